Context: an optimization exercise on an open-source flow, tuned for small area. The choices shown serve that exercise and are no tape-out recipe. At most, simulation tests tie the RTL to the original design; equivalence was not proved. Runs are listed by start time; runs that overlapped did not see each other's results, and the first one shown may already differ from the original design. The series may have gaps, and a smaller design here may also do less where the tests do not look. For runs 6 to 10, 12, 21 and 29, only the layout was checked, not whether the RTL still works. No driver is modelled on the clock port, so clock power and skew are understated where the tree is cut down; a real chip needs a root buffer or a tree. Power is estimated from default activity; no workload was simulated.

<file path="design/flow/config.mk">
export PLATFORM = sky130hd
export DESIGN_NAME = fsm
export DESIGN_NICKNAME = fsm
export VERILOG_FILES = /design/flow/design.v
export SDC_FILE = /design/flow/constraint.sdc
export NUM_CORES = 8
export LEC_CHECK = 0
export CAP_MARGIN = 20
export CORE_MARGIN = 2
export CORE_UTILIZATION = 40
export SLEW_MARGIN = 20
</file>
<file path="design/flow/constraint.sdc">
create_clock -name core_clock -period 6.0 [get_ports {clk}]
set_input_delay 1.2000 -clock core_clock [delete_from_list [all_inputs] [get_ports {clk}]]
set_output_delay 1.2000 -clock core_clock [all_outputs]
set_load 0.01 [all_outputs]
</file>
<file path="design/flow/design.v">
module fsm(
input clk,
input arst,
input [15:0]s_data,
input s_valid,
input s_last,
output s_ready,
input [7:0]s_keep,
output  reg [15:0] m_data,
output reg m_valid,
output reg m_last,
input  m_ready,
output reg [7:0]m_keep,
input rd_en,
input [11:0]block_len,
output reg last
    );
    reg [6:0]temp,temp1,temp2,tem;
    reg [3:0]fifo[127:0];reg[11:0]count; 
    reg [6:0]wr_ptr,rd_ptr;
    wire [6:0]wr_p1=wr_ptr+7'd1,wr_p2=wr_ptr+7'd2,wr_p3=wr_ptr+7'd3;
    wire [6:0]rd_p1=rd_ptr+7'd1,rd_p2=rd_ptr+7'd2,rd_p3=rd_ptr+7'd3;
    reg [3:0]state,next_state;
    parameter s0=3'd0,s1=3'd1,s2=3'd2,s3=3'd3,s4=3'd4,idle=3'd5;
    assign s_ready=m_ready;
    always@(posedge clk)
    begin
    if(~arst) begin
    state<=idle;end
    else
    state<=next_state;
    end
    always@(posedge clk)
    begin
    case(state)
    idle:begin
           next_state<=s0;
        end
    s0:begin
          if(s_valid & s_ready)
          begin
            if(s_keep==7'd0)
            next_state<=s0;
            else if(s_keep==7'd4)
            next_state<=s1;
            else if(s_keep==7'd8)
            next_state<=s2;
            else if(s_keep==7'd12)
            next_state<=s3;
            else if(s_keep==7'd16)
            next_state<=s4;
          end
        end
     s1:begin
           if(s_valid & s_ready)
              begin
                if(s_keep==7'd0)
                next_state<=s0;
                else if(s_keep==7'd4)
                next_state<=s1;
                else if(s_keep==7'd8)
                next_state<=s2;
                else if(s_keep==7'd12)
                next_state<=s3;
                else if(s_keep==7'd16)
                next_state<=s4;
              end
        end
     s2:begin
          if(s_valid & s_ready)
             begin
               if(s_keep==7'd0)
                 next_state<=s0;
                 else if(s_keep==7'd4)
                  next_state<=s1;
                  else if(s_keep==7'd8)
                  next_state<=s2;
                  else if(s_keep==7'd12)
                   next_state<=s3;
                   else if(s_keep==7'd16)
                  next_state<=s4;
               end
         end
   s3:begin
     if(s_valid & s_ready)
          begin
            if(s_keep==7'd0)
            next_state<=s0;
            else if(s_keep==7'd4)
            next_state<=s1;
            else if(s_keep==7'd8)
            next_state<=s2;
            else if(s_keep==7'd12)
            next_state<=s3;
            else if(s_keep==7'd16)
            next_state<=s4;
          end 
          end      
    s4:begin
    if(s_valid & s_ready)
              begin
                if(s_keep==7'd0)
                next_state<=s0;
                else if(s_keep==7'd4)
                next_state<=s1;
                else if(s_keep==7'd8)
                next_state<=s2;
                else if(s_keep==7'd12)
                next_state<=s3;
                else if(s_keep==7'd16)
                next_state<=s4;
              end
       end          
    endcase
    end
    always@(posedge clk)
    begin
    case(next_state)
    s0:begin
        wr_ptr<=0;
       end
    s1:begin
       fifo[wr_ptr]<=s_data[3:0];
       wr_ptr<=wr_ptr+1;   
       end
    s2:begin
       fifo[wr_ptr]<=s_data[3:0];
       fifo[wr_p1]<=s_data[7:4];
       wr_ptr<=wr_ptr+2;
       end
    s3:begin
       fifo[wr_ptr]<=s_data[3:0];
       fifo[wr_p1]<=s_data[7:4];
       fifo[wr_p2]<=s_data[12:8];
       wr_ptr<=wr_ptr+3;
       end
    s4:begin
          fifo[wr_ptr]<=s_data[3:0];
           fifo[wr_p1]<=s_data[7:4];
           fifo[wr_p2]<=s_data[11:8];
           fifo[wr_p3]<=s_data[15:12];
           wr_ptr<=wr_ptr+4;
       end
    endcase
    end
        always@(posedge clk)
          begin
			 if(s_last==1)
               begin
                 temp<=wr_ptr;
               end
               if(~arst) begin
               rd_ptr<=0;count<=0;
               end
            if(rd_en & m_ready)
              begin
                 if(temp==rd_ptr ) 
                    begin
                       m_data<={{fifo[rd_p3]},{fifo[rd_p2]},{fifo[rd_p1]},{fifo[rd_ptr]}};
                       rd_ptr<=rd_ptr+4;
                       m_keep<=7'd16;
                       m_valid<=1;
                       m_last<=1; 
                       count<=0;
                    end
               else if(temp==rd_ptr+1)
                    begin
                        m_data<={{4'b0},{4'b0},{4'b0},{fifo[rd_ptr]}};
                        rd_ptr<=rd_ptr+1;
                        m_keep<=7'd4;
                        m_valid<=1;m_last<=1;
                         temp<=0;  
                        count<=0;      
                    end
              else if(temp==rd_ptr+2)
                   begin
                       m_data<={{4'b0},{4'b0},{fifo[rd_p1]},{fifo[rd_ptr]}};
                       rd_ptr<=rd_ptr+2;
                       m_keep<=7'd8;
                       m_valid<=1;
                       m_last<=1; 
                       temp<=0; 
                       count<=0; 
                  end
             else if(temp==rd_ptr+3)
                   begin          
                      m_data<={{4'b0},{fifo[rd_p2]},{fifo[rd_p1]},{fifo[rd_ptr]}};
                      rd_ptr<=rd_ptr+3;
                      m_keep<=7'd12;
                      m_valid<=1;
                      m_last<=1; 
                       temp<=0; 
                      count<=0; 
                   end 
            else
                   begin 
                       if(count+4==block_len)
                       begin
                          m_data<={{4'b0},{4'b0},{4'b0},{fifo[rd_ptr]}};
                          rd_ptr<=rd_ptr+1;
                          m_keep<=7'd4;
                          m_valid<=1;
                          count<=0;
                         last<=1; 
                           m_last<=0; 
                       end
                       else if(count+8==block_len)
                                              begin
                                                 m_data<={{4'b0},{4'b0},{fifo[rd_p1]},{fifo[rd_ptr]}};
                                                 rd_ptr<=rd_ptr+2;
                                                 m_keep<=7'd8;
                                                 m_valid<=1;
                                                 count<=0;
                                                last<=1; 
                                                  m_last<=0; 
                                              end
                        else if(count+12==block_len)
                            begin
                                                                       m_data<={{4'b0},{fifo[rd_p2]},{fifo[rd_p1]},{fifo[rd_ptr]}};
                                                                       rd_ptr<=rd_ptr+3;
                                                                       m_keep<=7'd12;
                                                                       m_valid<=1;
                                                                       count<=0;
                                                                      last<=1; 
                                                                      m_last<=0; 
                                                                    end
                       else if(count<block_len)
                                              begin
                                              m_data<={{fifo[rd_p3],{fifo[rd_p2]},{fifo[rd_p1]},{fifo[rd_ptr]}}};
                                              rd_ptr<=rd_ptr+4;
                                              m_keep<=7'd16;
                                              m_valid<=1;
                                              last<=0;
                                              count<=count+16;
                                                m_last<=0; 
                                              end
                   end
        end
        else
                begin
                m_data<=0;
                m_valid<=0;
                m_last<=0;
                m_keep<=0;
                last<=0;
                end
        end
endmodule
</file>
<file path="design/flow/run.sh">
#!/bin/bash
# synth_recipe.tcl (not shown) runs the flow's synth.tcl, then flattens the netlist and writes it again
# the make line also repeats each setting of config.mk as NAME=value (left out here)
make -C /OpenROAD-flow-scripts/flow DESIGN_CONFIG=/design/flow/config.mk WORK_HOME=/design/flow/orfs CLKGATE_MAP_FILE= SYNTH_SCRIPT=/design/flow/synth_recipe.tcl finish
</file>
==> reports/results.ini, run 1 <==
[timing]
rsz0062_at_grt = false
finalSetupViolations = 0
max_slew_margin_pct = 6.274
fin_setup_tns_ns = 0
hold_violations = 0
maxClockFrequency_mhz = 187.4
tightest_slew_ns = 1.401
fin_worst_skew_ns = 0.02732
hold_slack_ns = 0.4521
period_needed_ns = 5.336
finalCritPeriodShare_pct = 88.93
slew_violations = 0

[worst_setup_path]
reg2reg_slack_ns = 0.66
timing.rr.end = m_data[14]
end_kind = flop
crit_type = reg2reg
r2r_cells = 11
r2r-start = rd_ptr[0]
crit_required_ns = 6.55
worstPathMaxFanout = 25
crit_path_start_kind = flop
crit_arrival_ns = 5.89

[cts]
h-tree-depth = 3
post_cts_buffers = 0
cts_root_buffer = clkbuf_16
clockBufferDepth = 3
cts.hold.buffers_added = 0
cts_buffers = 73
clock-sinks = 573
cts_tree = yes
worstSkewPairLatency_ns = 0.71
cts_resized = 0
path_clk_slew_ns = 0.06

[global_routing]
antenna_found_initial = 21
grt_max_degree = 137
track_usage_pct = 37.63
gr-total-overflow = 0
grt_pass1_vias = 51820
grt_first_pass_wirelength_um = 397100

[placed_design]
hpwl_um = 190400
io_buffers = 64
gp_congestion = 1.132
placed_area_um2 = 60470
place_inst = 7477

[synth]
synth-edff-count = 528
syn_area_per_cell_um2 = 9.851
async_flop_share_pct = 0
ys_seq_elements = 573
yosysUniqueCellTypes = 87
yosys_warnings = 1
synth_seq_area_share_pct = 29.03
synth_area_um2 = 57720
ys.flop_type = edfxtp_1
syn_inst = 5860

[drt]
drcViolationCount = 0
via_count = 55990
post_drt_wl_per_cell_um = 37.35
routed_wl_um = 284800
drtPass1Iterations = 6
viasPerCell = 7.345
drt_iter0_markers = 9710
ant_nets = 0

[run]
max_cap_violations = 0

[layout]
n_fill_cell = 13550
fin_util_pct = 43.80
area_growth_syn_to_layout_pct = 8.868
mostFrequentLayoutCell = nand2_1
finalInstanceArea_um2 = 62840
drive_gt1_share_pct = 21.69
fin_cells = 7623
final_cell_mix = nand2_1, nor2_1, mux2i_1, edfxtp_1, mux4_2
nNetsFinal = 5721

[status]
status = finished clean

[floorplanning]
io_pins = 70
initial_core_util_pct = 40.23
coreArea_um2 = 143500
dieArea_um2 = 147400
die_height_um = 383.9
dieWidth_um = 383.9
num_rows = 139

[pwr]
powerDensity_nw_per_um2 = 348.1
peakVddDrop_mv = 0.4251
p_leak_uw = 0.02159

[worst_hold_path]
hold_path_depth = 2
min_path_type = reg2reg
min_from = m_data[9]
min_to = m_data[9]

-- per-layer routing --
layer / global-route usage [%] / wire length [um]
met1: 46.65 / 97730
met2: 52.50 / 115900
met3: 14.75 / 45090
met4: 28.37 / 25810
met5: 0 / 179
-- critical path, stage by stage (launching register included) --
cell,delay [ns]
edfxtp_1,0.71
inv_1,0.23
ha_4,0.64
and2_2,0.69
buf_4,0.38
nand3_1,0.11
a31oi_1,0.26
nor3_1,0.13
a21oi_1,0.92
o21ai_0,0.57
o31ai_1,0.38
a21oi_1,0.10
-- registers in the layout, summed over array words and instances, names as in the netlist --
register    flops
rd_ptr          7
last            1
count          12
m_keep          3
m_data         16
wr_ptr          7
fifo          512
state           3
m_valid         1
m_last          1
next_state      3
temp            7
-- cell families (layout without fill, tap and decap cells) --
kind of cell / after synthesis / after routing / synth area share (%)
AND/OR/NAND/NOR: 1939 / 1939 / 14.05
multiplexers: 1489 / 1489 / 37.57
AO/OA/AOI/OAI: 1197 / 1197 / 13.46
flip-flops: 573 / 573 / 29.03
buffers and inverters: 540 / 383 / 3.832
XOR/XNOR: 91 / 91 / 1.394
adder cells (fa/ha/maj): 30 / 30 / 0.6503
other: 1 / 18 / 0.006496
-- through the flow --
stage | power (uW) | setup slack [ns]
CTS | 20990 | 1.330
floorplan | 11800 | 2.279
global route | 21930 | 0.7968
global placement | 16450 | 1.144
finish | 21870 | 0.6644
detailed placement | 16550 | 1.179
-- final cells by class --
| type | instances | area, um^2 | area share, % |
|---|---|---|---|
| Timing Repair Buffer | 222 | 2156 | 3.430 |
| Clock inverter | 39 | 334.1 | 0.5316 |
| Antenna cell | 13 | 32.53 | 0.05177 |
| Clock buffer | 94 | 1989 | 3.166 |
| Inverter | 28 | 105.1 | 0.1672 |
| Tap cell | 1903 | 2381 | 3.789 |
| Sequential cell | 573 | 16760 | 26.68 |
| Multi-Input combinational cell | 4751 | 39080 | 62.19 |
-- cell usage after synthesis, types with 15 or more instances --
master / count / area [um^2]
nand2_1: 950 / 3566
nor2_1: 616 / 2312
mux2i_1: 603 / 6036
edfxtp_1: 528 / 15860
mux4_2: 504 / 11350
mux2_2: 382 / 4302
clkbuf_1: 362 / 1359
o21ai_0: 344 / 1722
a21oi_1: 218 / 1091
a211oi_1: 164 / 1231
a21o_1: 154 / 1156
nand3_1: 135 / 675.7
buf_2: 106 / 530.5
xnor2_1: 50 / 437.9
o211ai_1: 46 / 345.3
dfxtp_1: 45 / 900.9
nor3_1: 45 / 225.2
nand4_1: 42 / 262.8
xor2_1: 40 / 350.3
a31oi_1: 33 / 206.5
buf_1: 31 / 116.4
ha_1: 30 / 375.4
o2111ai_1: 28 / 245.2
and3_1: 27 / 168.9
inv_1: 27 / 101.4
and2_1: 26 / 162.7
o22ai_1: 26 / 162.7
a2111o_1: 24 / 270.3
nor2b_1: 22 / 137.6
a22oi_1: 20 / 150.1
nand2b_1: 17 / 106.4
a32oi_1: 16 / 140.1
nand4b_1: 16 / 140.1
o221ai_1: 16 / 140.1
a311oi_1: 15 / 131.4
o31ai_1: 15 / 112.6
-- power by group --
| group | leakage [uW] | total, uW | switching [uW] | internal (uW) |
|---|---|---|---|---|
| Clock | 0.00115 | 4500 | 1980 | 2520 |
| Combinational | 0.0153 | 12400 | 8130 | 4270 |
| Sequential | 0.00515 | 4980 | 365 | 4610 |
-- how the worst max path moves through the flow --
stage | cells past startpoint | start | slack [ns] | endpoint
after floorplan | 16 | rd_ptr[0] | 2.28 | m_data[12]
after global placement | 11 | block_len[5] | 1.14 | m_data[13]
after detailed placement | 11 | block_len[5] | 1.18 | m_data[13]
after CTS | 11 | rd_ptr[1] | 1.33 | m_data[4]
after global routing | 11 | rd_ptr[0] | 0.80 | m_data[14]
final | 11 | rd_ptr[0] | 0.66 | m_data[14]
==> run 2: changes to the inputs <==
==> design/flow/design.v (replaced) <==
module fsm(
input clk,
input arst,
input [15:0]s_data,
input s_valid,
input s_last,
output s_ready,
input [7:0]s_keep,
output reg [15:0] m_data,
output m_valid,
output reg m_last,
input  m_ready,
output [7:0]m_keep,
input rd_en,
input [11:0]block_len,
output reg last
    );
    assign s_ready = m_ready;
    reg        rst_q;         
    reg  [2:0] wn;            
    reg  [6:0] wr_ptr;
    reg  [6:0] temp;          
    reg  [6:0] rd_ptr;
    reg  [7:0] cnt;           
    reg  [2:0] kq;            
    always @(posedge clk) rst_q <= ~arst;
    always @(posedge clk)
      if (rst_q) wn <= 3'd0;
      else if (s_valid & m_ready & (s_keep[7:5] == 3'd0) & (s_keep[1:0] == 2'd0) &
               ~(s_keep[4] & |s_keep[3:2]))
        wn <= s_keep[4:2];
    always @(posedge clk)
      wr_ptr <= (wn == 3'd0) ? 7'd0 : wr_ptr + {4'd0, wn};
    reg [511:0] mem;    
    genvar b, r;
    generate
      for (b = 0; b < 4; b = b + 1) begin : g_wb
        localparam [1:0] B = b;
        wire [1:0] off = B - wr_ptr[1:0];           
        wire       ben = {1'b0, off} < wn;
        wire [4:0] row = wr_ptr[6:2] + {4'd0, (B < wr_ptr[1:0])};
        wire [3:0] d   = s_data[{off, 2'b00} +: 4];
        for (r = 0; r < 32; r = r + 1) begin : g_r
          always @(posedge clk)
            if (ben && row == r) mem[(b*32+r)*4 +: 4] <= d;
        end
      end
    endgenerate
    wire [3:0] rq [0:3];    
    generate
      for (b = 0; b < 4; b = b + 1) begin : g_rb
        localparam [1:0] B = b;
        wire [4:0] row = rd_ptr[6:2] + {4'd0, (B < rd_ptr[1:0])};
        wire [127:0] bk = mem[b*128 +: 128];
        assign rq[b] = bk[{row, 2'b00} +: 4];
      end
    endgenerate
    wire [1:0] ro1 = rd_ptr[1:0] + 2'd1, ro2 = rd_ptr[1:0] + 2'd2, ro3 = rd_ptr[1:0] + 2'd3;
    wire [3:0] n0 = rq[rd_ptr[1:0]];
    wire [3:0] n1 = rq[ro1];
    wire [3:0] n2 = rq[ro2];
    wire [3:0] n3 = rq[ro3];
    wire [7:0] diff = {1'b0, temp} - {1'b0, rd_ptr};
    wire pe   = diff[7:2] == 6'd0;                  
    wire hieq = block_len[11:4] == cnt;
    wire blk  = hieq & (block_len[1:0] == 2'd0) & (block_len[3:2] != 2'd0);
    wire lt   = (cnt < block_len[11:4]) | (hieq & (block_len[3:0] != 4'd0));
    wire go   = rd_en & m_ready;
    wire adv  = go & (pe | blk | lt);
    wire [1:0] k  = pe ? diff[1:0] : blk ? block_len[3:2] : 2'd0;
    wire [2:0] nk = {k == 2'd0, k};
    always @(posedge clk) begin
      if (s_last) temp <= wr_ptr;
      if (adv & pe & (diff[1:0] != 2'd0)) temp <= 7'd0;
    end
    always @(posedge clk) begin
      if (adv) begin
        rd_ptr <= rd_ptr + {5'd0, k} + {4'd0, k == 2'd0, 2'd0};
        cnt    <= (pe | blk) ? 8'd0 : cnt + 8'd1;
      end else if (~arst) begin
        rd_ptr <= 7'd0;
        cnt    <= 8'd0;
      end
    end
    always @(posedge clk) begin
      if (~go) begin
        m_data <= 16'd0;
        kq     <= 3'd0;
        m_last <= 1'b0;
        last   <= 1'b0;
      end else if (adv) begin
        m_data <= {(k == 2'd0) ? n3 : 4'd0,
                   (k == 2'd0 || k == 2'd3) ? n2 : 4'd0,
                   (k != 2'd1) ? n1 : 4'd0,
                   n0};
        kq     <= nk;
        m_last <= pe;
        if (~pe) last <= blk;
      end
    end
    assign m_keep  = {3'd0, kq, 2'd0};
    assign m_valid = |kq;
endmodule
==> run 2 against run 1 <==
Cell count down 65%; fmax up 10%; largest cell class is now flip-flops and latches; sequential power down 12%; utilization up 2.0 points; highest routed layer is now met4; count of clock-buffer cells in the layout down 20.
==> reports/results.ini, run 2 <==
[worst_setup_path]
crit_required_ns = 6.35  ; was 6.55 ns
crit_arrival_ns = 5.18  ; was 5.89 ns
crit_slowest_cell = edfxtp_1  ; was a21oi_1
worstPathMaxFanout = 18  ; was 25
crit_type = reg2reg  ; unchanged
crit_family = adder cells  ; was compound AO/OA/AOI/OAI gates
crit_path_start_kind = flop  ; unchanged
worstPathCellList = inv_1 > ha_1 > a2111oi_0 > o221ai_1 > nor2_1 > mux2_2 > inv_1 > ha_1 > inv_1 > fa_1 > nor2b_1 > o21ai_0 > nor3_1 > xnor2_1 > nor2_1  ; was inv_1 > ha_4 > and2_2 > buf_4 > nand3_1 > a31oi_1 > nor3_1 > a21oi_1 > o21ai_0 > o31ai_1 > a21oi_1
end_kind = flop  ; unchanged
cpMostUsedCell = inv_1  ; was a21oi_1
crit_path_max_incr_delay_ns = 0.85  ; was 0.92 ns
path_buf_inv = 3  ; was 2

[synth]
ys_seq_elements = 566  ; was 573
syn_area_per_cell_um2 = 14.80  ; was 9.851 um^2
synth.top_cells.by_count = edfxtp_1, nor2_1, mux2i_1  ; was nand2_1, nor2_1, mux2i_1
ys.flop_type = edfxtp_1  ; unchanged
netlist.area_leader.share_pct = 62.84  ; was 27.47%
yosys_warnings = 1  ; unchanged
synth.most_common_cell = edfxtp_1  ; was nand2_1
async_flop_share_pct = 0  ; unchanged
synth.top_cells.by_area = edfxtp_1, mux2i_1, mux4_2, dfxtp_1, mux2_2  ; was edfxtp_1, mux4_2, mux2i_1, mux2_2, nand2_1
synth_seq_area_share_pct = 65.94  ; was 29.03%
yosysUniqueCellTypes = 68  ; was 87
yosysTopAreaCell = edfxtp_1  ; unchanged
synth-edff-count = 527  ; was 528
synth_area_um2 = 25180  ; was 57720 um^2
syn_inst = 1702  ; was 5860

[floorplanning]
dieWidth_um = 254.9  ; was 383.9 um
io_pins = 70  ; unchanged
die_height_um = 254.9  ; was 383.9 um
dieArea_um2 = 64980  ; was 147400 um^2
initial_core_util_pct = 40.66  ; was 40.23%
coreArea_um2 = 61940  ; was 143500 um^2
num_rows = 91  ; was 139

[timing]
fin_worst_skew_ns = 0.01964  ; was 0.02732 ns
hold_violations = 0  ; unchanged
max_slew_margin_pct = 19.75  ; was 6.274%
period_needed_ns = 4.836  ; was 5.336 ns
finalCritPeriodShare_pct = 80.59  ; was 88.93%
maxClockFrequency_mhz = 206.8  ; was 187.4 MHz
tightest_slew_ns = 1.196  ; was 1.401 ns
slew_violations = 0  ; unchanged
rsz0062_at_grt = false  ; unchanged
fin_setup_tns_ns = 0  ; unchanged
finalSetupViolations = 0  ; unchanged

[layout]
regMostFlops = mem  ; was fifo
area_growth_syn_to_layout_pct = 12.69  ; was 8.868%
n_fill_cell = 5438  ; was 13550
seqCellArea_um2 = 16610  ; was 16760 um^2
nNetsFinal = 1839  ; was 5721
top_regs = mem (512), m_data (16), cnt (8)  ; was fifo (512), m_data (16), count (12)
mostFrequentLayoutCell = edfxtp_1  ; was nand2_1
drive_gt1_share_pct = 12.53  ; was 21.69%
final_cell_mix = edfxtp_1, nor2_1, mux2i_1, clkdlybuf4s50_1, mux2_2  ; was nand2_1, nor2_1, mux2i_1, edfxtp_1, mux4_2
multiInputGateArea_um2 = 8000  ; was 39080 um^2
largest_register_ffs = 512  ; unchanged

[run]
max_cap_violations = 0  ; unchanged

[global_routing]
grt_first_pass_wirelength_um = 89940  ; was 397100 um
grt_max_degree = 84  ; was 137
track_usage_pct = 18.35  ; was 37.63%
gr-total-overflow = 0  ; unchanged
antenna_found_initial = 1  ; was 21
grt_pass1_vias = 14640  ; was 51820

[drt]
ant_nets = 0  ; unchanged
via_count = 14720  ; was 55990
drt_iter0_markers = 1491  ; was 9710
routed_wl_um = 59500  ; was 284800 um
viasPerCell = 5.590  ; was 7.345
drtPass1Iterations = 5  ; was 6
post_drt_wl_per_cell_um = 22.59  ; was 37.35 um
drcViolationCount = 0  ; unchanged

[pwr]
clockPowerShare_pct = 39.0  ; was 20.6%
switching_share_pct = 24.05  ; was 47.88%
seq_power_share_pct = 49.4  ; was 22.8%
p_int_uw = 6708  ; was 11400 uW
p_sw_uw = 2124  ; was 10470 uW
pwr-share-comb_pct = 11.6  ; was 56.7%
peakVddDrop_mv = 0.2180  ; was 0.4251 mV
report.power.total_uw = 8833  ; was 21870 uW
p_leak_uw = 0.009176  ; was 0.02159 uW
powerDensity_nw_per_um2 = 311.2  ; was 348.1 nW/um^2

[cts]
cts_tree = yes  ; unchanged
post_cts_buffers = 0  ; unchanged
clock-sinks = 566  ; was 573
cts_resized = 0  ; unchanged
clockBufferDepth = 3  ; unchanged
worstSkewPairLatency_ns = 0.62  ; was 0.71 ns
path_clk_slew_ns = 0.06  ; about the same
cts_buffers = 59  ; was 73
cts.hold.buffers_added = 0  ; unchanged
h-tree-depth = 2  ; was 3
cts_root_buffer = clkbuf_16  ; unchanged

[placed_design]
io_buffers = 64  ; unchanged
gp_congestion = 0.8394  ; was 1.132
hpwl_um = 39420  ; was 190400 um

[worst_hold_path]
min_path_type = reg2reg  ; unchanged

[status]
status = finished clean  ; unchanged

[run 2: layout make-up]
class                   instances  share of cell area (%)
diodes                          1                0.008818
clock buffers                  74                   5.401
repair buffers                 85                   2.857
clock inverters                32                  0.9127
well taps                     837                   3.690
flip-flops and latches        566                   58.52
multi-input cells            1007                   28.19
inverters                      32                  0.4233
[run 2: stage by stage]
| step | instance area (um^2) | hold WS, ns | setup slack [ns] | instances | util (%) |
|---|---|---|---|---|---|
| 3_3_place_gp | 26580 | 0.4325 | 1.219 | 2527 | 42.92 |
| 3_5_place_dp | 26580 | 0.4329 | 1.143 | 2527 | 42.92 |
| 6_report | 28380 | 0.4424 | 1.164 | 2634 | 45.82 |
| 2_1_floorplan | 25200 | 0.4139 | 1.343 | 1706 | - |
| 4_1_cts | 28380 | 0.4433 | 1.246 | 2633 | 45.81 |
| 5_1_grt | 28380 | 0.4610 | 0.8839 | 2634 | 45.82 |
[run 2: worst paths after layout]
path	from	cells after the start	slack, ns	to
worst min register to register	rst_q	1	0.44	wn[2]
worst max register to register	rd_ptr[3]	15	1.16	rd_ptr[6]
worst max-delay path	rd_ptr[3]	15	1.16	rd_ptr[6]
worst min-delay path	rst_q	1	0.44	wn[2]
[run 2: logic make-up after synthesis]
| group | share of synthesized area (%) |
|---|---|
| other | 0.01489 |
| XOR/XNOR | 1.009 |
| AND/OR/NAND/NOR | 7.865 |
| AO/OA/AOI/OAI | 7.835 |
| flip-flops | 65.94 |
| buffers and inverters | 2.499 |
| multiplexers | 12.46 |
| adder cells (fa/ha/maj) | 2.375 |
[run 2: power by group through the flow]
| stage | Clock (uW) | Combinational (uW) | Sequential, uW |
|---|---|---|---|
| 2_1_floorplan | 0 | 669 | 4440 |
| 3_3_place_gp | 0 | 1000 | 4450 |
| 3_5_place_dp | 0 | 1010 | 4450 |
| 4_1_cts | 3520 | 1020 | 4370 |
| 5_1_grt | 3670 | 1090 | 4370 |
| 6_report | 3440 | 1020 | 4370 |
[run 2: layer usage]
metal | vias up | track usage, % | share of wire, %
li1 | 6751 | - | -
met1 | 7349 | 26.61 | 46
met2 | 522 | 27.93 | 44
met3 | 102 | 3.356 | 7.2
met4 | 0 | 6.032 | 2.7
met5 | - | 0 | 0
==> run 3: changes to the inputs <==
--- a/design/flow/config.mk
+++ b/design/flow/config.mk
@@ -9,3 +9,4 @@
 export CORE_MARGIN = 2
-export CORE_UTILIZATION = 40
+export CORE_UTILIZATION = 60
+export CTS_BUF_LIST = sky130_fd_sc_hd__clkbuf_4
 export SLEW_MARGIN = 20
==> run 3 against run 2 <==
Critical path type unchanged; non-clock buffer count decreased by 4; worst hold slack improved by 0.0058 ns; critical endpoint unchanged; count of clock-buffer cells in the layout increased by 136; power decreased by 3.5%; die area decreased by 33%; synthesized area unchanged; synthesized cell count unchanged; fmax increased by 0.13%.
==> reports/results.ini, run 3 <==
[drt]
drt_iter0_markers = 1215  ; was 1491
post_drt_wl_per_cell_um = 23.07  ; was 22.59 um
ant_nets = 0  ; unchanged
via_count = 15140  ; was 14720
viasPerCell = 6.136  ; was 5.590
drcViolationCount = 0  ; unchanged
drtPass1Iterations = 5  ; unchanged
routed_wl_um = 56940  ; was 59500 um

[timing]
max_slew_margin_pct = 26.40  ; was 19.75%
fin_setup_tns_ns = 0  ; unchanged
rsz0062_at_grt = false  ; unchanged
finalCritPeriodShare_pct = 80.49  ; was 80.59%
final.setup.worst_slack_ns = 1.171  ; was 1.164 ns
fin_worst_skew_ns = 0.04594  ; was 0.01964 ns
period_needed_ns = 4.829  ; was 4.836 ns
finalSetupViolations = 0  ; unchanged
slew_violations = 0  ; unchanged
maxClockFrequency_mhz = 207.1  ; was 206.8 MHz
hold_slack_ns = 0.4482  ; was 0.4424 ns
hold_violations = 0  ; unchanged
tightest_slew_ns = 1.104  ; was 1.196 ns

[floorplanning]
coreArea_um2 = 41670  ; was 61940 um^2
io_pins = 70  ; unchanged
initial_core_util_pct = 60.44  ; was 40.66%
die_height_um = 208.9  ; was 254.9 um
dieArea_um2 = 43630  ; was 64980 um^2
num_rows = 75  ; was 91
dieWidth_um = 208.9  ; was 254.9 um

[synth]
yosysUniqueCellTypes = 68  ; unchanged
synth-edff-count = 527  ; unchanged
netlist.area_leader.share_pct = 62.84  ; unchanged
synthAdderAreaFrac_pct = 2.375  ; unchanged
synth.top_cells.by_count = edfxtp_1, nor2_1, mux2i_1  ; unchanged
synth.most_common_cell = edfxtp_1  ; unchanged
yosysTopAreaCell = edfxtp_1  ; unchanged
synth_seq_area_share_pct = 65.94  ; unchanged
async_flop_share_pct = 0  ; unchanged
yosys_warnings = 1  ; unchanged
ys_seq_elements = 566  ; unchanged
synth_top_family_by_area = multiplexers  ; unchanged
synth.top_cells.by_area = edfxtp_1, mux2i_1, mux4_2, dfxtp_1, mux2_2  ; unchanged
synth_compound_area_share_pct = 7.835  ; unchanged
syn_area_per_cell_um2 = 14.80  ; unchanged
ys.flop_type = edfxtp_1  ; unchanged
synth_area_um2 = 25180  ; unchanged
synthMuxAreaShare_pct = 12.46  ; unchanged
syn_inst = 1702  ; unchanged
synthSimpleGateAreaFrac_pct = 7.865  ; unchanged
synth_xor_area_share_pct = 1.009  ; unchanged

[layout]
final_cell_mix = edfxtp_1, clkbuf_4, nor2_1, mux2i_1, clkdlybuf4s50_1  ; was edfxtp_1, nor2_1, mux2i_1, clkdlybuf4s50_1, mux2_2
regMostFlops = mem  ; unchanged
fin_cells = 2468  ; was 2634
area_growth_syn_to_layout_pct = 10.94  ; was 12.69%
largest_register_ffs = 512  ; unchanged
drive_gt1_share_pct = 18.84  ; was 12.53%
top_regs = mem (512), m_data (16), cnt (8)  ; unchanged
nNetsFinal = 1921  ; was 1839
mostFrequentLayoutCell = edfxtp_1  ; unchanged

[cts]
cts_buffers = 145  ; was 59
cts_tree = yes  ; unchanged
worstSkewPairLatency_ns = 0.86  ; was 0.62 ns
post_cts_buffers = 0  ; unchanged
clockBufferDepth = 3  ; unchanged
clock-sinks = 566  ; unchanged
h-tree-depth = 4  ; was 2
cts_resized = 0  ; unchanged
cts.hold.buffers_added = 0  ; unchanged
cts_root_buffer = clkbuf_4  ; was clkbuf_16
path_clk_slew_ns = 0.07  ; was 0.06 ns

[worst_setup_path]
end_kind = flop  ; unchanged
worstPathCellList = buf_4 > clkinv_1 > ha_1 > a2111oi_0 > o221ai_1 > nor2_1 > mux2_2 > inv_1 > ha_1 > inv_1 > fa_1 > nor2b_1 > o21ai_0 > nor3_1 > xnor2_1 > nor2_1  ; was inv_1 > ha_1 > a2111oi_0 > o221ai_1 > nor2_1 > mux2_2 > inv_1 > ha_1 > inv_1 > fa_1 > nor2b_1 > o21ai_0 > nor3_1 > xnor2_1 > nor2_1
r2r-start = rd_ptr[5]  ; was rd_ptr[3]
crit_type = reg2reg  ; unchanged
crit_required_ns = 6.60  ; was 6.35 ns
crit_slowest_cell = nor2_1  ; was edfxtp_1
r2r_cells = 16  ; was 15
crit_path_max_incr_delay_ns = 0.51  ; was 0.85 ns
worstPathMaxFanout = 22  ; was 18
reg2reg_slack_ns = 1.17  ; was 1.16 ns
crit_arrival_ns = 5.43  ; was 5.18 ns
timing.rr.end = rd_ptr[6]  ; unchanged
crit_path_start_kind = flop  ; unchanged

[placed_design]
place_inst = 2225  ; was 2527
gp_congestion = 0.8683  ; was 0.8394
pre_cts_ws_ns = 1.085  ; was 1.143 ns
io_buffers = 64  ; unchanged
hpwl_um = 36930  ; was 39420 um

[worst_hold_path]
min_from = rst_q  ; unchanged
min_to = wn[2]  ; unchanged
hold_path_depth = 1  ; unchanged
min_path_type = reg2reg  ; unchanged

[pwr]
report.power.total_uw = 8523  ; was 8833 uW
peakVddDrop_mv = 0.1986  ; was 0.2180 mV
p_leak_uw = 0.009342  ; was 0.009176 uW
powerDensity_nw_per_um2 = 305.1  ; was 311.2 nW/um^2

[global_routing]
antenna_found_initial = 3  ; was 1
gr-total-overflow = 0  ; unchanged
track_usage_pct = 26.66  ; was 18.35%
grt_pass1_vias = 15520  ; was 14640
grt_first_pass_wirelength_um = 87770  ; was 89940 um
grt_max_degree = 84  ; unchanged

[status]
status = finished clean  ; unchanged

[run]
max_cap_violations = 0  ; unchanged

[run 3: per-layer routing]
metal  part of all wire (%)  global-route usage [%]
met1                     43                   36.39
met2                     47                   41.47
met3                    7.3                   6.643
met4                    2.5                   10.91
met5                      0                       0
[run 3: logic make-up after synthesis]
kind of cell	count (synthesis)
AOI/OAI and AO/OA	263
muxes	247
DFF	566
other	1
buffers and inverters	133
adders and majority gates	46
and+or+nand+nor	417
xor gates and xnor gates	29
[run 3: area by class of cell]
| type | instances | area, um^2 |
|---|---|---|
| Tap cell | 539 | 674.4 |
| Timing Repair Buffer | 81 | 768.2 |
| Antenna cell | 2 | 5.005 |
| Inverter | 32 | 120.1 |
| Fill cell | 3070 | 13730 |
| Sequential cell | 566 | 16610 |
| Clock inverter | 31 | 171.4 |
| Multi-Input combinational cell | 1007 | 8016 |
| Clock buffer | 210 | 1577 |
[run 3: report_power, final]
group	switching (uW)	internal [uW]
logic	607	400
clock network	1480	1680
registers	25.5	4330
total	2110	6410
[run 3: worst max path at each step]
stage | from | end | slack [ns] | depth (start not counted)
after floorplan | rd_ptr[1] | rd_ptr[6] | 1.34 | 19
after global placement | block_len[9] | rd_ptr[6] | 1.22 | 17
after CTS | rd_ptr[5] | rd_ptr[6] | 1.25 | 16
final | rd_ptr[5] | rd_ptr[6] | 1.17 | 16
after detailed placement | block_len[9] | rd_ptr[6] | 1.09 | 17
after global routing | rd_ptr[5] | rd_ptr[6] | 0.83 | 16
[run 3: per-stage QoR]
stage                     cell area, um^2  util [%]
final                               27940     67.05
after global routing                27940     67.05
after floorplan                     25200         -
after CTS                           27930     67.02
after detailed placement            26180     62.83
after global placement              26180     62.82
[run 3: worst max-delay path: cells and delay by family, from the launching register on]
kind	cells	cell delay (ns)
adders and majority gates	3	1.00
AOI/OAI and AO/OA	3	0.96
and+or+nand+nor	4	0.95
buffers and inverters	4	0.76
muxes	1	0.42
DFF	1	0.33
xor gates and xnor gates	1	0.15
==> run 4: changes to the inputs <==
--- a/design/flow/config.mk
+++ b/design/flow/config.mk
@@ -10,3 +10,5 @@
 export CORE_UTILIZATION = 60
-export CTS_BUF_LIST = sky130_fd_sc_hd__clkbuf_4
+export CTS_BUF_LIST = sky130_fd_sc_hd__clkbuf_16
+export CTS_CLUSTER_DIAMETER = 100
+export CTS_CLUSTER_SIZE = 30
 export SLEW_MARGIN = 20
==> run 4 against run 3 <==
Register-to-register slack is essentially flat; clock power shrank 41%; worst setup slack is essentially flat; count of clock-buffer cells in the layout shrank 186; routed wire length shrank 3.3%; global-route usage shrank 1.4 points; highest routed layer unchanged.
==> reports/results.ini, run 4 <==
[cts]
cts_buffers = 22  ; was 145
cts_resized = 0  ; unchanged
post_cts_buffers = 0  ; unchanged
clockBufferDepth = 3  ; unchanged
path_clk_slew_ns = 0.12  ; was 0.07 ns
worstSkewPairLatency_ns = 0.60  ; was 0.86 ns
cts_tree = yes  ; unchanged
h-tree-depth = 1  ; was 4
cts_root_buffer = clkbuf_16  ; was clkbuf_4
cts.hold.buffers_added = 0  ; unchanged
clock-sinks = 566  ; unchanged

[worst_setup_path]
path_buf_inv = 4  ; unchanged
worstPathMaxFanout = 22  ; unchanged
crit_slowest_cell = nor2_1  ; unchanged
crit_required_ns = 6.36  ; was 6.60 ns
crit_path_max_incr_delay_ns = 0.52  ; was 0.51 ns
crit_arrival_ns = 5.19  ; was 5.43 ns
end_kind = flop  ; unchanged
r2r-start = rd_ptr[5]  ; unchanged
crit_type = reg2reg  ; unchanged
startpoint = rd_ptr[5]  ; unchanged
worstPathCellList = buf_4 > clkinv_1 > ha_1 > a2111oi_0 > o221ai_1 > nor2_1 > mux2_2 > inv_1 > ha_1 > inv_1 > fa_1 > nor2b_1 > o21ai_0 > nor3_1 > xnor2_1 > nor2_1  ; unchanged
crit_path_start_kind = flop  ; unchanged
crit_family = adder cells  ; unchanged

[pwr]
p_sw_uw = 1760  ; was 2112 uW
p_leak_uw = 0.008667  ; was 0.009342 uW
clockPowerShare_pct = 25.8  ; was 37.0%
pwr-share-comb_pct = 13.9  ; was 11.8%
powerDensity_nw_per_um2 = 269.0  ; was 305.1 nW/um^2
seq_power_share_pct = 60.3  ; was 51.2%
p_int_uw = 5463  ; was 6412 uW
switching_share_pct = 24.37  ; was 24.77%
peakVddDrop_mv = 0.2255  ; was 0.1986 mV

[timing]
fin_worst_skew_ns = 0.02608  ; was 0.04594 ns
slew_violations = 0  ; unchanged
rsz0062_at_grt = false  ; unchanged
hold_violations = 0  ; unchanged
period_needed_ns = 4.829  ; about the same
finalSetupViolations = 0  ; unchanged
max_slew_margin_pct = 26.18  ; was 26.40%
tightest_slew_ns = 1.107  ; was 1.104 ns
finalCritPeriodShare_pct = 80.49  ; about the same
hold_slack_ns = 0.4577  ; was 0.4482 ns
fin_setup_tns_ns = 0  ; unchanged
maxClockFrequency_mhz = 207.1  ; about the same

[placed_design]
gp_congestion = 0.8683  ; unchanged
io_buffers = 64  ; unchanged
place_inst = 2225  ; unchanged
hpwl_um = 36930  ; unchanged

[layout]
top_regs = mem (512), m_data (16), cnt (8)  ; unchanged
final_cell_mix = edfxtp_1, nor2_1, mux2i_1, clkdlybuf4s50_1, mux2_2  ; was edfxtp_1, clkbuf_4, nor2_1, mux2i_1, clkdlybuf4s50_1
area_growth_syn_to_layout_pct = 6.613  ; was 10.94%
fin_util_pct = 64.44  ; was 67.05%
largest_register_ffs = 512  ; unchanged
nNetsFinal = 1798  ; was 1921
drive_gt1_share_pct = 9.791  ; was 18.84%
fin_cells = 2266  ; was 2468
regMostFlops = mem  ; unchanged
mostFrequentLayoutCell = edfxtp_1  ; unchanged
n_fill_cell = 3076  ; was 3070

[synth]
syn_area_per_cell_um2 = 14.80  ; unchanged
netlist.area_leader.share_pct = 62.84  ; unchanged
synth_seq_area_share_pct = 65.94  ; unchanged
synth_xor_area_share_pct = 1.009  ; unchanged
synth.top_cells.by_count = edfxtp_1, nor2_1, mux2i_1  ; unchanged
yosys_warnings = 1  ; unchanged
async_flop_share_pct = 0  ; unchanged
synth-edff-count = 527  ; unchanged
synthAdderAreaFrac_pct = 2.375  ; unchanged
synthMuxAreaShare_pct = 12.46  ; unchanged
yosysUniqueCellTypes = 68  ; unchanged
ys.flop_type = edfxtp_1  ; unchanged
synth_compound_area_share_pct = 7.835  ; unchanged
synth.most_common_cell = edfxtp_1  ; unchanged
synth.top_cells.by_area = edfxtp_1, mux2i_1, mux4_2, dfxtp_1, mux2_2  ; unchanged
yosysTopAreaCell = edfxtp_1  ; unchanged
synth_top_family_by_area = multiplexers  ; unchanged
syn_inst = 1702  ; unchanged
synthSimpleGateAreaFrac_pct = 7.865  ; unchanged
synth_area_um2 = 25180  ; unchanged
ys_seq_elements = 566  ; unchanged

[global_routing]
gr-total-overflow = 0  ; unchanged
grt_first_pass_wirelength_um = 84220  ; was 87770 um
antenna_found_initial = 2  ; was 3
grt_pass1_vias = 14300  ; was 15520
track_usage_pct = 25.28  ; was 26.66%
grt_max_degree = 84  ; unchanged

[drt]
ant_nets = 0  ; unchanged
post_drt_wl_per_cell_um = 24.30  ; was 23.07 um
routed_wl_um = 55070  ; was 56940 um
via_count = 14440  ; was 15140
drtPass1Iterations = 5  ; unchanged
viasPerCell = 6.370  ; was 6.136
drt_iter0_markers = 1302  ; was 1215
drcViolationCount = 0  ; unchanged

[worst_hold_path]
min_from = rst_q  ; unchanged
min_path_type = reg2reg  ; unchanged

[floorplanning]
dieArea_um2 = 43630  ; unchanged
coreArea_um2 = 41670  ; unchanged
initial_core_util_pct = 60.44  ; unchanged
die_height_um = 208.9  ; unchanged
num_rows = 75  ; unchanged
io_pins = 70  ; unchanged
dieWidth_um = 208.9  ; unchanged

[status]
status = finished clean  ; unchanged

[run]
max_cap_violations = 0  ; unchanged

[run 4: cell counts after synthesis]
Identical to the previous run, type by type.
[run 4: metal layers]
metal / track usage, % / vias to the layer above / share of wire (%)
li1: - / 6634 / -
met1: 36.46 / 7265 / 44
met2: 40.69 / 462 / 47
met3: 3.998 / 74 / 6.6
met4: 6.626 / 0 / 2.2
met5: 0 / - / 0
[run 4: cell families after synthesis]
group,count (synthesis)
other cells,1
simple gates,417
xor+xnor,29
flops,566
buf+inv,133
compound gates,263
mux,247
fa+ha+maj,46
[run 4: power groups by stage]
stage,clock [uW],sequential [uW],combinational (uW)
floorplan,0,4440,669
global placement,0,4440,982
detailed placement,0,4450,994
CTS,1890,4360,998
global route,2020,4360,1080
finish,1860,4350,1000
[run 4: layout make-up]
type                    instances  area (um^2)  area share (%)
clock buffers                  24        600.6           2.237
diodes                          1        2.502        0.009321
repair buffers                 81        768.2           2.861
well taps                     539        674.4           2.512
flip-flops and latches        566        16610           61.85
multi-input cells            1007         8016           29.86
clock inverters                16        60.06          0.2237
inverters                      32        120.1          0.4474
[run 4: path summary, 6_finish.rpt]
kind	depth (start not counted)	end	slack, ns
setup / recovery	16	rd_ptr[6]	1.17
setup reg to reg	16	rd_ptr[6]	1.17
hold reg to reg	1	wn[2]	0.46
hold / removal	1	wn[2]	0.46
[run 4: through the flow]
stage          worst slack (ns)  total power, uW  cell area [um^2]
2_1_floorplan             1.343             5108             25200
3_3_place_gp              1.221             5427             26180
3_5_place_dp              1.085             5439             26180
4_1_cts                   1.248             7245             26840
5_1_grt                  0.8173             7451             26850
6_report                  1.171             7223             26850
==> run 5: changes to the inputs <==
--- a/design/flow/config.mk
+++ b/design/flow/config.mk
@@ -10,5 +10,5 @@
 export CORE_UTILIZATION = 60
-export CTS_BUF_LIST = sky130_fd_sc_hd__clkbuf_16
+export CTS_BUF_LIST = sky130_fd_sc_hd__clkbuf_8
 export CTS_CLUSTER_DIAMETER = 100
-export CTS_CLUSTER_SIZE = 30
+export CTS_CLUSTER_SIZE = 18
 export SLEW_MARGIN = 20
==> run 5 against run 4 <==
Critical endpoint unchanged; worst hold slack lost 0.00051 ns; still clean; non-clock buffer count is the same; via count grew 0.57%; largest power group unchanged; first-iteration DRC count shrank 1.1%; global-route usage grew 0.42 points.
==> reports/results.ini, run 5 <==
[synth]
syn_area_per_cell_um2 = 14.80  ; unchanged
synth.most_common_cell = edfxtp_1  ; unchanged
synth_area_um2 = 25180  ; unchanged
yosysUniqueCellTypes = 68  ; unchanged
syn_inst = 1702  ; unchanged
yosys_warnings = 1  ; unchanged
ys.flop_type = edfxtp_1  ; unchanged
synth.top_cells.by_count = edfxtp_1, nor2_1, mux2i_1  ; unchanged
netlist.area_leader.share_pct = 62.84  ; unchanged
yosysTopAreaCell = edfxtp_1  ; unchanged
ys_seq_elements = 566  ; unchanged
async_flop_share_pct = 0  ; unchanged
synth.top_cells.by_area = edfxtp_1, mux2i_1, mux4_2, dfxtp_1, mux2_2  ; unchanged
synth-edff-count = 527  ; unchanged
synth_seq_area_share_pct = 65.94  ; unchanged

[drt]
routed_wl_um = 55430  ; was 55070 um
post_drt_wl_per_cell_um = 24.19  ; was 24.30 um
viasPerCell = 6.337  ; was 6.370
via_count = 14520  ; was 14440
drt_iter0_markers = 1288  ; was 1302
drtPass1Iterations = 5  ; unchanged
drcViolationCount = 0  ; unchanged
ant_nets = 0  ; unchanged

[layout]
area_growth_syn_to_layout_pct = 6.459  ; was 6.613%
largest_register_ffs = 512  ; unchanged
finalInstanceArea_um2 = 26810  ; was 26850 um^2
mostFrequentLayoutCell = edfxtp_1  ; unchanged
final_cell_mix = edfxtp_1, nor2_1, mux2i_1, clkdlybuf4s50_1, mux2_2  ; unchanged
nNetsFinal = 1813  ; was 1798
regMostFlops = mem  ; unchanged
top_regs = mem (512), m_data (16), cnt (8)  ; unchanged
drive_gt1_share_pct = 10.45  ; was 9.791%

[cts]
h-tree-depth = 2  ; was 1
path_clk_slew_ns = 0.12  ; about the same
worstSkewPairLatency_ns = 0.63  ; was 0.60 ns
cts_root_buffer = clkbuf_8  ; was clkbuf_16
clockBufferDepth = 3  ; unchanged
clock-sinks = 566  ; unchanged
cts_resized = 0  ; unchanged
cts_buffers = 37  ; was 22
post_cts_buffers = 0  ; unchanged
cts.hold.buffers_added = 0  ; unchanged
cts_tree = yes  ; unchanged

[floorplanning]
num_rows = 75  ; unchanged
io_pins = 70  ; unchanged
dieArea_um2 = 43630  ; unchanged
initial_core_util_pct = 60.44  ; unchanged
coreArea_um2 = 41670  ; unchanged
dieWidth_um = 208.9  ; unchanged
die_height_um = 208.9  ; unchanged

[timing]
final.setup.worst_slack_ns = 1.178  ; was 1.171 ns
finalCritPeriodShare_pct = 80.37  ; was 80.49%
tightest_slew_ns = 1.110  ; was 1.107 ns
hold_violations = 0  ; unchanged
finalSetupViolations = 0  ; unchanged
slew_violations = 0  ; unchanged
fin_setup_tns_ns = 0  ; unchanged
maxClockFrequency_mhz = 207.4  ; was 207.1 MHz
max_slew_margin_pct = 26.00  ; was 26.18%
rsz0062_at_grt = false  ; unchanged
period_needed_ns = 4.822  ; was 4.829 ns
fin_worst_skew_ns = 0.02933  ; was 0.02608 ns

[pwr]
powerDensity_nw_per_um2 = 265.5  ; was 269.0 nW/um^2
peakVddDrop_mv = 0.2090  ; was 0.2255 mV
p_leak_uw = 0.008702  ; was 0.008667 uW

[run]
max_cap_violations = 0  ; unchanged

[placed_design]
io_buffers = 64  ; unchanged
pre_cts_ws_ns = 1.085  ; unchanged
gp_congestion = 0.8683  ; unchanged
placed_area_um2 = 26180  ; unchanged
hpwl_um = 36930  ; unchanged

[worst_setup_path]
crit_slowest_cell = nor2_1  ; unchanged
crit_path_max_incr_delay_ns = 0.50  ; was 0.52 ns
end_kind = flop  ; unchanged
crit_path_start_kind = flop  ; unchanged
worstPathCellList = buf_4 > clkinv_1 > ha_1 > a2111oi_0 > o221ai_1 > nor2_1 > mux2_2 > inv_1 > ha_1 > inv_1 > fa_1 > nor2b_1 > o21ai_0 > nor3_1 > xnor2_1 > nor2_1  ; unchanged
crit_required_ns = 6.39  ; was 6.36 ns
crit_type = reg2reg  ; unchanged
crit_arrival_ns = 5.21  ; was 5.19 ns
worstPathMaxFanout = 22  ; unchanged

[global_routing]
grt_max_degree = 84  ; unchanged
gr-total-overflow = 0  ; unchanged
antenna_found_initial = 2  ; unchanged
track_usage_pct = 25.70  ; was 25.28%
grt_pass1_vias = 14460  ; was 14300
grt_first_pass_wirelength_um = 84880  ; was 84220 um

[worst_hold_path]
min_path_type = reg2reg  ; unchanged

[status]
status = finished clean  ; unchanged

run 5: cell counts after synthesis:
No cell type changed its count.
run 5: cells by family (layout without fill, tap and decap cells):
family          Yosys count  after routing  share of synthesized area [%]
flops                   566            566                          65.94
simple gates            417            417                          7.865
compound gates          263            263                          7.835
mux                     247            247                          12.46
buf+inv                 133            178                          2.499
fa+ha+maj                46             46                          2.375
xor+xnor                 29             29                          1.009
other cells               1              6                        0.01489
run 5: final cells by class:
| cell class | count | area [um^2] |
|---|---|---|
| Tap cell | 539 | 674.4 |
| Inverter | 32 | 120.1 |
| Clock inverter | 28 | 112.6 |
| Multi-Input combinational cell | 1007 | 8016 |
| Sequential cell | 566 | 16610 |
| Fill cell | 3119 | 14860 |
| Clock buffer | 37 | 509.2 |
| Timing Repair Buffer | 81 | 768.2 |
| Antenna cell | 1 | 2.502 |
run 5: path summary, 6_finish.rpt:
path | cells after the start | startpoint | to | slack, ns
worst max-delay path | 16 | rd_ptr[5] | rd_ptr[6] | 1.18
worst max register to register | 16 | rd_ptr[5] | rd_ptr[6] | 1.18
worst min register to register | 1 | rst_q | wn[2] | 0.46
worst min-delay path | 1 | rst_q | wn[2] | 0.46
run 5: power breakdown:
part / internal (uW) / switching, uW / total, uW
combinational: 400 / 605 / 1010
clock: 588 / 1170 / 1760
sequential: 4330 / 25.5 / 4350
total: 5320 / 1800 / 7120
run 5: through the flow:
stage	hold slack, ns	power [uW]	util, %	instances
5_1_grt	0.4805	7362	64.35	2291
3_3_place_gp	0.4365	5427	62.82	2225
6_report	0.4572	7119	64.35	2291
2_1_floorplan	0.4139	5108	-	1706
4_1_cts	0.4546	7155	64.32	2290
3_5_place_dp	0.4338	5439	62.83	2225
run 5: worst max-delay path: cells and delay by family (launching register included):
kind / cells / cell delay [ns]
xor gates and xnor gates: 1 / 0.15
buffers and inverters: 4 / 0.75
muxes: 1 / 0.41
and+or+nand+nor: 4 / 0.95
AOI/OAI and AO/OA: 3 / 0.95
adders and majority gates: 3 / 1.01
DFF: 1 / 0.35
run 5: layer usage:
metal	wire (um)	share of wire, %	vias to the layer above	track usage (%)
met3	4220	7.6	80	4.719
met1	24030	43	7238	36.68
met2	25920	47	526	40.82
met5	0	0	-	0
li1	-	-	6674	-
met4	1253	2.3	0	7.759
==> run 6: changes to the inputs <==
--- a/design/flow/design.v
+++ b/design/flow/design.v
@@ -48,3 +48,12 @@
     endgenerate
+    function [3:0] m4(input [15:0] x, input [1:0] s);
+      case (s)
+        2'd0: m4 = x[3:0];
+        2'd1: m4 = x[7:4];
+        2'd2: m4 = x[11:8];
+        default: m4 = x[15:12];
+      endcase
+    endfunction
     wire [3:0] rq [0:3];    
+    genvar i;
     generate
@@ -54,10 +63,15 @@
         wire [127:0] bk = mem[b*128 +: 128];
-        assign rq[b] = bk[{row, 2'b00} +: 4];
+        wire [31:0] l1;
+        for (i = 0; i < 8; i = i + 1) begin : g_l1
+          assign l1[i*4 +: 4] = m4(bk[i*16 +: 16], row[1:0]);
+        end
+        wire [7:0] l2 = {m4(l1[31:16], row[3:2]), m4(l1[15:0], row[3:2])};
+        assign rq[b] = row[4] ? l2[7:4] : l2[3:0];
       end
     endgenerate
-    wire [1:0] ro1 = rd_ptr[1:0] + 2'd1, ro2 = rd_ptr[1:0] + 2'd2, ro3 = rd_ptr[1:0] + 2'd3;
-    wire [3:0] n0 = rq[rd_ptr[1:0]];
-    wire [3:0] n1 = rq[ro1];
-    wire [3:0] n2 = rq[ro2];
-    wire [3:0] n3 = rq[ro3];
+    wire [1:0] ro = rd_ptr[1:0];
+    wire [3:0] n0 = m4({rq[3], rq[2], rq[1], rq[0]}, ro);
+    wire [3:0] n1 = m4({rq[0], rq[3], rq[2], rq[1]}, ro);
+    wire [3:0] n2 = m4({rq[1], rq[0], rq[3], rq[2]}, ro);
+    wire [3:0] n3 = m4({rq[2], rq[1], rq[0], rq[3]}, ro);
     wire [7:0] diff = {1'b0, temp} - {1'b0, rd_ptr};
--- a/design/flow/config.mk
+++ b/design/flow/config.mk
@@ -10,5 +10,5 @@
 export CORE_UTILIZATION = 60
-export CTS_BUF_LIST = sky130_fd_sc_hd__clkbuf_8
+export CTS_BUF_LIST = sky130_fd_sc_hd__clkbuf_16
 export CTS_CLUSTER_DIAMETER = 100
-export CTS_CLUSTER_SIZE = 18
+export CTS_CLUSTER_SIZE = 30
 export SLEW_MARGIN = 20
==> run 6 against run 5 <==
Worst hold slack improved by 0.016 ns; cell area down 1.3%; die area fell by 2.2%; routed wire length down 2.4%; register-to-register slack improved by 0.23 ns; critical path depth is 1 higher; clock skew is 0.0082 ns lower; utilization grew 0.77 points; worst setup slack better by 0.23 ns; non-clock buffer count rose by 9; first-iteration DRC count increased by 12%; via count decreased by 7.0%; highest routed layer unchanged.
==> reports/results.ini, run 6 <==
[synth]
syn_area_per_cell_um2 = 16.09  ; was 14.80 um^2
yosysTopAreaCell = edfxtp_1  ; unchanged
synthSimpleGateAreaFrac_pct = 7.732  ; was 7.865%
ys.flop_type = edfxtp_1  ; unchanged
synth.top_cells.by_count = edfxtp_1, nor2_1, mux4_2  ; was edfxtp_1, nor2_1, mux2i_1
synthAdderAreaFrac_pct = 2.428  ; was 2.375%
synth_compound_area_share_pct = 4.989  ; was 7.835%
async_flop_share_pct = 0  ; unchanged
syn_inst = 1531  ; was 1702
synth_seq_area_share_pct = 67.43  ; was 65.94%
synth-edff-count = 527  ; unchanged
ys_seq_elements = 566  ; unchanged
yosysUniqueCellTypes = 69  ; was 68
synth_area_um2 = 24630  ; was 25180 um^2
synth.top_cells.by_area = edfxtp_1, mux4_2, dfxtp_1, nor2_1, ha_1  ; was edfxtp_1, mux2i_1, mux4_2, dfxtp_1, mux2_2
yosys_warnings = 1  ; unchanged
netlist.area_leader.share_pct = 64.26  ; was 62.84%
synth_xor_area_share_pct = 0.9907  ; was 1.009%
synth.most_common_cell = edfxtp_1  ; unchanged
synthMuxAreaShare_pct = 14.42  ; was 12.46%
synth_top_family_by_area = multiplexers  ; unchanged

[drt]
ant_nets = 0  ; unchanged
drtPass1Iterations = 7  ; was 5
drcViolationCount = 0  ; unchanged
via_count = 13500  ; was 14520
post_drt_wl_per_cell_um = 25.54  ; was 24.19 um
drt_iter0_markers = 1448  ; was 1288
viasPerCell = 6.373  ; was 6.337
routed_wl_um = 54110  ; was 55430 um

[timing]
fin_worst_skew_ns = 0.02110  ; was 0.02933 ns
maxClockFrequency_mhz = 217.8  ; was 207.4 MHz
slew_violations = 0  ; unchanged
finalCritPeriodShare_pct = 76.51  ; was 80.37%
fin_setup_tns_ns = 0  ; unchanged
hold_slack_ns = 0.4736  ; was 0.4572 ns
rsz0062_at_grt = false  ; unchanged
period_needed_ns = 4.591  ; was 4.822 ns
tightest_slew_ns = 1.061  ; was 1.110 ns
finalSetupViolations = 0  ; unchanged
max_slew_margin_pct = 27.42  ; was 26.00%
hold_violations = 0  ; unchanged

[layout]
top_regs = mem (512), m_data (16), cnt (8)  ; unchanged
nNetsFinal = 1659  ; was 1813
drive_gt1_share_pct = 13.55  ; was 10.45%
n_fill_cell = 2877  ; was 3119
area_growth_syn_to_layout_pct = 7.468  ; was 6.459%
final_cell_mix = edfxtp_1, nor2_1, mux4_2, nand2_1, clkdlybuf4s50_1  ; was edfxtp_1, nor2_1, mux2i_1, clkdlybuf4s50_1, mux2_2
regMostFlops = mem  ; unchanged
mostFrequentLayoutCell = edfxtp_1  ; unchanged
num_antenna_cells = 0  ; was 1
largest_register_ffs = 512  ; unchanged

[cts]
post_cts_buffers = 0  ; unchanged
worstSkewPairLatency_ns = 0.59  ; was 0.63 ns
cts.hold.buffers_added = 0  ; unchanged
clock-sinks = 566  ; unchanged
cts_buffers = 22  ; was 37
h-tree-depth = 1  ; was 2
path_clk_slew_ns = 0.12  ; about the same
cts_tree = yes  ; unchanged
cts_resized = 0  ; unchanged
cts_root_buffer = clkbuf_16  ; was clkbuf_8
clockBufferDepth = 3  ; unchanged

[status]
status = finished clean  ; unchanged

[placed_design]
hpwl_um = 37230  ; was 36930 um
io_buffers = 64  ; unchanged
gp_congestion = 0.8545  ; was 0.8683

[global_routing]
track_usage_pct = 25.78  ; was 25.70%
grt_first_pass_wirelength_um = 80810  ; was 84880 um
gr-total-overflow = 0  ; unchanged
grt_pass1_vias = 12940  ; was 14460
grt_max_degree = 35  ; was 84
antenna_found_initial = 0  ; was 2

[worst_setup_path]
r2r-start = rd_ptr[3]  ; was rd_ptr[5]
timing.rr.end = rd_ptr[6]  ; unchanged
end_kind = flop  ; unchanged
crit_path_start_kind = flop  ; unchanged
r2r_cells = 17  ; was 16
crit_type = reg2reg  ; unchanged
crit_required_ns = 6.34  ; was 6.39 ns
crit_arrival_ns = 4.93  ; was 5.21 ns
reg2reg_slack_ns = 1.41  ; was 1.18 ns
worstPathMaxFanout = 34  ; was 22

[pwr]
peakVddDrop_mv = 0.2344  ; was 0.2090 mV
powerDensity_nw_per_um2 = 271.2  ; was 265.5 nW/um^2
p_leak_uw = 0.008491  ; was 0.008702 uW
report.power.total_uw = 7178  ; was 7119 uW

[worst_hold_path]
min_to = m_data[1]  ; was wn[2]
min_from = m_data[1]  ; was rst_q
hold_path_depth = 2  ; was 1
min_path_type = reg2reg  ; unchanged

[floorplanning]
num_rows = 74  ; was 75
coreArea_um2 = 40650  ; was 41670 um^2
die_height_um = 206.6  ; was 208.9 um
io_pins = 70  ; unchanged
initial_core_util_pct = 60.59  ; was 60.44%
dieWidth_um = 206.6  ; was 208.9 um
dieArea_um2 = 42680  ; was 43630 um^2

[run]
max_cap_violations = 0  ; unchanged

-- run 6: changes by cell type after synthesis, moves of 26 or more --
cell and delta:
a2111oi_0 -36, a211oi_1 -26, mux2_2 -51, mux2i_1 -97
mux4_2 +87, nor2b_1 -38
-- run 6: metal layers --
metal	track usage, %	vias up	part of all wire [%]
li1	-	6078	-
met1	39.13	6900	44
met2	41.05	470	47
met3	2.904	56	6.6
met4	5.714	0	2.1
met5	0	-	0
-- run 6: worst max-delay path by stage --
| stage | from | to | slack [ns] |
|---|---|---|---|
| detailed placement | block_len[6] | rd_ptr[6] | 1.20 |
| global route | rd_ptr[3] | rd_ptr[6] | 1.03 |
| finish | rd_ptr[3] | rd_ptr[6] | 1.41 |
| floorplan | rd_ptr[3] | rd_ptr[6] | 1.77 |
| global placement | block_len[6] | rd_ptr[6] | 1.29 |
| CTS | rd_ptr[2] | m_data[9] | 1.31 |
-- run 6: layout make-up --
cell class | count | area [um^2] | share of cell area, %
inverter | 37 | 138.9 | 0.5247
multi-input combinational | 854 | 7561 | 28.57
sequential | 566 | 16610 | 62.74
clock buffer | 24 | 600.6 | 2.269
clock inverter | 16 | 60.06 | 0.2269
timing repair buffer | 90 | 835.8 | 3.158
tap | 532 | 665.6 | 2.515
-- run 6: report_power, final --
part	total (uW)	leakage [uW]	switching [uW]	internal [uW]
sequential	4370	0.00508	36.5	4330
combinational	957	0.00303	528	428
clock	1860	0.000381	1120	733
total	7180	0.00849	1690	5490
-- run 6: stage by stage --
step	utilization (%)	setup WS, ns	cell area (um^2)	instances
global route	65.12	1.028	26470	2119
global placement	63.47	1.286	25800	2079
finish	65.12	1.409	26470	2119
floorplan	-	1.772	24640	1535
CTS	65.10	1.306	26460	2119
detailed placement	63.47	1.201	25800	2079
-- run 6: worst max-delay path, cell delays in order, from the launching register on --
cell and delay [ns]:
edfxtp_1 0.60, buf_4 0.49, inv_1 0.20, ha_1 0.37
o2111ai_1 0.23, o41ai_1 0.11, o2111a_1 0.13, o21ai_1 0.42
mux2_2 0.43, inv_1 0.11, ha_1 0.17, inv_1 0.06
fa_1 0.38, nor2b_1 0.17, o21ai_0 0.14, nor2_1 0.17
xnor2_1 0.13, nor2_1 0.06
-- run 6: logic make-up after synthesis --
logic type,count (synthesis)
simple gates,415
xor+xnor,27
other cells,1
mux,186
flops,566
buf+inv,115
compound gates,175
fa+ha+maj,46
==> run 7: changes to the inputs <==
--- a/design/flow/config.mk
+++ b/design/flow/config.mk
@@ -9,6 +9,6 @@
 export CORE_MARGIN = 2
-export CORE_UTILIZATION = 60
+export CORE_UTILIZATION = 70
 export CTS_BUF_LIST = sky130_fd_sc_hd__clkbuf_16
 export CTS_CLUSTER_DIAMETER = 100
-export CTS_CLUSTER_SIZE = 30
+export CTS_CLUSTER_SIZE = 25
 export SLEW_MARGIN = 20
==> run 7 against run 6 <==
Still clean on timing, DRC and antenna; first-iteration DRC count is 15% higher; combinational power is 0.4% higher; global-route usage is 4.2 points higher; worst setup slack worse by 0.19 ns; die area is 14% lower; synthesized area stayed put; largest cell class unchanged; highest routed layer unchanged.
==> reports/results.ini, run 7 <==
[worst_setup_path]
r2r-start = rd_ptr[1]  ; was rd_ptr[3]
crit_arrival_ns = 5.12  ; was 4.93 ns
path_buf_inv = 3  ; was 4
r2r_cells = 16  ; was 17
crit_family = compound AO/OA/AOI/OAI gates  ; unchanged
timing.rr.end = rd_ptr[6]  ; unchanged
crit_cells = 16  ; was 17
worstPathCellList = clkinv_1 > ha_1 > nor2b_1 > o21ai_0 > a21boi_0 > o21ai_1 > mux2_2 > inv_1 > ha_1 > inv_1 > fa_1 > nor2b_1 > o21ai_0 > nor2_1 > xnor2_1 > nor2_1  ; was buf_4 > inv_1 > ha_1 > o2111ai_1 > o41ai_1 > o2111a_1 > o21ai_1 > mux2_2 > inv_1 > ha_1 > inv_1 > fa_1 > nor2b_1 > o21ai_0 > nor2_1 > xnor2_1 > nor2_1
crit_slowest_cell = edfxtp_1  ; unchanged
crit_required_ns = 6.34  ; about the same
worstPathMaxFanout = 16  ; was 34
reg2reg_slack_ns = 1.22  ; was 1.41 ns
end_kind = flop  ; unchanged
crit_path_start_kind = flop  ; unchanged
endpoint = rd_ptr[6]  ; unchanged
crit_type = reg2reg  ; unchanged
crit_path_max_incr_delay_ns = 0.75  ; was 0.60 ns
startpoint = rd_ptr[1]  ; was rd_ptr[3]

[pwr]
peakVddDrop_mv = 0.3386  ; was 0.2344 mV
powerDensity_nw_per_um2 = 275.7  ; was 271.2 nW/um^2
p_leak_uw = 0.008547  ; was 0.008491 uW

[synth]
synth.top_cells.by_area = edfxtp_1, mux4_2, dfxtp_1, nor2_1, ha_1  ; unchanged
async_flop_share_pct = 0  ; unchanged
synth.most_common_cell = edfxtp_1  ; unchanged
synthSimpleGateAreaFrac_pct = 7.732  ; unchanged
yosysUniqueCellTypes = 69  ; unchanged
syn_inst = 1531  ; unchanged
synth_compound_area_share_pct = 4.989  ; unchanged
synth_seq_area_share_pct = 67.43  ; unchanged
syn_area_per_cell_um2 = 16.09  ; unchanged
synth_top_family_by_area = multiplexers  ; unchanged
ys_seq_elements = 566  ; unchanged
synthAdderAreaFrac_pct = 2.428  ; unchanged
yosysTopAreaCell = edfxtp_1  ; unchanged
yosys_warnings = 1  ; unchanged
synthMuxAreaShare_pct = 14.42  ; unchanged
synth_area_um2 = 24630  ; unchanged
netlist.area_leader.share_pct = 64.26  ; unchanged
ys.flop_type = edfxtp_1  ; unchanged
synth_xor_area_share_pct = 0.9907  ; unchanged
synth.top_cells.by_count = edfxtp_1, nor2_1, mux4_2  ; unchanged
synth-edff-count = 527  ; unchanged

[layout]
mostFrequentLayoutCell = edfxtp_1  ; unchanged
num_antenna_cells = 0  ; unchanged
finalInstanceArea_um2 = 26460  ; was 26470 um^2
area_growth_syn_to_layout_pct = 7.453  ; was 7.468%
n_fill_cell = 1957  ; was 2877
drive_gt1_share_pct = 13.56  ; was 13.55%
final_cell_mix = edfxtp_1, nor2_1, mux4_2, nand2_1, clkdlybuf4s50_1  ; unchanged
largest_register_ffs = 512  ; unchanged
top_regs = mem (512), m_data (16), cnt (8)  ; unchanged
regMostFlops = mem  ; unchanged
nNetsFinal = 1661  ; was 1659

[floorplanning]
io_pins = 70  ; unchanged
die_height_um = 191.6  ; was 206.6 um
dieArea_um2 = 36700  ; was 42680 um^2
dieWidth_um = 191.6  ; was 206.6 um
num_rows = 68  ; was 74
initial_core_util_pct = 71.12  ; was 60.59%
coreArea_um2 = 34630  ; was 40650 um^2

[timing]
finalSetupViolations = 0  ; unchanged
hold_violations = 0  ; unchanged
period_needed_ns = 4.780  ; was 4.591 ns
maxClockFrequency_mhz = 209.2  ; was 217.8 MHz
fin_setup_tns_ns = 0  ; unchanged
rsz0062_at_grt = false  ; unchanged
fin_worst_skew_ns = 0.02200  ; was 0.02110 ns
tightest_slew_ns = 1.037  ; was 1.061 ns
slew_violations = 0  ; unchanged
finalCritPeriodShare_pct = 79.67  ; was 76.51%
max_slew_margin_pct = 30.43  ; was 27.42%

[drt]
post_drt_wl_per_cell_um = 26.32  ; was 25.54 um
drt_iter0_markers = 1664  ; was 1448
drcViolationCount = 0  ; unchanged
ant_nets = 0  ; unchanged
via_count = 14070  ; was 13500
routed_wl_um = 53900  ; was 54110 um
drtPass1Iterations = 5  ; was 7
viasPerCell = 6.868  ; was 6.373

[placed_design]
placed_area_um2 = 25680  ; was 25800 um^2
io_buffers = 64  ; unchanged
gp_congestion = 0.9112  ; was 0.8545
hpwl_um = 36840  ; was 37230 um

[global_routing]
track_usage_pct = 29.96  ; was 25.78%
grt_max_degree = 43  ; was 35
gr-total-overflow = 0  ; unchanged
grt_pass1_vias = 13630  ; was 12940
grt_first_pass_wirelength_um = 81310  ; was 80810 um
antenna_found_initial = 0  ; unchanged

[cts]
clockBufferDepth = 3  ; unchanged
worstSkewPairLatency_ns = 0.59  ; about the same
path_clk_slew_ns = 0.10  ; was 0.12 ns
cts_buffers = 26  ; was 22
h-tree-depth = 1  ; unchanged
clock-sinks = 566  ; unchanged
cts_tree = yes  ; unchanged
cts_resized = 0  ; unchanged
post_cts_buffers = 0  ; unchanged
cts_root_buffer = clkbuf_16  ; unchanged
cts.hold.buffers_added = 0  ; unchanged

[worst_hold_path]
min_path_type = reg2reg  ; unchanged
min_from = rst_q  ; was m_data[1]
hold_path_depth = 1  ; was 2

[run]
max_cap_violations = 0  ; unchanged

[status]
status = finished clean  ; unchanged

## run 7: cell counts after synthesis
Identical to the previous run, type by type.
## run 7: cell type report
class	count	area [um^2]	area share, %
well taps	455	569.3	2.151
repair buffers	88	833.3	3.149
flip-flops and latches	566	16610	62.75
inverters	37	138.9	0.5248
clock inverters	21	86.33	0.3262
multi-input cells	854	7555	28.55
clock buffers	27	675.6	2.553
## run 7: per-layer routing
layer | track usage [%] | wire length (um) | vias up
met2 | 47.06 | 25320 | 830
met5 | 0 | 0 | -
met3 | 4.915 | 5443 | 89
met1 | 45.24 | 21880 | 7053
li1 | - | - | 6094
met4 | 7.012 | 1260 | 0
## run 7: per-stage QoR
step / hold WS [ns] / total power [uW] / worst slack [ns] / instances / util [%]
floorplan: 0.4139 / 5088 / 1.772 / 1535 / -
finish: 0.4782 / 7295 / 1.220 / 2048 / 76.42
global route: 0.4996 / 7488 / 0.9044 / 2048 / 76.42
CTS: 0.4772 / 7284 / 1.344 / 2047 / 76.37
detailed placement: 0.4464 / 5393 / 1.230 / 1999 / 74.17
global placement: 0.4524 / 5376 / 1.385 / 1999 / 74.16
## run 7: power by group
part | internal (uW) | switching (uW)
clock | 824 | 1150
combinational | 432 | 530
sequential | 4330 | 31.4
## run 7: worst min-delay path by stage
stage	end	slack (ns)
6_report	wn[0]	0.48
5_1_grt	wn[0]	0.50
4_1_cts	wn[0]	0.48
2_1_floorplan	wn[0]	0.41
3_5_place_dp	wn[0]	0.45
3_3_place_gp	wn[0]	0.45
## run 7: logic make-up (layout without fill, tap and decap cells)
logic type	after synthesis	after routing
flops	566	566
simple gates	415	415
mux	186	186
compound gates	175	175
buf+inv	115	173
fa+ha+maj	46	46
xor+xnor	27	27
other cells	1	5
==> run 8: changes to the inputs <==
--- a/design/flow/config.mk
+++ b/design/flow/config.mk
@@ -9,6 +9,6 @@
 export CORE_MARGIN = 2
-export CORE_UTILIZATION = 70
-export CTS_BUF_LIST = sky130_fd_sc_hd__clkbuf_16
-export CTS_CLUSTER_DIAMETER = 100
-export CTS_CLUSTER_SIZE = 25
+export CORE_UTILIZATION = 60
+export CTS_BUF_LIST = sky130_fd_sc_hd__clkbuf_8 sky130_fd_sc_hd__clkbuf_16
+export CTS_CLUSTER_DIAMETER = 80
+export CTS_CLUSTER_SIZE = 22
 export SLEW_MARGIN = 20
==> run 8 against run 7 <==
Still clean; critical path depth grew 1; worst setup slack gained 0.19 ns; first-iteration DRC count shrank 15%; utilization shrank 11 points; clock power grew 11%; sequential cell count is the same; register-to-register slack gained 0.19 ns; via count shrank 3.1%; sequential share of layout area shrank 0.60 points; cell area grew 0.96%; power grew 2.9%; synthesized area is the same; critical endpoint unchanged; highest routed layer unchanged.
==> reports/results.ini, run 8 <==
[layout]
regMostFlops = mem  ; unchanged
mostFrequentLayoutCell = edfxtp_1  ; unchanged
largest_register_ffs = 512  ; unchanged
fin_cells = 2135  ; was 2048
area_growth_syn_to_layout_pct = 8.489  ; was 7.453%
top_regs = mem (512), m_data (16), cnt (8)  ; unchanged
num_antenna_cells = 0  ; unchanged
nNetsFinal = 1667  ; was 1661
drive_gt1_share_pct = 14.16  ; was 13.56%
seqCellArea_um2 = 16610  ; unchanged
fin_util_pct = 65.74  ; was 76.42%
multiInputGateArea_um2 = 7561  ; was 7555 um^2
n_fill_cell = 2865  ; was 1957
final_cell_mix = edfxtp_1, nor2_1, mux4_2, nand2_1, clkdlybuf4s50_1  ; unchanged

[timing]
fin_setup_tns_ns = 0  ; unchanged
tightest_slew_ns = 1.099  ; was 1.037 ns
hold_slack_ns = 0.4719  ; was 0.4782 ns
fin_worst_skew_ns = 0.01859  ; was 0.02200 ns
rsz0062_at_grt = false  ; unchanged
max_slew_margin_pct = 24.81  ; was 30.43%
maxClockFrequency_mhz = 217.7  ; was 209.2 MHz
slew_violations = 0  ; unchanged
finalSetupViolations = 0  ; unchanged
finalCritPeriodShare_pct = 76.54  ; was 79.67%
period_needed_ns = 4.592  ; was 4.780 ns
hold_violations = 0  ; unchanged

[synth]
yosys_warnings = 1  ; unchanged
ys.flop_type = edfxtp_1  ; unchanged
yosysTopAreaCell = edfxtp_1  ; unchanged
synth_seq_area_share_pct = 67.43  ; unchanged
ys_seq_elements = 566  ; unchanged
yosysUniqueCellTypes = 69  ; unchanged
synth_area_um2 = 24630  ; unchanged
synth.top_cells.by_count = edfxtp_1, nor2_1, mux4_2  ; unchanged
async_flop_share_pct = 0  ; unchanged
synth.most_common_cell = edfxtp_1  ; unchanged
syn_area_per_cell_um2 = 16.09  ; unchanged
netlist.area_leader.share_pct = 64.26  ; unchanged
synth.top_cells.by_area = edfxtp_1, mux4_2, dfxtp_1, nor2_1, ha_1  ; unchanged
synth-edff-count = 527  ; unchanged
syn_inst = 1531  ; unchanged

[placed_design]
place_inst = 2079  ; was 1999
hpwl_um = 37230  ; was 36840 um
gp_congestion = 0.8545  ; was 0.9112
io_buffers = 64  ; unchanged

[floorplanning]
initial_core_util_pct = 60.59  ; was 71.12%
coreArea_um2 = 40650  ; was 34630 um^2
dieArea_um2 = 42680  ; was 36700 um^2
io_pins = 70  ; unchanged
dieWidth_um = 206.6  ; was 191.6 um
num_rows = 74  ; was 68
die_height_um = 206.6  ; was 191.6 um

[worst_setup_path]
worstPathMaxFanout = 34  ; was 16
end_kind = flop  ; unchanged
crit_family = compound AO/OA/AOI/OAI gates  ; unchanged
reg2reg_slack_ns = 1.41  ; was 1.22 ns
crit_arrival_ns = 4.95  ; was 5.12 ns
r2r_cells = 17  ; was 16
path_buf_inv = 4  ; was 3
worstPathCellList = buf_4 > inv_1 > ha_1 > o2111ai_1 > o41ai_1 > o2111a_1 > o21ai_1 > mux2_2 > inv_1 > ha_1 > inv_1 > fa_1 > nor2b_1 > o21ai_0 > nor2_1 > xnor2_1 > nor2_1  ; was clkinv_1 > ha_1 > nor2b_1 > o21ai_0 > a21boi_0 > o21ai_1 > mux2_2 > inv_1 > ha_1 > inv_1 > fa_1 > nor2b_1 > o21ai_0 > nor2_1 > xnor2_1 > nor2_1
crit_path_max_incr_delay_ns = 0.58  ; was 0.75 ns
cpMostUsedCell = inv_1
r2r-start = rd_ptr[3]  ; was rd_ptr[1]
crit_type = reg2reg  ; unchanged
crit_slowest_cell = edfxtp_1  ; unchanged
timing.rr.end = rd_ptr[6]  ; unchanged
crit_required_ns = 6.36  ; was 6.34 ns
crit_path_start_kind = flop  ; unchanged

[cts]
post_cts_buffers = 0  ; unchanged
cts_root_buffer = clkbuf_16  ; unchanged
path_clk_slew_ns = 0.09  ; was 0.10 ns
worstSkewPairLatency_ns = 0.61  ; was 0.59 ns
cts_tree = yes  ; unchanged
cts_resized = 0  ; unchanged
cts_buffers = 30  ; was 26
clock-sinks = 566  ; unchanged
h-tree-depth = 1  ; unchanged
clockBufferDepth = 3  ; unchanged
cts.hold.buffers_added = 0  ; unchanged

[global_routing]
track_usage_pct = 25.87  ; was 29.96%
antenna_found_initial = 0  ; unchanged
grt_first_pass_wirelength_um = 80720  ; was 81310 um
grt_pass1_vias = 12950  ; was 13630
gr-total-overflow = 0  ; unchanged
grt_max_degree = 35  ; was 43

[worst_hold_path]
min_to = m_data[1]  ; was wn[0]
min_path_type = reg2reg  ; unchanged
hold_path_depth = 2  ; was 1
min_from = m_data[1]  ; was rst_q

[drt]
post_drt_wl_per_cell_um = 25.36  ; was 26.32 um
viasPerCell = 6.385  ; was 6.868
via_count = 13630  ; was 14070
drt_iter0_markers = 1414  ; was 1664
routed_wl_um = 54140  ; was 53900 um
drtPass1Iterations = 5  ; unchanged
drcViolationCount = 0  ; unchanged
ant_nets = 0  ; unchanged

[pwr]
peakVddDrop_mv = 0.2878  ; was 0.3386 mV
powerDensity_nw_per_um2 = 280.9  ; was 275.7 nW/um^2
p_leak_uw = 0.008631  ; was 0.008547 uW
report.power.total_uw = 7505  ; was 7295 uW

[run]
max_cap_violations = 0  ; unchanged

[status]
status = finished clean  ; unchanged

[run 8: stage by stage]
stage,cell area [um^2],setup WS (ns)
2_1_floorplan,24640,1.772
3_3_place_gp,25800,1.286
3_5_place_dp,25800,1.201
4_1_cts,26710,1.307
5_1_grt,26720,1.032
6_report,26720,1.408
[run 8: worst max-delay path by stage]
stage / endpoint / slack, ns / start / depth (start not counted)
after detailed placement: rd_ptr[6] / 1.20 / block_len[6] / 17
after CTS: m_data[9] / 1.31 / rd_ptr[2] / 10
after floorplan: rd_ptr[6] / 1.77 / rd_ptr[3] / 19
after global placement: rd_ptr[6] / 1.29 / block_len[6] / 17
final: rd_ptr[6] / 1.41 / rd_ptr[3] / 17
after global routing: rd_ptr[6] / 1.03 / rd_ptr[3] / 17
[run 8: cells by family (layout without fill, tap and decap cells)]
logic type,Yosys count,in the layout,synth area share [%]
flip-flops,566,566,67.43
multiplexers,186,186,14.42
other,1,5,0.01523
AO/OA/AOI/OAI,175,175,4.989
XOR/XNOR,27,27,0.9907
buffers and inverters,115,183,1.996
adder cells (fa/ha/maj),46,46,2.428
AND/OR/NAND/NOR,415,415,7.732
[run 8: cell type report]
| class | instances | share of cell area, % |
|---|---|---|
| multi-input combinational | 854 | 28.30 |
| clock buffer | 31 | 2.903 |
| clock inverter | 25 | 0.5104 |
| sequential | 566 | 62.15 |
| tap | 532 | 2.491 |
| inverter | 37 | 0.5198 |
| timing repair buffer | 90 | 3.128 |
[run 8: worst min-delay path, delay by kind of cell, from the launching register on]
family	cells	cell delay [ns]
DFF	1	0.32
AOI/OAI and AO/OA	1	0.06
and+or+nand+nor	1	0.05
[run 8: power by group]
| group | internal [uW] | leakage (uW) | switching, uW | total, uW |
|---|---|---|---|---|
| registers | 4330 | 0.00508 | 36.5 | 4360 |
| clock network | 986 | 0.000521 | 1200 | 2180 |
| logic | 428 | 0.00303 | 530 | 958 |
| total | 5740 | 0.00863 | 1760 | 7500 |
[run 8: per-layer routing]
metal	global-route usage [%]	vias to the layer above	wire (um)
met4	6.429	0	1203
met3	3.673	65	4387
met1	38.95	6900	23220
met5	0	-	0
met2	40.61	565	25330
li1	-	6102	-
==> run 9: changes to the inputs <==
==> design/flow/flow/run.sh (new file) <==
#!/bin/bash
# Standard ORFS layout, with single-strength port buffers and a clock tree without dummy loads.
set -euo pipefail
export BUFFER_PORTS_ARGS="-buffer_cell sky130_fd_sc_hd__buf_1"
export CTS_ARGS="-sink_clustering_enable -repair_clock_nets -sink_clustering_size 30 -sink_clustering_max_diameter 100 -buf_list sky130_fd_sc_hd__clkbuf_16 -dont_use_dummy_load"
bash standard.sh synth > synth.log 2>&1
bash standard.sh > layout.log 2>&1
==> design/flow/standard.sh (new file) <==
#!/bin/bash
# synth_recipe.tcl (not shown) runs the flow's synth.tcl, then flattens the netlist and writes it again
# the make line also repeats each setting of config.mk as NAME=value (left out here)
make -C /OpenROAD-flow-scripts/flow DESIGN_CONFIG=/design/flow/config.mk WORK_HOME=/design/flow/orfs CLKGATE_MAP_FILE= SYNTH_SCRIPT=/design/flow/synth_recipe.tcl "${@:-finish}"
--- a/design/flow/config.mk
+++ b/design/flow/config.mk
@@ -10,5 +10,2 @@
 export CORE_UTILIZATION = 60
-export CTS_BUF_LIST = sky130_fd_sc_hd__clkbuf_8 sky130_fd_sc_hd__clkbuf_16
-export CTS_CLUSTER_DIAMETER = 80
-export CTS_CLUSTER_SIZE = 22
 export SLEW_MARGIN = 20
removed: design/flow/run.sh
==> run 9 against run 8 <==
Still clean; clock power fell by about 20%; clock skew rose by 0.0077 ns; routed wire length barely moved; cell area fell by 2.9%; cell count fell by 1.7%; die area did not move; power fell by 6.3%; count of clock-buffer cells in the layout fell by 9; highest routed layer unchanged.
==> reports/results.ini, run 9 <==
[status]
status = finished clean  ; unchanged

[synth]
ys.flop_type = edfxtp_1  ; unchanged
synth_area_um2 = 24630  ; unchanged
synth.top_cells.by_area = edfxtp_1, mux4_2, dfxtp_1, nor2_1, ha_1  ; unchanged
syn_inst = 1531  ; unchanged
yosys_warnings = 1  ; unchanged
synth.top_cells.by_count = edfxtp_1, nor2_1, mux4_2  ; unchanged
yosysUniqueCellTypes = 69  ; unchanged
netlist.area_leader.share_pct = 64.26  ; unchanged
syn_area_per_cell_um2 = 16.09  ; unchanged
async_flop_share_pct = 0  ; unchanged
ys_seq_elements = 566  ; unchanged
yosysTopAreaCell = edfxtp_1  ; unchanged
synth-edff-count = 527  ; unchanged
synth.most_common_cell = edfxtp_1  ; unchanged
synth_seq_area_share_pct = 67.43  ; unchanged

[pwr]
p_leak_uw = 0.008202  ; was 0.008631 uW
powerDensity_nw_per_um2 = 271.2  ; was 280.9 nW/um^2
peakVddDrop_mv = 0.2468  ; was 0.2878 mV
report.power.total_uw = 7035  ; was 7505 uW

[worst_setup_path]
crit_path_start_kind = flop  ; unchanged
r2r-start = rd_ptr[1]  ; was rd_ptr[3]
path_buf_inv = 3  ; was 4
crit_slowest_cell = edfxtp_1  ; unchanged
end_kind = flop  ; unchanged
crit_path_max_incr_delay_ns = 0.74  ; was 0.58 ns
crit_family = compound AO/OA/AOI/OAI gates  ; unchanged
crit_arrival_ns = 5.13  ; was 4.95 ns
timing.rr.end = rd_ptr[6]  ; unchanged
worstPathCellList = clkinv_1 > ha_1 > nor2b_1 > o21ai_0 > a21boi_0 > o21ai_1 > mux2_2 > inv_1 > ha_1 > inv_1 > fa_1 > nor2b_1 > o21ai_0 > nor2_1 > xnor2_1 > nor2_1  ; was buf_4 > inv_1 > ha_1 > o2111ai_1 > o41ai_1 > o2111a_1 > o21ai_1 > mux2_2 > inv_1 > ha_1 > inv_1 > fa_1 > nor2b_1 > o21ai_0 > nor2_1 > xnor2_1 > nor2_1
crit_required_ns = 6.33  ; was 6.36 ns
crit_type = reg2reg  ; unchanged
r2r_cells = 16  ; was 17
reg2reg_slack_ns = 1.20  ; was 1.41 ns
worstPathMaxFanout = 16  ; was 34
crit_cells = 16  ; was 17

[cts]
cts_buffers = 22  ; was 30
clock-sinks = 566  ; unchanged
post_cts_buffers = 0  ; unchanged
path_clk_slew_ns = 0.11  ; was 0.09 ns
cts.hold.buffers_added = 0  ; unchanged
worstSkewPairLatency_ns = 0.58  ; was 0.61 ns
h-tree-depth = 1  ; unchanged
cts_tree = yes  ; unchanged
cts_resized = 0  ; unchanged
clockBufferDepth = 3  ; unchanged
cts_root_buffer = clkbuf_16  ; unchanged

[global_routing]
grt_pass1_vias = 13160  ; was 12950
gr-total-overflow = 0  ; unchanged
grt_first_pass_wirelength_um = 81040  ; was 80720 um
grt-busiest-layer = met2  ; unchanged
antenna_found_initial = 1  ; was 0
grt_util_met2_pct = 41.11  ; was 40.61%
met1_usage_pct = 38.22  ; was 38.95%
grt_util_met3_pct = 3.987  ; was 3.673%
grt_max_degree = 42  ; was 35
track_usage_pct = 25.91  ; was 25.87%

[layout]
drive_gt1_share_pct = 13.41  ; was 14.16%
mostFrequentLayoutCell = edfxtp_1  ; unchanged
final_cell_mix = edfxtp_1, nor2_1, mux4_2, nand2_1, buf_1  ; was edfxtp_1, nor2_1, mux4_2, nand2_1, clkdlybuf4s50_1
top_regs = mem (512), m_data (16), cnt (8)  ; unchanged
n_fill_cell = 2983  ; was 2865
largest_register_ffs = 512  ; unchanged
area_growth_syn_to_layout_pct = 5.314  ; was 8.489%
finalInstanceArea_um2 = 25940  ; was 26720 um^2
fin_util_pct = 63.81  ; was 65.74%
fin_cells = 2099  ; was 2135
regMostFlops = mem  ; unchanged
nNetsFinal = 1656  ; was 1667

[drt]
routed_wl_um = 54160  ; was 54140 um
ant_nets = 0  ; unchanged
via_count = 13390  ; was 13630
post_drt_wl_per_cell_um = 25.80  ; was 25.36 um
drt_iter0_markers = 1273  ; was 1414
viasPerCell = 6.377  ; was 6.385
drcViolationCount = 0  ; unchanged
drtPass1Iterations = 5  ; unchanged

[worst_hold_path]
min_from = rst_q  ; was m_data[1]
min_to = wn[2]  ; was m_data[1]
hold_path_depth = 1  ; was 2
min_path_type = reg2reg  ; unchanged

[placed_design]
placed_area_um2 = 25380  ; was 25800 um^2
hpwl_um = 37340  ; was 37230 um
io_buffers = 64  ; unchanged
gp_congestion = 0.8784  ; was 0.8545
place_inst = 2076  ; was 2079

[timing]
hold_violations = 0  ; unchanged
maxClockFrequency_mhz = 208.3  ; was 217.7 MHz
finalSetupViolations = 0  ; unchanged
fin_setup_tns_ns = 0  ; unchanged
slew_violations = 0  ; unchanged
fin_worst_skew_ns = 0.02630  ; was 0.01859 ns
rsz0062_at_grt = false  ; unchanged
period_needed_ns = 4.800  ; was 4.592 ns
finalCritPeriodShare_pct = 80.00  ; was 76.54%
max_slew_margin_pct = 28.54  ; was 24.81%
tightest_slew_ns = 1.072  ; was 1.099 ns

[run]
max_cap_violations = 0  ; unchanged

[floorplanning]
dieArea_um2 = 42680  ; unchanged
io_pins = 70  ; unchanged
coreArea_um2 = 40650  ; unchanged
num_rows = 74  ; unchanged
die_height_um = 206.6  ; unchanged
initial_core_util_pct = 60.59  ; unchanged
dieWidth_um = 206.6  ; unchanged

run 9: kinds of logic after synthesis:
family,after synthesis,share of synthesized area [%]
xor+xnor,27,0.9907
buf+inv,115,1.996
mux,186,14.42
simple gates,415,7.732
other cells,1,0.01523
fa+ha+maj,46,2.428
flops,566,67.43
compound gates,175,4.989
run 9: where the power goes:
part | switching (uW) | leakage [uW] | internal, uW | total, uW
clock network | 1090 | 0.000271 | 665 | 1750
logic | 531 | 0.00286 | 390 | 920
registers | 31.2 | 0.00508 | 4330 | 4360
total | 1650 | 0.00820 | 5380 | 7030
run 9: cell type report:
| cell class | instances | area [um^2] | area share (%) |
|---|---|---|---|
| Sequential cell | 566 | 16610 | 64.02 |
| Multi-Input combinational cell | 854 | 7561 | 29.15 |
| Timing Repair Buffer | 87 | 412.9 | 1.592 |
| Inverter | 37 | 138.9 | 0.5355 |
| Antenna cell | 1 | 2.502 | 0.009648 |
| Clock buffer | 22 | 550.5 | 2.123 |
| Tap cell | 532 | 665.6 | 2.566 |
run 9: per-stage QoR:
| stage | hold WS, ns | worst slack (ns) |
|---|---|---|
| after floorplan | 0.4139 | 1.772 |
| after global placement | 0.4325 | 1.246 |
| after detailed placement | 0.4424 | 1.272 |
| after CTS | 0.4669 | 1.244 |
| after global routing | 0.4784 | 0.7409 |
| final | 0.4577 | 1.200 |
run 9: layer usage:
layer | routed length [um] | vias to the layer above
met5 | 0 | -
met4 | 1443 | 0
met3 | 3705 | 75
met2 | 25540 | 479
met1 | 23480 | 6780
li1 | - | 6052
run 9: worst max path at each step:
| stage | from | endpoint |
|---|---|---|
| after floorplan | rd_ptr[3] | rd_ptr[6] |
| after global placement | rd_ptr[1] | m_data[9] |
| after detailed placement | rd_ptr[1] | rd_ptr[6] |
| after CTS | rd_ptr[1] | rd_ptr[6] |
| after global routing | rd_ptr[1] | rd_ptr[6] |
| final | rd_ptr[1] | rd_ptr[6] |
==> run 10: changes to the inputs <==
--- a/design/flow/design.v
+++ b/design/flow/design.v
@@ -1 +1,26 @@
+module fsm_rdmux(
+input  [511:0] mem,     
+input  [31:0]  hb,      
+input  [15:0]  la,      
+input  [3:0]   rot,     
+output [15:0]  n        
+    );
+    reg [3:0] rq [0:3];
+    reg [15:0] nn;
+    integer b, h, l, i;
+    always @* begin
+      for (b = 0; b < 4; b = b + 1) begin
+        rq[b] = 4'd0;
+        for (h = 0; h < 8; h = h + 1)
+          for (l = 0; l < 4; l = l + 1)
+            rq[b] = rq[b] | ({4{hb[b*8+h] & la[b*4+l]}} & mem[(b*32+h*4+l)*4 +: 4]);
+      end
+      for (i = 0; i < 4; i = i + 1) begin
+        nn[i*4 +: 4] = 4'd0;
+        for (b = 0; b < 4; b = b + 1)
+          nn[i*4 +: 4] = nn[i*4 +: 4] | ({4{rot[(b - i + 4) % 4]}} & rq[b]);
+      end
+    end
+    assign n = nn;
+endmodule
 module fsm(
@@ -25,2 +50,3 @@
     reg  [2:0] kq;            
+    reg  [511:0] mem;         
     always @(posedge clk) rst_q <= ~arst;
@@ -33,3 +59,2 @@
       wr_ptr <= (wn == 3'd0) ? 7'd0 : wr_ptr + {4'd0, wn};
-    reg [511:0] mem;    
     genvar b, r;
@@ -48,12 +73,4 @@
     endgenerate
-    function [3:0] m4(input [15:0] x, input [1:0] s);
-      case (s)
-        2'd0: m4 = x[3:0];
-        2'd1: m4 = x[7:4];
-        2'd2: m4 = x[11:8];
-        default: m4 = x[15:12];
-      endcase
-    endfunction
-    wire [3:0] rq [0:3];    
-    genvar i;
+    wire [31:0] hb;
+    wire [15:0] la;
     generate
@@ -61,22 +78,19 @@
         localparam [1:0] B = b;
-        wire [4:0] row = rd_ptr[6:2] + {4'd0, (B < rd_ptr[1:0])};
-        wire [127:0] bk = mem[b*128 +: 128];
-        wire [31:0] l1;
-        for (i = 0; i < 8; i = i + 1) begin : g_l1
-          assign l1[i*4 +: 4] = m4(bk[i*16 +: 16], row[1:0]);
-        end
-        wire [7:0] l2 = {m4(l1[31:16], row[3:2]), m4(l1[15:0], row[3:2])};
-        assign rq[b] = row[4] ? l2[7:4] : l2[3:0];
+        wire       inc = B < rd_ptr[1:0];
+        wire [1:0] l   = rd_ptr[3:2] + {1'b0, inc};
+        wire [2:0] h   = rd_ptr[6:4] + {2'd0, inc & (rd_ptr[3:2] == 2'd3)};
+        assign la[b*4 +: 4] = 4'd1 << l;
+        assign hb[b*8 +: 8] = 8'd1 << h;
       end
     endgenerate
-    wire [1:0] ro = rd_ptr[1:0];
-    wire [3:0] n0 = m4({rq[3], rq[2], rq[1], rq[0]}, ro);
-    wire [3:0] n1 = m4({rq[0], rq[3], rq[2], rq[1]}, ro);
-    wire [3:0] n2 = m4({rq[1], rq[0], rq[3], rq[2]}, ro);
-    wire [3:0] n3 = m4({rq[2], rq[1], rq[0], rq[3]}, ro);
+    wire [3:0]  rot = 4'd1 << rd_ptr[1:0];
+    wire [15:0] nx;
+    fsm_rdmux u_rd (.mem(mem), .hb(hb), .la(la), .rot(rot), .n(nx));
+    wire [3:0] n0 = nx[3:0], n1 = nx[7:4], n2 = nx[11:8], n3 = nx[15:12];
     wire [7:0] diff = {1'b0, temp} - {1'b0, rd_ptr};
     wire pe   = diff[7:2] == 6'd0;                  
-    wire hieq = block_len[11:4] == cnt;
+    wire [8:0] cdf = {1'b0, block_len[11:4]} - {1'b0, cnt};
+    wire hieq = cdf == 9'd0;
     wire blk  = hieq & (block_len[1:0] == 2'd0) & (block_len[3:2] != 2'd0);
-    wire lt   = (cnt < block_len[11:4]) | (hieq & (block_len[3:0] != 4'd0));
+    wire lt   = (~cdf[8] & ~hieq) | (hieq & (block_len[3:0] != 4'd0));
     wire go   = rd_en & m_ready;
==> design/flow/flow/run.sh (replaced) <==
#!/bin/bash
# Layout flow: the standard synthesis for reference, then the same synthesis with the read
# mux (module fsm_rdmux) mapped by hand to cells; if both give the same flip-flops the mapped
# netlist is laid out, else the standard one. The layout is ORFS's, with buf_1 port buffers
# and a clock tree without dummy loads.
set -euo pipefail
W=$PWD
R=$W/orfs/results/$FLOW_PLATFORM/fsm/base
export BUFFER_PORTS_ARGS="-buffer_cell sky130_fd_sc_hd__buf_1"
export CTS_ARGS="-sink_clustering_enable -repair_clock_nets -sink_clustering_size 30 -sink_clustering_max_diameter 100 -buf_list sky130_fd_sc_hd__clkbuf_16 -dont_use_dummy_load"

bash standard.sh synth > std_synth.log 2>&1
cp $R/1_2_yosys.v std_1_2_yosys.v

python3 flow/gen_rdmux.py rdmux_cells.v > gen.log 2>&1
python3 flow/swap.py design.v rdmux_cells.v design_mapped.v >> gen.log 2>&1
sed -e "s#WORK_HOME=[^ ]*#WORK_HOME=$W/orfs_map VERILOG_FILES=$W/design_mapped.v#" standard.sh > mapped.sh
bash mapped.sh synth > map_synth.log 2>&1
M=$W/orfs_map/results/$FLOW_PLATFORM/fsm/base
if python3 flow/regs.py std_1_2_yosys.v $M/1_2_yosys.v mapped_1_2_yosys.v > regs.log 2>&1; then
  echo "using the mapped netlist" >> regs.log
  cp mapped_1_2_yosys.v $R/1_2_yosys.v
  rm -f $R/1_synth.odb
else
  echo "flip-flops differ: using the standard netlist" >> regs.log
fi
bash standard.sh > layout.log 2>&1
==> design/flow/flow/gen_rdmux.py (new file) <==
#!/usr/bin/env python3
"""Writes module fsm_rdmux of rtl/fsm.v built from sky130_fd_sc_hd cells (argv[1]).

Per bank b, bit j and low row bits l: the 8 rows 4h+l go through a222oi, a222oi and a22oi
under the one-hot hb lines, and a nand3 gives their OR; two a22oi and a nand2 pick one of
the four under the one-hot la lines. The output rotation is a one-hot 4:1 AND-OR (two a22oi
and a nand2) per output bit.
"""
import sys

P = "sky130_fd_sc_hd__"
out = []
w = out.append
n = [0]


def inst(cell, pins):
    n[0] += 1
    w(f"  {P}{cell} c{n[0]} ({', '.join(f'.{k}({v})' for k, v in pins)});")


def andor(pairs, y):
    """y = NOT OR of (s AND d) over 2 or 3 pairs."""
    pins = []
    for (s, d), (a, c) in zip(pairs, [("A1", "A2"), ("B1", "B2"), ("C1", "C2")]):
        pins += [(a, s), (c, d)]
    inst("a222oi_1" if len(pairs) == 3 else "a22oi_1", pins + [("Y", y)])


def mux4(sel, data, y, pre):
    """y = OR of sel[k] AND data[k], k < 4, for one-hot sel."""
    w(f"  wire {pre}_a, {pre}_b;")
    andor(list(zip(sel[:2], data[:2])), f"{pre}_a")
    andor(list(zip(sel[2:], data[2:])), f"{pre}_b")
    inst("nand2_1", [("A", f"{pre}_a"), ("B", f"{pre}_b"), ("Y", y)])


w("module fsm_rdmux(mem, hb, la, rot, n);")
w("  input [511:0] mem;")
w("  input [31:0] hb;")
w("  input [15:0] la;")
w("  input [3:0] rot;")
w("  output [15:0] n;")
w("  wire [15:0] rq;")
for b in range(4):
    for j in range(4):
        ys = []
        for l in range(4):
            pre = f"b{b}_{j}_{l}"
            pairs = [(f"hb[{b*8+h}]", f"mem[{(b*32+h*4+l)*4+j}]") for h in range(8)]
            w(f"  wire {pre}_z0, {pre}_z1, {pre}_z2, {pre}_y;")
            andor(pairs[0:3], f"{pre}_z0")
            andor(pairs[3:6], f"{pre}_z1")
            andor(pairs[6:8], f"{pre}_z2")
            inst("nand3_1", [("A", f"{pre}_z0"), ("B", f"{pre}_z1"), ("C", f"{pre}_z2"), ("Y", f"{pre}_y")])
            ys.append(f"{pre}_y")
        mux4([f"la[{b*4+l}]" for l in range(4)], ys, f"rq[{b*4+j}]", f"b{b}_{j}")
for i in range(4):
    for j in range(4):
        # output nibble i takes bank b when rot[(b - i) mod 4]
        mux4([f"rot[{(b - i) % 4}]" for b in range(4)], [f"rq[{b*4+j}]" for b in range(4)],
             f"n[{i*4+j}]", f"o{i}_{j}")
w("endmodule")
open(sys.argv[1], "w").write("\n".join(out) + "\n")
==> design/flow/flow/regs.py (new file) <==
#!/usr/bin/env python3
"""regs.py STD MAPPED OUT: if netlist MAPPED has the same flip-flops as STD (same register
names, up to the Yosys cell-type suffix after '$', and the same cells), write MAPPED to OUT
with its flip-flop instances renamed to STD's names and exit 0; else exit 1."""
import re
import sys

PAT = re.compile(r"^(\s*)(sky130_fd_sc_hd__\w*(?:df|dl)\w*)(\s+)(\S+)(\s*\()", re.M)


def regs(text):
    d = {}
    for _, cell, _, name, _ in PAT.findall(text):
        base = name.split("$")[0]
        if base in d:
            sys.exit(f"regs.py: register {base} twice")
        d[base] = (name, cell)
    return d


std_text, map_text = open(sys.argv[1]).read(), open(sys.argv[2]).read()
a, b = regs(std_text), regs(map_text)
print(f"regs.py: {len(a)} and {len(b)} flip-flops")
if not a or a.keys() != b.keys() or any(a[k][1] != b[k][1] for k in a):
    sys.exit(1)
renamed = PAT.sub(lambda m: m.group(1) + m.group(2) + m.group(3) + a[m.group(4).split("$")[0]][0]
                  + m.group(5), map_text)
if regs(renamed) != a:
    sys.exit(1)
open(sys.argv[3], "w").write(renamed)
==> design/flow/flow/swap.py (new file) <==
#!/usr/bin/env python3
"""swap.py DESIGN CELLS OUT: copy DESIGN with module fsm_rdmux replaced by the one in CELLS."""
import re
import sys

design = open(sys.argv[1]).read()
m = re.search(r"^\s*module\s+fsm_rdmux\b.*?^\s*endmodule\b", design, re.S | re.M)
if not m:
    sys.exit("swap.py: module fsm_rdmux not found")
open(sys.argv[3], "w").write(design[:m.start()] + "\n" + open(sys.argv[2]).read() + design[m.end():])
==> run 10 against run 9 <==
Fmax is 3.6% lower; combinational power is 25% higher; register-to-register slack worse by 0.18 ns; critical path type unchanged; routed wire length is 35% higher; count of clock-buffer cells in the layout stayed put; worst setup slack worse by 0.18 ns; critical endpoint is now rd_ptr[6]; non-clock buffer count is 18 higher; synthesized cell count is 37% higher; clock power is 3% higher; power is 3.7% higher; synthesized area is 7.2% higher.
==> reports/results.ini, run 10 <==
[timing]
max_slew_margin_pct = 23.58  ; was 28.54%
finalSetupViolations = 0  ; unchanged
hold_violations = 0  ; unchanged
tightest_slew_ns = 1.146  ; was 1.072 ns
maxClockFrequency_mhz = 200.8  ; was 208.3 MHz
rsz0062_at_grt = false  ; unchanged
finalCritPeriodShare_pct = 82.98  ; was 80.00%
fin_setup_tns_ns = 0  ; unchanged
fin_worst_skew_ns = 0.03038  ; was 0.02630 ns
slew_violations = 0  ; unchanged
period_needed_ns = 4.979  ; was 4.800 ns

[drt]
drtPass1Iterations = 7  ; was 5
drcViolationCount = 0  ; unchanged
via_count = 17970  ; was 13390
ant_nets = 0  ; unchanged
routed_wl_um = 73050  ; was 54160 um
drt_iter0_markers = 2394  ; was 1273
viasPerCell = 6.755  ; was 6.377
post_drt_wl_per_cell_um = 27.46  ; was 25.80 um

[worst_setup_path]
crit_path_start_kind = flop  ; unchanged
timing.rr.end = rd_ptr[6]  ; unchanged
crit_type = reg2reg  ; unchanged
reg2reg_slack_ns = 1.02  ; was 1.20 ns
crit_required_ns = 6.35  ; was 6.33 ns
worstPathMaxFanout = 41  ; was 16
r2r_cells = 16  ; unchanged
r2r-start = rd_ptr[3]  ; was rd_ptr[1]
crit_arrival_ns = 5.33  ; was 5.13 ns
end_kind = flop  ; unchanged

[synth]
synth.top_cells.by_area = edfxtp_1, nor2_1, dfxtp_1, mux2i_1, nand3_1  ; was edfxtp_1, mux4_2, dfxtp_1, nor2_1, ha_1
netlist.area_leader.share_pct = 59.96  ; was 64.26%
ys_seq_elements = 566  ; unchanged
yosysUniqueCellTypes = 90  ; was 69
synth.most_common_cell = edfxtp_1  ; unchanged
syn_inst = 2094  ; was 1531
async_flop_share_pct = 0  ; unchanged
ys.flop_type = edfxtp_1  ; unchanged
synth-edff-count = 527  ; unchanged
synth_area_um2 = 26390  ; was 24630 um^2
syn_area_per_cell_um2 = 12.60  ; was 16.09 um^2
yosys_warnings = 3  ; was 1
synth.top_cells.by_count = edfxtp_1, nor2_1, nand2_1  ; was edfxtp_1, nor2_1, mux4_2
synth_seq_area_share_pct = 62.92  ; was 67.43%
yosysTopAreaCell = edfxtp_1  ; unchanged

[cts]
cts_tree = yes  ; unchanged
worstSkewPairLatency_ns = 0.60  ; was 0.58 ns
cts_root_buffer = clkbuf_16  ; unchanged
cts_resized = 0  ; unchanged
cts_buffers = 22  ; unchanged
clockBufferDepth = 3  ; unchanged
h-tree-depth = 1  ; unchanged
clock-sinks = 566  ; unchanged
path_clk_slew_ns = 0.12  ; was 0.11 ns
post_cts_buffers = 0  ; unchanged
cts.hold.buffers_added = 0  ; unchanged

[global_routing]
grt_max_degree = 56  ; was 42
track_usage_pct = 32.15  ; was 25.91%
gr-total-overflow = 0  ; unchanged
grt_first_pass_wirelength_um = 108400  ; was 81040 um
antenna_found_initial = 1  ; unchanged
grt_pass1_vias = 17250  ; was 13160

[pwr]
p_leak_uw = 0.008827  ; was 0.008202 uW
p_sw_uw = 1941  ; was 1652 uW
powerDensity_nw_per_um2 = 264.1  ; was 271.2 nW/um^2
peakVddDrop_mv = 0.2849  ; was 0.2468 mV
clockPowerShare_pct = 24.7  ; was 24.9%
p_int_uw = 5357  ; was 5383 uW
seq_power_share_pct = 59.6  ; was 62.0%
switching_share_pct = 26.59  ; was 23.48%
pwr-share-comb_pct = 15.7  ; was 13.1%

[worst_hold_path]
min_to = wn[1]  ; was wn[2]
min_from = rst_q  ; unchanged
hold_path_depth = 1  ; unchanged
min_path_type = reg2reg  ; unchanged

[layout]
n_fill_cell = 3335  ; was 2983
mostFrequentLayoutCell = edfxtp_1  ; unchanged
num_antenna_cells = 0  ; was 1
nNetsFinal = 2168  ; was 1656
drive_gt1_share_pct = 6.988  ; was 13.41%
area_growth_syn_to_layout_pct = 4.703  ; was 5.314%
regMostFlops = mem  ; unchanged
largest_register_ffs = 512  ; unchanged
top_regs = mem (512), m_data (16), cnt (8)  ; unchanged
final_cell_mix = edfxtp_1, nor2_1, nand2_1, nand3_1, mux2i_1  ; was edfxtp_1, nor2_1, mux4_2, nand2_1, buf_1
finalInstanceArea_um2 = 27630  ; was 25940 um^2

[placed_design]
gp_congestion = 0.9354  ; was 0.8784
io_buffers = 64  ; unchanged
hpwl_um = 49680  ; was 37340 um
placed_area_um2 = 27080  ; was 25380 um^2

[floorplanning]
io_pins = 70  ; unchanged
coreArea_um2 = 43270  ; was 40650 um^2
dieWidth_um = 213.7  ; was 206.6 um
dieArea_um2 = 45680  ; was 42680 um^2
initial_core_util_pct = 61.00  ; was 60.59%
die_height_um = 213.7  ; was 206.6 um
num_rows = 76  ; was 74

[run]
max_cap_violations = 0  ; unchanged

[status]
status = finished clean  ; unchanged

[run 10: cell count changes after synthesis, moves of 24 or more]
cell      before  now
a21oi_1       28   67
a31oi_1        9   44
buf_2         21   54
clkbuf_1      37   61
mux2i_1       41   78
mux4_2       134   18
nand2_1       70  139
nand3_1       32  128
nand4_1        7   35
nor2_1       184  209
[run 10: worst max path at each step]
stage / start / endpoint / slack, ns / cells past startpoint
2_1_floorplan: block_len[6] / rd_ptr[6] / 1.35 / 15
3_3_place_gp: block_len[6] / rd_ptr[6] / 1.00 / 16
3_5_place_dp: block_len[6] / rd_ptr[6] / 0.88 / 16
4_1_cts: rd_ptr[3] / rd_ptr[6] / 1.07 / 16
5_1_grt: rd_ptr[3] / rd_ptr[6] / 0.75 / 16
6_report: rd_ptr[3] / rd_ptr[6] / 1.02 / 16
[run 10: routing by layer]
metal | global-route usage, % | vias up | wire [um]
li1 | - | 7958 | -
met1 | 46.93 | 8833 | 30150
met2 | 48.65 | 1061 | 32700
met3 | 7.909 | 117 | 8332
met4 | 8.573 | 0 | 1865
met5 | 0 | - | 0
[run 10: final cells by class]
cell class / instances / area, um^2 / area share, %
Sequential cell: 566 / 16610 / 60.09
Inverter: 40 / 150.1 / 0.5434
Clock buffer: 22 / 550.5 / 1.992
Tap cell: 585 / 732.0 / 2.649
Multi-Input combinational cell: 1342 / 9009 / 32.60
Timing Repair Buffer: 105 / 585.6 / 2.119
[run 10: through the flow]
| step | setup WS [ns] | hold slack [ns] | instances | utilization, % | power, uW |
|---|---|---|---|---|---|
| after global placement | 1.002 | 0.4391 | 2638 | 62.58 | 5543 |
| after floorplan | 1.354 | 0.4139 | 2098 | - | 5169 |
| after CTS | 1.075 | 0.4701 | 2660 | 63.87 | 7285 |
| final | 1.021 | 0.4786 | 2660 | 63.87 | 7298 |
| after detailed placement | 0.8775 | 0.4376 | 2638 | 62.59 | 5554 |
| after global routing | 0.7455 | 0.4866 | 2660 | 63.87 | 7509 |
[run 10: cells by family (layout without fill, tap and decap cells)]
family | Yosys count | after routing | synth area share [%]
simple gates | 753 | 753 | 14.25
flops | 566 | 566 | 62.92
compound gates | 375 | 375 | 10.08
buf+inv | 190 | 167 | 3.229
mux | 126 | 126 | 5.774
fa+ha+maj | 49 | 49 | 2.408
xor+xnor | 34 | 34 | 1.327
other cells | 1 | 5 | 0.01421
[run 10: critical path: stages, from the launching register on]
cell,delay [ns]
edfxtp_1,0.38
buf_4,0.54
inv_2,0.25
ha_1,0.41
nor3_1,0.20
a21oi_1,0.07
o31a_1,0.27
or3_1,0.51
and3_1,0.24
a21oi_1,0.41
ha_1,0.37
ha_1,0.21
nor2b_1,0.17
o21ai_0,0.13
or3_1,0.38
xnor2_1,0.14
nor2_1,0.05
[run 10: power by group through the flow]
stage | combinational (uW) | clock [uW] | sequential, uW
4_1_cts | 1120 | 1820 | 4350
5_1_grt | 1220 | 1930 | 4350
2_1_floorplan | 733 | 0 | 4440
3_5_place_dp | 1110 | 0 | 4440
6_report | 1150 | 1800 | 4350
3_3_place_gp | 1100 | 0 | 4440
==> run 11: changes to the inputs <==
--- a/design/flow/design.v
+++ b/design/flow/design.v
@@ -2,4 +2,3 @@
 input  [511:0] mem,     
-input  [31:0]  hb,      
-input  [15:0]  la,      
+input  [127:0] rsel,    
 input  [3:0]   rot,     
@@ -9,3 +8,3 @@
     reg [15:0] nn;
-    integer b, h, l, i;
+    integer b, r, i;
     always @* begin
@@ -13,5 +12,4 @@
         rq[b] = 4'd0;
-        for (h = 0; h < 8; h = h + 1)
-          for (l = 0; l < 4; l = l + 1)
-            rq[b] = rq[b] | ({4{hb[b*8+h] & la[b*4+l]}} & mem[(b*32+h*4+l)*4 +: 4]);
+        for (r = 0; r < 32; r = r + 1)
+          rq[b] = rq[b] | ({4{rsel[b*32+r]}} & mem[(b*32+r)*4 +: 4]);
       end
@@ -73,4 +71,3 @@
     endgenerate
-    wire [31:0] hb;
-    wire [15:0] la;
+    wire [127:0] rsel;
     generate
@@ -78,7 +75,4 @@
         localparam [1:0] B = b;
-        wire       inc = B < rd_ptr[1:0];
-        wire [1:0] l   = rd_ptr[3:2] + {1'b0, inc};
-        wire [2:0] h   = rd_ptr[6:4] + {2'd0, inc & (rd_ptr[3:2] == 2'd3)};
-        assign la[b*4 +: 4] = 4'd1 << l;
-        assign hb[b*8 +: 8] = 8'd1 << h;
+        wire [4:0] row = rd_ptr[6:2] + {4'd0, (B < rd_ptr[1:0])};
+        assign rsel[b*32 +: 32] = 32'd1 << row;
       end
@@ -87,3 +81,3 @@
     wire [15:0] nx;
-    fsm_rdmux u_rd (.mem(mem), .hb(hb), .la(la), .rot(rot), .n(nx));
+    fsm_rdmux u_rd (.mem(mem), .rsel(rsel), .rot(rot), .n(nx));
     wire [3:0] n0 = nx[3:0], n1 = nx[7:4], n2 = nx[11:8], n3 = nx[15:12];
==> design/flow/flow/gen_rdmux.py (replaced) <==
#!/usr/bin/env python3
"""Writes module fsm_rdmux of rtl/fsm.v built from sky130_fd_sc_hd cells (argv[1]).

Per bank b and bit j: the 32 rows' (rsel, data) pairs go through ten a222oi and one a22oi
(active-low partial ORs); nand4/nand4/nand3 and an or3 give the bank's bit. The output
rotation is a one-hot 4:1 AND-OR (two a22oi and a nand2) per output bit.
"""
import sys

P = "sky130_fd_sc_hd__"
out = []
w = out.append
n = [0]


def inst(cell, pins):
    n[0] += 1
    w(f"  {P}{cell} c{n[0]} ({', '.join(f'.{k}({v})' for k, v in pins)});")


w("module fsm_rdmux(mem, rsel, rot, n);")
w("  input [511:0] mem;")
w("  input [127:0] rsel;")
w("  input [3:0] rot;")
w("  output [15:0] n;")
w("  wire [15:0] rq;")
for b in range(4):
    for j in range(4):
        pre = f"b{b}_{j}"
        ys = []
        pairs = [(f"rsel[{b*32+r}]", f"mem[{(b*32+r)*4+j}]") for r in range(32)]
        groups = [pairs[i:i + 3] for i in range(0, 30, 3)] + [pairs[30:32]]
        for g, grp in enumerate(groups):
            y = f"{pre}_y{g}"
            w(f"  wire {y};")
            ys.append(y)
            pins = []
            for (s, d), (a, c) in zip(grp, [("A1", "A2"), ("B1", "B2"), ("C1", "C2")]):
                pins += [(a, s), (c, d)]
            inst("a222oi_1" if len(grp) == 3 else "a22oi_1", pins + [("Y", y)])
        w(f"  wire {pre}_p0, {pre}_p1, {pre}_p2;")
        inst("nand4_1", [("A", ys[0]), ("B", ys[1]), ("C", ys[2]), ("D", ys[3]), ("Y", f"{pre}_p0")])
        inst("nand4_1", [("A", ys[4]), ("B", ys[5]), ("C", ys[6]), ("D", ys[7]), ("Y", f"{pre}_p1")])
        inst("nand3_1", [("A", ys[8]), ("B", ys[9]), ("C", ys[10]), ("Y", f"{pre}_p2")])
        inst("or3_1", [("A", f"{pre}_p0"), ("B", f"{pre}_p1"), ("C", f"{pre}_p2"), ("X", f"rq[{b*4+j}]")])
for i in range(4):
    for j in range(4):
        pre = f"o{i}_{j}"
        w(f"  wire {pre}_a, {pre}_b;")
        # output nibble i takes bank b when rot[(b - i) mod 4]
        t = [(f"rot[{(b - i) % 4}]", f"rq[{b*4+j}]") for b in range(4)]
        inst("a22oi_1", [("A1", t[0][0]), ("A2", t[0][1]), ("B1", t[1][0]), ("B2", t[1][1]), ("Y", f"{pre}_a")])
        inst("a22oi_1", [("A1", t[2][0]), ("A2", t[2][1]), ("B1", t[3][0]), ("B2", t[3][1]), ("Y", f"{pre}_b")])
        inst("nand2_1", [("A", f"{pre}_a"), ("B", f"{pre}_b"), ("Y", f"n[{i*4+j}]")])
w("endmodule")
open(sys.argv[1], "w").write("\n".join(out) + "\n")
==> run 11 against run 10 <==
Still clean; combinational power is 45% lower; synthesized cell count decreased by 20%; power is 7.7% lower; utilization grew 0.52 points; sequential power is essentially flat; non-clock buffer count is 38 lower; register-to-register slack gained 0.33 ns; worst setup slack better by 0.33 ns; cell area shrank 9.5%; fmax up 7.2%; global-route usage decreased by 4.1 points; clock skew fell by 0.0045 ns; largest cell class unchanged.
==> reports/results.ini, run 11 <==
[timing]
tightest_slew_ns = 1.088  ; was 1.146 ns
finalCritPeriodShare_pct = 77.42  ; was 82.98%
period_needed_ns = 4.645  ; was 4.979 ns
fin_worst_skew_ns = 0.02590  ; was 0.03038 ns
rsz0062_at_grt = false  ; unchanged
hold_violations = 0  ; unchanged
max_slew_margin_pct = 26.42  ; was 23.58%
final.setup.worst_slack_ns = 1.355  ; was 1.021 ns
finalSetupViolations = 0  ; unchanged
fin_setup_tns_ns = 0  ; unchanged
maxClockFrequency_mhz = 215.3  ; was 200.8 MHz
slew_violations = 0  ; unchanged

[worst_setup_path]
reg2reg_slack_ns = 1.35  ; was 1.02 ns
crit_type = reg2reg  ; unchanged
end_kind = flop  ; unchanged
crit_required_ns = 6.45  ; was 6.35 ns
endpoint = m_data[14]  ; was rd_ptr[6]
timing.rr.end = m_data[14]  ; was rd_ptr[6]
r2r-start = rd_ptr[1]  ; was rd_ptr[3]
r2r_cells = 13  ; was 16
crit_arrival_ns = 5.09  ; was 5.33 ns
crit_path_start_kind = flop  ; unchanged
startpoint = rd_ptr[1]  ; was rd_ptr[3]
worstPathMaxFanout = 17  ; was 41

[drt]
drcViolationCount = 0  ; unchanged
ant_nets = 0  ; unchanged
routed_wl_um = 57910  ; was 73050 um
drt_iter0_markers = 1990  ; was 2394
drtPass1Iterations = 10  ; was 7
via_count = 15250  ; was 17970
post_drt_wl_per_cell_um = 25.90  ; was 27.46 um
viasPerCell = 6.821  ; was 6.755

[layout]
largest_register_ffs = 512  ; unchanged
finalInstanceArea_um2 = 25000  ; was 27630 um^2
multiInputGateArea_um2 = 6812  ; was 9009 um^2
final_cell_mix = edfxtp_1, nor2_1, a222oi_1, nand2_1, buf_1  ; was edfxtp_1, nor2_1, nand2_1, nand3_1, mux2i_1
n_fill_cell = 2899  ; was 3335
regMostFlops = mem  ; unchanged
drive_gt1_share_pct = 3.786  ; was 6.988%
area_growth_syn_to_layout_pct = 5.236  ; was 4.703%
top_regs = mem (512), m_data (16), cnt (8)  ; unchanged
nNetsFinal = 1807  ; was 2168
mostFrequentLayoutCell = edfxtp_1  ; unchanged
seqCellArea_um2 = 16610  ; about the same

[cts]
post_cts_buffers = 0  ; unchanged
clockBufferDepth = 3  ; unchanged
clock-sinks = 566  ; unchanged
cts_tree = yes  ; unchanged
cts.hold.buffers_added = 0  ; unchanged
worstSkewPairLatency_ns = 0.57  ; was 0.60 ns
path_clk_slew_ns = 0.11  ; was 0.12 ns
h-tree-depth = 1  ; unchanged
cts_root_buffer = clkbuf_16  ; unchanged
cts_buffers = 22  ; unchanged
cts_resized = 0  ; unchanged

[run]
max_cap_violations = 0  ; unchanged

[floorplanning]
dieArea_um2 = 41200  ; was 45680 um^2
initial_core_util_pct = 61.18  ; was 61.00%
coreArea_um2 = 38830  ; was 43270 um^2
dieWidth_um = 203.0  ; was 213.7 um
die_height_um = 203.0  ; was 213.7 um
num_rows = 72  ; was 76
io_pins = 70  ; unchanged

[global_routing]
antenna_found_initial = 3  ; was 1
track_usage_pct = 28.08  ; was 32.15%
grt_pass1_vias = 14710  ; was 17250
grt_first_pass_wirelength_um = 87080  ; was 108400 um
grt_util_met2_pct = 45.40  ; was 48.65%
grt_util_met3_pct = 4.109  ; was 7.909%
gr-total-overflow = 0  ; unchanged
grt-busiest-layer = met2  ; unchanged
grt_max_degree = 33  ; was 56
met1_usage_pct = 40.45  ; was 46.93%

[synth]
synth_area_um2 = 23760  ; was 26390 um^2
yosys_warnings = 3  ; unchanged
syn_area_per_cell_um2 = 14.17  ; was 12.60 um^2
syn_inst = 1676  ; was 2094

[pwr]
peakVddDrop_mv = 0.2459  ; was 0.2849 mV
powerDensity_nw_per_um2 = 269.4  ; was 264.1 nW/um^2
p_leak_uw = 0.007891  ; was 0.008827 uW

[worst_hold_path]
min_path_type = reg2reg  ; unchanged
hold_path_depth = 2  ; was 1

[placed_design]
placed_area_um2 = 24440  ; was 27080 um^2
io_buffers = 64  ; unchanged
pre_cts_ws_ns = 1.056  ; was 0.8775 ns
hpwl_um = 39720  ; was 49680 um
gp_congestion = 0.9230  ; was 0.9354

[status]
status = finished clean  ; unchanged

## run 11: layout make-up
cell class / count / area share (%)
flip-flops and latches: 566 / 66.43
clock buffers: 22 / 2.202
diodes: 1 / 0.01001
repair buffers: 67 / 1.051
well taps: 518 / 2.593
inverters: 31 / 0.4655
multi-input cells: 1031 / 27.25
## run 11: how the worst min path moves through the flow
stage	from	endpoint	slack, ns
after floorplan	rst_q	wn[0]	0.41
after global routing	rst_q	wn[2]	0.50
after global placement	rst_q	wn[0]	0.45
after detailed placement	rst_q	wn[0]	0.44
after CTS	m_data[10]	m_data[10]	0.47
final	m_data[10]	m_data[10]	0.46
## run 11: layer usage
metal	share of wire [%]	vias to the layer above
li1	-	6802
met1	42	7500
met2	47	844
met3	9.4	105
met4	2.6	0
met5	0	-
## run 11: worst max-delay path: stages (launching register included)
cell      delay [ns]
edfxtp_1        0.51
and2_1          0.58
ha_1            0.29
ha_1            0.30
nor3_1          0.07
a31oi_1         0.78
nor2_1          0.23
a222oi_1        0.45
nand4_1         0.22
or3_1           0.58
a22oi_1         0.24
nand2_1         0.08
nand3_1         0.09
mux2i_1         0.09
## run 11: metrics by stage
step           util, %  hold slack [ns]  instances  power [uW]
4_1_cts          64.38           0.4666       2235        6759
3_5_place_dp     62.96           0.4379       2213        5057
6_report         64.39           0.4618       2236        6734
2_1_floorplan        -           0.4139       1680        4826
5_1_grt          64.38           0.4953       2235        6938
3_3_place_gp     62.96           0.4453       2213        5050
## run 11: power by group
| part | switching, uW | total [uW] | internal [uW] |
|---|---|---|---|
| registers | 23.5 | 4350 | 4320 |
| logic | 446 | 635 | 188 |
| clock network | 1090 | 1750 | 664 |
| total | 1560 | 6730 | 5170 |
==> run 12: changes to the inputs <==
--- a/design/flow/design.v
+++ b/design/flow/design.v
@@ -2,3 +2,4 @@
 input  [511:0] mem,     
-input  [127:0] rsel,    
+input  [31:0]  hb,      
+input  [15:0]  la,      
 input  [3:0]   rot,     
@@ -8,3 +9,3 @@
     reg [15:0] nn;
-    integer b, r, i;
+    integer b, h, l, i;
     always @* begin
@@ -12,4 +13,5 @@
         rq[b] = 4'd0;
-        for (r = 0; r < 32; r = r + 1)
-          rq[b] = rq[b] | ({4{rsel[b*32+r]}} & mem[(b*32+r)*4 +: 4]);
+        for (h = 0; h < 8; h = h + 1)
+          for (l = 0; l < 4; l = l + 1)
+            rq[b] = rq[b] | ({4{hb[b*8+h] & la[b*4+l]}} & mem[(b*32+h*4+l)*4 +: 4]);
       end
@@ -71,3 +73,4 @@
     endgenerate
-    wire [127:0] rsel;
+    wire [31:0] hb;
+    wire [15:0] la;
     generate
@@ -75,4 +78,7 @@
         localparam [1:0] B = b;
-        wire [4:0] row = rd_ptr[6:2] + {4'd0, (B < rd_ptr[1:0])};
-        assign rsel[b*32 +: 32] = 32'd1 << row;
+        wire       inc = B < rd_ptr[1:0];
+        wire [1:0] l   = rd_ptr[3:2] + {1'b0, inc};
+        wire [2:0] h   = rd_ptr[6:4] + {2'd0, inc & (rd_ptr[3:2] == 2'd3)};
+        assign la[b*4 +: 4] = 4'd1 << l;
+        assign hb[b*8 +: 8] = 8'd1 << h;
       end
@@ -81,3 +87,3 @@
     wire [15:0] nx;
-    fsm_rdmux u_rd (.mem(mem), .rsel(rsel), .rot(rot), .n(nx));
+    fsm_rdmux u_rd (.mem(mem), .hb(hb), .la(la), .rot(rot), .n(nx));
     wire [3:0] n0 = nx[3:0], n1 = nx[7:4], n2 = nx[11:8], n3 = nx[15:12];
==> design/flow/flow/gen_rdmux.py (replaced) <==
#!/usr/bin/env python3
"""Writes module fsm_rdmux of rtl/fsm.v built from sky130_fd_sc_hd cells (argv[1]).

Per bank b, bit j and low row bits l: the 8 rows 4h+l go through a222oi, a222oi and a22oi
under the one-hot hb lines, and a nand3 gives their OR; two a22oi and a nand2 pick one of
the four under the one-hot la lines. The output rotation is a one-hot 4:1 AND-OR (two a22oi
and a nand2) per output bit.
"""
import sys

P = "sky130_fd_sc_hd__"
out = []
w = out.append
n = [0]


def inst(cell, pins):
    n[0] += 1
    w(f"  {P}{cell} c{n[0]} ({', '.join(f'.{k}({v})' for k, v in pins)});")


def andor(pairs, y):
    """y = NOT OR of (s AND d) over 2 or 3 pairs."""
    pins = []
    for (s, d), (a, c) in zip(pairs, [("A1", "A2"), ("B1", "B2"), ("C1", "C2")]):
        pins += [(a, s), (c, d)]
    inst("a222oi_1" if len(pairs) == 3 else "a22oi_1", pins + [("Y", y)])


def mux4(sel, data, y, pre):
    """y = OR of sel[k] AND data[k], k < 4, for one-hot sel."""
    w(f"  wire {pre}_a, {pre}_b;")
    andor(list(zip(sel[:2], data[:2])), f"{pre}_a")
    andor(list(zip(sel[2:], data[2:])), f"{pre}_b")
    inst("nand2_1", [("A", f"{pre}_a"), ("B", f"{pre}_b"), ("Y", y)])


w("module fsm_rdmux(mem, hb, la, rot, n);")
w("  input [511:0] mem;")
w("  input [31:0] hb;")
w("  input [15:0] la;")
w("  input [3:0] rot;")
w("  output [15:0] n;")
w("  wire [15:0] rq;")
for b in range(4):
    for j in range(4):
        ys = []
        for l in range(4):
            pre = f"b{b}_{j}_{l}"
            pairs = [(f"hb[{b*8+h}]", f"mem[{(b*32+h*4+l)*4+j}]") for h in range(8)]
            w(f"  wire {pre}_z0, {pre}_z1, {pre}_z2, {pre}_y;")
            andor(pairs[0:3], f"{pre}_z0")
            andor(pairs[3:6], f"{pre}_z1")
            andor(pairs[6:8], f"{pre}_z2")
            inst("nand3_1", [("A", f"{pre}_z0"), ("B", f"{pre}_z1"), ("C", f"{pre}_z2"), ("Y", f"{pre}_y")])
            ys.append(f"{pre}_y")
        mux4([f"la[{b*4+l}]" for l in range(4)], ys, f"rq[{b*4+j}]", f"b{b}_{j}")
for i in range(4):
    for j in range(4):
        # output nibble i takes bank b when rot[(b - i) mod 4]
        mux4([f"rot[{(b - i) % 4}]" for b in range(4)], [f"rq[{b*4+j}]" for b in range(4)],
             f"n[{i*4+j}]", f"o{i}_{j}")
w("endmodule")
open(sys.argv[1], "w").write("\n".join(out) + "\n")
--- a/design/flow/flow/regs.py
+++ b/design/flow/flow/regs.py
@@ -7,3 +7,3 @@
 
-PAT = re.compile(r"^(\s*)(sky130_fd_sc_hd__\w*(?:df|dl)\w*)(\s+)(\S+)(\s*\()", re.M)
+PAT = re.compile(r"^(\s*)(sky130_fd_sc_hd__(?:s?e?df|dl[xr]|s?dlclkp)\w*)(\s+)(\S+)(\s*\()", re.M)
 
==> run 12 against run 11 <==
Register-to-register slack better by 0.51 ns; clock skew is 0.016 ns higher; critical path depth rose by 2; non-clock buffer count rose by 21; cell area barely moved; via count fell by 4.8%; clock power barely moved; worst setup slack gained 0.51 ns; global-route usage down 1.0 points; combinational power rose by 14%; largest power group unchanged; first-iteration DRC count fell by 1.9%.
==> reports/results.ini, run 12 <==
[status]
status = finished clean  ; unchanged

[cts]
cts.hold.buffers_added = 0  ; unchanged
path_clk_slew_ns = 0.12  ; was 0.11 ns
post_cts_buffers = 0  ; unchanged
cts_tree = yes  ; unchanged
cts_root_buffer = clkbuf_16  ; unchanged
clock-sinks = 566  ; unchanged
h-tree-depth = 1  ; unchanged
worstSkewPairLatency_ns = 0.58  ; was 0.57 ns
cts_buffers = 22  ; unchanged
clockBufferDepth = 3  ; unchanged
cts_resized = 0  ; unchanged

[synth]
syn_area_per_cell_um2 = 14.82  ; was 14.17 um^2
synth_area_um2 = 23570  ; was 23760 um^2
syn_inst = 1590  ; was 1676
yosys_warnings = 3  ; unchanged

[timing]
finalCritPeriodShare_pct = 68.89  ; was 77.42%
finalSetupViolations = 0  ; unchanged
rsz0062_at_grt = false  ; unchanged
hold_violations = 0  ; unchanged
fin_setup_tns_ns = 0  ; unchanged
period_needed_ns = 4.134  ; was 4.645 ns
fin_worst_skew_ns = 0.04153  ; was 0.02590 ns
maxClockFrequency_mhz = 241.9  ; was 215.3 MHz
tightest_slew_ns = 1.016  ; was 1.088 ns
max_slew_margin_pct = 32.15  ; was 26.42%
final.setup.worst_slack_ns = 1.866  ; was 1.355 ns
slew_violations = 0  ; unchanged

[drt]
via_count = 14520  ; was 15250
ant_nets = 0  ; unchanged
viasPerCell = 6.662  ; was 6.821
post_drt_wl_per_cell_um = 25.62  ; was 25.90 um
drt_iter0_markers = 1952  ; was 1990
drcViolationCount = 0  ; unchanged
routed_wl_um = 55840  ; was 57910 um
drtPass1Iterations = 10  ; unchanged

[layout]
regMostFlops = mem  ; unchanged
largest_register_ffs = 512  ; unchanged
final_cell_mix = edfxtp_1, nor2_1, a222oi_1, a22oi_1, nand2_1  ; was edfxtp_1, nor2_1, a222oi_1, nand2_1, buf_1
fin_util_pct = 64.56  ; was 64.39%
area_growth_syn_to_layout_pct = 6.127  ; was 5.236%
mostFrequentLayoutCell = edfxtp_1  ; unchanged
top_regs = mem (512), m_data (16), cnt (8)  ; unchanged
drive_gt1_share_pct = 5.659  ; was 3.786%
fin_cells = 2180  ; was 2236
nNetsFinal = 1754  ; was 1807

[pwr]
peakVddDrop_mv = 0.2784  ; was 0.2459 mV
report.power.total_uw = 6829  ; was 6734 uW
powerDensity_nw_per_um2 = 273.1  ; was 269.4 nW/um^2
p_leak_uw = 0.007987  ; was 0.007891 uW

[floorplanning]
dieWidth_um = 202.2  ; was 203.0 um
die_height_um = 202.2  ; was 203.0 um
io_pins = 70  ; unchanged
coreArea_um2 = 38740  ; was 38830 um^2
initial_core_util_pct = 60.83  ; was 61.18%
dieArea_um2 = 40880  ; was 41200 um^2
num_rows = 72  ; unchanged

[placed_design]
gp_congestion = 0.8662  ; was 0.9230
place_inst = 2157  ; was 2213
hpwl_um = 37880  ; was 39720 um
pre_cts_ws_ns = 1.442  ; was 1.056 ns
io_buffers = 64  ; unchanged

[worst_hold_path]
min_path_type = reg2reg  ; unchanged

[global_routing]
antenna_found_initial = 4  ; was 3
gr-total-overflow = 0  ; unchanged
grt_pass1_vias = 14080  ; was 14710
grt_max_degree = 41  ; was 33
grt_first_pass_wirelength_um = 83940  ; was 87080 um
track_usage_pct = 27.08  ; was 28.08%

[run]
max_cap_violations = 0  ; unchanged

[worst_setup_path]
worstPathCellList = nand2_1 > nor2b_1 > ha_1 > ha_1 > xor2_1 > nor2_1 > buf_4 > a222oi_1 > nand3_1 > a22oi_1 > nand2_1 > a22oi_1 > nand2_1 > nand3_1 > mux2i_1  ; was and2_1 > ha_1 > ha_1 > nor3_1 > a31oi_1 > nor2_1 > a222oi_1 > nand4_1 > or3_1 > a22oi_1 > nand2_1 > nand3_1 > mux2i_1
crit_slowest_cell = edfxtp_1  ; was a31oi_1
path_buf_inv = 1  ; was 0
end_kind = flop  ; unchanged
crit_type = reg2reg  ; unchanged
worstPathMaxFanout = 16  ; was 17
crit_family = simple AND/OR/NAND/NOR gates  ; unchanged
crit_required_ns = 6.48  ; was 6.45 ns
crit_path_max_incr_delay_ns = 0.77  ; was 0.78 ns
cpMostUsedCell = nand2_1  ; was ha_1
crit_arrival_ns = 4.61  ; was 5.09 ns
crit_path_start_kind = flop  ; unchanged

==> run 12: worst reg2reg max path, cell delays in order, from the launching register on <==
cell and delay (ns):
edfxtp_1 0.77, nand2_1 0.29, nor2b_1 0.19, ha_1 0.16
ha_1 0.20, xor2_1 0.36, nor2_1 0.09, buf_4 0.22
a222oi_1 0.48, nand3_1 0.15, a22oi_1 0.33, nand2_1 0.27
a22oi_1 0.25, nand2_1 0.09, nand3_1 0.10, mux2i_1 0.07
==> run 12: final cells by class <==
| class | count | area (um^2) |
|---|---|---|
| clock buffers | 22 | 550.5 |
| inverters | 30 | 112.6 |
| diodes | 1 | 2.502 |
| flip-flops and latches | 566 | 16610 |
| well taps | 518 | 648.1 |
| fillers | 2889 | 13730 |
| repair buffers | 88 | 420.4 |
| multi-input cells | 955 | 6668 |
==> run 12: stage by stage <==
| step | hold WS [ns] | area (um^2) |
|---|---|---|
| global placement | 0.4375 | 24420 |
| finish | 0.4641 | 25010 |
| floorplan | 0.4139 | 23580 |
| detailed placement | 0.4469 | 24440 |
| global route | 0.4979 | 25010 |
| CTS | 0.4736 | 24990 |
==> run 12: report_power, final <==
part	internal (uW)	leakage [uW]	switching, uW
Sequential	4320	0.00507	29.8
Clock	665	0.000271	1090
Combinational	237	0.00264	485
==> run 12: path summary, 6_finish.rpt <==
kind | start | endpoint | slack [ns] | cells after the start
worst max-delay path | rd_ptr[3] | m_data[14] | 1.87 | 15
worst min-delay path | rst_q | wn[1] | 0.46 | 1
worst max register to register | rd_ptr[3] | m_data[14] | 1.87 | 15
worst min register to register | rst_q | wn[1] | 0.46 | 1
==> run 12: metal layers <==
| metal | vias to the layer above | GRT usage [%] | share of wire [%] | routed length, um |
|---|---|---|---|---|
| met4 | 6 | 6.126 | 2.3 | 1265 |
| met2 | 613 | 44.87 | 48 | 26940 |
| met5 | - | 0 | 0.070 | 39 |
| met1 | 7253 | 38.65 | 42 | 23230 |
| met3 | 76 | 3.886 | 7.8 | 4362 |
| li1 | 6575 | - | - | - |
==> run 13: changes to the inputs <==
--- a/design/flow/design.v
+++ b/design/flow/design.v
@@ -1,25 +1,34 @@
+module fsm_wrdec(
+input  [6:0]   wr_ptr,
+input  [2:0]   wn,      
+input  [15:0]  s_data,
+output [127:0] we,      
+output [15:0]  wd       
+    );
+    genvar b, r;
+    generate
+      for (b = 0; b < 4; b = b + 1) begin : g_b
+        localparam [1:0] B = b;
+        wire [1:0] off = B - wr_ptr[1:0];           
+        wire       ben = {1'b0, off} < wn;
+        wire [4:0] row = wr_ptr[6:2] + {4'd0, (B < wr_ptr[1:0])};
+        assign wd[b*4 +: 4] = s_data[{off, 2'b00} +: 4];
+        for (r = 0; r < 32; r = r + 1) begin : g_r
+          assign we[b*32+r] = ben && row == r;
+        end
+      end
+    endgenerate
+endmodule
 module fsm_rdmux(
 input  [511:0] mem,     
-input  [31:0]  hb,      
-input  [15:0]  la,      
-input  [3:0]   rot,     
-output [15:0]  n        
+input  [6:0]   rd_ptr,
+output [15:0]  n
     );
-    reg [3:0] rq [0:3];
-    reg [15:0] nn;
-    integer b, h, l, i;
-    always @* begin
-      for (b = 0; b < 4; b = b + 1) begin
-        rq[b] = 4'd0;
-        for (h = 0; h < 8; h = h + 1)
-          for (l = 0; l < 4; l = l + 1)
-            rq[b] = rq[b] | ({4{hb[b*8+h] & la[b*4+l]}} & mem[(b*32+h*4+l)*4 +: 4]);
+    genvar i;
+    generate
+      for (i = 0; i < 4; i = i + 1) begin : g_n
+        wire [6:0] e = rd_ptr + i;
+        assign n[i*4 +: 4] = mem[{e[1:0], e[6:2], 2'b00} +: 4];
       end
-      for (i = 0; i < 4; i = i + 1) begin
-        nn[i*4 +: 4] = 4'd0;
-        for (b = 0; b < 4; b = b + 1)
-          nn[i*4 +: 4] = nn[i*4 +: 4] | ({4{rot[(b - i + 4) % 4]}} & rq[b]);
-      end
-    end
-    assign n = nn;
+    endgenerate
 endmodule
@@ -59,2 +68,5 @@
       wr_ptr <= (wn == 3'd0) ? 7'd0 : wr_ptr + {4'd0, wn};
+    wire [127:0] we;
+    wire [15:0]  wd;
+    fsm_wrdec u_wr (.wr_ptr(wr_ptr), .wn(wn), .s_data(s_data), .we(we), .wd(wd));
     genvar b, r;
@@ -62,10 +74,5 @@
       for (b = 0; b < 4; b = b + 1) begin : g_wb
-        localparam [1:0] B = b;
-        wire [1:0] off = B - wr_ptr[1:0];           
-        wire       ben = {1'b0, off} < wn;
-        wire [4:0] row = wr_ptr[6:2] + {4'd0, (B < wr_ptr[1:0])};
-        wire [3:0] d   = s_data[{off, 2'b00} +: 4];
         for (r = 0; r < 32; r = r + 1) begin : g_r
           always @(posedge clk)
-            if (ben && row == r) mem[(b*32+r)*4 +: 4] <= d;
+            if (we[b*32+r]) mem[(b*32+r)*4 +: 4] <= wd[b*4 +: 4];
         end
@@ -73,17 +80,4 @@
     endgenerate
-    wire [31:0] hb;
-    wire [15:0] la;
-    generate
-      for (b = 0; b < 4; b = b + 1) begin : g_rb
-        localparam [1:0] B = b;
-        wire       inc = B < rd_ptr[1:0];
-        wire [1:0] l   = rd_ptr[3:2] + {1'b0, inc};
-        wire [2:0] h   = rd_ptr[6:4] + {2'd0, inc & (rd_ptr[3:2] == 2'd3)};
-        assign la[b*4 +: 4] = 4'd1 << l;
-        assign hb[b*8 +: 8] = 8'd1 << h;
-      end
-    endgenerate
-    wire [3:0]  rot = 4'd1 << rd_ptr[1:0];
     wire [15:0] nx;
-    fsm_rdmux u_rd (.mem(mem), .hb(hb), .la(la), .rot(rot), .n(nx));
+    fsm_rdmux u_rd (.mem(mem), .rd_ptr(rd_ptr), .n(nx));
     wire [3:0] n0 = nx[3:0], n1 = nx[7:4], n2 = nx[11:8], n3 = nx[15:12];
--- a/design/flow/flow/run.sh
+++ b/design/flow/flow/run.sh
@@ -1,6 +1,6 @@
 #!/bin/bash
-# Layout flow: the standard synthesis for reference, then the same synthesis with the read
-# mux (module fsm_rdmux) mapped by hand to cells; if both give the same flip-flops the mapped
-# netlist is laid out, else the standard one. The layout is ORFS's, with buf_1 port buffers
-# and a clock tree without dummy loads.
+# Layout flow: the standard synthesis for reference, then the same synthesis with the
+# combinational modules fsm_wrdec and fsm_rdmux mapped by hand to cells (flow/gen_cells.py);
+# if both give the same flip-flops the mapped netlist is laid out, else the standard one.
+# The layout is ORFS's, with buf_1 port buffers and a clock tree without dummy loads.
 set -euo pipefail
@@ -14,4 +14,4 @@
 
-python3 flow/gen_rdmux.py rdmux_cells.v > gen.log 2>&1
-python3 flow/swap.py design.v rdmux_cells.v design_mapped.v >> gen.log 2>&1
+python3 flow/gen_cells.py cells.v > gen.log 2>&1
+python3 flow/swap.py design.v cells.v design_mapped.v >> gen.log 2>&1
 sed -e "s#WORK_HOME=[^ ]*#WORK_HOME=$W/orfs_map VERILOG_FILES=$W/design_mapped.v#" standard.sh > mapped.sh
==> design/flow/flow/gen_cells.py (new file) <==
#!/usr/bin/env python3
"""Writes modules fsm_wrdec and fsm_rdmux of rtl/fsm.v built from sky130_fd_sc_hd cells
to argv[1]. Both are combinational; fsm_rdmux's structure is described in rdmux()."""
import sys

P = "sky130_fd_sc_hd__"
out = []
w = out.append
cnt = [0]
PINS2 = [("A1", "A2"), ("B1", "B2"), ("C1", "C2")]


def g(cell, y, ins, yname="Y"):
    """Instance of cell with inputs ins (list of (pin, net)) driving net y."""
    cnt[0] += 1
    pins = ins + [(yname, y)]
    w(f"  {P}{cell} u{cnt[0]} ({', '.join(f'.{k}({v})' for k, v in pins)});")
    return y


def wire(*names):
    w(f"  wire {', '.join(names)};")


def inv(y, a):
    return g("inv_1", y, [("A", a)])


def nand2(y, a, b):
    return g("nand2_1", y, [("A", a), ("B", b)])


def nor2(y, a, b):
    return g("nor2_1", y, [("A", a), ("B", b)])


def nand3(y, a, b, c):
    return g("nand3_1", y, [("A", a), ("B", b), ("C", c)])


def nor3(y, a, b, c):
    return g("nor3_1", y, [("A", a), ("B", b), ("C", c)])


def and2(y, a, b):
    return g("and2_1", y, [("A", a), ("B", b)], "X")


def aoi(y, pairs):
    """y = NOT OR of (a AND b) over 2 or 3 pairs."""
    ins = []
    for (a, b), (p, q) in zip(pairs, PINS2):
        ins += [(p, a), (q, b)]
    return g("a222oi_1" if len(pairs) == 3 else "a22oi_1", y, ins)


def a22o(y, pairs):
    ins = []
    for (a, b), (p, q) in zip(pairs, PINS2):
        ins += [(p, a), (q, b)]
    return g("a22o_1", y, ins, "X")


def sel4(y, pre, sel, data):
    """y = OR over k < 4 of sel[k] AND data[k]."""
    wire(f"{pre}_a", f"{pre}_b")
    aoi(f"{pre}_a", list(zip(sel[:2], data[:2])))
    aoi(f"{pre}_b", list(zip(sel[2:], data[2:])))
    return nand2(y, f"{pre}_a", f"{pre}_b")


def decode(pre, bits, nbits, polarity):
    """One-hot lines pre[k] = (bits == k); active-high if polarity else active-low.
    bits and nbits: the bits and their complements, LSB first."""
    n = len(bits)
    lines = []
    for k in range(1 << n):
        y = f"{pre}{k}"
        wire(y)
        # active-high: NOR of the literals that must be 0; active-low: NAND of the true literals
        if polarity:
            lits = [nbits[i] if (k >> i) & 1 else bits[i] for i in range(n)]
            (nor2 if n == 2 else nor3)(y, *lits)
        else:
            lits = [bits[i] if (k >> i) & 1 else nbits[i] for i in range(n)]
            (nand2 if n == 2 else nand3)(y, *lits)
        lines.append(y)
    return lines


def inverted(pre, nets):
    res = []
    for i, a in enumerate(nets):
        y = f"{pre}{i}"
        wire(y)
        res.append(inv(y, a))
    return res


def wrdec():
    w("module fsm_wrdec(wr_ptr, wn, s_data, we, wd);")
    w("  input [6:0] wr_ptr;")
    w("  input [2:0] wn;")
    w("  input [15:0] s_data;")
    w("  output [127:0] we;")
    w("  output [15:0] wd;")
    p = [f"wr_ptr[{i}]" for i in range(7)]
    np_ = inverted("np", p)
    o = decode("o", p[0:2], np_[0:2], True)         # wr_ptr[1:0] == k
    lo = decode("l", p[2:4], np_[2:4], True)        # wr_ptr[3:2] == l
    hi = decode("h", p[4:7], np_[4:7], True)        # wr_ptr[6:4] == h
    hin = decode("hn", p[4:7], np_[4:7], False)     # active-low
    # e[k]: a bank k nibbles past the write pointer is written (wn > k)
    wire("e0", "e1", "e2")
    g("or3_1", "e0", [("A", "wn[0]"), ("B", "wn[1]"), ("C", "wn[2]")], "X")
    g("or2_1", "e1", [("A", "wn[1]"), ("B", "wn[2]")], "X")
    g("a21o_1", "e2", [("A1", "wn[1]"), ("A2", "wn[0]"), ("B1", "wn[2]")], "X")
    e = ["e0", "e1", "e2", "wn[2]"]
    # bank b holds nibble (b - wr_ptr[1:0]) mod 4 of s_data
    for b in range(4):
        for j in range(4):
            sel4(f"wd[{b*4+j}]", f"d{b}_{j}", o,
                 [f"s_data[{4*((b - k) % 4) + j}]" for k in range(4)])
    ben = []
    for b in range(4):
        wire(f"ben{b}")
        ben.append(sel4(f"ben{b}", f"be{b}", o, [e[(b - k) % 4] for k in range(4)]))
    # inc[b]: bank b's row is one past wr_ptr[6:2] (b < wr_ptr[1:0])
    wire("inc0", "inc2n")
    nand2("inc0", np_[0], np_[1])
    inc = ["inc0", p[1], o[3]]
    incn = [o[0], np_[1], nand2("inc2n", p[0], p[1])]
    for b in range(3):
        wire(f"bi0_{b}", f"bi1_{b}", f"pp{b}", f"qq{b}")
        and2(f"bi0_{b}", ben[b], incn[b])           # written, row = wr_ptr[6:2]
        and2(f"bi1_{b}", ben[b], inc[b])            # written, row = wr_ptr[6:2] + 1
        and2(f"pp{b}", f"bi0_{b}", lo[0])           # row bits 1:0 = 0, no carry
        and2(f"qq{b}", f"bi1_{b}", lo[3])           # row bits 1:0 = 0, carry into 4:2
        for h in range(8):
            a22o(f"we[{b*32+4*h}]", [(f"pp{b}", hi[h]), (f"qq{b}", hi[(h - 1) % 8])])
        for l in range(1, 4):
            wire(f"lan{b}_{l}")
            aoi(f"lan{b}_{l}", [(f"bi0_{b}", lo[l]), (f"bi1_{b}", lo[l - 1])])
            for h in range(8):
                nor2(f"we[{b*32+4*h+l}]", f"lan{b}_{l}", hin[h])
    for l in range(4):
        wire(f"lan3_{l}")
        nand2(f"lan3_{l}", ben[3], lo[l])
        for h in range(8):
            nor2(f"we[{96+4*h+l}]", f"lan3_{l}", hin[h])
    w("endmodule")


def rdmux():
    """Bank b reads row R + inc[b] (R = rd_ptr[6:2]). Per bank, bit and row bits 1:0 = l,
    an AND-OR over the 8 rows 4h+l under one-hot lines of the row's bits 4:2 (with the
    carry from bits 1:0 only for l = 0), then a one-hot 4:1 over l, then the rotation that
    puts bank (rd_ptr + i) mod 4 on output nibble i."""
    w("module fsm_rdmux(mem, rd_ptr, n);")
    w("  input [511:0] mem;")
    w("  input [6:0] rd_ptr;")
    w("  output [15:0] n;")
    p = [f"rd_ptr[{i}]" for i in range(7)]
    np_ = inverted("np", p)
    o = decode("o", p[0:2], np_[0:2], True)
    lo = decode("l", p[2:4], np_[2:4], True)
    hi = decode("h", p[4:7], np_[4:7], True)
    wire("inc0", "inc2n")
    nand2("inc0", np_[0], np_[1])
    inc = ["inc0", p[1], o[3]]
    incn = [o[0], np_[1], nand2("inc2n", p[0], p[1])]
    hb0, la = [], []
    for b in range(3):
        wire(f"c{b}", f"cn{b}")
        and2(f"c{b}", inc[b], lo[3])
        nand2(f"cn{b}", inc[b], lo[3])
        lines = []
        for h in range(8):
            y = f"hz{b}_{h}"
            wire(y)
            lines.append(a22o(y, [(f"cn{b}", hi[h]), (f"c{b}", hi[(h - 1) % 8])]))
        hb0.append(lines)
        lines = []
        for l in range(4):
            y = f"la{b}_{l}"
            wire(y)
            lines.append(a22o(y, [(incn[b], lo[l]), (inc[b], lo[(l - 1) % 4])]))
        la.append(lines)
    hb0.append(hi)
    la.append(lo)
    wire("rq[15:0]")
    for b in range(4):
        for j in range(4):
            ys = []
            for l in range(4):
                pre = f"m{b}_{j}_{l}"
                hb = hb0[b] if l == 0 else hi
                pairs = [(hb[h], f"mem[{(b*32 + 4*h + l)*4 + j}]") for h in range(8)]
                wire(f"{pre}_z0", f"{pre}_z1", f"{pre}_z2", f"{pre}_y")
                aoi(f"{pre}_z0", pairs[0:3])
                aoi(f"{pre}_z1", pairs[3:6])
                aoi(f"{pre}_z2", pairs[6:8])
                ys.append(nand3(f"{pre}_y", f"{pre}_z0", f"{pre}_z1", f"{pre}_z2"))
            sel4(f"rq[{b*4+j}]", f"q{b}_{j}", la[b], ys)
    for i in range(4):
        for j in range(4):
            sel4(f"n[{i*4+j}]", f"r{i}_{j}", [o[(b - i) % 4] for b in range(4)],
                 [f"rq[{b*4+j}]" for b in range(4)])
    w("endmodule")


wrdec()
cnt[0] = 0
rdmux()
open(sys.argv[1], "w").write("\n".join(out) + "\n")
==> design/flow/flow/swap.py (replaced) <==
#!/usr/bin/env python3
"""swap.py DESIGN CELLS OUT: copy DESIGN with each module that CELLS defines replaced by
CELLS's version."""
import re
import sys

design, cells = open(sys.argv[1]).read(), open(sys.argv[2]).read()
for name in re.findall(r"^\s*module\s+(\w+)", cells, re.M):
    m = re.search(r"^\s*module\s+" + name + r"\b.*?^\s*endmodule\b", design, re.S | re.M)
    if not m:
        sys.exit(f"swap.py: module {name} not found")
    design = design[:m.start()] + design[m.end():]
open(sys.argv[3], "w").write(design + "\n" + cells)
--- a/design/flow/config.mk
+++ b/design/flow/config.mk
@@ -7,5 +7,5 @@
 export LEC_CHECK = 0
-export CAP_MARGIN = 20
+export CAP_MARGIN = 10
 export CORE_MARGIN = 2
 export CORE_UTILIZATION = 60
-export SLEW_MARGIN = 20
+export SLEW_MARGIN = 10
removed: design/flow/flow/gen_rdmux.py
==> run 13 against run 12 <==
Still clean; die area shrank 2.6%; first-iteration DRC count increased by 3.0%; critical path depth unchanged; utilization up 0.68 points; sequential cell count did not move; count of clock-buffer cells in the layout stayed put; worst setup slack got worse by 0.50 ns; synthesized cell count down 4.5%; clock power barely moved; critical path type unchanged; critical endpoint is now rd_ptr[6]; largest power group unchanged.
==> reports/results.ini, run 13 <==
[status]
status = finished clean  ; unchanged

[worst_setup_path]
crit_path_max_incr_delay_ns = 0.76  ; was 0.77 ns
r2r_cells = 15  ; unchanged
cpMostUsedCell = inv_1  ; was nand2_1
crit_type = reg2reg  ; unchanged
crit_cells = 15  ; unchanged
crit_slowest_cell = a211o_1  ; was edfxtp_1
timing.rr.end = rd_ptr[6]  ; was m_data[14]
worstPathMaxFanout = 27  ; was 16
end_kind = flop  ; unchanged
path_buf_inv = 3  ; was 1
crit_path_start_kind = flop  ; unchanged
endpoint = rd_ptr[6]  ; was m_data[14]
r2r-start = rd_ptr[1]  ; was rd_ptr[3]
crit_family = compound AO/OA/AOI/OAI gates  ; was simple AND/OR/NAND/NOR gates
startpoint = rd_ptr[1]  ; was rd_ptr[3]
worstPathCellList = inv_1 > ha_1 > nand3b_1 > and3_1 > a311oi_1 > a211o_1 > a31oi_1 > inv_1 > ha_1 > inv_1 > fa_1 > o21ai_0 > nand4_1 > xnor2_1 > nor2_1  ; was nand2_1 > nor2b_1 > ha_1 > ha_1 > xor2_1 > nor2_1 > buf_4 > a222oi_1 > nand3_1 > a22oi_1 > nand2_1 > a22oi_1 > nand2_1 > nand3_1 > mux2i_1
crit_arrival_ns = 4.95  ; was 4.61 ns
reg2reg_slack_ns = 1.36  ; was 1.87 ns
crit_required_ns = 6.31  ; was 6.48 ns

[cts]
path_clk_slew_ns = 0.11  ; was 0.12 ns
cts_resized = 0  ; unchanged
worstSkewPairLatency_ns = 0.57  ; was 0.58 ns
clockBufferDepth = 3  ; unchanged
cts_root_buffer = clkbuf_16  ; unchanged
cts_buffers = 22  ; unchanged
h-tree-depth = 1  ; unchanged
cts.hold.buffers_added = 0  ; unchanged
clock-sinks = 566  ; unchanged
cts_tree = yes  ; unchanged
post_cts_buffers = 0  ; unchanged

[timing]
tightest_slew_ns = 1.208  ; was 1.016 ns
max_slew_margin_pct = 19.20  ; was 32.15%
fin_worst_skew_ns = 0.02903  ; was 0.04153 ns
fin_setup_tns_ns = 0  ; unchanged
period_needed_ns = 4.638  ; was 4.134 ns
slew_violations = 0  ; unchanged
finalCritPeriodShare_pct = 77.30  ; was 68.89%
maxClockFrequency_mhz = 215.6  ; was 241.9 MHz
finalSetupViolations = 0  ; unchanged
final.setup.worst_slack_ns = 1.362  ; was 1.866 ns
hold_violations = 0  ; unchanged
rsz0062_at_grt = false  ; unchanged

[layout]
final_cell_mix = edfxtp_1, a22oi_1, nor2_1, a222oi_1, nand3_1  ; was edfxtp_1, nor2_1, a222oi_1, a22oi_1, nand2_1
regMostFlops = mem  ; unchanged
mostFrequentLayoutCell = edfxtp_1  ; unchanged
drive_gt1_share_pct = 4.257  ; was 5.659%
nNetsFinal = 1692  ; was 1754
area_growth_syn_to_layout_pct = 7.094  ; was 6.127%
num_antenna_cells = 0  ; was 1
largest_register_ffs = 512  ; unchanged
top_regs = mem (512), m_data (16), cnt (8)  ; unchanged
fin_util_pct = 65.24  ; was 64.56%

[floorplanning]
dieWidth_um = 199.6  ; was 202.2 um
die_height_um = 199.6  ; was 202.2 um
dieArea_um2 = 39820  ; was 40880 um^2
io_pins = 70  ; unchanged
initial_core_util_pct = 60.92  ; was 60.83%
coreArea_um2 = 37670  ; was 38740 um^2
num_rows = 71  ; was 72

[global_routing]
grt_first_pass_wirelength_um = 84270  ; was 83940 um
track_usage_pct = 28.51  ; was 27.08%
antenna_found_initial = 0  ; was 4
gr-total-overflow = 0  ; unchanged
grt_pass1_vias = 13840  ; was 14080
grt_max_degree = 59  ; was 41

[placed_design]
io_buffers = 64  ; unchanged
gp_congestion = 0.8721  ; was 0.8662
pre_cts_ws_ns = 1.262  ; was 1.442 ns
hpwl_um = 35730  ; was 37880 um

[worst_hold_path]
min_path_type = reg2reg  ; unchanged

[pwr]
clockPowerShare_pct = 25.8  ; was 25.7%
powerDensity_nw_per_um2 = 273.5  ; was 273.1 nW/um^2
pwr-share-comb_pct = 9.6  ; was 10.6%
p_leak_uw = 0.007691  ; was 0.007987 uW
peakVddDrop_mv = 0.2771  ; was 0.2784 mV
p_sw_uw = 1533  ; was 1604 uW
switching_share_pct = 22.81  ; was 23.49%
p_int_uw = 5188  ; was 5225 uW
seq_power_share_pct = 64.6  ; was 63.7%

[drt]
drt_iter0_markers = 2010  ; was 1952
viasPerCell = 6.874  ; was 6.662
routed_wl_um = 56690  ; was 55840 um
drtPass1Iterations = 9  ; was 10
via_count = 14660  ; was 14520
post_drt_wl_per_cell_um = 26.59  ; was 25.62 um
ant_nets = 0  ; unchanged
drcViolationCount = 0  ; unchanged

[synth]
yosys_warnings = 1  ; was 3
synth_area_um2 = 22950  ; was 23570 um^2
syn_area_per_cell_um2 = 15.12  ; was 14.82 um^2
syn_inst = 1518  ; was 1590

[run]
max_cap_violations = 0  ; unchanged

## run 13: layout make-up
cell class | count | area, um^2
fill | 2806 | 13090
inverter | 40 | 150.1
tap | 511 | 639.4
sequential | 566 | 16610
clock buffer | 22 | 550.5
timing repair buffer | 95 | 493.0
multi-input combinational | 898 | 6135
## run 13: power groups by stage
stage / combinational [uW] / sequential, uW / clock (uW)
4_1_cts: 635 / 4340 / 1770
3_5_place_dp: 634 / 4430 / 0
3_3_place_gp: 619 / 4430 / 0
5_1_grt: 699 / 4340 / 1880
6_report: 645 / 4340 / 1730
2_1_floorplan: 414 / 4430 / 0
## run 13: worst reg2reg max path: cells and delay by family, from the launching register on
family                   cells  cell delay (ns)
AND/OR/NAND/NOR              4             0.47
AO/OA/AOI/OAI                4             1.76
XOR/XNOR                     1             0.16
adder cells (fa/ha/maj)      3             0.91
flip-flops                   1             0.65
buffers and inverters        3             0.44
## run 13: per-layer routing
| metal | global-route usage [%] | up-vias | part of all wire (%) | routed length (um) |
|---|---|---|---|---|
| met4 | 6.228 | 0 | 2.0 | 1150 |
| met5 | 0 | - | 0 | 0 |
| met3 | 3.578 | 58 | 9.0 | 5078 |
| met1 | 43.09 | 7329 | 43 | 24270 |
| met2 | 44.93 | 725 | 46 | 26190 |
| li1 | - | 6544 | - | - |
## run 13: worst min-delay path by stage
| stage | start | to | cells after the start |
|---|---|---|---|
| finish | m_data[12] | m_data[12] | 2 |
| global placement | m_data[5] | m_data[5] | 2 |
| global route | m_data[12] | m_data[12] | 2 |
| detailed placement | rst_q | wn[1] | 1 |
| floorplan | rst_q | wn[0] | 1 |
| CTS | m_data[12] | m_data[12] | 2 |
## run 13: metrics by stage
| stage | area [um^2] | instances | power, uW | hold slack, ns |
|---|---|---|---|---|
| finish | 24570 | 2132 | 6720 | 0.4717 |
| floorplan | 22960 | 1522 | 4841 | 0.4139 |
| CTS | 24550 | 2131 | 6748 | 0.4737 |
| global placement | 24000 | 2109 | 5050 | 0.4516 |
| global route | 24570 | 2132 | 6929 | 0.4966 |
| detailed placement | 24000 | 2109 | 5065 | 0.4381 |
==> run 14: changes to the inputs <==
--- a/design/flow/config.mk
+++ b/design/flow/config.mk
@@ -7,5 +7,5 @@
 export LEC_CHECK = 0
-export CAP_MARGIN = 10
+export CAP_MARGIN = 20
 export CORE_MARGIN = 2
-export CORE_UTILIZATION = 60
-export SLEW_MARGIN = 10
+export CORE_UTILIZATION = 70
+export SLEW_MARGIN = 20
==> run 14 against run 13 <==
Still clean on timing, DRC and antenna; routed wire length is 1.1% lower; clock power about the same; critical path depth unchanged; register-to-register slack got worse by 0.04 ns; cell count shrank 3.2%; sequential power about the same; sequential share of layout area grew 0.072 points; synthesized cell count did not move; count of clock-buffer cells in the layout stayed put; critical path type unchanged.
==> reports/results.ini, run 14 <==
[status]
status = finished clean  ; unchanged

[pwr]
powerDensity_nw_per_um2 = 273.4  ; was 273.5 nW/um^2
peakVddDrop_mv = 0.3859  ; was 0.2771 mV
p_sw_uw = 1523  ; was 1533 uW
switching_share_pct = 22.69  ; was 22.81%
pwr-share-comb_pct = 9.7  ; was 9.6%
clockPowerShare_pct = 25.7  ; was 25.8%
p_leak_uw = 0.007702  ; was 0.007691 uW
seq_power_share_pct = 64.7  ; was 64.6%
report.power.total_uw = 6712  ; was 6720 uW
p_int_uw = 5189  ; was 5188 uW

[synth]
yosys_warnings = 1  ; unchanged
syn_area_per_cell_um2 = 15.12  ; unchanged
syn_inst = 1518  ; unchanged
synth_area_um2 = 22950  ; unchanged

[worst_setup_path]
crit_type = reg2reg  ; unchanged
cpMostUsedCell = inv_1  ; unchanged
worstPathCellList = inv_1 > ha_1 > or3_1 > or4b_1 > a211o_1 > nor2_1 > a31oi_1 > inv_1 > ha_1 > inv_1 > fa_1 > o21ai_0 > nand4_1 > xnor2_1 > nor2_1  ; was inv_1 > ha_1 > nand3b_1 > and3_1 > a311oi_1 > a211o_1 > a31oi_1 > inv_1 > ha_1 > inv_1 > fa_1 > o21ai_0 > nand4_1 > xnor2_1 > nor2_1
worstPathMaxFanout = 27  ; unchanged
crit_path_start_kind = flop  ; unchanged
crit_slowest_cell = a211o_1  ; unchanged
end_kind = flop  ; unchanged
crit_arrival_ns = 4.99  ; was 4.95 ns
crit_required_ns = 6.31  ; about the same
crit_path_max_incr_delay_ns = 0.63  ; was 0.76 ns

[layout]
final_cell_mix = edfxtp_1, a22oi_1, nor2_1, a222oi_1, nand3_1  ; unchanged
regMostFlops = mem  ; unchanged
top_regs = mem (512), m_data (16), cnt (8)  ; unchanged
area_growth_syn_to_layout_pct = 6.980  ; was 7.094%
finalInstanceArea_um2 = 24550  ; was 24570 um^2
fin_util_pct = 75.83  ; was 65.24%
drive_gt1_share_pct = 4.994  ; was 4.257%
nNetsFinal = 1693  ; was 1692
mostFrequentLayoutCell = edfxtp_1  ; unchanged
largest_register_ffs = 512  ; unchanged
num_antenna_cells = 0  ; unchanged

[placed_design]
hpwl_um = 35010  ; was 35730 um
gp_congestion = 0.8967  ; was 0.8721
io_buffers = 64  ; unchanged
pre_cts_ws_ns = 1.246  ; was 1.262 ns
placed_area_um2 = 23890  ; was 24000 um^2

[timing]
slew_violations = 0  ; unchanged
finalSetupViolations = 0  ; unchanged
hold_violations = 0  ; unchanged
tightest_slew_ns = 1.195  ; was 1.208 ns
finalCritPeriodShare_pct = 78.01  ; was 77.30%
period_needed_ns = 4.680  ; was 4.638 ns
fin_worst_skew_ns = 0.04103  ; was 0.02903 ns
max_slew_margin_pct = 20.05  ; was 19.20%
final.setup.worst_slack_ns = 1.320  ; was 1.362 ns
maxClockFrequency_mhz = 213.7  ; was 215.6 MHz
rsz0062_at_grt = false  ; unchanged
fin_setup_tns_ns = 0  ; unchanged

[cts]
clockBufferDepth = 3  ; unchanged
cts_tree = yes  ; unchanged
post_cts_buffers = 0  ; unchanged
worstSkewPairLatency_ns = 0.57  ; about the same
clock-sinks = 566  ; unchanged
cts_root_buffer = clkbuf_16  ; unchanged
path_clk_slew_ns = 0.12  ; was 0.11 ns
cts_buffers = 22  ; unchanged
cts.hold.buffers_added = 0  ; unchanged
cts_resized = 0  ; unchanged
h-tree-depth = 1  ; unchanged

[drt]
drtPass1Iterations = 9  ; unchanged
drcViolationCount = 0  ; unchanged
ant_nets = 0  ; unchanged
via_count = 15260  ; was 14660
routed_wl_um = 56040  ; was 56690 um
viasPerCell = 7.393  ; was 6.874
post_drt_wl_per_cell_um = 27.15  ; was 26.59 um
drt_iter0_markers = 2430  ; was 2010

[global_routing]
gr-total-overflow = 0  ; unchanged
antenna_found_initial = 1  ; was 0
grt_pass1_vias = 14400  ; was 13840
grt_first_pass_wirelength_um = 83940  ; was 84270 um
grt_max_degree = 59  ; unchanged
track_usage_pct = 32.98  ; was 28.51%

[run]
max_cap_violations = 0  ; unchanged

[floorplanning]
coreArea_um2 = 32370  ; was 37670 um^2
dieArea_um2 = 34240  ; was 39820 um^2
num_rows = 66  ; was 71
dieWidth_um = 185.1  ; was 199.6 um
io_pins = 70  ; unchanged
die_height_um = 185.1  ; was 199.6 um
initial_core_util_pct = 70.88  ; was 60.92%

[worst_hold_path]
min_path_type = reg2reg  ; unchanged

run 14: final timing paths:
path / slack (ns) / end / cells past startpoint / from
max: 1.32 / rd_ptr[6] / 15 / rd_ptr[4]
min: 0.47 / wn[1] / 1 / rst_q
max reg2reg: 1.32 / rd_ptr[6] / 15 / rd_ptr[4]
min reg2reg: 0.47 / wn[1] / 1 / rst_q
run 14: metal layers:
layer | vias up | GRT usage [%] | part of all wire [%]
met5 | - | 0 | 0
met4 | 0 | 11.68 | 3.4
met3 | 128 | 6.351 | 12
met2 | 1074 | 51.78 | 46
met1 | 7511 | 47.04 | 38
li1 | 6546 | - | -
run 14: stage by stage:
| step | std cells | hold WS, ns |
|---|---|---|
| 5_1_grt | 2064 | 0.4839 |
| 3_5_place_dp | 2037 | 0.4374 |
| 4_1_cts | 2059 | 0.4702 |
| 6_report | 2064 | 0.4660 |
| 3_3_place_gp | 2037 | 0.4384 |
| 2_1_floorplan | 1522 | 0.4139 |
run 14: power groups by stage:
| stage | combinational [uW] | sequential, uW | clock (uW) |
|---|---|---|---|
| floorplan | 414 | 4430 | 0 |
| global placement | 606 | 4430 | 0 |
| detailed placement | 621 | 4430 | 0 |
| CTS | 624 | 4340 | 1740 |
| global route | 694 | 4340 | 1850 |
| finish | 648 | 4340 | 1720 |
run 14: worst max-delay path, delay by kind of cell, from the launching register on:
kind / cells / cell delay [ns]
xor gates and xnor gates: 1 / 0.16
and+or+nand+nor: 5 / 1.32
DFF: 1 / 0.57
AOI/OAI and AO/OA: 3 / 1.08
buffers and inverters: 3 / 0.38
adders and majority gates: 3 / 0.95
run 14: final cells by class:
type                       instances  area (um^2)
sequential                       566        16610
tap                              442        553.0
fill                            2040         7824
inverter                          40        150.1
clock buffer                      22        550.5
multi-input combinational        898         6165
timing repair buffer              96        523.0
==> run 15: changes to the inputs <==
--- a/design/flow/flow/run.sh
+++ b/design/flow/flow/run.sh
@@ -9,3 +9,3 @@
 export BUFFER_PORTS_ARGS="-buffer_cell sky130_fd_sc_hd__buf_1"
-export CTS_ARGS="-sink_clustering_enable -repair_clock_nets -sink_clustering_size 30 -sink_clustering_max_diameter 100 -buf_list sky130_fd_sc_hd__clkbuf_16 -dont_use_dummy_load"
+export CTS_ARGS="-sink_clustering_enable -repair_clock_nets -sink_clustering_size 32 -sink_clustering_max_diameter 60 -buf_list sky130_fd_sc_hd__clkbuf_16 -dont_use_dummy_load"
 
--- a/design/flow/config.mk
+++ b/design/flow/config.mk
@@ -9,3 +9,3 @@
 export CORE_MARGIN = 2
-export CORE_UTILIZATION = 70
+export CORE_UTILIZATION = 60
 export SLEW_MARGIN = 20
==> run 15 against run 14 <==
Sequential power is essentially flat; combinational power rose by 0.6%; still clean on timing, DRC and antenna; global-route usage is 3.9 points lower; cell count up 4.1%; clock power up about 30%; critical path depth unchanged; via count shrank 2.3%.
==> reports/results.ini, run 15 <==
[worst_setup_path]
reg2reg_slack_ns = 1.37  ; was 1.32 ns
crit_type = reg2reg  ; unchanged
crit_required_ns = 6.27  ; was 6.31 ns
crit_path_max_incr_delay_ns = 0.76  ; was 0.63 ns
worstPathMaxFanout = 27  ; unchanged
crit_arrival_ns = 4.91  ; was 4.99 ns
cpMostUsedCell = inv_1  ; unchanged
crit_path_start_kind = flop  ; unchanged
end_kind = flop  ; unchanged
crit_slowest_cell = a211o_1  ; unchanged
worstPathCellList = inv_1 > ha_1 > nand3b_1 > and3_1 > a311oi_1 > a211o_1 > a31oi_1 > inv_1 > ha_1 > inv_1 > fa_1 > o21ai_0 > nand4_1 > xnor2_1 > nor2_1  ; was inv_1 > ha_1 > or3_1 > or4b_1 > a211o_1 > nor2_1 > a31oi_1 > inv_1 > ha_1 > inv_1 > fa_1 > o21ai_0 > nand4_1 > xnor2_1 > nor2_1

[synth]
syn_inst = 1518  ; unchanged
syn_area_per_cell_um2 = 15.12  ; unchanged
yosys_warnings = 1  ; unchanged
synth_area_um2 = 22950  ; unchanged

[timing]
fin_setup_tns_ns = 0  ; unchanged
fin_worst_skew_ns = 0.06449  ; was 0.04103 ns
period_needed_ns = 4.635  ; was 4.680 ns
hold_slack_ns = 0.4659  ; was 0.4660 ns
max_slew_margin_pct = 24.90  ; was 20.05%
tightest_slew_ns = 1.118  ; was 1.195 ns
hold_violations = 0  ; unchanged
maxClockFrequency_mhz = 215.8  ; was 213.7 MHz
finalSetupViolations = 0  ; unchanged
finalCritPeriodShare_pct = 77.25  ; was 78.01%
rsz0062_at_grt = false  ; unchanged
slew_violations = 0  ; unchanged

[global_routing]
grt_max_degree = 59  ; unchanged
grt_first_pass_wirelength_um = 85120  ; was 83940 um
track_usage_pct = 29.04  ; was 32.98%
grt_pass1_vias = 14090  ; was 14400
antenna_found_initial = 0  ; was 1
gr-total-overflow = 0  ; unchanged

[run]
max_cap_violations = 0  ; unchanged

[placed_design]
hpwl_um = 35870  ; was 35010 um
gp_congestion = 0.8721  ; was 0.8967
io_buffers = 64  ; unchanged

[status]
status = finished clean  ; unchanged

[pwr]
p_leak_uw = 0.007881  ; was 0.007702 uW
clockPowerShare_pct = 30.9  ; was 25.7%
p_int_uw = 5595  ; was 5189 uW
powerDensity_nw_per_um2 = 289.2  ; was 273.4 nW/um^2
peakVddDrop_mv = 0.2573  ; was 0.3859 mV
p_sw_uw = 1630  ; was 1523 uW
pwr-share-comb_pct = 9.0  ; was 9.7%
switching_share_pct = 22.56  ; was 22.69%
seq_power_share_pct = 60.1  ; was 64.7%

[cts]
cts.hold.buffers_added = 0  ; unchanged
clockBufferDepth = 3  ; unchanged
clock-sinks = 566  ; unchanged
cts_resized = 0  ; unchanged
cts_tree = yes  ; unchanged
cts_root_buffer = clkbuf_16  ; unchanged
worstSkewPairLatency_ns = 0.58  ; was 0.57 ns
h-tree-depth = 2  ; was 1
path_clk_slew_ns = 0.07  ; was 0.12 ns
post_cts_buffers = 0  ; unchanged
cts_buffers = 36  ; was 22

[floorplanning]
initial_core_util_pct = 60.92  ; was 70.88%
dieArea_um2 = 39820  ; was 34240 um^2
dieWidth_um = 199.6  ; was 185.1 um
io_pins = 70  ; unchanged
die_height_um = 199.6  ; was 185.1 um
num_rows = 71  ; was 66
coreArea_um2 = 37670  ; was 32370 um^2

[layout]
drive_gt1_share_pct = 5.861  ; was 4.994%
mostFrequentLayoutCell = edfxtp_1  ; unchanged
nNetsFinal = 1709  ; was 1693
area_growth_syn_to_layout_pct = 8.861  ; was 6.980%
final_cell_mix = edfxtp_1, a22oi_1, nor2_1, a222oi_1, nand3_1  ; unchanged
num_antenna_cells = 0  ; unchanged
n_fill_cell = 2797  ; was 2040
top_regs = mem (512), m_data (16), cnt (8)  ; unchanged
largest_register_ffs = 512  ; unchanged
regMostFlops = mem  ; unchanged

[drt]
via_count = 14910  ; was 15260
drtPass1Iterations = 9  ; unchanged
routed_wl_um = 57390  ; was 56040 um
drt_iter0_markers = 2092  ; was 2430
drcViolationCount = 0  ; unchanged
ant_nets = 0  ; unchanged
viasPerCell = 6.938  ; was 7.393
post_drt_wl_per_cell_um = 26.70  ; was 27.15 um

[worst_hold_path]
min_path_type = reg2reg  ; unchanged

## run 15: changes by cell type in the layout (fill, tap and decap cells not counted), sizes merged
cell / previous run / this run
buf: 96 / 98
clkbuf: 22 / 36
## run 15: path summary, 6_finish.rpt
| kind | startpoint | endpoint | cells after the start |
|---|---|---|---|
| worst min-delay path | m_data[8] | m_data[8] | 2 |
| worst min register to register | m_data[8] | m_data[8] | 2 |
| worst max register to register | rd_ptr[1] | rd_ptr[6] | 15 |
| worst max-delay path | rd_ptr[1] | rd_ptr[6] | 15 |
## run 15: final cells by class
| type | instances | area, um^2 | area share [%] |
|---|---|---|---|
| inverters | 40 | 150.1 | 0.6011 |
| repair buffers | 98 | 523.0 | 2.094 |
| well taps | 511 | 639.4 | 2.560 |
| multi-input cells | 898 | 6160 | 24.66 |
| flip-flops and latches | 566 | 16610 | 66.48 |
| clock buffers | 36 | 900.9 | 3.606 |
## run 15: power by group through the flow
stage / clock [uW] / sequential, uW / combinational, uW
2_1_floorplan: 0 / 4430 / 414
3_3_place_gp: 0 / 4430 / 619
3_5_place_dp: 0 / 4430 / 635
4_1_cts: 2270 / 4340 / 637
5_1_grt: 2390 / 4340 / 703
6_report: 2230 / 4340 / 652
## run 15: critical path: cells and delay by family, from the launching register on
kind | cells | cell delay [ns]
flops | 1 | 0.64
xor+xnor | 1 | 0.16
compound gates | 4 | 1.77
buf+inv | 3 | 0.43
simple gates | 4 | 0.46
fa+ha+maj | 3 | 0.91
## run 15: routing by layer
layer / track usage (%) / up-vias / routed length, um
li1: - / 6585 / -
met1: 42.60 / 7472 / 24160
met2: 44.82 / 753 / 26320
met3: 4.895 / 99 / 5380
met4: 9.328 / 0 / 1526
met5: 0 / - / 0
## run 15: stage by stage
| step | area (um^2) | instances | setup WS, ns | utilization, % | power, uW |
|---|---|---|---|---|---|
| 5_1_grt | 24980 | 2149 | 1.011 | 66.32 | 7438 |
| 4_1_cts | 24920 | 2146 | 1.391 | 66.17 | 7246 |
| 2_1_floorplan | 22960 | 1522 | 1.132 | - | 4841 |
| 3_5_place_dp | 24020 | 2110 | 1.244 | 63.78 | 5066 |
| 6_report | 24980 | 2149 | 1.365 | 66.32 | 7225 |
| 3_3_place_gp | 24000 | 2109 | 1.367 | 63.71 | 5050 |
==> run 16: changes to the inputs <==
--- a/design/flow/flow/run.sh
+++ b/design/flow/flow/run.sh
@@ -9,3 +9,3 @@
 export BUFFER_PORTS_ARGS="-buffer_cell sky130_fd_sc_hd__buf_1"
-export CTS_ARGS="-sink_clustering_enable -repair_clock_nets -sink_clustering_size 32 -sink_clustering_max_diameter 60 -buf_list sky130_fd_sc_hd__clkbuf_16 -dont_use_dummy_load"
+export CTS_ARGS="-sink_clustering_enable -repair_clock_nets -sink_clustering_size 30 -sink_clustering_max_diameter 100 -buf_list sky130_fd_sc_hd__clkbuf_16 -dont_use_dummy_load"
 
==> run 16 against run 15 <==
Critical path type unchanged; critical path depth unchanged; highest routed layer unchanged; count of clock-buffer cells in the layout shrank 14; routed wire length shrank 1.2%; cell area is 1.4% lower; cell count decreased by 0.70%.
==> reports/results.ini, run 16 <==
[cts]
clock-sinks = 566  ; unchanged
path_clk_slew_ns = 0.11  ; was 0.07 ns
cts_resized = 0  ; unchanged
worstSkewPairLatency_ns = 0.57  ; was 0.58 ns
cts.hold.buffers_added = 0  ; unchanged
clockBufferDepth = 3  ; unchanged
post_cts_buffers = 0  ; unchanged
cts_tree = yes  ; unchanged
cts_root_buffer = clkbuf_16  ; unchanged
h-tree-depth = 1  ; was 2
cts_buffers = 22  ; was 36

[floorplanning]
initial_core_util_pct = 60.92  ; unchanged
dieWidth_um = 199.6  ; unchanged
coreArea_um2 = 37670  ; unchanged
die_height_um = 199.6  ; unchanged
io_pins = 70  ; unchanged
dieArea_um2 = 39820  ; unchanged
num_rows = 71  ; unchanged

[timing]
hold_violations = 0  ; unchanged
tightest_slew_ns = 1.141  ; was 1.118 ns
period_needed_ns = 4.606  ; was 4.635 ns
fin_worst_skew_ns = 0.03110  ; was 0.06449 ns
hold_slack_ns = 0.4715  ; was 0.4659 ns
finalSetupViolations = 0  ; unchanged
finalCritPeriodShare_pct = 76.77  ; was 77.25%
maxClockFrequency_mhz = 217.1  ; was 215.8 MHz
rsz0062_at_grt = false  ; unchanged
fin_setup_tns_ns = 0  ; unchanged
slew_violations = 0  ; unchanged
max_slew_margin_pct = 23.37  ; was 24.90%

[drt]
drt_iter0_markers = 2149  ; was 2092
via_count = 14840  ; was 14910
viasPerCell = 6.955  ; was 6.938
wl_met3_um = 5401  ; was 5380 um
highest_layer = met4  ; unchanged
drtPass1Iterations = 10  ; was 9
post_drt_wl_per_cell_um = 26.58  ; was 26.70 um
ant_nets = 0  ; unchanged
drcViolationCount = 0  ; unchanged
routed_wl_um = 56710  ; was 57390 um
wl_met1_um = 24010  ; was 24160 um
met2WireLength_um = 26020  ; was 26320 um

[worst_setup_path]
end_kind = flop  ; unchanged
crit_type = reg2reg  ; unchanged
crit_family = simple AND/OR/NAND/NOR gates  ; was compound AO/OA/AOI/OAI gates
worstPathCellList = inv_1 > ha_1 > or3_1 > or4b_1 > a211o_1 > nor2_1 > a31oi_1 > inv_1 > ha_1 > inv_1 > fa_1 > o21ai_0 > nand4_1 > xnor2_1 > nor2_1  ; was inv_1 > ha_1 > nand3b_1 > and3_1 > a311oi_1 > a211o_1 > a31oi_1 > inv_1 > ha_1 > inv_1 > fa_1 > o21ai_0 > nand4_1 > xnor2_1 > nor2_1
path_buf_inv = 3  ; unchanged
crit_arrival_ns = 4.92  ; was 4.91 ns
crit_required_ns = 6.32  ; was 6.27 ns
crit_path_max_incr_delay_ns = 0.63  ; was 0.76 ns
worstPathMaxFanout = 27  ; unchanged
crit_path_start_kind = flop  ; unchanged
cpMostUsedCell = inv_1  ; unchanged
crit_slowest_cell = a211o_1  ; unchanged

[layout]
regMostFlops = mem  ; unchanged
area_growth_syn_to_layout_pct = 7.312  ; was 8.861%
final_cell_mix = edfxtp_1, a22oi_1, nor2_1, a222oi_1, nand3_1  ; unchanged
largest_register_ffs = 512  ; unchanged
top_regs = mem (512), m_data (16), cnt (8)  ; unchanged
nNetsFinal = 1694  ; was 1709
num_antenna_cells = 0  ; unchanged
drive_gt1_share_pct = 5.052  ; was 5.861%
n_fill_cell = 2829  ; was 2797
mostFrequentLayoutCell = edfxtp_1  ; unchanged

[synth]
synth_area_um2 = 22950  ; unchanged
yosys_warnings = 1  ; unchanged
syn_inst = 1518  ; unchanged
syn_area_per_cell_um2 = 15.12  ; unchanged

[global_routing]
grt_pass1_vias = 13880  ; was 14090
gr-total-overflow = 0  ; unchanged
track_usage_pct = 28.55  ; was 29.04%
grt_first_pass_wirelength_um = 84440  ; was 85120 um
grt_max_degree = 59  ; unchanged
antenna_found_initial = 0  ; unchanged

[placed_design]
gp_congestion = 0.8721  ; unchanged
io_buffers = 64  ; unchanged
hpwl_um = 35870  ; unchanged

[run]
max_cap_violations = 0  ; unchanged

[pwr]
powerDensity_nw_per_um2 = 273.1  ; was 289.2 nW/um^2
report.power.total_uw = 6725  ; was 7225 uW
peakVddDrop_mv = 0.2317  ; was 0.2573 mV
p_leak_uw = 0.007703  ; was 0.007881 uW

[worst_hold_path]
min_path_type = reg2reg  ; unchanged

[status]
status = finished clean  ; unchanged

[run 16: report_power, final]
| group | internal [uW] | leakage, uW | total (uW) | switching, uW |
|---|---|---|---|---|
| Clock | 664 | 0.000271 | 1740 | 1070 |
| Combinational | 205 | 0.00236 | 648 | 444 |
| Sequential | 4320 | 0.00507 | 4340 | 18.3 |
| Total | 5190 | 0.00770 | 6720 | 1540 |
[run 16: metal layers]
metal / vias to the layer above / global-route usage (%)
met5: - / 0
met4: 0 / 6.612
met3: 76 / 3.848
met2: 780 / 44.65
met1: 7435 / 43.12
li1: 6550 / -
[run 16: area by class of cell]
type / count / area, um^2 / area share (%)
Inverter: 40 / 150.1 / 0.6098
Tap cell: 511 / 639.4 / 2.597
Timing Repair Buffer: 97 / 515.5 / 2.093
Multi-Input combinational cell: 898 / 6162 / 25.03
Clock buffer: 22 / 550.5 / 2.236
Sequential cell: 566 / 16610 / 67.44
[run 16: metrics by stage]
step	setup slack, ns	util [%]	std cells	cell area [um^2]
global placement	1.367	63.71	2109	24000
floorplan	1.132	-	1522	22960
detailed placement	1.244	63.78	2110	24020
finish	1.394	65.37	2134	24620
CTS	1.396	65.24	2132	24570
global route	1.033	65.37	2134	24620
[run 16: final timing paths]
kind	slack, ns	depth (start not counted)	to	start
min	0.47	2	m_data[8]	m_data[8]
min reg2reg	0.47	2	m_data[8]	m_data[8]
max	1.39	15	rd_ptr[6]	rd_ptr[4]
max reg2reg	1.39	15	rd_ptr[6]	rd_ptr[4]
[run 16: worst min-delay path: stages (launching register included)]
cell,delay (ns)
dfxtp_1,0.32
nand3_1,0.06
a21oi_1,0.05
==> run 17: changes to the inputs <==
--- a/design/flow/flow/run.sh
+++ b/design/flow/flow/run.sh
@@ -2,3 +2,4 @@
 # Layout flow: the standard synthesis for reference, then the same synthesis with the
-# combinational modules fsm_wrdec and fsm_rdmux mapped by hand to cells (flow/gen_cells.py);
+# combinational modules fsm_wrdec and fsm_rdmux mapped by hand to cells (flow/gen_cells.py),
+# without ORFS's adder cells and with Yosys's default ABC script (flow/my_synth.tcl);
 # if both give the same flip-flops the mapped netlist is laid out, else the standard one.
@@ -16,3 +17,4 @@
 python3 flow/swap.py design.v cells.v design_mapped.v >> gen.log 2>&1
-sed -e "s#WORK_HOME=[^ ]*#WORK_HOME=$W/orfs_map VERILOG_FILES=$W/design_mapped.v#" standard.sh > mapped.sh
+sed -e "s#WORK_HOME=[^ ]*#WORK_HOME=$W/orfs_map VERILOG_FILES=$W/design_mapped.v#" \
+    -e "s#SYNTH_SCRIPT=[^ ]*#SYNTH_SCRIPT=$W/flow/my_synth.tcl ADDER_MAP_FILE=#" standard.sh > mapped.sh
 bash mapped.sh synth > map_synth.log 2>&1
==> design/flow/flow/my_synth.tcl (new file) <==
# synth_recipe.tcl (the standard synthesis script) with Yosys's default ABC script in place of
# ORFS's speed script; registers are made exactly as in the standard synthesis.
proc synth {args} { yosys synth -nofsm -noshare {*}$args }
proc abc {args} {
  set out {}
  set skip 0
  foreach a $args {
    if {$skip} { set skip 0; continue }
    if {$a eq "-script"} { set skip 1; continue }
    lappend out $a
  }
  yosys abc {*}$out
}
source $::env(SCRIPTS_DIR)/synth.tcl
# left out here: clear keep_hierarchy, flatten, clean up, hide names made inside functions, write 1_2_yosys.v
--- a/design/flow/config.mk
+++ b/design/flow/config.mk
@@ -7,5 +7,5 @@
 export LEC_CHECK = 0
-export CAP_MARGIN = 20
+export CAP_MARGIN = 10
 export CORE_MARGIN = 2
 export CORE_UTILIZATION = 60
-export SLEW_MARGIN = 20
+export SLEW_MARGIN = 10
==> run 17 against run 16 <==
Critical path depth is 3 lower; synthesized area fell by 2.4%; sequential cell count did not move; cell area is 2.6% lower; via count is 3.7% lower; sequential power barely moved; sequential share of layout area rose by 1.8 points; utilization about the same; clock skew is 0.016 ns higher; die area is 2.4% lower; largest cell class unchanged; still clean.
==> reports/results.ini, run 17 <==
[status]
status = finished clean  ; unchanged

[drt]
viasPerCell = 7.072  ; was 6.955
routed_wl_um = 56560  ; was 56710 um
ant_nets = 0  ; unchanged
via_count = 14290  ; was 14840
drt_iter0_markers = 1773  ; was 2149
drcViolationCount = 0  ; unchanged
drtPass1Iterations = 12  ; was 10
post_drt_wl_per_cell_um = 28.00  ; was 26.58 um

[cts]
h-tree-depth = 1  ; unchanged
cts_tree = yes  ; unchanged
clockBufferDepth = 3  ; unchanged
cts_resized = 0  ; unchanged
post_cts_buffers = 0  ; unchanged
cts.hold.buffers_added = 0  ; unchanged
cts_root_buffer = clkbuf_16  ; unchanged
path_clk_slew_ns = 0.11  ; about the same
worstSkewPairLatency_ns = 0.58  ; was 0.57 ns
clock-sinks = 566  ; unchanged
cts_buffers = 22  ; unchanged

[placed_design]
io_buffers = 64  ; unchanged
hpwl_um = 35770  ; was 35870 um
gp_congestion = 0.8465  ; was 0.8721

[synth]
yosys_warnings = 1  ; unchanged
synth_area_um2 = 22390  ; was 22950 um^2
syn_inst = 1441  ; was 1518
syn_area_per_cell_um2 = 15.54  ; was 15.12 um^2

[worst_setup_path]
crit_required_ns = 6.44  ; was 6.32 ns
worstPathMaxFanout = 9  ; was 27
crit_path_start_kind = flop  ; unchanged
crit_type = reg2reg  ; unchanged
crit_arrival_ns = 4.72  ; was 4.92 ns
end_kind = flop  ; unchanged

[floorplanning]
dieArea_um2 = 38870  ; was 39820 um^2
initial_core_util_pct = 61.01  ; was 60.92%
die_height_um = 197.2  ; was 199.6 um
coreArea_um2 = 36700  ; was 37670 um^2
dieWidth_um = 197.2  ; was 199.6 um
io_pins = 70  ; unchanged
num_rows = 70  ; was 71

[timing]
max_slew_margin_pct = 16.88  ; was 23.37%
tightest_slew_ns = 1.243  ; was 1.141 ns
hold_violations = 0  ; unchanged
fin_worst_skew_ns = 0.04679  ; was 0.03110 ns
finalSetupViolations = 0  ; unchanged
slew_violations = 0  ; unchanged
fin_setup_tns_ns = 0  ; unchanged
maxClockFrequency_mhz = 233.8  ; was 217.1 MHz
rsz0062_at_grt = false  ; unchanged
finalCritPeriodShare_pct = 71.29  ; was 76.77%
period_needed_ns = 4.277  ; was 4.606 ns

[global_routing]
track_usage_pct = 29.16  ; was 28.55%
antenna_found_initial = 0  ; unchanged
grt_first_pass_wirelength_um = 84170  ; was 84440 um
grt_max_degree = 59  ; unchanged
gr-total-overflow = 0  ; unchanged
grt_pass1_vias = 13700  ; was 13880

[pwr]
report.power.total_uw = 6742  ; was 6725 uW
powerDensity_nw_per_um2 = 281.0  ; was 273.1 nW/um^2
peakVddDrop_mv = 0.2511  ; was 0.2317 mV
p_leak_uw = 0.007476  ; was 0.007703 uW

[layout]
regMostFlops = mem  ; unchanged
largest_register_ffs = 512  ; unchanged
area_growth_syn_to_layout_pct = 7.148  ; was 7.312%
top_regs = mem (512), m_data (16), cnt (8)  ; unchanged
drive_gt1_share_pct = 4.961  ; was 5.052%
final_cell_mix = edfxtp_1, a22oi_1, nor2_1, a222oi_1, nand3_1  ; unchanged
nNetsFinal = 1596  ; was 1694
num_antenna_cells = 0  ; unchanged
mostFrequentLayoutCell = edfxtp_1  ; unchanged
n_fill_cell = 2691  ; was 2829

[worst_hold_path]
min_path_type = reg2reg  ; unchanged

[run]
max_cap_violations = 0  ; unchanged

==> run 17: worst paths after layout <==
kind | from | endpoint | slack (ns) | cells after the start
worst min-delay path | rst_q | wn[2] | 0.47 | 1
worst min register to register | rst_q | wn[2] | 0.47 | 1
worst max register to register | rd_ptr[3] | m_data[0] | 1.72 | 12
worst max-delay path | rd_ptr[3] | m_data[0] | 1.72 | 12
==> run 17: critical path, cell delays in order (launching register included) <==
cell      delay (ns)
edfxtp_1        0.60
inv_1           0.11
nor2_1          0.88
buf_4           0.34
nand2_1         0.20
a22o_1          0.31
a222oi_1        0.39
nand3_1         0.11
a22oi_1         0.34
nand2_1         0.27
a22oi_1         0.27
nand2_1         0.13
a22o_1          0.23
==> run 17: final cells by class <==
class / count / area, um^2 / area share, %
inverter: 23 / 86.33 / 0.3599
tap: 468 / 585.6 / 2.441
sequential: 566 / 16610 / 69.23
timing repair buffer: 96 / 488.0 / 2.034
multi-input combinational: 845 / 5672 / 23.64
clock buffer: 22 / 550.5 / 2.295
==> run 17: where the power goes <==
| part | internal (uW) | switching, uW |
|---|---|---|
| clock network | 663 | 1070 |
| logic | 204 | 450 |
| registers | 4330 | 29.5 |
==> run 17: per-stage QoR <==
step	area [um^2]	setup WS [ns]	utilization, %	cells	hold slack (ns)
after floorplan	22400	1.246	-	1445	0.4139
after global placement	23420	1.680	63.83	1997	0.4382
after detailed placement	23420	1.580	63.83	1997	0.4413
after CTS	23970	1.930	65.33	2019	0.4641
after global routing	23990	1.627	65.37	2020	0.4937
final	23990	1.723	65.37	2020	0.4675
==> run 17: layer usage <==
| layer | part of all wire [%] | vias to the layer above | GRT usage, % |
|---|---|---|---|
| met3 | 8.5 | 87 | 3.807 |
| met5 | 0 | - | 0 |
| met4 | 2.9 | 0 | 8.438 |
| li1 | - | 6301 | - |
| met2 | 48 | 653 | 47.14 |
| met1 | 41 | 7244 | 42.22 |
==> run 18: changes to the inputs <==
--- a/design/flow/flow/run.sh
+++ b/design/flow/flow/run.sh
@@ -10,3 +10,3 @@
 export BUFFER_PORTS_ARGS="-buffer_cell sky130_fd_sc_hd__buf_1"
-export CTS_ARGS="-sink_clustering_enable -repair_clock_nets -sink_clustering_size 30 -sink_clustering_max_diameter 100 -buf_list sky130_fd_sc_hd__clkbuf_16 -dont_use_dummy_load"
+export CTS_ARGS="-sink_clustering_enable -repair_clock_nets -sink_clustering_size 30 -sink_clustering_max_diameter 150 -buf_list sky130_fd_sc_hd__clkbuf_16 -dont_use_dummy_load"
 
==> run 18 against run 17 <==
Largest cell class unchanged; highest routed layer unchanged; still clean on timing, DRC and antenna; register-to-register slack improved by 0.10 ns; global-route usage barely moved; routed wire length barely moved; die area did not move; clock skew fell by 0.0095 ns.
==> reports/results.ini, run 18 <==
[worst_setup_path]
timing.rr.end = m_data[0]  ; unchanged
end_kind = flop  ; unchanged
r2r_cells = 12  ; unchanged
cpMostUsedCell = nand2_1  ; unchanged
crit_path_start_kind = flop  ; unchanged
crit_required_ns = 6.45  ; was 6.44 ns
crit_family = simple AND/OR/NAND/NOR gates  ; unchanged
reg2reg_slack_ns = 1.82  ; was 1.72 ns
r2r-start = rd_ptr[3]  ; unchanged
worstPathCellList = inv_1 > nor2_1 > buf_4 > nand2_1 > a22o_1 > a222oi_1 > nand3_1 > a22oi_1 > nand2_1 > a22oi_1 > nand2_1 > a22o_1  ; unchanged
crit_arrival_ns = 4.63  ; was 4.72 ns
crit_cells = 12  ; unchanged
startpoint = rd_ptr[3]  ; unchanged
crit_type = reg2reg  ; unchanged
crit_slowest_cell = nor2_1  ; unchanged
crit_path_max_incr_delay_ns = 0.86  ; was 0.88 ns
worstPathMaxFanout = 9  ; unchanged
endpoint = m_data[0]  ; unchanged
path_buf_inv = 2  ; unchanged

[pwr]
clockPowerShare_pct = 25.7  ; about the same
peakVddDrop_mv = 0.2512  ; was 0.2511 mV
powerDensity_nw_per_um2 = 281.3  ; was 281.0 nW/um^2
pwr-share-comb_pct = 9.7  ; about the same
switching_share_pct = 23.01  ; was 22.97%
p_int_uw = 5193  ; about the same
seq_power_share_pct = 64.6  ; about the same
p_sw_uw = 1552  ; was 1548 uW
p_leak_uw = 0.007469  ; was 0.007476 uW

[cts]
post_cts_buffers = 0  ; unchanged
clockBufferDepth = 3  ; unchanged
worstSkewPairLatency_ns = 0.58  ; about the same
path_clk_slew_ns = 0.11  ; about the same
cts_tree = yes  ; unchanged
clock-sinks = 566  ; unchanged
cts_resized = 0  ; unchanged
cts.hold.buffers_added = 0  ; unchanged
cts_root_buffer = clkbuf_16  ; unchanged
h-tree-depth = 1  ; unchanged
cts_buffers = 22  ; unchanged

[drt]
routed_wl_um = 56500  ; was 56560 um
drt_iter0_markers = 2112  ; was 1773
drtPass1Iterations = 7  ; was 12
drcViolationCount = 0  ; unchanged
ant_nets = 0  ; unchanged
viasPerCell = 7.081  ; was 7.072
post_drt_wl_per_cell_um = 27.99  ; was 28.00 um
via_count = 14300  ; was 14290

[synth]
synth_area_um2 = 22390  ; unchanged
yosys_warnings = 1  ; unchanged
syn_area_per_cell_um2 = 15.54  ; unchanged
syn_inst = 1441  ; unchanged

[layout]
nNetsFinal = 1595  ; was 1596
drive_gt1_share_pct = 4.900  ; was 4.961%
largest_register_ffs = 512  ; unchanged
num_antenna_cells = 0  ; unchanged
mostFrequentLayoutCell = edfxtp_1  ; unchanged
top_regs = mem (512), m_data (16), cnt (8)  ; unchanged
regMostFlops = mem  ; unchanged
area_growth_syn_to_layout_pct = 7.081  ; was 7.148%
final_cell_mix = edfxtp_1, a22oi_1, nor2_1, a222oi_1, nand3_1  ; unchanged

[floorplanning]
num_rows = 70  ; unchanged
io_pins = 70  ; unchanged
initial_core_util_pct = 61.01  ; unchanged
dieWidth_um = 197.2  ; unchanged
dieArea_um2 = 38870  ; unchanged
die_height_um = 197.2  ; unchanged
coreArea_um2 = 36700  ; unchanged

[timing]
maxClockFrequency_mhz = 239.5  ; was 233.8 MHz
fin_worst_skew_ns = 0.03726  ; was 0.04679 ns
rsz0062_at_grt = false  ; unchanged
final.setup.worst_slack_ns = 1.824  ; was 1.723 ns
slew_violations = 0  ; unchanged
finalSetupViolations = 0  ; unchanged
finalCritPeriodShare_pct = 69.60  ; was 71.29%
max_slew_margin_pct = 14.49  ; was 16.88%
tightest_slew_ns = 1.279  ; was 1.243 ns
fin_setup_tns_ns = 0  ; unchanged
period_needed_ns = 4.176  ; was 4.277 ns
hold_violations = 0  ; unchanged

[worst_hold_path]
min_path_type = reg2reg  ; unchanged

[global_routing]
gr-total-overflow = 0  ; unchanged
track_usage_pct = 29.18  ; was 29.16%
grt_pass1_vias = 13700  ; about the same
grt_util_met3_pct = 3.876  ; was 3.807%
grt_max_degree = 59  ; unchanged
antenna_found_initial = 0  ; unchanged
grt_first_pass_wirelength_um = 84220  ; was 84170 um
met1_usage_pct = 42.23  ; was 42.22%
grt_util_met2_pct = 47.15  ; was 47.14%
grt-busiest-layer = met2  ; unchanged

[placed_design]
io_buffers = 64  ; unchanged
gp_congestion = 0.8465  ; unchanged
hpwl_um = 35770  ; unchanged
pre_cts_ws_ns = 1.580  ; unchanged

[run]
max_cap_violations = 0  ; unchanged

[status]
status = finished clean  ; unchanged

run 18: routing by layer:
| layer | vias up | part of all wire [%] | routed length [um] |
|---|---|---|---|
| met5 | - | 0 | 0 |
| met4 | 0 | 2.9 | 1634 |
| met3 | 87 | 8.6 | 4872 |
| met2 | 697 | 48 | 27070 |
| met1 | 7218 | 41 | 22930 |
| li1 | 6294 | - | - |
run 18: power by group through the flow:
stage	sequential, uW	combinational (uW)	clock [uW]
after floorplan	4440	402	0
after global placement	4440	628	0
after detailed placement	4440	642	0
after CTS	4360	643	1770
after global routing	4360	705	1890
final	4360	653	1740
run 18: worst register-to-register path, cell delays in order (launching register included):
cell and delay [ns]:
edfxtp_1 0.59, inv_1 0.12, nor2_1 0.86, buf_4 0.34, nand2_1 0.20, a22o_1 0.31, a222oi_1 0.37, nand3_1 0.11
a22oi_1 0.30, nand2_1 0.25, a22oi_1 0.27, nand2_1 0.13, a22o_1 0.23
run 18: how the worst min path moves through the flow:
| stage | endpoint | depth (start not counted) | from | slack, ns |
|---|---|---|---|---|
| 2_1_floorplan | wn[0] | 1 | rst_q | 0.41 |
| 3_3_place_gp | wn[1] | 1 | rst_q | 0.44 |
| 3_5_place_dp | wn[1] | 1 | rst_q | 0.44 |
| 4_1_cts | wn[2] | 1 | rst_q | 0.47 |
| 5_1_grt | m_data[6] | 1 | m_data[6] | 0.50 |
| 6_report | wn[2] | 1 | rst_q | 0.47 |
run 18: area by class of cell:
type                            count  area, um^2
Clock buffer                       22       550.5
Fill cell                        2691       12720
Inverter                           23       86.33
Multi-Input combinational cell    845        5672
Sequential cell                   566       16610
Tap cell                          468       585.6
Timing Repair Buffer               95       473.0
run 18: stage by stage:
stage	hold WS [ns]	total power, uW	instance area [um^2]	cells	utilization (%)
after floorplan	0.4139	4838	22400	1445	-
after global placement	0.4382	5073	23420	1997	63.83
after detailed placement	0.4413	5087	23420	1997	63.83
after CTS	0.4700	6769	23970	2019	65.33
after global routing	0.4987	6954	23970	2019	65.33
final	0.4745	6744	23970	2019	65.33
==> run 19: changes to the inputs <==
--- a/design/flow/flow/run.sh
+++ b/design/flow/flow/run.sh
@@ -10,3 +10,3 @@
 export BUFFER_PORTS_ARGS="-buffer_cell sky130_fd_sc_hd__buf_1"
-export CTS_ARGS="-sink_clustering_enable -repair_clock_nets -sink_clustering_size 30 -sink_clustering_max_diameter 150 -buf_list sky130_fd_sc_hd__clkbuf_16 -dont_use_dummy_load"
+export CTS_ARGS="-sink_clustering_enable -repair_clock_nets -sink_clustering_size 32 -sink_clustering_max_diameter 120 -buf_list sky130_fd_sc_hd__clkbuf_16 -dont_use_dummy_load"
 
==> run 19 against run 18 <==
Sequential cell count is the same; routed wire length is essentially flat; clock power shrank 2%.
==> reports/results.ini, run 19 <==
[floorplanning]
initial_core_util_pct = 61.01  ; unchanged
num_rows = 70  ; unchanged
dieArea_um2 = 38870  ; unchanged
coreArea_um2 = 36700  ; unchanged
io_pins = 70  ; unchanged
die_height_um = 197.2  ; unchanged
dieWidth_um = 197.2  ; unchanged

[cts]
post_cts_buffers = 0  ; unchanged
cts_tree = yes  ; unchanged
cts_buffers = 21  ; was 22
worstSkewPairLatency_ns = 0.58  ; about the same
cts_resized = 0  ; unchanged
h-tree-depth = 1  ; unchanged
path_clk_slew_ns = 0.12  ; was 0.11 ns
cts_root_buffer = clkbuf_16  ; unchanged
clock-sinks = 566  ; unchanged
cts.hold.buffers_added = 0  ; unchanged
clockBufferDepth = 3  ; unchanged

[synth]
syn_area_per_cell_um2 = 15.54  ; unchanged
yosys_warnings = 1  ; unchanged
synth_area_um2 = 22390  ; unchanged
syn_inst = 1441  ; unchanged

[worst_setup_path]
end_kind = flop  ; unchanged
reg2reg_slack_ns = 1.74  ; was 1.82 ns
crit_type = reg2reg  ; unchanged
crit_arrival_ns = 4.72  ; was 4.63 ns
crit_required_ns = 6.46  ; was 6.45 ns
r2r_cells = 12  ; unchanged
crit_path_start_kind = flop  ; unchanged
startpoint = rd_ptr[2]  ; was rd_ptr[3]
endpoint = m_data[0]  ; unchanged
worstPathMaxFanout = 9  ; unchanged
r2r-start = rd_ptr[2]  ; was rd_ptr[3]
timing.rr.end = m_data[0]  ; unchanged

[placed_design]
hpwl_um = 35770  ; unchanged
gp_congestion = 0.8465  ; unchanged
io_buffers = 64  ; unchanged

[drt]
viasPerCell = 7.078  ; was 7.081
drt_iter0_markers = 2085  ; was 2112
routed_wl_um = 56500  ; about the same
ant_nets = 0  ; unchanged
drcViolationCount = 0  ; unchanged
drtPass1Iterations = 9  ; was 7
via_count = 14280  ; was 14300
post_drt_wl_per_cell_um = 28.00  ; was 27.99 um

[global_routing]
grt_pass1_vias = 13710  ; was 13700
grt_max_degree = 59  ; unchanged
gr-total-overflow = 0  ; unchanged
track_usage_pct = 29.17  ; was 29.18%
antenna_found_initial = 0  ; unchanged
grt_first_pass_wirelength_um = 84370  ; was 84220 um

[timing]
fin_setup_tns_ns = 0  ; unchanged
fin_worst_skew_ns = 0.03526  ; was 0.03726 ns
period_needed_ns = 4.259  ; was 4.176 ns
finalSetupViolations = 0  ; unchanged
max_slew_margin_pct = 13.14  ; was 14.49%
slew_violations = 0  ; unchanged
tightest_slew_ns = 1.293  ; was 1.279 ns
rsz0062_at_grt = false  ; unchanged
finalCritPeriodShare_pct = 70.98  ; was 69.60%
hold_violations = 0  ; unchanged
maxClockFrequency_mhz = 234.8  ; was 239.5 MHz

[pwr]
peakVddDrop_mv = 0.2548  ; was 0.2512 mV
p_leak_uw = 0.007456  ; was 0.007469 uW
powerDensity_nw_per_um2 = 280.3  ; was 281.3 nW/um^2

[layout]
regMostFlops = mem  ; unchanged
top_regs = mem (512), m_data (16), cnt (8)  ; unchanged
nNetsFinal = 1594  ; was 1595
final_cell_mix = edfxtp_1, a22oi_1, nor2_1, a222oi_1, nand3_1  ; unchanged
largest_register_ffs = 512  ; unchanged
area_growth_syn_to_layout_pct = 6.969  ; was 7.081%
fin_util_pct = 65.26  ; was 65.33%
drive_gt1_share_pct = 4.839  ; was 4.900%
mostFrequentLayoutCell = edfxtp_1  ; unchanged
num_antenna_cells = 0  ; unchanged

[status]
status = finished clean  ; unchanged

[run]
max_cap_violations = 0  ; unchanged

[worst_hold_path]
min_path_type = reg2reg  ; unchanged

==> run 19: cell count changes in the layout (fill, tap and decap cells not counted), sizes merged <==
cell    delta
clkbuf     -1
==> run 19: per-layer routing <==
layer / track usage [%] / share of wire (%) / vias up
li1: - / - / 6302
met1: 42.33 / 41 / 7219
met2: 47.68 / 48 / 688
met3: 3.978 / 8.4 / 74
met4: 6.878 / 2.4 / 0
met5: 0 / 0 / -
==> run 19: critical path, cell delays in order, from the launching register on <==
cell and delay, ns:
edfxtp_1 0.58, inv_1 0.11, nor2_1 0.90, buf_4 0.34, nand2_1 0.20, a22o_1 0.31
a222oi_1 0.38, nand3_1 0.11, a22oi_1 0.33, nand2_1 0.27, a22oi_1 0.27, nand2_1 0.13
a22o_1 0.23
==> run 19: report_power, final <==
group | switching [uW] | internal (uW) | total [uW]
Clock | 1070 | 636 | 1700
Combinational | 448 | 203 | 651
Sequential | 30.1 | 4330 | 4360
Total | 1550 | 5170 | 6710
==> run 19: worst min-delay path by stage <==
stage	end	slack [ns]	depth (start not counted)	start
2_1_floorplan	wn[0]	0.41	1	rst_q
3_3_place_gp	wn[1]	0.44	1	rst_q
3_5_place_dp	wn[1]	0.44	1	rst_q
4_1_cts	wn[2]	0.46	1	rst_q
5_1_grt	wn[2]	0.48	1	rst_q
6_report	wn[2]	0.46	1	rst_q
==> run 19: cell type report <==
type | instances | area, um^2
clock buffers | 21 | 525.5
fillers | 2689 | 12750
inverters | 23 | 86.33
multi-input cells | 845 | 5672
flip-flops and latches | 566 | 16610
well taps | 468 | 585.6
repair buffers | 95 | 473.0
==> run 19: metrics by stage <==
step | power, uW | worst slack, ns | std cells | hold slack (ns) | instance area, um^2
2_1_floorplan | 4838 | 1.246 | 1445 | 0.4139 | 22400
5_1_grt | 6911 | 1.622 | 2018 | 0.4838 | 23950
3_5_place_dp | 5087 | 1.580 | 1997 | 0.4413 | 23420
6_report | 6712 | 1.741 | 2018 | 0.4576 | 23950
4_1_cts | 6730 | 1.929 | 2018 | 0.4567 | 23950
3_3_place_gp | 5073 | 1.680 | 1997 | 0.4382 | 23420
==> run 20: changes to the inputs <==
--- a/design/flow/flow/run.sh
+++ b/design/flow/flow/run.sh
@@ -10,3 +10,3 @@
 export BUFFER_PORTS_ARGS="-buffer_cell sky130_fd_sc_hd__buf_1"
-export CTS_ARGS="-sink_clustering_enable -repair_clock_nets -sink_clustering_size 32 -sink_clustering_max_diameter 120 -buf_list sky130_fd_sc_hd__clkbuf_16 -dont_use_dummy_load"
+export CTS_ARGS="-sink_clustering_enable -repair_clock_nets -sink_clustering_size 30 -sink_clustering_max_diameter 100 -sink_clustering_levels 1 -buf_list sky130_fd_sc_hd__clkbuf_16 -dont_use_dummy_load"
 
==> run 20 against run 19 <==
Highest routed layer unchanged; global-route usage about the same; first-iteration DRC count is 15% lower; critical path depth unchanged; power rose by 0.45%; via count is essentially flat; die area unchanged; synthesized cell count unchanged; largest power group unchanged; worst setup slack got worse by 0.018 ns; still clean; cell area increased by 0.17%; worst hold slack gained 0.0099 ns; count of clock-buffer cells in the layout grew 1; fmax is 0.43% lower.
==> reports/results.ini, run 20 <==
[placed_design]
pre_cts_ws_ns = 1.580  ; unchanged
hpwl_um = 35770  ; unchanged
gp_congestion = 0.8465  ; unchanged
io_buffers = 64  ; unchanged

[floorplanning]
initial_core_util_pct = 61.01  ; unchanged
io_pins = 70  ; unchanged
dieArea_um2 = 38870  ; unchanged
coreArea_um2 = 36700  ; unchanged
dieWidth_um = 197.2  ; unchanged
num_rows = 70  ; unchanged
die_height_um = 197.2  ; unchanged

[synth]
yosys_warnings = 1  ; unchanged
syn_area_per_cell_um2 = 15.54  ; unchanged
synth_area_um2 = 22390  ; unchanged
syn_inst = 1441  ; unchanged

[layout]
nNetsFinal = 1596  ; was 1594
final_cell_mix = edfxtp_1, a22oi_1, nor2_1, a222oi_1, nand3_1  ; unchanged
top_regs = mem (512), m_data (16), cnt (8)  ; unchanged
regMostFlops = mem  ; unchanged
largest_register_ffs = 512  ; unchanged
mostFrequentLayoutCell = edfxtp_1  ; unchanged
n_fill_cell = 2691  ; was 2689
num_antenna_cells = 0  ; unchanged
drive_gt1_share_pct = 4.961  ; was 4.839%
multiInputGateArea_um2 = 5672  ; unchanged
area_growth_syn_to_layout_pct = 7.148  ; was 6.969%
seqCellArea_um2 = 16610  ; unchanged
fin_util_pct = 65.37  ; was 65.26%

[worst_setup_path]
cpMostUsedCell = nand2_1  ; unchanged
crit_slowest_cell = nor2_1  ; unchanged
end_kind = flop  ; unchanged
crit_family = simple AND/OR/NAND/NOR gates  ; unchanged
startpoint = rd_ptr[3]  ; was rd_ptr[2]
crit_arrival_ns = 4.72  ; about the same
reg2reg_slack_ns = 1.72  ; was 1.74 ns
crit_path_max_incr_delay_ns = 0.88  ; was 0.90 ns
crit_required_ns = 6.44  ; was 6.46 ns
worstPathCellList = inv_1 > nor2_1 > buf_4 > nand2_1 > a22o_1 > a222oi_1 > nand3_1 > a22oi_1 > nand2_1 > a22oi_1 > nand2_1 > a22o_1  ; unchanged
crit_path_start_kind = flop  ; unchanged
worstPathMaxFanout = 9  ; unchanged
r2r-start = rd_ptr[3]  ; was rd_ptr[2]
crit_type = reg2reg  ; unchanged
path_buf_inv = 2  ; unchanged

[drt]
drtPass1Iterations = 12  ; was 9
viasPerCell = 7.072  ; was 7.078
ant_nets = 0  ; unchanged
wl_met3_um = 4800  ; was 4723 um
routed_wl_um = 56560  ; was 56500 um
via_count = 14290  ; was 14280
highest_layer = met4  ; unchanged
drt_iter0_markers = 1773  ; was 2085
met2WireLength_um = 27060  ; was 27090 um
wl_met1_um = 23030  ; was 23330 um
drcViolationCount = 0  ; unchanged
post_drt_wl_per_cell_um = 28.00  ; about the same

[timing]
period_needed_ns = 4.277  ; was 4.259 ns
maxClockFrequency_mhz = 233.8  ; was 234.8 MHz
finalCritPeriodShare_pct = 71.29  ; was 70.98%
fin_setup_tns_ns = 0  ; unchanged
max_slew_margin_pct = 16.88  ; was 13.14%
slew_violations = 0  ; unchanged
tightest_slew_ns = 1.243  ; was 1.293 ns
fin_worst_skew_ns = 0.04679  ; was 0.03526 ns
finalSetupViolations = 0  ; unchanged
hold_violations = 0  ; unchanged
rsz0062_at_grt = false  ; unchanged
final.setup.worst_slack_ns = 1.723  ; was 1.741 ns

[status]
status = finished clean  ; unchanged

[cts]
cts_tree = yes  ; unchanged
cts_root_buffer = clkbuf_16  ; unchanged
worstSkewPairLatency_ns = 0.58  ; about the same
cts_resized = 0  ; unchanged
cts.hold.buffers_added = 0  ; unchanged
path_clk_slew_ns = 0.11  ; was 0.12 ns
post_cts_buffers = 0  ; unchanged
cts_buffers = 22  ; was 21
clockBufferDepth = 3  ; unchanged
h-tree-depth = 1  ; unchanged
clock-sinks = 566  ; unchanged

[pwr]
peakVddDrop_mv = 0.2511  ; was 0.2548 mV
p_leak_uw = 0.007476  ; was 0.007456 uW
powerDensity_nw_per_um2 = 281.0  ; was 280.3 nW/um^2

[worst_hold_path]
min_path_type = reg2reg  ; unchanged
min_from = rst_q  ; unchanged

[global_routing]
gr-total-overflow = 0  ; unchanged
antenna_found_initial = 0  ; unchanged
track_usage_pct = 29.16  ; was 29.17%
grt_pass1_vias = 13700  ; was 13710
grt_max_degree = 59  ; unchanged
grt_first_pass_wirelength_um = 84170  ; was 84370 um

[run]
max_cap_violations = 0  ; unchanged

run 20: path summary, 6_finish.rpt:
check / end / cells after the start
worst max register to register: m_data[0] / 12
worst min register to register: wn[2] / 1
worst max-delay path: m_data[0] / 12
worst min-delay path: wn[2] / 1
run 20: per-layer routing:
| layer | GRT usage [%] | vias up |
|---|---|---|
| met1 | 42.22 | 7244 |
| met3 | 3.807 | 87 |
| met5 | 0 | - |
| li1 | - | 6301 |
| met4 | 8.438 | 0 |
| met2 | 47.14 | 653 |
run 20: through the flow:
stage	total power [uW]	std cells	cell area, um^2	hold slack (ns)
4_1_cts	6763	2019	23970	0.4641
2_1_floorplan	4838	1445	22400	0.4139
3_5_place_dp	5087	1997	23420	0.4413
3_3_place_gp	5073	1997	23420	0.4382
6_report	6742	2020	23990	0.4675
5_1_grt	6948	2020	23990	0.4937
run 20: power breakdown:
part	internal [uW]	switching (uW)
Combinational	204	450
Sequential	4330	29.5
Clock	663	1070
Total	5190	1550
run 20: layout make-up:
type	count	share of cell area (%)
sequential	566	69.23
multi-input combinational	845	23.64
tap	468	2.441
clock buffer	22	2.295
timing repair buffer	96	2.034
inverter	23	0.3599
==> run 21: changes to the inputs <==
--- a/design/flow/design.v
+++ b/design/flow/design.v
@@ -24,3 +24,3 @@
 input  [6:0]   rd_ptr,
-output [15:0]  n
+output [15:0]  nn       
     );
@@ -30,3 +30,3 @@
         wire [6:0] e = rd_ptr + i;
-        assign n[i*4 +: 4] = mem[{e[1:0], e[6:2], 2'b00} +: 4];
+        assign nn[i*4 +: 4] = ~mem[{e[1:0], e[6:2], 2'b00} +: 4];
       end
@@ -80,4 +80,5 @@
     endgenerate
-    wire [15:0] nx;
-    fsm_rdmux u_rd (.mem(mem), .rd_ptr(rd_ptr), .n(nx));
+    wire [15:0] nxn;
+    fsm_rdmux u_rd (.mem(mem), .rd_ptr(rd_ptr), .nn(nxn));
+    wire [15:0] nx = ~nxn;
     wire [3:0] n0 = nx[3:0], n1 = nx[7:4], n2 = nx[11:8], n3 = nx[15:12];
--- a/design/flow/flow/run.sh
+++ b/design/flow/flow/run.sh
@@ -10,3 +10,3 @@
 export BUFFER_PORTS_ARGS="-buffer_cell sky130_fd_sc_hd__buf_1"
-export CTS_ARGS="-sink_clustering_enable -repair_clock_nets -sink_clustering_size 30 -sink_clustering_max_diameter 100 -sink_clustering_levels 1 -buf_list sky130_fd_sc_hd__clkbuf_16 -dont_use_dummy_load"
+export CTS_ARGS="-sink_clustering_enable -repair_clock_nets -sink_clustering_size 30 -sink_clustering_max_diameter 100 -buf_list sky130_fd_sc_hd__clkbuf_16 -dont_use_dummy_load"
 
--- a/design/flow/flow/gen_cells.py
+++ b/design/flow/flow/gen_cells.py
@@ -153,21 +153,37 @@
 
+def a31oi(y, a1, a2, a3, b1):
+    return g("a31oi_1", y, [("A1", a1), ("A2", a2), ("A3", a3), ("B1", b1)])
+
+
+def nor4(y, a, b, c, d):
+    return g("nor4_1", y, [("A", a), ("B", b), ("C", c), ("D", d)])
+
+
+def o22ai(y, a1, a2, b1, b2):
+    return g("o22ai_1", y, [("A1", a1), ("A2", a2), ("B1", b1), ("B2", b2)])
+
+
 def rdmux():
-    """Bank b reads row R + inc[b] (R = rd_ptr[6:2]). Per bank, bit and row bits 1:0 = l,
+    """Bank b reads row R + inc[b] (R = rd_ptr[6:2]). Per bank, bit and row bits 1:0 = l:
     an AND-OR over the 8 rows 4h+l under one-hot lines of the row's bits 4:2 (with the
-    carry from bits 1:0 only for l = 0), then a one-hot 4:1 over l, then the rotation that
-    puts bank (rd_ptr + i) mod 4 on output nibble i."""
-    w("module fsm_rdmux(mem, rd_ptr, n);")
+    carry from bits 1:0 only for l = 0) gives three active-low partials, which an a31oi
+    combines with the active-low line of l; a nor4 over l gives the bank's bit inverted.
+    Then the rotation that puts bank (rd_ptr + i) mod 4 on output nibble i (inverted)."""
+    w("module fsm_rdmux(mem, rd_ptr, nn);")
     w("  input [511:0] mem;")
     w("  input [6:0] rd_ptr;")
-    w("  output [15:0] n;")
+    w("  output [15:0] nn;")
     p = [f"rd_ptr[{i}]" for i in range(7)]
     np_ = inverted("np", p)
-    o = decode("o", p[0:2], np_[0:2], True)
-    lo = decode("l", p[2:4], np_[2:4], True)
-    hi = decode("h", p[4:7], np_[4:7], True)
-    wire("inc0", "inc2n")
+    on = decode("on", p[0:2], np_[0:2], False)      # rd_ptr[1:0] == k, active-low
+    lo = decode("l", p[2:4], np_[2:4], True)        # rd_ptr[3:2] == l
+    lon = decode("ln", p[2:4], np_[2:4], False)
+    hi = decode("h", p[4:7], np_[4:7], True)        # rd_ptr[6:4] == h
+    wire("inc0", "inc2", "o0", "inc2n")
     nand2("inc0", np_[0], np_[1])
-    inc = ["inc0", p[1], o[3]]
-    incn = [o[0], np_[1], nand2("inc2n", p[0], p[1])]
-    hb0, la = [], []
+    nor2("inc2", np_[0], np_[1])
+    nor2("o0", p[0], p[1])
+    inc = ["inc0", p[1], "inc2"]
+    incn = ["o0", np_[1], nand2("inc2n", p[0], p[1])]
+    hb0, lan = [], []
     for b in range(3):
@@ -184,12 +200,12 @@
         for l in range(4):
-            y = f"la{b}_{l}"
+            y = f"lan{b}_{l}"
             wire(y)
-            lines.append(a22o(y, [(incn[b], lo[l]), (inc[b], lo[(l - 1) % 4])]))
-        la.append(lines)
+            lines.append(aoi(y, [(incn[b], lo[l]), (inc[b], lo[(l - 1) % 4])]))
+        lan.append(lines)
     hb0.append(hi)
-    la.append(lo)
-    wire("rq[15:0]")
+    lan.append(lon)
+    rqn = {}
     for b in range(4):
         for j in range(4):
-            ys = []
+            ts = []
             for l in range(4):
@@ -198,3 +214,3 @@
                 pairs = [(hb[h], f"mem[{(b*32 + 4*h + l)*4 + j}]") for h in range(8)]
-                wire(f"{pre}_z0", f"{pre}_z1", f"{pre}_z2", f"{pre}_y")
+                wire(f"{pre}_z0", f"{pre}_z1", f"{pre}_z2", f"{pre}_t")
                 aoi(f"{pre}_z0", pairs[0:3])
@@ -202,8 +218,14 @@
                 aoi(f"{pre}_z2", pairs[6:8])
-                ys.append(nand3(f"{pre}_y", f"{pre}_z0", f"{pre}_z1", f"{pre}_z2"))
-            sel4(f"rq[{b*4+j}]", f"q{b}_{j}", la[b], ys)
+                ts.append(a31oi(f"{pre}_t", f"{pre}_z0", f"{pre}_z1", f"{pre}_z2", lan[b][l]))
+            y = f"rqn{b}_{j}"
+            wire(y)
+            rqn[b, j] = nor4(y, *ts)
     for i in range(4):
         for j in range(4):
-            sel4(f"n[{i*4+j}]", f"r{i}_{j}", [o[(b - i) % 4] for b in range(4)],
-                 [f"rq[{b*4+j}]" for b in range(4)])
+            pre = f"r{i}_{j}"
+            wire(f"{pre}_a", f"{pre}_b")
+            s = [on[(b - i) % 4] for b in range(4)]
+            o22ai(f"{pre}_a", s[0], rqn[0, j], s[1], rqn[1, j])
+            o22ai(f"{pre}_b", s[2], rqn[2, j], s[3], rqn[3, j])
+            nor2(f"nn[{i*4+j}]", f"{pre}_a", f"{pre}_b")
     w("endmodule")
==> run 21 against run 20 <==
First-iteration DRC count is 20% higher; sequential power hardly changed; still clean; count of clock-buffer cells in the layout stayed put; power is 1.6% lower; global-route usage is 0.26 points lower; combinational power is 15% lower; synthesized area is 0.58% lower.
==> reports/results.ini, run 21 <==
[global_routing]
grt_util_met2_pct = 45.32  ; was 47.14%
track_usage_pct = 28.90  ; was 29.16%
grt_util_met3_pct = 4.569  ; was 3.807%
grt_max_degree = 59  ; unchanged
grt-busiest-layer = met2  ; unchanged
gr-total-overflow = 0  ; unchanged
grt_first_pass_wirelength_um = 82650  ; was 84170 um
grt_pass1_vias = 13520  ; was 13700
met1_usage_pct = 43.06  ; was 42.22%
antenna_found_initial = 0  ; unchanged

[placed_design]
io_buffers = 64  ; unchanged
hpwl_um = 36260  ; was 35770 um
pre_cts_ws_ns = 1.142  ; was 1.580 ns
gp_congestion = 0.8777  ; was 0.8465

[synth]
synth_area_um2 = 22260  ; was 22390 um^2
yosys_warnings = 1  ; unchanged
syn_area_per_cell_um2 = 15.49  ; was 15.54 um^2
syn_inst = 1437  ; was 1441

[timing]
maxClockFrequency_mhz = 234.8  ; was 233.8 MHz
final.setup.worst_slack_ns = 1.741  ; was 1.723 ns
finalCritPeriodShare_pct = 70.98  ; was 71.29%
rsz0062_at_grt = false  ; unchanged
fin_setup_tns_ns = 0  ; unchanged
fin_worst_skew_ns = 0.01885  ; was 0.04679 ns
tightest_slew_ns = 1.155  ; was 1.243 ns
max_slew_margin_pct = 22.81  ; was 16.88%
finalSetupViolations = 0  ; unchanged
hold_violations = 0  ; unchanged
period_needed_ns = 4.259  ; was 4.277 ns
slew_violations = 0  ; unchanged

[floorplanning]
die_height_um = 196.6  ; was 197.2 um
num_rows = 70  ; unchanged
coreArea_um2 = 36610  ; was 36700 um^2
initial_core_util_pct = 60.80  ; was 61.01%
dieArea_um2 = 38650  ; was 38870 um^2
io_pins = 70  ; unchanged
dieWidth_um = 196.6  ; was 197.2 um

[cts]
clock-sinks = 566  ; unchanged
cts.hold.buffers_added = 0  ; unchanged
path_clk_slew_ns = 0.11  ; about the same
cts_resized = 0  ; unchanged
worstSkewPairLatency_ns = 0.56  ; was 0.58 ns
clockBufferDepth = 3  ; unchanged
cts_buffers = 22  ; unchanged
cts_tree = yes  ; unchanged
cts_root_buffer = clkbuf_16  ; unchanged
post_cts_buffers = 0  ; unchanged
h-tree-depth = 1  ; unchanged

[layout]
regMostFlops = mem  ; unchanged
area_growth_syn_to_layout_pct = 7.521  ; was 7.148%
final_cell_mix = edfxtp_1, nor2_1, a222oi_1, a22oi_1, nand2_1  ; was edfxtp_1, a22oi_1, nor2_1, a222oi_1, nand3_1
num_antenna_cells = 0  ; unchanged
top_regs = mem (512), m_data (16), cnt (8)  ; unchanged
drive_gt1_share_pct = 5.395  ; was 4.961%
mostFrequentLayoutCell = edfxtp_1  ; unchanged
nNetsFinal = 1601  ; was 1596
largest_register_ffs = 512  ; unchanged

[run]
max_cap_violations = 0  ; unchanged

[pwr]
peakVddDrop_mv = 0.2355  ; was 0.2511 mV
p_leak_uw = 0.007133  ; was 0.007476 uW
powerDensity_nw_per_um2 = 277.3  ; was 281.0 nW/um^2

[worst_hold_path]
min_from = rst_q  ; unchanged
min_path_type = reg2reg  ; unchanged

[worst_setup_path]
startpoint = rd_ptr[1]  ; was rd_ptr[3]
end_kind = flop  ; unchanged
crit_type = reg2reg  ; unchanged
r2r-start = rd_ptr[1]  ; was rd_ptr[3]
crit_path_start_kind = flop  ; unchanged
worstPathMaxFanout = 16  ; was 9
crit_required_ns = 6.21  ; was 6.44 ns
crit_arrival_ns = 4.47  ; was 4.72 ns

[status]
status = finished clean  ; unchanged

[drt]
post_drt_wl_per_cell_um = 27.86  ; was 28.00 um
routed_wl_um = 56420  ; was 56560 um
via_count = 14410  ; was 14290
drtPass1Iterations = 12  ; unchanged
drcViolationCount = 0  ; unchanged
viasPerCell = 7.114  ; was 7.072
ant_nets = 0  ; unchanged
drt_iter0_markers = 2134  ; was 1773

-- run 21: critical path, cell delays in order, from the launching register on --
cell	delay, ns
edfxtp_1	0.63
xnor2_1	0.42
a21oi_2	0.13
o21a_1	0.21
xnor2_1	0.11
or4_1	0.42
or3_1	0.50
nand3_1	0.16
o21bai_1	0.17
nand3_1	0.46
nand2_1	0.68
-- run 21: worst paths after layout --
check	endpoint	slack [ns]	cells past startpoint
worst max register to register	cnt[2]	1.74	10
worst max-delay path	cnt[2]	1.74	10
worst min register to register	wn[2]	0.44	1
worst min-delay path	wn[2]	0.44	1
-- run 21: report_power, final --
| part | switching, uW | leakage, uW | total, uW | internal [uW] |
|---|---|---|---|---|
| combinational | 382 | 0.00179 | 558 | 176 |
| clock | 1070 | 0.000271 | 1730 | 664 |
| sequential | 21.6 | 0.00507 | 4340 | 4320 |
-- run 21: metal layers --
metal / vias to the layer above / share of wire, %
li1: 6312 / -
met1: 7207 / 41
met2: 803 / 46
met3: 84 / 11
met4: 0 / 2.8
met5: - / 0
-- run 21: stage by stage --
| stage | util (%) | hold WS (ns) | instance area, um^2 | std cells | power, uW |
|---|---|---|---|---|---|
| finish | 65.37 | 0.4439 | 23930 | 2025 | 6637 |
| global route | 65.37 | 0.4742 | 23930 | 2025 | 6835 |
| CTS | 65.36 | 0.4444 | 23930 | 2025 | 6656 |
| detailed placement | 63.86 | 0.4274 | 23380 | 2003 | 4979 |
| global placement | 63.86 | 0.4255 | 23380 | 2003 | 4972 |
| floorplan | - | 0.4139 | 22270 | 1441 | 4754 |
-- run 21: final cells by class --
cell class	instances	area, um^2
clock buffer	22	550.5
fill	2658	12680
tap	468	585.6
timing repair buffer	106	555.5
multi-input combinational	836	5533
inverter	27	101.3
sequential	566	16610
==> run 22: changes to the inputs <==
--- a/design/flow/design.v
+++ b/design/flow/design.v
@@ -84,4 +84,8 @@
     wire [3:0] n0 = nx[3:0], n1 = nx[7:4], n2 = nx[11:8], n3 = nx[15:12];
-    wire [7:0] diff = {1'b0, temp} - {1'b0, rd_ptr};
-    wire pe   = diff[7:2] == 6'd0;                  
+    wire eqh  = temp[6:2] == rd_ptr[6:2];
+    wire nxh  = {1'b0, temp[6:2]} == {1'b0, rd_ptr[6:2]} + 6'd1;
+    wire lge  = temp[1:0] >= rd_ptr[1:0];
+    wire pe   = (eqh & lge) | (nxh & ~lge);
+    wire [1:0] dlo = temp[1:0] - rd_ptr[1:0];
+    wire [7:0] diff = {6'd0, dlo};
     wire [8:0] cdf = {1'b0, block_len[11:4]} - {1'b0, cnt};
--- a/design/flow/flow/gen_cells.py
+++ b/design/flow/flow/gen_cells.py
@@ -63,3 +63,3 @@
 
-def sel4(y, pre, sel, data):
+def sel4(y, pre, sel, data, last="nand2_1"):
     """y = OR over k < 4 of sel[k] AND data[k]."""
@@ -68,3 +68,3 @@
     aoi(f"{pre}_b", list(zip(sel[2:], data[2:])))
-    return nand2(y, f"{pre}_a", f"{pre}_b")
+    return g(last, y, [("A", f"{pre}_a"), ("B", f"{pre}_b")])
 
@@ -90,2 +90,17 @@
 
+def inv2(y, a):
+    """Strong inverter (inv_2 is as small as inv_1) for lines with many loads."""
+    return g("inv_2", y, [("A", a)])
+
+
+def strong(pre, lines):
+    """Strong complements of lines."""
+    res = []
+    for k, a in enumerate(lines):
+        y = f"{pre}{k}"
+        wire(y)
+        res.append(inv2(y, a))
+    return res
+
+
 def inverted(pre, nets):
@@ -108,6 +123,6 @@
     np_ = inverted("np", p)
-    o = decode("o", p[0:2], np_[0:2], True)         # wr_ptr[1:0] == k
+    o = strong("o", decode("on", p[0:2], np_[0:2], False))   # wr_ptr[1:0] == k
     lo = decode("l", p[2:4], np_[2:4], True)        # wr_ptr[3:2] == l
     hi = decode("h", p[4:7], np_[4:7], True)        # wr_ptr[6:4] == h
-    hin = decode("hn", p[4:7], np_[4:7], False)     # active-low
+    hin = strong("hn", hi)                          # active-low
     # e[k]: a bank k nibbles past the write pointer is written (wn > k)
@@ -122,3 +137,3 @@
             sel4(f"wd[{b*4+j}]", f"d{b}_{j}", o,
-                 [f"s_data[{4*((b - k) % 4) + j}]" for k in range(4)])
+                 [f"s_data[{4*((b - k) % 4) + j}]" for k in range(4)], "nand2_2")
     ben = []
@@ -158,3 +173,3 @@
 def nor4(y, a, b, c, d):
-    return g("nor4_1", y, [("A", a), ("B", b), ("C", c), ("D", d)])
+    return g("nor4_2", y, [("A", a), ("B", b), ("C", c), ("D", d)])
 
@@ -180,3 +195,3 @@
     lon = decode("ln", p[2:4], np_[2:4], False)
-    hi = decode("h", p[4:7], np_[4:7], True)        # rd_ptr[6:4] == h
+    hi = strong("h", decode("hn", p[4:7], np_[4:7], False))  # rd_ptr[6:4] == h
     wire("inc0", "inc2", "o0", "inc2n")
==> run 22 against run 21 <==
Non-clock buffer count fell by 33; clock power is essentially flat; cell area shrank 0.59%; first-iteration DRC count decreased by 5.4%; die area increased by 0.62%; still clean on timing, DRC and antenna; count of clock-buffer cells in the layout did not move; critical endpoint is now m_data[5]; sequential cell count stayed put; sequential share of layout area rose by 0.41 points; routed wire length decreased by 1.9%; via count decreased by 1.4%; sequential power hardly changed; clock skew fell by 0.0043 ns.
==> reports/results.ini, run 22 <==
[placed_design]
place_inst = 1983  ; was 2003
io_buffers = 64  ; unchanged
hpwl_um = 35640  ; was 36260 um
gp_congestion = 0.9060  ; was 0.8777

[layout]
fin_util_pct = 64.83  ; was 65.37%
nNetsFinal = 1581  ; was 1601
regMostFlops = mem  ; unchanged
final_cell_mix = edfxtp_1, nor2_1, a222oi_1, a22oi_1  ; was edfxtp_1, nor2_1, a222oi_1, a22oi_1, nand2_1
num_antenna_cells = 0  ; unchanged
largest_register_ffs = 512  ; unchanged
top_regs = mem (512), m_data (16), cnt (8)  ; unchanged
n_fill_cell = 2626  ; was 2658
area_growth_syn_to_layout_pct = 6.217  ; was 7.521%
fin_cells = 2005  ; was 2025
drive_gt1_share_pct = 6.051  ; was 5.395%
mostFrequentLayoutCell = edfxtp_1  ; unchanged

[drt]
drcViolationCount = 0  ; unchanged
viasPerCell = 7.088  ; was 7.114
via_count = 14210  ; was 14410
ant_nets = 0  ; unchanged
post_drt_wl_per_cell_um = 27.59  ; was 27.86 um
drtPass1Iterations = 12  ; unchanged
drt_iter0_markers = 2019  ; was 2134
routed_wl_um = 55320  ; was 56420 um

[cts]
cts.hold.buffers_added = 0  ; unchanged
cts_root_buffer = clkbuf_16  ; unchanged
cts_tree = yes  ; unchanged
cts_buffers = 22  ; unchanged
clockBufferDepth = 3  ; unchanged
cts_resized = 0  ; unchanged
h-tree-depth = 1  ; unchanged
worstSkewPairLatency_ns = 0.56  ; about the same
clock-sinks = 566  ; unchanged
post_cts_buffers = 0  ; unchanged
path_clk_slew_ns = 0.11  ; about the same

[worst_hold_path]
min_from = rst_q  ; unchanged
hold_path_depth = 1  ; unchanged
min_path_type = reg2reg  ; unchanged
min_to = wn[1]  ; was wn[2]

[worst_setup_path]
crit_path_max_incr_delay_ns = 0.78  ; was 0.68 ns
worstPathCellList = inv_1 > nor2_1 > nand2_1 > a22o_1 > a222oi_1 > a31oi_1 > nor4_2 > o22ai_1 > nor2_1 > nor2_1 > nand3_1 > nand2_1  ; was xnor2_1 > a21oi_2 > o21a_1 > xnor2_1 > or4_1 > or3_1 > nand3_1 > o21bai_1 > nand3_1 > nand2_1
r2r-start = rd_ptr[2]  ; was rd_ptr[1]
path_buf_inv = 1  ; was 0
r2r_cells = 12  ; was 10
crit_required_ns = 6.46  ; was 6.21 ns
crit_path_start_kind = flop  ; unchanged
worstPathMaxFanout = 14  ; was 16
crit_type = reg2reg  ; unchanged
timing.rr.end = m_data[5]  ; was cnt[2]
end_kind = flop  ; unchanged
cpMostUsedCell = nor2_1
crit_arrival_ns = 4.69  ; was 4.47 ns
reg2reg_slack_ns = 1.77  ; was 1.74 ns
crit_slowest_cell = nor2_1  ; was nand2_1
crit_family = simple AND/OR/NAND/NOR gates  ; unchanged

[synth]
syn_area_per_cell_um2 = 15.45  ; was 15.49 um^2
syn_inst = 1450  ; was 1437
synth_area_um2 = 22400  ; was 22260 um^2
yosys_warnings = 1  ; unchanged

[floorplanning]
die_height_um = 197.2  ; was 196.6 um
dieWidth_um = 197.2  ; was 196.6 um
coreArea_um2 = 36700  ; was 36610 um^2
dieArea_um2 = 38890  ; was 38650 um^2
io_pins = 70  ; unchanged
initial_core_util_pct = 61.03  ; was 60.80%
num_rows = 70  ; unchanged

[global_routing]
grt_max_degree = 51  ; was 59
gr-total-overflow = 0  ; unchanged
grt_pass1_vias = 13340  ; was 13520
track_usage_pct = 28.34  ; was 28.90%
antenna_found_initial = 0  ; unchanged
grt_first_pass_wirelength_um = 81940  ; was 82650 um

[timing]
hold_violations = 0  ; unchanged
tightest_slew_ns = 1.007  ; was 1.155 ns
max_slew_margin_pct = 32.86  ; was 22.81%
finalSetupViolations = 0  ; unchanged
period_needed_ns = 4.230  ; was 4.259 ns
slew_violations = 0  ; unchanged
fin_worst_skew_ns = 0.01460  ; was 0.01885 ns
finalCritPeriodShare_pct = 70.50  ; was 70.98%
rsz0062_at_grt = false  ; unchanged
maxClockFrequency_mhz = 236.4  ; was 234.8 MHz
hold_slack_ns = 0.4542  ; was 0.4439 ns
fin_setup_tns_ns = 0  ; unchanged

[status]
status = finished clean  ; unchanged

[pwr]
p_leak_uw = 0.007039  ; was 0.007133 uW
peakVddDrop_mv = 0.2715  ; was 0.2355 mV
powerDensity_nw_per_um2 = 281.1  ; was 277.3 nW/um^2

[run]
max_cap_violations = 0  ; unchanged

[run 22: cell type report]
cell class	count	area [um^2]	area share, %
clock buffer	22	550.5	2.314
multi-input combinational	832	5575	23.44
timing repair buffer	73	307.8	1.294
sequential	566	16610	69.80
inverter	44	165.2	0.6942
tap	468	585.6	2.461
[run 22: how the worst max path moves through the flow]
stage                      endpoint  slack (ns)          from  cells past startpoint
after global placement       cnt[2]        1.99  block_len[5]                     11
after global routing      m_data[4]        1.63     rd_ptr[2]                     10
after detailed placement  m_data[0]        1.90  block_len[5]                     12
after floorplan           rd_ptr[5]        2.43  block_len[5]                     12
after CTS                 m_data[5]        1.92     rd_ptr[2]                     12
final                     m_data[5]        1.77     rd_ptr[2]                     12
[run 22: per-layer routing]
layer	up-vias	GRT usage, %	wire [um]	share of wire [%]
li1	6267	-	-	-
met1	7107	42.83	23320	42
met2	775	44.51	25300	46
met3	62	3.859	5455	9.9
met4	0	6.572	1251	2.3
met5	-	0	0	0
[run 22: power by group]
| part | total (uW) | leakage [uW] | switching (uW) | internal [uW] |
|---|---|---|---|---|
| Combinational | 610 | 0.00170 | 423 | 187 |
| Sequential | 4350 | 0.00507 | 27.1 | 4330 |
| Clock | 1720 | 0.000271 | 1060 | 663 |
| Total | 6690 | 0.00704 | 1510 | 5180 |
[run 22: worst reg2reg max path, cell delays in order (launching register included)]
cell	delay, ns
edfxtp_1	0.68
inv_1	0.17
nor2_1	0.78
nand2_1	0.39
a22o_1	0.34
a222oi_1	0.39
a31oi_1	0.16
nor4_2	0.66
o22ai_1	0.15
nor2_1	0.18
nor2_1	0.08
nand3_1	0.10
nand2_1	0.05
[run 22: metrics by stage]
step	total power [uW]	area (um^2)	setup slack [ns]
2_1_floorplan	4814	22410	2.433
4_1_cts	6713	23790	1.924
3_5_place_dp	5042	23240	1.896
6_report	6687	23790	1.770
3_3_place_gp	5032	23240	1.989
5_1_grt	6883	23790	1.634
==> run 23: changes to the inputs <==
--- a/design/flow/flow/gen_cells.py
+++ b/design/flow/flow/gen_cells.py
@@ -63,3 +63,3 @@
 
-def sel4(y, pre, sel, data, last="nand2_1"):
+def sel4(y, pre, sel, data):
     """y = OR over k < 4 of sel[k] AND data[k]."""
@@ -68,3 +68,3 @@
     aoi(f"{pre}_b", list(zip(sel[2:], data[2:])))
-    return g(last, y, [("A", f"{pre}_a"), ("B", f"{pre}_b")])
+    return nand2(y, f"{pre}_a", f"{pre}_b")
 
@@ -90,17 +90,2 @@
 
-def inv2(y, a):
-    """Strong inverter (inv_2 is as small as inv_1) for lines with many loads."""
-    return g("inv_2", y, [("A", a)])
-
-
-def strong(pre, lines):
-    """Strong complements of lines."""
-    res = []
-    for k, a in enumerate(lines):
-        y = f"{pre}{k}"
-        wire(y)
-        res.append(inv2(y, a))
-    return res
-
-
 def inverted(pre, nets):
@@ -123,6 +108,6 @@
     np_ = inverted("np", p)
-    o = strong("o", decode("on", p[0:2], np_[0:2], False))   # wr_ptr[1:0] == k
+    o = decode("o", p[0:2], np_[0:2], True)         # wr_ptr[1:0] == k
     lo = decode("l", p[2:4], np_[2:4], True)        # wr_ptr[3:2] == l
     hi = decode("h", p[4:7], np_[4:7], True)        # wr_ptr[6:4] == h
-    hin = strong("hn", hi)                          # active-low
+    hin = decode("hn", p[4:7], np_[4:7], False)     # active-low
     # e[k]: a bank k nibbles past the write pointer is written (wn > k)
@@ -137,3 +122,3 @@
             sel4(f"wd[{b*4+j}]", f"d{b}_{j}", o,
-                 [f"s_data[{4*((b - k) % 4) + j}]" for k in range(4)], "nand2_2")
+                 [f"s_data[{4*((b - k) % 4) + j}]" for k in range(4)])
     ben = []
@@ -173,3 +158,3 @@
 def nor4(y, a, b, c, d):
-    return g("nor4_2", y, [("A", a), ("B", b), ("C", c), ("D", d)])
+    return g("nor4_1", y, [("A", a), ("B", b), ("C", c), ("D", d)])
 
@@ -195,3 +180,3 @@
     lon = decode("ln", p[2:4], np_[2:4], False)
-    hi = strong("h", decode("hn", p[4:7], np_[4:7], False))  # rd_ptr[6:4] == h
+    hi = decode("h", p[4:7], np_[4:7], True)        # rd_ptr[6:4] == h
     wire("inc0", "inc2", "o0", "inc2n")
==> run 23 against run 22 <==
Still clean on timing, DRC and antenna; sequential power about the same; clock skew increased by 0.011 ns; cell area increased by 0.38%; via count increased by 2.6%; sequential share of layout area decreased by 0.26 points; combinational power increased by 1%; critical endpoint unchanged; largest cell class unchanged; largest power group unchanged.
==> reports/results.ini, run 23 <==
[status]
status = finished clean  ; unchanged

[cts]
worstSkewPairLatency_ns = 0.57  ; was 0.56 ns
cts_tree = yes  ; unchanged
h-tree-depth = 1  ; unchanged
cts_buffers = 22  ; unchanged
cts_root_buffer = clkbuf_16  ; unchanged
post_cts_buffers = 0  ; unchanged
clockBufferDepth = 3  ; unchanged
cts.hold.buffers_added = 0  ; unchanged
path_clk_slew_ns = 0.11  ; about the same
cts_resized = 0  ; unchanged
clock-sinks = 566  ; unchanged

[drt]
drcViolationCount = 0  ; unchanged
drtPass1Iterations = 11  ; was 12
post_drt_wl_per_cell_um = 28.63  ; was 27.59 um
viasPerCell = 7.224  ; was 7.088
drt_iter0_markers = 2199  ; was 2019
ant_nets = 0  ; unchanged
via_count = 14590  ; was 14210
routed_wl_um = 57800  ; was 55320 um

[pwr]
report.power.total_uw = 6732  ; was 6687 uW
peakVddDrop_mv = 0.2729  ; was 0.2715 mV
powerDensity_nw_per_um2 = 281.9  ; was 281.1 nW/um^2
p_leak_uw = 0.007071  ; was 0.007039 uW

[synth]
syn_inst = 1438  ; was 1450
yosys_warnings = 1  ; unchanged
syn_area_per_cell_um2 = 15.45  ; about the same
synth_area_um2 = 22220  ; was 22400 um^2

[layout]
final_cell_mix = edfxtp_1, nor2_1, a222oi_1, a22oi_1, nand2_1  ; was edfxtp_1, nor2_1, a222oi_1, a22oi_1
nNetsFinal = 1595  ; was 1581
area_growth_syn_to_layout_pct = 7.460  ; was 6.217%
top_regs = mem (512), m_data (16), cnt (8)  ; unchanged
drive_gt1_share_pct = 5.029  ; was 6.051%
num_antenna_cells = 0  ; unchanged
finalInstanceArea_um2 = 23880  ; was 23790 um^2
largest_register_ffs = 512  ; unchanged
regMostFlops = mem  ; unchanged
mostFrequentLayoutCell = edfxtp_1  ; unchanged

[floorplanning]
io_pins = 70  ; unchanged
coreArea_um2 = 36520  ; was 36700 um^2
num_rows = 70  ; unchanged
dieArea_um2 = 38590  ; was 38890 um^2
die_height_um = 196.5  ; was 197.2 um
initial_core_util_pct = 60.85  ; was 61.03%
dieWidth_um = 196.5  ; was 197.2 um

[timing]
fin_worst_skew_ns = 0.02584  ; was 0.01460 ns
tightest_slew_ns = 1.261  ; was 1.007 ns
slew_violations = 0  ; unchanged
period_needed_ns = 4.650  ; was 4.230 ns
fin_setup_tns_ns = 0  ; unchanged
maxClockFrequency_mhz = 215.0  ; was 236.4 MHz
hold_violations = 0  ; unchanged
finalSetupViolations = 0  ; unchanged
rsz0062_at_grt = false  ; unchanged
max_slew_margin_pct = 15.19  ; was 32.86%
finalCritPeriodShare_pct = 77.51  ; was 70.50%

[placed_design]
hpwl_um = 36810  ; was 35640 um
io_buffers = 64  ; unchanged
placed_area_um2 = 23310  ; was 23240 um^2
gp_congestion = 0.9094  ; was 0.9060

[worst_setup_path]
crit_type = reg2reg  ; unchanged
crit_arrival_ns = 5.10  ; was 4.69 ns
crit_path_start_kind = flop  ; unchanged
worstPathMaxFanout = 14  ; unchanged
crit_required_ns = 6.45  ; was 6.46 ns
end_kind = flop  ; unchanged

[run]
max_cap_violations = 0  ; unchanged

[worst_hold_path]
min_path_type = reg2reg  ; unchanged

[global_routing]
antenna_found_initial = 0  ; unchanged
grt_max_degree = 59  ; was 51
track_usage_pct = 29.72  ; was 28.34%
grt_first_pass_wirelength_um = 85170  ; was 81940 um
gr-total-overflow = 0  ; unchanged
grt_pass1_vias = 13500  ; was 13340

run 23: area by class of cell:
class,count,area [um^2]
multi-input cells,840,5538
fillers,2630,12640
clock buffers,22,550.5
well taps,468,585.6
flip-flops and latches,566,16610
inverters,24,90.09
repair buffers,99,510.5
run 23: path summary, 6_finish.rpt:
path	slack, ns	startpoint	end	cells past startpoint
min	0.46	rst_q	wn[2]	1
max	1.35	rd_ptr[2]	m_data[5]	12
max reg2reg	1.35	rd_ptr[2]	m_data[5]	12
min reg2reg	0.46	rst_q	wn[2]	1
run 23: stage by stage:
stage	cells	util [%]	setup slack [ns]	hold slack (ns)
floorplan	1442	-	1.114	0.4139
detailed placement	1996	63.82	1.456	0.4321
global placement	1996	63.80	1.538	0.4286
global route	2019	65.39	1.200	0.4726
CTS	2018	65.33	1.439	0.4505
finish	2019	65.39	1.350	0.4552
run 23: report_power, final:
| part | internal [uW] | switching, uW |
|---|---|---|
| registers | 4330 | 27.4 |
| clock network | 664 | 1100 |
| logic | 189 | 429 |
run 23: routing by layer:
metal	vias up	part of all wire, %	track usage [%]
met3	67	11	3.901
li1	6309	-	-
met1	7362	42	45.70
met5	-	0	0
met2	848	45	46.19
met4	0	2.2	6.425
run 23: critical path: stages (launching register included):
cell and delay [ns]:
edfxtp_1 0.63, inv_1 0.16, nor2_1 0.62, nand2_1 0.37, a22o_1 0.35, a222oi_1 0.40
a31oi_1 0.22, nor4_1 1.09, o22ai_1 0.18, nor2_1 0.25, nor2_1 0.10, nand3_1 0.12
nand2_1 0.06
==> run 24: changes to the inputs <==
--- a/design/flow/flow/gen_cells.py
+++ b/design/flow/flow/gen_cells.py
@@ -63,3 +63,3 @@
 
-def sel4(y, pre, sel, data):
+def sel4(y, pre, sel, data, last="nand2_1"):
     """y = OR over k < 4 of sel[k] AND data[k]."""
@@ -68,3 +68,3 @@
     aoi(f"{pre}_b", list(zip(sel[2:], data[2:])))
-    return nand2(y, f"{pre}_a", f"{pre}_b")
+    return g(last, y, [("A", f"{pre}_a"), ("B", f"{pre}_b")])
 
@@ -90,2 +90,17 @@
 
+def inv2(y, a):
+    """Strong inverter (inv_2 is as small as inv_1) for lines with many loads."""
+    return g("inv_2", y, [("A", a)])
+
+
+def strong(pre, lines):
+    """Strong complements of lines."""
+    res = []
+    for k, a in enumerate(lines):
+        y = f"{pre}{k}"
+        wire(y)
+        res.append(inv2(y, a))
+    return res
+
+
 def inverted(pre, nets):
@@ -108,6 +123,6 @@
     np_ = inverted("np", p)
-    o = decode("o", p[0:2], np_[0:2], True)         # wr_ptr[1:0] == k
+    o = strong("o", decode("on", p[0:2], np_[0:2], False))   # wr_ptr[1:0] == k
     lo = decode("l", p[2:4], np_[2:4], True)        # wr_ptr[3:2] == l
     hi = decode("h", p[4:7], np_[4:7], True)        # wr_ptr[6:4] == h
-    hin = decode("hn", p[4:7], np_[4:7], False)     # active-low
+    hin = strong("hn", hi)                          # active-low
     # e[k]: a bank k nibbles past the write pointer is written (wn > k)
@@ -122,3 +137,3 @@
             sel4(f"wd[{b*4+j}]", f"d{b}_{j}", o,
-                 [f"s_data[{4*((b - k) % 4) + j}]" for k in range(4)])
+                 [f"s_data[{4*((b - k) % 4) + j}]" for k in range(4)], "nand2_2")
     ben = []
@@ -180,3 +195,3 @@
     lon = decode("ln", p[2:4], np_[2:4], False)
-    hi = decode("h", p[4:7], np_[4:7], True)        # rd_ptr[6:4] == h
+    hi = strong("h", decode("hn", p[4:7], np_[4:7], False))  # rd_ptr[6:4] == h
     wire("inc0", "inc2", "o0", "inc2n")
--- a/design/flow/config.mk
+++ b/design/flow/config.mk
@@ -7,3 +7,3 @@
 export LEC_CHECK = 0
-export CAP_MARGIN = 10
+export CAP_MARGIN = 20
 export CORE_MARGIN = 2
==> run 24 against run 23 <==
Largest cell class unchanged; critical path depth unchanged; synthesized area up 0.34%; routed wire length up 0.57%; highest routed layer unchanged; worst hold slack better by 0.0024 ns; utilization down 0.50 points.
==> reports/results.ini, run 24 <==
[synth]
synth_area_um2 = 22300  ; was 22220 um^2
syn_inst = 1450  ; was 1438
yosys_warnings = 1  ; unchanged
syn_area_per_cell_um2 = 15.38  ; was 15.45 um^2

[worst_setup_path]
worstPathCellList = inv_1 > nor2_1 > nand2_1 > a22o_1 > a222oi_1 > a31oi_1 > nor4_1 > o22ai_1 > nor2_1 > nor2_1 > nand3_1 > nand2_1  ; unchanged
r2r_cells = 12  ; unchanged
worstPathMaxFanout = 14  ; unchanged
end_kind = flop  ; unchanged
crit_required_ns = 6.48  ; was 6.45 ns
reg2reg_slack_ns = 1.96  ; was 1.35 ns
crit_arrival_ns = 4.52  ; was 5.10 ns
r2r-start = rd_ptr[2]  ; unchanged
crit_type = reg2reg  ; unchanged
timing.rr.end = m_data[5]  ; unchanged
startpoint = rd_ptr[2]  ; unchanged
crit_slowest_cell = nor4_1  ; unchanged
crit_path_max_incr_delay_ns = 0.88  ; was 1.09 ns
endpoint = m_data[5]  ; unchanged
crit_path_start_kind = flop  ; unchanged
cpMostUsedCell = nor2_1  ; unchanged

[timing]
period_needed_ns = 4.042  ; was 4.650 ns
rsz0062_at_grt = false  ; unchanged
tightest_slew_ns = 1.093  ; was 1.261 ns
fin_setup_tns_ns = 0  ; unchanged
fin_worst_skew_ns = 0.02629  ; was 0.02584 ns
slew_violations = 0  ; unchanged
maxClockFrequency_mhz = 247.4  ; was 215.0 MHz
finalCritPeriodShare_pct = 67.37  ; was 77.51%
finalSetupViolations = 0  ; unchanged
hold_violations = 0  ; unchanged
max_slew_margin_pct = 26.44  ; was 15.19%

[drt]
viasPerCell = 7.130  ; was 7.224
routed_wl_um = 58130  ; was 57800 um
post_drt_wl_per_cell_um = 28.86  ; was 28.63 um
ant_nets = 0  ; unchanged
drcViolationCount = 0  ; unchanged
via_count = 14360  ; was 14590
drt_iter0_markers = 2193  ; was 2199
drtPass1Iterations = 11  ; unchanged

[cts]
h-tree-depth = 1  ; unchanged
cts_root_buffer = clkbuf_16  ; unchanged
cts_resized = 0  ; unchanged
cts_buffers = 22  ; unchanged
cts_tree = yes  ; unchanged
clockBufferDepth = 3  ; unchanged
cts.hold.buffers_added = 0  ; unchanged
clock-sinks = 566  ; unchanged
path_clk_slew_ns = 0.11  ; about the same
worstSkewPairLatency_ns = 0.58  ; was 0.57 ns
post_cts_buffers = 0  ; unchanged

[pwr]
p_leak_uw = 0.007054  ; was 0.007071 uW
powerDensity_nw_per_um2 = 282.8  ; was 281.9 nW/um^2
peakVddDrop_mv = 0.3277  ; was 0.2729 mV
report.power.total_uw = 6718  ; was 6732 uW

[run]
max_cap_violations = 0  ; unchanged

[worst_hold_path]
min_path_type = reg2reg  ; unchanged
min_from = m_data[5]  ; was rst_q

[layout]
seqCellArea_um2 = 16610  ; unchanged
nNetsFinal = 1589  ; was 1595
drive_gt1_share_pct = 5.566  ; was 5.029%
regMostFlops = mem  ; unchanged
mostFrequentLayoutCell = edfxtp_1  ; unchanged
top_regs = mem (512), m_data (16), cnt (8)  ; unchanged
n_fill_cell = 2667  ; was 2630
multiInputGateArea_um2 = 5485  ; was 5538 um^2
final_cell_mix = edfxtp_1, nor2_1, a222oi_1, a22oi_1  ; was edfxtp_1, nor2_1, a222oi_1, a22oi_1, nand2_1
largest_register_ffs = 512  ; unchanged
area_growth_syn_to_layout_pct = 6.526  ; was 7.460%

[global_routing]
gr-total-overflow = 0  ; unchanged
antenna_found_initial = 0  ; unchanged
grt_max_degree = 43  ; was 59
grt_pass1_vias = 13500  ; about the same
track_usage_pct = 29.95  ; was 29.72%
grt_first_pass_wirelength_um = 85100  ; was 85170 um

[placed_design]
io_buffers = 64  ; unchanged
hpwl_um = 37450  ; was 36810 um
gp_congestion = 0.9144  ; was 0.9094

[floorplanning]
die_height_um = 196.8  ; was 196.5 um
dieWidth_um = 196.8  ; was 196.5 um
num_rows = 70  ; unchanged
io_pins = 70  ; unchanged
initial_core_util_pct = 60.91  ; was 60.85%
dieArea_um2 = 38720  ; was 38590 um^2
coreArea_um2 = 36610  ; was 36520 um^2

[status]
status = finished clean  ; unchanged

## run 24: worst min-delay path by stage
| stage | slack, ns | depth (start not counted) | endpoint |
|---|---|---|---|
| after global placement | 0.43 | 1 | wn[2] |
| final | 0.46 | 2 | m_data[5] |
| after global routing | 0.47 | 2 | m_data[5] |
| after floorplan | 0.41 | 1 | wn[0] |
| after detailed placement | 0.44 | 1 | wn[0] |
| after CTS | 0.46 | 2 | m_data[5] |
## run 24: final cells by class
cell class,instances,area share [%]
Clock buffer,22,2.318
Inverter,44,0.6953
Timing Repair Buffer,81,1.507
Multi-Input combinational cell,832,23.09
Tap cell,468,2.465
Sequential cell,566,69.91
Antenna cell,1,0.01054
## run 24: critical path, delay by kind of cell (launching register included)
family	cells	cell delay, ns
simple gates	7	2.18
flops	1	0.63
compound gates	4	0.97
buf+inv	1	0.15
## run 24: per-layer routing
layer | global-route usage [%] | part of all wire (%)
met5 | 0 | 0
met4 | 9.552 | 3.6
met3 | 4.620 | 9.0
met2 | 48.00 | 47
met1 | 42.88 | 41
## run 24: per-stage QoR
| step | cells | area, um^2 | worst slack (ns) | util, % | hold WS (ns) |
|---|---|---|---|---|---|
| 6_report | 2014 | 23750 | 1.958 | 64.88 | 0.4576 |
| 5_1_grt | 2013 | 23750 | 1.803 | 64.87 | 0.4723 |
| 4_1_cts | 2012 | 23750 | 2.085 | 64.86 | 0.4582 |
| 3_5_place_dp | 1990 | 23190 | 2.064 | 63.36 | 0.4354 |
| 3_3_place_gp | 1986 | 23170 | 1.857 | 63.28 | 0.4336 |
| 2_1_floorplan | 1454 | 22310 | 2.433 | - | 0.4139 |
## run 24: report_power, final
group          switching (uW)  internal (uW)  total, uW
combinational             433            187        620
sequential               25.8           4330       4350
clock                    1080            664       1750
total                    1540           5180       6720
==> run 25: changes to the inputs <==
--- a/design/flow/flow/gen_cells.py
+++ b/design/flow/flow/gen_cells.py
@@ -204,5 +204,4 @@
     for b in range(3):
-        wire(f"c{b}", f"cn{b}")
-        and2(f"c{b}", inc[b], lo[3])
-        nand2(f"cn{b}", inc[b], lo[3])
+        # the l = 0 rows are read only when row bits 1:0 of R + inc[b] are 0, and then
+        # bits 4:2 carry exactly when inc[b]
         lines = []
@@ -211,3 +210,3 @@
             wire(y)
-            lines.append(a22o(y, [(f"cn{b}", hi[h]), (f"c{b}", hi[(h - 1) % 8])]))
+            lines.append(a22o(y, [(incn[b], hi[h]), (inc[b], hi[(h - 1) % 8])]))
         hb0.append(lines)
--- a/design/flow/flow/my_synth.tcl
+++ b/design/flow/flow/my_synth.tcl
@@ -1,3 +1,4 @@
-# synth_recipe.tcl (the standard synthesis script) with Yosys's default ABC script in place of
-# ORFS's speed script; registers are made exactly as in the standard synthesis.
+# synth_recipe.tcl (the standard synthesis script) with an area-oriented ABC script (deep
+# AIG synthesis, then area mapping) in place of ORFS's speed script; registers are made
+# exactly as in the standard synthesis.
 proc synth {args} { yosys synth -nofsm -noshare {*}$args }
@@ -11,2 +12,3 @@
   }
+  lappend out -script "+strash;&get,-n;&deepsyn,-J,50,-S,1;&put;&get,-n;&dch,-f;&nf,-a,-R,1000;&put"
   yosys abc {*}$out
==> run 25 against run 24 <==
Power is 0.52% lower; clock power hardly changed; clock skew is 0.00051 ns higher; combinational power is 3.5% lower; critical path type unchanged; critical endpoint is now m_data[4]; largest cell class unchanged; largest power group unchanged.
==> reports/results.ini, run 25 <==
[status]
status = finished clean  ; unchanged

[worst_setup_path]
worstPathMaxFanout = 20  ; was 14
reg2reg_slack_ns = 1.75  ; was 1.96 ns
crit_type = reg2reg  ; unchanged
end_kind = flop  ; unchanged
crit_arrival_ns = 4.69  ; was 4.52 ns
r2r_cells = 9  ; was 12
crit_required_ns = 6.44  ; was 6.48 ns
crit_path_start_kind = flop  ; unchanged
timing.rr.end = m_data[4]  ; was m_data[5]
r2r-start = rd_ptr[1]  ; was rd_ptr[2]

[cts]
worstSkewPairLatency_ns = 0.57  ; was 0.58 ns
cts_tree = yes  ; unchanged
clock-sinks = 566  ; unchanged
cts_resized = 0  ; unchanged
cts_root_buffer = clkbuf_16  ; unchanged
post_cts_buffers = 0  ; unchanged
path_clk_slew_ns = 0.12  ; was 0.11 ns
clockBufferDepth = 3  ; unchanged
cts.hold.buffers_added = 0  ; unchanged
cts_buffers = 22  ; unchanged
h-tree-depth = 1  ; unchanged

[layout]
nNetsFinal = 1567  ; was 1589
area_growth_syn_to_layout_pct = 6.660  ; was 6.526%
drive_gt1_share_pct = 4.924  ; was 5.566%
largest_register_ffs = 512  ; unchanged
top_regs = mem (512), m_data (16), cnt (8)  ; unchanged
num_antenna_cells = 0  ; was 1
n_fill_cell = 2711  ; was 2667
fin_cells = 1991  ; was 2014
seqCellArea_um2 = 16610  ; unchanged
mostFrequentLayoutCell = edfxtp_1  ; unchanged
final_cell_mix = edfxtp_1, nor2_1, a222oi_1, a22oi_1, a31oi_1  ; was edfxtp_1, nor2_1, a222oi_1, a22oi_1
multiInputGateArea_um2 = 5286  ; was 5485 um^2
regMostFlops = mem  ; unchanged

[timing]
finalSetupViolations = 0  ; unchanged
tightest_slew_ns = 1.301  ; was 1.093 ns
max_slew_margin_pct = 12.48  ; was 26.44%
final.setup.worst_slack_ns = 1.752  ; was 1.958 ns
rsz0062_at_grt = false  ; unchanged
finalCritPeriodShare_pct = 70.79  ; was 67.37%
hold_slack_ns = 0.4599  ; was 0.4576 ns
slew_violations = 0  ; unchanged
period_needed_ns = 4.248  ; was 4.042 ns
fin_setup_tns_ns = 0  ; unchanged
fin_worst_skew_ns = 0.02681  ; was 0.02629 ns
hold_violations = 0  ; unchanged
maxClockFrequency_mhz = 235.4  ; was 247.4 MHz

[floorplanning]
num_rows = 70  ; unchanged
dieArea_um2 = 38380  ; was 38720 um^2
dieWidth_um = 195.9  ; was 196.8 um
io_pins = 70  ; unchanged
die_height_um = 195.9  ; was 196.8 um
initial_core_util_pct = 60.64  ; was 60.91%
coreArea_um2 = 36430  ; was 36610 um^2

[worst_hold_path]
min_from = m_last  ; was m_data[5]
min_to = m_last  ; was m_data[5]
min_path_type = reg2reg  ; unchanged
hold_path_depth = 2  ; unchanged

[synth]
syn_inst = 1422  ; was 1450
synth_area_um2 = 22090  ; was 22300 um^2
syn_area_per_cell_um2 = 15.54  ; was 15.38 um^2
yosys_warnings = 1  ; unchanged

[global_routing]
grt_max_degree = 36  ; was 43
grt_pass1_vias = 13080  ; was 13500
grt_first_pass_wirelength_um = 82300  ; was 85100 um
antenna_found_initial = 1  ; was 0
track_usage_pct = 28.85  ; was 29.95%
gr-total-overflow = 0  ; unchanged

[drt]
routed_wl_um = 55990  ; was 58130 um
drtPass1Iterations = 13  ; was 11
drcViolationCount = 0  ; unchanged
post_drt_wl_per_cell_um = 28.12  ; was 28.86 um
drt_iter0_markers = 2319  ; was 2193
ant_nets = 0  ; unchanged
via_count = 14260  ; was 14360
viasPerCell = 7.162  ; was 7.130

[pwr]
p_sw_uw = 1516  ; was 1541 uW
clockPowerShare_pct = 25.9  ; was 26.0%
p_leak_uw = 0.006973  ; was 0.007054 uW
pwr-share-comb_pct = 8.9  ; was 9.2%
switching_share_pct = 22.68  ; was 22.94%
peakVddDrop_mv = 0.2931  ; was 0.3277 mV
seq_power_share_pct = 65.2  ; was 64.8%
powerDensity_nw_per_um2 = 283.6  ; was 282.8 nW/um^2
p_int_uw = 5167  ; was 5177 uW

[run]
max_cap_violations = 0  ; unchanged

[placed_design]
gp_congestion = 0.8649  ; was 0.9144
pre_cts_ws_ns = 1.662  ; was 2.064 ns
io_buffers = 64  ; unchanged
hpwl_um = 35490  ; was 37450 um
place_inst = 1968  ; was 1990

run 25: how the worst max path moves through the flow:
stage | startpoint | end | slack, ns | depth (start not counted)
after floorplan | block_len[5] | rd_ptr[6] | 2.21 | 16
after global placement | block_len[5] | rd_ptr[6] | 1.84 | 17
after detailed placement | block_len[5] | rd_ptr[6] | 1.66 | 17
after CTS | rd_ptr[1] | rd_ptr[6] | 1.94 | 16
after global routing | rd_ptr[1] | m_data[6] | 1.57 | 9
final | rd_ptr[1] | m_data[4] | 1.75 | 9
run 25: area by class of cell:
cell class              count  area share [%]
clock buffers              22           2.336
inverters                  46          0.7327
multi-input cells         808           22.43
flip-flops and latches    566           70.46
well taps                 468           2.485
repair buffers             81           1.550
run 25: critical path, stage by stage (launching register included):
cell and delay [ns]:
edfxtp_1 0.73, inv_1 0.54, nand2_1 0.40, a22o_1 0.34, a222oi_1 0.43, a31oi_1 0.20, nor4_1 0.95, o22ai_1 0.15
nor2_1 0.24, o21ai_0 0.12
run 25: through the flow:
step | power [uW] | cell area [um^2] | utilization (%)
after detailed placement | 5024 | 23010 | 63.16
final | 6683 | 23570 | 64.68
after floorplan | 4784 | 22110 | -
after CTS | 6712 | 23560 | 64.67
after global placement | 5010 | 23000 | 63.14
after global routing | 6885 | 23570 | 64.68
run 25: power groups by stage:
stage / combinational, uW / clock, uW / sequential [uW]
floorplan: 346 / 0 / 4440
global placement: 568 / 0 / 4440
detailed placement: 581 / 0 / 4440
CTS: 582 / 1780 / 4350
global route: 636 / 1890 / 4360
finish: 598 / 1730 / 4350
run 25: routing by layer:
metal  vias up  track usage [%]  part of all wire [%]
met5         -                0                     0
met4         0            7.884                   2.6
met3        75            4.642                    12
met2       892            42.24                    44
met1      7075            45.51                    41
li1       6217                -                     -
==> run 26: changes to the inputs <==
--- a/design/flow/flow/run.sh
+++ b/design/flow/flow/run.sh
@@ -5,3 +5,4 @@
 # if both give the same flip-flops the mapped netlist is laid out, else the standard one.
-# The layout is ORFS's, with buf_1 port buffers and a clock tree without dummy loads.
+# The layout is ORFS's, with buf_1 port buffers and a clock tree without dummy loads, whose
+# middle level of buffers flow/clk.tcl removes after CTS.
 set -euo pipefail
@@ -28,2 +29,4 @@
 fi
+bash standard.sh cts > layout_cts.log 2>&1
+CLK_ODB_IN=$R/4_cts.odb CLK_ODB_OUT=$R/4_cts.odb CLK_PORT=clk openroad -no_init -exit flow/clk.tcl > clk.log 2>&1
 bash standard.sh > layout.log 2>&1
==> design/flow/flow/clk.tcl (new file) <==
# Flatten the clock tree by one level: buffers that the root clock buffer drives and that drive
# only clock buffers are removed, and their loads are connected to the root buffer's output.
read_db $::env(CLK_ODB_IN)
set block [ord::get_db_block]
proc is_clkbuf {inst} { string match "sky130_fd_sc_hd__clkbuf_*" [[$inst getMaster] getName] }
set clk_net [[$block findBTerm $::env(CLK_PORT)] getNet]
set roots {}
foreach it [$clk_net getITerms] { lappend roots [$it getInst] }
if {[llength $roots] == 1 && [is_clkbuf [lindex $roots 0]]} {
  set root [lindex $roots 0]
  set rnet [[$root findITerm X] getNet]
  set mids {}
  foreach it [$rnet getITerms] {
    set inst [$it getInst]
    if {$inst == $root || ![is_clkbuf $inst]} { continue }
    set onet [[$inst findITerm X] getNet]
    set ok 1
    foreach l [$onet getITerms] {
      if {[$l getInst] != $inst && ![is_clkbuf [$l getInst]]} { set ok 0 }
    }
    if {$ok} { lappend mids $inst }
  }
  foreach inst $mids {
    set onet [[$inst findITerm X] getNet]
    set loads {}
    foreach l [$onet getITerms] { if {[$l getInst] != $inst} { lappend loads $l } }
    foreach l $loads { $l disconnect; $l connect $rnet }
    puts "removed clock buffer [$inst getName] ([llength $loads] loads moved)"
    [$inst findITerm A] disconnect
    [$inst findITerm X] disconnect
    odb::dbInst_destroy $inst
    odb::dbNet_destroy $onet
  }
}
write_db $::env(CLK_ODB_OUT)
==> run 26 against run 25 <==
Cell area fell by 0.19%; non-clock buffer count grew 1; worst setup slack got worse by 0.030 ns; still clean; register-to-register slack got worse by 0.03 ns; global-route usage up 0.75 points; worst hold slack is essentially flat; highest routed layer unchanged; fmax shrank 0.71%; cell count barely moved; clock power fell by 5%.
==> reports/results.ini, run 26 <==
[pwr]
p_sw_uw = 1501  ; was 1516 uW
pwr-share-comb_pct = 9.1  ; was 8.9%
peakVddDrop_mv = 0.2908  ; was 0.2931 mV
p_leak_uw = 0.006952  ; was 0.006973 uW
seq_power_share_pct = 66.0  ; was 65.2%
p_int_uw = 5099  ; was 5167 uW
powerDensity_nw_per_um2 = 280.6  ; was 283.6 nW/um^2
clockPowerShare_pct = 25.0  ; was 25.9%
switching_share_pct = 22.74  ; was 22.68%

[cts]
post_cts_buffers = 0  ; unchanged
cts.hold.buffers_added = 0  ; unchanged
cts_resized = 0  ; unchanged
worstSkewPairLatency_ns = 0.57  ; about the same
clock-sinks = 566  ; unchanged
path_clk_slew_ns = 0.12  ; about the same

[layout]
area_growth_syn_to_layout_pct = 6.456  ; was 6.660%
seqCellArea_um2 = 16610  ; unchanged
num_antenna_cells = 0  ; unchanged
largest_register_ffs = 512  ; unchanged
fin_util_pct = 64.56  ; was 64.68%
multiInputGateArea_um2 = 5286  ; unchanged
nNetsFinal = 1566  ; was 1567
final_cell_mix = edfxtp_1, nor2_1, a222oi_1, a22oi_1, a31oi_1  ; unchanged
regMostFlops = mem  ; unchanged
drive_gt1_share_pct = 4.862  ; was 4.924%
top_regs = mem (512), m_data (16), cnt (8)  ; unchanged
mostFrequentLayoutCell = edfxtp_1  ; unchanged
n_fill_cell = 2716  ; was 2711

[timing]
rsz0062_at_grt = false  ; unchanged
fin_worst_skew_ns = 0.02723  ; was 0.02681 ns
max_slew_margin_pct = 16.86  ; was 12.48%
tightest_slew_ns = 1.236  ; was 1.301 ns
finalSetupViolations = 0  ; unchanged
maxClockFrequency_mhz = 233.8  ; was 235.4 MHz
slew_violations = 0  ; unchanged
hold_violations = 0  ; unchanged
fin_setup_tns_ns = 0  ; unchanged
final.setup.worst_slack_ns = 1.722  ; was 1.752 ns
period_needed_ns = 4.278  ; was 4.248 ns
finalCritPeriodShare_pct = 71.30  ; was 70.79%

[worst_setup_path]
r2r_cells = 9  ; unchanged
crit_path_start_kind = flop  ; unchanged
end_kind = flop  ; unchanged
worstPathMaxFanout = 20  ; unchanged
endpoint = m_data[4]  ; unchanged
crit_path_max_incr_delay_ns = 0.97  ; was 0.95 ns
crit_arrival_ns = 4.72  ; was 4.69 ns
r2r-start = rd_ptr[1]  ; unchanged
crit_slowest_cell = nor4_1  ; unchanged
worstPathCellList = inv_1 > nand2_1 > a22o_1 > a222oi_1 > a31oi_1 > nor4_1 > o22ai_1 > nor2_1 > o21ai_0  ; unchanged
startpoint = rd_ptr[1]  ; unchanged
reg2reg_slack_ns = 1.72  ; was 1.75 ns
crit_required_ns = 6.45  ; was 6.44 ns
timing.rr.end = m_data[4]  ; unchanged
crit_type = reg2reg  ; unchanged

[global_routing]
grt_pass1_vias = 13030  ; was 13080
met1_usage_pct = 45.52  ; was 45.51%
gr-total-overflow = 0  ; unchanged
grt_max_degree = 36  ; unchanged
antenna_found_initial = 0  ; was 1
grt_util_met3_pct = 5.690  ; was 4.642%
grt_util_met2_pct = 43.18  ; was 42.24%
track_usage_pct = 29.61  ; was 28.85%
grt-busiest-layer = met1  ; unchanged
grt_first_pass_wirelength_um = 82170  ; was 82300 um

[floorplanning]
dieArea_um2 = 38380  ; unchanged
coreArea_um2 = 36430  ; unchanged
num_rows = 70  ; unchanged
initial_core_util_pct = 60.64  ; unchanged
io_pins = 70  ; unchanged
dieWidth_um = 195.9  ; unchanged
die_height_um = 195.9  ; unchanged

[drt]
drt_iter0_markers = 2340  ; was 2319
drcViolationCount = 0  ; unchanged
ant_nets = 0  ; unchanged
via_count = 14200  ; was 14260
viasPerCell = 7.135  ; was 7.162
post_drt_wl_per_cell_um = 28.11  ; was 28.12 um
routed_wl_um = 55940  ; was 55990 um
drtPass1Iterations = 12  ; was 13

[placed_design]
gp_congestion = 0.8649  ; unchanged
pre_cts_ws_ns = 1.662  ; unchanged
hpwl_um = 35490  ; unchanged
io_buffers = 64  ; unchanged

[synth]
syn_area_per_cell_um2 = 15.54  ; unchanged
syn_inst = 1422  ; unchanged
yosys_warnings = 1  ; unchanged
synth_area_um2 = 22090  ; unchanged

[worst_hold_path]
min_path_type = reg2reg  ; unchanged

[run]
max_cap_violations = 0  ; unchanged

[status]
status = finished clean  ; unchanged

run 26: layer usage:
metal  share of wire [%]  vias up
met4                 2.1        0
met5                   0        -
met3                  11       67
met1                  43     7057
met2                  44      859
li1                    -     6216
run 26: power groups by stage:
| stage | clock network (uW) | registers (uW) | logic [uW] |
|---|---|---|---|
| floorplan | 0 | 4440 | 346 |
| global placement | 0 | 4440 | 568 |
| detailed placement | 0 | 4440 | 581 |
| CTS | 1780 | 4350 | 582 |
| global route | 1800 | 4360 | 637 |
| finish | 1650 | 4350 | 598 |
run 26: metrics by stage:
stage | hold slack, ns | area [um^2] | total power (uW) | instances
after floorplan | 0.4587 | 22110 | 4784 | 1426
after global placement | 0.4293 | 23000 | 5010 | 1967
after detailed placement | 0.4411 | 23010 | 5024 | 1968
after CTS | 0.4570 | 23560 | 6712 | 1990
after global routing | 0.4949 | 23520 | 6795 | 1990
final | 0.4602 | 23520 | 6601 | 1990
run 26: worst min path at each step:
stage / start / end / cells after the start
6_report: m_last / m_last / 2
5_1_grt: m_data[10] / m_data[10] / 2
4_1_cts: m_last / m_last / 2
3_5_place_dp: m_last / m_last / 2
3_3_place_gp: m_last / m_last / 2
2_1_floorplan: temp[4] / temp[4] / 1
run 26: final cells by class:
class	count	area share, %
sequential	566	70.60
timing repair buffer	82	1.575
clock buffer	20	2.128
tap	468	2.489
multi-input combinational	808	22.47
inverter	46	0.7341
run 26: worst max-delay path: cells and delay by family (launching register included):
| kind | cells | cell delay, ns |
|---|---|---|
| buffers and inverters | 1 | 0.56 |
| and+or+nand+nor | 3 | 1.61 |
| AOI/OAI and AO/OA | 5 | 1.24 |
| DFF | 1 | 0.73 |
==> run 27: changes to the inputs <==
--- a/design/flow/flow/gen_cells.py
+++ b/design/flow/flow/gen_cells.py
@@ -95,4 +95,4 @@
 
-def strong(pre, lines):
-    """Strong complements of lines."""
+def strong(pre, lines, cell="inv_2"):
+    """Strong complements of lines (inv_2 is as small as inv_1)."""
     res = []
@@ -101,3 +101,3 @@
         wire(y)
-        res.append(inv2(y, a))
+        res.append(g(cell, y, [("A", a)]))
     return res
@@ -173,3 +173,4 @@
 def nor4(y, a, b, c, d):
-    return g("nor4_1", y, [("A", a), ("B", b), ("C", c), ("D", d)])
+    # nor4_1 can drive only 37 fF: too little for the wire to the output rotation
+    return g("nor4_2", y, [("A", a), ("B", b), ("C", c), ("D", d)])
 
@@ -195,3 +196,3 @@
     lon = decode("ln", p[2:4], np_[2:4], False)
-    hi = strong("h", decode("hn", p[4:7], np_[4:7], False))  # rd_ptr[6:4] == h
+    hi = strong("h", decode("hn", p[4:7], np_[4:7], False), "inv_4")  # rd_ptr[6:4] == h
     wire("inc0", "inc2", "o0", "inc2n")
--- a/design/flow/config.mk
+++ b/design/flow/config.mk
@@ -7,3 +7,3 @@
 export LEC_CHECK = 0
-export CAP_MARGIN = 20
+export CAP_MARGIN = 10
 export CORE_MARGIN = 2
==> run 27 against run 26 <==
Still clean on timing, DRC and antenna; utilization decreased by 0.17 points; worst setup slack better by 0.34 ns; die area increased by 0.53%; synthesized area is 0.54% higher; critical endpoint is now rd_ptr[6].
==> reports/results.ini, run 27 <==
[placed_design]
gp_congestion = 0.8627  ; was 0.8649
placed_area_um2 = 23010  ; unchanged
pre_cts_ws_ns = 1.669  ; was 1.662 ns
io_buffers = 64  ; unchanged
place_inst = 1952  ; was 1968
hpwl_um = 34510  ; was 35490 um

[cts]
clock-sinks = 566  ; unchanged
path_clk_slew_ns = 0.10  ; was 0.12 ns
cts_resized = 0  ; unchanged
worstSkewPairLatency_ns = 0.56  ; was 0.57 ns
post_cts_buffers = 0  ; unchanged
cts.hold.buffers_added = 0  ; unchanged

[timing]
finalCritPeriodShare_pct = 65.57  ; was 71.30%
tightest_slew_ns = 1.002  ; was 1.236 ns
max_slew_margin_pct = 32.70  ; was 16.86%
fin_setup_tns_ns = 0  ; unchanged
maxClockFrequency_mhz = 254.2  ; was 233.8 MHz
final.setup.worst_slack_ns = 2.066  ; was 1.722 ns
finalSetupViolations = 0  ; unchanged
rsz0062_at_grt = false  ; unchanged
fin_worst_skew_ns = 0.01260  ; was 0.02723 ns
period_needed_ns = 3.934  ; was 4.278 ns
hold_slack_ns = 0.4563  ; was 0.4602 ns
hold_violations = 0  ; unchanged
slew_violations = 0  ; unchanged

[floorplanning]
dieWidth_um = 196.4  ; was 195.9 um
dieArea_um2 = 38580  ; was 38380 um^2
die_height_um = 196.4  ; was 195.9 um
initial_core_util_pct = 60.83  ; was 60.64%
num_rows = 70  ; unchanged
io_pins = 70  ; unchanged
coreArea_um2 = 36520  ; was 36430 um^2

[layout]
final_cell_mix = edfxtp_1, nor2_1, a222oi_1, a22oi_1, a31oi_1  ; unchanged
area_growth_syn_to_layout_pct = 5.857  ; was 6.456%
fin_cells = 1973  ; was 1990
seqCellArea_um2 = 16610  ; unchanged
largest_register_ffs = 512  ; unchanged
regMostFlops = mem  ; unchanged
multiInputGateArea_um2 = 5389  ; was 5286 um^2
top_regs = mem (512), m_data (16), cnt (8)  ; unchanged
mostFrequentLayoutCell = edfxtp_1  ; unchanged
nNetsFinal = 1548  ; was 1566
n_fill_cell = 2643  ; was 2716
finalInstanceArea_um2 = 23520  ; about the same
drive_gt1_share_pct = 4.854  ; was 4.862%

[drt]
viasPerCell = 7.096  ; was 7.135
via_count = 14000  ; was 14200
drt_iter0_markers = 2192  ; was 2340
routed_wl_um = 55480  ; was 55940 um
post_drt_wl_per_cell_um = 28.12  ; was 28.11 um
drtPass1Iterations = 12  ; unchanged
ant_nets = 0  ; unchanged
drcViolationCount = 0  ; unchanged

[global_routing]
grt_first_pass_wirelength_um = 81790  ; was 82170 um
grt_pass1_vias = 13400  ; was 13030
antenna_found_initial = 1  ; was 0
grt_max_degree = 59  ; was 36
track_usage_pct = 29.35  ; was 29.61%
gr-total-overflow = 0  ; unchanged

[worst_setup_path]
crit_required_ns = 6.39  ; was 6.45 ns
end_kind = flop  ; unchanged
crit_path_start_kind = flop  ; unchanged
crit_arrival_ns = 4.33  ; was 4.72 ns
worstPathCellList = xnor2_1 > nand2_1 > o21ai_0 > nor3_1 > a21oi_1 > nor3_1 > a41o_1 > nor2_1 > a22o_1 > and2_0 > maj3_1 > nor2_1 > nor2_1 > and3_1 > and3_1 > nor3_1  ; was inv_1 > nand2_1 > a22o_1 > a222oi_1 > a31oi_1 > nor4_1 > o22ai_1 > nor2_1 > o21ai_0
crit_path_max_incr_delay_ns = 0.79  ; was 0.97 ns
worstPathMaxFanout = 20  ; unchanged
crit_type = reg2reg  ; unchanged
crit_slowest_cell = edfxtp_1  ; was nor4_1
reg2reg_slack_ns = 2.07  ; was 1.72 ns

[worst_hold_path]
min_path_type = reg2reg  ; unchanged

[synth]
syn_area_per_cell_um2 = 15.62  ; was 15.54 um^2
syn_inst = 1422  ; unchanged
synth_area_um2 = 22220  ; was 22090 um^2
yosys_warnings = 1  ; unchanged

[pwr]
powerDensity_nw_per_um2 = 280.4  ; was 280.6 nW/um^2
peakVddDrop_mv = 0.2663  ; was 0.2908 mV
p_leak_uw = 0.006882  ; was 0.006952 uW

[run]
max_cap_violations = 0  ; unchanged

[status]
status = finished clean  ; unchanged

-- run 27: layout make-up --
class                      instances  share of cell area (%)
antenna                            1                 0.01064
sequential                       566                   70.61
timing repair buffer              64                   1.022
tap                              468                   2.490
inverter                          46                  0.8194
multi-input combinational        808                   22.92
clock buffer                      20                   2.128
-- run 27: critical path: cells and delay by family (launching register included) --
| kind | cells | cell delay, ns |
|---|---|---|
| AO/OA/AOI/OAI | 4 | 0.74 |
| adder cells (fa/ha/maj) | 1 | 0.38 |
| AND/OR/NAND/NOR | 10 | 1.62 |
| XOR/XNOR | 1 | 0.23 |
| flip-flops | 1 | 0.79 |
-- run 27: final timing paths --
check	start	depth (start not counted)	endpoint
max	rd_ptr[1]	16	rd_ptr[6]
min	m_last	2	m_last
max reg2reg	rd_ptr[1]	16	rd_ptr[6]
min reg2reg	m_last	2	m_last
-- run 27: metal layers --
metal | routed length [um] | part of all wire [%] | vias to the layer above | track usage, %
li1 | - | - | 6192 | -
met1 | 23180 | 42 | 7007 | 42.40
met2 | 25530 | 46 | 725 | 45.00
met3 | 5400 | 9.7 | 76 | 6.331
met4 | 1367 | 2.5 | 0 | 9.933
met5 | 0 | 0 | - | 0
-- run 27: stage by stage --
| stage | total power, uW | utilization, % |
|---|---|---|
| after global routing | 6792 | 64.38 |
| after detailed placement | 5031 | 63.00 |
| after global placement | 5021 | 63.00 |
| after CTS | 6712 | 64.51 |
| final | 6593 | 64.39 |
| after floorplan | 4803 | - |
-- run 27: power by group --
| group | internal (uW) | leakage (uW) | total, uW | switching, uW |
|---|---|---|---|---|
| Clock | 594 | 0.000246 | 1640 | 1050 |
| Sequential | 4330 | 0.00507 | 4360 | 29.5 |
| Combinational | 177 | 0.00156 | 596 | 419 |
==> run 28: changes to the inputs <==
--- a/design/flow/config.mk
+++ b/design/flow/config.mk
@@ -7,3 +7,3 @@
 export LEC_CHECK = 0
-export CAP_MARGIN = 10
+export CAP_MARGIN = 20
 export CORE_MARGIN = 2
==> run 28 against run 27 <==
Synthesized cell count unchanged; power is the same; utilization is the same; synthesized area unchanged; worst setup slack stayed put; clock power is essentially flat; fmax is the same; sequential cell count did not move; worst hold slack is the same; cell area unchanged; die area unchanged.
==> reports/results.ini, run 28 <==
[cts]
cts.hold.buffers_added = 0  ; unchanged
worstSkewPairLatency_ns = 0.56  ; about the same
path_clk_slew_ns = 0.10  ; about the same
clock-sinks = 566  ; unchanged
post_cts_buffers = 0  ; unchanged
cts_resized = 0  ; unchanged

[timing]
finalCritPeriodShare_pct = 65.57  ; unchanged
maxClockFrequency_mhz = 254.2  ; unchanged
tightest_slew_ns = 1.002  ; unchanged
finalSetupViolations = 0  ; unchanged
slew_violations = 0  ; unchanged
hold_violations = 0  ; unchanged
period_needed_ns = 3.934  ; unchanged
fin_setup_tns_ns = 0  ; unchanged
fin_worst_skew_ns = 0.01260  ; unchanged
max_slew_margin_pct = 32.70  ; unchanged
rsz0062_at_grt = false  ; unchanged

[floorplanning]
coreArea_um2 = 36520  ; unchanged
io_pins = 70  ; unchanged
dieArea_um2 = 38580  ; unchanged
die_height_um = 196.4  ; unchanged
num_rows = 70  ; unchanged
initial_core_util_pct = 60.83  ; unchanged
dieWidth_um = 196.4  ; unchanged

[synth]
syn_area_per_cell_um2 = 15.62  ; unchanged
synth_area_um2 = 22220  ; unchanged
yosys_warnings = 1  ; unchanged
syn_inst = 1422  ; unchanged

[worst_setup_path]
crit_path_max_incr_delay_ns = 0.79  ; about the same
worstPathCellList = xnor2_1 > nand2_1 > o21ai_0 > nor3_1 > a21oi_1 > nor3_1 > a41o_1 > nor2_1 > a22o_1 > and2_0 > maj3_1 > nor2_1 > nor2_1 > and3_1 > and3_1 > nor3_1  ; unchanged
end_kind = flop  ; unchanged
worstPathMaxFanout = 20  ; unchanged
crit_required_ns = 6.39  ; about the same
crit_slowest_cell = edfxtp_1  ; unchanged
crit_arrival_ns = 4.33  ; about the same
crit_family = simple AND/OR/NAND/NOR gates  ; unchanged
path_buf_inv = 0  ; unchanged
crit_path_start_kind = flop  ; unchanged
crit_type = reg2reg  ; unchanged

[drt]
viasPerCell = 7.096  ; unchanged
drt_iter0_markers = 2192  ; unchanged
post_drt_wl_per_cell_um = 28.12  ; unchanged
ant_nets = 0  ; unchanged
drcViolationCount = 0  ; unchanged
routed_wl_um = 55480  ; unchanged
via_count = 14000  ; unchanged
drtPass1Iterations = 12  ; unchanged

[worst_hold_path]
min_path_type = reg2reg  ; unchanged

[status]
status = finished clean  ; unchanged

[layout]
multiInputGateArea_um2 = 5389  ; unchanged
mostFrequentLayoutCell = edfxtp_1  ; unchanged
top_regs = mem (512), m_data (16), cnt (8)  ; unchanged
final_cell_mix = edfxtp_1, nor2_1, a222oi_1, a22oi_1, a31oi_1  ; unchanged
regMostFlops = mem  ; unchanged
area_growth_syn_to_layout_pct = 5.857  ; unchanged
drive_gt1_share_pct = 4.854  ; unchanged
nNetsFinal = 1548  ; unchanged
seqCellArea_um2 = 16610  ; unchanged
largest_register_ffs = 512  ; unchanged
n_fill_cell = 2643  ; unchanged

[placed_design]
io_buffers = 64  ; unchanged
hpwl_um = 34510  ; unchanged
gp_congestion = 0.8627  ; unchanged

[global_routing]
grt_pass1_vias = 13400  ; unchanged
grt_max_degree = 59  ; unchanged
grt_first_pass_wirelength_um = 81790  ; unchanged
antenna_found_initial = 1  ; unchanged
track_usage_pct = 29.35  ; unchanged
gr-total-overflow = 0  ; unchanged

[run]
max_cap_violations = 0  ; unchanged

[pwr]
p_leak_uw = 0.006882  ; unchanged
peakVddDrop_mv = 0.2663  ; unchanged
report.power.total_uw = 6593  ; unchanged
powerDensity_nw_per_um2 = 280.4  ; unchanged

==> run 28: final cells by class <==
cell class,instances,share of cell area (%)
Antenna cell,1,0.01064
Clock buffer,20,2.128
Inverter,46,0.8194
Multi-Input combinational cell,808,22.92
Sequential cell,566,70.61
Tap cell,468,2.490
Timing Repair Buffer,64,1.022
==> run 28: worst register-to-register path: stages (launching register included) <==
cell      delay (ns)
edfxtp_1        0.79
xnor2_1         0.23
nand2_1         0.10
o21ai_0         0.13
nor3_1          0.21
a21oi_1         0.06
nor3_1          0.20
a41o_1          0.25
nor2_1          0.12
a22o_1          0.30
and2_0          0.22
maj3_1          0.38
nor2_1          0.10
nor2_1          0.08
and3_1          0.24
and3_1          0.19
nor3_1          0.16
==> run 28: through the flow <==
step	hold slack [ns]	instances	area, um^2	setup WS (ns)	util [%]
floorplan	0.4587	1426	22230	2.212	-
global placement	0.4338	1952	23010	1.773	63.00
detailed placement	0.4463	1952	23010	1.669	63.00
CTS	0.4644	1974	23560	2.118	64.51
global route	0.5020	1972	23510	1.767	64.38
finish	0.4563	1973	23520	2.066	64.39
==> run 28: worst paths after layout <==
check                           startpoint   endpoint  slack (ns)  cells after the start
worst max-delay path             rd_ptr[1]  rd_ptr[6]        2.07                     16
worst min-delay path                m_last     m_last        0.46                      2
worst max register to register   rd_ptr[1]  rd_ptr[6]        2.07                     16
worst min register to register      m_last     m_last        0.46                      2
==> run 28: routing by layer <==
metal  vias to the layer above  part of all wire (%)  track usage [%]
met4                         0                   2.5            9.933
met5                         -                     0                0
met1                      7007                    42            42.40
met3                        76                   9.7            6.331
met2                       725                    46            45.00
li1                       6192                     -                -
==> run 28: power breakdown <==
| group | total [uW] | internal (uW) | switching [uW] |
|---|---|---|---|
| clock network | 1640 | 594 | 1050 |
| registers | 4360 | 4330 | 29.5 |
| logic | 596 | 177 | 419 |
==> run 29: changes to the inputs <==
--- a/design/flow/design.v
+++ b/design/flow/design.v
@@ -24,3 +24,3 @@
 input  [6:0]   rd_ptr,
-output [15:0]  nn       
+output [15:0]  n
     );
@@ -30,3 +30,3 @@
         wire [6:0] e = rd_ptr + i;
-        assign nn[i*4 +: 4] = ~mem[{e[1:0], e[6:2], 2'b00} +: 4];
+        assign n[i*4 +: 4] = mem[{e[1:0], e[6:2], 2'b00} +: 4];
       end
@@ -80,5 +80,4 @@
     endgenerate
-    wire [15:0] nxn;
-    fsm_rdmux u_rd (.mem(mem), .rd_ptr(rd_ptr), .nn(nxn));
-    wire [15:0] nx = ~nxn;
+    wire [15:0] nx;
+    fsm_rdmux u_rd (.mem(mem), .rd_ptr(rd_ptr), .n(nx));
     wire [3:0] n0 = nx[3:0], n1 = nx[7:4], n2 = nx[11:8], n3 = nx[15:12];
--- a/design/flow/flow/run.sh
+++ b/design/flow/flow/run.sh
@@ -20,5 +20,5 @@
     -e "s#SYNTH_SCRIPT=[^ ]*#SYNTH_SCRIPT=$W/flow/my_synth.tcl ADDER_MAP_FILE=#" standard.sh > mapped.sh
-bash mapped.sh synth > map_synth.log 2>&1
 M=$W/orfs_map/results/$FLOW_PLATFORM/fsm/base
-if python3 flow/regs.py std_1_2_yosys.v $M/1_2_yosys.v mapped_1_2_yosys.v > regs.log 2>&1; then
+if bash mapped.sh synth > map_synth.log 2>&1 &&
+   python3 flow/regs.py std_1_2_yosys.v $M/1_2_yosys.v mapped_1_2_yosys.v > regs.log 2>&1; then
   echo "using the mapped netlist" >> regs.log
@@ -27,3 +27,3 @@
 else
-  echo "flip-flops differ: using the standard netlist" >> regs.log
+  echo "mapped synthesis failed or its flip-flops differ: using the standard netlist" >> regs.log
 fi
--- a/design/flow/flow/gen_cells.py
+++ b/design/flow/flow/gen_cells.py
@@ -172,9 +172,4 @@
 
-def nor4(y, a, b, c, d):
-    # nor4_1 can drive only 37 fF: too little for the wire to the output rotation
-    return g("nor4_2", y, [("A", a), ("B", b), ("C", c), ("D", d)])
-
-
-def o22ai(y, a1, a2, b1, b2):
-    return g("o22ai_1", y, [("A1", a1), ("A2", a2), ("B1", b1), ("B2", b2)])
+
+
 
@@ -185,11 +180,11 @@
     carry from bits 1:0 only for l = 0) gives three active-low partials, which an a31oi
-    combines with the active-low line of l; a nor4 over l gives the bank's bit inverted.
-    Then the rotation that puts bank (rd_ptr + i) mod 4 on output nibble i (inverted)."""
-    w("module fsm_rdmux(mem, rd_ptr, nn);")
+    combines with the active-low line of l; an or4 over l gives the bank's bit. Then the
+    rotation that puts bank (rd_ptr + i) mod 4 on output nibble i."""
+    w("module fsm_rdmux(mem, rd_ptr, n);")
     w("  input [511:0] mem;")
     w("  input [6:0] rd_ptr;")
-    w("  output [15:0] nn;")
+    w("  output [15:0] n;")
     p = [f"rd_ptr[{i}]" for i in range(7)]
     np_ = inverted("np", p)
-    on = decode("on", p[0:2], np_[0:2], False)      # rd_ptr[1:0] == k, active-low
+    o = strong("o", decode("on", p[0:2], np_[0:2], False))  # rd_ptr[1:0] == k
     lo = decode("l", p[2:4], np_[2:4], True)        # rd_ptr[3:2] == l
@@ -197,8 +192,6 @@
     hi = strong("h", decode("hn", p[4:7], np_[4:7], False), "inv_4")  # rd_ptr[6:4] == h
-    wire("inc0", "inc2", "o0", "inc2n")
+    wire("inc0", "inc2n")
     nand2("inc0", np_[0], np_[1])
-    nor2("inc2", np_[0], np_[1])
-    nor2("o0", p[0], p[1])
-    inc = ["inc0", p[1], "inc2"]
-    incn = ["o0", np_[1], nand2("inc2n", p[0], p[1])]
+    inc = ["inc0", p[1], o[3]]
+    incn = [o[0], np_[1], nand2("inc2n", p[0], p[1])]
     hb0, lan = [], []
@@ -221,3 +214,3 @@
     lan.append(lon)
-    rqn = {}
+    rq = {}
     for b in range(4):
@@ -234,13 +227,9 @@
                 ts.append(a31oi(f"{pre}_t", f"{pre}_z0", f"{pre}_z1", f"{pre}_z2", lan[b][l]))
-            y = f"rqn{b}_{j}"
+            y = f"rq{b}_{j}"
             wire(y)
-            rqn[b, j] = nor4(y, *ts)
+            rq[b, j] = g("or4_1", y, [("A", ts[0]), ("B", ts[1]), ("C", ts[2]), ("D", ts[3])], "X")
     for i in range(4):
         for j in range(4):
-            pre = f"r{i}_{j}"
-            wire(f"{pre}_a", f"{pre}_b")
-            s = [on[(b - i) % 4] for b in range(4)]
-            o22ai(f"{pre}_a", s[0], rqn[0, j], s[1], rqn[1, j])
-            o22ai(f"{pre}_b", s[2], rqn[2, j], s[3], rqn[3, j])
-            nor2(f"nn[{i*4+j}]", f"{pre}_a", f"{pre}_b")
+            sel4(f"n[{i*4+j}]", f"r{i}_{j}", [o[(b - i) % 4] for b in range(4)],
+                 [rq[b, j] for b in range(4)])
     w("endmodule")
==> run 29 against run 28 <==
Die area decreased by 0.13%; worst setup slack got worse by 0.023 ns; register-to-register slack got worse by 0.02 ns; via count increased by 0.54%; routed wire length increased by 2.9%; clock skew increased by 0.0067 ns; synthesized area decreased by 0.14%; first-iteration DRC count decreased by 2.3%; sequential cell count unchanged; utilization about the same; largest cell class unchanged.
==> reports/results.ini, run 29 <==
[status]
status = finished clean  ; unchanged

[worst_setup_path]
reg2reg_slack_ns = 2.04  ; was 2.07 ns
crit_cells = 15  ; was 16
r2r_cells = 15  ; was 16
crit_required_ns = 6.29  ; was 6.39 ns
crit_arrival_ns = 4.25  ; was 4.33 ns
cpMostUsedCell = o21ai_0
startpoint = rd_ptr[1]  ; unchanged
endpoint = rd_ptr[5]  ; was rd_ptr[6]
crit_path_max_incr_delay_ns = 0.83  ; was 0.79 ns
crit_path_start_kind = flop  ; unchanged
crit_family = compound AO/OA/AOI/OAI gates  ; was simple AND/OR/NAND/NOR gates
path_buf_inv = 2  ; was 0
worstPathMaxFanout = 19  ; was 20
crit_slowest_cell = edfxtp_1  ; unchanged
worstPathCellList = clkinv_1 > o21ai_0 > o21ai_0 > a2111oi_0 > a31oi_1 > clkinv_1 > nor2_1 > nand2_1 > o21ai_0 > and2_0 > maj3_1 > or2_0 > and3_1 > nor2_1 > nor3b_1  ; was xnor2_1 > nand2_1 > o21ai_0 > nor3_1 > a21oi_1 > nor3_1 > a41o_1 > nor2_1 > a22o_1 > and2_0 > maj3_1 > nor2_1 > nor2_1 > and3_1 > and3_1 > nor3_1
r2r-start = rd_ptr[1]  ; unchanged
end_kind = flop  ; unchanged
timing.rr.end = rd_ptr[5]  ; was rd_ptr[6]
crit_type = reg2reg  ; unchanged

[placed_design]
gp_congestion = 0.8554  ; was 0.8627
io_buffers = 64  ; unchanged
place_inst = 1947  ; was 1952
hpwl_um = 35560  ; was 34510 um

[drt]
drtPass1Iterations = 9  ; was 12
post_drt_wl_per_cell_um = 29.00  ; was 28.12 um
via_count = 14080  ; was 14000
viasPerCell = 7.152  ; was 7.096
ant_nets = 0  ; unchanged
routed_wl_um = 57060  ; was 55480 um
drcViolationCount = 0  ; unchanged
drt_iter0_markers = 2141  ; was 2192

[timing]
rsz0062_at_grt = false  ; unchanged
fin_worst_skew_ns = 0.01930  ; was 0.01260 ns
finalCritPeriodShare_pct = 65.96  ; was 65.57%
fin_setup_tns_ns = 0  ; unchanged
finalSetupViolations = 0  ; unchanged
slew_violations = 0  ; unchanged
hold_violations = 0  ; unchanged
tightest_slew_ns = 1.110  ; was 1.002 ns
max_slew_margin_pct = 25.40  ; was 32.70%
period_needed_ns = 3.958  ; was 3.934 ns
maxClockFrequency_mhz = 252.7  ; was 254.2 MHz

[floorplanning]
io_pins = 70  ; unchanged
die_height_um = 196.3  ; was 196.4 um
dieArea_um2 = 38530  ; was 38580 um^2
initial_core_util_pct = 60.74  ; was 60.83%
coreArea_um2 = 36520  ; unchanged
dieWidth_um = 196.3  ; was 196.4 um
num_rows = 70  ; unchanged

[cts]
worstSkewPairLatency_ns = 0.57  ; was 0.56 ns
post_cts_buffers = 0  ; unchanged
clock-sinks = 566  ; unchanged
cts_resized = 0  ; unchanged
cts.hold.buffers_added = 0  ; unchanged
path_clk_slew_ns = 0.11  ; was 0.10 ns

[layout]
nNetsFinal = 1544  ; was 1548
final_cell_mix = edfxtp_1, a22oi_1, nor2_1, a222oi_1, a22o_1  ; was edfxtp_1, nor2_1, a222oi_1, a22oi_1, a31oi_1
drive_gt1_share_pct = 4.400  ; was 4.854%
top_regs = mem (512), m_data (16), cnt (8)  ; unchanged
n_fill_cell = 2672  ; was 2643
regMostFlops = mem  ; unchanged
area_growth_syn_to_layout_pct = 6.035  ; was 5.857%
fin_cells = 1968  ; was 1973
seqCellArea_um2 = 16610  ; unchanged
num_antenna_cells = 0  ; was 1
multiInputGateArea_um2 = 5323  ; was 5389 um^2
mostFrequentLayoutCell = edfxtp_1  ; unchanged
largest_register_ffs = 512  ; unchanged

[pwr]
p_leak_uw = 0.007045  ; was 0.006882 uW
peakVddDrop_mv = 0.2604  ; was 0.2663 mV
powerDensity_nw_per_um2 = 282.8  ; was 280.4 nW/um^2

[global_routing]
grt_pass1_vias = 13340  ; was 13400
grt_max_degree = 59  ; unchanged
track_usage_pct = 30.48  ; was 29.35%
antenna_found_initial = 0  ; was 1
gr-total-overflow = 0  ; unchanged
grt_first_pass_wirelength_um = 84500  ; was 81790 um

[worst_hold_path]
min_path_type = reg2reg  ; unchanged
min_from = m_data[3]  ; was m_last

[synth]
syn_inst = 1412  ; was 1422
syn_area_per_cell_um2 = 15.71  ; was 15.62 um^2
yosys_warnings = 1  ; unchanged
synth_area_um2 = 22190  ; was 22220 um^2

[run]
max_cap_violations = 0  ; unchanged

-- run 29: worst min-delay path by stage --
stage                      to  slack (ns)  depth (start not counted)
global route           m_last        0.50                          1
global placement       m_last        0.44                          1
finish              m_data[3]        0.47                          2
detailed placement     m_last        0.45                          1
CTS                 m_data[1]        0.47                          2
floorplan             temp[2]        0.46                          1
-- run 29: metal layers --
layer  GRT usage (%)  up-vias  part of all wire (%)
met5               0        -                     0
met4           12.26        0                   3.3
met3           6.258      107                    10
met2           47.29      762                    47
met1           42.87     7049                    40
li1                -     6158                     -
-- run 29: worst reg2reg max path: cells and delay by family (launching register included) --
| family | cells | cell delay, ns |
|---|---|---|
| buffers and inverters | 2 | 0.34 |
| flip-flops | 1 | 0.83 |
| adder cells (fa/ha/maj) | 1 | 0.37 |
| AND/OR/NAND/NOR | 7 | 1.06 |
| AO/OA/AOI/OAI | 5 | 1.09 |
-- run 29: cell type report --
class / count / share of cell area (%)
repair buffers: 70 / 1.202
flip-flops and latches: 566 / 70.59
well taps: 468 / 2.489
clock buffers: 20 / 2.128
inverters: 55 / 0.9627
multi-input cells: 789 / 22.63
-- run 29: through the flow --
step | cell area (um^2) | power [uW] | setup slack (ns) | utilization (%) | hold WS (ns)
after floorplan | 22200 | 4820 | 2.171 | - | 0.4555
after global placement | 23020 | 5064 | 1.857 | 63.03 | 0.4375
after detailed placement | 23020 | 5074 | 1.729 | 63.03 | 0.4469
after CTS | 23570 | 6751 | 2.060 | 64.53 | 0.4718
after global routing | 23520 | 6855 | 1.487 | 64.41 | 0.5031
final | 23520 | 6652 | 2.043 | 64.41 | 0.4660
-- run 29: where the power goes --
part           leakage, uW  internal [uW]  total (uW)  switching, uW
Sequential         0.00507           4330        4360           28.0
Combinational      0.00172            185         637            452
Clock             0.000246            595        1660           1060
Total              0.00704           5110        6650           1540
==> run 30: changes to the inputs <==
--- a/design/flow/design.v
+++ b/design/flow/design.v
@@ -24,3 +24,3 @@
 input  [6:0]   rd_ptr,
-output [15:0]  n
+output [15:0]  nn       
     );
@@ -30,3 +30,3 @@
         wire [6:0] e = rd_ptr + i;
-        assign n[i*4 +: 4] = mem[{e[1:0], e[6:2], 2'b00} +: 4];
+        assign nn[i*4 +: 4] = ~mem[{e[1:0], e[6:2], 2'b00} +: 4];
       end
@@ -80,4 +80,5 @@
     endgenerate
-    wire [15:0] nx;
-    fsm_rdmux u_rd (.mem(mem), .rd_ptr(rd_ptr), .n(nx));
+    wire [15:0] nxn;
+    fsm_rdmux u_rd (.mem(mem), .rd_ptr(rd_ptr), .nn(nxn));
+    wire [15:0] nx = ~nxn;
     wire [3:0] n0 = nx[3:0], n1 = nx[7:4], n2 = nx[11:8], n3 = nx[15:12];
--- a/design/flow/flow/run.sh
+++ b/design/flow/flow/run.sh
@@ -20,5 +20,5 @@
     -e "s#SYNTH_SCRIPT=[^ ]*#SYNTH_SCRIPT=$W/flow/my_synth.tcl ADDER_MAP_FILE=#" standard.sh > mapped.sh
+bash mapped.sh synth > map_synth.log 2>&1
 M=$W/orfs_map/results/$FLOW_PLATFORM/fsm/base
-if bash mapped.sh synth > map_synth.log 2>&1 &&
-   python3 flow/regs.py std_1_2_yosys.v $M/1_2_yosys.v mapped_1_2_yosys.v > regs.log 2>&1; then
+if python3 flow/regs.py std_1_2_yosys.v $M/1_2_yosys.v mapped_1_2_yosys.v > regs.log 2>&1; then
   echo "using the mapped netlist" >> regs.log
@@ -27,3 +27,3 @@
 else
-  echo "mapped synthesis failed or its flip-flops differ: using the standard netlist" >> regs.log
+  echo "flip-flops differ: using the standard netlist" >> regs.log
 fi
--- a/design/flow/flow/gen_cells.py
+++ b/design/flow/flow/gen_cells.py
@@ -172,4 +172,8 @@
 
-
-
+def nor4(y, a, b, c, d):
+    return g("nor4_1", y, [("A", a), ("B", b), ("C", c), ("D", d)])
+
+
+def o22ai(y, a1, a2, b1, b2):
+    return g("o22ai_1", y, [("A1", a1), ("A2", a2), ("B1", b1), ("B2", b2)])
 
@@ -180,11 +184,11 @@
     carry from bits 1:0 only for l = 0) gives three active-low partials, which an a31oi
-    combines with the active-low line of l; an or4 over l gives the bank's bit. Then the
-    rotation that puts bank (rd_ptr + i) mod 4 on output nibble i."""
-    w("module fsm_rdmux(mem, rd_ptr, n);")
+    combines with the active-low line of l; a nor4 over l gives the bank's bit inverted.
+    Then the rotation that puts bank (rd_ptr + i) mod 4 on output nibble i (inverted)."""
+    w("module fsm_rdmux(mem, rd_ptr, nn);")
     w("  input [511:0] mem;")
     w("  input [6:0] rd_ptr;")
-    w("  output [15:0] n;")
+    w("  output [15:0] nn;")
     p = [f"rd_ptr[{i}]" for i in range(7)]
     np_ = inverted("np", p)
-    o = strong("o", decode("on", p[0:2], np_[0:2], False))  # rd_ptr[1:0] == k
+    on = decode("on", p[0:2], np_[0:2], False)      # rd_ptr[1:0] == k, active-low
     lo = decode("l", p[2:4], np_[2:4], True)        # rd_ptr[3:2] == l
@@ -192,6 +196,8 @@
     hi = strong("h", decode("hn", p[4:7], np_[4:7], False), "inv_4")  # rd_ptr[6:4] == h
-    wire("inc0", "inc2n")
+    wire("inc0", "inc2", "o0", "inc2n")
     nand2("inc0", np_[0], np_[1])
-    inc = ["inc0", p[1], o[3]]
-    incn = [o[0], np_[1], nand2("inc2n", p[0], p[1])]
+    nor2("inc2", np_[0], np_[1])
+    nor2("o0", p[0], p[1])
+    inc = ["inc0", p[1], "inc2"]
+    incn = ["o0", np_[1], nand2("inc2n", p[0], p[1])]
     hb0, lan = [], []
@@ -214,3 +220,3 @@
     lan.append(lon)
-    rq = {}
+    rqn = {}
     for b in range(4):
@@ -227,9 +233,13 @@
                 ts.append(a31oi(f"{pre}_t", f"{pre}_z0", f"{pre}_z1", f"{pre}_z2", lan[b][l]))
-            y = f"rq{b}_{j}"
+            y = f"rqn{b}_{j}"
             wire(y)
-            rq[b, j] = g("or4_1", y, [("A", ts[0]), ("B", ts[1]), ("C", ts[2]), ("D", ts[3])], "X")
+            rqn[b, j] = nor4(y, *ts)
     for i in range(4):
         for j in range(4):
-            sel4(f"n[{i*4+j}]", f"r{i}_{j}", [o[(b - i) % 4] for b in range(4)],
-                 [rq[b, j] for b in range(4)])
+            pre = f"r{i}_{j}"
+            wire(f"{pre}_a", f"{pre}_b")
+            s = [on[(b - i) % 4] for b in range(4)]
+            o22ai(f"{pre}_a", s[0], rqn[0, j], s[1], rqn[1, j])
+            o22ai(f"{pre}_b", s[2], rqn[2, j], s[3], rqn[3, j])
+            nor2(f"nn[{i*4+j}]", f"{pre}_a", f"{pre}_b")
     w("endmodule")
--- a/design/flow/config.mk
+++ b/design/flow/config.mk
@@ -7,3 +7,3 @@
 export LEC_CHECK = 0
-export CAP_MARGIN = 20
+export CAP_MARGIN = 40
 export CORE_MARGIN = 2
==> run 30 against run 29 <==
Die area is 0.31% lower; sequential share of layout area about the same; routed wire length decreased by 2.8%; fmax down 2.0%; critical endpoint is now m_data[15].
==> reports/results.ini, run 30 <==
[cts]
cts.hold.buffers_added = 0  ; unchanged
post_cts_buffers = 0  ; unchanged
worstSkewPairLatency_ns = 0.57  ; about the same
clock-sinks = 566  ; unchanged
path_clk_slew_ns = 0.12  ; was 0.11 ns
cts_resized = 0  ; unchanged

[timing]
fin_setup_tns_ns = 0  ; unchanged
rsz0062_at_grt = false  ; unchanged
period_needed_ns = 4.040  ; was 3.958 ns
slew_violations = 0  ; unchanged
tightest_slew_ns = 1.043  ; was 1.110 ns
maxClockFrequency_mhz = 247.6  ; was 252.7 MHz
hold_violations = 0  ; unchanged
max_slew_margin_pct = 30.48  ; was 25.40%
finalCritPeriodShare_pct = 67.33  ; was 65.96%
fin_worst_skew_ns = 0.02599  ; was 0.01930 ns
finalSetupViolations = 0  ; unchanged

[worst_setup_path]
endpoint = m_data[15]  ; was rd_ptr[5]
crit_slowest_cell = nor4_1  ; was edfxtp_1
startpoint = rd_ptr[1]  ; unchanged
worstPathCellList = inv_1 > nand2_1 > a22o_1 > a222oi_1 > a31oi_1 > nor4_1 > o22ai_1 > nor2_1 > o21ai_0  ; was clkinv_1 > o21ai_0 > o21ai_0 > a2111oi_0 > a31oi_1 > clkinv_1 > nor2_1 > nand2_1 > o21ai_0 > and2_0 > maj3_1 > or2_0 > and3_1 > nor2_1 > nor3b_1
crit_arrival_ns = 4.49  ; was 4.25 ns
worstPathMaxFanout = 20  ; was 19
crit_path_start_kind = flop  ; unchanged
r2r-start = rd_ptr[1]  ; unchanged
crit_path_max_incr_delay_ns = 0.86  ; was 0.83 ns
crit_required_ns = 6.45  ; was 6.29 ns
reg2reg_slack_ns = 1.96  ; was 2.04 ns
r2r_cells = 9  ; was 15
crit_type = reg2reg  ; unchanged
timing.rr.end = m_data[15]  ; was rd_ptr[5]
end_kind = flop  ; unchanged

[global_routing]
grt_max_degree = 59  ; unchanged
grt-busiest-layer = met2  ; unchanged
track_usage_pct = 29.47  ; was 30.48%
grt_first_pass_wirelength_um = 81760  ; was 84500 um
grt_pass1_vias = 13350  ; was 13340
grt_util_met2_pct = 43.38  ; was 47.29%
met1_usage_pct = 42.64  ; was 42.87%
antenna_found_initial = 1  ; was 0
grt_util_met3_pct = 7.736  ; was 6.258%
gr-total-overflow = 0  ; unchanged

[layout]
n_fill_cell = 2668  ; was 2672
largest_register_ffs = 512  ; unchanged
num_antenna_cells = 0  ; unchanged
fin_cells = 1987  ; was 1968
mostFrequentLayoutCell = edfxtp_1  ; unchanged
finalInstanceArea_um2 = 23520  ; about the same
final_cell_mix = edfxtp_1, nor2_1, a222oi_1, a22oi_1, a31oi_1  ; was edfxtp_1, a22oi_1, nor2_1, a222oi_1, a22o_1
top_regs = mem (512), m_data (16), cnt (8)  ; unchanged
regMostFlops = mem  ; unchanged
area_growth_syn_to_layout_pct = 6.348  ; was 6.035%
nNetsFinal = 1563  ; was 1544
drive_gt1_share_pct = 4.674  ; was 4.400%

[placed_design]
gp_congestion = 0.8793  ; was 0.8554
place_inst = 1966  ; was 1947
hpwl_um = 34040  ; was 35560 um
io_buffers = 64  ; unchanged
placed_area_um2 = 23010  ; was 23020 um^2

[drt]
viasPerCell = 7.077  ; was 7.152
drt_iter0_markers = 2103  ; was 2141
post_drt_wl_per_cell_um = 27.92  ; was 29.00 um
ant_nets = 0  ; unchanged
drtPass1Iterations = 6  ; was 9
drcViolationCount = 0  ; unchanged
routed_wl_um = 55480  ; was 57060 um
via_count = 14060  ; was 14080

[floorplanning]
coreArea_um2 = 36430  ; was 36520 um^2
die_height_um = 196.0  ; was 196.3 um
initial_core_util_pct = 60.70  ; was 60.74%
num_rows = 70  ; unchanged
dieArea_um2 = 38410  ; was 38530 um^2
dieWidth_um = 196.0  ; was 196.3 um
io_pins = 70  ; unchanged

[pwr]
p_int_uw = 5107  ; was 5108 uW
peakVddDrop_mv = 0.2835  ; was 0.2604 mV
seq_power_share_pct = 65.9  ; was 65.5%
powerDensity_nw_per_um2 = 281.1  ; was 282.8 nW/um^2
pwr-share-comb_pct = 9.2  ; was 9.6%
switching_share_pct = 22.74  ; was 23.22%
p_leak_uw = 0.006927  ; was 0.007045 uW
clockPowerShare_pct = 24.9  ; about the same
p_sw_uw = 1503  ; was 1544 uW

[status]
status = finished clean  ; unchanged

[synth]
yosys_warnings = 1  ; unchanged
syn_area_per_cell_um2 = 15.55  ; was 15.71 um^2
synth_area_um2 = 22110  ; was 22190 um^2
syn_inst = 1422  ; was 1412

[worst_hold_path]
min_path_type = reg2reg  ; unchanged
min_from = m_data[13]  ; was m_data[3]

[run]
max_cap_violations = 0  ; unchanged

[run 30: power by group through the flow]
stage / clock network, uW / registers [uW] / logic (uW)
CTS: 1770 / 4350 / 597
global route: 1800 / 4360 / 654
floorplan: 0 / 4440 / 348
detailed placement: 0 / 4440 / 596
finish: 1640 / 4350 / 611
global placement: 0 / 4440 / 573
[run 30: critical path, delay by kind of cell, from the launching register on]
kind | cells | cell delay (ns)
flip-flops | 1 | 0.72
AND/OR/NAND/NOR | 3 | 1.43
AO/OA/AOI/OAI | 5 | 1.23
buffers and inverters | 1 | 0.52
[run 30: routing by layer]
layer  vias up  routed length (um)
met2       803               24390
met5         -                  11
li1       6206                   -
met1      6943               22800
met3       108                6376
met4         2                1907
[run 30: area by class of cell]
cell class	instances	area (um^2)	share of cell area (%)
Tap cell	468	585.6	2.490
Clock buffer	20	500.5	2.128
Timing Repair Buffer	79	347.8	1.479
Inverter	46	192.7	0.8193
Multi-Input combinational cell	808	5286	22.48
Sequential cell	566	16610	70.61
[run 30: worst min-delay path by stage]
stage	depth (start not counted)	slack, ns	end
after global placement	2	0.44	m_last
after floorplan	1	0.46	temp[4]
after detailed placement	2	0.44	m_data[13]
after global routing	2	0.49	m_last
after CTS	2	0.46	m_last
final	2	0.46	m_data[13]
[run 30: through the flow]
stage | setup slack, ns | total power, uW | util [%] | hold slack [ns]
after floorplan | 2.212 | 4786 | - | 0.4587
after global placement | 1.772 | 5016 | 63.00 | 0.4357
after detailed placement | 1.640 | 5041 | 63.16 | 0.4407
after CTS | 1.978 | 6721 | 64.67 | 0.4627
after global routing | 1.567 | 6809 | 64.55 | 0.4866
final | 1.960 | 6611 | 64.55 | 0.4587
==> run 31: changes to the inputs <==
--- a/design/flow/config.mk
+++ b/design/flow/config.mk
@@ -7,3 +7,3 @@
 export LEC_CHECK = 0
-export CAP_MARGIN = 40
+export CAP_MARGIN = 30
 export CORE_MARGIN = 2
==> run 31 against run 30 <==
Via count up 0.60%; cell area down 0.13%; clock skew down 0.0076 ns; routed wire length about the same; sequential power about the same; synthesized cell count unchanged; utilization down 0.082 points; global-route usage down 0.18 points; critical path depth unchanged; sequential cell count unchanged; clock power about the same; critical endpoint unchanged.
==> reports/results.ini, run 31 <==
[status]
status = finished clean  ; unchanged

[synth]
syn_area_per_cell_um2 = 15.55  ; unchanged
synth_area_um2 = 22110  ; unchanged
yosys_warnings = 1  ; unchanged
syn_inst = 1422  ; unchanged

[global_routing]
track_usage_pct = 29.29  ; was 29.47%
grt_max_degree = 59  ; unchanged
grt_first_pass_wirelength_um = 81500  ; was 81760 um
antenna_found_initial = 0  ; was 1
gr-total-overflow = 0  ; unchanged
grt_pass1_vias = 13420  ; was 13350

[floorplanning]
dieWidth_um = 196.0  ; unchanged
dieArea_um2 = 38410  ; unchanged
io_pins = 70  ; unchanged
coreArea_um2 = 36430  ; unchanged
die_height_um = 196.0  ; unchanged
initial_core_util_pct = 60.70  ; unchanged
num_rows = 70  ; unchanged

[layout]
drive_gt1_share_pct = 4.485  ; was 4.674%
largest_register_ffs = 512  ; unchanged
final_cell_mix = edfxtp_1, nor2_1, a222oi_1, a22oi_1, a31oi_1  ; unchanged
num_antenna_cells = 0  ; unchanged
top_regs = mem (512), m_data (16), cnt (8)  ; unchanged
nNetsFinal = 1560  ; was 1563
regMostFlops = mem  ; unchanged
area_growth_syn_to_layout_pct = 6.212  ; was 6.348%
n_fill_cell = 2662  ; was 2668
mostFrequentLayoutCell = edfxtp_1  ; unchanged

[worst_setup_path]
r2r_cells = 9  ; unchanged
end_kind = flop  ; unchanged
reg2reg_slack_ns = 1.98  ; was 1.96 ns
worstPathCellList = inv_1 > nand2_1 > a22o_1 > a222oi_1 > a31oi_1 > nor4_1 > o22ai_1 > nor2_1 > o21ai_0  ; unchanged
worstPathMaxFanout = 20  ; unchanged
timing.rr.end = m_data[15]  ; unchanged
crit_path_start_kind = flop  ; unchanged
crit_arrival_ns = 4.47  ; was 4.49 ns
crit_required_ns = 6.45  ; about the same
crit_type = reg2reg  ; unchanged
crit_slowest_cell = nor4_1  ; unchanged
crit_path_max_incr_delay_ns = 0.84  ; was 0.86 ns
r2r-start = rd_ptr[1]  ; unchanged

[drt]
drt_iter0_markers = 2195  ; was 2103
routed_wl_um = 55430  ; was 55480 um
post_drt_wl_per_cell_um = 27.94  ; was 27.92 um
drcViolationCount = 0  ; unchanged
ant_nets = 0  ; unchanged
via_count = 14150  ; was 14060
viasPerCell = 7.131  ; was 7.077
drtPass1Iterations = 9  ; was 6

[cts]
cts.hold.buffers_added = 0  ; unchanged
worstSkewPairLatency_ns = 0.56  ; was 0.57 ns
path_clk_slew_ns = 0.11  ; was 0.12 ns
cts_resized = 0  ; unchanged
clock-sinks = 566  ; unchanged
post_cts_buffers = 0  ; unchanged

[placed_design]
hpwl_um = 34090  ; was 34040 um
pre_cts_ws_ns = 1.629  ; was 1.640 ns
io_buffers = 64  ; unchanged
gp_congestion = 0.8793  ; unchanged

[timing]
fin_worst_skew_ns = 0.01837  ; was 0.02599 ns
fin_setup_tns_ns = 0  ; unchanged
slew_violations = 0  ; unchanged
maxClockFrequency_mhz = 248.8  ; was 247.6 MHz
hold_violations = 0  ; unchanged
max_slew_margin_pct = 27.83  ; was 30.48%
final.setup.worst_slack_ns = 1.981  ; was 1.960 ns
period_needed_ns = 4.019  ; was 4.040 ns
finalCritPeriodShare_pct = 66.99  ; was 67.33%
tightest_slew_ns = 1.073  ; was 1.043 ns
finalSetupViolations = 0  ; unchanged
rsz0062_at_grt = false  ; unchanged

[pwr]
powerDensity_nw_per_um2 = 280.8  ; was 281.1 nW/um^2
p_leak_uw = 0.006911  ; was 0.006927 uW
peakVddDrop_mv = 0.2666  ; was 0.2835 mV

[worst_hold_path]
hold_path_depth = 2  ; unchanged
min_path_type = reg2reg  ; unchanged
min_from = m_data[13]  ; unchanged
min_to = m_data[13]  ; unchanged

[run]
max_cap_violations = 0  ; unchanged

[run 31: where the power goes]
part | switching [uW] | internal [uW] | total [uW] | leakage [uW]
clock network | 1040 | 594 | 1630 | 0.000246
registers | 28.7 | 4330 | 4350 | 0.00507
logic | 423 | 183 | 606 | 0.00159
total | 1490 | 5100 | 6600 | 0.00691
[run 31: worst max-delay path by stage]
stage / startpoint / end / slack (ns) / cells past startpoint
3_3_place_gp: block_len[5] / rd_ptr[6] / 1.77 / 17
6_report: rd_ptr[1] / m_data[15] / 1.98 / 9
2_1_floorplan: block_len[5] / rd_ptr[6] / 2.21 / 16
4_1_cts: rd_ptr[1] / rd_ptr[6] / 1.99 / 16
5_1_grt: rd_ptr[1] / rd_ptr[6] / 1.59 / 15
3_5_place_dp: block_len[5] / rd_ptr[6] / 1.63 / 17
[run 31: critical path, delay by kind of cell (launching register included)]
family / cells / cell delay [ns]
buffers and inverters: 1 / 0.51
flip-flops: 1 / 0.72
AO/OA/AOI/OAI: 5 / 1.24
AND/OR/NAND/NOR: 3 / 1.44
[run 31: through the flow]
stage	total power, uW	hold slack (ns)	cell area (um^2)	utilization, %	cells
2_1_floorplan	4786	0.4587	22130	-	1426
3_3_place_gp	5016	0.4357	22960	63.00	1958
3_5_place_dp	5034	0.4407	22980	63.07	1962
4_1_cts	6706	0.4617	23530	64.58	1984
5_1_grt	6793	0.4923	23490	64.47	1984
6_report	6596	0.4607	23490	64.47	1984
[run 31: area by class of cell]
type	instances	area, um^2	share of cell area [%]
sequential	566	16610	70.70
multi-input combinational	808	5286	22.51
tap	468	585.6	2.493
clock buffer	20	500.5	2.131
timing repair buffer	76	317.8	1.353
inverter	46	192.7	0.8203
[run 31: per-layer routing]
metal  part of all wire, %  GRT usage [%]
met4                   3.1          11.50
met2                    45          43.96
met3                    10          6.894
met5                     0              0
met1                    42          42.15
==> run 32: changes to the inputs <==
--- a/design/flow/flow/gen_cells.py
+++ b/design/flow/flow/gen_cells.py
@@ -137,3 +137,3 @@
             sel4(f"wd[{b*4+j}]", f"d{b}_{j}", o,
-                 [f"s_data[{4*((b - k) % 4) + j}]" for k in range(4)], "nand2_2")
+                 [f"s_data[{4*((b - k) % 4) + j}]" for k in range(4)])
     ben = []
==> run 32 against run 31 <==
First-iteration DRC count decreased by 7.7%; synthesized area decreased by 0.18%; utilization increased by 0.78 points; clock skew decreased by 0.0050 ns; sequential power about the same; sequential share of layout area decreased by 0.85 points; count of clock-buffer cells in the layout unchanged; power increased by 0.51%; critical endpoint is now rd_ptr[6]; highest routed layer unchanged.
==> reports/results.ini, run 32 <==
[status]
status = finished clean  ; unchanged

[timing]
fin_setup_tns_ns = 0  ; unchanged
finalSetupViolations = 0  ; unchanged
tightest_slew_ns = 1.008  ; was 1.073 ns
maxClockFrequency_mhz = 250.1  ; was 248.8 MHz
final.setup.worst_slack_ns = 2.002  ; was 1.981 ns
max_slew_margin_pct = 32.57  ; was 27.83%
hold_violations = 0  ; unchanged
rsz0062_at_grt = false  ; unchanged
period_needed_ns = 3.998  ; was 4.019 ns
finalCritPeriodShare_pct = 66.63  ; was 66.99%
slew_violations = 0  ; unchanged
fin_worst_skew_ns = 0.01335  ; was 0.01837 ns

[pwr]
p_leak_uw = 0.007076  ; was 0.006911 uW
powerDensity_nw_per_um2 = 278.8  ; was 280.8 nW/um^2
peakVddDrop_mv = 0.2676  ; was 0.2666 mV

[cts]
cts_resized = 0  ; unchanged
path_clk_slew_ns = 0.10  ; was 0.11 ns
post_cts_buffers = 0  ; unchanged
worstSkewPairLatency_ns = 0.57  ; was 0.56 ns
clock-sinks = 566  ; unchanged
cts.hold.buffers_added = 0  ; unchanged

[drt]
via_count = 14380  ; was 14150
post_drt_wl_per_cell_um = 28.36  ; was 27.94 um
viasPerCell = 7.167  ; was 7.131
drcViolationCount = 0  ; unchanged
ant_nets = 0  ; unchanged
drt_iter0_markers = 2025  ; was 2195
routed_wl_um = 56910  ; was 55430 um
drtPass1Iterations = 9  ; unchanged

[synth]
syn_area_per_cell_um2 = 15.52  ; was 15.55 um^2
yosys_warnings = 1  ; unchanged
synth_area_um2 = 22070  ; was 22110 um^2
syn_inst = 1422  ; unchanged

[worst_setup_path]
startpoint = rd_ptr[1]  ; unchanged
crit_path_max_incr_delay_ns = 0.83  ; was 0.84 ns
crit_type = reg2reg  ; unchanged
end_kind = flop  ; unchanged
crit_slowest_cell = edfxtp_1  ; was nor4_1
worstPathMaxFanout = 20  ; unchanged
worstPathCellList = xnor2_1 > nand2_1 > o21ai_0 > nor3_1 > a21oi_1 > nor3_1 > a41o_1 > nor2_1 > a22o_1 > and2_0 > maj3_1 > nor2_1 > nor2_1 > and3_1 > and3_1 > nor3_1  ; was inv_1 > nand2_1 > a22o_1 > a222oi_1 > a31oi_1 > nor4_1 > o22ai_1 > nor2_1 > o21ai_0
crit_arrival_ns = 4.39  ; was 4.47 ns
crit_required_ns = 6.39  ; was 6.45 ns
r2r-start = rd_ptr[1]  ; unchanged
crit_path_start_kind = flop  ; unchanged

[placed_design]
io_buffers = 64  ; unchanged
hpwl_um = 35950  ; was 34090 um
gp_congestion = 0.8877  ; was 0.8793
place_inst = 1983  ; was 1962
pre_cts_ws_ns = 1.667  ; was 1.629 ns

[layout]
area_growth_syn_to_layout_pct = 7.697  ; was 6.212%
regMostFlops = mem  ; unchanged
mostFrequentLayoutCell = edfxtp_1  ; unchanged
final_cell_mix = edfxtp_1, nor2_1, a222oi_1, a22oi_1, nand2_1  ; was edfxtp_1, nor2_1, a222oi_1, a22oi_1, a31oi_1
largest_register_ffs = 512  ; unchanged
fin_cells = 2007  ; was 1984
drive_gt1_share_pct = 4.750  ; was 4.485%
fin_util_pct = 65.25  ; was 64.47%
nNetsFinal = 1581  ; was 1560
top_regs = mem (512), m_data (16), cnt (8)  ; unchanged

[global_routing]
grt_max_degree = 59  ; unchanged
gr-total-overflow = 0  ; unchanged
grt_pass1_vias = 13120  ; was 13420
track_usage_pct = 30.26  ; was 29.29%
grt_first_pass_wirelength_um = 83800  ; was 81500 um
antenna_found_initial = 2  ; was 0

[floorplanning]
initial_core_util_pct = 60.59  ; was 60.70%
die_height_um = 195.8  ; was 196.0 um
coreArea_um2 = 36430  ; unchanged
num_rows = 70  ; unchanged
dieWidth_um = 195.8  ; was 196.0 um
io_pins = 70  ; unchanged
dieArea_um2 = 38340  ; was 38410 um^2

[worst_hold_path]
min_from = m_last  ; was m_data[13]
min_path_type = reg2reg  ; unchanged

[run]
max_cap_violations = 0  ; unchanged

[run 32: path summary, 6_finish.rpt]
kind                             endpoint  slack, ns  depth (start not counted)
worst max-delay path            rd_ptr[6]       2.00                         16
worst min-delay path               m_last       0.45                          2
worst max register to register  rd_ptr[6]       2.00                         16
worst min register to register     m_last       0.45                          2
[run 32: layer usage]
metal	up-vias	global-route usage [%]	share of wire [%]
met5	-	0	0
met4	0	9.989	2.5
met3	92	5.243	9.9
met2	834	45.64	45
met1	7209	45.47	42
li1	6249	-	-
[run 32: area by class of cell]
class | count | area (um^2)
multi-input cells | 808 | 5246
diodes | 2 | 5.005
inverters | 46 | 192.7
clock buffers | 20 | 500.5
repair buffers | 97 | 638.1
fillers | 2655 | 12660
well taps | 468 | 585.6
flip-flops and latches | 566 | 16610
[run 32: report_power, final]
part	leakage, uW	internal (uW)	switching (uW)
Clock	0.000246	594	1050
Combinational	0.00176	203	426
Sequential	0.00507	4320	30.3
Total	0.00708	5120	1510
[run 32: critical path: cells and delay by family, from the launching register on]
family | cells | cell delay (ns)
AO/OA/AOI/OAI | 4 | 0.75
XOR/XNOR | 1 | 0.22
adder cells (fa/ha/maj) | 1 | 0.38
flip-flops | 1 | 0.83
AND/OR/NAND/NOR | 10 | 1.64
[run 32: metrics by stage]
stage / cell area [um^2] / total power [uW] / hold slack, ns
finish: 23770 / 6629 / 0.4524
detailed placement: 23260 / 5059 / 0.4387
CTS: 23810 / 6736 / 0.4532
global route: 23770 / 6824 / 0.4910
global placement: 22980 / 5026 / 0.4299
floorplan: 22090 / 4785 / 0.4587

[separate check: timing with driven ports]
No port has a modelled driver above. Below, the same layouts with a new extraction and two added sets of constraints.
Step 1 assumes that a clkbuf_16 drives the clock port and a buf_2 every other input.
Step 2 also shifts input and output timing later by t, the mid clock arrival at the registers, as if the neighbouring blocks saw the same clock.
a / b / c = ideal / step 1 / step 2; a / b = the first two.
run	t, ns	slack for setup (ns)	worst setup path at the end	clock arrival spread, ns	worst slew at a driven data input, ns
run 1	0.784	0.664 / 0.664 / 0.664	register to register	0.036 / 0.036	0.04
run 2	0.665	1.164 / 1.164 / 1.069	input to register	0.020 / 0.020	0.10
run 3	0.888	1.171 / 1.171 / 1.048	input to register	0.048 / 0.048	0.09
run 4	0.636	1.171 / 1.171 / 1.057	input to register	0.031 / 0.030	0.09
run 5	0.665	1.178 / 1.178 / 1.031	input to register	0.030 / 0.030	0.09
run 6	0.631	1.409 / 1.409 / 1.196	input to register	0.023 / 0.023	0.06
run 7	0.633	1.220 / 1.220 / 1.194	input to register	0.023 / 0.023	0.05
run 8	0.653	1.408 / 1.408 / 1.199	input to register	0.019 / 0.019	0.06
run 9	0.619	1.200 / 1.200 / 1.200	register to register	0.028 / 0.029	0.09
run 10	0.641	1.021 / 1.021 / 0.844	input to register	0.036 / 0.035	0.10
run 11	0.614	1.355 / 1.355 / 1.062	input to register	0.028 / 0.028	0.10
run 12	0.615	1.866 / 1.866 / 1.457	input to register	0.043 / 0.043	0.11
run 13	0.614	1.362 / 1.362 / 1.239	input to register	0.032 / 0.032	0.04
run 14	0.605	1.320 / 1.320 / 1.231	input to register	0.045 / 0.045	0.04
run 15	0.609	1.365 / 1.365 / 1.208	input to register	0.064 / 0.065	0.04
run 16	0.615	1.394 / 1.394 / 1.233	input to register	0.035 / 0.035	0.04
run 17	0.615	1.723 / 1.723 / 1.486	input to register	0.052 / 0.052	0.04
run 18	0.613	1.824 / 1.824 / 1.487	input to register	0.047 / 0.047	0.04
run 19	0.621	1.741 / 1.741 / 1.495	input to register	0.038 / 0.037	0.03
run 20	0.615	1.723 / 1.723 / 1.486	input to register	0.052 / 0.052	0.04
run 21	0.603	1.741 / 1.741 / 1.178	input to register	0.025 / 0.025	0.05
run 22	0.607	1.770 / 1.770 / 1.770	register to register	0.019 / 0.019	0.05
run 23	0.611	1.350 / 1.350 / 1.350	register to register	0.031 / 0.031	0.05
run 24	0.617	1.958 / 1.958 / 1.958	register to register	0.028 / 0.028	0.06
run 25	0.613	1.752 / 1.752 / 1.693	input to register	0.027 / 0.027	0.06
run 26	0.608	1.722 / 1.722 / 1.687	input to register	0.028 / 0.028	0.06
run 27	0.610	2.066 / 2.066 / 1.575	input to register	0.015 / 0.014	0.04
run 28	0.610	2.066 / 2.066 / 1.575	input to register	0.015 / 0.014	0.04
run 29	0.615	2.043 / 2.042 / 1.705	input to register	0.019 / 0.020	0.06
run 30	0.603	1.960 / 1.960 / 1.624	input to register	0.026 / 0.026	0.04
run 31	0.598	1.981 / 1.981 / 1.655	input to register	0.019 / 0.018	0.04
run 32	0.614	2.002 / 2.002 / 1.699	input to register	0.017 / 0.018	0.10
After both steps setup and hold are still met in every run listed. The setup slack of run 21, which loses most, moves by 0.000 ns with the drivers and by -0.563 ns with both steps.
